This design comes from an exercise in tuning for small area, a short achievable clock period and few clock cycles per item on the open sky130 flow, not from production work. Where RTL was checked, it was by simulation tests only, not by an equivalence proof against the original. The runs stand in the order in which they began. Some may have run side by side, so a run need not build on the results above it, and the first need not be the original design. Some runs may be left out. An edit can pass the tests and still lose a function that they never use. Only the layout flow was run in runs 21 and 28; the RTL was not checked for function there. No driver is modelled on the clock port, so clocking that relies on it looks cheaper here than on a real chip.

--- flow/design.v ---
`timescale 1ns / 1ps
module mult(
    input clk,
    input rst,
    input start,
    input [7:0] a,
    input [7:0] b,
    output wire ready,
    output wire busy,
    output reg [15:0] y
);
localparam IDLE =      1'b0;
localparam WORK =      1'b1;
reg [2:0] ctr;
wire [2:0] end_step;
wire [7:0] part_sum;
wire [15:0] shifted_part_sum;
reg [15:0] part_res;
reg state;
reg ready_in;
assign part_sum = a & { 8{ b[ctr] }};
assign shifted_part_sum = part_sum << ctr;
assign end_step = (ctr == 3'h7);
assign busy = state;
assign ready = ready_in;
always @(posedge clk)
    if (rst) begin
        ctr <= 0;
        part_res <= 0;
        y <= 0;
        state <= IDLE;
        ready_in <= 1;
    end else begin
        case (state)
            IDLE: 
                if (ready && start) begin
                    state <= WORK;
                    ctr <= 0;
                    part_res <= 0;
                    ready_in <= 0;
                end
            WORK:
                begin
                    if (end_step) begin
                        state <= IDLE;
                        y <= part_res + shifted_part_sum;
                        ready_in <= 1;
                    end
                    part_res <= part_res + shifted_part_sum;
                    ctr <= ctr + 1;
                end
        endcase
    end
endmodule
`timescale 1ns / 1ps
module sqrt(
    input clk,
    input rst,
    input start,
    input [16:0] x_b,
    output wire ready,
    output wire busy,
    output reg [8:0] y_b
);
localparam IDLE = 1'b0;
localparam WORK = 1'b1;
localparam start_m = 1 << 16;
reg state;
reg [16:0] x, b, y;
reg [16:0] m;
reg ready_in;
assign finished = (m == 0);
assign busy = state;
assign ready = ready_in;
always @(posedge clk)
    if (rst) begin
        m <= start_m;
        y <= 0;
        y_b <= 0;
        state <= IDLE;
        ready_in <= 1;
    end else begin
        case (state)
            IDLE:
                if (ready && start) begin
                    state <= WORK;
                    m <= start_m;
                    x <= x_b;
                    y <= 0;
                    ready_in <= 0;
                end
            WORK:
                begin
                    if (finished) begin
                        state <= IDLE;
                        y_b <= y;
                        ready_in <= 1;
                    end 
                    b = y | m;
                    y = y >> 1;
                    if (x >= b) begin
                        x <= x - b;
                        y <= y | m;
                    end
                    m = m >> 2;
                end
        endcase
    end
endmodule
`timescale 1ns / 1ps
module main(
    input clk,
    input rst,
    input start,
    input [7:0] a,
    input [7:0] b,
    output wire ready,
    output wire busy,
    output reg [8:0] y
);
localparam IDLE = 2'b00;
localparam WAIT_MULT = 2'b01;
localparam WAIT_SQRT = 2'b10;
reg [1:0] state;
reg rst_mult;
reg rst_sqrt;
wire [15:0] a_square_wire, b_square_wire;
reg [15:0] a_square, b_square;
wire a_wait, b_wait, sqrt_wait;
wire a_ready, b_ready, sqrt_ready;
reg [16:0] square_sum;
wire [8:0] result_wire;
reg start_multiplying;
reg start_sqrt;
reg ready_in;
assign ready = ready_in;
mult a_square_calc( 
    .clk(clk), .rst(rst_mult), .start(start_multiplying), 
    .a(a), .b(a), .ready(a_ready), .busy(a_wait), .y(a_square_wire)
);
mult b_square_calc( 
    .clk(clk), .rst(rst_mult), .start(start_multiplying), 
    .a(b), .b(b), .ready(b_ready), .busy(b_wait), .y(b_square_wire)
);
sqrt sqrt_calc( 
    .clk(clk), .rst(rst_sqrt), .start(start_sqrt), 
    .x_b(square_sum), .ready(sqrt_ready), .busy(sqrt_wait), .y_b(result_wire)
);
assign busy = (state > 0);
always @(posedge clk)
    if (rst) begin
        state <= IDLE;
        y <= 0;
        start_multiplying <= 0;
        start_sqrt <= 0;
        rst_mult <= 1;
        rst_sqrt <= 1;
        square_sum <= 0;
        ready_in <= 1;
    end else begin
        case (state)
            IDLE:
                if (start && sqrt_ready && b_ready && a_ready) begin
                    rst_mult <= 0;
                    rst_sqrt <= 0;
                    start_multiplying <= 1;
                    state <= WAIT_MULT;
                    ready_in <= 0;
                end
            WAIT_MULT:
                begin
                   if (start_multiplying) begin
                        start_multiplying <= 0;
                   end else if (!a_wait && !b_wait) begin
                        a_square <= a_square_wire;
                        b_square <= b_square_wire;
                        square_sum <= a_square_wire + b_square_wire;
                        start_sqrt <= 1;
                        state <= WAIT_SQRT;
                    end
                end
            WAIT_SQRT:
                begin
                    if (start_sqrt) begin
                        start_sqrt <= 0;
                    end else if (!sqrt_wait) begin
                        y <= result_wire;
                        state <= IDLE;
                        ready_in <= 1;
                    end
                end
        endcase
    end
endmodule
--- flow/run.sh ---
#!/bin/bash
# synth_recipe.tcl (not shown) runs the flow's synth.tcl, then flattens the netlist and writes it again
# the make line also repeats each setting of config.mk as NAME=value (left out here)
make -C /OpenROAD-flow-scripts/flow DESIGN_CONFIG=/design/flow/config.mk WORK_HOME=/design/flow/orfs CLKGATE_MAP_FILE= SYNTH_SCRIPT=/design/flow/synth_recipe.tcl finish
--- flow/config.mk ---
export PLATFORM = sky130hd
export DESIGN_NAME = main
export DESIGN_NICKNAME = main
export VERILOG_FILES = /design/flow/design.v
export SDC_FILE = /design/flow/constraint.sdc
export NUM_CORES = 4
export LEC_CHECK = 0
export CAP_MARGIN = 20
export CORE_MARGIN = 2
export CORE_UTILIZATION = 40
export SLEW_MARGIN = 20
--- flow/constraint.sdc ---
create_clock -name core_clock -period 5.0 [get_ports {clk}]
set_input_delay 1.0000 -clock core_clock [delete_from_list [all_inputs] [get_ports {clk}]]
set_output_delay 1.0000 -clock core_clock [all_outputs]
set_load 0.01 [all_outputs]
==> results of run 1 <==
## cell families after synthesis
| family | Yosys count |
|---|---|
| simple gates | 426 |
| compound gates | 363 |
| flops | 160 |
| buf+inv | 105 |
| fa+ha+maj | 77 |
| mux | 38 |
| xor+xnor | 30 |
## critical path, stage by stage
cell and delay (ps):
clkdlybuf4s50_1 480, mux4_2 540, mux2i_4 260, a211oi_1 80
and2_1 220, ha_1 360, a21o_1 180, a21oi_1 270
nor3b_1 230, a221o_1 230, nor4_1 70, a211o_1 290
## per-layer routing
metal	vias up	routed length, um
met5	-	0
met2	140	11100
li1	4404	-
met3	30	766
met1	3985	11600
met4	0	388
## worst max path at each step
stage | startpoint | end | slack (ps) | cells past startpoint
2_1_floorplan | a[3] | a_square_calc.part_res[14] | 1430 | 11
3_3_place_gp | a[4] | a_square_calc.y[14] | 700 | 12
3_5_place_dp | a[4] | a_square_calc.y[14] | 670 | 12
4_1_cts | a[4] | a_square_calc.y[14] | 1130 | 12
5_1_grt | a[4] | a_square_calc.y[14] | 880 | 12
6_report | a[4] | a_square_calc.y[14] | 1100 | 12
## layout make-up
type                       instances  area [um^2]  area share
clock inverter                    15          166      0.0150
multi-input combinational        934         6180       0.558
tap                              324          405      0.0366
sequential                       160         3380       0.305
inverter                          42          158      0.0142
clock buffer                      17          425      0.0384
timing repair buffer              38          358      0.0323
## metrics by stage
step	cells	area, um^2	util	setup slack (ps)	hold WS [ps]
after floorplan	1199	9950	-	1430	429
after global placement	1498	10500	0.430	700	439
after detailed placement	1498	10500	0.430	665	445
after CTS	1530	11100	0.454	1130	454
after global routing	1530	11100	0.454	881	471
final	1530	11100	0.454	1100	453
## cells in the mapped netlist, drive strengths merged, types with 11 or more instances
library cell,n,area (um^2)
o21bai,11,86.3
xnor2,21,184
nand3,32,160
nor2,150,563
a21o,19,143
buf,13,56.3
and2,13,81.3
clkbuf,50,188
nand2,118,443
inv,41,154
o21ai,45,229
mux2,11,124
dfxtp,143,2860
a31oi,16,100
a22oi,44,330
o21a,14,105
nor3,36,180
ha,73,913
edfxtp,17,510
a21oi,106,531
mux2i,22,233
o211ai,11,87.6
a211oi,29,233
## sequential cells by signal, summed over array words and instances, names as in the netlist, 2 cells and up
signal and count:
b_square_calc.ctr 3, square_sum 17, sqrt_calc.y_b 9, sqrt_calc.y 17
b_square_calc.part_res 16, sqrt_calc.m 9, b_square_calc.y 16, a_square_calc.ctr 3
sqrt_calc.x 17, y 9, a_square_calc.y 16, state 2
a_square_calc.part_res 16
## placed cells by master, fill, tap and decap left out, types with 17 or more instances in the layout
cell type,count
xnor2_1,21
mux2i_1,21
nor3_1,36
clkdlybuf4s50_1,29
a21oi_1,105
inv_1,41
nor2_1,150
a211oi_1,26
edfxtp_1,17
ha_1,73
nand3_1,32
a22oi_1,44
clkbuf_16,17
dfxtp_1,141
o21ai_0,32
nand2_1,118
a21o_1,19
==> report_table.html, run 1 <==
<table>
<tr><th>Metric</th><th>Value</th></tr>
<tr><th colspan="2">GRT</th></tr>
<tr><td>Global Route Usage Sum</td><td>0.187</td></tr>
<tr><td>Routing usage on met1</td><td>0.245</td></tr>
<tr><td>Met3 track demand over resource in global routing</td><td>0.0312</td></tr>
<tr><td>Busiest layer in global routing</td><td>met2</td></tr>
<tr><td>Global-route wire length before repair</td><td>40300 um</td></tr>
<tr><td>Met2 Usage GRT</td><td>0.314</td></tr>
<tr><td>Largest net degree at the start of global routing</td><td>63</td></tr>
<tr><td>Antenna violations before repair</td><td>0</td></tr>
<tr><td>Final global-route overflow total</td><td>0</td></tr>
<tr><td>Number of global-route vias before repair</td><td>between 8000 and 9000</td></tr>
<tr><th colspan="2">Synthesis</th></tr>
<tr><td>Post-synth ARST share</td><td>0</td></tr>
<tr><td>Simple-Gate Fraction of Synth Area</td><td>0.198</td></tr>
<tr><td>Mapped Cells</td><td>1199</td></tr>
<tr><td>Count of flip-flops with a built-in enable after synthesis</td><td>17</td></tr>
<tr><td>Flip-flop and latch count after synthesis</td><td>160</td></tr>
<tr><td>Fraction of synthesized area in multiplexers</td><td>0.0472</td></tr>
<tr><td>Compound-cell area share of the yosys netlist</td><td>0.249</td></tr>
<tr><td>Xor-xnor portion of the synthesized cell area</td><td>0.0264</td></tr>
<tr><td>Syn Std Cell Area</td><td>9950 um^2</td></tr>
<tr><td>Post-Syn Nets</td><td>1295</td></tr>
<tr><td>Primary flip-flop cell chosen by synthesis mapping</td><td>dfxtp_1</td></tr>
<tr><td>Adder-Cell Fraction of Synth Area</td><td>0.0999</td></tr>
<tr><td>Cell variety after synth</td><td>78</td></tr>
<tr><td>Sequential element share of the synthesized area</td><td>0.339</td></tr>
<tr><td>Number of warning messages in the yosys log</td><td>4</td></tr>
<tr><td>Synthesized area divided by synthesized cell count</td><td>8.30 um^2</td></tr>
<tr><td>Dominant combinational cell family by area after synthesis</td><td>compound AO/OA/AOI/OAI gates</td></tr>
<tr><th colspan="2">Worst setup path</th></tr>
<tr><td>Critical Path Fanout Max</td><td>8</td></tr>
<tr><td>Critical path start-end classification</td><td>input pin to register</td></tr>
<tr><td>Beginning of the worst register-to-register path</td><td>b_square_calc.ctr[0]</td></tr>
<tr><td>Critical Path Sink Type</td><td>register</td></tr>
<tr><td>Worst reg-to-reg path cell count</td><td>11</td></tr>
<tr><td>CP required</td><td>5330 ps</td></tr>
<tr><td>Reg2reg end</td><td>b_square_calc.part_res[13]</td></tr>
<tr><td>Worst Setup Start Kind</td><td>input pin</td></tr>
<tr><td>Arrival time at the worst endpoint</td><td>4230 ps</td></tr>
<tr><td>Worst reg2reg setup slack</td><td>between 1000 and 1500 ps</td></tr>
<tr><th colspan="2">Status</th></tr>
<tr><td>Outcome</td><td>complete, no violations</td></tr>
<tr><th colspan="2">Drt</th></tr>
<tr><td>Count of routing violations after the opening detailed-route iteration</td><td>about 540</td></tr>
<tr><td>Per-cell routed wire length</td><td>15.6 um</td></tr>
<tr><td>Remaining design rule violation count</td><td>0</td></tr>
<tr><td>Pre-Repair DR Iteration Count</td><td>5</td></tr>
<tr><td>Final routed wirelength across all metal layers</td><td>23900 um</td></tr>
<tr><td>Routed vias</td><td>8559</td></tr>
<tr><td>Detail Route Antenna Nets</td><td>0</td></tr>
<tr><td>Detail-routed via count per cell</td><td>5.59</td></tr>
<tr><th colspan="2">Timing</th></tr>
<tr><td>Number of slew-limit violations in the final report</td><td>0</td></tr>
<tr><td>Unrepaired setup endpoints after global routing</td><td>no</td></tr>
<tr><td>Max frequency</td><td>~0.26 GHz</td></tr>
<tr><td>Crit path time final</td><td>3900 ps</td></tr>
<tr><td>Aggregate negative setup slack</td><td>0 ps</td></tr>
<tr><td>Final Hold Vio Count</td><td>0</td></tr>
<tr><td>Worst-Margin Slew</td><td>941 ps</td></tr>
<tr><td>Rel. slew slack</td><td>0.370</td></tr>
<tr><td>Share of the cycle needed by the critical path after routing</td><td>0.780</td></tr>
<tr><td>Final-report setup violation count</td><td>0</td></tr>
<tr><td>Final clock skew</td><td>11.0 ps</td></tr>
<tr><th colspan="2">CTS</th></tr>
<tr><td>CTS tree</td><td>built</td></tr>
<tr><td>Clock-pin slew on the worst setup and hold paths</td><td>approximately 70 ps</td></tr>
<tr><td>Depth of the CTS H-tree</td><td>4</td></tr>
<tr><td>TritonCTS Buffers</td><td>17</td></tr>
<tr><td>Maximum count of clock buffers along a single path</td><td>2</td></tr>
<tr><td># Post-CTS Setup Buffers</td><td>0</td></tr>
<tr><td>Hold-fix buffer count after cts</td><td>0</td></tr>
<tr><td>Clock root buffer master</td><td>clkbuf_16</td></tr>
<tr><td>Worst-Skew Late Latency</td><td>430 ps</td></tr>
<tr><td>Number of sinks driven by the clock tree</td><td>160</td></tr>
<tr><td>Gates resized, CTS repair</td><td>0</td></tr>
<tr><th colspan="2">Hold path</th></tr>
<tr><td>Origin of the worst min-delay path</td><td>square_sum[2]</td></tr>
<tr><td>Cell count of the worst hold path</td><td>2</td></tr>
<tr><td>Worst hold-check path type</td><td>register to register</td></tr>
<tr><td>WHS Endpoint</td><td>square_sum[2]</td></tr>
<tr><th colspan="2">Floorplan</th></tr>
<tr><td>Die H</td><td>162 um</td></tr>
<tr><td>Starting utilization of the core area</td><td>0.408</td></tr>
<tr><td>I/O pin cnt</td><td>30</td></tr>
<tr><td>Floorplan core area</td><td>24400 um^2</td></tr>
<tr><td>Floorplan die area</td><td>roughly 26000 um^2</td></tr>
<tr><td>Row count</td><td>57</td></tr>
<tr><td>Die width</td><td>162 um</td></tr>
<tr><th colspan="2">Cells and area</th></tr>
<tr><td>Antenna diode count</td><td>0</td></tr>
<tr><td>Fillcell total</td><td>2432</td></tr>
<tr><td>Final-stage net count</td><td>about 1300</td></tr>
<tr><td>Layout area overhead</td><td>11.3%</td></tr>
<tr><td>Share of post-route cells with drive strength above 1</td><td>0.0680</td></tr>
<tr><th colspan="2">Placed design</th></tr>
<tr><td>Gp weighted congestion</td><td>between 0.8 and 0.9</td></tr>
<tr><td>Detailed-placement wirelength estimate</td><td>17400 um</td></tr>
<tr><td>Port-buffer cells</td><td>29</td></tr>
<tr><th colspan="2">Run</th></tr>
<tr><td>Maximum Capacitance Violations</td><td>0</td></tr>
</table>
Testbench counts, summed over its fixed seeds: cycles 47,104, items 2,048.
Power of run 1 is not shown: the default activity estimate is doubtful for this run.
==> inputs of run 2 (changes only) <==
==> flow/design.v (replaced) <==
`timescale 1ns / 1ps
module main(
    input clk,
    input rst,
    input start,
    input [7:0] a,
    input [7:0] b,
    output wire ready,
    output wire busy,
    output reg [8:0] y
);
reg ready_r;
reg [7:0] ar, br;      
reg [6:0] m;           
reg [9:0] r;           
assign ready = ready_r;
assign busy = ~ready_r;
wire [2:0] a2 = {1'b0, a[7:6]};
wire [2:0] b2 = {1'b0, b[7:6]};
wire [4:0] s2 = a2 * a2 + b2 * b2;
wire [2:0] q2 = (s2 >= 5'd16) ? 3'd4 : (s2 >= 5'd9) ? 3'd3 : (s2 >= 5'd4) ? 3'd2 : (s2 != 5'd0) ? 3'd1 : 3'd0;
wire [4:0] r2 = s2 - q2 * q2;
wire ak = ar[7];
wire bk = br[7];
wire [6:0] ah = ar[6:0] & m & {7{ak}};
wire [6:0] bh = br[6:0] & m & {7{bk}};
wire [10:0] sum3 = r + ah + bh;
wire [12:0] t  = {sum3, ak & bk, ak ^ bk};
wire [8:0] yinc = y + 9'd1;
wire [12:0] c3 = {y, 3'b100} + {yinc, 2'b01};
wire [13:0] t1 = {1'b0, t} - {3'b0, y, 2'b01};
wire [13:0] t2 = {1'b0, t} - {2'b0, y, 3'b100};
wire [13:0] t3 = {1'b0, t} - {1'b0, c3};
always @(posedge clk) begin
    if (ready_r) begin
        ar <= {a[5:0], a[7:6]};
        br <= {b[5:0], b[7:6]};
        m <= 7'b0000011;
        r <= r2;
    end else begin
        ar <= {ar[6:0], ar[7]};
        br <= {br[6:0], br[7]};
        m <= {m[5:0], 1'b1};
        if (!t3[13]) r <= t3[9:0];
        else if (!t2[13]) r <= t2[9:0];
        else if (!t1[13]) r <= t1[9:0];
        else r <= t[9:0];
    end
    if (ready_r) begin
        if (start) y <= q2;
    end else begin
        if (!t3[13]) y <= {yinc[7:0], 1'b1};
        else if (!t2[13]) y <= {yinc[7:0], 1'b0};
        else if (!t1[13]) y <= {y[7:0], 1'b1};
        else y <= {y[7:0], 1'b0};
    end
end
always @(posedge clk)
    if (rst) ready_r <= 1'b1;
    else if (ready_r) ready_r <= ~start;
    else ready_r <= m[6];
endmodule
==> run 2 against run 1 <==
Against the previous run: final cell count shrank 59%; routed wire length shrank 59%; still clean; global-route usage shrank 0.32 points; register-to-register slack lost 980 ps; flip-flop and latch count shrank 119; worst hold slack gained 26 ps.
==> report_table.html, run 2 <==
<table>
<tr><th>Metric</th><th>Value</th></tr>
<tr><th colspan="2">Cells and area</th></tr>
<tr><td>Largest register FFs</td><td>10</td></tr>
<tr><td>Final-stage net count</td><td>578 (-55%)</td></tr>
<tr><td>Layout area overhead</td><td>14.4%</td></tr>
<tr><td>Share of post-route cells with drive strength above 1</td><td>0.0896 (+0.0216)</td></tr>
<tr><td>Register with the most flip-flops</td><td>r</td></tr>
<tr><td>Antenna diode count</td><td>0 (unchanged)</td></tr>
<tr><td>Fillcell total</td><td>967 (-60%)</td></tr>
<tr><td>Most frequent standard cell in the layout excluding fill and tap cells</td><td>ha_1</td></tr>
<tr><td>Largest registers in the final layout</td><td>r: 10 flops, y: 9 flops</td></tr>
<tr><td>Top library cells by usage in the layout, fill and taps aside</td><td>58 x ha_1, 33 x xnor2_1, 32 x inv_1</td></tr>
<tr><th colspan="2">Placed design</th></tr>
<tr><td>Pre-CTS setup slack</td><td>245 ps (-421 ps)</td></tr>
<tr><td>Gp weighted congestion</td><td>0.885 (+1.6%)</td></tr>
<tr><td>Port-buffer cells</td><td>29 (unchanged)</td></tr>
<tr><td>Detailed-placement wirelength estimate</td><td>7870 um (-55%)</td></tr>
<tr><th colspan="2">Synthesis</th></tr>
<tr><td>Syn Std Cell Area</td><td>4080 um^2 (-59%)</td></tr>
<tr><td>Post-synth ARST share</td><td>0 (unchanged)</td></tr>
<tr><td>Number of warning messages in the yosys log</td><td>1 (-3)</td></tr>
<tr><td>Sequential element share of the synthesized area</td><td>0.223 (-0.116)</td></tr>
<tr><td>Cell variety after synth</td><td>62 (-21%)</td></tr>
<tr><td>Area contributors post-synth</td><td>ha_1 18%, dfxtp_1 16%, xnor2_1 7.1%, edfxtp_1 6.6%, fa_1 5.4%</td></tr>
<tr><td>Most common cell in the netlist</td><td>ha_1</td></tr>
<tr><td>Mapped Cells</td><td>458 (-62%)</td></tr>
<tr><td>Flip-flop and latch count after synthesis</td><td>41 (-74%)</td></tr>
<tr><td>Post-Syn Nets</td><td>546 (-58%)</td></tr>
<tr><td>Synthesized area divided by synthesized cell count</td><td>8.92 um^2 (+7.5%)</td></tr>
<tr><td>Count of flip-flops with a built-in enable after synthesis</td><td>9 (-8)</td></tr>
<tr><td>Post-synth top cells</td><td>58 x ha_1, 33 x xnor2_1, 32 x dfxtp_1, 32 x inv_1</td></tr>
<tr><td>Primary flip-flop cell chosen by synthesis mapping</td><td>dfxtp_1</td></tr>
<tr><td>Share of the synthesized area in the top cell type</td><td>0.178 (-0.110)</td></tr>
<tr><td>Cell type with the highest aggregate area in the netlist</td><td>ha_1</td></tr>
<tr><th colspan="2">Floorplan</th></tr>
<tr><td>Die width</td><td>105 um (-35%)</td></tr>
<tr><td>Row count</td><td>36 (-37%)</td></tr>
<tr><td>I/O pin cnt</td><td>30 (unchanged)</td></tr>
<tr><td>Floorplan core area</td><td>9860 um^2 (-60%)</td></tr>
<tr><td>Floorplan die area</td><td>11000 um^2 (-58%)</td></tr>
<tr><td>Die H</td><td>105 um (-35%)</td></tr>
<tr><td>Starting utilization of the core area</td><td>0.414 (+0.00624)</td></tr>
<tr><th colspan="2">Timing</th></tr>
<tr><td>Final clock skew</td><td>12.0 ps (+1.01 ps)</td></tr>
<tr><td>Crit path time final</td><td>4660 ps (+760 ps)</td></tr>
<tr><td>Final-report setup violation count</td><td>0 (unchanged)</td></tr>
<tr><td>Rel. slew slack</td><td>0.595 (+0.225)</td></tr>
<tr><td>Unrepaired setup endpoints after global routing</td><td>no</td></tr>
<tr><td>Number of slew-limit violations in the final report</td><td>0 (unchanged)</td></tr>
<tr><td>Setup slack of the critical path after layout</td><td>339 ps (-760 ps)</td></tr>
<tr><td>Aggregate negative setup slack</td><td>0 ps (unchanged)</td></tr>
<tr><td>Max frequency</td><td>0.215 GHz (-16%)</td></tr>
<tr><td>Final Hold Vio Count</td><td>0 (unchanged)</td></tr>
<tr><td>Share of the cycle needed by the critical path after routing</td><td>0.932 (+0.152)</td></tr>
<tr><td>Worst-Margin Slew</td><td>607 ps (-333 ps)</td></tr>
<tr><th colspan="2">GRT</th></tr>
<tr><td>Global-route wire length before repair</td><td>16300 um (-59%)</td></tr>
<tr><td>Largest net degree at the start of global routing</td><td>50 (-21%)</td></tr>
<tr><td>Number of global-route vias before repair</td><td>3311 (-59%)</td></tr>
<tr><td>Global Route Usage Sum</td><td>0.183 (-0.00324)</td></tr>
<tr><td>Antenna violations before repair</td><td>0 (unchanged)</td></tr>
<tr><td>Final global-route overflow total</td><td>0 (unchanged)</td></tr>
<tr><th colspan="2">CTS</th></tr>
<tr><td>TritonCTS Buffers</td><td>5 (-12)</td></tr>
<tr><td>Depth of the CTS H-tree</td><td>2 (-2)</td></tr>
<tr><td>Number of sinks driven by the clock tree</td><td>41 (-74%)</td></tr>
<tr><td>Worst-Skew Late Latency</td><td>310 ps (-120 ps)</td></tr>
<tr><td>Clock root buffer master</td><td>clkbuf_8</td></tr>
<tr><td>CTS tree</td><td>built</td></tr>
<tr><td>Maximum count of clock buffers along a single path</td><td>2 (unchanged)</td></tr>
<tr><td>Clock-pin slew on the worst setup and hold paths</td><td>80 ps (about the same)</td></tr>
<tr><td>Hold-fix buffer count after cts</td><td>0 (unchanged)</td></tr>
<tr><th colspan="2">Hold path</th></tr>
<tr><td>Worst hold-check path type</td><td>register to register</td></tr>
<tr><td>Cell count of the worst hold path</td><td>1 (-1)</td></tr>
<tr><th colspan="2">Drt</th></tr>
<tr><td>Count of routing violations after the opening detailed-route iteration</td><td>191 (-64%)</td></tr>
<tr><td>Per-cell routed wire length</td><td>15.6 um (+0.24%)</td></tr>
<tr><td>Final routed wirelength across all metal layers</td><td>9760 um (-59%)</td></tr>
<tr><td>Pre-Repair DR Iteration Count</td><td>4 (-1)</td></tr>
<tr><td>Detail Route Antenna Nets</td><td>0 (unchanged)</td></tr>
<tr><td>Detail-routed via count per cell</td><td>5.47 (-2.2%)</td></tr>
<tr><td>Routed vias</td><td>3414 (-60%)</td></tr>
<tr><td>Remaining design rule violation count</td><td>0 (unchanged)</td></tr>
<tr><th colspan="2">Worst setup path</th></tr>
<tr><td>Worst reg2reg setup slack</td><td>340 ps (-980 ps)</td></tr>
<tr><td>Cell type with the highest occurrence count on the critical path</td><td>ha_1</td></tr>
<tr><td>Crit path max-delay cell type</td><td>fa_1</td></tr>
<tr><td>Buffer and inverter count on the worst path</td><td>2 (+1)</td></tr>
<tr><td>Arrival time at the worst endpoint</td><td>4820 ps (+590 ps)</td></tr>
<tr><td>Worst reg-to-reg path cell count</td><td>18 (+7)</td></tr>
<tr><td>Cell depth of the worst setup path</td><td>18 (+6)</td></tr>
<tr><td>Critical path start-end classification</td><td>register to register</td></tr>
<tr><td>Delay contributed by the slowest stage of the critical path</td><td>510 ps (-30 ps)</td></tr>
<tr><td>CP required</td><td>5160 ps (-170 ps)</td></tr>
<tr><td>Critical Path Sink Type</td><td>register</td></tr>
<tr><td>Critical Path Fanout Max</td><td>10 (+2)</td></tr>
<tr><td>Cell Chain, Critical Path</td><td>and2_1 -&gt; fa_1 -&gt; ha_1 -&gt; inv_1 -&gt; fa_1 -&gt; nor2b_4 -&gt; o2111ai_2 -&gt; and4_4 -&gt; a31oi_1 -&gt; nand2_1 -&gt; ha_1 -&gt; inv_1 -&gt; ha_1 -&gt; a2111o_1 -&gt; o22ai_2 -&gt; nand2_1 -&gt; o22ai_1 -&gt; a211oi_1</td></tr>
<tr><td>Kind of cell with the highest combined delay on the critical path</td><td>adder cells</td></tr>
<tr><td>Worst Setup Start Kind</td><td>register</td></tr>
<tr><th colspan="2">Run</th></tr>
<tr><td>Maximum Capacitance Violations</td><td>0 (unchanged)</td></tr>
<tr><th colspan="2">Status</th></tr>
<tr><td>Outcome</td><td>complete, no violations</td></tr>
</table>
-- run 2: cell types whose count changed after synthesis, sizes merged, moves of 31 or more --
cell	delta
a21oi	-79
nor3	-31
nand2	-90
a22oi	-41
dfxtp	-111
nor2	-121
clkbuf	-44
-- run 2: final cells by class --
class	count	area (um^2)	area share
multi-input cells	373	3010	0.644
flip-flops and latches	41	915	0.196
repair buffers	37	350	0.0750
well taps	133	166	0.0356
inverters	32	120	0.0257
clock buffers	5	68.8	0.0147
clock inverters	3	45.0	0.00964
-- run 2: final timing paths --
check,end,startpoint
min,m[5],m[4]
min reg2reg,m[5],m[4]
max reg2reg,r[6],ar[7]
max,r[6],ar[7]
-- run 2: logic make-up after synthesis --
group / count (synthesis) / share of synthesized area
XOR/XNOR: 45 / 0.0965
adder cells (fa/ha/maj): 69 / 0.232
AND/OR/NAND/NOR: 108 / 0.135
AO/OA/AOI/OAI: 132 / 0.221
multiplexers: 19 / 0.0512
buffers and inverters: 44 / 0.0417
flip-flops: 41 / 0.223
-- run 2: metal layers --
metal / global-route usage / up-vias / routed length (um)
met2: 0.297 / 59 / 4510
met5: 0 / - / 0
li1: - / 1728 / -
met3: 0.0206 / 13 / 255
met4: 0.0533 / 0 / 152
met1: 0.256 / 1614 / 4850
-- run 2: stage by stage --
| stage | instance area [um^2] | instances | hold WS (ps) | util |
|---|---|---|---|---|
| 6_report | 4670 | 624 | 479 | 0.474 |
| 5_1_grt | 4670 | 624 | 501 | 0.474 |
| 4_1_cts | 4670 | 624 | 480 | 0.473 |
| 3_5_place_dp | 4550 | 616 | 465 | 0.461 |
| 3_3_place_gp | 4550 | 616 | 458 | 0.461 |
| 2_1_floorplan | 4080 | 458 | 444 | - |
-- run 2: what timing repair did --
| action | 4_1_cts | 5_1_grt |
|---|---|---|
| endpoints found under the setup margin | 0 | 15 |
| setup buffers | 0 | 0 |
| resized for setup | 0 | 4 |
-- run 2: worst reg2reg max path, stage by stage (launching register included) --
cell,delay (ps)
dfxtp_2,380
and2_1,170
fa_1,510
ha_1,190
inv_1,60
fa_1,430
nor2b_4,160
o2111ai_2,130
and4_4,200
a31oi_1,130
nand2_1,110
ha_1,350
inv_1,60
ha_1,220
a2111o_1,420
o22ai_2,400
nand2_1,250
o22ai_1,250
a211oi_1,90
Testbench counts for the RTL of run 2, summed over its fixed seeds: cycles 14,336, items 2,048.
Power of run 2 is not shown: the default activity estimate is doubtful for this run.
==> inputs of run 3 (changes only) <==
--- a/flow/config.mk
+++ b/flow/config.mk
@@ -9,3 +9,4 @@
 export CORE_MARGIN = 2
-export CORE_UTILIZATION = 40
+export CORE_UTILIZATION = 60
+export PLACE_DENSITY = 0.7
 export SLEW_MARGIN = 20
==> run 3 against run 2 <==
Against the previous run: highest routed layer unchanged; final cell count down 8.0%; synthesized cell count unchanged; first-iteration DRC count grew 3.1%; critical path depth shrank 2; global-route usage increased by 9.9 points; clock skew decreased by 1.4 ps; worst setup slack got worse by 23 ps; critical path type unchanged.
==> report_table.html, run 3 <==
<table>
<tr><th>Metric</th><th>Value</th></tr>
<tr><th colspan="2">Status</th></tr>
<tr><td>Outcome</td><td>complete, no violations</td></tr>
<tr><th colspan="2">Drt</th></tr>
<tr><td>Routed vias</td><td>3565 (+4.4%)</td></tr>
<tr><td>Remaining design rule violation count</td><td>0 (unchanged)</td></tr>
<tr><td>Final routed wirelength across all metal layers</td><td>10100 um (+3.4%)</td></tr>
<tr><td>Detail Route Antenna Nets</td><td>0 (unchanged)</td></tr>
<tr><td>Count of routing violations after the opening detailed-route iteration</td><td>197 (+3.1%)</td></tr>
<tr><td>Detail-routed via count per cell</td><td>6.21 (+14%)</td></tr>
<tr><td>Pre-Repair DR Iteration Count</td><td>5 (+1)</td></tr>
<tr><td>Per-cell routed wire length</td><td>17.6 um (+12%)</td></tr>
<tr><th colspan="2">GRT</th></tr>
<tr><td>Largest net degree at the start of global routing</td><td>50 (unchanged)</td></tr>
<tr><td>Global Route Usage Sum</td><td>0.282 (+0.0989)</td></tr>
<tr><td>Global-route wire length before repair</td><td>16600 um (+1.4%)</td></tr>
<tr><td>Final global-route overflow total</td><td>0 (unchanged)</td></tr>
<tr><td>Antenna violations before repair</td><td>0 (unchanged)</td></tr>
<tr><td>Number of global-route vias before repair</td><td>3364 (+1.6%)</td></tr>
<tr><th colspan="2">Worst setup path</th></tr>
<tr><td>Worst reg-to-reg path cell count</td><td>16 (-2)</td></tr>
<tr><td>Critical path start-end classification</td><td>register to register</td></tr>
<tr><td>Delay contributed by the slowest stage of the critical path</td><td>500 ps (about the same)</td></tr>
<tr><td>Cell Chain, Critical Path</td><td>and3_1 -&gt; fa_1 -&gt; ha_1 -&gt; a211oi_1 -&gt; nor2_1 -&gt; or2_2 -&gt; a21oi_1 -&gt; xnor2_1 -&gt; ha_1 -&gt; o21bai_1 -&gt; ha_1 -&gt; a2111o_1 -&gt; o22a_2 -&gt; nor2_4 -&gt; mux2i_1 -&gt; o21ai_0</td></tr>
<tr><td>Crit path max-delay cell type</td><td>dfxtp_1</td></tr>
<tr><td>Critical Path Sink Type</td><td>register</td></tr>
<tr><td>Reg2reg end</td><td>y[2]</td></tr>
<tr><td>Worst Setup Start Kind</td><td>register</td></tr>
<tr><td>Buffer and inverter count on the worst path</td><td>0 (-2)</td></tr>
<tr><td>CP required</td><td>5050 ps (-110 ps)</td></tr>
<tr><td>Arrival time at the worst endpoint</td><td>4730 ps (-90 ps)</td></tr>
<tr><td>Worst reg2reg setup slack</td><td>320 ps (-20 ps)</td></tr>
<tr><td>Critical Path Fanout Max</td><td>10 (unchanged)</td></tr>
<tr><td>Beginning of the worst register-to-register path</td><td>ar[7]</td></tr>
<tr><td>Cell type with the highest occurrence count on the critical path</td><td>ha_1</td></tr>
<tr><td>Kind of cell with the highest combined delay on the critical path</td><td>compound AO/OA/AOI/OAI gates</td></tr>
<tr><th colspan="2">Cells and area</th></tr>
<tr><td>Top library cells by usage in the layout, fill and taps aside</td><td>58 x ha_1, 33 x xnor2_1, 32 x inv_1</td></tr>
<tr><td>Final-stage net count</td><td>581 (+0.52%)</td></tr>
<tr><td>Antenna diode count</td><td>0 (unchanged)</td></tr>
<tr><td>Most frequent standard cell in the layout excluding fill and tap cells</td><td>ha_1</td></tr>
<tr><td>Largest register FFs</td><td>10 (unchanged)</td></tr>
<tr><td>Share of post-route cells with drive strength above 1</td><td>0.0931 (+0.00350)</td></tr>
<tr><td>Layout area overhead</td><td>14.0%</td></tr>
<tr><td>Register with the most flip-flops</td><td>r</td></tr>
<tr><td>Largest registers in the final layout</td><td>r: 10 flops, y: 9 flops</td></tr>
<tr><th colspan="2">Synthesis</th></tr>
<tr><td>Post-Syn Nets</td><td>546 (unchanged)</td></tr>
<tr><td>Most common cell in the netlist</td><td>ha_1</td></tr>
<tr><td>Primary flip-flop cell chosen by synthesis mapping</td><td>dfxtp_1</td></tr>
<tr><td>Cell variety after synth</td><td>62 (unchanged)</td></tr>
<tr><td>Number of warning messages in the yosys log</td><td>1 (unchanged)</td></tr>
<tr><td>Syn Std Cell Area</td><td>4080 um^2 (unchanged)</td></tr>
<tr><td>Post-synth top cells</td><td>58 x ha_1, 33 x xnor2_1, 32 x dfxtp_1, 32 x inv_1</td></tr>
<tr><td>Count of flip-flops with a built-in enable after synthesis</td><td>9 (unchanged)</td></tr>
<tr><td>Post-synth ARST share</td><td>0 (unchanged)</td></tr>
<tr><td>Share of the synthesized area in the top cell type</td><td>0.178 (unchanged)</td></tr>
<tr><td>Cell type with the highest aggregate area in the netlist</td><td>ha_1</td></tr>
<tr><td>Mapped Cells</td><td>458 (unchanged)</td></tr>
<tr><td>Sequential element share of the synthesized area</td><td>0.223 (unchanged)</td></tr>
<tr><td>Flip-flop and latch count after synthesis</td><td>41 (unchanged)</td></tr>
<tr><td>Synthesized area divided by synthesized cell count</td><td>8.92 um^2 (unchanged)</td></tr>
<tr><td>Area contributors post-synth</td><td>ha_1 18%, dfxtp_1 16%, xnor2_1 7.1%, edfxtp_1 6.6%, fa_1 5.4%</td></tr>
<tr><th colspan="2">Floorplan</th></tr>
<tr><td>Die H</td><td>86.5 um (-18%)</td></tr>
<tr><td>Floorplan core area</td><td>6680 um^2 (-32%)</td></tr>
<tr><td>Row count</td><td>30 (-17%)</td></tr>
<tr><td>I/O pin cnt</td><td>30 (unchanged)</td></tr>
<tr><td>Floorplan die area</td><td>7480 um^2 (-32%)</td></tr>
<tr><td>Die width</td><td>86.5 um (-18%)</td></tr>
<tr><td>Starting utilization of the core area</td><td>0.611 (+0.197)</td></tr>
<tr><th colspan="2">CTS</th></tr>
<tr><td>Maximum count of clock buffers along a single path</td><td>2 (unchanged)</td></tr>
<tr><td>Depth of the CTS H-tree</td><td>2 (unchanged)</td></tr>
<tr><td>Worst-Skew Late Latency</td><td>310 ps (about the same)</td></tr>
<tr><td>Clock root buffer master</td><td>clkbuf_8</td></tr>
<tr><td>CTS tree</td><td>built</td></tr>
<tr><td>Clock-pin slew on the worst setup and hold paths</td><td>100 ps (+20 ps)</td></tr>
<tr><td>Hold-fix buffer count after cts</td><td>0 (unchanged)</td></tr>
<tr><td>Number of sinks driven by the clock tree</td><td>41 (unchanged)</td></tr>
<tr><td>TritonCTS Buffers</td><td>5 (unchanged)</td></tr>
<tr><th colspan="2">Placed design</th></tr>
<tr><td>Port-buffer cells</td><td>29 (unchanged)</td></tr>
<tr><td>Gp weighted congestion</td><td>0.937 (+5.8%)</td></tr>
<tr><td>Detailed-placement wirelength estimate</td><td>7920 um (+0.65%)</td></tr>
<tr><th colspan="2">Hold path</th></tr>
<tr><td>Cell count of the worst hold path</td><td>1 (unchanged)</td></tr>
<tr><td>WHS Endpoint</td><td>m[3]</td></tr>
<tr><td>Origin of the worst min-delay path</td><td>m[2]</td></tr>
<tr><td>Worst hold-check path type</td><td>register to register</td></tr>
<tr><th colspan="2">Timing</th></tr>
<tr><td>Share of the cycle needed by the critical path after routing</td><td>0.937 (+0.00459)</td></tr>
<tr><td>Crit path time final</td><td>4680 ps (+22.9 ps)</td></tr>
<tr><td>Hold Worst Slack</td><td>479 ps (+0.800 ps)</td></tr>
<tr><td>Worst-Margin Slew</td><td>652 ps (+44.6 ps)</td></tr>
<tr><td>Number of slew-limit violations in the final report</td><td>0 (unchanged)</td></tr>
<tr><td>Final-report setup violation count</td><td>0 (unchanged)</td></tr>
<tr><td>Max frequency</td><td>0.213 GHz (-0.49%)</td></tr>
<tr><td>Unrepaired setup endpoints after global routing</td><td>no</td></tr>
<tr><td>Rel. slew slack</td><td>0.565 (-0.0297)</td></tr>
<tr><td>Aggregate negative setup slack</td><td>0 ps (unchanged)</td></tr>
<tr><td>Final Hold Vio Count</td><td>0 (unchanged)</td></tr>
<tr><td>Final clock skew</td><td>10.6 ps (-1.44 ps)</td></tr>
<tr><th colspan="2">Run</th></tr>
<tr><td>Maximum Capacitance Violations</td><td>0 (unchanged)</td></tr>
</table>
-- run 3: cell counts after synthesis --
Identical to the previous run, type by type.
-- run 3: worst max path at each step --
stage	startpoint	to	slack, ps	depth (start not counted)
CTS	ar[7]	y[6]	140	16
detailed placement	ar[7]	y[6]	180	16
finish	ar[7]	y[2]	320	16
global placement	ar[7]	y[6]	260	16
floorplan	ar[7]	y[3]	720	19
global route	ar[7]	y[6]	40	18
-- run 3: stage by stage --
step                utilization  cell area (um^2)  worst slack [ps]  std cells
finish                    0.697              4650               316        574
global route              0.697              4650              35.5        574
CTS                       0.696              4650               140        574
detailed placement        0.677              4520               181        566
global placement          0.677              4520               261        566
floorplan                     -              4080               718        458
-- run 3: layer usage --
layer / vias up / share of wire / global-route usage
met4: 0 / 0.019 / 0.0781
li1: 1732 / - / -
met2: 110 / 0.47 / 0.453
met1: 1705 / 0.45 / 0.399
met5: - / 0 / 0
met3: 18 / 0.063 / 0.0381
-- run 3: final cells by class --
| cell class | instances | area (um^2) |
|---|---|---|
| Inverter | 32 | 120 |
| Clock buffer | 7 | 119 |
| Tap cell | 80 | 100 |
| Clock inverter | 1 | 8.76 |
| Multi-Input combinational cell | 373 | 3010 |
| Fill cell | 547 | 2030 |
| Sequential cell | 41 | 913 |
| Timing Repair Buffer | 40 | 385 |
-- run 3: timing repair --
action	CTS	global route
resized for setup	0	3
setup endpoints to repair	0	11
buffers inserted	0	0
endpoints found under the hold margin	0	0
-- run 3: cells by family after synthesis --
logic type,after synthesis,share of synthesized area
AO/OA/AOI/OAI,132,0.221
XOR/XNOR,45,0.0965
adder cells (fa/ha/maj),69,0.232
buffers and inverters,44,0.0417
flip-flops,41,0.223
multiplexers,19,0.0512
AND/OR/NAND/NOR,108,0.135
Power of run 3 is not shown: the default activity estimate is doubtful for this run.
==> inputs of run 4 (changes only) <==
--- a/flow/config.mk
+++ b/flow/config.mk
@@ -7,6 +7,6 @@
 export LEC_CHECK = 0
+export ABC_AREA = 1
 export CAP_MARGIN = 20
 export CORE_MARGIN = 2
-export CORE_UTILIZATION = 60
-export PLACE_DENSITY = 0.7
+export CORE_UTILIZATION = 40
 export SLEW_MARGIN = 20
==> run 4 against run 3 <==
Against the previous run: still clean on timing, DRC and antenna; design area rose by 4.3%; first-iteration DRC count fell by 0.51%; final cell count increased by 30%; synthesized cell count increased by 28%; register-to-register slack better by 130 ps; worst setup slack gained 130 ps; via count rose by 4.0%.
==> report_table.html, run 4 <==
<table>
<tr><th>Metric</th><th>Value</th></tr>
<tr><th colspan="2">Synthesis</th></tr>
<tr><td>Post-Syn Nets</td><td>675 (+24%)</td></tr>
<tr><td>Primary flip-flop cell chosen by synthesis mapping</td><td>dfxtp_1</td></tr>
<tr><td>Sequential element share of the synthesized area</td><td>0.212 (-0.0112)</td></tr>
<tr><td>Cell type with the highest aggregate area in the netlist</td><td>ha_1</td></tr>
<tr><td>Share of the synthesized area in the top cell type</td><td>0.169 (-0.00894)</td></tr>
<tr><td>Post-synth ARST share</td><td>0 (unchanged)</td></tr>
<tr><td>Most common cell in the netlist</td><td>nand2_1</td></tr>
<tr><td>Cell variety after synth</td><td>45 (-27%)</td></tr>
<tr><td>Post-synth top cells</td><td>127 x nand2_1, 95 x inv_1, 58 x ha_1, 39 x a21oi_1, 34 x o21ai_0</td></tr>
<tr><td>Count of flip-flops with a built-in enable after synthesis</td><td>9 (unchanged)</td></tr>
<tr><td>Syn Std Cell Area</td><td>4300 um^2 (+5.3%)</td></tr>
<tr><td>Number of warning messages in the yosys log</td><td>1 (unchanged)</td></tr>
<tr><td>Flip-flop and latch count after synthesis</td><td>41 (unchanged)</td></tr>
<tr><td>Mapped Cells</td><td>587 (+28%)</td></tr>
<tr><td>Synthesized area divided by synthesized cell count</td><td>7.33 um^2 (-18%)</td></tr>
<tr><td>Area contributors post-synth</td><td>ha_1 17%, dfxtp_1 15%, nand2_1 11%, inv_1 8.3%, xor2_1 6.5%</td></tr>
<tr><th colspan="2">Timing</th></tr>
<tr><td>Crit path time final</td><td>4550 ps (-132 ps)</td></tr>
<tr><td>Aggregate negative setup slack</td><td>0 ps (unchanged)</td></tr>
<tr><td>Final Hold Vio Count</td><td>0 (unchanged)</td></tr>
<tr><td>Final-report setup violation count</td><td>0 (unchanged)</td></tr>
<tr><td>Worst-Margin Slew</td><td>673 ps (+21.0 ps)</td></tr>
<tr><td>Max frequency</td><td>0.220 GHz (+2.9%)</td></tr>
<tr><td>Final clock skew</td><td>5.73 ps (-4.84 ps)</td></tr>
<tr><td>Unrepaired setup endpoints after global routing</td><td>no</td></tr>
<tr><td>Share of the cycle needed by the critical path after routing</td><td>0.910 (-0.0264)</td></tr>
<tr><td>Number of slew-limit violations in the final report</td><td>0 (unchanged)</td></tr>
<tr><td>Rel. slew slack</td><td>0.551 (-0.0146)</td></tr>
<tr><th colspan="2">Worst setup path</th></tr>
<tr><td>Critical path start-end classification</td><td>register to register</td></tr>
<tr><td>Critical Path Sink Type</td><td>register</td></tr>
<tr><td>CP endpoint</td><td>y[6]</td></tr>
<tr><td>Beginning of the worst register-to-register path</td><td>br[7]</td></tr>
<tr><td>Timing startpoint of the critical path</td><td>br[7]</td></tr>
<tr><td>Arrival time at the worst endpoint</td><td>4600 ps (-130 ps)</td></tr>
<tr><td>Worst reg-to-reg path cell count</td><td>21 (+5)</td></tr>
<tr><td>Reg2reg end</td><td>y[6]</td></tr>
<tr><td>Critical Path Fanout Max</td><td>15 (+5)</td></tr>
<tr><td>Worst Setup Start Kind</td><td>register</td></tr>
<tr><td>Worst reg2reg setup slack</td><td>450 ps (+130 ps)</td></tr>
<tr><td>CP required</td><td>5050 ps (about the same)</td></tr>
<tr><th colspan="2">Placed design</th></tr>
<tr><td>Port-buffer cells</td><td>29 (unchanged)</td></tr>
<tr><td>Count of placed standard cells including taps</td><td>740 (+31%)</td></tr>
<tr><td>Placed cell areas</td><td>4680 um^2 (+3.6%)</td></tr>
<tr><td>Gp weighted congestion</td><td>0.892 (-4.7%)</td></tr>
<tr><td>Detailed-placement wirelength estimate</td><td>8280 um (+4.5%)</td></tr>
<tr><th colspan="2">GRT</th></tr>
<tr><td>Global Route Usage Sum</td><td>0.186 (-0.0965)</td></tr>
<tr><td>Final global-route overflow total</td><td>0 (unchanged)</td></tr>
<tr><td>Number of global-route vias before repair</td><td>3589 (+6.7%)</td></tr>
<tr><td>Largest net degree at the start of global routing</td><td>29 (-42%)</td></tr>
<tr><td>Antenna violations before repair</td><td>0 (unchanged)</td></tr>
<tr><td>Global-route wire length before repair</td><td>17100 um (+3.2%)</td></tr>
<tr><th colspan="2">Hold path</th></tr>
<tr><td>Worst hold-check path type</td><td>register to register</td></tr>
<tr><th colspan="2">Floorplan</th></tr>
<tr><td>Floorplan die area</td><td>11600 um^2 (+55%)</td></tr>
<tr><td>Starting utilization of the core area</td><td>0.415 (-0.197)</td></tr>
<tr><td>Row count</td><td>37 (+23%)</td></tr>
<tr><td>Floorplan core area</td><td>10400 um^2 (+55%)</td></tr>
<tr><td>I/O pin cnt</td><td>30 (unchanged)</td></tr>
<tr><td>Die H</td><td>108 um (+24%)</td></tr>
<tr><td>Die width</td><td>108 um (+24%)</td></tr>
<tr><th colspan="2">Drt</th></tr>
<tr><td>Final routed wirelength across all metal layers</td><td>10200 um (+0.80%)</td></tr>
<tr><td>Count of routing violations after the opening detailed-route iteration</td><td>196 (-0.51%)</td></tr>
<tr><td>Detail-routed via count per cell</td><td>4.95 (-20%)</td></tr>
<tr><td>Pre-Repair DR Iteration Count</td><td>5 (unchanged)</td></tr>
<tr><td>Routed vias</td><td>3707 (+4.0%)</td></tr>
<tr><td>Detail Route Antenna Nets</td><td>0 (unchanged)</td></tr>
<tr><td>Per-cell routed wire length</td><td>13.6 um (-23%)</td></tr>
<tr><td>Remaining design rule violation count</td><td>0 (unchanged)</td></tr>
<tr><th colspan="2">CTS</th></tr>
<tr><td>Worst-Skew Late Latency</td><td>300 ps (about the same)</td></tr>
<tr><td>Depth of the CTS H-tree</td><td>2 (unchanged)</td></tr>
<tr><td>Number of sinks driven by the clock tree</td><td>41 (unchanged)</td></tr>
<tr><td>Hold-fix buffer count after cts</td><td>0 (unchanged)</td></tr>
<tr><td>Clock-pin slew on the worst setup and hold paths</td><td>90 ps (about the same)</td></tr>
<tr><td>Maximum count of clock buffers along a single path</td><td>2 (unchanged)</td></tr>
<tr><td>CTS tree</td><td>built</td></tr>
<tr><td>Clock root buffer master</td><td>clkbuf_8</td></tr>
<tr><td>TritonCTS Buffers</td><td>5 (unchanged)</td></tr>
<tr><th colspan="2">Cells and area</th></tr>
<tr><td>Largest register FFs</td><td>10 (unchanged)</td></tr>
<tr><td>Most frequent standard cell in the layout excluding fill and tap cells</td><td>nand2_1</td></tr>
<tr><td>Final-stage net count</td><td>700 (+20%)</td></tr>
<tr><td>Antenna diode count</td><td>0 (unchanged)</td></tr>
<tr><td>Largest registers in the final layout</td><td>r: 10 flops, y: 9 flops</td></tr>
<tr><td>Share of post-route cells with drive strength above 1</td><td>0.0783 (-0.0148)</td></tr>
<tr><td>Top library cells by usage in the layout, fill and taps aside</td><td>127 x nand2_1, 94 x inv_1, 58 x ha_1</td></tr>
<tr><td>Non-filler instance count after layout</td><td>749 (+30%)</td></tr>
<tr><td>Core Util, Final</td><td>0.468 (-0.229)</td></tr>
<tr><td>Register with the most flip-flops</td><td>r</td></tr>
<tr><td>Final design instance area without fill</td><td>4850 um^2 (+4.3%)</td></tr>
<tr><td>Layout area overhead</td><td>12.9%</td></tr>
<tr><th colspan="2">Status</th></tr>
<tr><td>Outcome</td><td>complete, no violations</td></tr>
<tr><th colspan="2">Run</th></tr>
<tr><td>Maximum Capacitance Violations</td><td>0 (unchanged)</td></tr>
</table>
==> run 4: cell count changes in the layout (fill, tap and decap cells not counted), moves of 11 or more <==
cell     change
xnor2_1     -21
nand3_1     +20
a21oi_1     +11
nand2_1     +99
mux2_2      -15
inv_1       +62
xor2_1      +20
==> run 4: how the worst min path moves through the flow <==
stage	start	depth (start not counted)	endpoint
after floorplan	ar[1]	2	ar[2]
after global placement	m[3]	2	m[4]
after detailed placement	m[4]	2	m[5]
after CTS	m[4]	2	m[5]
after global routing	ar[1]	2	ar[2]
final	br[1]	2	br[2]
==> run 4: cell families after synthesis <==
kind of cell / Yosys count / share of synthesized area
simple gates: 213 / 0.222
buf+inv: 113 / 0.109
compound gates: 107 / 0.147
fa+ha+maj: 69 / 0.220
xor+xnor: 44 / 0.0896
flops: 41 / 0.212
==> run 4: cell type report <==
class,instances,area [um^2]
fillers,1076,5520
repair buffers,33,320
multi-input cells,433,2940
flip-flops and latches,41,911
inverters,98,375
well taps,136,170
clock inverters,2,38.8
clock buffers,6,93.8
==> run 4: worst max-delay path, cell delays in order, from the launching register on <==
cell and delay (ps):
dfxtp_1 400, inv_1 160, nor3_1 280, fa_1 470, ha_1 370, nand2_1 90, nand2_1 60, nand2_1 50
nand2_1 80, a21oi_2 160, xor2_1 310, inv_1 100, ha_1 300, ha_1 340, a21oi_1 130, o21ai_0 110
nand2_1 90, nand3_2 210, inv_6 180, nand2_4 140, o21ai_0 200, a21oi_1 60
==> run 4: metal layers <==
| layer | part of all wire | up-vias | global-route usage |
|---|---|---|---|
| met2 | 0.48 | 65 | 0.323 |
| met1 | 0.48 | 1690 | 0.249 |
| met4 | 0.0092 | 0 | 0.0339 |
| li1 | - | 1944 | - |
| met3 | 0.029 | 8 | 0.0212 |
| met5 | 0 | - | 0 |
==> run 4: metrics by stage <==
step                setup WS [ps]  hold WS [ps]
finish                        448           465
global route                 62.3           490
CTS                           296           465
detailed placement            322           445
global placement              461           446
floorplan                     972           419
==> run 4: timing repair <==
action,in CTS,in global routing
setup buffers,0,1
gates resized for setup,0,8
setup endpoints to repair,0,10
Power of run 4 is not shown: default switching activity piles up to over one toggle a cycle in this logic, so the estimate is an artifact.
==> inputs of run 5 (changes only) <==
--- a/flow/config.mk
+++ b/flow/config.mk
@@ -7,3 +7,2 @@
 export LEC_CHECK = 0
-export ABC_AREA = 1
 export CAP_MARGIN = 20
@@ -11,2 +10,3 @@
 export CORE_UTILIZATION = 40
+export SETUP_SLACK_MARGIN = 1.2
 export SLEW_MARGIN = 20
==> run 5 against run 4 <==
Against the previous run: still clean; clock-buffer cell count is the same; flip-flop and latch count is the same; synthesized cell count shrank 22%; critical path depth is the same; global-route usage grew 0.55 points; non-clock buffer count grew 36; critical path type unchanged; largest cell class unchanged; highest routed layer unchanged.
==> report_table.html, run 5 <==
<table>
<tr><th>Metric</th><th>Value</th></tr>
<tr><th colspan="2">Worst setup path</th></tr>
<tr><td>CP required</td><td>5150 ps (+100 ps)</td></tr>
<tr><td>Cell Chain, Critical Path</td><td>buf_6 -&gt; buf_6 -&gt; and2_4 -&gt; fa_2 -&gt; ha_4 -&gt; buf_6 -&gt; a211oi_4 -&gt; nor2_4 -&gt; or2_4 -&gt; nor2_4 -&gt; o21ai_4 -&gt; xor2_2 -&gt; ha_2 -&gt; o21bai_4 -&gt; ha_4 -&gt; a2111o_1 -&gt; buf_4 -&gt; o22ai_4 -&gt; nand2_1 -&gt; o22ai_1 -&gt; a211oi_1</td></tr>
<tr><td>Timing startpoint of the critical path</td><td>br[7]</td></tr>
<tr><td>Crit path max-delay cell type</td><td>a2111o_1</td></tr>
<tr><td>Critical path start-end classification</td><td>register to register</td></tr>
<tr><td>Critical Path Sink Type</td><td>register</td></tr>
<tr><td>Cell type with the highest occurrence count on the critical path</td><td>buf_6</td></tr>
<tr><td>Critical Path Fanout Max</td><td>5 (-10)</td></tr>
<tr><td>Beginning of the worst register-to-register path</td><td>br[7]</td></tr>
<tr><td>Delay contributed by the slowest stage of the critical path</td><td>450 ps (-20 ps)</td></tr>
<tr><td>Worst Setup Start Kind</td><td>register</td></tr>
<tr><td>Arrival time at the worst endpoint</td><td>4560 ps (-40 ps)</td></tr>
<tr><th colspan="2">GRT</th></tr>
<tr><td>Global-route wire length before repair</td><td>17000 um (-0.53%)</td></tr>
<tr><td>Final global-route overflow total</td><td>0 (unchanged)</td></tr>
<tr><td>Largest net degree at the start of global routing</td><td>50 (+72%)</td></tr>
<tr><td>Global Route Usage Sum</td><td>0.191 (+0.00552)</td></tr>
<tr><td>Number of global-route vias before repair</td><td>3443 (-4.1%)</td></tr>
<tr><td>Antenna violations before repair</td><td>0 (unchanged)</td></tr>
<tr><th colspan="2">Timing</th></tr>
<tr><td>Worst-Margin Slew</td><td>566 ps (-107 ps)</td></tr>
<tr><td>Final clock skew</td><td>10.0 ps (+4.28 ps)</td></tr>
<tr><td>Hold Worst Slack</td><td>466 ps (+0.929 ps)</td></tr>
<tr><td>Crit path time final</td><td>4410 ps (-143 ps)</td></tr>
<tr><td>Unrepaired setup endpoints after global routing</td><td>yes</td></tr>
<tr><td>Rel. slew slack</td><td>0.619 (+0.0686)</td></tr>
<tr><td>Final Hold Vio Count</td><td>0 (unchanged)</td></tr>
<tr><td>Setup slack of the critical path after layout</td><td>591 ps (+143 ps)</td></tr>
<tr><td>Max frequency</td><td>0.227 GHz (+3.3%)</td></tr>
<tr><td>Final-report setup violation count</td><td>0 (unchanged)</td></tr>
<tr><td>Aggregate negative setup slack</td><td>0 ps (unchanged)</td></tr>
<tr><td>Number of slew-limit violations in the final report</td><td>0 (unchanged)</td></tr>
<tr><td>Share of the cycle needed by the critical path after routing</td><td>0.882 (-0.0287)</td></tr>
<tr><th colspan="2">CTS</th></tr>
<tr><td>CTS tree</td><td>built</td></tr>
<tr><td>Maximum count of clock buffers along a single path</td><td>2 (unchanged)</td></tr>
<tr><td>Number of sinks driven by the clock tree</td><td>41 (unchanged)</td></tr>
<tr><td>Clock-pin slew on the worst setup and hold paths</td><td>100 ps (about the same)</td></tr>
<tr><td>TritonCTS Buffers</td><td>5 (unchanged)</td></tr>
<tr><td>Clock root buffer master</td><td>clkbuf_8</td></tr>
<tr><td>Worst-Skew Late Latency</td><td>300 ps (about the same)</td></tr>
<tr><td>Depth of the CTS H-tree</td><td>2 (unchanged)</td></tr>
<tr><th colspan="2">Synthesis</th></tr>
<tr><td>Flip-flop and latch count after synthesis</td><td>41 (unchanged)</td></tr>
<tr><td>Number of warning messages in the yosys log</td><td>1 (unchanged)</td></tr>
<tr><td>Share of the synthesized area in the top cell type</td><td>0.178 (+0.00894)</td></tr>
<tr><td>Most common cell in the netlist</td><td>ha_1</td></tr>
<tr><td>Fraction of synthesized area in multiplexers</td><td>0.0512 (+0.0512)</td></tr>
<tr><td>Dominant combinational cell family by area after synthesis</td><td>adder cells</td></tr>
<tr><td>Synthesized area divided by synthesized cell count</td><td>8.92 um^2 (+22%)</td></tr>
<tr><td>Syn Std Cell Area</td><td>4080 um^2 (-5.0%)</td></tr>
<tr><td>Simple-Gate Fraction of Synth Area</td><td>0.135 (-0.0872)</td></tr>
<tr><td>Compound-cell area share of the yosys netlist</td><td>0.221 (+0.0737)</td></tr>
<tr><td>Mapped Cells</td><td>458 (-22%)</td></tr>
<tr><td>Area contributors post-synth</td><td>ha_1 18%, dfxtp_1 16%, xnor2_1 7.1%, edfxtp_1 6.6%, fa_1 5.4%</td></tr>
<tr><td>Cell type with the highest aggregate area in the netlist</td><td>ha_1</td></tr>
<tr><td>Post-Syn Nets</td><td>546 (-19%)</td></tr>
<tr><td>Post-synth top cells</td><td>58 x ha_1, 33 x xnor2_1, 32 x dfxtp_1, 32 x inv_1</td></tr>
<tr><td>Adder-Cell Fraction of Synth Area</td><td>0.232 (+0.0117)</td></tr>
<tr><td>Primary flip-flop cell chosen by synthesis mapping</td><td>dfxtp_1</td></tr>
<tr><td>Post-synth ARST share</td><td>0 (unchanged)</td></tr>
<tr><td>Cell variety after synth</td><td>62 (+38%)</td></tr>
<tr><td>Count of flip-flops with a built-in enable after synthesis</td><td>9 (unchanged)</td></tr>
<tr><td>Sequential element share of the synthesized area</td><td>0.223 (+0.0112)</td></tr>
<tr><td>Xor-xnor portion of the synthesized cell area</td><td>0.0965 (+0.00689)</td></tr>
<tr><th colspan="2">Drt</th></tr>
<tr><td>Detail-routed via count per cell</td><td>5.42 (+9.5%)</td></tr>
<tr><td>Remaining design rule violation count</td><td>0 (unchanged)</td></tr>
<tr><td>Detail Route Antenna Nets</td><td>0 (unchanged)</td></tr>
<tr><td>Per-cell routed wire length</td><td>16.3 um (+20%)</td></tr>
<tr><td>Routed vias</td><td>3554 (-4.1%)</td></tr>
<tr><td>Pre-Repair DR Iteration Count</td><td>4 (-1)</td></tr>
<tr><td>Final routed wirelength across all metal layers</td><td>10700 um (+5.1%)</td></tr>
<tr><td>Count of routing violations after the opening detailed-route iteration</td><td>228 (+16%)</td></tr>
<tr><th colspan="2">Placed design</th></tr>
<tr><td>Pre-CTS setup slack</td><td>214 ps (-108 ps)</td></tr>
<tr><td>Detailed-placement wirelength estimate</td><td>7590 um (-8.3%)</td></tr>
<tr><td>Count of placed standard cells including taps</td><td>612 (-17%)</td></tr>
<tr><td>Port-buffer cells</td><td>29 (unchanged)</td></tr>
<tr><td>Gp weighted congestion</td><td>0.880 (-1.4%)</td></tr>
<tr><th colspan="2">Floorplan</th></tr>
<tr><td>Floorplan core area</td><td>9860 um^2 (-4.9%)</td></tr>
<tr><td>Die H</td><td>105 um (-2.5%)</td></tr>
<tr><td>Die width</td><td>105 um (-2.5%)</td></tr>
<tr><td>Row count</td><td>36 (-2.7%)</td></tr>
<tr><td>I/O pin cnt</td><td>30 (unchanged)</td></tr>
<tr><td>Starting utilization of the core area</td><td>0.414 (-0.000693)</td></tr>
<tr><td>Floorplan die area</td><td>11000 um^2 (-4.8%)</td></tr>
<tr><th colspan="2">Hold path</th></tr>
<tr><td>Origin of the worst min-delay path</td><td>m[4]</td></tr>
<tr><td>Worst hold-check path type</td><td>register to register</td></tr>
<tr><th colspan="2">Cells and area</th></tr>
<tr><td>Register with the most flip-flops</td><td>r</td></tr>
<tr><td>Most frequent standard cell in the layout excluding fill and tap cells</td><td>ha_1</td></tr>
<tr><td>Layout area overhead</td><td>31.5%</td></tr>
<tr><td>Share of post-route cells with drive strength above 1</td><td>0.260 (+0.182)</td></tr>
<tr><td>Final-stage net count</td><td>610 (-13%)</td></tr>
<tr><td>Top library cells by usage in the layout, fill and taps aside</td><td>47 x ha_1, 31 x buf_4, 29 x inv_1, 29 x dfxtp_1, 29 x clkdlybuf4s50_1</td></tr>
<tr><td>Largest register FFs</td><td>10 (unchanged)</td></tr>
<tr><td>Antenna diode count</td><td>0 (unchanged)</td></tr>
<tr><td>Non-filler instance count after layout</td><td>656 (-12%)</td></tr>
<tr><td>Largest registers in the final layout</td><td>r: 10 flops, y: 9 flops</td></tr>
<tr><th colspan="2">Status</th></tr>
<tr><td>Outcome</td><td>complete, no violations</td></tr>
<tr><th colspan="2">Run</th></tr>
<tr><td>Maximum Capacitance Violations</td><td>0 (unchanged)</td></tr>
</table>
run 5: cell types whose count changed after synthesis, moves of 7 or more:
| cell | previous run | this run |
|---|---|---|
| nand2_1 | 127 | 28 |
| inv_1 | 95 | 32 |
| xnor2_1 | 12 | 33 |
| nand3_1 | 24 | 4 |
| xor2_1 | 32 | 12 |
| mux2_2 | 0 | 15 |
| a21oi_1 | 39 | 27 |
| and3_1 | 1 | 10 |
| nand2_2 | 9 | 0 |
| nor2b_1 | 0 | 9 |
| nor3_1 | 12 | 5 |
| o21a_1 | 2 | 9 |
run 5: per-layer routing:
layer,up-vias,routed length (um),track usage
li1,1780,-,-
met1,1685,4900,0.252
met2,76,5310,0.330
met3,13,326,0.0218
met4,0,158,0.0524
met5,-,0,0
run 5: what timing repair did:
action                                  CTS  global route
gates cloned                              0             1
pin swaps                                13            33
gates resized for setup                  30            47
endpoints found under the hold margin     0             0
buffers inserted                         19            16
hold buffers                              0             0
endpoints found under the setup margin   19            19
run 5: logic make-up (layout without fill, tap and decap cells):
kind of cell | count (synthesis) | count (layout)
compound gates | 132 | 132
simple gates | 108 | 108
fa+ha+maj | 69 | 69
xor+xnor | 45 | 45
buf+inv | 44 | 109
flops | 41 | 41
mux | 19 | 19
run 5: layout make-up:
type	count	area, um^2
tap	133	166
sequential	41	920
multi-input combinational	373	3440
fill	906	4500
clock buffer	6	82.6
clock inverter	2	13.8
timing repair buffer	69	624
inverter	32	120
run 5: final timing paths:
check | to | slack, ps | cells past startpoint
worst max-delay path | r[6] | 590 | 21
worst min-delay path | m[5] | 470 | 1
worst max register to register | r[6] | 590 | 21
worst min register to register | m[5] | 470 | 1
run 5: worst max-delay path: cells and delay by family, from the launching register on:
family	cells	cell delay (ps)
compound gates	7	1460
buf+inv	4	510
xor+xnor	1	170
flops	1	380
simple gates	5	810
fa+ha+maj	4	920
run 5: through the flow:
step	utilization	instance area, um^2
floorplan	-	4190
global placement	0.469	4620
detailed placement	0.469	4620
CTS	0.509	5020
global route	0.544	5370
finish	0.544	5370
Power of run 5 is not shown: the default activity estimate is doubtful for this run.
==> inputs of run 6 (changes only) <==
--- a/flow/config.mk
+++ b/flow/config.mk
@@ -10,3 +10,3 @@
 export CORE_UTILIZATION = 40
-export SETUP_SLACK_MARGIN = 1.2
+export SETUP_SLACK_MARGIN = 0.5
 export SLEW_MARGIN = 20
==> run 6 against run 5 <==
Against the previous run: still clean on timing, DRC and antenna; sequential share of layout area rose by 1.4 points; clock-buffer cell count fell by 1; synthesized cell count did not move; die area did not move; critical path type unchanged; largest cell class unchanged.
==> report_table.html, run 6 <==
<table>
<tr><th>Metric</th><th>Value</th></tr>
<tr><th colspan="2">Cells and area</th></tr>
<tr><td>Final design instance area without fill</td><td>4950 um^2 (-7.7%)</td></tr>
<tr><td>Final-stage net count</td><td>591 (-3.1%)</td></tr>
<tr><td>Layout area overhead</td><td>21.3%</td></tr>
<tr><td>Non-filler instance count after layout</td><td>637 (-2.9%)</td></tr>
<tr><td>Largest register FFs</td><td>10 (unchanged)</td></tr>
<tr><td>Register with the most flip-flops</td><td>r</td></tr>
<tr><td>Top library cells by usage in the layout, fill and taps aside</td><td>52 x ha_1, 32 x xnor2_1, 29 x dfxtp_1, 29 x clkdlybuf4s50_1, 28 x inv_1</td></tr>
<tr><td>Share of post-route cells with drive strength above 1</td><td>0.171 (-0.0894)</td></tr>
<tr><td>Most frequent standard cell in the layout excluding fill and tap cells</td><td>ha_1</td></tr>
<tr><td>Antenna diode count</td><td>0 (unchanged)</td></tr>
<tr><td>Core Util, Final</td><td>0.502 (-0.0421)</td></tr>
<tr><td>Largest registers in the final layout</td><td>r: 10 flops, y: 9 flops</td></tr>
<tr><th colspan="2">Floorplan</th></tr>
<tr><td>Floorplan core area</td><td>9860 um^2 (unchanged)</td></tr>
<tr><td>I/O pin cnt</td><td>30 (unchanged)</td></tr>
<tr><td>Floorplan die area</td><td>11000 um^2 (unchanged)</td></tr>
<tr><td>Die width</td><td>105 um (unchanged)</td></tr>
<tr><td>Die H</td><td>105 um (unchanged)</td></tr>
<tr><td>Row count</td><td>36 (unchanged)</td></tr>
<tr><td>Starting utilization of the core area</td><td>0.414 (unchanged)</td></tr>
<tr><th colspan="2">Drt</th></tr>
<tr><td>Pre-Repair DR Iteration Count</td><td>4 (unchanged)</td></tr>
<tr><td>Detail-routed via count per cell</td><td>5.51 (+1.7%)</td></tr>
<tr><td>Per-cell routed wire length</td><td>15.9 um (-2.2%)</td></tr>
<tr><td>Detail Route Antenna Nets</td><td>0 (unchanged)</td></tr>
<tr><td>Final routed wirelength across all metal layers</td><td>10200 um (-5.0%)</td></tr>
<tr><td>Routed vias</td><td>3511 (-1.2%)</td></tr>
<tr><td>Remaining design rule violation count</td><td>0 (unchanged)</td></tr>
<tr><td>Count of routing violations after the opening detailed-route iteration</td><td>197 (-14%)</td></tr>
<tr><th colspan="2">Placed design</th></tr>
<tr><td>Placed cell areas</td><td>4550 um^2 (-1.5%)</td></tr>
<tr><td>Detailed-placement wirelength estimate</td><td>7870 um (+3.7%)</td></tr>
<tr><td>Port-buffer cells</td><td>29 (unchanged)</td></tr>
<tr><td>Count of placed standard cells including taps</td><td>616 (+0.65%)</td></tr>
<tr><td>Gp weighted congestion</td><td>0.885 (+0.59%)</td></tr>
<tr><th colspan="2">Timing</th></tr>
<tr><td>Aggregate negative setup slack</td><td>0 ps (unchanged)</td></tr>
<tr><td>Number of slew-limit violations in the final report</td><td>0 (unchanged)</td></tr>
<tr><td>Unrepaired setup endpoints after global routing</td><td>yes</td></tr>
<tr><td>Worst-Margin Slew</td><td>603 ps (+37.3 ps)</td></tr>
<tr><td>Max frequency</td><td>0.227 GHz (+0.25%)</td></tr>
<tr><td>Rel. slew slack</td><td>0.598 (-0.0214)</td></tr>
<tr><td>Crit path time final</td><td>4400 ps (-11.1 ps)</td></tr>
<tr><td>Final clock skew</td><td>7.65 ps (-2.35 ps)</td></tr>
<tr><td>Final-report setup violation count</td><td>0 (unchanged)</td></tr>
<tr><td>Share of the cycle needed by the critical path after routing</td><td>0.880 (-0.00222)</td></tr>
<tr><td>Final Hold Vio Count</td><td>0 (unchanged)</td></tr>
<tr><th colspan="2">Synthesis</th></tr>
<tr><td>Area contributors post-synth</td><td>ha_1 18%, dfxtp_1 16%, xnor2_1 7.1%, edfxtp_1 6.6%, fa_1 5.4%</td></tr>
<tr><td>Cell type with the highest aggregate area in the netlist</td><td>ha_1</td></tr>
<tr><td>Mapped Cells</td><td>458 (unchanged)</td></tr>
<tr><td>Synthesized area divided by synthesized cell count</td><td>8.92 um^2 (unchanged)</td></tr>
<tr><td>Post-synth top cells</td><td>58 x ha_1, 33 x xnor2_1, 32 x dfxtp_1, 32 x inv_1</td></tr>
<tr><td>Primary flip-flop cell chosen by synthesis mapping</td><td>dfxtp_1</td></tr>
<tr><td>Post-synth ARST share</td><td>0 (unchanged)</td></tr>
<tr><td>Cell variety after synth</td><td>62 (unchanged)</td></tr>
<tr><td>Flip-flop and latch count after synthesis</td><td>41 (unchanged)</td></tr>
<tr><td>Syn Std Cell Area</td><td>4080 um^2 (unchanged)</td></tr>
<tr><td>Number of warning messages in the yosys log</td><td>1 (unchanged)</td></tr>
<tr><td>Share of the synthesized area in the top cell type</td><td>0.178 (unchanged)</td></tr>
<tr><td>Sequential element share of the synthesized area</td><td>0.223 (unchanged)</td></tr>
<tr><td>Post-Syn Nets</td><td>546 (unchanged)</td></tr>
<tr><td>Count of flip-flops with a built-in enable after synthesis</td><td>9 (unchanged)</td></tr>
<tr><td>Most common cell in the netlist</td><td>ha_1</td></tr>
<tr><th colspan="2">CTS</th></tr>
<tr><td>Clock root buffer master</td><td>clkbuf_8</td></tr>
<tr><td>Clock-pin slew on the worst setup and hold paths</td><td>90 ps (about the same)</td></tr>
<tr><td>Maximum count of clock buffers along a single path</td><td>2 (unchanged)</td></tr>
<tr><td>TritonCTS Buffers</td><td>5 (unchanged)</td></tr>
<tr><td>Hold-fix buffer count after cts</td><td>0 (unchanged)</td></tr>
<tr><td>Depth of the CTS H-tree</td><td>2 (unchanged)</td></tr>
<tr><td>Worst-Skew Late Latency</td><td>300 ps (about the same)</td></tr>
<tr><td>CTS tree</td><td>built</td></tr>
<tr><td>Number of sinks driven by the clock tree</td><td>41 (unchanged)</td></tr>
<tr><th colspan="2">Worst setup path</th></tr>
<tr><td>CP required</td><td>5220 ps (+70 ps)</td></tr>
<tr><td>Critical path start-end classification</td><td>register to register</td></tr>
<tr><td>Worst Setup Start Kind</td><td>register</td></tr>
<tr><td>Arrival time at the worst endpoint</td><td>4620 ps (+60 ps)</td></tr>
<tr><td>Critical Path Sink Type</td><td>register</td></tr>
<tr><td>Worst reg-to-reg path cell count</td><td>19 (-9.5%)</td></tr>
<tr><td>Critical Path Fanout Max</td><td>7 (+2)</td></tr>
<tr><th colspan="2">Run</th></tr>
<tr><td>Maximum Capacitance Violations</td><td>0 (unchanged)</td></tr>
<tr><th colspan="2">GRT</th></tr>
<tr><td>Global Route Usage Sum</td><td>0.184 (-0.00742)</td></tr>
<tr><td>Largest net degree at the start of global routing</td><td>50 (unchanged)</td></tr>
<tr><td>Global-route wire length before repair</td><td>16400 um (-3.7%)</td></tr>
<tr><td>Antenna violations before repair</td><td>0 (unchanged)</td></tr>
<tr><td>Number of global-route vias before repair</td><td>3319 (-3.6%)</td></tr>
<tr><td>Final global-route overflow total</td><td>0 (unchanged)</td></tr>
<tr><th colspan="2">Status</th></tr>
<tr><td>Outcome</td><td>complete, no violations</td></tr>
<tr><th colspan="2">Hold path</th></tr>
<tr><td>Worst hold-check path type</td><td>register to register</td></tr>
<tr><td>Cell count of the worst hold path</td><td>1 (unchanged)</td></tr>
</table>
## run 6: cell families (layout without fill, tap and decap cells)
logic type / Yosys count / after routing / share of synthesized area
fa+ha+maj: 69 / 69 / 0.232
buf+inv: 44 / 90 / 0.0417
simple gates: 108 / 108 / 0.135
mux: 19 / 19 / 0.0512
xor+xnor: 45 / 45 / 0.0965
compound gates: 132 / 132 / 0.221
flops: 41 / 41 / 0.223
## run 6: area by class of cell
type | instances | area, um^2
Timing Repair Buffer | 50 | 453
Tap cell | 133 | 166
Clock buffer | 5 | 68.8
Sequential cell | 41 | 920
Inverter | 32 | 120
Fill cell | 944 | 4910
Clock inverter | 3 | 45.0
Multi-Input combinational cell | 373 | 3180
## run 6: metal layers
metal	wire, um	vias to the layer above	share of wire	track usage
li1	-	1755	-	-
met3	413	13	0.041	0.0206
met2	4720	91	0.46	0.298
met4	165	0	0.016	0.0533
met1	4860	1652	0.48	0.257
met5	0	-	0	0
## run 6: worst paths after layout
kind | from | slack [ps] | end
max | br[7] | 600 | r[9]
min | m[4] | 480 | m[5]
max reg2reg | br[7] | 600 | r[9]
min reg2reg | m[4] | 480 | m[5]
## run 6: per-stage QoR
step	setup slack, ps	hold slack (ps)
5_1_grt	443	502
3_5_place_dp	245	465
2_1_floorplan	718	444
3_3_place_gp	341	458
4_1_cts	501	480
6_report	602	478
## run 6: critical path, stage by stage (launching register included)
cell       delay (ps)
dfxtp_4           380
and2_4            140
fa_1              500
ha_2              200
inv_2              40
fa_2              390
nor2b_4           150
o2111ai_2         170
and4_4            240
a31oi_4           160
nand2_4            80
ha_4              280
inv_2              40
ha_4              160
a2111o_1          430
o22a_4            270
nor2_4            220
buf_4             160
nand2_1           100
o22ai_1           200
## run 6: what timing repair did
action,CTS,global route
setup buffers,1,12
resized for setup,15,36
pin swaps,3,16
endpoints found under the setup margin,19,19
Power of run 6 is not shown: the default activity estimate is doubtful for this run.
==> inputs of run 7 (changes only) <==
--- a/flow/design.v
+++ b/flow/design.v
@@ -17,7 +17,15 @@
 assign busy = ~ready_r;
-wire [2:0] a2 = {1'b0, a[7:6]};
-wire [2:0] b2 = {1'b0, b[7:6]};
-wire [4:0] s2 = a2 * a2 + b2 * b2;
-wire [2:0] q2 = (s2 >= 5'd16) ? 3'd4 : (s2 >= 5'd9) ? 3'd3 : (s2 >= 5'd4) ? 3'd2 : (s2 != 5'd0) ? 3'd1 : 3'd0;
-wire [4:0] r2 = s2 - q2 * q2;
+wire [5:0] ab3 = {a[7:5], b[7:5]};
+wire [8:0] qr3;
+assign qr3[0] = (ab3 == 6'd9) | (ab3 == 6'd10) | (ab3 == 6'd11) | (ab3 == 6'd12) | (ab3 == 6'd13) | (ab3 == 6'd14) | (ab3 == 6'd15) | (ab3 == 6'd17) | (ab3 == 6'd25) | (ab3 == 6'd29) | (ab3 == 6'd30) | (ab3 == 6'd31) | (ab3 == 6'd33) | (ab3 == 6'd36) | (ab3 == 6'd37) | (ab3 == 6'd38) | (ab3 == 6'd39) | (ab3 == 6'd41) | (ab3 == 6'd43) | (ab3 == 6'd44) | (ab3 == 6'd45) | (ab3 == 6'd49) | (ab3 == 6'd51) | (ab3 == 6'd52) | (ab3 == 6'd57) | (ab3 == 6'd59) | (ab3 == 6'd60) | (ab3 == 6'd63);
+assign qr3[1] = (ab3 == 6'd27) | (ab3 == 6'd36) | (ab3 == 6'd38) | (ab3 == 6'd47) | (ab3 == 6'd52) | (ab3 == 6'd61);
+assign qr3[2] = (ab3 == 6'd18) | (ab3 == 6'd19) | (ab3 == 6'd20) | (ab3 == 6'd21) | (ab3 == 6'd22) | (ab3 == 6'd23) | (ab3 == 6'd26) | (ab3 == 6'd34) | (ab3 == 6'd36) | (ab3 == 6'd37) | (ab3 == 6'd42) | (ab3 == 6'd44) | (ab3 == 6'd46) | (ab3 == 6'd50) | (ab3 == 6'd53) | (ab3 == 6'd55) | (ab3 == 6'd58) | (ab3 == 6'd62);
+assign qr3[3] = (ab3 == 6'd29) | (ab3 == 6'd30) | (ab3 == 6'd31) | (ab3 == 6'd43) | (ab3 == 6'd46) | (ab3 == 6'd47) | (ab3 == 6'd51) | (ab3 == 6'd53) | (ab3 == 6'd54) | (ab3 == 6'd59) | (ab3 == 6'd61);
+assign qr3[4] = (ab3 == 6'd63);
+assign qr3[5] = (ab3 == 6'd1) | (ab3 == 6'd3) | (ab3 == 6'd5) | (ab3 == 6'd7) | (ab3 == 6'd8) | (ab3 == 6'd9) | (ab3 == 6'd11) | (ab3 == 6'd13) | (ab3 == 6'd15) | (ab3 == 6'd19) | (ab3 == 6'd21) | (ab3 == 6'd23) | (ab3 == 6'd24) | (ab3 == 6'd25) | (ab3 == 6'd26) | (ab3 == 6'd28) | (ab3 == 6'd29) | (ab3 == 6'd31) | (ab3 == 6'd35) | (ab3 == 6'd36) | (ab3 == 6'd38) | (ab3 == 6'd40) | (ab3 == 6'd41) | (ab3 == 6'd42) | (ab3 == 6'd43) | (ab3 == 6'd45) | (ab3 == 6'd46) | (ab3 == 6'd52) | (ab3 == 6'd53) | (ab3 == 6'd55) | (ab3 == 6'd56) | (ab3 == 6'd57) | (ab3 == 6'd58) | (ab3 == 6'd59) | (ab3 == 6'd62) | (ab3 == 6'd63);
+assign qr3[6] = (ab3 == 6'd2) | (ab3 == 6'd3) | (ab3 == 6'd6) | (ab3 == 6'd7) | (ab3 == 6'd10) | (ab3 == 6'd11) | (ab3 == 6'd14) | (ab3 == 6'd15) | (ab3 == 6'd16) | (ab3 == 6'd17) | (ab3 == 6'd18) | (ab3 == 6'd19) | (ab3 == 6'd22) | (ab3 == 6'd23) | (ab3 == 6'd24) | (ab3 == 6'd25) | (ab3 == 6'd26) | (ab3 == 6'd30) | (ab3 == 6'd31) | (ab3 == 6'd37) | (ab3 == 6'd38) | (ab3 == 6'd44) | (ab3 == 6'd45) | (ab3 == 6'd46) | (ab3 == 6'd48) | (ab3 == 6'd49) | (ab3 == 6'd50) | (ab3 == 6'd51) | (ab3 == 6'd52) | (ab3 == 6'd53) | (ab3 == 6'd56) | (ab3 == 6'd57) | (ab3 == 6'd58) | (ab3 == 6'd59);
+assign qr3[7] = (ab3 == 6'd4) | (ab3 == 6'd5) | (ab3 == 6'd6) | (ab3 == 6'd7) | (ab3 == 6'd12) | (ab3 == 6'd13) | (ab3 == 6'd14) | (ab3 == 6'd15) | (ab3 == 6'd20) | (ab3 == 6'd21) | (ab3 == 6'd22) | (ab3 == 6'd23) | (ab3 == 6'd27) | (ab3 == 6'd28) | (ab3 == 6'd29) | (ab3 == 6'd30) | (ab3 == 6'd31) | (ab3 == 6'd32) | (ab3 == 6'd33) | (ab3 == 6'd34) | (ab3 == 6'd35) | (ab3 == 6'd36) | (ab3 == 6'd37) | (ab3 == 6'd38) | (ab3 == 6'd40) | (ab3 == 6'd41) | (ab3 == 6'd42) | (ab3 == 6'd43) | (ab3 == 6'd44) | (ab3 == 6'd45) | (ab3 == 6'd46) | (ab3 == 6'd48) | (ab3 == 6'd49) | (ab3 == 6'd50) | (ab3 == 6'd51) | (ab3 == 6'd52) | (ab3 == 6'd53) | (ab3 == 6'd56) | (ab3 == 6'd57) | (ab3 == 6'd58) | (ab3 == 6'd59);
+assign qr3[8] = (ab3 == 6'd39) | (ab3 == 6'd47) | (ab3 == 6'd54) | (ab3 == 6'd55) | (ab3 == 6'd60) | (ab3 == 6'd61) | (ab3 == 6'd62) | (ab3 == 6'd63);
+wire [3:0] q3 = qr3[8:5];
+wire [4:0] r3 = qr3[4:0];
 wire ak = ar[7];
@@ -35,6 +43,6 @@
     if (ready_r) begin
-        ar <= {a[5:0], a[7:6]};
-        br <= {b[5:0], b[7:6]};
-        m <= 7'b0000011;
-        r <= r2;
+        ar <= {a[4:0], a[7:5]};
+        br <= {b[4:0], b[7:5]};
+        m <= 7'b0000111;
+        r <= r3;
     end else begin
@@ -49,3 +57,3 @@
     if (ready_r) begin
-        if (start) y <= q2;
+        if (start) y <= q3;
     end else begin
--- a/flow/config.mk
+++ b/flow/config.mk
@@ -10,3 +10,2 @@
 export CORE_UTILIZATION = 40
-export SETUP_SLACK_MARGIN = 0.5
 export SLEW_MARGIN = 20
==> run 7 against run 6 <==
Against the previous run: non-clock buffer count fell by 8; register-to-register slack worse by 400 ps; worst setup slack worse by 400 ps; routed wire length is 5.0% lower; flip-flop and latch count is 1 lower; design area is 5.9% lower; clock skew is 5.1 ps higher; sequential share of layout area grew 0.63 points; critical endpoint is now y[5].
==> report_table.html, run 7 <==
<table>
<tr><th>Metric</th><th>Value</th></tr>
<tr><th colspan="2">CTS</th></tr>
<tr><td>Worst-Skew Late Latency</td><td>300 ps (about the same)</td></tr>
<tr><td>TritonCTS Buffers</td><td>5 (unchanged)</td></tr>
<tr><td>Clock-pin slew on the worst setup and hold paths</td><td>100 ps (about the same)</td></tr>
<tr><td>CTS tree</td><td>built</td></tr>
<tr><td>Clock root buffer master</td><td>clkbuf_8</td></tr>
<tr><td>Depth of the CTS H-tree</td><td>2 (unchanged)</td></tr>
<tr><td>Number of sinks driven by the clock tree</td><td>40 (-2.4%)</td></tr>
<tr><td>Hold-fix buffer count after cts</td><td>0 (unchanged)</td></tr>
<tr><td>Maximum count of clock buffers along a single path</td><td>2 (unchanged)</td></tr>
<tr><th colspan="2">Floorplan</th></tr>
<tr><td>Starting utilization of the core area</td><td>0.414 (about the same)</td></tr>
<tr><td>Row count</td><td>36 (unchanged)</td></tr>
<tr><td>Die H</td><td>105 um (-0.20%)</td></tr>
<tr><td>I/O pin cnt</td><td>30 (unchanged)</td></tr>
<tr><td>Die width</td><td>105 um (-0.20%)</td></tr>
<tr><td>Floorplan die area</td><td>11000 um^2 (-0.39%)</td></tr>
<tr><td>Floorplan core area</td><td>9820 um^2 (-0.46%)</td></tr>
<tr><th colspan="2">Placed design</th></tr>
<tr><td>Gp weighted congestion</td><td>0.851 (-3.8%)</td></tr>
<tr><td>Detailed-placement wirelength estimate</td><td>7420 um (-5.7%)</td></tr>
<tr><td>Port-buffer cells</td><td>29 (unchanged)</td></tr>
<tr><td>Placed cell areas</td><td>4540 um^2 (-0.28%)</td></tr>
<tr><th colspan="2">Synthesis</th></tr>
<tr><td>Dominant combinational cell family by area after synthesis</td><td>compound AO/OA/AOI/OAI gates</td></tr>
<tr><td>Simple-Gate Fraction of Synth Area</td><td>0.152 (+0.0168)</td></tr>
<tr><td>Cell variety after synth</td><td>72 (+16%)</td></tr>
<tr><td>Area contributors post-synth</td><td>dfxtp_1 15%, ha_1 13%, fa_1 7.9%, xnor2_1 7.3%, edfxtp_1 6.6%</td></tr>
<tr><td>Adder-Cell Fraction of Synth Area</td><td>0.205 (-0.0268)</td></tr>
<tr><td>Fraction of synthesized area in multiplexers</td><td>0.0692 (+0.0180)</td></tr>
<tr><td>Xor-xnor portion of the synthesized cell area</td><td>0.0861 (-0.0104)</td></tr>
<tr><td>Mapped Cells</td><td>461 (+0.66%)</td></tr>
<tr><td>Post-Syn Nets</td><td>537 (-1.6%)</td></tr>
<tr><td>Post-synth ARST share</td><td>0 (unchanged)</td></tr>
<tr><td>Primary flip-flop cell chosen by synthesis mapping</td><td>dfxtp_1</td></tr>
<tr><td>Syn Std Cell Area</td><td>4070 um^2 (-0.40%)</td></tr>
<tr><td>Most common cell in the netlist</td><td>ha_1</td></tr>
<tr><td>Cell type with the highest aggregate area in the netlist</td><td>dfxtp_1</td></tr>
<tr><td>Post-synth top cells</td><td>41 x ha_1, 34 x xnor2_1, 33 x nor2_1, 31 x dfxtp_1</td></tr>
<tr><td>Synthesized area divided by synthesized cell count</td><td>8.82 um^2 (-1.0%)</td></tr>
<tr><td>Count of flip-flops with a built-in enable after synthesis</td><td>9 (unchanged)</td></tr>
<tr><td>Flip-flop and latch count after synthesis</td><td>40 (-2.4%)</td></tr>
<tr><td>Share of the synthesized area in the top cell type</td><td>0.153 (-0.0251)</td></tr>
<tr><td>Number of warning messages in the yosys log</td><td>1 (unchanged)</td></tr>
<tr><td>Compound-cell area share of the yosys netlist</td><td>0.226 (+0.00519)</td></tr>
<tr><td>Sequential element share of the synthesized area</td><td>0.219 (-0.00403)</td></tr>
<tr><th colspan="2">Run</th></tr>
<tr><td>Maximum Capacitance Violations</td><td>0 (unchanged)</td></tr>
<tr><th colspan="2">Drt</th></tr>
<tr><td>Pre-Repair DR Iteration Count</td><td>4 (unchanged)</td></tr>
<tr><td>Per-cell routed wire length</td><td>15.4 um (-3.3%)</td></tr>
<tr><td>Remaining design rule violation count</td><td>0 (unchanged)</td></tr>
<tr><td>Detail-routed via count per cell</td><td>5.48 (-0.59%)</td></tr>
<tr><td>Routed vias</td><td>3430 (-2.3%)</td></tr>
<tr><td>Count of routing violations after the opening detailed-route iteration</td><td>151 (-23%)</td></tr>
<tr><td>Final routed wirelength across all metal layers</td><td>9650 um (-5.0%)</td></tr>
<tr><td>Detail Route Antenna Nets</td><td>0 (unchanged)</td></tr>
<tr><th colspan="2">Cells and area</th></tr>
<tr><td>Most frequent standard cell in the layout excluding fill and tap cells</td><td>ha_1</td></tr>
<tr><td>Register with the most flip-flops</td><td>r</td></tr>
<tr><td>Antenna diode count</td><td>0 (unchanged)</td></tr>
<tr><td>Final-stage net count</td><td>568 (-3.9%)</td></tr>
<tr><td>Share of post-route cells with drive strength above 1</td><td>0.112 (-0.0591)</td></tr>
<tr><td>Layout area overhead</td><td>14.6%</td></tr>
<tr><td>Final design instance area without fill</td><td>4660 um^2 (-5.9%)</td></tr>
<tr><td>Top library cells by usage in the layout, fill and taps aside</td><td>41 x ha_1, 34 x xnor2_1, 33 x nor2_1</td></tr>
<tr><td>Largest register FFs</td><td>10 (unchanged)</td></tr>
<tr><td>Largest registers in the final layout</td><td>r: 10 flops, y: 9 flops</td></tr>
<tr><th colspan="2">Worst setup path</th></tr>
<tr><td>Worst reg2reg setup slack</td><td>200 ps (-400 ps)</td></tr>
<tr><td>CP required</td><td>5040 ps (-180 ps)</td></tr>
<tr><td>Critical Path Fanout Max</td><td>9 (+2)</td></tr>
<tr><td>Reg2reg end</td><td>y[5]</td></tr>
<tr><td>Worst reg-to-reg path cell count</td><td>16 (-3)</td></tr>
<tr><td>Critical path start-end classification</td><td>register to register</td></tr>
<tr><td>Delay contributed by the slowest stage of the critical path</td><td>510 ps (about the same)</td></tr>
<tr><td>Crit path max-delay cell type</td><td>fa_1</td></tr>
<tr><td>Critical Path Sink Type</td><td>register</td></tr>
<tr><td>Buffer and inverter count on the worst path</td><td>1 (-2)</td></tr>
<tr><td>Beginning of the worst register-to-register path</td><td>ar[7]</td></tr>
<tr><td>Kind of cell with the highest combined delay on the critical path</td><td>adder cells</td></tr>
<tr><td>Worst Setup Start Kind</td><td>register</td></tr>
<tr><td>Cell Chain, Critical Path</td><td>and3_1 -&gt; fa_1 -&gt; ha_1 -&gt; nand3_1 -&gt; o211ai_1 -&gt; nor2_1 -&gt; xnor2_1 -&gt; fa_1 -&gt; ha_1 -&gt; a21o_1 -&gt; a41o_1 -&gt; a31o_4 -&gt; nor2_2 -&gt; buf_4 -&gt; or3_1 -&gt; a21oi_1</td></tr>
<tr><td>Arrival time at the worst endpoint</td><td>4840 ps (+220 ps)</td></tr>
<tr><th colspan="2">Hold path</th></tr>
<tr><td>Origin of the worst min-delay path</td><td>m[4]</td></tr>
<tr><td>WHS Endpoint</td><td>m[5]</td></tr>
<tr><td>Worst hold-check path type</td><td>register to register</td></tr>
<tr><td>Cell count of the worst hold path</td><td>1 (unchanged)</td></tr>
<tr><th colspan="2">Timing</th></tr>
<tr><td>Worst-Margin Slew</td><td>713 ps (+110 ps)</td></tr>
<tr><td>Max frequency</td><td>0.208 GHz (-8.4%)</td></tr>
<tr><td>Final clock skew</td><td>12.8 ps (+5.14 ps)</td></tr>
<tr><td>Crit path time final</td><td>4800 ps (+405 ps)</td></tr>
<tr><td>Final Hold Vio Count</td><td>0 (unchanged)</td></tr>
<tr><td>Number of slew-limit violations in the final report</td><td>0 (unchanged)</td></tr>
<tr><td>Rel. slew slack</td><td>0.523 (-0.0748)</td></tr>
<tr><td>Aggregate negative setup slack</td><td>0 ps (unchanged)</td></tr>
<tr><td>Final-report setup violation count</td><td>0 (unchanged)</td></tr>
<tr><td>Unrepaired setup endpoints after global routing</td><td>no</td></tr>
<tr><td>Share of the cycle needed by the critical path after routing</td><td>0.960 (+0.0810)</td></tr>
<tr><th colspan="2">GRT</th></tr>
<tr><td>Antenna violations before repair</td><td>0 (unchanged)</td></tr>
<tr><td>Largest net degree at the start of global routing</td><td>49 (-2.0%)</td></tr>
<tr><td>Final global-route overflow total</td><td>0 (unchanged)</td></tr>
<tr><td>Global Route Usage Sum</td><td>0.179 (-0.00500)</td></tr>
<tr><td>Global-route wire length before repair</td><td>16100 um (-1.7%)</td></tr>
<tr><td>Number of global-route vias before repair</td><td>3312 (-0.21%)</td></tr>
<tr><th colspan="2">Status</th></tr>
<tr><td>Outcome</td><td>complete, no violations</td></tr>
</table>
run 7: cell count changes after synthesis, moves of 6 or more:
cell / previous run / this run
ha_1: 58 / 41
o21ai_0: 28 / 17
inv_1: 32 / 23
clkbuf_1: 6 / 13
nand3_1: 4 / 11
o21ai_1: 2 / 9
nor3_1: 5 / 11
o21a_1: 9 / 3
xor2_1: 12 / 6
run 7: logic make-up after synthesis:
logic type,after synthesis
compound gates,130
simple gates,126
fa+ha+maj,57
buf+inv,42
xor+xnor,40
flops,40
mux,26
run 7: worst max-delay path by stage:
stage               endpoint  slack [ps]  cells after the start  startpoint
finish                  y[5]         200                     16       ar[7]
global route            y[3]          20                     16       ar[7]
CTS                     y[3]         110                     17       ar[7]
detailed placement      y[3]         110                     17       ar[7]
global placement        y[6]         190                     17       ar[7]
floorplan               y[2]         510                     16       ar[7]
run 7: area by class of cell:
cell class,instances,area [um^2]
fill,995,5160
multi-input combinational,379,3010
sequential,40,895
timing repair buffer,42,388
tap,133,166
inverter,24,90.1
clock buffer,5,68.8
clock inverter,3,45.0
run 7: repair_timing:
item / CTS / global route
buffers inserted: 0 / 0
endpoints found under the hold margin: 0 / 0
endpoints found under the setup margin: 0 / 18
resized for setup: 0 / 3
run 7: through the flow:
| step | util | setup slack, ps | std cells | hold WS, ps |
|---|---|---|---|---|
| 2_1_floorplan | - | 506 | 461 | 444 |
| 3_3_place_gp | 0.462 | 192 | 618 | 451 |
| 3_5_place_dp | 0.462 | 114 | 618 | 457 |
| 4_1_cts | 0.474 | 112 | 626 | 455 |
| 5_1_grt | 0.475 | 18.1 | 626 | 486 |
| 6_report | 0.475 | 198 | 626 | 455 |
run 7: routing by layer:
layer	vias up	GRT usage	wire (um)
met5	-	0	0
met1	1635	0.240	4650
met2	44	0.306	4660
met3	9	0.0212	204
met4	0	0.0438	135
li1	1742	-	-
Testbench counts for the RTL of run 7, summed over its fixed seeds: cycles 12,288, items 2,048.
Power of run 7 is not shown: the default activity estimate is doubtful for this run.
==> inputs of run 8 (changes only) <==
--- a/flow/design.v
+++ b/flow/design.v
@@ -15,2 +15,3 @@
 reg [9:0] r;           
+reg [7:0] x;           
 assign ready = ready_r;
@@ -30,7 +31,8 @@
 wire [4:0] r3 = qr3[4:0];
+wire [7:0] ar_n = ready_r ? {a[4:0], a[7:5]} : {ar[6:0], ar[7]};
+wire [7:0] br_n = ready_r ? {b[4:0], b[7:5]} : {br[6:0], br[7]};
+wire [6:0] m_n  = ready_r ? 7'b0000111 : {m[5:0], 1'b1};
 wire ak = ar[7];
 wire bk = br[7];
-wire [6:0] ah = ar[6:0] & m & {7{ak}};
-wire [6:0] bh = br[6:0] & m & {7{bk}};
-wire [10:0] sum3 = r + ah + bh;
+wire [10:0] sum3 = r + x;
 wire [12:0] t  = {sum3, ak & bk, ak ^ bk};
@@ -42,11 +44,9 @@
 always @(posedge clk) begin
+    ar <= ar_n;
+    br <= br_n;
+    m <= m_n;
+    x <= (ar_n[7] ? ar_n[6:0] & m_n : 7'd0) + (br_n[7] ? br_n[6:0] & m_n : 7'd0);
     if (ready_r) begin
-        ar <= {a[4:0], a[7:5]};
-        br <= {b[4:0], b[7:5]};
-        m <= 7'b0000111;
         r <= r3;
     end else begin
-        ar <= {ar[6:0], ar[7]};
-        br <= {br[6:0], br[7]};
-        m <= {m[5:0], 1'b1};
         if (!t3[13]) r <= t3[9:0];
==> run 8 against run 7 <==
Against the previous run: still clean; core utilization down 1.8 points; worst hold slack got worse by 9.0 ps; register-to-register slack improved by 370 ps; clock-buffer cell count grew 1; critical endpoint is now y[3]; largest cell class unchanged.
==> report_table.html, run 8 <==
<table>
<tr><th>Metric</th><th>Value</th></tr>
<tr><th colspan="2">Status</th></tr>
<tr><td>Outcome</td><td>complete, no violations</td></tr>
<tr><th colspan="2">Synthesis</th></tr>
<tr><td>Number of warning messages in the yosys log</td><td>1 (unchanged)</td></tr>
<tr><td>Flip-flop and latch count after synthesis</td><td>48 (+20%)</td></tr>
<tr><td>Cell variety after synth</td><td>70 (-2.8%)</td></tr>
<tr><td>Cell type with the highest aggregate area in the netlist</td><td>dfxtp_1</td></tr>
<tr><td>Post-synth top cells</td><td>53 x ha_1, 44 x nor2_1, 40 x xnor2_1, 39 x dfxtp_1, 37 x a21oi_1</td></tr>
<tr><td>Sequential element share of the synthesized area</td><td>0.238 (+0.0194)</td></tr>
<tr><td>Most common cell in the netlist</td><td>ha_1</td></tr>
<tr><td>Primary flip-flop cell chosen by synthesis mapping</td><td>dfxtp_1</td></tr>
<tr><td>Share of the synthesized area in the top cell type</td><td>0.177 (+0.0246)</td></tr>
<tr><td>Area contributors post-synth</td><td>dfxtp_1 18%, ha_1 15%, xnor2_1 7.9%, edfxtp_1 6.1%, a21oi_1 4.2%</td></tr>
<tr><td>Mapped Cells</td><td>514 (+11%)</td></tr>
<tr><td>Count of flip-flops with a built-in enable after synthesis</td><td>9 (unchanged)</td></tr>
<tr><td>Synthesized area divided by synthesized cell count</td><td>8.58 um^2 (-2.8%)</td></tr>
<tr><td>Post-Syn Nets</td><td>593 (+10%)</td></tr>
<tr><td>Post-synth ARST share</td><td>0 (unchanged)</td></tr>
<tr><td>Syn Std Cell Area</td><td>4410 um^2 (+8.4%)</td></tr>
<tr><th colspan="2">Cells and area</th></tr>
<tr><td>Most frequent standard cell in the layout excluding fill and tap cells</td><td>ha_1</td></tr>
<tr><td>Largest registers in the final layout</td><td>r: 10 flops, y: 9 flops</td></tr>
<tr><td>Register with the most flip-flops</td><td>r</td></tr>
<tr><td>Share of post-route cells with drive strength above 1</td><td>0.0784 (-0.0332)</td></tr>
<tr><td>Antenna diode count</td><td>0 (unchanged)</td></tr>
<tr><td>Largest register FFs</td><td>10 (unchanged)</td></tr>
<tr><td>Layout area overhead</td><td>11.8%</td></tr>
<tr><td>Final-stage net count</td><td>614 (+8.1%)</td></tr>
<tr><td>Area of the multi-input gates</td><td>3150 um^2 (+4.7%)</td></tr>
<tr><td>Sequential cell area</td><td>1050 um^2 (+18%)</td></tr>
<tr><td>Fillcell total</td><td>1037 (+4.2%)</td></tr>
<tr><td>Non-filler instance count after layout</td><td>676 (+8.0%)</td></tr>
<tr><td>Top library cells by usage in the layout, fill and taps aside</td><td>53 x ha_1, 44 x nor2_1, 40 x xnor2_1</td></tr>
<tr><th colspan="2">GRT</th></tr>
<tr><td>Global-route wire length before repair</td><td>16700 um (+4.0%)</td></tr>
<tr><td>Antenna violations before repair</td><td>0 (unchanged)</td></tr>
<tr><td>Global Route Usage Sum</td><td>0.177 (-0.00167)</td></tr>
<tr><td>Largest net degree at the start of global routing</td><td>27 (-45%)</td></tr>
<tr><td>Number of global-route vias before repair</td><td>3432 (+3.6%)</td></tr>
<tr><td>Final global-route overflow total</td><td>0 (unchanged)</td></tr>
<tr><th colspan="2">Timing</th></tr>
<tr><td>Max frequency</td><td>0.225 GHz (+8.3%)</td></tr>
<tr><td>Hold Worst Slack</td><td>446 ps (-9.01 ps)</td></tr>
<tr><td>Worst-Margin Slew</td><td>1000 ps (+287 ps)</td></tr>
<tr><td>Share of the cycle needed by the critical path after routing</td><td>0.887 (-0.0733)</td></tr>
<tr><td>Final-report setup violation count</td><td>0 (unchanged)</td></tr>
<tr><td>Rel. slew slack</td><td>0.331 (-0.193)</td></tr>
<tr><td>Final Hold Vio Count</td><td>0 (unchanged)</td></tr>
<tr><td>Aggregate negative setup slack</td><td>0 ps (unchanged)</td></tr>
<tr><td>Number of slew-limit violations in the final report</td><td>0 (unchanged)</td></tr>
<tr><td>Final clock skew</td><td>8.71 ps (-4.09 ps)</td></tr>
<tr><td>Crit path time final</td><td>4440 ps (-367 ps)</td></tr>
<tr><td>Setup slack of the critical path after layout</td><td>564 ps (+367 ps)</td></tr>
<tr><td>Unrepaired setup endpoints after global routing</td><td>no</td></tr>
<tr><th colspan="2">Hold path</th></tr>
<tr><td>Worst hold-check path type</td><td>register to register</td></tr>
<tr><td>Cell count of the worst hold path</td><td>2 (+1)</td></tr>
<tr><th colspan="2">Worst setup path</th></tr>
<tr><td>Crit path max-delay cell type</td><td>fa_1</td></tr>
<tr><td>Cell depth of the worst setup path</td><td>15 (-1)</td></tr>
<tr><td>Cell Chain, Critical Path</td><td>ha_1 -&gt; fa_1 -&gt; a21oi_1 -&gt; o21ai_0 -&gt; nor2_1 -&gt; fa_1 -&gt; ha_1 -&gt; o21a_1 -&gt; o21ai_0 -&gt; nor3_1 -&gt; o22ai_2 -&gt; nand2_2 -&gt; nand2_1 -&gt; xnor2_1 -&gt; mux2i_1</td></tr>
<tr><td>Buffer and inverter count on the worst path</td><td>0 (-1)</td></tr>
<tr><td>Critical path start-end classification</td><td>register to register</td></tr>
<tr><td>Critical Path Sink Type</td><td>register</td></tr>
<tr><td>Worst reg-to-reg path cell count</td><td>15 (-1)</td></tr>
<tr><td>Worst Setup Start Kind</td><td>register</td></tr>
<tr><td>CP required</td><td>5050 ps (about the same)</td></tr>
<tr><td>Delay contributed by the slowest stage of the critical path</td><td>490 ps (-20 ps)</td></tr>
<tr><td>Kind of cell with the highest combined delay on the critical path</td><td>adder cells</td></tr>
<tr><td>Critical Path Fanout Max</td><td>10 (+1)</td></tr>
<tr><td>Arrival time at the worst endpoint</td><td>4480 ps (-360 ps)</td></tr>
<tr><th colspan="2">Floorplan</th></tr>
<tr><td>Floorplan die area</td><td>11900 um^2 (+8.0%)</td></tr>
<tr><td>Floorplan core area</td><td>10800 um^2 (+9.9%)</td></tr>
<tr><td>I/O pin cnt</td><td>30 (unchanged)</td></tr>
<tr><td>Row count</td><td>38 (+5.6%)</td></tr>
<tr><td>Die width</td><td>109 um (+3.9%)</td></tr>
<tr><td>Die H</td><td>109 um (+3.9%)</td></tr>
<tr><td>Starting utilization of the core area</td><td>0.408 (-0.00583)</td></tr>
<tr><th colspan="2">Drt</th></tr>
<tr><td>Detail-routed via count per cell</td><td>5.38 (-1.8%)</td></tr>
<tr><td>Routed vias</td><td>3638 (+6.1%)</td></tr>
<tr><td>Detail Route Antenna Nets</td><td>0 (unchanged)</td></tr>
<tr><td>Count of routing violations after the opening detailed-route iteration</td><td>150 (-0.66%)</td></tr>
<tr><td>Per-cell routed wire length</td><td>15.1 um (-2.1%)</td></tr>
<tr><td>Final routed wirelength across all metal layers</td><td>10200 um (+5.7%)</td></tr>
<tr><td>Pre-Repair DR Iteration Count</td><td>4 (unchanged)</td></tr>
<tr><td>Remaining design rule violation count</td><td>0 (unchanged)</td></tr>
<tr><th colspan="2">CTS</th></tr>
<tr><td>Maximum count of clock buffers along a single path</td><td>2 (unchanged)</td></tr>
<tr><td>CTS tree</td><td>built</td></tr>
<tr><td>TritonCTS Buffers</td><td>5 (unchanged)</td></tr>
<tr><td>Clock root buffer master</td><td>clkbuf_8</td></tr>
<tr><td>Depth of the CTS H-tree</td><td>2 (unchanged)</td></tr>
<tr><td>Number of sinks driven by the clock tree</td><td>48 (+20%)</td></tr>
<tr><td>Gates resized, CTS repair</td><td>0 (unchanged)</td></tr>
<tr><td># Post-CTS Setup Buffers</td><td>0 (unchanged)</td></tr>
<tr><td>Worst-Skew Late Latency</td><td>310 ps (about the same)</td></tr>
<tr><td>Clock-pin slew on the worst setup and hold paths</td><td>90 ps (about the same)</td></tr>
<tr><td>Hold-fix buffer count after cts</td><td>0 (unchanged)</td></tr>
<tr><th colspan="2">Placed design</th></tr>
<tr><td>Count of placed standard cells including taps</td><td>668 (+8.1%)</td></tr>
<tr><td>Pre-CTS setup slack</td><td>556 ps (+442 ps)</td></tr>
<tr><td>Detailed-placement wirelength estimate</td><td>7970 um (+7.5%)</td></tr>
<tr><td>Port-buffer cells</td><td>29 (unchanged)</td></tr>
<tr><td>Gp weighted congestion</td><td>0.876 (+2.9%)</td></tr>
<tr><th colspan="2">Run</th></tr>
<tr><td>Maximum Capacitance Violations</td><td>0 (unchanged)</td></tr>
</table>
==> run 8: cell count changes in the layout (fill, tap and decap cells not counted), moves of 9 or more <==
cell / change
dfxtp_1: +10
ha_1: +12
a21oi_1: +10
nor2_1: +11
fa_1: -9
buf_4: -9
o21ai_0: +13
nor2b_1: +9
==> run 8: worst paths after layout <==
kind / from / to / slack (ps)
min reg2reg: m[6] / ready_r / 450
min: m[6] / ready_r / 450
max: r[0] / y[3] / 560
max reg2reg: r[0] / y[3] / 560
==> run 8: final cells by class <==
| type | count | area share |
|---|---|---|
| Multi-Input combinational cell | 418 | 0.639 |
| Timing Repair Buffer | 33 | 0.0650 |
| Inverter | 29 | 0.0221 |
| Clock inverter | 2 | 0.00787 |
| Tap cell | 140 | 0.0355 |
| Clock buffer | 6 | 0.0168 |
| Sequential cell | 48 | 0.214 |
==> run 8: worst reg2reg max path: stages, from the launching register on <==
cell and delay, ps:
dfxtp_1 310, ha_1 230, fa_1 410, a21oi_1 190, o21ai_0 260, nor2_1 390, fa_1 490, ha_1 340
o21a_1 130, o21ai_0 230, nor3_1 130, o22ai_2 430, nand2_2 280, nand2_1 150, xnor2_1 120, mux2i_1 90
==> run 8: logic make-up after synthesis <==
family,count (synthesis),share of synthesized area
AND/OR/NAND/NOR,143,0.161
buffers and inverters,48,0.0468
XOR/XNOR,48,0.0954
adder cells (fa/ha/maj),60,0.182
AO/OA/AOI/OAI,143,0.217
flip-flops,48,0.238
multiplexers,24,0.0596
==> run 8: metal layers <==
layer / GRT usage / vias to the layer above / part of all wire
li1: - / 1897 / -
met5: 0 / - / 0
met1: 0.230 / 1684 / 0.48
met2: 0.311 / 47 / 0.49
met4: 0.0449 / 0 / 0.013
met3: 0.0197 / 10 / 0.021
==> run 8: through the flow <==
stage / utilization / cell area [um^2]
3_5_place_dp: 0.445 / 4810
3_3_place_gp: 0.445 / 4810
4_1_cts: 0.457 / 4930
6_report: 0.457 / 4930
5_1_grt: 0.457 / 4930
2_1_floorplan: - / 4410
Testbench counts for the RTL of run 8, summed over its fixed seeds: cycles 12,288, items 2,048.
Power of run 8 is not shown: the default activity estimate is doubtful for this run.
==> inputs of run 9 (changes only) <==
--- a/flow/design.v
+++ b/flow/design.v
@@ -12,6 +12,6 @@
 reg ready_r;
-reg [7:0] ar, br;      
-reg [6:0] m;           
+reg [4:0] kh;          
 reg [9:0] r;           
 reg [7:0] x;           
+reg ak, bk;            
 assign ready = ready_r;
@@ -31,7 +31,11 @@
 wire [4:0] r3 = qr3[4:0];
-wire [7:0] ar_n = ready_r ? {a[4:0], a[7:5]} : {ar[6:0], ar[7]};
-wire [7:0] br_n = ready_r ? {b[4:0], b[7:5]} : {br[6:0], br[7]};
-wire [6:0] m_n  = ready_r ? 7'b0000111 : {m[5:0], 1'b1};
-wire ak = ar[7];
-wire bk = br[7];
+wire [4:0] kh_n = ready_r ? 5'b10000 : {1'b0, kh[4:1]};
+wire ak_n = |(kh_n & a[4:0]);
+wire bk_n = |(kh_n & b[4:0]);
+wire [6:0] a_n = ({7{kh_n[4]}} & {4'd0, a[7:5]}) | ({7{kh_n[3]}} & {3'd0, a[7:4]}) |
+                 ({7{kh_n[2]}} & {2'd0, a[7:3]}) | ({7{kh_n[1]}} & {1'd0, a[7:2]}) |
+                 ({7{kh_n[0]}} & a[7:1]);
+wire [6:0] b_n = ({7{kh_n[4]}} & {4'd0, b[7:5]}) | ({7{kh_n[3]}} & {3'd0, b[7:4]}) |
+                 ({7{kh_n[2]}} & {2'd0, b[7:3]}) | ({7{kh_n[1]}} & {1'd0, b[7:2]}) |
+                 ({7{kh_n[0]}} & b[7:1]);
 wire [10:0] sum3 = r + x;
@@ -44,6 +48,6 @@
 always @(posedge clk) begin
-    ar <= ar_n;
-    br <= br_n;
-    m <= m_n;
-    x <= (ar_n[7] ? ar_n[6:0] & m_n : 7'd0) + (br_n[7] ? br_n[6:0] & m_n : 7'd0);
+    kh <= kh_n;
+    ak <= ak_n;
+    bk <= bk_n;
+    x <= (ak_n ? a_n : 7'd0) + (bk_n ? b_n : 7'd0);
     if (ready_r) begin
@@ -68,3 +72,3 @@
     else if (ready_r) ready_r <= ~start;
-    else ready_r <= m[6];
+    else ready_r <= kh[0];
 endmodule
==> run 9 against run 8 <==
Against the previous run: critical path depth is the same; area after synthesis shrank 2.1%; clock-buffer cell count is the same; core utilization grew 0.86 points; global-route usage grew 2.7 points; sequential share of layout area shrank 5.0 points; register-to-register slack gained 20 ps; worst hold slack is essentially flat; non-clock buffer count grew 7.
==> report_table.html, run 9 <==
<table>
<tr><th>Metric</th><th>Value</th></tr>
<tr><th colspan="2">Floorplan</th></tr>
<tr><td>Row count</td><td>37 (-2.6%)</td></tr>
<tr><td>Floorplan die area</td><td>11600 um^2 (-2.0%)</td></tr>
<tr><td>Starting utilization of the core area</td><td>0.414 (+0.00588)</td></tr>
<tr><td>Floorplan core area</td><td>10400 um^2 (-3.5%)</td></tr>
<tr><td>I/O pin cnt</td><td>30 (unchanged)</td></tr>
<tr><td>Die H</td><td>108 um (-1.0%)</td></tr>
<tr><td>Die width</td><td>108 um (-1.0%)</td></tr>
<tr><th colspan="2">Synthesis</th></tr>
<tr><td>Number of warning messages in the yosys log</td><td>1 (unchanged)</td></tr>
<tr><td>Post-synth top cells</td><td>53 x ha_1, 48 x nand2_1, 47 x a21oi_1, 36 x xnor2_1</td></tr>
<tr><td>Mapped Cells</td><td>555 (+8.0%)</td></tr>
<tr><td>Cell type with the highest aggregate area in the netlist</td><td>ha_1</td></tr>
<tr><td>Most common cell in the netlist</td><td>ha_1</td></tr>
<tr><td>Synthesized area divided by synthesized cell count</td><td>7.78 um^2 (-9.3%)</td></tr>
<tr><td>Flip-flop and latch count after synthesis</td><td>35 (-27%)</td></tr>
<tr><td>Cell variety after synth</td><td>63 (-10%)</td></tr>
<tr><td>Sequential element share of the synthesized area</td><td>0.183 (-0.0552)</td></tr>
<tr><td>Primary flip-flop cell chosen by synthesis mapping</td><td>dfxtp_1</td></tr>
<tr><td>Syn Std Cell Area</td><td>4320 um^2 (-2.1%)</td></tr>
<tr><td>Post-synth ARST share</td><td>0 (unchanged)</td></tr>
<tr><td>Share of the synthesized area in the top cell type</td><td>0.154 (-0.0235)</td></tr>
<tr><td>Area contributors post-synth</td><td>ha_1 15%, dfxtp_1 12%, xnor2_1 7.3%, edfxtp_1 6.3%, a21oi_1 5.5%</td></tr>
<tr><td>Count of flip-flops with a built-in enable after synthesis</td><td>9 (unchanged)</td></tr>
<tr><td>Post-Syn Nets</td><td>634 (+6.9%)</td></tr>
<tr><th colspan="2">GRT</th></tr>
<tr><td>Final global-route overflow total</td><td>0 (unchanged)</td></tr>
<tr><td>Global Route Usage Sum</td><td>0.204 (+0.0265)</td></tr>
<tr><td>Antenna violations before repair</td><td>0 (unchanged)</td></tr>
<tr><td>Global-route wire length before repair</td><td>18900 um (+13%)</td></tr>
<tr><td>Largest net degree at the start of global routing</td><td>30 (+11%)</td></tr>
<tr><td>Number of global-route vias before repair</td><td>3859 (+12%)</td></tr>
<tr><th colspan="2">Timing</th></tr>
<tr><td>Share of the cycle needed by the critical path after routing</td><td>0.884 (-0.00361)</td></tr>
<tr><td>Unrepaired setup endpoints after global routing</td><td>no</td></tr>
<tr><td>Aggregate negative setup slack</td><td>0 ps (unchanged)</td></tr>
<tr><td>Worst-Margin Slew</td><td>990 ps (-9.34 ps)</td></tr>
<tr><td>Rel. slew slack</td><td>0.338 (+0.00780)</td></tr>
<tr><td>Final clock skew</td><td>8.02 ps (-0.686 ps)</td></tr>
<tr><td>Number of slew-limit violations in the final report</td><td>0 (unchanged)</td></tr>
<tr><td>Max frequency</td><td>0.226 GHz (+0.41%)</td></tr>
<tr><td>Crit path time final</td><td>4420 ps (-18.1 ps)</td></tr>
<tr><td>Final-report setup violation count</td><td>0 (unchanged)</td></tr>
<tr><td>Final Hold Vio Count</td><td>0 (unchanged)</td></tr>
<tr><th colspan="2">Drt</th></tr>
<tr><td>Met2 routed wirelength</td><td>5520 um (+11%)</td></tr>
<tr><td>Detail Route Antenna Nets</td><td>0 (unchanged)</td></tr>
<tr><td>Per-cell routed wire length</td><td>16.2 um (+7.2%)</td></tr>
<tr><td>Top layer reached by signal wires</td><td>met4</td></tr>
<tr><td>Remaining design rule violation count</td><td>0 (unchanged)</td></tr>
<tr><td>Final routed wirelength across all metal layers</td><td>11500 um (+12%)</td></tr>
<tr><td>Pre-Repair DR Iteration Count</td><td>5 (+1)</td></tr>
<tr><td>Detail-routed via count per cell</td><td>5.80 (+7.7%)</td></tr>
<tr><td>Routed vias</td><td>4109 (+13%)</td></tr>
<tr><td>Count of routing violations after the opening detailed-route iteration</td><td>211 (+41%)</td></tr>
<tr><td>Total length of routed met3 wires</td><td>430 um (+100%)</td></tr>
<tr><td>Wire length on met1</td><td>5300 um (+8.5%)</td></tr>
<tr><th colspan="2">Cells and area</th></tr>
<tr><td>Largest register FFs</td><td>10 (unchanged)</td></tr>
<tr><td>Final-stage net count</td><td>651 (+6.0%)</td></tr>
<tr><td>Layout area overhead</td><td>12.3%</td></tr>
<tr><td>Top library cells by usage in the layout, fill and taps aside</td><td>53 x ha_1, 48 x nand2_1, 47 x a21oi_1</td></tr>
<tr><td>Register with the most flip-flops</td><td>r</td></tr>
<tr><td>Most frequent standard cell in the layout excluding fill and tap cells</td><td>ha_1</td></tr>
<tr><td>Share of post-route cells with drive strength above 1</td><td>0.0506 (-0.0277)</td></tr>
<tr><td>Largest registers in the final layout</td><td>r: 10 flops, y: 9 flops, x: 8 flops</td></tr>
<tr><td>Antenna diode count</td><td>0 (unchanged)</td></tr>
<tr><th colspan="2">CTS</th></tr>
<tr><td>TritonCTS Buffers</td><td>5 (unchanged)</td></tr>
<tr><td>Depth of the CTS H-tree</td><td>2 (unchanged)</td></tr>
<tr><td>Worst-Skew Late Latency</td><td>300 ps (about the same)</td></tr>
<tr><td>CTS tree</td><td>built</td></tr>
<tr><td>Hold-fix buffer count after cts</td><td>0 (unchanged)</td></tr>
<tr><td>Clock root buffer master</td><td>clkbuf_8</td></tr>
<tr><td>Number of sinks driven by the clock tree</td><td>35 (-27%)</td></tr>
<tr><td>Clock-pin slew on the worst setup and hold paths</td><td>80 ps (about the same)</td></tr>
<tr><td># Post-CTS Setup Buffers</td><td>0 (unchanged)</td></tr>
<tr><td>Gates resized, CTS repair</td><td>0 (unchanged)</td></tr>
<tr><td>Maximum count of clock buffers along a single path</td><td>2 (unchanged)</td></tr>
<tr><th colspan="2">Worst setup path</th></tr>
<tr><td>CP required</td><td>5190 ps (+140 ps)</td></tr>
<tr><td>Critical path start-end classification</td><td>register to register</td></tr>
<tr><td>Beginning of the worst register-to-register path</td><td>r[0]</td></tr>
<tr><td>Timing startpoint of the critical path</td><td>r[0]</td></tr>
<tr><td>Critical Path Fanout Max</td><td>18 (+8)</td></tr>
<tr><td>Critical Path Sink Type</td><td>register</td></tr>
<tr><td>Arrival time at the worst endpoint</td><td>4610 ps (+130 ps)</td></tr>
<tr><td>Worst Setup Start Kind</td><td>register</td></tr>
<tr><th colspan="2">Placed design</th></tr>
<tr><td>Gp weighted congestion</td><td>0.879 (+0.40%)</td></tr>
<tr><td>Port-buffer cells</td><td>29 (unchanged)</td></tr>
<tr><td>Detailed-placement wirelength estimate</td><td>8850 um (+11%)</td></tr>
<tr><th colspan="2">Status</th></tr>
<tr><td>Outcome</td><td>complete, no violations</td></tr>
<tr><th colspan="2">Run</th></tr>
<tr><td>Maximum Capacitance Violations</td><td>0 (unchanged)</td></tr>
<tr><th colspan="2">Hold path</th></tr>
<tr><td>Worst hold-check path type</td><td>register to register</td></tr>
<tr><td>Origin of the worst min-delay path</td><td>kh[0]</td></tr>
</table>
-- run 9: cell types whose count changed in the layout (fill, tap and decap cells not counted), sizes merged, moves of 10 or more --
cell   before  now
mux2       15    1
nand2      32   48
nor2       44   34
a31oi       5   19
dfxtp      39   26
a22oi       0   24
-- run 9: final timing paths --
path	endpoint	slack (ps)	cells past startpoint
worst max-delay path	r[3]	580	15
worst min-delay path	ready_r	450	2
worst min register to register	ready_r	450	2
worst max register to register	r[3]	580	15
-- run 9: area by class of cell --
class                      count  area, um^2
fill                        1054        5570
multi-input combinational    460        3290
sequential                    35         791
timing repair buffer          40         373
tap                          136         170
inverter                      30         113
clock buffer                   6        93.8
clock inverter                 2        13.8
-- run 9: cell families (layout without fill, tap and decap cells) --
family,count (synthesis),after routing,share of synthesized area
muxes,5,5,0.0119
adders and majority gates,60,60,0.186
buffers and inverters,60,78,0.0539
DFF,35,35,0.183
and+or+nand+nor,152,152,0.172
xor gates and xnor gates,44,44,0.0893
AOI/OAI and AO/OA,199,199,0.304
-- run 9: metal layers --
metal,up-vias,GRT usage
li1,2093,-
met1,1902,0.263
met2,100,0.353
met3,14,0.0230
met4,0,0.0650
met5,-,0
-- run 9: worst max-delay path, stage by stage, from the launching register on --
cell     delay [ps]
dfxtp_1         310
ha_1            230
fa_1            410
a21o_1          190
nand4_1         110
a31oi_1         170
xnor2_1         340
ha_1            300
ha_1            290
o21a_1          200
o21ai_0         200
a22oi_1         140
a41o_1          470
or3_4           500
a211o_1         230
a31o_1          210
-- run 9: stage by stage --
step | util | area, um^2 | worst slack, ps | hold WS [ps] | instances
CTS | 0.465 | 4850 | 589 | 459 | 709
finish | 0.465 | 4850 | 582 | 446 | 709
floorplan | - | 4320 | 1090 | 412 | 555
detailed placement | 0.455 | 4740 | 627 | 445 | 701
global route | 0.465 | 4850 | 271 | 471 | 709
global placement | 0.455 | 4740 | 675 | 432 | 701
Testbench counts for the RTL of run 9, summed over its fixed seeds: cycles 12,288, items 2,048.
Power of run 9 is not shown: the default activity estimate is doubtful for this run.
==> inputs of run 10 (changes only) <==
--- a/flow/config.mk
+++ b/flow/config.mk
@@ -10,2 +10,3 @@
 export CORE_UTILIZATION = 40
+export SETUP_SLACK_MARGIN = 0.6
 export SLEW_MARGIN = 20
==> run 10 against run 9 <==
Against the previous run: still clean; fmax increased by 5.3%; final cell count increased by 0.28%; global-route usage about the same; non-clock buffer count increased by 2; first-iteration DRC count increased by 18%; core utilization increased by 0.46 points; area after synthesis unchanged; clock skew increased by 2.6 ps; worst hold slack got worse by 3.2 ps; via count increased by 0.66%; highest routed layer unchanged.
==> report_table.html, run 10 <==
<table>
<tr><th>Metric</th><th>Value</th></tr>
<tr><th colspan="2">Status</th></tr>
<tr><td>Outcome</td><td>complete, no violations</td></tr>
<tr><th colspan="2">Synthesis</th></tr>
<tr><td>Adder-Cell Fraction of Synth Area</td><td>0.186 (unchanged)</td></tr>
<tr><td>Fraction of synthesized area in multiplexers</td><td>0.0119 (unchanged)</td></tr>
<tr><td>Dominant combinational cell family by area after synthesis</td><td>compound AO/OA/AOI/OAI gates</td></tr>
<tr><td>Number of warning messages in the yosys log</td><td>1 (unchanged)</td></tr>
<tr><td>Cell variety after synth</td><td>63 (unchanged)</td></tr>
<tr><td>Most common cell in the netlist</td><td>ha_1</td></tr>
<tr><td>Post-synth top cells</td><td>53 x ha_1, 48 x nand2_1, 47 x a21oi_1, 36 x xnor2_1</td></tr>
<tr><td>Xor-xnor portion of the synthesized cell area</td><td>0.0893 (unchanged)</td></tr>
<tr><td>Sequential element share of the synthesized area</td><td>0.183 (unchanged)</td></tr>
<tr><td>Post-synth ARST share</td><td>0 (unchanged)</td></tr>
<tr><td>Post-Syn Nets</td><td>634 (unchanged)</td></tr>
<tr><td>Cell type with the highest aggregate area in the netlist</td><td>ha_1</td></tr>
<tr><td>Share of the synthesized area in the top cell type</td><td>0.154 (unchanged)</td></tr>
<tr><td>Primary flip-flop cell chosen by synthesis mapping</td><td>dfxtp_1</td></tr>
<tr><td>Mapped Cells</td><td>555 (unchanged)</td></tr>
<tr><td>Syn Std Cell Area</td><td>4320 um^2 (unchanged)</td></tr>
<tr><td>Simple-Gate Fraction of Synth Area</td><td>0.172 (unchanged)</td></tr>
<tr><td>Area contributors post-synth</td><td>ha_1 15%, dfxtp_1 12%, xnor2_1 7.3%, edfxtp_1 6.3%, a21oi_1 5.5%</td></tr>
<tr><td>Count of flip-flops with a built-in enable after synthesis</td><td>9 (unchanged)</td></tr>
<tr><td>Synthesized area divided by synthesized cell count</td><td>7.78 um^2 (unchanged)</td></tr>
<tr><td>Flip-flop and latch count after synthesis</td><td>35 (unchanged)</td></tr>
<tr><td>Compound-cell area share of the yosys netlist</td><td>0.304 (unchanged)</td></tr>
<tr><th colspan="2">Worst setup path</th></tr>
<tr><td>CP required</td><td>5190 ps (about the same)</td></tr>
<tr><td>Critical path start-end classification</td><td>register to register</td></tr>
<tr><td>Delay contributed by the slowest stage of the critical path</td><td>430 ps (-70 ps)</td></tr>
<tr><td>Arrival time at the worst endpoint</td><td>4380 ps (-230 ps)</td></tr>
<tr><td>Beginning of the worst register-to-register path</td><td>r[0]</td></tr>
<tr><td>Timing startpoint of the critical path</td><td>r[0]</td></tr>
<tr><td>Cell type with the highest occurrence count on the critical path</td><td>ha_1</td></tr>
<tr><td>CP endpoint</td><td>r[3]</td></tr>
<tr><td>Worst reg-to-reg path cell count</td><td>15 (unchanged)</td></tr>
<tr><td>Cell Chain, Critical Path</td><td>ha_1 -&gt; fa_1 -&gt; a21o_1 -&gt; nand4_1 -&gt; a31oi_1 -&gt; xnor2_2 -&gt; ha_1 -&gt; ha_1 -&gt; o21a_1 -&gt; o21ai_0 -&gt; a22oi_1 -&gt; a41o_4 -&gt; or3_4 -&gt; a211o_1 -&gt; a31o_1</td></tr>
<tr><td>Worst Setup Start Kind</td><td>register</td></tr>
<tr><td>Crit path max-delay cell type</td><td>or3_4</td></tr>
<tr><td>Critical Path Fanout Max</td><td>18 (unchanged)</td></tr>
<tr><td>Worst reg2reg setup slack</td><td>800 ps (+220 ps)</td></tr>
<tr><td>Reg2reg end</td><td>r[3]</td></tr>
<tr><td>Critical Path Sink Type</td><td>register</td></tr>
<tr><th colspan="2">Floorplan</th></tr>
<tr><td>Die width</td><td>108 um (unchanged)</td></tr>
<tr><td>Floorplan core area</td><td>10400 um^2 (unchanged)</td></tr>
<tr><td>Row count</td><td>37 (unchanged)</td></tr>
<tr><td>I/O pin cnt</td><td>30 (unchanged)</td></tr>
<tr><td>Starting utilization of the core area</td><td>0.414 (unchanged)</td></tr>
<tr><td>Floorplan die area</td><td>11600 um^2 (unchanged)</td></tr>
<tr><td>Die H</td><td>108 um (unchanged)</td></tr>
<tr><th colspan="2">CTS</th></tr>
<tr><td>Worst-Skew Late Latency</td><td>300 ps (about the same)</td></tr>
<tr><td>Clock root buffer master</td><td>clkbuf_8</td></tr>
<tr><td>Depth of the CTS H-tree</td><td>2 (unchanged)</td></tr>
<tr><td>Maximum count of clock buffers along a single path</td><td>2 (unchanged)</td></tr>
<tr><td>TritonCTS Buffers</td><td>5 (unchanged)</td></tr>
<tr><td>Clock-pin slew on the worst setup and hold paths</td><td>90 ps (about the same)</td></tr>
<tr><td>CTS tree</td><td>built</td></tr>
<tr><td>Number of sinks driven by the clock tree</td><td>35 (unchanged)</td></tr>
<tr><th colspan="2">GRT</th></tr>
<tr><td>Global Route Usage Sum</td><td>0.204 (+0.000253)</td></tr>
<tr><td>Antenna violations before repair</td><td>0 (unchanged)</td></tr>
<tr><td>Largest net degree at the start of global routing</td><td>30 (unchanged)</td></tr>
<tr><td>Final global-route overflow total</td><td>0 (unchanged)</td></tr>
<tr><td>Global-route wire length before repair</td><td>18900 um (+0.15%)</td></tr>
<tr><td>Number of global-route vias before repair</td><td>3864 (+0.13%)</td></tr>
<tr><th colspan="2">Cells and area</th></tr>
<tr><td>Top library cells by usage in the layout, fill and taps aside</td><td>53 x ha_1, 48 x nand2_1, 47 x a21oi_1</td></tr>
<tr><td>Antenna diode count</td><td>0 (unchanged)</td></tr>
<tr><td>Final-stage net count</td><td>653 (+0.31%)</td></tr>
<tr><td>Share of post-route cells with drive strength above 1</td><td>0.0591 (+0.00852)</td></tr>
<tr><td>Most frequent standard cell in the layout excluding fill and tap cells</td><td>ha_1</td></tr>
<tr><td>Largest register FFs</td><td>10 (unchanged)</td></tr>
<tr><td>Layout area overhead</td><td>13.4%</td></tr>
<tr><td>Largest registers in the final layout</td><td>r: 10 flops, y: 9 flops, x: 8 flops</td></tr>
<tr><td>Core Util, Final</td><td>0.470 (+0.00456)</td></tr>
<tr><td>Register with the most flip-flops</td><td>r</td></tr>
<tr><th colspan="2">Hold path</th></tr>
<tr><td>Worst hold-check path type</td><td>register to register</td></tr>
<tr><td>Cell count of the worst hold path</td><td>2 (unchanged)</td></tr>
<tr><th colspan="2">Timing</th></tr>
<tr><td>Crit path time final</td><td>4200 ps (-222 ps)</td></tr>
<tr><td>Max frequency</td><td>0.238 GHz (+5.3%)</td></tr>
<tr><td>Rel. slew slack</td><td>0.356 (+0.0175)</td></tr>
<tr><td>Final clock skew</td><td>10.7 ps (+2.63 ps)</td></tr>
<tr><td>Unrepaired setup endpoints after global routing</td><td>no</td></tr>
<tr><td>Setup slack of the critical path after layout</td><td>804 ps (+222 ps)</td></tr>
<tr><td>Number of slew-limit violations in the final report</td><td>0 (unchanged)</td></tr>
<tr><td>Final-report setup violation count</td><td>0 (unchanged)</td></tr>
<tr><td>Share of the cycle needed by the critical path after routing</td><td>0.839 (-0.0444)</td></tr>
<tr><td>Aggregate negative setup slack</td><td>0 ps (unchanged)</td></tr>
<tr><td>Worst-Margin Slew</td><td>964 ps (-26.2 ps)</td></tr>
<tr><td>Final Hold Vio Count</td><td>0 (unchanged)</td></tr>
<tr><th colspan="2">Run</th></tr>
<tr><td>Maximum Capacitance Violations</td><td>0 (unchanged)</td></tr>
<tr><th colspan="2">Drt</th></tr>
<tr><td>Detail Route Antenna Nets</td><td>0 (unchanged)</td></tr>
<tr><td>Detail-routed via count per cell</td><td>5.82 (+0.37%)</td></tr>
<tr><td>Routed vias</td><td>4136 (+0.66%)</td></tr>
<tr><td>Pre-Repair DR Iteration Count</td><td>5 (unchanged)</td></tr>
<tr><td>Per-cell routed wire length</td><td>16.3 um (+0.52%)</td></tr>
<tr><td>Remaining design rule violation count</td><td>0 (unchanged)</td></tr>
<tr><td>Final routed wirelength across all metal layers</td><td>11600 um (+0.80%)</td></tr>
<tr><td>Count of routing violations after the opening detailed-route iteration</td><td>249 (+18%)</td></tr>
<tr><th colspan="2">Placed design</th></tr>
<tr><td>Detailed-placement wirelength estimate</td><td>8850 um (unchanged)</td></tr>
<tr><td>Pre-CTS setup slack</td><td>627 ps (unchanged)</td></tr>
<tr><td>Gp weighted congestion</td><td>0.879 (unchanged)</td></tr>
<tr><td>Port-buffer cells</td><td>29 (unchanged)</td></tr>
</table>
[run 10: cell counts after synthesis]
Identical to the previous run, type by type.
[run 10: layout make-up]
| type | instances | area, um^2 |
|---|---|---|
| clock buffer | 6 | 93.8 |
| clock inverter | 2 | 13.8 |
| fill | 1053 | 5520 |
| inverter | 30 | 113 |
| multi-input combinational | 460 | 3320 |
| sequential | 35 | 791 |
| tap | 136 | 170 |
| timing repair buffer | 42 | 388 |
[run 10: cells by family (layout without fill, tap and decap cells)]
family | count (synthesis) | count (layout)
compound gates | 199 | 199
xor+xnor | 44 | 44
fa+ha+maj | 60 | 60
buf+inv | 60 | 80
flops | 35 | 35
mux | 5 | 5
simple gates | 152 | 152
[run 10: worst max-delay path, delay by kind of cell (launching register included)]
| family | cells | cell delay (ps) |
|---|---|---|
| XOR/XNOR | 1 | 280 |
| AND/OR/NAND/NOR | 2 | 540 |
| AO/OA/AOI/OAI | 8 | 1760 |
| flip-flops | 1 | 310 |
| adder cells (fa/ha/maj) | 4 | 1200 |
[run 10: worst min path at each step]
stage	start	end	slack, ps
floorplan	kh[0]	ready_r	410
global placement	kh[0]	ready_r	430
detailed placement	kh[0]	ready_r	450
CTS	kh[0]	ready_r	460
global route	kh[0]	ready_r	470
finish	kh[0]	ready_r	440
[run 10: layer usage]
| metal | wire, um | up-vias | GRT usage |
|---|---|---|---|
| li1 | - | 2097 | - |
| met1 | 5290 | 1916 | 0.263 |
| met2 | 5590 | 109 | 0.354 |
| met3 | 466 | 14 | 0.0230 |
| met4 | 210 | 0 | 0.0650 |
| met5 | 0 | - | 0 |
[run 10: metrics by stage]
| step | instances | hold slack [ps] | area (um^2) |
|---|---|---|---|
| after global routing | 711 | 471 | 4890 |
| after detailed placement | 701 | 445 | 4740 |
| after floorplan | 555 | 412 | 4320 |
| after global placement | 701 | 432 | 4740 |
| after CTS | 709 | 459 | 4850 |
| final | 711 | 443 | 4890 |
[run 10: what timing repair did]
| action | 4_1_cts | 5_1_grt |
|---|---|---|
| pin swaps | 0 | 1 |
| setup buffers | 0 | 2 |
| hold buffers | 0 | 0 |
| setup endpoints to repair | 1 | 8 |
| gates resized for setup | 1 | 5 |
Power of run 10 is not shown: the default activity estimate is doubtful for this run.
==> inputs of run 11 (changes only) <==
--- a/flow/config.mk
+++ b/flow/config.mk
@@ -10,3 +10,3 @@
 export CORE_UTILIZATION = 40
-export SETUP_SLACK_MARGIN = 0.6
+export SETUP_SLACK_MARGIN = 0.3
 export SLEW_MARGIN = 20
==> run 11 against run 10 <==
Against the previous run: highest routed layer unchanged; largest cell class unchanged; critical endpoint unchanged; final cell count shrank 0.28%; design area shrank 0.82%; global-route usage is essentially flat; worst hold slack is essentially flat; fmax shrank 2.9%.
==> report_table.html, run 11 <==
<table>
<tr><th>Metric</th><th>Value</th></tr>
<tr><th colspan="2">GRT</th></tr>
<tr><td>Number of global-route vias before repair</td><td>3859 (-0.13%)</td></tr>
<tr><td>Global-route wire length before repair</td><td>18900 um (-0.15%)</td></tr>
<tr><td>Largest net degree at the start of global routing</td><td>30 (unchanged)</td></tr>
<tr><td>Final global-route overflow total</td><td>0 (unchanged)</td></tr>
<tr><td>Global Route Usage Sum</td><td>0.204 (-0.000253)</td></tr>
<tr><td>Antenna violations before repair</td><td>0 (unchanged)</td></tr>
<tr><th colspan="2">Placed design</th></tr>
<tr><td>Gp weighted congestion</td><td>0.879 (unchanged)</td></tr>
<tr><td>Port-buffer cells</td><td>29 (unchanged)</td></tr>
<tr><td>Placed cell areas</td><td>4740 um^2 (unchanged)</td></tr>
<tr><td>Detailed-placement wirelength estimate</td><td>8850 um (unchanged)</td></tr>
<tr><th colspan="2">Drt</th></tr>
<tr><td>Final routed wirelength across all metal layers</td><td>11500 um (-0.77%)</td></tr>
<tr><td>Per-cell routed wire length</td><td>16.2 um (-0.49%)</td></tr>
<tr><td>Detail Route Antenna Nets</td><td>0 (unchanged)</td></tr>
<tr><td>Remaining design rule violation count</td><td>0 (unchanged)</td></tr>
<tr><td>Routed vias</td><td>4126 (-0.24%)</td></tr>
<tr><td>Pre-Repair DR Iteration Count</td><td>5 (unchanged)</td></tr>
<tr><td>Detail-routed via count per cell</td><td>5.82 (about the same)</td></tr>
<tr><td>Count of routing violations after the opening detailed-route iteration</td><td>206 (-17%)</td></tr>
<tr><th colspan="2">Synthesis</th></tr>
<tr><td>Post-Syn Nets</td><td>634 (unchanged)</td></tr>
<tr><td>Primary flip-flop cell chosen by synthesis mapping</td><td>dfxtp_1</td></tr>
<tr><td>Synthesized area divided by synthesized cell count</td><td>7.78 um^2 (unchanged)</td></tr>
<tr><td>Mapped Cells</td><td>555 (unchanged)</td></tr>
<tr><td>Count of flip-flops with a built-in enable after synthesis</td><td>9 (unchanged)</td></tr>
<tr><td>Flip-flop and latch count after synthesis</td><td>35 (unchanged)</td></tr>
<tr><td>Post-synth top cells</td><td>53 x ha_1, 48 x nand2_1, 47 x a21oi_1, 36 x xnor2_1</td></tr>
<tr><td>Most common cell in the netlist</td><td>ha_1</td></tr>
<tr><td>Syn Std Cell Area</td><td>4320 um^2 (unchanged)</td></tr>
<tr><td>Post-synth ARST share</td><td>0 (unchanged)</td></tr>
<tr><td>Number of warning messages in the yosys log</td><td>1 (unchanged)</td></tr>
<tr><td>Share of the synthesized area in the top cell type</td><td>0.154 (unchanged)</td></tr>
<tr><td>Cell variety after synth</td><td>63 (unchanged)</td></tr>
<tr><td>Sequential element share of the synthesized area</td><td>0.183 (unchanged)</td></tr>
<tr><td>Cell type with the highest aggregate area in the netlist</td><td>ha_1</td></tr>
<tr><td>Area contributors post-synth</td><td>ha_1 15%, dfxtp_1 12%, xnor2_1 7.3%, edfxtp_1 6.3%, a21oi_1 5.5%</td></tr>
<tr><th colspan="2">Floorplan</th></tr>
<tr><td>Floorplan die area</td><td>11600 um^2 (unchanged)</td></tr>
<tr><td>Die H</td><td>108 um (unchanged)</td></tr>
<tr><td>Starting utilization of the core area</td><td>0.414 (unchanged)</td></tr>
<tr><td>Row count</td><td>37 (unchanged)</td></tr>
<tr><td>Floorplan core area</td><td>10400 um^2 (unchanged)</td></tr>
<tr><td>I/O pin cnt</td><td>30 (unchanged)</td></tr>
<tr><td>Die width</td><td>108 um (unchanged)</td></tr>
<tr><th colspan="2">Worst setup path</th></tr>
<tr><td>Reg2reg end</td><td>r[3]</td></tr>
<tr><td>Worst reg2reg setup slack</td><td>680 ps (-130 ps)</td></tr>
<tr><td>CP endpoint</td><td>r[3]</td></tr>
<tr><td>Critical Path Fanout Max</td><td>18 (unchanged)</td></tr>
<tr><td>Worst reg-to-reg path cell count</td><td>14 (-1)</td></tr>
<tr><td>Critical Path Sink Type</td><td>register</td></tr>
<tr><td>CP required</td><td>5190 ps (about the same)</td></tr>
<tr><td>Critical path start-end classification</td><td>register to register</td></tr>
<tr><td>Timing startpoint of the critical path</td><td>r[0]</td></tr>
<tr><td>Arrival time at the worst endpoint</td><td>4510 ps (+130 ps)</td></tr>
<tr><td>Worst Setup Start Kind</td><td>register</td></tr>
<tr><td>Beginning of the worst register-to-register path</td><td>r[0]</td></tr>
<tr><th colspan="2">CTS</th></tr>
<tr><td>Number of sinks driven by the clock tree</td><td>35 (unchanged)</td></tr>
<tr><td>Maximum count of clock buffers along a single path</td><td>2 (unchanged)</td></tr>
<tr><td>CTS tree</td><td>built</td></tr>
<tr><td>Worst-Skew Late Latency</td><td>300 ps (about the same)</td></tr>
<tr><td>Clock-pin slew on the worst setup and hold paths</td><td>90 ps (about the same)</td></tr>
<tr><td>Depth of the CTS H-tree</td><td>2 (unchanged)</td></tr>
<tr><td>Clock root buffer master</td><td>clkbuf_8</td></tr>
<tr><td>TritonCTS Buffers</td><td>5 (unchanged)</td></tr>
<tr><td># Post-CTS Setup Buffers</td><td>0 (unchanged)</td></tr>
<tr><td>Gates resized, CTS repair</td><td>0 (-1)</td></tr>
<tr><td>Hold-fix buffer count after cts</td><td>0 (unchanged)</td></tr>
<tr><th colspan="2">Timing</th></tr>
<tr><td>Final Hold Vio Count</td><td>0 (unchanged)</td></tr>
<tr><td>Max frequency</td><td>0.231 GHz (-2.9%)</td></tr>
<tr><td>Rel. slew slack</td><td>0.350 (-0.00613)</td></tr>
<tr><td>Aggregate negative setup slack</td><td>0 ps (unchanged)</td></tr>
<tr><td>Share of the cycle needed by the critical path after routing</td><td>0.864 (+0.0252)</td></tr>
<tr><td>Worst-Margin Slew</td><td>973 ps (+9.18 ps)</td></tr>
<tr><td>Final clock skew</td><td>10.7 ps (+0.0202 ps)</td></tr>
<tr><td>Final-report setup violation count</td><td>0 (unchanged)</td></tr>
<tr><td>Number of slew-limit violations in the final report</td><td>0 (unchanged)</td></tr>
<tr><td>Unrepaired setup endpoints after global routing</td><td>no</td></tr>
<tr><td>Crit path time final</td><td>4320 ps (+126 ps)</td></tr>
<tr><th colspan="2">Cells and area</th></tr>
<tr><td>Register with the most flip-flops</td><td>r</td></tr>
<tr><td>Antenna diode count</td><td>0 (unchanged)</td></tr>
<tr><td>Largest registers in the final layout</td><td>r: 10 flops, y: 9 flops, x: 8 flops</td></tr>
<tr><td>Core Util, Final</td><td>0.466 (-0.00384)</td></tr>
<tr><td>Final-stage net count</td><td>651 (-0.31%)</td></tr>
<tr><td>Top library cells by usage in the layout, fill and taps aside</td><td>53 x ha_1, 48 x nand2_1, 47 x a21oi_1</td></tr>
<tr><td>Largest register FFs</td><td>10 (unchanged)</td></tr>
<tr><td>Final design instance area without fill</td><td>4850 um^2 (-0.82%)</td></tr>
<tr><td>Share of post-route cells with drive strength above 1</td><td>0.0524 (-0.00677)</td></tr>
<tr><td>Most frequent standard cell in the layout excluding fill and tap cells</td><td>ha_1</td></tr>
<tr><td>Layout area overhead</td><td>12.5%</td></tr>
<tr><th colspan="2">Hold path</th></tr>
<tr><td>Worst hold-check path type</td><td>register to register</td></tr>
<tr><th colspan="2">Status</th></tr>
<tr><td>Outcome</td><td>complete, no violations</td></tr>
<tr><th colspan="2">Run</th></tr>
<tr><td>Maximum Capacitance Violations</td><td>0 (unchanged)</td></tr>
</table>
## run 11: kinds of logic after synthesis
group | share of synthesized area
AOI/OAI and AO/OA | 0.304
xor gates and xnor gates | 0.0893
DFF | 0.183
adders and majority gates | 0.186
buffers and inverters | 0.0539
and+or+nand+nor | 0.172
muxes | 0.0119
## run 11: worst min-delay path by stage
stage,end,slack [ps],cells after the start,start
3_3_place_gp,ready_r,430,2,kh[0]
5_1_grt,ready_r,470,2,kh[0]
3_5_place_dp,ready_r,450,2,kh[0]
2_1_floorplan,ready_r,410,2,kh[0]
6_report,ready_r,440,2,kh[0]
4_1_cts,ready_r,460,2,kh[0]
## run 11: routing by layer
metal  share of wire  vias up  track usage
li1                -     2094            -
met1            0.45     1890        0.263
met2            0.48      119        0.353
met3           0.045       23       0.0230
met4           0.022        0       0.0650
met5               0        -            0
## run 11: layout make-up
| type | instances | area (um^2) |
|---|---|---|
| repair buffers | 40 | 373 |
| multi-input cells | 460 | 3300 |
| fillers | 1054 | 5560 |
| well taps | 136 | 170 |
| flip-flops and latches | 35 | 791 |
| inverters | 30 | 113 |
| clock inverters | 2 | 13.8 |
| clock buffers | 6 | 93.8 |
## run 11: stage by stage
stage / setup slack (ps) / std cells / hold WS (ps)
finish: 679 / 709 / 443
global route: 424 / 709 / 471
CTS: 589 / 709 / 459
detailed placement: 627 / 701 / 445
global placement: 675 / 701 / 432
floorplan: 1090 / 555 / 412
## run 11: worst max-delay path, stage by stage (launching register included)
cell and delay (ps):
dfxtp_1 310, ha_1 230, fa_1 410, a21o_1 190, a21oi_1 170, xnor2_1 260, fa_1 500, ha_1 360
o21ai_0 190, nand2b_1 70, o41a_1 140, a41o_2 440, or3_4 460, a211o_1 240, a31o_1 220
Power of run 11 is not shown: the default activity estimate is doubtful for this run.
==> inputs of run 12 (changes only) <==
--- a/flow/config.mk
+++ b/flow/config.mk
@@ -10,3 +10,3 @@
 export CORE_UTILIZATION = 40
-export SETUP_SLACK_MARGIN = 0.3
+export SETUP_SLACK_MARGIN = 1.0
 export SLEW_MARGIN = 20
==> run 12 against run 11 <==
Against the previous run: area after synthesis did not move; clock-buffer cell count did not move; global-route usage rose by 0.37 points; critical path depth fell by 2; still clean; clock skew barely moved.
==> report_table.html, run 12 <==
<table>
<tr><th>Metric</th><th>Value</th></tr>
<tr><th colspan="2">Status</th></tr>
<tr><td>Outcome</td><td>complete, no violations</td></tr>
<tr><th colspan="2">Placed design</th></tr>
<tr><td>Detailed-placement wirelength estimate</td><td>8850 um (unchanged)</td></tr>
<tr><td>Gp weighted congestion</td><td>0.879 (unchanged)</td></tr>
<tr><td>Count of placed standard cells including taps</td><td>701 (unchanged)</td></tr>
<tr><td>Port-buffer cells</td><td>29 (unchanged)</td></tr>
<tr><td>Pre-CTS setup slack</td><td>627 ps (unchanged)</td></tr>
<tr><th colspan="2">Timing</th></tr>
<tr><td>Number of slew-limit violations in the final report</td><td>0 (unchanged)</td></tr>
<tr><td>Final clock skew</td><td>10.7 ps (+0.0447 ps)</td></tr>
<tr><td>Worst-Margin Slew</td><td>1020 ps (+51.2 ps)</td></tr>
<tr><td>Rel. slew slack</td><td>0.315 (-0.0342)</td></tr>
<tr><td>Share of the cycle needed by the critical path after routing</td><td>0.779 (-0.0857)</td></tr>
<tr><td>Crit path time final</td><td>3890 ps (-429 ps)</td></tr>
<tr><td>Max frequency</td><td>0.257 GHz (+11%)</td></tr>
<tr><td>Aggregate negative setup slack</td><td>0 ps (unchanged)</td></tr>
<tr><td>Unrepaired setup endpoints after global routing</td><td>no</td></tr>
<tr><td>Final-report setup violation count</td><td>0 (unchanged)</td></tr>
<tr><td>Final Hold Vio Count</td><td>0 (unchanged)</td></tr>
<tr><td>Setup slack of the critical path after layout</td><td>1110 ps (+429 ps)</td></tr>
<tr><th colspan="2">Cells and area</th></tr>
<tr><td>Final-stage net count</td><td>658 (+1.1%)</td></tr>
<tr><td>Fillcell total</td><td>1034 (-1.9%)</td></tr>
<tr><td>Sequential cell area</td><td>791 um^2 (unchanged)</td></tr>
<tr><td>Register with the most flip-flops</td><td>r</td></tr>
<tr><td>Layout area overhead</td><td>17.7%</td></tr>
<tr><td>Core Util, Final</td><td>0.488 (+0.0216)</td></tr>
<tr><td>Most frequent standard cell in the layout excluding fill and tap cells</td><td>ha_1</td></tr>
<tr><td>Largest register FFs</td><td>10 (unchanged)</td></tr>
<tr><td>Antenna diode count</td><td>0 (unchanged)</td></tr>
<tr><td>Largest registers in the final layout</td><td>r: 10 flops, y: 9 flops, x: 8 flops</td></tr>
<tr><td>Area of the multi-input gates</td><td>3470 um^2 (+5.2%)</td></tr>
<tr><td>Non-filler instance count after layout</td><td>716 (+0.99%)</td></tr>
<tr><td>Top library cells by usage in the layout, fill and taps aside</td><td>50 x ha_1, 48 x nand2_1, 43 x a21oi_1</td></tr>
<tr><td>Share of post-route cells with drive strength above 1</td><td>0.107 (+0.0545)</td></tr>
<tr><th colspan="2">Drt</th></tr>
<tr><td>Top layer reached by signal wires</td><td>met4</td></tr>
<tr><td>Total length of routed met3 wires</td><td>424 um (-18%)</td></tr>
<tr><td>Remaining design rule violation count</td><td>0 (unchanged)</td></tr>
<tr><td>Per-cell routed wire length</td><td>16.5 um (+2.3%)</td></tr>
<tr><td>Detail Route Antenna Nets</td><td>0 (unchanged)</td></tr>
<tr><td>Met2 routed wirelength</td><td>5760 um (+4.9%)</td></tr>
<tr><td>Pre-Repair DR Iteration Count</td><td>5 (unchanged)</td></tr>
<tr><td>Wire length on met1</td><td>5360 um (+2.7%)</td></tr>
<tr><td>Count of routing violations after the opening detailed-route iteration</td><td>217 (+5.3%)</td></tr>
<tr><td>Final routed wirelength across all metal layers</td><td>11800 um (+3.3%)</td></tr>
<tr><td>Detail-routed via count per cell</td><td>5.82 (about the same)</td></tr>
<tr><td>Routed vias</td><td>4168 (+1.0%)</td></tr>
<tr><th colspan="2">Floorplan</th></tr>
<tr><td>Floorplan die area</td><td>11600 um^2 (unchanged)</td></tr>
<tr><td>I/O pin cnt</td><td>30 (unchanged)</td></tr>
<tr><td>Die width</td><td>108 um (unchanged)</td></tr>
<tr><td>Floorplan core area</td><td>10400 um^2 (unchanged)</td></tr>
<tr><td>Starting utilization of the core area</td><td>0.414 (unchanged)</td></tr>
<tr><td>Die H</td><td>108 um (unchanged)</td></tr>
<tr><td>Row count</td><td>37 (unchanged)</td></tr>
<tr><th colspan="2">Synthesis</th></tr>
<tr><td>Cell type with the highest aggregate area in the netlist</td><td>ha_1</td></tr>
<tr><td>Post-synth top cells</td><td>53 x ha_1, 48 x nand2_1, 47 x a21oi_1, 36 x xnor2_1</td></tr>
<tr><td>Number of warning messages in the yosys log</td><td>1 (unchanged)</td></tr>
<tr><td>Compound-cell area share of the yosys netlist</td><td>0.304 (unchanged)</td></tr>
<tr><td>Synthesized area divided by synthesized cell count</td><td>7.78 um^2 (unchanged)</td></tr>
<tr><td>Adder-Cell Fraction of Synth Area</td><td>0.186 (unchanged)</td></tr>
<tr><td>Xor-xnor portion of the synthesized cell area</td><td>0.0893 (unchanged)</td></tr>
<tr><td>Post-Syn Nets</td><td>634 (unchanged)</td></tr>
<tr><td>Simple-Gate Fraction of Synth Area</td><td>0.172 (unchanged)</td></tr>
<tr><td>Post-synth ARST share</td><td>0 (unchanged)</td></tr>
<tr><td>Area contributors post-synth</td><td>ha_1 15%, dfxtp_1 12%, xnor2_1 7.3%, edfxtp_1 6.3%, a21oi_1 5.5%</td></tr>
<tr><td>Fraction of synthesized area in multiplexers</td><td>0.0119 (unchanged)</td></tr>
<tr><td>Syn Std Cell Area</td><td>4320 um^2 (unchanged)</td></tr>
<tr><td>Sequential element share of the synthesized area</td><td>0.183 (unchanged)</td></tr>
<tr><td>Mapped Cells</td><td>555 (unchanged)</td></tr>
<tr><td>Flip-flop and latch count after synthesis</td><td>35 (unchanged)</td></tr>
<tr><td>Cell variety after synth</td><td>63 (unchanged)</td></tr>
<tr><td>Share of the synthesized area in the top cell type</td><td>0.154 (unchanged)</td></tr>
<tr><td>Count of flip-flops with a built-in enable after synthesis</td><td>9 (unchanged)</td></tr>
<tr><td>Dominant combinational cell family by area after synthesis</td><td>compound AO/OA/AOI/OAI gates</td></tr>
<tr><td>Primary flip-flop cell chosen by synthesis mapping</td><td>dfxtp_1</td></tr>
<tr><td>Most common cell in the netlist</td><td>ha_1</td></tr>
<tr><th colspan="2">CTS</th></tr>
<tr><td>Depth of the CTS H-tree</td><td>2 (unchanged)</td></tr>
<tr><td>Worst-Skew Late Latency</td><td>300 ps (about the same)</td></tr>
<tr><td>Maximum count of clock buffers along a single path</td><td>2 (unchanged)</td></tr>
<tr><td>TritonCTS Buffers</td><td>5 (unchanged)</td></tr>
<tr><td>Clock-pin slew on the worst setup and hold paths</td><td>90 ps (about the same)</td></tr>
<tr><td>Clock root buffer master</td><td>clkbuf_8</td></tr>
<tr><td>CTS tree</td><td>built</td></tr>
<tr><td>Hold-fix buffer count after cts</td><td>0 (unchanged)</td></tr>
<tr><td>Number of sinks driven by the clock tree</td><td>35 (unchanged)</td></tr>
<tr><th colspan="2">Worst setup path</th></tr>
<tr><td>CP required</td><td>5190 ps (about the same)</td></tr>
<tr><td>Cell type with the highest occurrence count on the critical path</td><td>ha_1</td></tr>
<tr><td>Critical Path Fanout Max</td><td>5 (-13)</td></tr>
<tr><td>Worst reg-to-reg path cell count</td><td>12 (-2)</td></tr>
<tr><td>Kind of cell with the highest combined delay on the critical path</td><td>compound AO/OA/AOI/OAI gates</td></tr>
<tr><td>Worst reg2reg setup slack</td><td>1110 ps (+430 ps)</td></tr>
<tr><td>Beginning of the worst register-to-register path</td><td>r[1]</td></tr>
<tr><td>Worst Setup Start Kind</td><td>register</td></tr>
<tr><td>Critical Path Sink Type</td><td>register</td></tr>
<tr><td>Critical path start-end classification</td><td>register to register</td></tr>
<tr><td>Crit path max-delay cell type</td><td>o41a_1</td></tr>
<tr><td>Arrival time at the worst endpoint</td><td>4080 ps (-430 ps)</td></tr>
<tr><td>Buffer and inverter count on the worst path</td><td>0 (unchanged)</td></tr>
<tr><td>Reg2reg end</td><td>r[3]</td></tr>
<tr><td>Delay contributed by the slowest stage of the critical path</td><td>480 ps (-20 ps)</td></tr>
<tr><td>Cell Chain, Critical Path</td><td>ha_1 -&gt; a211oi_2 -&gt; o21bai_1 -&gt; a21oi_2 -&gt; xnor2_2 -&gt; fa_1 -&gt; ha_1 -&gt; o41a_1 -&gt; a41o_4 -&gt; or3_4 -&gt; a211o_1 -&gt; a31o_1</td></tr>
<tr><th colspan="2">GRT</th></tr>
<tr><td>Largest net degree at the start of global routing</td><td>30 (unchanged)</td></tr>
<tr><td>Number of global-route vias before repair</td><td>3947 (+2.3%)</td></tr>
<tr><td>Global-route wire length before repair</td><td>19200 um (+1.7%)</td></tr>
<tr><td>Antenna violations before repair</td><td>0 (unchanged)</td></tr>
<tr><td>Final global-route overflow total</td><td>0 (unchanged)</td></tr>
<tr><td>Global Route Usage Sum</td><td>0.207 (+0.00373)</td></tr>
<tr><th colspan="2">Hold path</th></tr>
<tr><td>WHS Endpoint</td><td>ready_r</td></tr>
<tr><td>Worst hold-check path type</td><td>register to register</td></tr>
<tr><td>Origin of the worst min-delay path</td><td>kh[0]</td></tr>
<tr><td>Cell count of the worst hold path</td><td>2 (unchanged)</td></tr>
<tr><th colspan="2">Run</th></tr>
<tr><td>Maximum Capacitance Violations</td><td>0 (unchanged)</td></tr>
</table>
==> run 12: repair_timing <==
| item | in CTS | in global routing |
|---|---|---|
| gates resized for setup | 9 | 24 |
| setup buffers | 3 | 4 |
| endpoints found under the setup margin | 14 | 17 |
| pin swaps | 2 | 3 |
==> run 12: area by class of cell <==
| class | instances | share of cell area |
|---|---|---|
| Clock inverter | 2 | 0.00271 |
| Timing Repair Buffer | 47 | 0.0838 |
| Tap cell | 136 | 0.0335 |
| Multi-Input combinational cell | 460 | 0.684 |
| Sequential cell | 35 | 0.156 |
| Inverter | 30 | 0.0222 |
| Clock buffer | 6 | 0.0185 |
==> run 12: worst reg2reg max path: cells and delay by family (launching register included) <==
kind	cells	cell delay [ps]
DFF	1	340
adders and majority gates	3	1050
and+or+nand+nor	1	410
AOI/OAI and AO/OA	7	1810
xor gates and xnor gates	1	170
==> run 12: kinds of logic (layout without fill, tap and decap cells) <==
logic type | Yosys count | in the layout
xor gates and xnor gates | 44 | 44
buffers and inverters | 60 | 85
muxes | 5 | 5
adders and majority gates | 60 | 60
AOI/OAI and AO/OA | 199 | 199
and+or+nand+nor | 152 | 152
DFF | 35 | 35
==> run 12: per-layer routing <==
metal | vias up | global-route usage
met3 | 21 | 0.0230
met1 | 1930 | 0.265
met2 | 108 | 0.358
li1 | 2109 | -
met5 | - | 0
met4 | 0 | 0.0760
==> run 12: worst max path at each step <==
stage,from,end,slack (ps),depth (start not counted)
2_1_floorplan,r[0],r[3],1090,15
3_3_place_gp,r[0],r[3],670,14
3_5_place_dp,r[0],r[3],630,14
4_1_cts,r[0],r[3],1020,14
5_1_grt,r[1],r[3],970,14
6_report,r[1],r[3],1110,12
==> run 12: per-stage QoR <==
| stage | instance area [um^2] | hold slack [ps] |
|---|---|---|
| after floorplan | 4320 | 412 |
| after global placement | 4740 | 432 |
| after detailed placement | 4740 | 445 |
| after CTS | 4910 | 459 |
| after global routing | 5080 | 471 |
| final | 5080 | 444 |
Power of run 12 is not shown: the default activity estimate is doubtful for this run.
==> inputs of run 13 (changes only) <==
--- a/flow/config.mk
+++ b/flow/config.mk
@@ -10,3 +10,3 @@
 export CORE_UTILIZATION = 40
-export SETUP_SLACK_MARGIN = 1.0
+export SETUP_SLACK_MARGIN = 1.5
 export SLEW_MARGIN = 20
==> run 13 against run 12 <==
Against the previous run: highest routed layer unchanged; critical endpoint unchanged; clock skew is 9.5 ps higher; sequential share of layout area is 1.7 points lower; worst setup slack better by 55 ps; area after synthesis unchanged; clock-buffer cell count unchanged; core utilization rose by 6.3 points; synthesized cell count is the same; non-clock buffer count rose by 39.
==> report_table.html, run 13 <==
<table>
<tr><th>Metric</th><th>Value</th></tr>
<tr><th colspan="2">Timing</th></tr>
<tr><td>Worst-Margin Slew</td><td>840 ps (-185 ps)</td></tr>
<tr><td>Share of the cycle needed by the critical path after routing</td><td>0.768 (-0.0110)</td></tr>
<tr><td>Aggregate negative setup slack</td><td>0 ps (unchanged)</td></tr>
<tr><td>Hold Worst Slack</td><td>451 ps (+6.88 ps)</td></tr>
<tr><td>Max frequency</td><td>0.261 GHz (+1.4%)</td></tr>
<tr><td>Crit path time final</td><td>3840 ps (-55.1 ps)</td></tr>
<tr><td>Final-report setup violation count</td><td>0 (unchanged)</td></tr>
<tr><td>Rel. slew slack</td><td>0.439 (+0.123)</td></tr>
<tr><td>Final clock skew</td><td>20.2 ps (+9.48 ps)</td></tr>
<tr><td>Final Hold Vio Count</td><td>0 (unchanged)</td></tr>
<tr><td>Unrepaired setup endpoints after global routing</td><td>yes</td></tr>
<tr><td>Number of slew-limit violations in the final report</td><td>0 (unchanged)</td></tr>
<tr><th colspan="2">Worst setup path</th></tr>
<tr><td>Cell type with the highest occurrence count on the critical path</td><td>ha_1</td></tr>
<tr><td>Worst Setup Start Kind</td><td>register</td></tr>
<tr><td>Cell Chain, Critical Path</td><td>ha_4 -&gt; fa_2 -&gt; a21o_1 -&gt; nand4_1 -&gt; a31oi_4 -&gt; xnor2_2 -&gt; ha_1 -&gt; ha_1 -&gt; o21a_1 -&gt; o21ai_2 -&gt; a22oi_2 -&gt; a41o_4 -&gt; or3_4 -&gt; a211o_1 -&gt; a31o_1</td></tr>
<tr><td>Critical path start-end classification</td><td>register to register</td></tr>
<tr><td>CP required</td><td>5210 ps (+20 ps)</td></tr>
<tr><td>Crit path max-delay cell type</td><td>or3_4</td></tr>
<tr><td>Critical Path Sink Type</td><td>register</td></tr>
<tr><td>Critical Path Fanout Max</td><td>5 (unchanged)</td></tr>
<tr><td>Arrival time at the worst endpoint</td><td>4050 ps (-30 ps)</td></tr>
<tr><td>Delay contributed by the slowest stage of the critical path</td><td>420 ps (-60 ps)</td></tr>
<tr><th colspan="2">Cells and area</th></tr>
<tr><td>Layout area overhead</td><td>33.0%</td></tr>
<tr><td>Largest register FFs</td><td>10 (unchanged)</td></tr>
<tr><td>Top library cells by usage in the layout, fill and taps aside</td><td>48 x buf_4, 46 x nand2_1, 46 x ha_1</td></tr>
<tr><td>Largest registers in the final layout</td><td>r: 10 flops, y: 9 flops, x: 8 flops</td></tr>
<tr><td>Most frequent standard cell in the layout excluding fill and tap cells</td><td>buf_4</td></tr>
<tr><td>Antenna diode count</td><td>0 (unchanged)</td></tr>
<tr><td>Share of post-route cells with drive strength above 1</td><td>0.228 (+0.121)</td></tr>
<tr><td>Register with the most flip-flops</td><td>r</td></tr>
<tr><td>Final-stage net count</td><td>697 (+5.9%)</td></tr>
<tr><th colspan="2">CTS</th></tr>
<tr><td>Number of sinks driven by the clock tree</td><td>35 (unchanged)</td></tr>
<tr><td>CTS tree</td><td>built</td></tr>
<tr><td>TritonCTS Buffers</td><td>5 (unchanged)</td></tr>
<tr><td>Hold-fix buffer count after cts</td><td>0 (unchanged)</td></tr>
<tr><td>Clock-pin slew on the worst setup and hold paths</td><td>100 ps (about the same)</td></tr>
<tr><td>Maximum count of clock buffers along a single path</td><td>2 (unchanged)</td></tr>
<tr><td>Clock root buffer master</td><td>clkbuf_8</td></tr>
<tr><td>Depth of the CTS H-tree</td><td>2 (unchanged)</td></tr>
<tr><td>Worst-Skew Late Latency</td><td>310 ps (about the same)</td></tr>
<tr><th colspan="2">Synthesis</th></tr>
<tr><td>Post-synth ARST share</td><td>0 (unchanged)</td></tr>
<tr><td>Area contributors post-synth</td><td>ha_1 15%, dfxtp_1 12%, xnor2_1 7.3%, edfxtp_1 6.3%, a21oi_1 5.5%</td></tr>
<tr><td>Flip-flop and latch count after synthesis</td><td>35 (unchanged)</td></tr>
<tr><td>Share of the synthesized area in the top cell type</td><td>0.154 (unchanged)</td></tr>
<tr><td>Synthesized area divided by synthesized cell count</td><td>7.78 um^2 (unchanged)</td></tr>
<tr><td>Cell type with the highest aggregate area in the netlist</td><td>ha_1</td></tr>
<tr><td>Primary flip-flop cell chosen by synthesis mapping</td><td>dfxtp_1</td></tr>
<tr><td>Sequential element share of the synthesized area</td><td>0.183 (unchanged)</td></tr>
<tr><td>Most common cell in the netlist</td><td>ha_1</td></tr>
<tr><td>Post-Syn Nets</td><td>634 (unchanged)</td></tr>
<tr><td>Cell variety after synth</td><td>63 (unchanged)</td></tr>
<tr><td>Syn Std Cell Area</td><td>4320 um^2 (unchanged)</td></tr>
<tr><td>Count of flip-flops with a built-in enable after synthesis</td><td>9 (unchanged)</td></tr>
<tr><td>Post-synth top cells</td><td>53 x ha_1, 48 x nand2_1, 47 x a21oi_1, 36 x xnor2_1</td></tr>
<tr><td>Mapped Cells</td><td>555 (unchanged)</td></tr>
<tr><td>Number of warning messages in the yosys log</td><td>1 (unchanged)</td></tr>
<tr><th colspan="2">GRT</th></tr>
<tr><td>Antenna violations before repair</td><td>0 (unchanged)</td></tr>
<tr><td>Global Route Usage Sum</td><td>0.213 (+0.00562)</td></tr>
<tr><td>Global-route wire length before repair</td><td>19900 um (+3.8%)</td></tr>
<tr><td>Number of global-route vias before repair</td><td>4027 (+2.0%)</td></tr>
<tr><td>Final global-route overflow total</td><td>0 (unchanged)</td></tr>
<tr><td>Largest net degree at the start of global routing</td><td>29 (-3.3%)</td></tr>
<tr><th colspan="2">Placed design</th></tr>
<tr><td>Detailed-placement wirelength estimate</td><td>8670 um (-2.0%)</td></tr>
<tr><td>Gp weighted congestion</td><td>0.863 (-1.8%)</td></tr>
<tr><td>Port-buffer cells</td><td>29 (unchanged)</td></tr>
<tr><th colspan="2">Floorplan</th></tr>
<tr><td>Floorplan die area</td><td>11600 um^2 (unchanged)</td></tr>
<tr><td>Row count</td><td>37 (unchanged)</td></tr>
<tr><td>Die width</td><td>108 um (unchanged)</td></tr>
<tr><td>Floorplan core area</td><td>10400 um^2 (unchanged)</td></tr>
<tr><td>Starting utilization of the core area</td><td>0.414 (unchanged)</td></tr>
<tr><td>Die H</td><td>108 um (unchanged)</td></tr>
<tr><td>I/O pin cnt</td><td>30 (unchanged)</td></tr>
<tr><th colspan="2">Hold path</th></tr>
<tr><td>Worst hold-check path type</td><td>register to register</td></tr>
<tr><th colspan="2">Drt</th></tr>
<tr><td>Per-cell routed wire length</td><td>16.9 um (+2.0%)</td></tr>
<tr><td>Detail Route Antenna Nets</td><td>0 (unchanged)</td></tr>
<tr><td>Pre-Repair DR Iteration Count</td><td>4 (-1)</td></tr>
<tr><td>Final routed wirelength across all metal layers</td><td>12700 um (+7.6%)</td></tr>
<tr><td>Routed vias</td><td>4417 (+6.0%)</td></tr>
<tr><td>Count of routing violations after the opening detailed-route iteration</td><td>192 (-12%)</td></tr>
<tr><td>Detail-routed via count per cell</td><td>5.85 (+0.50%)</td></tr>
<tr><td>Remaining design rule violation count</td><td>0 (unchanged)</td></tr>
<tr><th colspan="2">Status</th></tr>
<tr><td>Outcome</td><td>complete, no violations</td></tr>
<tr><th colspan="2">Run</th></tr>
<tr><td>Maximum Capacitance Violations</td><td>0 (unchanged)</td></tr>
</table>
==> run 13: cell counts after synthesis <==
Identical to the previous run, type by type.
==> run 13: worst paths after layout <==
check                           endpoint  slack [ps]  depth (start not counted)  start
worst max register to register      r[3]        1160                         15   r[0]
worst max-delay path                r[3]        1160                         15   r[0]
worst min-delay path             ready_r         450                          2  kh[0]
worst min register to register   ready_r         450                          2  kh[0]
==> run 13: kinds of logic (layout without fill, tap and decap cells) <==
group	after synthesis	in the layout	synth area share
xor gates and xnor gates	44	44	0.0893
muxes	5	5	0.0119
and+or+nand+nor	152	152	0.172
buffers and inverters	60	124	0.0539
AOI/OAI and AO/OA	199	199	0.304
DFF	35	35	0.183
adders and majority gates	60	60	0.186
==> run 13: metrics by stage <==
step | setup slack (ps) | std cells | util | cell area (um^2)
5_1_grt | 1040 | 755 | 0.551 | 5740
2_1_floorplan | 1280 | 555 | - | 4360
6_report | 1160 | 755 | 0.551 | 5740
3_3_place_gp | 658 | 700 | 0.459 | 4780
3_5_place_dp | 618 | 700 | 0.459 | 4780
4_1_cts | 1170 | 730 | 0.510 | 5320
==> run 13: area by class of cell <==
class,count,area [um^2]
Sequential cell,35,796
Clock buffer,6,93.8
Clock inverter,2,13.8
Tap cell,136,170
Fill cell,984,4680
Inverter,30,113
Timing Repair Buffer,86,759
Multi-Input combinational cell,460,3790
==> run 13: critical path, delay by kind of cell (launching register included) <==
kind | cells | cell delay (ps)
xor gates and xnor gates | 1 | 170
AOI/OAI and AO/OA | 8 | 1520
DFF | 1 | 340
and+or+nand+nor | 2 | 580
adders and majority gates | 4 | 1130
==> run 13: layer usage <==
metal | vias up | global-route usage | share of wire
li1 | 2186 | - | -
met1 | 2055 | 0.282 | 0.44
met2 | 145 | 0.362 | 0.48
met3 | 31 | 0.0254 | 0.045
met4 | 0 | 0.0641 | 0.031
met5 | - | 0 | 0
==> run 13: timing repair <==
item / in CTS / in global routing
pin swaps: 37 / 20
endpoints found under the setup margin: 22 / 22
resized for setup: 50 / 48
setup buffers: 21 / 25
cloned: 1 / 0
Power of run 13 is not shown: the default activity estimate is doubtful for this run.
==> inputs of run 14 (changes only) <==
--- a/flow/config.mk
+++ b/flow/config.mk
@@ -10,3 +10,3 @@
 export CORE_UTILIZATION = 40
-export SETUP_SLACK_MARGIN = 1.5
+export SETUP_SLACK_MARGIN = 1.2
 export SLEW_MARGIN = 20
==> run 14 against run 13 <==
Against the previous run: still clean on timing, DRC and antenna; routed wire length down 5.7%; synthesized cell count unchanged; design area down 8.2%; final cell count down 3.8%; flip-flop and latch count unchanged; clock skew down 11 ps; global-route usage down 0.73 points; worst setup slack better by 1.8 ps; via count down 4.5%; register-to-register slack about the same; first-iteration DRC count unchanged; worst hold slack worse by 1.0 ps; largest cell class unchanged.
==> report_table.html, run 14 <==
<table>
<tr><th>Metric</th><th>Value</th></tr>
<tr><th colspan="2">CTS</th></tr>
<tr><td>TritonCTS Buffers</td><td>5 (unchanged)</td></tr>
<tr><td>Number of sinks driven by the clock tree</td><td>35 (unchanged)</td></tr>
<tr><td>Maximum count of clock buffers along a single path</td><td>2 (unchanged)</td></tr>
<tr><td>Clock root buffer master</td><td>clkbuf_8</td></tr>
<tr><td>Depth of the CTS H-tree</td><td>2 (unchanged)</td></tr>
<tr><td>CTS tree</td><td>built</td></tr>
<tr><td>Worst-Skew Late Latency</td><td>300 ps (about the same)</td></tr>
<tr><td>Clock-pin slew on the worst setup and hold paths</td><td>80 ps (-20 ps)</td></tr>
<tr><td>Hold-fix buffer count after cts</td><td>0 (unchanged)</td></tr>
<tr><th colspan="2">Drt</th></tr>
<tr><td>Routed vias</td><td>4217 (-4.5%)</td></tr>
<tr><td>Final routed wirelength across all metal layers</td><td>12000 um (-5.7%)</td></tr>
<tr><td>Count of routing violations after the opening detailed-route iteration</td><td>192 (unchanged)</td></tr>
<tr><td>Detail-routed via count per cell</td><td>5.81 (-0.71%)</td></tr>
<tr><td>Per-cell routed wire length</td><td>16.5 um (-2.0%)</td></tr>
<tr><td>Detail Route Antenna Nets</td><td>0 (unchanged)</td></tr>
<tr><td>Remaining design rule violation count</td><td>0 (unchanged)</td></tr>
<tr><td>Pre-Repair DR Iteration Count</td><td>5 (+1)</td></tr>
<tr><th colspan="2">Synthesis</th></tr>
<tr><td>Area contributors post-synth</td><td>ha_1 15%, dfxtp_1 12%, xnor2_1 7.3%, edfxtp_1 6.3%, a21oi_1 5.5%</td></tr>
<tr><td>Primary flip-flop cell chosen by synthesis mapping</td><td>dfxtp_1</td></tr>
<tr><td>Most common cell in the netlist</td><td>ha_1</td></tr>
<tr><td>Number of warning messages in the yosys log</td><td>1 (unchanged)</td></tr>
<tr><td>Simple-Gate Fraction of Synth Area</td><td>0.172 (unchanged)</td></tr>
<tr><td>Cell type with the highest aggregate area in the netlist</td><td>ha_1</td></tr>
<tr><td>Xor-xnor portion of the synthesized cell area</td><td>0.0893 (unchanged)</td></tr>
<tr><td>Synthesized area divided by synthesized cell count</td><td>7.78 um^2 (unchanged)</td></tr>
<tr><td>Syn Std Cell Area</td><td>4320 um^2 (unchanged)</td></tr>
<tr><td>Fraction of synthesized area in multiplexers</td><td>0.0119 (unchanged)</td></tr>
<tr><td>Post-synth ARST share</td><td>0 (unchanged)</td></tr>
<tr><td>Post-Syn Nets</td><td>634 (unchanged)</td></tr>
<tr><td>Compound-cell area share of the yosys netlist</td><td>0.304 (unchanged)</td></tr>
<tr><td>Mapped Cells</td><td>555 (unchanged)</td></tr>
<tr><td>Cell variety after synth</td><td>63 (unchanged)</td></tr>
<tr><td>Post-synth top cells</td><td>53 x ha_1, 48 x nand2_1, 47 x a21oi_1, 36 x xnor2_1</td></tr>
<tr><td>Adder-Cell Fraction of Synth Area</td><td>0.186 (unchanged)</td></tr>
<tr><td>Share of the synthesized area in the top cell type</td><td>0.154 (unchanged)</td></tr>
<tr><td>Flip-flop and latch count after synthesis</td><td>35 (unchanged)</td></tr>
<tr><td>Dominant combinational cell family by area after synthesis</td><td>compound AO/OA/AOI/OAI gates</td></tr>
<tr><td>Count of flip-flops with a built-in enable after synthesis</td><td>9 (unchanged)</td></tr>
<tr><td>Sequential element share of the synthesized area</td><td>0.183 (unchanged)</td></tr>
<tr><th colspan="2">Worst setup path</th></tr>
<tr><td>Arrival time at the worst endpoint</td><td>4030 ps (-20 ps)</td></tr>
<tr><td>Worst Setup Start Kind</td><td>register</td></tr>
<tr><td>Critical Path Sink Type</td><td>register</td></tr>
<tr><td>Critical path start-end classification</td><td>register to register</td></tr>
<tr><td>Critical Path Fanout Max</td><td>6 (+1)</td></tr>
<tr><td>Worst reg2reg setup slack</td><td>1160 ps (about the same)</td></tr>
<tr><td>Reg2reg end</td><td>r[3]</td></tr>
<tr><td>Worst reg-to-reg path cell count</td><td>15 (unchanged)</td></tr>
<tr><td>Beginning of the worst register-to-register path</td><td>x[0]</td></tr>
<tr><td>CP required</td><td>5190 ps (-20 ps)</td></tr>
<tr><th colspan="2">Timing</th></tr>
<tr><td>Final clock skew</td><td>9.04 ps (-11.2 ps)</td></tr>
<tr><td>Max frequency</td><td>0.261 GHz (about the same)</td></tr>
<tr><td>Final Hold Vio Count</td><td>0 (unchanged)</td></tr>
<tr><td>Unrepaired setup endpoints after global routing</td><td>yes</td></tr>
<tr><td>Final-report setup violation count</td><td>0 (unchanged)</td></tr>
<tr><td>Number of slew-limit violations in the final report</td><td>0 (unchanged)</td></tr>
<tr><td>Rel. slew slack</td><td>0.357 (-0.0820)</td></tr>
<tr><td>Aggregate negative setup slack</td><td>0 ps (unchanged)</td></tr>
<tr><td>Share of the cycle needed by the critical path after routing</td><td>0.767 (about the same)</td></tr>
<tr><td>Worst-Margin Slew</td><td>963 ps (+123 ps)</td></tr>
<tr><td>Crit path time final</td><td>3840 ps (-1.78 ps)</td></tr>
<tr><th colspan="2">Hold path</th></tr>
<tr><td>Origin of the worst min-delay path</td><td>kh[0]</td></tr>
<tr><td>Cell count of the worst hold path</td><td>2 (unchanged)</td></tr>
<tr><td>WHS Endpoint</td><td>ready_r</td></tr>
<tr><td>Worst hold-check path type</td><td>register to register</td></tr>
<tr><th colspan="2">Placed design</th></tr>
<tr><td>Detailed-placement wirelength estimate</td><td>8780 um (+1.2%)</td></tr>
<tr><td>Gp weighted congestion</td><td>0.880 (+1.9%)</td></tr>
<tr><td>Port-buffer cells</td><td>29 (unchanged)</td></tr>
<tr><th colspan="2">Floorplan</th></tr>
<tr><td>Floorplan die area</td><td>11600 um^2 (unchanged)</td></tr>
<tr><td>I/O pin cnt</td><td>30 (unchanged)</td></tr>
<tr><td>Die width</td><td>108 um (unchanged)</td></tr>
<tr><td>Die H</td><td>108 um (unchanged)</td></tr>
<tr><td>Starting utilization of the core area</td><td>0.414 (unchanged)</td></tr>
<tr><td>Row count</td><td>37 (unchanged)</td></tr>
<tr><td>Floorplan core area</td><td>10400 um^2 (unchanged)</td></tr>
<tr><th colspan="2">GRT</th></tr>
<tr><td>Global-route wire length before repair</td><td>19400 um (-2.5%)</td></tr>
<tr><td>Antenna violations before repair</td><td>0 (unchanged)</td></tr>
<tr><td>Final global-route overflow total</td><td>0 (unchanged)</td></tr>
<tr><td>Number of global-route vias before repair</td><td>3912 (-2.9%)</td></tr>
<tr><td>Global Route Usage Sum</td><td>0.206 (-0.00732)</td></tr>
<tr><td>Largest net degree at the start of global routing</td><td>30 (+3.4%)</td></tr>
<tr><th colspan="2">Cells and area</th></tr>
<tr><td>Final-stage net count</td><td>668 (-4.2%)</td></tr>
<tr><td>Largest registers in the final layout</td><td>r: 10 flops, y: 9 flops, x: 8 flops</td></tr>
<tr><td>Top library cells by usage in the layout, fill and taps aside</td><td>50 x ha_1, 47 x nand2_1, 42 x a21oi_1</td></tr>
<tr><td>Area of the multi-input gates</td><td>3580 um^2 (-5.7%)</td></tr>
<tr><td>Layout area overhead</td><td>22.0%</td></tr>
<tr><td>Sequential cell area</td><td>795 um^2 (-0.16%)</td></tr>
<tr><td>Register with the most flip-flops</td><td>r</td></tr>
<tr><td>Largest register FFs</td><td>10 (unchanged)</td></tr>
<tr><td>Antenna diode count</td><td>0 (unchanged)</td></tr>
<tr><td>Share of post-route cells with drive strength above 1</td><td>0.154 (-0.0735)</td></tr>
<tr><td>Most frequent standard cell in the layout excluding fill and tap cells</td><td>ha_1</td></tr>
<tr><td>Fillcell total</td><td>996 (+1.2%)</td></tr>
<tr><th colspan="2">Run</th></tr>
<tr><td>Maximum Capacitance Violations</td><td>0 (unchanged)</td></tr>
<tr><th colspan="2">Status</th></tr>
<tr><td>Outcome</td><td>complete, no violations</td></tr>
</table>
run 14: cell counts after synthesis:
No cell type changed its count.
run 14: cells by family (layout without fill, tap and decap cells):
| group | after synthesis | in the layout |
|---|---|---|
| AOI/OAI and AO/OA | 199 | 199 |
| xor gates and xnor gates | 44 | 44 |
| adders and majority gates | 60 | 60 |
| buffers and inverters | 60 | 95 |
| DFF | 35 | 35 |
| muxes | 5 | 5 |
| and+or+nand+nor | 152 | 152 |
run 14: per-layer routing:
layer  global-route usage  vias up  share of wire
li1                     -     2132              -
met1                0.272     1969           0.45
met2                0.352       99           0.49
met3               0.0278       17          0.042
met4               0.0495        0          0.015
met5                    0        -              0
run 14: how the worst max path moves through the flow:
stage,from,endpoint,cells past startpoint
global placement,r[1],r[3],12
CTS,x[0],r[3],15
detailed placement,r[0],r[3],15
global route,x[0],r[3],15
finish,x[0],r[3],15
floorplan,r[1],r[3],13
run 14: layout make-up:
cell class / count / area share
clock inverter: 2 / 0.00261
inverter: 30 / 0.0214
timing repair buffer: 57 / 0.0957
clock buffer: 6 / 0.0178
tap: 136 / 0.0323
multi-input combinational: 460 / 0.679
sequential: 35 / 0.151
run 14: what timing repair did:
item | CTS | global route
setup endpoints to repair | 19 | 22
setup buffers | 10 | 8
gates resized for setup | 25 | 30
pin swaps | 16 | 19
run 14: metrics by stage:
step                      worst slack [ps]  utilization  hold slack, ps  cell area [um^2]  cells
after floorplan                       1210            -             412              4350    555
after global placement                 745        0.457             424              4760    700
after detailed placement               647        0.457             433              4760    700
after CTS                             1160        0.487             459              5070    718
after global routing                  1000        0.506             479              5270    726
final                                 1160        0.506             450              5270    726
run 14: critical path, stage by stage (launching register included):
cell and delay, ps:
dfxtp_2 340, ha_4 160, fa_2 370, a21o_1 220, nand4_1 170, a31oi_4 120, xnor2_2 190, ha_1 270
ha_1 290, o21a_1 190, o21ai_2 180, a22oi_2 120, a41o_4 300, or3_4 350, a211o_1 230, a31o_1 220
Power of run 14 is not shown: the default activity estimate is doubtful for this run.
==> inputs of run 15 (changes only) <==
--- a/flow/config.mk
+++ b/flow/config.mk
@@ -10,3 +10,3 @@
 export CORE_UTILIZATION = 40
-export SETUP_SLACK_MARGIN = 1.2
+export SETUP_SLACK_MARGIN = 0.8
 export SLEW_MARGIN = 20
==> run 15 against run 14 <==
Against the previous run: flip-flop and latch count did not move; synthesized cell count did not move; still clean on timing, DRC and antenna; critical path depth did not move; first-iteration DRC count rose by 18%; worst hold slack got worse by 8.6 ps; routed wire length fell by 1.4%; clock skew rose by 2.3 ps; critical path type unchanged; final cell count fell by 1.5%; die area did not move; global-route usage fell by 0.16 points; highest routed layer unchanged; design area fell by 5.3%.
==> report_table.html, run 15 <==
<table>
<tr><th>Metric</th><th>Value</th></tr>
<tr><th colspan="2">Worst setup path</th></tr>
<tr><td>Arrival time at the worst endpoint</td><td>4260 ps (+230 ps)</td></tr>
<tr><td>CP required</td><td>5190 ps (about the same)</td></tr>
<tr><td>Reg2reg end</td><td>r[3]</td></tr>
<tr><td>Beginning of the worst register-to-register path</td><td>r[0]</td></tr>
<tr><td>Timing startpoint of the critical path</td><td>r[0]</td></tr>
<tr><td>Critical path start-end classification</td><td>register to register</td></tr>
<tr><td>Worst reg-to-reg path cell count</td><td>15 (unchanged)</td></tr>
<tr><td>Critical Path Sink Type</td><td>register</td></tr>
<tr><td>Worst reg2reg setup slack</td><td>930 ps (-230 ps)</td></tr>
<tr><td>Critical Path Fanout Max</td><td>6 (unchanged)</td></tr>
<tr><td>Worst Setup Start Kind</td><td>register</td></tr>
<tr><th colspan="2">Drt</th></tr>
<tr><td>Pre-Repair DR Iteration Count</td><td>4 (-1)</td></tr>
<tr><td>Routed vias</td><td>4187 (-0.71%)</td></tr>
<tr><td>Per-cell routed wire length</td><td>16.6 um (about the same)</td></tr>
<tr><td>Detail-routed via count per cell</td><td>5.86 (+0.82%)</td></tr>
<tr><td>Detail Route Antenna Nets</td><td>0 (unchanged)</td></tr>
<tr><td>Count of routing violations after the opening detailed-route iteration</td><td>226 (+18%)</td></tr>
<tr><td>Remaining design rule violation count</td><td>0 (unchanged)</td></tr>
<tr><td>Final routed wirelength across all metal layers</td><td>11800 um (-1.4%)</td></tr>
<tr><th colspan="2">Floorplan</th></tr>
<tr><td>Die H</td><td>108 um (unchanged)</td></tr>
<tr><td>Floorplan die area</td><td>11600 um^2 (unchanged)</td></tr>
<tr><td>Die width</td><td>108 um (unchanged)</td></tr>
<tr><td>Row count</td><td>37 (unchanged)</td></tr>
<tr><td>I/O pin cnt</td><td>30 (unchanged)</td></tr>
<tr><td>Starting utilization of the core area</td><td>0.414 (unchanged)</td></tr>
<tr><td>Floorplan core area</td><td>10400 um^2 (unchanged)</td></tr>
<tr><th colspan="2">GRT</th></tr>
<tr><td>Antenna violations before repair</td><td>0 (unchanged)</td></tr>
<tr><td>Final global-route overflow total</td><td>0 (unchanged)</td></tr>
<tr><td>Global Route Usage Sum</td><td>0.204 (-0.00162)</td></tr>
<tr><td>Number of global-route vias before repair</td><td>3887 (-0.64%)</td></tr>
<tr><td>Largest net degree at the start of global routing</td><td>30 (unchanged)</td></tr>
<tr><td>Global-route wire length before repair</td><td>18900 um (-2.5%)</td></tr>
<tr><th colspan="2">Timing</th></tr>
<tr><td>Rel. slew slack</td><td>0.357 (+0.000471)</td></tr>
<tr><td>Unrepaired setup endpoints after global routing</td><td>no</td></tr>
<tr><td>Aggregate negative setup slack</td><td>0 ps (unchanged)</td></tr>
<tr><td>Final-report setup violation count</td><td>0 (unchanged)</td></tr>
<tr><td>Final clock skew</td><td>11.3 ps (+2.30 ps)</td></tr>
<tr><td>Final Hold Vio Count</td><td>0 (unchanged)</td></tr>
<tr><td>Number of slew-limit violations in the final report</td><td>0 (unchanged)</td></tr>
<tr><td>Max frequency</td><td>0.246 GHz (-5.7%)</td></tr>
<tr><td>Worst-Margin Slew</td><td>962 ps (-0.705 ps)</td></tr>
<tr><td>Share of the cycle needed by the critical path after routing</td><td>0.814 (+0.0467)</td></tr>
<tr><td>Crit path time final</td><td>4070 ps (+233 ps)</td></tr>
<tr><th colspan="2">Cells and area</th></tr>
<tr><td>Largest register FFs</td><td>10 (unchanged)</td></tr>
<tr><td>Most frequent standard cell in the layout excluding fill and tap cells</td><td>ha_1</td></tr>
<tr><td>Antenna diode count</td><td>0 (unchanged)</td></tr>
<tr><td>Layout area overhead</td><td>15.5%</td></tr>
<tr><td>Register with the most flip-flops</td><td>r</td></tr>
<tr><td>Largest registers in the final layout</td><td>r: 10 flops, y: 9 flops, x: 8 flops</td></tr>
<tr><td>Share of post-route cells with drive strength above 1</td><td>0.0794 (-0.0748)</td></tr>
<tr><td>Fillcell total</td><td>1044 (+4.8%)</td></tr>
<tr><td>Top library cells by usage in the layout, fill and taps aside</td><td>52 x ha_1, 48 x nand2_1, 46 x a21oi_1</td></tr>
<tr><td>Final-stage net count</td><td>657 (-1.6%)</td></tr>
<tr><th colspan="2">Synthesis</th></tr>
<tr><td>Area contributors post-synth</td><td>ha_1 15%, dfxtp_1 12%, xnor2_1 7.3%, edfxtp_1 6.3%, a21oi_1 5.5%</td></tr>
<tr><td>Post-synth ARST share</td><td>0 (unchanged)</td></tr>
<tr><td>Dominant combinational cell family by area after synthesis</td><td>compound AO/OA/AOI/OAI gates</td></tr>
<tr><td>Primary flip-flop cell chosen by synthesis mapping</td><td>dfxtp_1</td></tr>
<tr><td>Xor-xnor portion of the synthesized cell area</td><td>0.0893 (unchanged)</td></tr>
<tr><td>Compound-cell area share of the yosys netlist</td><td>0.304 (unchanged)</td></tr>
<tr><td>Syn Std Cell Area</td><td>4320 um^2 (unchanged)</td></tr>
<tr><td>Post-Syn Nets</td><td>634 (unchanged)</td></tr>
<tr><td>Mapped Cells</td><td>555 (unchanged)</td></tr>
<tr><td>Cell variety after synth</td><td>63 (unchanged)</td></tr>
<tr><td>Post-synth top cells</td><td>53 x ha_1, 48 x nand2_1, 47 x a21oi_1, 36 x xnor2_1</td></tr>
<tr><td>Fraction of synthesized area in multiplexers</td><td>0.0119 (unchanged)</td></tr>
<tr><td>Adder-Cell Fraction of Synth Area</td><td>0.186 (unchanged)</td></tr>
<tr><td>Synthesized area divided by synthesized cell count</td><td>7.78 um^2 (unchanged)</td></tr>
<tr><td>Share of the synthesized area in the top cell type</td><td>0.154 (unchanged)</td></tr>
<tr><td>Most common cell in the netlist</td><td>ha_1</td></tr>
<tr><td>Number of warning messages in the yosys log</td><td>1 (unchanged)</td></tr>
<tr><td>Count of flip-flops with a built-in enable after synthesis</td><td>9 (unchanged)</td></tr>
<tr><td>Sequential element share of the synthesized area</td><td>0.183 (unchanged)</td></tr>
<tr><td>Cell type with the highest aggregate area in the netlist</td><td>ha_1</td></tr>
<tr><td>Simple-Gate Fraction of Synth Area</td><td>0.172 (unchanged)</td></tr>
<tr><td>Flip-flop and latch count after synthesis</td><td>35 (unchanged)</td></tr>
<tr><th colspan="2">Run</th></tr>
<tr><td>Maximum Capacitance Violations</td><td>0 (unchanged)</td></tr>
<tr><th colspan="2">Status</th></tr>
<tr><td>Outcome</td><td>complete, no violations</td></tr>
<tr><th colspan="2">CTS</th></tr>
<tr><td>Clock-pin slew on the worst setup and hold paths</td><td>90 ps (about the same)</td></tr>
<tr><td>Depth of the CTS H-tree</td><td>2 (unchanged)</td></tr>
<tr><td>Maximum count of clock buffers along a single path</td><td>2 (unchanged)</td></tr>
<tr><td>Clock root buffer master</td><td>clkbuf_8</td></tr>
<tr><td>Worst-Skew Late Latency</td><td>300 ps (about the same)</td></tr>
<tr><td>TritonCTS Buffers</td><td>5 (unchanged)</td></tr>
<tr><td>CTS tree</td><td>built</td></tr>
<tr><td>Number of sinks driven by the clock tree</td><td>35 (unchanged)</td></tr>
<tr><td>Hold-fix buffer count after cts</td><td>0 (unchanged)</td></tr>
<tr><th colspan="2">Placed design</th></tr>
<tr><td>Detailed-placement wirelength estimate</td><td>8850 um (+0.82%)</td></tr>
<tr><td>Gp weighted congestion</td><td>0.879 (about the same)</td></tr>
<tr><td>Port-buffer cells</td><td>29 (unchanged)</td></tr>
<tr><th colspan="2">Hold path</th></tr>
<tr><td>Cell count of the worst hold path</td><td>2 (unchanged)</td></tr>
<tr><td>Worst hold-check path type</td><td>register to register</td></tr>
<tr><td>Origin of the worst min-delay path</td><td>kh[0]</td></tr>
<tr><td>WHS Endpoint</td><td>ready_r</td></tr>
</table>
run 15: cell counts after synthesis:
Identical to the previous run, type by type.
run 15: routing by layer:
metal,global-route usage,vias to the layer above,part of all wire
met5,0,-,0
met4,0.0705,0,0.023
met3,0.0230,18,0.041
met2,0.352,113,0.48
met1,0.262,1945,0.45
li1,-,2111,-
run 15: kinds of logic (layout without fill, tap and decap cells):
logic type,count (synthesis),count (layout)
xor gates and xnor gates,44,44
adders and majority gates,60,60
muxes,5,5
buffers and inverters,60,83
and+or+nand+nor,152,152
DFF,35,35
AOI/OAI and AO/OA,199,200
run 15: what timing repair did:
action / in CTS / in global routing
setup buffers: 0 / 5
hold endpoints to repair: 0 / 0
pin swaps: 0 / 3
setup endpoints to repair: 8 / 13
resized for setup: 4 / 12
cloned: 0 / 1
run 15: critical path, cell delays in order, from the launching register on:
cell and delay, ps:
dfxtp_1 310, ha_1 240, fa_1 420, a21o_1 210
nand4_1 140, a31oi_4 140, xnor2_2 250, ha_1 270
ha_1 290, o21a_1 210, o21ai_2 160, nand2_1 140
a41o_4 330, or3_4 410, a211o_1 230, a31o_1 210
run 15: per-stage QoR:
stage	utilization	hold WS [ps]	area, um^2	worst slack, ps	cells
finish	0.479	441	4990	931	715
global route	0.479	471	4990	771	715
CTS	0.468	459	4870	821	709
detailed placement	0.455	445	4740	627	701
global placement	0.455	432	4740	675	701
floorplan	-	412	4320	1090	555
run 15: layout make-up:
| class | instances | area, um^2 | share of cell area |
|---|---|---|---|
| clock buffers | 6 | 93.8 | 0.0188 |
| multi-input cells | 461 | 3390 | 0.681 |
| well taps | 136 | 170 | 0.0341 |
| repair buffers | 45 | 410 | 0.0823 |
| flip-flops and latches | 35 | 791 | 0.159 |
| inverters | 30 | 113 | 0.0226 |
| clock inverters | 2 | 13.8 | 0.00276 |
run 15: worst max path at each step:
stage	end	slack, ps	depth (start not counted)
2_1_floorplan	r[3]	1090	15
3_3_place_gp	r[3]	670	14
3_5_place_dp	r[3]	630	14
4_1_cts	r[3]	820	14
5_1_grt	r[3]	770	15
6_report	r[3]	930	15
Power of run 15 is not shown: the default activity estimate is doubtful for this run.
==> inputs of run 16 (changes only) <==
==> flow/flow/run.sh (new file) <==
#!/bin/bash
# The standard layout (standard.sh: the standard synthesis, then ORFS to
# the routed layout), with the input and output ports buffered by the smallest
# buffer, sky130_fd_sc_hd__buf_1, instead of the one buffer_ports picks itself.
# make's full output goes to standard.log in the work folder; ORFS's own logs
# stay under orfs/logs.
set -euo pipefail
export BUFFER_PORTS_ARGS="-buffer_cell sky130_fd_sc_hd__buf_1"
bash standard.sh finish > standard.log 2>&1
==> flow/standard.sh (new file) <==
#!/bin/bash
# synth_recipe.tcl (not shown) runs the flow's synth.tcl, then flattens the netlist and writes it again
# the make line also repeats each setting of config.mk as NAME=value (left out here)
make -C /OpenROAD-flow-scripts/flow DESIGN_CONFIG=/design/flow/config.mk WORK_HOME=/design/flow/orfs CLKGATE_MAP_FILE= SYNTH_SCRIPT=/design/flow/synth_recipe.tcl "${@:-finish}"
--- a/flow/config.mk
+++ b/flow/config.mk
@@ -10,3 +10,3 @@
 export CORE_UTILIZATION = 40
-export SETUP_SLACK_MARGIN = 0.8
+export SETUP_SLACK_MARGIN = 1.0
 export SLEW_MARGIN = 20
removed: flow/run.sh
==> run 16 against run 15 <==
Against the previous run: sequential share of layout area increased by 0.35 points; routed wire length shrank 1.8%; still clean; synthesized cell count stayed put; clock-buffer cell count unchanged.
==> report_table.html, run 16 <==
<table>
<tr><th>Metric</th><th>Value</th></tr>
<tr><th colspan="2">Status</th></tr>
<tr><td>Outcome</td><td>complete, no violations</td></tr>
<tr><th colspan="2">CTS</th></tr>
<tr><td>Maximum count of clock buffers along a single path</td><td>2 (unchanged)</td></tr>
<tr><td>Clock-pin slew on the worst setup and hold paths</td><td>90 ps (about the same)</td></tr>
<tr><td>Depth of the CTS H-tree</td><td>2 (unchanged)</td></tr>
<tr><td>CTS tree</td><td>built</td></tr>
<tr><td>Clock root buffer master</td><td>clkbuf_8</td></tr>
<tr><td>Number of sinks driven by the clock tree</td><td>35 (unchanged)</td></tr>
<tr><td>Hold-fix buffer count after cts</td><td>0 (unchanged)</td></tr>
<tr><td>Worst-Skew Late Latency</td><td>300 ps (about the same)</td></tr>
<tr><td>TritonCTS Buffers</td><td>5 (unchanged)</td></tr>
<tr><th colspan="2">Cells and area</th></tr>
<tr><td>Layout area overhead</td><td>13.1%</td></tr>
<tr><td>Most frequent standard cell in the layout excluding fill and tap cells</td><td>ha_1</td></tr>
<tr><td>Final design instance area without fill</td><td>4880 um^2 (-2.1%)</td></tr>
<tr><td>Final-stage net count</td><td>659 (+0.30%)</td></tr>
<tr><td>Non-filler instance count after layout</td><td>717 (+0.28%)</td></tr>
<tr><td>Fillcell total</td><td>1065 (+2.0%)</td></tr>
<tr><td>Register with the most flip-flops</td><td>r</td></tr>
<tr><td>Top library cells by usage in the layout, fill and taps aside</td><td>49 x ha_1, 48 x nand2_1, 43 x a21oi_1</td></tr>
<tr><td>Share of post-route cells with drive strength above 1</td><td>0.103 (+0.0238)</td></tr>
<tr><td>Largest register FFs</td><td>10 (unchanged)</td></tr>
<tr><td>Largest registers in the final layout</td><td>r: 10 flops, y: 9 flops, x: 8 flops</td></tr>
<tr><td>Sequential cell area</td><td>791 um^2 (unchanged)</td></tr>
<tr><td>Area of the multi-input gates</td><td>3450 um^2 (+1.5%)</td></tr>
<tr><td>Antenna diode count</td><td>0 (unchanged)</td></tr>
<tr><th colspan="2">Synthesis</th></tr>
<tr><td>Share of the synthesized area in the top cell type</td><td>0.154 (unchanged)</td></tr>
<tr><td>Most common cell in the netlist</td><td>ha_1</td></tr>
<tr><td>Post-Syn Nets</td><td>634 (unchanged)</td></tr>
<tr><td>Synthesized area divided by synthesized cell count</td><td>7.78 um^2 (unchanged)</td></tr>
<tr><td>Count of flip-flops with a built-in enable after synthesis</td><td>9 (unchanged)</td></tr>
<tr><td>Cell type with the highest aggregate area in the netlist</td><td>ha_1</td></tr>
<tr><td>Post-synth ARST share</td><td>0 (unchanged)</td></tr>
<tr><td>Area contributors post-synth</td><td>ha_1 15%, dfxtp_1 12%, xnor2_1 7.3%, edfxtp_1 6.3%, a21oi_1 5.5%</td></tr>
<tr><td>Cell variety after synth</td><td>63 (unchanged)</td></tr>
<tr><td>Syn Std Cell Area</td><td>4320 um^2 (unchanged)</td></tr>
<tr><td>Number of warning messages in the yosys log</td><td>1 (unchanged)</td></tr>
<tr><td>Post-synth top cells</td><td>53 x ha_1, 48 x nand2_1, 47 x a21oi_1, 36 x xnor2_1</td></tr>
<tr><td>Flip-flop and latch count after synthesis</td><td>35 (unchanged)</td></tr>
<tr><td>Sequential element share of the synthesized area</td><td>0.183 (unchanged)</td></tr>
<tr><td>Mapped Cells</td><td>555 (unchanged)</td></tr>
<tr><td>Primary flip-flop cell chosen by synthesis mapping</td><td>dfxtp_1</td></tr>
<tr><th colspan="2">Worst setup path</th></tr>
<tr><td>CP required</td><td>5240 ps (+50 ps)</td></tr>
<tr><td>Critical Path Fanout Max</td><td>5 (-1)</td></tr>
<tr><td>Critical path start-end classification</td><td>register to register</td></tr>
<tr><td>Arrival time at the worst endpoint</td><td>4090 ps (-170 ps)</td></tr>
<tr><td>Worst Setup Start Kind</td><td>register</td></tr>
<tr><td>Critical Path Sink Type</td><td>register</td></tr>
<tr><th colspan="2">Drt</th></tr>
<tr><td>Wire length on met1</td><td>5250 um (-2.4%)</td></tr>
<tr><td>Detail Route Antenna Nets</td><td>0 (unchanged)</td></tr>
<tr><td>Remaining design rule violation count</td><td>0 (unchanged)</td></tr>
<tr><td>Top layer reached by signal wires</td><td>met4</td></tr>
<tr><td>Final routed wirelength across all metal layers</td><td>11600 um (-1.8%)</td></tr>
<tr><td>Per-cell routed wire length</td><td>16.2 um (-2.0%)</td></tr>
<tr><td>Routed vias</td><td>4195 (+0.19%)</td></tr>
<tr><td>Met2 routed wirelength</td><td>5560 um (-2.6%)</td></tr>
<tr><td>Detail-routed via count per cell</td><td>5.85 (about the same)</td></tr>
<tr><td>Count of routing violations after the opening detailed-route iteration</td><td>218 (-3.5%)</td></tr>
<tr><td>Total length of routed met3 wires</td><td>574 um (+19%)</td></tr>
<tr><td>Pre-Repair DR Iteration Count</td><td>5 (+1)</td></tr>
<tr><th colspan="2">Timing</th></tr>
<tr><td>Share of the cycle needed by the critical path after routing</td><td>0.771 (-0.0427)</td></tr>
<tr><td>Final Hold Vio Count</td><td>0 (unchanged)</td></tr>
<tr><td>Crit path time final</td><td>3860 ps (-213 ps)</td></tr>
<tr><td>Final-report setup violation count</td><td>0 (unchanged)</td></tr>
<tr><td>Rel. slew slack</td><td>0.327 (-0.0306)</td></tr>
<tr><td>Number of slew-limit violations in the final report</td><td>0 (unchanged)</td></tr>
<tr><td>Aggregate negative setup slack</td><td>0 ps (unchanged)</td></tr>
<tr><td>Max frequency</td><td>0.259 GHz (+5.5%)</td></tr>
<tr><td>Final clock skew</td><td>14.8 ps (+3.41 ps)</td></tr>
<tr><td>Worst-Margin Slew</td><td>1010 ps (+45.8 ps)</td></tr>
<tr><td>Unrepaired setup endpoints after global routing</td><td>yes</td></tr>
<tr><th colspan="2">Floorplan</th></tr>
<tr><td>Floorplan die area</td><td>11600 um^2 (unchanged)</td></tr>
<tr><td>Die width</td><td>108 um (unchanged)</td></tr>
<tr><td>Floorplan core area</td><td>10400 um^2 (unchanged)</td></tr>
<tr><td>Die H</td><td>108 um (unchanged)</td></tr>
<tr><td>Row count</td><td>37 (unchanged)</td></tr>
<tr><td>Starting utilization of the core area</td><td>0.414 (unchanged)</td></tr>
<tr><td>I/O pin cnt</td><td>30 (unchanged)</td></tr>
<tr><th colspan="2">Placed design</th></tr>
<tr><td>Gp weighted congestion</td><td>0.872 (-0.88%)</td></tr>
<tr><td>Placed cell areas</td><td>4560 um^2 (-3.7%)</td></tr>
<tr><td>Port-buffer cells</td><td>29 (unchanged)</td></tr>
<tr><td>Detailed-placement wirelength estimate</td><td>8730 um (-1.3%)</td></tr>
<tr><td>Count of placed standard cells including taps</td><td>702 (+0.14%)</td></tr>
<tr><th colspan="2">GRT</th></tr>
<tr><td>Largest net degree at the start of global routing</td><td>31 (+3.3%)</td></tr>
<tr><td>Global-route wire length before repair</td><td>18800 um (-0.47%)</td></tr>
<tr><td>Antenna violations before repair</td><td>0 (unchanged)</td></tr>
<tr><td>Global Route Usage Sum</td><td>0.201 (-0.00344)</td></tr>
<tr><td>Number of global-route vias before repair</td><td>3886 (-0.026%)</td></tr>
<tr><td>Final global-route overflow total</td><td>0 (unchanged)</td></tr>
<tr><th colspan="2">Hold path</th></tr>
<tr><td>Worst hold-check path type</td><td>register to register</td></tr>
<tr><th colspan="2">Run</th></tr>
<tr><td>Maximum Capacitance Violations</td><td>0 (unchanged)</td></tr>
</table>
==> run 16: worst paths after layout <==
check                           slack (ps)  endpoint  cells past startpoint   from
worst max-delay path                  1140      r[7]                     15   r[4]
worst min-delay path                   440   ready_r                      2  kh[0]
worst max register to register        1140      r[7]                     15   r[4]
worst min register to register         440   ready_r                      2  kh[0]
==> run 16: stage by stage <==
stage | hold WS (ps) | util | setup WS, ps
after floorplan | 412 | - | 1090
after global placement | 427 | 0.438 | 837
after detailed placement | 434 | 0.438 | 818
after CTS | 450 | 0.456 | 1000
after global routing | 467 | 0.468 | 950
final | 440 | 0.468 | 1140
==> run 16: layout make-up <==
class,count,area share
clock buffers,6,0.0192
flip-flops and latches,35,0.162
repair buffers,48,0.0515
inverters,30,0.0231
clock inverters,2,0.00282
well taps,136,0.0349
multi-input cells,460,0.706
==> run 16: critical path, stage by stage (launching register included) <==
cell	delay [ps]
dfxtp_1	340
ha_1	400
a21o_1	200
a21oi_1	310
a31oi_4	180
xnor2_2	180
buf_4	150
ha_1	290
and3_1	180
o211a_1	120
a311oi_1	270
buf_4	200
nand2_1	150
mux2i_1	200
a2111oi_1	430
buf_4	190
==> run 16: routing by layer <==
layer,vias to the layer above,track usage
met5,-,0
met4,0,0.0687
met3,20,0.0254
met2,132,0.342
met1,1929,0.260
li1,2114,-
==> run 16: logic make-up after synthesis <==
group,share of synthesized area
simple gates,0.172
compound gates,0.304
mux,0.0119
buf+inv,0.0539
xor+xnor,0.0893
flops,0.183
fa+ha+maj,0.186
==> run 16: repair_timing <==
action / CTS / global route
gates cloned: 0 / 0
gates resized for setup: 12 / 18
pin swaps: 1 / 11
setup buffers: 1 / 6
setup endpoints to repair: 13 / 17
Power of run 16 is not shown: the default activity estimate is doubtful for this run.
==> inputs of run 17 (changes only) <==
--- a/flow/flow/run.sh
+++ b/flow/flow/run.sh
@@ -8,2 +8,3 @@
 export BUFFER_PORTS_ARGS="-buffer_cell sky130_fd_sc_hd__buf_1"
+export RECOVER_POWER=100
 bash standard.sh finish > standard.log 2>&1
==> run 17 against run 16 <==
Against the previous run: still clean on timing, DRC and antenna; non-clock buffer count is the same; global-route usage is the same; via count is essentially flat; register-to-register slack lost 350 ps; synthesized cell count is the same; critical path depth is the same; worst setup slack lost 350 ps; routed wire length shrank 0.55%; clock skew grew 1.3 ps; critical endpoint is now r[4].
==> report_table.html, run 17 <==
<table>
<tr><th>Metric</th><th>Value</th></tr>
<tr><th colspan="2">Status</th></tr>
<tr><td>Outcome</td><td>complete, no violations</td></tr>
<tr><th colspan="2">GRT</th></tr>
<tr><td>Number of global-route vias before repair</td><td>3886 (unchanged)</td></tr>
<tr><td>Antenna violations before repair</td><td>0 (unchanged)</td></tr>
<tr><td>Global Route Usage Sum</td><td>0.201 (unchanged)</td></tr>
<tr><td>Largest net degree at the start of global routing</td><td>31 (unchanged)</td></tr>
<tr><td>Global-route wire length before repair</td><td>18800 um (unchanged)</td></tr>
<tr><td>Final global-route overflow total</td><td>0 (unchanged)</td></tr>
<tr><th colspan="2">Timing</th></tr>
<tr><td>Final-report setup violation count</td><td>0 (unchanged)</td></tr>
<tr><td>Max frequency</td><td>0.238 GHz (-8.4%)</td></tr>
<tr><td>Worst-Margin Slew</td><td>1000 ps (-4.70 ps)</td></tr>
<tr><td>Final Hold Vio Count</td><td>0 (unchanged)</td></tr>
<tr><td>Share of the cycle needed by the critical path after routing</td><td>0.842 (+0.0706)</td></tr>
<tr><td>Rel. slew slack</td><td>0.331 (+0.00452)</td></tr>
<tr><td>Crit path time final</td><td>4210 ps (+353 ps)</td></tr>
<tr><td>Number of slew-limit violations in the final report</td><td>0 (unchanged)</td></tr>
<tr><td>Aggregate negative setup slack</td><td>0 ps (unchanged)</td></tr>
<tr><td>Final clock skew</td><td>16.1 ps (+1.33 ps)</td></tr>
<tr><td>Unrepaired setup endpoints after global routing</td><td>yes</td></tr>
<tr><td>Hold Worst Slack</td><td>439 ps (-1.23 ps)</td></tr>
<tr><th colspan="2">Placed design</th></tr>
<tr><td>Port-buffer cells</td><td>29 (unchanged)</td></tr>
<tr><td>Placed cell areas</td><td>4560 um^2 (unchanged)</td></tr>
<tr><td>Gp weighted congestion</td><td>0.872 (unchanged)</td></tr>
<tr><td>Detailed-placement wirelength estimate</td><td>8730 um (unchanged)</td></tr>
<tr><th colspan="2">CTS</th></tr>
<tr><td>Worst-Skew Late Latency</td><td>300 ps (about the same)</td></tr>
<tr><td>Clock root buffer master</td><td>clkbuf_8</td></tr>
<tr><td>Hold-fix buffer count after cts</td><td>0 (unchanged)</td></tr>
<tr><td>Number of sinks driven by the clock tree</td><td>35 (unchanged)</td></tr>
<tr><td>CTS tree</td><td>built</td></tr>
<tr><td>Depth of the CTS H-tree</td><td>2 (unchanged)</td></tr>
<tr><td>Clock-pin slew on the worst setup and hold paths</td><td>90 ps (about the same)</td></tr>
<tr><td>TritonCTS Buffers</td><td>5 (unchanged)</td></tr>
<tr><td>Maximum count of clock buffers along a single path</td><td>2 (unchanged)</td></tr>
<tr><th colspan="2">Cells and area</th></tr>
<tr><td>Final design instance area without fill</td><td>4820 um^2 (-1.3%)</td></tr>
<tr><td>Layout area overhead</td><td>11.6%</td></tr>
<tr><td>Fillcell total</td><td>1080 (+1.4%)</td></tr>
<tr><td>Antenna diode count</td><td>0 (unchanged)</td></tr>
<tr><td>Largest registers in the final layout</td><td>r: 10 flops, y: 9 flops, x: 8 flops</td></tr>
<tr><td>Top library cells by usage in the layout, fill and taps aside</td><td>50 x ha_1, 48 x nand2_1, 43 x a21oi_1</td></tr>
<tr><td>Most frequent standard cell in the layout excluding fill and tap cells</td><td>ha_1</td></tr>
<tr><td>Share of post-route cells with drive strength above 1</td><td>0.0843 (-0.0189)</td></tr>
<tr><td>Final-stage net count</td><td>659 (unchanged)</td></tr>
<tr><td>Register with the most flip-flops</td><td>r</td></tr>
<tr><td>Largest register FFs</td><td>10 (unchanged)</td></tr>
<tr><th colspan="2">Worst setup path</th></tr>
<tr><td>Cell Chain, Critical Path</td><td>ha_1 -&gt; fa_1 -&gt; a21o_1 -&gt; nand4_1 -&gt; a31oi_1 -&gt; xnor2_2 -&gt; ha_1 -&gt; ha_1 -&gt; o21a_1 -&gt; o21ai_0 -&gt; a22oi_1 -&gt; a41o_1 -&gt; or3_1 -&gt; a211oi_1 -&gt; o22ai_1</td></tr>
<tr><td>Crit path max-delay cell type</td><td>fa_1</td></tr>
<tr><td>Cell type with the highest occurrence count on the critical path</td><td>ha_1</td></tr>
<tr><td>CP endpoint</td><td>r[4]</td></tr>
<tr><td>CP required</td><td>5170 ps (-70 ps)</td></tr>
<tr><td>Critical path start-end classification</td><td>register to register</td></tr>
<tr><td>Timing startpoint of the critical path</td><td>r[0]</td></tr>
<tr><td>Reg2reg end</td><td>r[4]</td></tr>
<tr><td>Critical Path Fanout Max</td><td>8 (+3)</td></tr>
<tr><td>Arrival time at the worst endpoint</td><td>4380 ps (+290 ps)</td></tr>
<tr><td>Worst reg2reg setup slack</td><td>790 ps (-350 ps)</td></tr>
<tr><td>Critical Path Sink Type</td><td>register</td></tr>
<tr><td>Worst Setup Start Kind</td><td>register</td></tr>
<tr><td>Beginning of the worst register-to-register path</td><td>r[0]</td></tr>
<tr><td>Delay contributed by the slowest stage of the critical path</td><td>450 ps (+20 ps)</td></tr>
<tr><td>Worst reg-to-reg path cell count</td><td>15 (unchanged)</td></tr>
<tr><th colspan="2">Synthesis</th></tr>
<tr><td>Count of flip-flops with a built-in enable after synthesis</td><td>9 (unchanged)</td></tr>
<tr><td>Post-synth ARST share</td><td>0 (unchanged)</td></tr>
<tr><td>Flip-flop and latch count after synthesis</td><td>35 (unchanged)</td></tr>
<tr><td>Number of warning messages in the yosys log</td><td>1 (unchanged)</td></tr>
<tr><td>Cell variety after synth</td><td>63 (unchanged)</td></tr>
<tr><td>Share of the synthesized area in the top cell type</td><td>0.154 (unchanged)</td></tr>
<tr><td>Post-Syn Nets</td><td>634 (unchanged)</td></tr>
<tr><td>Post-synth top cells</td><td>53 x ha_1, 48 x nand2_1, 47 x a21oi_1, 36 x xnor2_1</td></tr>
<tr><td>Syn Std Cell Area</td><td>4320 um^2 (unchanged)</td></tr>
<tr><td>Most common cell in the netlist</td><td>ha_1</td></tr>
<tr><td>Synthesized area divided by synthesized cell count</td><td>7.78 um^2 (unchanged)</td></tr>
<tr><td>Mapped Cells</td><td>555 (unchanged)</td></tr>
<tr><td>Cell type with the highest aggregate area in the netlist</td><td>ha_1</td></tr>
<tr><td>Area contributors post-synth</td><td>ha_1 15%, dfxtp_1 12%, xnor2_1 7.3%, edfxtp_1 6.3%, a21oi_1 5.5%</td></tr>
<tr><td>Primary flip-flop cell chosen by synthesis mapping</td><td>dfxtp_1</td></tr>
<tr><td>Sequential element share of the synthesized area</td><td>0.183 (unchanged)</td></tr>
<tr><th colspan="2">Floorplan</th></tr>
<tr><td>Row count</td><td>37 (unchanged)</td></tr>
<tr><td>Starting utilization of the core area</td><td>0.414 (unchanged)</td></tr>
<tr><td>Die width</td><td>108 um (unchanged)</td></tr>
<tr><td>Floorplan die area</td><td>11600 um^2 (unchanged)</td></tr>
<tr><td>I/O pin cnt</td><td>30 (unchanged)</td></tr>
<tr><td>Floorplan core area</td><td>10400 um^2 (unchanged)</td></tr>
<tr><td>Die H</td><td>108 um (unchanged)</td></tr>
<tr><th colspan="2">Drt</th></tr>
<tr><td>Detail-routed via count per cell</td><td>5.85 (about the same)</td></tr>
<tr><td>Routed vias</td><td>4194 (-0.024%)</td></tr>
<tr><td>Detail Route Antenna Nets</td><td>0 (unchanged)</td></tr>
<tr><td>Final routed wirelength across all metal layers</td><td>11600 um (-0.55%)</td></tr>
<tr><td>Per-cell routed wire length</td><td>16.1 um (-0.55%)</td></tr>
<tr><td>Count of routing violations after the opening detailed-route iteration</td><td>284 (+30%)</td></tr>
<tr><td>Pre-Repair DR Iteration Count</td><td>6 (+1)</td></tr>
<tr><td>Remaining design rule violation count</td><td>0 (unchanged)</td></tr>
<tr><th colspan="2">Hold path</th></tr>
<tr><td>Cell count of the worst hold path</td><td>2 (unchanged)</td></tr>
<tr><td>Worst hold-check path type</td><td>register to register</td></tr>
<tr><th colspan="2">Run</th></tr>
<tr><td>Maximum Capacitance Violations</td><td>0 (unchanged)</td></tr>
</table>
[run 17: logic make-up after synthesis]
kind of cell | synth area share
AO/OA/AOI/OAI | 0.304
AND/OR/NAND/NOR | 0.172
buffers and inverters | 0.0539
adder cells (fa/ha/maj) | 0.186
XOR/XNOR | 0.0893
flip-flops | 0.183
multiplexers | 0.0119
[run 17: how the worst min path moves through the flow]
stage,startpoint,end
5_1_grt,kh[0],ready_r
3_3_place_gp,kh[0],ready_r
4_1_cts,kh[0],ready_r
6_report,kh[0],ready_r
3_5_place_dp,kh[0],ready_r
2_1_floorplan,kh[0],ready_r
[run 17: through the flow]
step | utilization | setup WS (ps) | instances
after CTS | 0.456 | 1000 | 711
after global routing | 0.462 | 558 | 717
after detailed placement | 0.438 | 818 | 702
after global placement | 0.438 | 837 | 702
after floorplan | - | 1090 | 555
final | 0.462 | 791 | 717
[run 17: critical path, delay by kind of cell, from the launching register on]
| kind | cells | cell delay, ps |
|---|---|---|
| simple gates | 2 | 540 |
| flops | 1 | 310 |
| fa+ha+maj | 4 | 1290 |
| compound gates | 8 | 1740 |
| xor+xnor | 1 | 210 |
[run 17: layout make-up]
type                            instances  area (um^2)  area share
Timing Repair Buffer                   48          240      0.0499
Clock buffer                            6         93.8      0.0195
Tap cell                              136          170      0.0353
Multi-Input combinational cell        460         3390       0.705
Sequential cell                        35          791       0.164
Inverter                               30          113      0.0234
Clock inverter                          2         13.8     0.00286
[run 17: metal layers]
layer | vias up | routed length [um] | track usage
met5 | - | 0 | 0
met4 | 0 | 235 | 0.0687
met3 | 18 | 594 | 0.0254
met2 | 126 | 5540 | 0.342
met1 | 1939 | 5200 | 0.260
li1 | 2111 | - | -
[run 17: timing repair]
action	CTS	global route
pin swaps	1	11
setup endpoints to repair	13	17
setup buffers	1	6
resized for setup	12	18
Power of run 17 is not shown: the default activity estimate is doubtful for this run.
==> inputs of run 18 (changes only) <==
==> flow/flow/run.sh (replaced) <==
#!/bin/bash
# The standard layout (standard.sh: the standard synthesis, then ORFS to
# the routed layout), with two changes:
#  - the input and output ports are buffered by the smallest buffer,
#    sky130_fd_sc_hd__buf_1, instead of the one buffer_ports picks itself;
#  - after CTS, flow/recover.tcl downsizes cells off the critical paths.
# make's full output goes to standard.log in the work folder; ORFS's own logs
# stay under orfs/logs.
set -euo pipefail
export BUFFER_PORTS_ARGS="-buffer_cell sky130_fd_sc_hd__buf_1"
export POST_CTS_TCL="$PWD/flow/recover.tcl"
bash standard.sh finish > standard.log 2>&1
==> flow/flow/recover.tcl (new file) <==
# After CTS and its timing repair: downsize the cells whose paths have slack to
# spare, keeping the setup slack margin that the repair aimed for.
repair_timing -recover_power 100 -setup_margin $::env(SETUP_SLACK_MARGIN) -verbose
detailed_placement
check_placement -verbose
==> run 18 against run 17 <==
Against the previous run: clock-buffer cell count unchanged; design area increased by 1.3%; global-route usage about the same; fmax increased by 8.9%; worst hold slack improved by 1.9 ps; worst setup slack improved by 340 ps; via count about the same; still clean on timing, DRC and antenna; routed wire length increased by 0.11%; flip-flop and latch count unchanged.
==> report_table.html, run 18 <==
<table>
<tr><th>Metric</th><th>Value</th></tr>
<tr><th colspan="2">Status</th></tr>
<tr><td>Outcome</td><td>complete, no violations</td></tr>
<tr><th colspan="2">Worst setup path</th></tr>
<tr><td>Worst Setup Start Kind</td><td>register</td></tr>
<tr><td>CP required</td><td>5190 ps (+20 ps)</td></tr>
<tr><td>Critical Path Sink Type</td><td>register</td></tr>
<tr><td>Critical path start-end classification</td><td>register to register</td></tr>
<tr><td>Arrival time at the worst endpoint</td><td>4060 ps (-320 ps)</td></tr>
<tr><td>Critical Path Fanout Max</td><td>8 (unchanged)</td></tr>
<tr><th colspan="2">Placed design</th></tr>
<tr><td>Detailed-placement wirelength estimate</td><td>8730 um (unchanged)</td></tr>
<tr><td>Port-buffer cells</td><td>29 (unchanged)</td></tr>
<tr><td>Pre-CTS setup slack</td><td>818 ps (unchanged)</td></tr>
<tr><td>Gp weighted congestion</td><td>0.872 (unchanged)</td></tr>
<tr><th colspan="2">Synthesis</th></tr>
<tr><td>Syn Std Cell Area</td><td>4320 um^2 (unchanged)</td></tr>
<tr><td>Dominant combinational cell family by area after synthesis</td><td>compound AO/OA/AOI/OAI gates</td></tr>
<tr><td>Simple-Gate Fraction of Synth Area</td><td>0.172 (unchanged)</td></tr>
<tr><td>Synthesized area divided by synthesized cell count</td><td>7.78 um^2 (unchanged)</td></tr>
<tr><td>Cell variety after synth</td><td>63 (unchanged)</td></tr>
<tr><td>Post-Syn Nets</td><td>634 (unchanged)</td></tr>
<tr><td>Most common cell in the netlist</td><td>ha_1</td></tr>
<tr><td>Fraction of synthesized area in multiplexers</td><td>0.0119 (unchanged)</td></tr>
<tr><td>Area contributors post-synth</td><td>ha_1 15%, dfxtp_1 12%, xnor2_1 7.3%, edfxtp_1 6.3%, a21oi_1 5.5%</td></tr>
<tr><td>Post-synth ARST share</td><td>0 (unchanged)</td></tr>
<tr><td>Adder-Cell Fraction of Synth Area</td><td>0.186 (unchanged)</td></tr>
<tr><td>Compound-cell area share of the yosys netlist</td><td>0.304 (unchanged)</td></tr>
<tr><td>Number of warning messages in the yosys log</td><td>1 (unchanged)</td></tr>
<tr><td>Post-synth top cells</td><td>53 x ha_1, 48 x nand2_1, 47 x a21oi_1, 36 x xnor2_1</td></tr>
<tr><td>Count of flip-flops with a built-in enable after synthesis</td><td>9 (unchanged)</td></tr>
<tr><td>Xor-xnor portion of the synthesized cell area</td><td>0.0893 (unchanged)</td></tr>
<tr><td>Flip-flop and latch count after synthesis</td><td>35 (unchanged)</td></tr>
<tr><td>Cell type with the highest aggregate area in the netlist</td><td>ha_1</td></tr>
<tr><td>Primary flip-flop cell chosen by synthesis mapping</td><td>dfxtp_1</td></tr>
<tr><td>Mapped Cells</td><td>555 (unchanged)</td></tr>
<tr><td>Sequential element share of the synthesized area</td><td>0.183 (unchanged)</td></tr>
<tr><td>Share of the synthesized area in the top cell type</td><td>0.154 (unchanged)</td></tr>
<tr><th colspan="2">GRT</th></tr>
<tr><td>Global Route Usage Sum</td><td>0.200 (about the same)</td></tr>
<tr><td>Antenna violations before repair</td><td>0 (unchanged)</td></tr>
<tr><td>Number of global-route vias before repair</td><td>3885 (-0.026%)</td></tr>
<tr><td>Global-route wire length before repair</td><td>18800 um (about the same)</td></tr>
<tr><td>Largest net degree at the start of global routing</td><td>31 (unchanged)</td></tr>
<tr><td>Final global-route overflow total</td><td>0 (unchanged)</td></tr>
<tr><th colspan="2">Timing</th></tr>
<tr><td>Max frequency</td><td>0.259 GHz (+8.9%)</td></tr>
<tr><td>Worst-Margin Slew</td><td>1020 ps (+15.8 ps)</td></tr>
<tr><td>Setup slack of the critical path after layout</td><td>1130 ps (+343 ps)</td></tr>
<tr><td>Final clock skew</td><td>16.4 ps (+0.358 ps)</td></tr>
<tr><td>Unrepaired setup endpoints after global routing</td><td>yes</td></tr>
<tr><td>Final-report setup violation count</td><td>0 (unchanged)</td></tr>
<tr><td>Rel. slew slack</td><td>0.319 (-0.0119)</td></tr>
<tr><td>Aggregate negative setup slack</td><td>0 ps (unchanged)</td></tr>
<tr><td>Share of the cycle needed by the critical path after routing</td><td>0.773 (-0.0687)</td></tr>
<tr><td>Final Hold Vio Count</td><td>0 (unchanged)</td></tr>
<tr><td>Hold Worst Slack</td><td>441 ps (+1.91 ps)</td></tr>
<tr><td>Crit path time final</td><td>3870 ps (-343 ps)</td></tr>
<tr><td>Number of slew-limit violations in the final report</td><td>0 (unchanged)</td></tr>
<tr><th colspan="2">Drt</th></tr>
<tr><td>Count of routing violations after the opening detailed-route iteration</td><td>267 (-6.0%)</td></tr>
<tr><td>Per-cell routed wire length</td><td>16.1 um (about the same)</td></tr>
<tr><td>Final routed wirelength across all metal layers</td><td>11600 um (+0.11%)</td></tr>
<tr><td>Detail Route Antenna Nets</td><td>0 (unchanged)</td></tr>
<tr><td>Pre-Repair DR Iteration Count</td><td>5 (-1)</td></tr>
<tr><td>Remaining design rule violation count</td><td>0 (unchanged)</td></tr>
<tr><td>Routed vias</td><td>4191 (-0.072%)</td></tr>
<tr><td>Detail-routed via count per cell</td><td>5.84 (-0.21%)</td></tr>
<tr><th colspan="2">Cells and area</th></tr>
<tr><td>Register with the most flip-flops</td><td>r</td></tr>
<tr><td>Largest registers in the final layout</td><td>r: 10 flops, y: 9 flops, x: 8 flops</td></tr>
<tr><td>Largest register FFs</td><td>10 (unchanged)</td></tr>
<tr><td>Layout area overhead</td><td>13.0%</td></tr>
<tr><td>Top library cells by usage in the layout, fill and taps aside</td><td>49 x ha_1, 48 x nand2_1, 43 x a21oi_1</td></tr>
<tr><td>Most frequent standard cell in the layout excluding fill and tap cells</td><td>ha_1</td></tr>
<tr><td>Antenna diode count</td><td>0 (unchanged)</td></tr>
<tr><td>Final-stage net count</td><td>660 (+0.15%)</td></tr>
<tr><td>Sequential cell area</td><td>791 um^2 (unchanged)</td></tr>
<tr><td>Fillcell total</td><td>1071 (-0.83%)</td></tr>
<tr><td>Share of post-route cells with drive strength above 1</td><td>0.101 (+0.0170)</td></tr>
<tr><td>Area of the multi-input gates</td><td>3450 um^2 (+1.6%)</td></tr>
<tr><th colspan="2">CTS</th></tr>
<tr><td>Clock-pin slew on the worst setup and hold paths</td><td>90 ps (about the same)</td></tr>
<tr><td>CTS tree</td><td>built</td></tr>
<tr><td>Number of sinks driven by the clock tree</td><td>35 (unchanged)</td></tr>
<tr><td>Worst-Skew Late Latency</td><td>300 ps (about the same)</td></tr>
<tr><th colspan="2">Hold path</th></tr>
<tr><td>Worst hold-check path type</td><td>register to register</td></tr>
<tr><th colspan="2">Run</th></tr>
<tr><td>Maximum Capacitance Violations</td><td>0 (unchanged)</td></tr>
<tr><th colspan="2">Floorplan</th></tr>
<tr><td>Row count</td><td>37 (unchanged)</td></tr>
<tr><td>I/O pin cnt</td><td>30 (unchanged)</td></tr>
<tr><td>Die H</td><td>108 um (unchanged)</td></tr>
<tr><td>Floorplan core area</td><td>10400 um^2 (unchanged)</td></tr>
<tr><td>Starting utilization of the core area</td><td>0.414 (unchanged)</td></tr>
<tr><td>Floorplan die area</td><td>11600 um^2 (unchanged)</td></tr>
<tr><td>Die width</td><td>108 um (unchanged)</td></tr>
</table>
==> run 18: changes by cell type in the layout (fill, tap and decap cells not counted), sizes merged <==
| cell | before | now |
|---|---|---|
| buf | 43 | 45 |
| clkbuf | 11 | 10 |
==> run 18: final timing paths <==
path	startpoint	endpoint	slack [ps]	cells past startpoint
worst max-delay path	r[4]	r[3]	1130	14
worst min-delay path	kh[0]	ready_r	440	2
worst max register to register	r[4]	r[3]	1130	14
worst min register to register	kh[0]	ready_r	440	2
==> run 18: per-stage QoR <==
step           area, um^2  utilization  cells
2_1_floorplan        4320            -    555
3_3_place_gp         4560        0.438    702
3_5_place_dp         4560        0.438    702
5_1_grt              4880        0.468    718
6_report             4880        0.468    718
==> run 18: layout make-up <==
cell class              instances  area share
flip-flops and latches         35       0.162
multi-input cells             460       0.707
clock buffers                   6      0.0192
repair buffers                 49      0.0508
inverters                      30      0.0231
well taps                     136      0.0349
clock inverters                 2     0.00282
==> run 18: cell families after synthesis <==
logic type | count (synthesis)
buf+inv | 60
fa+ha+maj | 60
simple gates | 152
flops | 35
xor+xnor | 44
compound gates | 199
mux | 5
==> run 18: worst max-delay path, cell delays in order, from the launching register on <==
cell and delay, ps:
dfxtp_1 340, ha_1 400, a21o_1 200, a21oi_1 310, a31oi_4 180, xnor2_2 180, ha_1 300, ha_1 290
o21a_1 200, o21ai_2 120, a22oi_1 130, a41o_4 300, or3_4 350, a211o_1 240, a31o_1 220
==> run 18: layer usage <==
metal | part of all wire | track usage | vias up
met2 | 0.48 | 0.342 | 122
li1 | - | - | 2117
met5 | 0 | 0 | -
met4 | 0.023 | 0.0687 | 0
met3 | 0.045 | 0.0254 | 24
met1 | 0.45 | 0.260 | 1928
Power of run 18 is not shown: the default activity estimate is doubtful for this run.
==> inputs of run 19 (changes only) <==
==> flow/flow/run.sh (replaced) <==
#!/bin/bash
# The standard layout (standard.sh: the standard synthesis, then ORFS to
# the routed layout), with the input and output ports buffered by the smallest
# buffer, sky130_fd_sc_hd__buf_1, instead of the one buffer_ports picks itself.
# make's full output goes to standard.log in the work folder; ORFS's own logs
# stay under orfs/logs.
set -euo pipefail
export BUFFER_PORTS_ARGS="-buffer_cell sky130_fd_sc_hd__buf_1"
bash standard.sh finish > standard.log 2>&1
--- a/flow/config.mk
+++ b/flow/config.mk
@@ -9,3 +9,4 @@
 export CORE_MARGIN = 2
-export CORE_UTILIZATION = 40
+export CORE_UTILIZATION = 50
+export PLACE_DENSITY = 0.75
 export SETUP_SLACK_MARGIN = 1.0
removed: flow/flow/recover.tcl
==> run 19 against run 18 <==
Against the previous run: die area fell by 19%; core utilization rose by 12 points; critical path depth fell by 2; worst setup slack got worse by 110 ps; still clean on timing, DRC and antenna.
==> report_table.html, run 19 <==
<table>
<tr><th>Metric</th><th>Value</th></tr>
<tr><th colspan="2">Floorplan</th></tr>
<tr><td>Die width</td><td>96.9 um (-10%)</td></tr>
<tr><td>Floorplan die area</td><td>9390 um^2 (-19%)</td></tr>
<tr><td>Die H</td><td>96.9 um (-10%)</td></tr>
<tr><td>Floorplan core area</td><td>8300 um^2 (-20%)</td></tr>
<tr><td>I/O pin cnt</td><td>30 (unchanged)</td></tr>
<tr><td>Starting utilization of the core area</td><td>0.520 (+0.106)</td></tr>
<tr><td>Row count</td><td>33 (-11%)</td></tr>
<tr><th colspan="2">Worst setup path</th></tr>
<tr><td>Worst reg-to-reg path cell count</td><td>12 (-2)</td></tr>
<tr><td>Cell Chain, Critical Path</td><td>ha_1 -&gt; a211oi_2 -&gt; o21bai_1 -&gt; a21oi_2 -&gt; xnor2_2 -&gt; fa_1 -&gt; ha_1 -&gt; o41a_1 -&gt; a41o_4 -&gt; or3_4 -&gt; a211o_1 -&gt; a31o_1</td></tr>
<tr><td>Crit path max-delay cell type</td><td>o41a_1</td></tr>
<tr><td>Beginning of the worst register-to-register path</td><td>r[1]</td></tr>
<tr><td>CP required</td><td>5200 ps (about the same)</td></tr>
<tr><td>Cell type with the highest occurrence count on the critical path</td><td>ha_1</td></tr>
<tr><td>Delay contributed by the slowest stage of the critical path</td><td>490 ps (+90 ps)</td></tr>
<tr><td>Kind of cell with the highest combined delay on the critical path</td><td>compound AO/OA/AOI/OAI gates</td></tr>
<tr><td>Arrival time at the worst endpoint</td><td>4180 ps (+120 ps)</td></tr>
<tr><td>Reg2reg end</td><td>r[3]</td></tr>
<tr><td>Buffer and inverter count on the worst path</td><td>0 (unchanged)</td></tr>
<tr><td>Critical Path Sink Type</td><td>register</td></tr>
<tr><td>Critical Path Fanout Max</td><td>8 (unchanged)</td></tr>
<tr><td>Worst Setup Start Kind</td><td>register</td></tr>
<tr><td>Worst reg2reg setup slack</td><td>1020 ps (-110 ps)</td></tr>
<tr><td>Critical path start-end classification</td><td>register to register</td></tr>
<tr><th colspan="2">Synthesis</th></tr>
<tr><td>Simple-Gate Fraction of Synth Area</td><td>0.172 (unchanged)</td></tr>
<tr><td>Mapped Cells</td><td>555 (unchanged)</td></tr>
<tr><td>Most common cell in the netlist</td><td>ha_1</td></tr>
<tr><td>Share of the synthesized area in the top cell type</td><td>0.154 (unchanged)</td></tr>
<tr><td>Xor-xnor portion of the synthesized cell area</td><td>0.0893 (unchanged)</td></tr>
<tr><td>Sequential element share of the synthesized area</td><td>0.183 (unchanged)</td></tr>
<tr><td>Post-synth ARST share</td><td>0 (unchanged)</td></tr>
<tr><td>Compound-cell area share of the yosys netlist</td><td>0.304 (unchanged)</td></tr>
<tr><td>Cell type with the highest aggregate area in the netlist</td><td>ha_1</td></tr>
<tr><td>Primary flip-flop cell chosen by synthesis mapping</td><td>dfxtp_1</td></tr>
<tr><td>Adder-Cell Fraction of Synth Area</td><td>0.186 (unchanged)</td></tr>
<tr><td>Cell variety after synth</td><td>63 (unchanged)</td></tr>
<tr><td>Area contributors post-synth</td><td>ha_1 15%, dfxtp_1 12%, xnor2_1 7.3%, edfxtp_1 6.3%, a21oi_1 5.5%</td></tr>
<tr><td>Flip-flop and latch count after synthesis</td><td>35 (unchanged)</td></tr>
<tr><td>Dominant combinational cell family by area after synthesis</td><td>compound AO/OA/AOI/OAI gates</td></tr>
<tr><td>Fraction of synthesized area in multiplexers</td><td>0.0119 (unchanged)</td></tr>
<tr><td>Count of flip-flops with a built-in enable after synthesis</td><td>9 (unchanged)</td></tr>
<tr><td>Post-synth top cells</td><td>53 x ha_1, 48 x nand2_1, 47 x a21oi_1, 36 x xnor2_1</td></tr>
<tr><td>Synthesized area divided by synthesized cell count</td><td>7.78 um^2 (unchanged)</td></tr>
<tr><td>Post-Syn Nets</td><td>634 (unchanged)</td></tr>
<tr><td>Number of warning messages in the yosys log</td><td>1 (unchanged)</td></tr>
<tr><td>Syn Std Cell Area</td><td>4320 um^2 (unchanged)</td></tr>
<tr><th colspan="2">Timing</th></tr>
<tr><td>Rel. slew slack</td><td>0.327 (+0.00725)</td></tr>
<tr><td>Setup slack of the critical path after layout</td><td>1020 ps (-112 ps)</td></tr>
<tr><td>Crit path time final</td><td>3980 ps (+112 ps)</td></tr>
<tr><td>Number of slew-limit violations in the final report</td><td>0 (unchanged)</td></tr>
<tr><td>Unrepaired setup endpoints after global routing</td><td>yes</td></tr>
<tr><td>Aggregate negative setup slack</td><td>0 ps (unchanged)</td></tr>
<tr><td>Final clock skew</td><td>18.2 ps (+1.76 ps)</td></tr>
<tr><td>Max frequency</td><td>0.251 GHz (-2.8%)</td></tr>
<tr><td>Share of the cycle needed by the critical path after routing</td><td>0.795 (+0.0223)</td></tr>
<tr><td>Worst-Margin Slew</td><td>1010 ps (-10.8 ps)</td></tr>
<tr><td>Final-report setup violation count</td><td>0 (unchanged)</td></tr>
<tr><td>Final Hold Vio Count</td><td>0 (unchanged)</td></tr>
<tr><th colspan="2">Drt</th></tr>
<tr><td>Remaining design rule violation count</td><td>0 (unchanged)</td></tr>
<tr><td>Pre-Repair DR Iteration Count</td><td>5 (unchanged)</td></tr>
<tr><td>Routed vias</td><td>4305 (+2.7%)</td></tr>
<tr><td>Detail Route Antenna Nets</td><td>0 (unchanged)</td></tr>
<tr><td>Count of routing violations after the opening detailed-route iteration</td><td>250 (-6.4%)</td></tr>
<tr><td>Final routed wirelength across all metal layers</td><td>11800 um (+2.2%)</td></tr>
<tr><td>Detail-routed via count per cell</td><td>6.27 (+7.4%)</td></tr>
<tr><td>Per-cell routed wire length</td><td>17.2 um (+6.8%)</td></tr>
<tr><th colspan="2">Hold path</th></tr>
<tr><td>Worst hold-check path type</td><td>register to register</td></tr>
<tr><td>WHS Endpoint</td><td>ready_r</td></tr>
<tr><td>Origin of the worst min-delay path</td><td>kh[0]</td></tr>
<tr><td>Cell count of the worst hold path</td><td>2 (unchanged)</td></tr>
<tr><th colspan="2">CTS</th></tr>
<tr><td>Worst-Skew Late Latency</td><td>300 ps (about the same)</td></tr>
<tr><td>Depth of the CTS H-tree</td><td>2</td></tr>
<tr><td>Clock root buffer master</td><td>clkbuf_8</td></tr>
<tr><td>TritonCTS Buffers</td><td>5</td></tr>
<tr><td>Hold-fix buffer count after cts</td><td>0</td></tr>
<tr><td>Clock-pin slew on the worst setup and hold paths</td><td>90 ps (about the same)</td></tr>
<tr><td>Number of sinks driven by the clock tree</td><td>35 (unchanged)</td></tr>
<tr><td>Maximum count of clock buffers along a single path</td><td>2</td></tr>
<tr><td>CTS tree</td><td>built</td></tr>
<tr><th colspan="2">Placed design</th></tr>
<tr><td>Gp weighted congestion</td><td>0.998 (+14%)</td></tr>
<tr><td>Detailed-placement wirelength estimate</td><td>8460 um (-3.1%)</td></tr>
<tr><td>Port-buffer cells</td><td>29 (unchanged)</td></tr>
<tr><td>Pre-CTS setup slack</td><td>698 ps (-120 ps)</td></tr>
<tr><td>Placed cell areas</td><td>4520 um^2 (-1.0%)</td></tr>
<tr><td>Count of placed standard cells including taps</td><td>670 (-4.6%)</td></tr>
<tr><th colspan="2">GRT</th></tr>
<tr><td>Number of global-route vias before repair</td><td>4001 (+3.0%)</td></tr>
<tr><td>Antenna violations before repair</td><td>0 (unchanged)</td></tr>
<tr><td>Global-route wire length before repair</td><td>19100 um (+1.8%)</td></tr>
<tr><td>Final global-route overflow total</td><td>0 (unchanged)</td></tr>
<tr><td>Global Route Usage Sum</td><td>0.242 (+0.0419)</td></tr>
<tr><td>Largest net degree at the start of global routing</td><td>31 (unchanged)</td></tr>
<tr><th colspan="2">Cells and area</th></tr>
<tr><td>Antenna diode count</td><td>0 (unchanged)</td></tr>
<tr><td>Layout area overhead</td><td>12.8%</td></tr>
<tr><td>Top library cells by usage in the layout, fill and taps aside</td><td>49 x ha_1, 47 x nand2_1, 42 x a21oi_1</td></tr>
<tr><td>Largest registers in the final layout</td><td>r: 10 flops, y: 9 flops, x: 8 flops</td></tr>
<tr><td>Largest register FFs</td><td>10 (unchanged)</td></tr>
<tr><td>Share of post-route cells with drive strength above 1</td><td>0.112 (+0.0103)</td></tr>
<tr><td>Register with the most flip-flops</td><td>r</td></tr>
<tr><td>Final-stage net count</td><td>660 (unchanged)</td></tr>
<tr><td>Most frequent standard cell in the layout excluding fill and tap cells</td><td>ha_1</td></tr>
<tr><td>Non-filler instance count after layout</td><td>687 (-4.3%)</td></tr>
<tr><td>Final design instance area without fill</td><td>4870 um^2 (-0.26%)</td></tr>
<tr><th colspan="2">Run</th></tr>
<tr><td>Maximum Capacitance Violations</td><td>0 (unchanged)</td></tr>
<tr><th colspan="2">Status</th></tr>
<tr><td>Outcome</td><td>complete, no violations</td></tr>
</table>
==> run 19: worst max-delay path by stage <==
stage	startpoint	endpoint	slack (ps)	cells after the start
5_1_grt	r[1]	r[3]	860	13
6_report	r[1]	r[3]	1020	12
3_3_place_gp	r[0]	y[1]	820	15
3_5_place_dp	r[0]	y[1]	700	15
4_1_cts	r[1]	r[3]	1010	12
2_1_floorplan	r[0]	r[3]	1090	15
==> run 19: timing repair <==
action                                  CTS  global route
buffers inserted                          1             8
pin swaps                                 1             9
endpoints found under the setup margin   15            16
gates resized for setup                  18            19
==> run 19: layer usage <==
metal,vias up,track usage,share of wire,wire length (um)
li1,2110,-,-,-
met5,-,0,0,0
met2,157,0.420,0.50,5930
met4,0,0.0715,0.019,222
met1,2014,0.316,0.43,5120
met3,24,0.0289,0.048,567
==> run 19: per-stage QoR <==
| stage | hold WS, ps | utilization |
|---|---|---|
| after floorplan | 412 | - |
| after global placement | 431 | 0.544 |
| after detailed placement | 436 | 0.544 |
| after CTS | 460 | 0.567 |
| after global routing | 478 | 0.586 |
| final | 456 | 0.586 |
==> run 19: kinds of logic (layout without fill, tap and decap cells) <==
kind of cell               Yosys count  in the layout
adders and majority gates           60             60
xor gates and xnor gates            44             44
muxes                                5              5
AOI/OAI and AO/OA                  199            199
buffers and inverters               60             87
and+or+nand+nor                    152            152
DFF                                 35             35
==> run 19: worst reg2reg max path: cells and delay by family, from the launching register on <==
kind                     cells  cell delay, ps
AO/OA/AOI/OAI                7            1860
adder cells (fa/ha/maj)      3            1070
AND/OR/NAND/NOR              1             420
flip-flops                   1             340
XOR/XNOR                     1             190
==> run 19: final cells by class <==
type | instances | area, um^2
Clock inverter | 3 | 15.0
Tap cell | 105 | 131
Fill cell | 763 | 3430
Sequential cell | 35 | 791
Inverter | 30 | 113
Clock buffer | 5 | 68.8
Multi-Input combinational cell | 460 | 3490
Timing Repair Buffer | 49 | 259
Power of run 19 is not shown: the default activity estimate is doubtful for this run.
==> inputs of run 20 (changes only) <==
--- a/flow/config.mk
+++ b/flow/config.mk
@@ -9,5 +9,6 @@
 export CORE_MARGIN = 2
-export CORE_UTILIZATION = 50
-export PLACE_DENSITY = 0.75
+export CORE_UTILIZATION = 40
+export GPL_ROUTABILITY_DRIVEN = 0
 export SETUP_SLACK_MARGIN = 1.0
 export SLEW_MARGIN = 20
+export TNS_END_PERCENT = 100
==> run 20 against run 19 <==
Against the previous run: largest cell class unchanged; via count fell by 2.6%; still clean; area after synthesis is the same; synthesized cell count unchanged.
==> report_table.html, run 20 <==
<table>
<tr><th>Metric</th><th>Value</th></tr>
<tr><th colspan="2">Synthesis</th></tr>
<tr><td>Mapped Cells</td><td>555 (unchanged)</td></tr>
<tr><td>Sequential element share of the synthesized area</td><td>0.183 (unchanged)</td></tr>
<tr><td>Primary flip-flop cell chosen by synthesis mapping</td><td>dfxtp_1</td></tr>
<tr><td>Number of warning messages in the yosys log</td><td>1 (unchanged)</td></tr>
<tr><td>Compound-cell area share of the yosys netlist</td><td>0.304 (unchanged)</td></tr>
<tr><td>Syn Std Cell Area</td><td>4320 um^2 (unchanged)</td></tr>
<tr><td>Post-synth top cells</td><td>53 x ha_1, 48 x nand2_1, 47 x a21oi_1, 36 x xnor2_1</td></tr>
<tr><td>Simple-Gate Fraction of Synth Area</td><td>0.172 (unchanged)</td></tr>
<tr><td>Post-Syn Nets</td><td>634 (unchanged)</td></tr>
<tr><td>Area contributors post-synth</td><td>ha_1 15%, dfxtp_1 12%, xnor2_1 7.3%, edfxtp_1 6.3%, a21oi_1 5.5%</td></tr>
<tr><td>Post-synth ARST share</td><td>0 (unchanged)</td></tr>
<tr><td>Adder-Cell Fraction of Synth Area</td><td>0.186 (unchanged)</td></tr>
<tr><td>Cell type with the highest aggregate area in the netlist</td><td>ha_1</td></tr>
<tr><td>Fraction of synthesized area in multiplexers</td><td>0.0119 (unchanged)</td></tr>
<tr><td>Synthesized area divided by synthesized cell count</td><td>7.78 um^2 (unchanged)</td></tr>
<tr><td>Xor-xnor portion of the synthesized cell area</td><td>0.0893 (unchanged)</td></tr>
<tr><td>Cell variety after synth</td><td>63 (unchanged)</td></tr>
<tr><td>Share of the synthesized area in the top cell type</td><td>0.154 (unchanged)</td></tr>
<tr><td>Count of flip-flops with a built-in enable after synthesis</td><td>9 (unchanged)</td></tr>
<tr><td>Dominant combinational cell family by area after synthesis</td><td>compound AO/OA/AOI/OAI gates</td></tr>
<tr><td>Most common cell in the netlist</td><td>ha_1</td></tr>
<tr><td>Flip-flop and latch count after synthesis</td><td>35 (unchanged)</td></tr>
<tr><th colspan="2">Worst setup path</th></tr>
<tr><td>Worst Setup Start Kind</td><td>register</td></tr>
<tr><td>Delay contributed by the slowest stage of the critical path</td><td>430 ps (-60 ps)</td></tr>
<tr><td>CP required</td><td>5240 ps (+40 ps)</td></tr>
<tr><td>Worst reg2reg setup slack</td><td>1140 ps (+120 ps)</td></tr>
<tr><td>Worst reg-to-reg path cell count</td><td>15 (+3)</td></tr>
<tr><td>Crit path max-delay cell type</td><td>a2111oi_1</td></tr>
<tr><td>Critical Path Fanout Max</td><td>5 (-3)</td></tr>
<tr><td>Beginning of the worst register-to-register path</td><td>r[4]</td></tr>
<tr><td>Critical Path Sink Type</td><td>register</td></tr>
<tr><td>Cell Chain, Critical Path</td><td>ha_1 -&gt; a21o_1 -&gt; a21oi_1 -&gt; a31oi_4 -&gt; xnor2_2 -&gt; buf_4 -&gt; ha_1 -&gt; and3_1 -&gt; o211a_1 -&gt; a311oi_1 -&gt; buf_4 -&gt; nand2_1 -&gt; mux2i_1 -&gt; a2111oi_1 -&gt; buf_4</td></tr>
<tr><td>Critical path start-end classification</td><td>register to register</td></tr>
<tr><td>Reg2reg end</td><td>r[7]</td></tr>
<tr><td>Arrival time at the worst endpoint</td><td>4090 ps (-90 ps)</td></tr>
<tr><td>Cell type with the highest occurrence count on the critical path</td><td>buf_4</td></tr>
<tr><th colspan="2">CTS</th></tr>
<tr><td>Clock-pin slew on the worst setup and hold paths</td><td>90 ps (about the same)</td></tr>
<tr><td>Number of sinks driven by the clock tree</td><td>35 (unchanged)</td></tr>
<tr><td>Hold-fix buffer count after cts</td><td>0 (unchanged)</td></tr>
<tr><td>CTS tree</td><td>built</td></tr>
<tr><td>Worst-Skew Late Latency</td><td>300 ps (about the same)</td></tr>
<tr><td>Maximum count of clock buffers along a single path</td><td>2 (unchanged)</td></tr>
<tr><td>TritonCTS Buffers</td><td>5 (unchanged)</td></tr>
<tr><td>Clock root buffer master</td><td>clkbuf_8</td></tr>
<tr><td>Depth of the CTS H-tree</td><td>2 (unchanged)</td></tr>
<tr><th colspan="2">Cells and area</th></tr>
<tr><td>Share of post-route cells with drive strength above 1</td><td>0.103 (-0.00841)</td></tr>
<tr><td>Register with the most flip-flops</td><td>r</td></tr>
<tr><td>Largest register FFs</td><td>10 (unchanged)</td></tr>
<tr><td>Top library cells by usage in the layout, fill and taps aside</td><td>49 x ha_1, 48 x nand2_1, 43 x a21oi_1</td></tr>
<tr><td>Final-stage net count</td><td>659 (-0.15%)</td></tr>
<tr><td>Final design instance area without fill</td><td>4880 um^2 (+0.28%)</td></tr>
<tr><td>Non-filler instance count after layout</td><td>717 (+4.4%)</td></tr>
<tr><td>Fillcell total</td><td>1065 (+40%)</td></tr>
<tr><td>Antenna diode count</td><td>0 (unchanged)</td></tr>
<tr><td>Most frequent standard cell in the layout excluding fill and tap cells</td><td>ha_1</td></tr>
<tr><td>Layout area overhead</td><td>13.1%</td></tr>
<tr><td>Largest registers in the final layout</td><td>r: 10 flops, y: 9 flops, x: 8 flops</td></tr>
<tr><td>Core Util, Final</td><td>0.468 (-0.118)</td></tr>
<tr><th colspan="2">GRT</th></tr>
<tr><td>Number of global-route vias before repair</td><td>3886 (-2.9%)</td></tr>
<tr><td>Global Route Usage Sum</td><td>0.201 (-0.0417)</td></tr>
<tr><td>Largest net degree at the start of global routing</td><td>31 (unchanged)</td></tr>
<tr><td>Antenna violations before repair</td><td>0 (unchanged)</td></tr>
<tr><td>Global-route wire length before repair</td><td>18800 um (-1.7%)</td></tr>
<tr><td>Final global-route overflow total</td><td>0 (unchanged)</td></tr>
<tr><th colspan="2">Floorplan</th></tr>
<tr><td>I/O pin cnt</td><td>30 (unchanged)</td></tr>
<tr><td>Starting utilization of the core area</td><td>0.414 (-0.106)</td></tr>
<tr><td>Row count</td><td>37 (+12%)</td></tr>
<tr><td>Floorplan core area</td><td>10400 um^2 (+26%)</td></tr>
<tr><td>Floorplan die area</td><td>11600 um^2 (+24%)</td></tr>
<tr><td>Die H</td><td>108 um (+11%)</td></tr>
<tr><td>Die width</td><td>108 um (+11%)</td></tr>
<tr><th colspan="2">Timing</th></tr>
<tr><td>Aggregate negative setup slack</td><td>0 ps (unchanged)</td></tr>
<tr><td>Final-report setup violation count</td><td>0 (unchanged)</td></tr>
<tr><td>Unrepaired setup endpoints after global routing</td><td>yes</td></tr>
<tr><td>Final Hold Vio Count</td><td>0 (unchanged)</td></tr>
<tr><td>Final clock skew</td><td>14.8 ps (-3.44 ps)</td></tr>
<tr><td>Worst-Margin Slew</td><td>1010 ps (-0.210 ps)</td></tr>
<tr><td>Rel. slew slack</td><td>0.327 (about the same)</td></tr>
<tr><td>Share of the cycle needed by the critical path after routing</td><td>0.771 (-0.0242)</td></tr>
<tr><td>Number of slew-limit violations in the final report</td><td>0 (unchanged)</td></tr>
<tr><td>Max frequency</td><td>0.259 GHz (+3.1%)</td></tr>
<tr><td>Crit path time final</td><td>3860 ps (-121 ps)</td></tr>
<tr><th colspan="2">Drt</th></tr>
<tr><td>Detail-routed via count per cell</td><td>5.85 (-6.6%)</td></tr>
<tr><td>Remaining design rule violation count</td><td>0 (unchanged)</td></tr>
<tr><td>Count of routing violations after the opening detailed-route iteration</td><td>218 (-13%)</td></tr>
<tr><td>Per-cell routed wire length</td><td>16.2 um (-5.8%)</td></tr>
<tr><td>Pre-Repair DR Iteration Count</td><td>5 (unchanged)</td></tr>
<tr><td>Detail Route Antenna Nets</td><td>0 (unchanged)</td></tr>
<tr><td>Final routed wirelength across all metal layers</td><td>11600 um (-1.7%)</td></tr>
<tr><td>Routed vias</td><td>4195 (-2.6%)</td></tr>
<tr><th colspan="2">Hold path</th></tr>
<tr><td>Cell count of the worst hold path</td><td>2 (unchanged)</td></tr>
<tr><td>WHS Endpoint</td><td>ready_r</td></tr>
<tr><td>Worst hold-check path type</td><td>register to register</td></tr>
<tr><td>Origin of the worst min-delay path</td><td>kh[0]</td></tr>
<tr><th colspan="2">Status</th></tr>
<tr><td>Outcome</td><td>complete, no violations</td></tr>
<tr><th colspan="2">Placed design</th></tr>
<tr><td>Placed cell areas</td><td>4560 um^2 (+1.0%)</td></tr>
<tr><td>Count of placed standard cells including taps</td><td>702 (+4.8%)</td></tr>
<tr><td>Detailed-placement wirelength estimate</td><td>8730 um (+3.2%)</td></tr>
<tr><td>Port-buffer cells</td><td>29 (unchanged)</td></tr>
<tr><th colspan="2">Run</th></tr>
<tr><td>Maximum Capacitance Violations</td><td>0 (unchanged)</td></tr>
</table>
run 20: cells by family (layout without fill, tap and decap cells):
| logic type | count (synthesis) | after routing |
|---|---|---|
| compound gates | 199 | 199 |
| xor+xnor | 44 | 44 |
| fa+ha+maj | 60 | 60 |
| buf+inv | 60 | 86 |
| flops | 35 | 35 |
| mux | 5 | 5 |
| simple gates | 152 | 152 |
run 20: critical path: cells and delay by family, from the launching register on:
family	cells	cell delay, ps
adders and majority gates	2	690
and+or+nand+nor	2	330
muxes	1	200
AOI/OAI and AO/OA	6	1510
xor gates and xnor gates	1	180
buffers and inverters	3	540
DFF	1	340
run 20: worst max-delay path by stage:
| stage | from | end | slack (ps) | depth (start not counted) |
|---|---|---|---|---|
| after global placement | r[0] | r[3] | 840 | 14 |
| final | r[4] | r[7] | 1140 | 15 |
| after CTS | r[0] | r[3] | 1000 | 14 |
| after detailed placement | r[0] | r[3] | 820 | 15 |
| after global routing | r[0] | r[7] | 950 | 15 |
| after floorplan | r[0] | r[3] | 1090 | 15 |
run 20: area by class of cell:
| cell class | count | area, um^2 | share of cell area |
|---|---|---|---|
| Multi-Input combinational cell | 460 | 3450 | 0.706 |
| Sequential cell | 35 | 791 | 0.162 |
| Timing Repair Buffer | 48 | 251 | 0.0515 |
| Tap cell | 136 | 170 | 0.0349 |
| Inverter | 30 | 113 | 0.0231 |
| Clock buffer | 6 | 93.8 | 0.0192 |
| Clock inverter | 2 | 13.8 | 0.00282 |
run 20: metrics by stage:
| stage | worst slack (ps) | hold WS (ps) |
|---|---|---|
| 4_1_cts | 1000 | 450 |
| 3_5_place_dp | 818 | 434 |
| 2_1_floorplan | 1090 | 412 |
| 3_3_place_gp | 837 | 427 |
| 5_1_grt | 950 | 467 |
| 6_report | 1140 | 440 |
run 20: what timing repair did:
| item | CTS | global route |
|---|---|---|
| resized for setup | 12 | 18 |
| buffers inserted | 1 | 6 |
| pin swaps | 1 | 11 |
| cloned | 0 | 0 |
| setup endpoints to repair | 13 | 17 |
| endpoints found under the hold margin | 0 | 0 |
run 20: metal layers:
metal  vias to the layer above  global-route usage  part of all wire
met5                         -                   0                 0
met3                        20              0.0254             0.049
li1                       2114                   -                 -
met4                         0              0.0687             0.021
met1                      1929               0.260              0.45
met2                       132               0.342              0.48
Power of run 20 is not shown: the default activity estimate is doubtful for this run.
==> inputs of run 21 (changes only) <==
--- a/flow/design.v
+++ b/flow/design.v
@@ -43,3 +43,3 @@
 wire [8:0] yinc = y + 9'd1;
-wire [12:0] c3 = {y, 3'b100} + {yinc, 2'b01};
+wire [12:0] c3 = {1'b0, y, 2'b11} + {y, 3'b110};    
 wire [13:0] t1 = {1'b0, t} - {3'b0, y, 2'b01};
--- a/flow/config.mk
+++ b/flow/config.mk
@@ -10,5 +10,3 @@
 export CORE_UTILIZATION = 40
-export GPL_ROUTABILITY_DRIVEN = 0
 export SETUP_SLACK_MARGIN = 1.0
 export SLEW_MARGIN = 20
-export TNS_END_PERCENT = 100
==> run 21 against run 20 <==
Against the previous run: critical endpoint is now y[7]; synthesized cell count unchanged; fmax decreased by 3.0%; via count increased by 2.9%; register-to-register slack got worse by 120 ps; sequential share of layout area decreased by 1.2 points; non-clock buffer count increased by 15.
==> report_table.html, run 21 <==
<table>
<tr><th>Metric</th><th>Value</th></tr>
<tr><th colspan="2">Status</th></tr>
<tr><td>Outcome</td><td>complete, no violations</td></tr>
<tr><th colspan="2">Worst setup path</th></tr>
<tr><td>CP required</td><td>5050 ps (-190 ps)</td></tr>
<tr><td>Critical Path Sink Type</td><td>register</td></tr>
<tr><td>Critical path start-end classification</td><td>register to register</td></tr>
<tr><td>Critical Path Fanout Max</td><td>6 (+1)</td></tr>
<tr><td>Worst reg2reg setup slack</td><td>1020 ps (-120 ps)</td></tr>
<tr><td>Worst Setup Start Kind</td><td>register</td></tr>
<tr><td>Arrival time at the worst endpoint</td><td>4020 ps (-70 ps)</td></tr>
<tr><th colspan="2">Synthesis</th></tr>
<tr><td>Post-synth ARST share</td><td>0 (unchanged)</td></tr>
<tr><td>Number of warning messages in the yosys log</td><td>1 (unchanged)</td></tr>
<tr><td>Post-Syn Nets</td><td>640 (+0.95%)</td></tr>
<tr><td>Area contributors post-synth</td><td>ha_1 16%, dfxtp_1 12%, edfxtp_1 6.1%, fa_1 5.0%, a21oi_1 4.5%</td></tr>
<tr><td>Sequential element share of the synthesized area</td><td>0.178 (-0.00496)</td></tr>
<tr><td>Post-synth top cells</td><td>55 x ha_1, 52 x inv_1, 43 x nand2_1, 40 x a21oi_1, 35 x nor2_1</td></tr>
<tr><td>Mapped Cells</td><td>555 (unchanged)</td></tr>
<tr><td>Cell variety after synth</td><td>72 (+14%)</td></tr>
<tr><td>Flip-flop and latch count after synthesis</td><td>35 (unchanged)</td></tr>
<tr><td>Synthesized area divided by synthesized cell count</td><td>7.99 um^2 (+2.8%)</td></tr>
<tr><td>Syn Std Cell Area</td><td>4440 um^2 (+2.8%)</td></tr>
<tr><td>Primary flip-flop cell chosen by synthesis mapping</td><td>dfxtp_1</td></tr>
<tr><td>Share of the synthesized area in the top cell type</td><td>0.155 (+0.00148)</td></tr>
<tr><td>Cell type with the highest aggregate area in the netlist</td><td>ha_1</td></tr>
<tr><td>Most common cell in the netlist</td><td>ha_1</td></tr>
<tr><td>Count of flip-flops with a built-in enable after synthesis</td><td>9 (unchanged)</td></tr>
<tr><th colspan="2">Drt</th></tr>
<tr><td>Per-cell routed wire length</td><td>17.4 um (+7.6%)</td></tr>
<tr><td>Routed vias</td><td>4316 (+2.9%)</td></tr>
<tr><td>Pre-Repair DR Iteration Count</td><td>7 (+2)</td></tr>
<tr><td>Detail Route Antenna Nets</td><td>0 (unchanged)</td></tr>
<tr><td>Count of routing violations after the opening detailed-route iteration</td><td>274 (+26%)</td></tr>
<tr><td>Final routed wirelength across all metal layers</td><td>12900 um (+11%)</td></tr>
<tr><td>Remaining design rule violation count</td><td>0 (unchanged)</td></tr>
<tr><td>Detail-routed via count per cell</td><td>5.82 (-0.45%)</td></tr>
<tr><th colspan="2">Floorplan</th></tr>
<tr><td>Floorplan die area</td><td>11900 um^2 (+2.7%)</td></tr>
<tr><td>Floorplan core area</td><td>10800 um^2 (+4.1%)</td></tr>
<tr><td>I/O pin cnt</td><td>30 (unchanged)</td></tr>
<tr><td>Die width</td><td>109 um (+1.3%)</td></tr>
<tr><td>Die H</td><td>109 um (+1.3%)</td></tr>
<tr><td>Starting utilization of the core area</td><td>0.409 (-0.00513)</td></tr>
<tr><td>Row count</td><td>38 (+2.7%)</td></tr>
<tr><th colspan="2">CTS</th></tr>
<tr><td>Maximum count of clock buffers along a single path</td><td>2 (unchanged)</td></tr>
<tr><td>Depth of the CTS H-tree</td><td>2 (unchanged)</td></tr>
<tr><td>Clock-pin slew on the worst setup and hold paths</td><td>80 ps (about the same)</td></tr>
<tr><td>Number of sinks driven by the clock tree</td><td>35 (unchanged)</td></tr>
<tr><td>TritonCTS Buffers</td><td>5 (unchanged)</td></tr>
<tr><td>CTS tree</td><td>built</td></tr>
<tr><td>Worst-Skew Late Latency</td><td>310 ps (about the same)</td></tr>
<tr><td>Clock root buffer master</td><td>clkbuf_8</td></tr>
<tr><th colspan="2">Timing</th></tr>
<tr><td>Final clock skew</td><td>15.3 ps (+0.509 ps)</td></tr>
<tr><td>Final Hold Vio Count</td><td>0 (unchanged)</td></tr>
<tr><td>Rel. slew slack</td><td>0.344 (+0.0176)</td></tr>
<tr><td>Crit path time final</td><td>3980 ps (+119 ps)</td></tr>
<tr><td>Worst-Margin Slew</td><td>981 ps (-26.4 ps)</td></tr>
<tr><td>Aggregate negative setup slack</td><td>0 ps (unchanged)</td></tr>
<tr><td>Unrepaired setup endpoints after global routing</td><td>yes</td></tr>
<tr><td>Max frequency</td><td>0.252 GHz (-3.0%)</td></tr>
<tr><td>Final-report setup violation count</td><td>0 (unchanged)</td></tr>
<tr><td>Number of slew-limit violations in the final report</td><td>0 (unchanged)</td></tr>
<tr><td>Share of the cycle needed by the critical path after routing</td><td>0.795 (+0.0239)</td></tr>
<tr><th colspan="2">Cells and area</th></tr>
<tr><td>Register with the most flip-flops</td><td>r</td></tr>
<tr><td>Top library cells by usage in the layout, fill and taps aside</td><td>50 x inv_1, 49 x ha_1, 42 x nand2_1</td></tr>
<tr><td>Fillcell total</td><td>1090 (+2.3%)</td></tr>
<tr><td>Largest register FFs</td><td>10 (unchanged)</td></tr>
<tr><td>Antenna diode count</td><td>0 (unchanged)</td></tr>
<tr><td>Largest registers in the final layout</td><td>r: 10 flops, y: 9 flops, x: 8 flops</td></tr>
<tr><td>Area of the multi-input gates</td><td>3650 um^2 (+6.0%)</td></tr>
<tr><td>Sequential cell area</td><td>793 um^2 (+0.32%)</td></tr>
<tr><td>Share of post-route cells with drive strength above 1</td><td>0.170 (+0.0664)</td></tr>
<tr><td>Most frequent standard cell in the layout excluding fill and tap cells</td><td>inv_1</td></tr>
<tr><td>Layout area overhead</td><td>19.6%</td></tr>
<tr><td>Final-stage net count</td><td>685 (+3.9%)</td></tr>
<tr><th colspan="2">GRT</th></tr>
<tr><td>Global-route wire length before repair</td><td>20100 um (+7.0%)</td></tr>
<tr><td>Number of global-route vias before repair</td><td>4007 (+3.1%)</td></tr>
<tr><td>Antenna violations before repair</td><td>0 (unchanged)</td></tr>
<tr><td>Final global-route overflow total</td><td>0 (unchanged)</td></tr>
<tr><td>Largest net degree at the start of global routing</td><td>33 (+6.5%)</td></tr>
<tr><td>Global Route Usage Sum</td><td>0.214 (+0.0138)</td></tr>
<tr><th colspan="2">Placed design</th></tr>
<tr><td>Detailed-placement wirelength estimate</td><td>9380 um (+7.4%)</td></tr>
<tr><td>Gp weighted congestion</td><td>0.950</td></tr>
<tr><td>Port-buffer cells</td><td>29 (unchanged)</td></tr>
<tr><th colspan="2">Run</th></tr>
<tr><td>Maximum Capacitance Violations</td><td>0 (unchanged)</td></tr>
<tr><th colspan="2">Hold path</th></tr>
<tr><td>Worst hold-check path type</td><td>register to register</td></tr>
</table>
run 21: worst paths after layout:
| check | startpoint | endpoint | depth (start not counted) |
|---|---|---|---|
| worst max-delay path | x[0] | y[7] | 17 |
| worst min-delay path | kh[0] | ready_r | 2 |
| worst max register to register | x[0] | y[7] | 17 |
| worst min register to register | kh[0] | ready_r | 2 |
run 21: worst max-delay path, stage by stage, from the launching register on:
cell      delay, ps
dfxtp_2         340
ha_4            170
fa_2            350
a21o_1          210
nand4_1         140
nand3_2         110
nor2b_4         140
xor2_2          210
inv_1            90
fa_2            520
inv_1            60
ha_4            170
a211oi_4        230
a21boi_4        110
a41o_4          300
o311ai_1        340
xnor2_1         160
nor2_1           50
run 21: through the flow:
step                      cell area (um^2)  worst slack, ps  cells   util  hold slack [ps]
after floorplan                       4440             1060    555      -              412
final                                 5300             1020    741  0.489              446
after CTS                             4970              946    727  0.459              452
after detailed placement              4690              328    708  0.433              433
after global routing                  5300              859    741  0.489              470
after global placement                4690              501    708  0.433              426
run 21: per-layer routing:
metal | global-route usage | wire (um) | vias to the layer above | part of all wire
met5 | 0 | 0 | - | 0
met4 | 0.0660 | 286 | 0 | 0.022
met3 | 0.0332 | 685 | 24 | 0.053
met2 | 0.363 | 6180 | 158 | 0.48
met1 | 0.281 | 5770 | 2012 | 0.45
li1 | - | - | 2122 | -
run 21: area by class of cell:
type	count	area share
clock buffer	6	0.0137
clock inverter	2	0.00212
inverter	54	0.0387
multi-input combinational	441	0.689
sequential	35	0.150
tap	140	0.0330
timing repair buffer	63	0.0738
run 21: kinds of logic (layout without fill, tap and decap cells):
| family | Yosys count | in the layout | share of synthesized area |
|---|---|---|---|
| simple gates | 136 | 136 | 0.149 |
| fa+ha+maj | 66 | 66 | 0.205 |
| compound gates | 201 | 201 | 0.320 |
| buf+inv | 79 | 125 | 0.0674 |
| xor+xnor | 34 | 34 | 0.0714 |
| mux | 4 | 4 | 0.00903 |
| flops | 35 | 35 | 0.178 |
run 21: what timing repair did:
action | CTS | global route
hold buffers | 0 | 0
setup endpoints to repair | 19 | 19
pin swaps | 8 | 28
endpoints found under the hold margin | 0 | 0
resized for setup | 23 | 51
setup buffers | 11 | 14
Power of run 21 is not shown: the default activity estimate is doubtful for this run.
==> inputs of run 22 (changes only) <==
--- a/flow/design.v
+++ b/flow/design.v
@@ -13,3 +13,3 @@
 reg [4:0] kh;          
-reg [9:0] r;           
+reg [8:0] r;           
 reg [7:0] x;           
@@ -40,9 +40,10 @@
                  ({7{kh_n[0]}} & b[7:1]);
-wire [10:0] sum3 = r + x;
-wire [12:0] t  = {sum3, ak & bk, ak ^ bk};
-wire [8:0] yinc = y + 9'd1;
-wire [12:0] c3 = {1'b0, y, 2'b11} + {y, 3'b110};    
-wire [13:0] t1 = {1'b0, t} - {3'b0, y, 2'b01};
-wire [13:0] t2 = {1'b0, t} - {2'b0, y, 3'b100};
-wire [13:0] t3 = {1'b0, t} - {1'b0, c3};
+wire [7:0] q = y[7:0];
+wire [9:0] sum3 = r + x;
+wire [11:0] t  = {sum3, ak & bk, ak ^ bk};
+wire [7:0] qinc = q + 8'd1;
+wire [11:0] c3 = {1'b0, q, 3'b100} + {2'b0, qinc, 2'b01};
+wire [12:0] t1 = {1'b0, t} - {3'b0, q, 2'b01};
+wire [12:0] t2 = {1'b0, t} - {2'b0, q, 3'b100};
+wire [12:0] t3 = {1'b0, t} - {1'b0, c3};
 always @(posedge clk) begin
@@ -53,16 +54,16 @@
     if (ready_r) begin
-        r <= r3;
+        r <= {4'd0, r3};
     end else begin
-        if (!t3[13]) r <= t3[9:0];
-        else if (!t2[13]) r <= t2[9:0];
-        else if (!t1[13]) r <= t1[9:0];
-        else r <= t[9:0];
+        if (!t3[12]) r <= t3[8:0];
+        else if (!t2[12]) r <= t2[8:0];
+        else if (!t1[12]) r <= t1[8:0];
+        else r <= t[8:0];
     end
     if (ready_r) begin
-        if (start) y <= q3;
+        if (start) y <= {5'd0, q3};
     end else begin
-        if (!t3[13]) y <= {yinc[7:0], 1'b1};
-        else if (!t2[13]) y <= {yinc[7:0], 1'b0};
-        else if (!t1[13]) y <= {y[7:0], 1'b1};
-        else y <= {y[7:0], 1'b0};
+        if (!t3[12]) y <= {qinc, 1'b1};
+        else if (!t2[12]) y <= {qinc, 1'b0};
+        else if (!t1[12]) y <= {q, 1'b1};
+        else y <= {q, 1'b0};
     end
==> run 22 against run 21 <==
Against the previous run: final cell count shrank 5.9%; via count down 4.0%; sequential share of layout area rose by 1.4 points; global-route usage decreased by 1.2 points; routed wire length fell by 13%; clock skew is 6.9 ps lower; non-clock buffer count is 19 lower; first-iteration DRC count decreased by 14%.
==> report_table.html, run 22 <==
<table>
<tr><th>Metric</th><th>Value</th></tr>
<tr><th colspan="2">Status</th></tr>
<tr><td>Outcome</td><td>complete, no violations</td></tr>
<tr><th colspan="2">Run</th></tr>
<tr><td>Maximum Capacitance Violations</td><td>0 (unchanged)</td></tr>
<tr><th colspan="2">Synthesis</th></tr>
<tr><td>Most common cell in the netlist</td><td>nand2_1</td></tr>
<tr><td>Post-synth top cells</td><td>52 x nand2_1, 50 x ha_1, 41 x a21oi_1, 33 x nor2_1, 33 x xnor2_1</td></tr>
<tr><td>Area contributors post-synth</td><td>ha_1 15%, dfxtp_1 12%, xnor2_1 6.8%, edfxtp_1 6.4%, a21oi_1 4.8%</td></tr>
<tr><td>Number of warning messages in the yosys log</td><td>1 (unchanged)</td></tr>
<tr><td>Flip-flop and latch count after synthesis</td><td>34 (-2.9%)</td></tr>
<tr><td>Mapped Cells</td><td>545 (-1.8%)</td></tr>
<tr><td>Post-Syn Nets</td><td>619 (-3.3%)</td></tr>
<tr><td>Synthesized area divided by synthesized cell count</td><td>7.78 um^2 (-2.6%)</td></tr>
<tr><td>Primary flip-flop cell chosen by synthesis mapping</td><td>dfxtp_1</td></tr>
<tr><td>Post-synth ARST share</td><td>0 (unchanged)</td></tr>
<tr><td>Cell type with the highest aggregate area in the netlist</td><td>ha_1</td></tr>
<tr><td>Count of flip-flops with a built-in enable after synthesis</td><td>9 (unchanged)</td></tr>
<tr><td>Sequential element share of the synthesized area</td><td>0.182 (+0.00349)</td></tr>
<tr><td>Share of the synthesized area in the top cell type</td><td>0.148 (-0.00761)</td></tr>
<tr><td>Syn Std Cell Area</td><td>4240 um^2 (-4.4%)</td></tr>
<tr><td>Cell variety after synth</td><td>69 (-4.2%)</td></tr>
<tr><th colspan="2">Floorplan</th></tr>
<tr><td>Starting utilization of the core area</td><td>0.411 (+0.00157)</td></tr>
<tr><td>Floorplan core area</td><td>10300 um^2 (-4.8%)</td></tr>
<tr><td>Die width</td><td>107 um (-2.1%)</td></tr>
<tr><td>I/O pin cnt</td><td>30 (unchanged)</td></tr>
<tr><td>Die H</td><td>107 um (-2.1%)</td></tr>
<tr><td>Row count</td><td>37 (-2.6%)</td></tr>
<tr><td>Floorplan die area</td><td>11400 um^2 (-4.2%)</td></tr>
<tr><th colspan="2">Cells and area</th></tr>
<tr><td>Antenna diode count</td><td>0 (unchanged)</td></tr>
<tr><td>Top library cells by usage in the layout, fill and taps aside</td><td>51 x nand2_1, 48 x ha_1, 38 x a21oi_1</td></tr>
<tr><td>Final-stage net count</td><td>634 (-7.4%)</td></tr>
<tr><td>Most frequent standard cell in the layout excluding fill and tap cells</td><td>nand2_1</td></tr>
<tr><td>Share of post-route cells with drive strength above 1</td><td>0.0802 (-0.0895)</td></tr>
<tr><td>Layout area overhead</td><td>11.1%</td></tr>
<tr><td>Largest registers in the final layout</td><td>r: 9 flops, y: 9 flops, x: 8 flops</td></tr>
<tr><th colspan="2">Drt</th></tr>
<tr><td>Pre-Repair DR Iteration Count</td><td>5 (-2)</td></tr>
<tr><td>Detail-routed via count per cell</td><td>5.94 (+2.0%)</td></tr>
<tr><td>Count of routing violations after the opening detailed-route iteration</td><td>235 (-14%)</td></tr>
<tr><td>Routed vias</td><td>4142 (-4.0%)</td></tr>
<tr><td>Per-cell routed wire length</td><td>16.2 um (-7.3%)</td></tr>
<tr><td>Detail Route Antenna Nets</td><td>0 (unchanged)</td></tr>
<tr><td>Final routed wirelength across all metal layers</td><td>11300 um (-13%)</td></tr>
<tr><td>Remaining design rule violation count</td><td>0 (unchanged)</td></tr>
<tr><th colspan="2">Timing</th></tr>
<tr><td>Unrepaired setup endpoints after global routing</td><td>no</td></tr>
<tr><td>Final Hold Vio Count</td><td>0 (unchanged)</td></tr>
<tr><td>Final clock skew</td><td>8.36 ps (-6.90 ps)</td></tr>
<tr><td>Share of the cycle needed by the critical path after routing</td><td>0.762 (-0.0333)</td></tr>
<tr><td>Aggregate negative setup slack</td><td>0 ps (unchanged)</td></tr>
<tr><td>Rel. slew slack</td><td>0.333 (-0.0116)</td></tr>
<tr><td>Worst-Margin Slew</td><td>999 ps (+17.4 ps)</td></tr>
<tr><td>Crit path time final</td><td>3810 ps (-166 ps)</td></tr>
<tr><td>Final-report setup violation count</td><td>0 (unchanged)</td></tr>
<tr><td>Number of slew-limit violations in the final report</td><td>0 (unchanged)</td></tr>
<tr><td>Max frequency</td><td>0.263 GHz (+4.4%)</td></tr>
<tr><th colspan="2">CTS</th></tr>
<tr><td>Number of sinks driven by the clock tree</td><td>34 (-2.9%)</td></tr>
<tr><td>Clock root buffer master</td><td>clkbuf_8</td></tr>
<tr><td>Hold-fix buffer count after cts</td><td>0 (unchanged)</td></tr>
<tr><td>Depth of the CTS H-tree</td><td>2 (unchanged)</td></tr>
<tr><td>Clock-pin slew on the worst setup and hold paths</td><td>80 ps (about the same)</td></tr>
<tr><td>TritonCTS Buffers</td><td>5 (unchanged)</td></tr>
<tr><td>Maximum count of clock buffers along a single path</td><td>2 (unchanged)</td></tr>
<tr><td>CTS tree</td><td>built</td></tr>
<tr><td>Worst-Skew Late Latency</td><td>300 ps (about the same)</td></tr>
<tr><th colspan="2">Placed design</th></tr>
<tr><td>Gp weighted congestion</td><td>0.873 (-8.1%)</td></tr>
<tr><td>Detailed-placement wirelength estimate</td><td>8490 um (-9.4%)</td></tr>
<tr><td>Port-buffer cells</td><td>29 (unchanged)</td></tr>
<tr><th colspan="2">Worst setup path</th></tr>
<tr><td>Timing startpoint of the critical path</td><td>r[2]</td></tr>
<tr><td>Arrival time at the worst endpoint</td><td>3850 ps (-170 ps)</td></tr>
<tr><td>Critical Path Fanout Max</td><td>4 (-2)</td></tr>
<tr><td>Reg2reg end</td><td>y[1]</td></tr>
<tr><td>Worst reg2reg setup slack</td><td>1190 ps (+170 ps)</td></tr>
<tr><td>CP endpoint</td><td>y[1]</td></tr>
<tr><td>CP required</td><td>5040 ps (about the same)</td></tr>
<tr><td>Beginning of the worst register-to-register path</td><td>r[2]</td></tr>
<tr><td>Worst Setup Start Kind</td><td>register</td></tr>
<tr><td>Critical path start-end classification</td><td>register to register</td></tr>
<tr><td>Worst reg-to-reg path cell count</td><td>15 (-2)</td></tr>
<tr><td>Critical Path Sink Type</td><td>register</td></tr>
<tr><th colspan="2">GRT</th></tr>
<tr><td>Final global-route overflow total</td><td>0 (unchanged)</td></tr>
<tr><td>Global-route wire length before repair</td><td>18700 um (-7.3%)</td></tr>
<tr><td>Number of global-route vias before repair</td><td>3922 (-2.1%)</td></tr>
<tr><td>Largest net degree at the start of global routing</td><td>36 (+9.1%)</td></tr>
<tr><td>Antenna violations before repair</td><td>0 (unchanged)</td></tr>
<tr><td>Global Route Usage Sum</td><td>0.202 (-0.0119)</td></tr>
<tr><th colspan="2">Hold path</th></tr>
<tr><td>Worst hold-check path type</td><td>register to register</td></tr>
</table>
## run 22: cell types whose count changed in the layout (fill, tap and decap cells not counted), sizes merged, moves of 5 or more
cell | previous run | this run
o22ai | 1 | 6
inv | 55 | 27
ha | 55 | 50
fa | 11 | 5
buf | 63 | 44
nand2 | 43 | 52
nor3 | 13 | 7
xnor2 | 21 | 33
## run 22: layout make-up
cell class,count,area [um^2]
inverters,27,101
flip-flops and latches,34,771
multi-input cells,448,3310
clock buffers,6,93.8
clock inverters,2,38.8
well taps,136,170
repair buffers,44,229
fillers,1040,5610
## run 22: how the worst min path moves through the flow
stage	start	to	slack [ps]	depth (start not counted)
after floorplan	ready_r	kh[4]	390	0
after global placement	kh[0]	ready_r	420	2
after detailed placement	kh[0]	ready_r	420	2
after CTS	kh[0]	ready_r	440	2
after global routing	kh[0]	ready_r	470	2
final	kh[0]	ready_r	440	2
## run 22: what timing repair did
item / in CTS / in global routing
endpoints found under the setup margin: 18 / 16
pin swaps: 1 / 5
gates resized for setup: 2 / 15
buffers inserted: 3 / 3
## run 22: logic make-up after synthesis
kind of cell / Yosys count / synth area share
compound gates: 200 / 0.323
simple gates: 142 / 0.159
buf+inv: 63 / 0.0567
fa+ha+maj: 55 / 0.171
xor+xnor: 42 / 0.0868
flops: 34 / 0.182
mux: 9 / 0.0218
## run 22: per-layer routing
layer | GRT usage | routed length (um) | part of all wire | vias to the layer above
met5 | 0 | 0 | 0 | -
met4 | 0.0631 | 250 | 0.022 | 0
met3 | 0.0347 | 604 | 0.054 | 23
met2 | 0.345 | 5360 | 0.48 | 133
met1 | 0.261 | 5060 | 0.45 | 1929
li1 | - | - | - | 2057
## run 22: per-stage QoR
| stage | std cells | hold WS (ps) | util | setup WS (ps) | area (um^2) |
|---|---|---|---|---|---|
| after floorplan | 545 | 392 | - | 1320 | 4240 |
| after global routing | 697 | 468 | 0.456 | 955 | 4710 |
| final | 697 | 441 | 0.456 | 1190 | 4710 |
| after detailed placement | 683 | 423 | 0.431 | 655 | 4450 |
| after global placement | 683 | 424 | 0.431 | 759 | 4450 |
| after CTS | 694 | 445 | 0.448 | 1070 | 4620 |
## run 22: worst max-delay path, cell delays in order (launching register included)
cell and delay (ps):
dfxtp_1 340, ha_1 350, o21ai_0 90, nor2_1 240
o21a_1 150, nor2_1 50, xnor2_1 420, ha_1 330
ha_1 350, a21oi_1 180, o211ai_1 170, a221oi_4 330
buf_6 160, nand2_1 110, xnor2_1 200, o21ai_0 90
Testbench counts for the RTL of run 22, summed over its fixed seeds: cycles 12,288, items 2,048.
Power of run 22 is not shown: the default activity estimate is doubtful for this run.
==> inputs of run 23 (changes only) <==
--- a/flow/config.mk
+++ b/flow/config.mk
@@ -10,3 +10,3 @@
 export CORE_UTILIZATION = 40
-export SETUP_SLACK_MARGIN = 1.0
+export SETUP_SLACK_MARGIN = 0.7
 export SLEW_MARGIN = 20
==> run 23 against run 22 <==
Against the previous run: non-clock buffer count down 3; via count down 1.3%; worst setup slack worse by 150 ps; flip-flop and latch count unchanged; final cell count down 0.43%; fmax down 3.8%; synthesized cell count unchanged; critical path type unchanged; highest routed layer unchanged; global-route usage about the same.
==> report_table.html, run 23 <==
<table>
<tr><th>Metric</th><th>Value</th></tr>
<tr><th colspan="2">Timing</th></tr>
<tr><td>Crit path time final</td><td>3960 ps (+150 ps)</td></tr>
<tr><td>Number of slew-limit violations in the final report</td><td>0 (unchanged)</td></tr>
<tr><td>Final clock skew</td><td>8.56 ps (+0.195 ps)</td></tr>
<tr><td>Aggregate negative setup slack</td><td>0 ps (unchanged)</td></tr>
<tr><td>Rel. slew slack</td><td>0.328 (-0.00451)</td></tr>
<tr><td>Share of the cycle needed by the critical path after routing</td><td>0.792 (+0.0300)</td></tr>
<tr><td>Final Hold Vio Count</td><td>0 (unchanged)</td></tr>
<tr><td>Final-report setup violation count</td><td>0 (unchanged)</td></tr>
<tr><td>Unrepaired setup endpoints after global routing</td><td>no</td></tr>
<tr><td>Max frequency</td><td>0.253 GHz (-3.8%)</td></tr>
<tr><td>Worst-Margin Slew</td><td>1010 ps (+6.75 ps)</td></tr>
<tr><td>Hold Worst Slack</td><td>441 ps (+0.0290 ps)</td></tr>
<tr><th colspan="2">Placed design</th></tr>
<tr><td>Detailed-placement wirelength estimate</td><td>8490 um (unchanged)</td></tr>
<tr><td>Gp weighted congestion</td><td>0.873 (unchanged)</td></tr>
<tr><td>Port-buffer cells</td><td>29 (unchanged)</td></tr>
<tr><th colspan="2">CTS</th></tr>
<tr><td>Number of sinks driven by the clock tree</td><td>34 (unchanged)</td></tr>
<tr><td>Clock root buffer master</td><td>clkbuf_8</td></tr>
<tr><td>Hold-fix buffer count after cts</td><td>0 (unchanged)</td></tr>
<tr><td>Depth of the CTS H-tree</td><td>2 (unchanged)</td></tr>
<tr><td>CTS tree</td><td>built</td></tr>
<tr><td>Worst-Skew Late Latency</td><td>300 ps (about the same)</td></tr>
<tr><td>Maximum count of clock buffers along a single path</td><td>2 (unchanged)</td></tr>
<tr><td>Clock-pin slew on the worst setup and hold paths</td><td>90 ps (about the same)</td></tr>
<tr><td>TritonCTS Buffers</td><td>5 (unchanged)</td></tr>
<tr><th colspan="2">GRT</th></tr>
<tr><td>Final global-route overflow total</td><td>0 (unchanged)</td></tr>
<tr><td>Global-route wire length before repair</td><td>18700 um (-0.11%)</td></tr>
<tr><td>Antenna violations before repair</td><td>0 (unchanged)</td></tr>
<tr><td>Number of global-route vias before repair</td><td>3910 (-0.31%)</td></tr>
<tr><td>Global Route Usage Sum</td><td>0.202 (about the same)</td></tr>
<tr><td>Largest net degree at the start of global routing</td><td>36 (unchanged)</td></tr>
<tr><th colspan="2">Hold path</th></tr>
<tr><td>Origin of the worst min-delay path</td><td>kh[0]</td></tr>
<tr><td>WHS Endpoint</td><td>ready_r</td></tr>
<tr><td>Worst hold-check path type</td><td>register to register</td></tr>
<tr><td>Cell count of the worst hold path</td><td>2 (unchanged)</td></tr>
<tr><th colspan="2">Synthesis</th></tr>
<tr><td>Syn Std Cell Area</td><td>4240 um^2 (unchanged)</td></tr>
<tr><td>Fraction of synthesized area in multiplexers</td><td>0.0218 (unchanged)</td></tr>
<tr><td>Compound-cell area share of the yosys netlist</td><td>0.323 (unchanged)</td></tr>
<tr><td>Post-Syn Nets</td><td>619 (unchanged)</td></tr>
<tr><td>Area contributors post-synth</td><td>ha_1 15%, dfxtp_1 12%, xnor2_1 6.8%, edfxtp_1 6.4%, a21oi_1 4.8%</td></tr>
<tr><td>Cell variety after synth</td><td>69 (unchanged)</td></tr>
<tr><td>Count of flip-flops with a built-in enable after synthesis</td><td>9 (unchanged)</td></tr>
<tr><td>Most common cell in the netlist</td><td>nand2_1</td></tr>
<tr><td>Simple-Gate Fraction of Synth Area</td><td>0.159 (unchanged)</td></tr>
<tr><td>Xor-xnor portion of the synthesized cell area</td><td>0.0868 (unchanged)</td></tr>
<tr><td>Post-synth ARST share</td><td>0 (unchanged)</td></tr>
<tr><td>Share of the synthesized area in the top cell type</td><td>0.148 (unchanged)</td></tr>
<tr><td>Cell type with the highest aggregate area in the netlist</td><td>ha_1</td></tr>
<tr><td>Mapped Cells</td><td>545 (unchanged)</td></tr>
<tr><td>Post-synth top cells</td><td>52 x nand2_1, 50 x ha_1, 41 x a21oi_1, 33 x nor2_1, 33 x xnor2_1</td></tr>
<tr><td>Adder-Cell Fraction of Synth Area</td><td>0.171 (unchanged)</td></tr>
<tr><td>Sequential element share of the synthesized area</td><td>0.182 (unchanged)</td></tr>
<tr><td>Dominant combinational cell family by area after synthesis</td><td>compound AO/OA/AOI/OAI gates</td></tr>
<tr><td>Synthesized area divided by synthesized cell count</td><td>7.78 um^2 (unchanged)</td></tr>
<tr><td>Primary flip-flop cell chosen by synthesis mapping</td><td>dfxtp_1</td></tr>
<tr><td>Flip-flop and latch count after synthesis</td><td>34 (unchanged)</td></tr>
<tr><td>Number of warning messages in the yosys log</td><td>1 (unchanged)</td></tr>
<tr><th colspan="2">Drt</th></tr>
<tr><td>Detail Route Antenna Nets</td><td>0 (unchanged)</td></tr>
<tr><td>Per-cell routed wire length</td><td>16.0 um (-0.84%)</td></tr>
<tr><td>Remaining design rule violation count</td><td>0 (unchanged)</td></tr>
<tr><td>Final routed wirelength across all metal layers</td><td>11100 um (-1.3%)</td></tr>
<tr><td>Count of routing violations after the opening detailed-route iteration</td><td>233 (-0.85%)</td></tr>
<tr><td>Detail-routed via count per cell</td><td>5.89 (-0.90%)</td></tr>
<tr><td>Routed vias</td><td>4087 (-1.3%)</td></tr>
<tr><td>Pre-Repair DR Iteration Count</td><td>4 (-1)</td></tr>
<tr><th colspan="2">Floorplan</th></tr>
<tr><td>Row count</td><td>37 (unchanged)</td></tr>
<tr><td>I/O pin cnt</td><td>30 (unchanged)</td></tr>
<tr><td>Die width</td><td>107 um (unchanged)</td></tr>
<tr><td>Floorplan die area</td><td>11400 um^2 (unchanged)</td></tr>
<tr><td>Starting utilization of the core area</td><td>0.411 (unchanged)</td></tr>
<tr><td>Die H</td><td>107 um (unchanged)</td></tr>
<tr><td>Floorplan core area</td><td>10300 um^2 (unchanged)</td></tr>
<tr><th colspan="2">Worst setup path</th></tr>
<tr><td>Worst Setup Start Kind</td><td>register</td></tr>
<tr><td>Critical Path Sink Type</td><td>register</td></tr>
<tr><td>Arrival time at the worst endpoint</td><td>4000 ps (+150 ps)</td></tr>
<tr><td>CP required</td><td>5040 ps (about the same)</td></tr>
<tr><td>Critical path start-end classification</td><td>register to register</td></tr>
<tr><td>Worst reg-to-reg path cell count</td><td>16 (+1)</td></tr>
<tr><td>Beginning of the worst register-to-register path</td><td>r[0]</td></tr>
<tr><td>Worst reg2reg setup slack</td><td>1040 ps (-150 ps)</td></tr>
<tr><td>Reg2reg end</td><td>y[5]</td></tr>
<tr><td>Critical Path Fanout Max</td><td>5 (+1)</td></tr>
<tr><th colspan="2">Cells and area</th></tr>
<tr><td>Fillcell total</td><td>1047 (+0.67%)</td></tr>
<tr><td>Largest registers in the final layout</td><td>r: 9 flops, y: 9 flops, x: 8 flops</td></tr>
<tr><td>Core Util, Final</td><td>0.448 (-0.00873)</td></tr>
<tr><td>Layout area overhead</td><td>9.00%</td></tr>
<tr><td>Final-stage net count</td><td>631 (-0.47%)</td></tr>
<tr><td>Antenna diode count</td><td>0 (unchanged)</td></tr>
<tr><td>Top library cells by usage in the layout, fill and taps aside</td><td>52 x nand2_1, 50 x ha_1, 41 x a21oi_1</td></tr>
<tr><td>Share of post-route cells with drive strength above 1</td><td>0.0556 (-0.0247)</td></tr>
<tr><td>Most frequent standard cell in the layout excluding fill and tap cells</td><td>nand2_1</td></tr>
<tr><th colspan="2">Status</th></tr>
<tr><td>Outcome</td><td>complete, no violations</td></tr>
<tr><th colspan="2">Run</th></tr>
<tr><td>Maximum Capacitance Violations</td><td>0 (unchanged)</td></tr>
</table>
==> run 23: cell counts after synthesis <==
Identical to the previous run, type by type.
==> run 23: worst max path at each step <==
stage | startpoint | endpoint | slack [ps] | cells past startpoint
after floorplan | r[0] | y[5] | 1320 | 15
after global routing | r[0] | r[7] | 750 | 15
final | r[0] | y[5] | 1040 | 16
after CTS | r[0] | y[0] | 770 | 14
after detailed placement | r[0] | y[0] | 660 | 14
after global placement | r[0] | y[0] | 760 | 14
==> run 23: final cells by class <==
cell class,instances,area [um^2],area share
Clock buffer,6,93.8,0.0203
Clock inverter,2,38.8,0.00839
Inverter,27,101,0.0219
Multi-Input combinational cell,448,3250,0.703
Sequential cell,34,771,0.167
Tap cell,136,170,0.0368
Timing Repair Buffer,41,199,0.0430
==> run 23: critical path, stage by stage (launching register included) <==
cell and delay, ps:
dfxtp_1 310, ha_1 220, fa_1 420, a21o_1 200, nand4_1 110, nand2_1 160, xor2_2 280, fa_1 470
ha_1 320, o21ai_0 90, a21oi_1 270, a221oi_4 100, buf_4 180, buf_4 130, a211oi_1 240, xnor2_1 150
nor2_1 50
==> run 23: kinds of logic (layout without fill, tap and decap cells) <==
family | Yosys count | count (layout)
compound gates | 200 | 200
flops | 34 | 34
buf+inv | 63 | 76
xor+xnor | 42 | 42
fa+ha+maj | 55 | 55
mux | 9 | 9
simple gates | 142 | 142
==> run 23: repair_timing <==
| item | CTS | global route |
|---|---|---|
| setup endpoints to repair | 5 | 14 |
| pin swaps | 0 | 1 |
| setup buffers | 0 | 3 |
| gates resized for setup | 1 | 1 |
==> run 23: per-stage QoR <==
| step | std cells | instance area [um^2] | setup slack (ps) |
|---|---|---|---|
| 2_1_floorplan | 545 | 4240 | 1320 |
| 3_3_place_gp | 683 | 4450 | 759 |
| 3_5_place_dp | 683 | 4450 | 655 |
| 4_1_cts | 691 | 4590 | 772 |
| 5_1_grt | 694 | 4620 | 755 |
| 6_report | 694 | 4620 | 1040 |
==> run 23: routing by layer <==
| metal | vias up | wire (um) | track usage |
|---|---|---|---|
| met4 | 0 | 249 | 0.0649 |
| met1 | 1896 | 5040 | 0.261 |
| met2 | 119 | 5260 | 0.343 |
| li1 | 2049 | - | - |
| met3 | 23 | 585 | 0.0347 |
| met5 | - | 0 | 0 |
Power of run 23 is not shown: the default activity estimate is doubtful for this run.
==> inputs of run 24 (changes only) <==
--- a/flow/config.mk
+++ b/flow/config.mk
@@ -10,3 +10,3 @@
 export CORE_UTILIZATION = 40
-export SETUP_SLACK_MARGIN = 0.7
+export SETUP_SLACK_MARGIN = 1.6
 export SLEW_MARGIN = 20
==> run 24 against run 23 <==
Against the previous run: final cell count up 3.3%; die area unchanged; routed wire length up 6.8%; area after synthesis stayed put; non-clock buffer count is 23 higher; clock skew shrank 4.3 ps; synthesized cell count unchanged.
==> report_table.html, run 24 <==
<table>
<tr><th>Metric</th><th>Value</th></tr>
<tr><th colspan="2">Status</th></tr>
<tr><td>Outcome</td><td>complete, no violations</td></tr>
<tr><th colspan="2">Synthesis</th></tr>
<tr><td>Number of warning messages in the yosys log</td><td>1 (unchanged)</td></tr>
<tr><td>Post-synth top cells</td><td>52 x nand2_1, 50 x ha_1, 41 x a21oi_1, 33 x nor2_1, 33 x xnor2_1</td></tr>
<tr><td>Post-synth ARST share</td><td>0 (unchanged)</td></tr>
<tr><td>Most common cell in the netlist</td><td>nand2_1</td></tr>
<tr><td>Mapped Cells</td><td>545 (unchanged)</td></tr>
<tr><td>Sequential element share of the synthesized area</td><td>0.182 (unchanged)</td></tr>
<tr><td>Flip-flop and latch count after synthesis</td><td>34 (unchanged)</td></tr>
<tr><td>Synthesized area divided by synthesized cell count</td><td>7.78 um^2 (unchanged)</td></tr>
<tr><td>Cell type with the highest aggregate area in the netlist</td><td>ha_1</td></tr>
<tr><td>Post-Syn Nets</td><td>619 (unchanged)</td></tr>
<tr><td>Cell variety after synth</td><td>69 (unchanged)</td></tr>
<tr><td>Area contributors post-synth</td><td>ha_1 15%, dfxtp_1 12%, xnor2_1 6.8%, edfxtp_1 6.4%, a21oi_1 4.8%</td></tr>
<tr><td>Count of flip-flops with a built-in enable after synthesis</td><td>9 (unchanged)</td></tr>
<tr><td>Primary flip-flop cell chosen by synthesis mapping</td><td>dfxtp_1</td></tr>
<tr><td>Syn Std Cell Area</td><td>4240 um^2 (unchanged)</td></tr>
<tr><td>Share of the synthesized area in the top cell type</td><td>0.148 (unchanged)</td></tr>
<tr><th colspan="2">CTS</th></tr>
<tr><td>Hold-fix buffer count after cts</td><td>0 (unchanged)</td></tr>
<tr><td>Clock-pin slew on the worst setup and hold paths</td><td>80 ps (about the same)</td></tr>
<tr><td>Clock root buffer master</td><td>clkbuf_8</td></tr>
<tr><td>Depth of the CTS H-tree</td><td>2 (unchanged)</td></tr>
<tr><td>TritonCTS Buffers</td><td>5 (unchanged)</td></tr>
<tr><td>Maximum count of clock buffers along a single path</td><td>2 (unchanged)</td></tr>
<tr><td>Number of sinks driven by the clock tree</td><td>34 (unchanged)</td></tr>
<tr><td>CTS tree</td><td>built</td></tr>
<tr><td>Worst-Skew Late Latency</td><td>290 ps (about the same)</td></tr>
<tr><th colspan="2">Worst setup path</th></tr>
<tr><td>CP endpoint</td><td>r[4]</td></tr>
<tr><td>Critical path start-end classification</td><td>register to register</td></tr>
<tr><td>Worst reg-to-reg path cell count</td><td>17 (+1)</td></tr>
<tr><td>Beginning of the worst register-to-register path</td><td>x[0]</td></tr>
<tr><td>CP required</td><td>5230 ps (+190 ps)</td></tr>
<tr><td>Timing startpoint of the critical path</td><td>x[0]</td></tr>
<tr><td>Worst Setup Start Kind</td><td>register</td></tr>
<tr><td>Critical Path Sink Type</td><td>register</td></tr>
<tr><td>Worst reg2reg setup slack</td><td>1370 ps (+330 ps)</td></tr>
<tr><td>Reg2reg end</td><td>r[4]</td></tr>
<tr><td>Critical Path Fanout Max</td><td>5 (unchanged)</td></tr>
<tr><td>Arrival time at the worst endpoint</td><td>3860 ps (-140 ps)</td></tr>
<tr><th colspan="2">GRT</th></tr>
<tr><td>Number of global-route vias before repair</td><td>3948 (+0.97%)</td></tr>
<tr><td>Largest net degree at the start of global routing</td><td>36 (unchanged)</td></tr>
<tr><td>Global Route Usage Sum</td><td>0.208 (+0.00605)</td></tr>
<tr><td>Global-route wire length before repair</td><td>19400 um (+3.9%)</td></tr>
<tr><td>Final global-route overflow total</td><td>0 (unchanged)</td></tr>
<tr><td>Antenna violations before repair</td><td>0 (unchanged)</td></tr>
<tr><th colspan="2">Drt</th></tr>
<tr><td>Remaining design rule violation count</td><td>0 (unchanged)</td></tr>
<tr><td>Detail Route Antenna Nets</td><td>0 (unchanged)</td></tr>
<tr><td>Detail-routed via count per cell</td><td>5.87 (-0.25%)</td></tr>
<tr><td>Pre-Repair DR Iteration Count</td><td>5 (+1)</td></tr>
<tr><td>Final routed wirelength across all metal layers</td><td>11900 um (+6.8%)</td></tr>
<tr><td>Routed vias</td><td>4212 (+3.1%)</td></tr>
<tr><td>Count of routing violations after the opening detailed-route iteration</td><td>231 (-0.86%)</td></tr>
<tr><td>Per-cell routed wire length</td><td>16.6 um (+3.4%)</td></tr>
<tr><th colspan="2">Cells and area</th></tr>
<tr><td>Largest registers in the final layout</td><td>r: 9 flops, y: 9 flops, x: 8 flops</td></tr>
<tr><td>Fillcell total</td><td>984 (-6.0%)</td></tr>
<tr><td>Share of post-route cells with drive strength above 1</td><td>0.182 (+0.127)</td></tr>
<tr><td>Antenna diode count</td><td>0 (unchanged)</td></tr>
<tr><td>Final-stage net count</td><td>654 (+3.6%)</td></tr>
<tr><td>Layout area overhead</td><td>22.5%</td></tr>
<tr><td>Top library cells by usage in the layout, fill and taps aside</td><td>48 x nand2_1, 43 x ha_1, 37 x a21oi_1</td></tr>
<tr><td>Most frequent standard cell in the layout excluding fill and tap cells</td><td>nand2_1</td></tr>
<tr><td>Core Util, Final</td><td>0.503 (+0.0553)</td></tr>
<tr><th colspan="2">Timing</th></tr>
<tr><td>Rel. slew slack</td><td>0.429 (+0.101)</td></tr>
<tr><td>Hold Worst Slack</td><td>444 ps (+2.80 ps)</td></tr>
<tr><td>Worst-Margin Slew</td><td>855 ps (-151 ps)</td></tr>
<tr><td>Share of the cycle needed by the critical path after routing</td><td>0.726 (-0.0656)</td></tr>
<tr><td>Crit path time final</td><td>3630 ps (-328 ps)</td></tr>
<tr><td>Final clock skew</td><td>4.28 ps (-4.27 ps)</td></tr>
<tr><td>Final Hold Vio Count</td><td>0 (unchanged)</td></tr>
<tr><td>Number of slew-limit violations in the final report</td><td>0 (unchanged)</td></tr>
<tr><td>Max frequency</td><td>0.275 GHz (+9.0%)</td></tr>
<tr><td>Unrepaired setup endpoints after global routing</td><td>yes</td></tr>
<tr><td>Final-report setup violation count</td><td>0 (unchanged)</td></tr>
<tr><td>Aggregate negative setup slack</td><td>0 ps (unchanged)</td></tr>
<tr><th colspan="2">Floorplan</th></tr>
<tr><td>Starting utilization of the core area</td><td>0.411 (unchanged)</td></tr>
<tr><td>Floorplan core area</td><td>10300 um^2 (unchanged)</td></tr>
<tr><td>Die H</td><td>107 um (unchanged)</td></tr>
<tr><td>Row count</td><td>37 (unchanged)</td></tr>
<tr><td>I/O pin cnt</td><td>30 (unchanged)</td></tr>
<tr><td>Die width</td><td>107 um (unchanged)</td></tr>
<tr><td>Floorplan die area</td><td>11400 um^2 (unchanged)</td></tr>
<tr><th colspan="2">Run</th></tr>
<tr><td>Maximum Capacitance Violations</td><td>0 (unchanged)</td></tr>
<tr><th colspan="2">Placed design</th></tr>
<tr><td>Port-buffer cells</td><td>29 (unchanged)</td></tr>
<tr><td>Detailed-placement wirelength estimate</td><td>8480 um (-0.18%)</td></tr>
<tr><td>Gp weighted congestion</td><td>0.868 (-0.68%)</td></tr>
<tr><th colspan="2">Hold path</th></tr>
<tr><td>Worst hold-check path type</td><td>register to register</td></tr>
</table>
## run 24: metrics by stage
step	instances	area [um^2]	setup WS (ps)
final	717	5190	1370
after global routing	717	5190	1210
after CTS	709	4950	1420
after detailed placement	683	4480	859
after floorplan	545	4280	1560
after global placement	683	4480	945
## run 24: critical path, stage by stage (launching register included)
cell and delay (ps):
dfxtp_2 330, ha_4 160, fa_2 390, a21o_1 230, nand4_1 150, nand2_4 110, xor2_4 180, fa_1 540
ha_4 210, o21ai_2 120, a21oi_2 90, a221oi_4 290, buf_6 160, buf_12 100, buf_16 100, nand4_1 80
mux2i_1 190, a311o_1 130
## run 24: layout make-up
cell class                 count  area, um^2  share of cell area
timing repair buffer          64         450              0.0867
multi-input combinational    448        3600               0.694
sequential                    34         773               0.149
clock inverter                 2        11.3             0.00217
clock buffer                   6        82.6              0.0159
inverter                      27         101              0.0195
tap                          136         170              0.0328
## run 24: cell families after synthesis
| family | share of synthesized area |
|---|---|
| mux | 0.0218 |
| compound gates | 0.323 |
| simple gates | 0.159 |
| flops | 0.182 |
| buf+inv | 0.0567 |
| xor+xnor | 0.0868 |
| fa+ha+maj | 0.171 |
## run 24: worst min path at each step
stage	startpoint	cells past startpoint	slack, ps	to
4_1_cts	kh[0]	2	450	ready_r
5_1_grt	kh[0]	2	460	ready_r
6_report	kh[0]	2	440	ready_r
2_1_floorplan	ready_r	0	390	kh[4]
3_5_place_dp	kh[0]	2	430	ready_r
3_3_place_gp	kh[0]	2	420	ready_r
## run 24: what timing repair did
action | CTS | global route
pin swaps | 22 | 20
hold endpoints to repair | 0 | 0
gates cloned | 1 | 0
resized for setup | 48 | 32
setup endpoints to repair | 20 | 22
setup buffers | 17 | 8
## run 24: layer usage
layer  vias to the layer above  wire (um)  global-route usage
met5                         -          0                   0
met1                      1944       5430               0.275
met3                        26        587              0.0274
met2                       148       5540               0.352
li1                       2094          -                   -
met4                         0        329              0.0677
Power of run 24 is not shown: the default activity estimate is doubtful for this run.
==> inputs of run 25 (changes only) <==
--- a/flow/config.mk
+++ b/flow/config.mk
@@ -10,3 +10,5 @@
 export CORE_UTILIZATION = 40
-export SETUP_SLACK_MARGIN = 1.6
+export CTS_CLUSTER_DIAMETER = 100
+export CTS_CLUSTER_SIZE = 30
+export SETUP_SLACK_MARGIN = 1.3
 export SLEW_MARGIN = 20
==> run 25 against run 24 <==
Against the previous run: global-route usage decreased by 0.34 points; flip-flop and latch count unchanged; core utilization decreased by 2.7 points; worst setup slack improved by 8.8 ps; register-to-register slack about the same; still clean; critical endpoint is now r[5]; first-iteration DRC count decreased by 7.8%.
==> report_table.html, run 25 <==
<table>
<tr><th>Metric</th><th>Value</th></tr>
<tr><th colspan="2">Status</th></tr>
<tr><td>Outcome</td><td>complete, no violations</td></tr>
<tr><th colspan="2">Worst setup path</th></tr>
<tr><td>CP required</td><td>5180 ps (-50 ps)</td></tr>
<tr><td>Crit path max-delay cell type</td><td>fa_2</td></tr>
<tr><td>Critical Path Sink Type</td><td>register</td></tr>
<tr><td>Delay contributed by the slowest stage of the critical path</td><td>370 ps (-170 ps)</td></tr>
<tr><td>Buffer and inverter count on the worst path</td><td>2 (-1)</td></tr>
<tr><td>Arrival time at the worst endpoint</td><td>3800 ps (-60 ps)</td></tr>
<tr><td>Critical path start-end classification</td><td>register to register</td></tr>
<tr><td>Kind of cell with the highest combined delay on the critical path</td><td>compound AO/OA/AOI/OAI gates</td></tr>
<tr><td>Critical Path Fanout Max</td><td>7 (+2)</td></tr>
<tr><td>Worst Setup Start Kind</td><td>register</td></tr>
<tr><td>Cell Chain, Critical Path</td><td>ha_4 -&gt; fa_2 -&gt; a21o_1 -&gt; a21oi_2 -&gt; xnor2_2 -&gt; ha_1 -&gt; ha_4 -&gt; a21o_1 -&gt; a21oi_2 -&gt; o211ai_1 -&gt; a221oi_4 -&gt; buf_6 -&gt; buf_6 -&gt; nor2_1 -&gt; a311oi_1</td></tr>
<tr><th colspan="2">Synthesis</th></tr>
<tr><td>Area contributors post-synth</td><td>ha_1 15%, dfxtp_1 12%, xnor2_1 6.8%, edfxtp_1 6.4%, a21oi_1 4.8%</td></tr>
<tr><td>Synthesized area divided by synthesized cell count</td><td>7.78 um^2 (unchanged)</td></tr>
<tr><td>Number of warning messages in the yosys log</td><td>1 (unchanged)</td></tr>
<tr><td>Sequential element share of the synthesized area</td><td>0.182 (unchanged)</td></tr>
<tr><td>Adder-Cell Fraction of Synth Area</td><td>0.171 (unchanged)</td></tr>
<tr><td>Simple-Gate Fraction of Synth Area</td><td>0.159 (unchanged)</td></tr>
<tr><td>Dominant combinational cell family by area after synthesis</td><td>compound AO/OA/AOI/OAI gates</td></tr>
<tr><td>Primary flip-flop cell chosen by synthesis mapping</td><td>dfxtp_1</td></tr>
<tr><td>Post-Syn Nets</td><td>619 (unchanged)</td></tr>
<tr><td>Flip-flop and latch count after synthesis</td><td>34 (unchanged)</td></tr>
<tr><td>Mapped Cells</td><td>545 (unchanged)</td></tr>
<tr><td>Cell variety after synth</td><td>69 (unchanged)</td></tr>
<tr><td>Cell type with the highest aggregate area in the netlist</td><td>ha_1</td></tr>
<tr><td>Count of flip-flops with a built-in enable after synthesis</td><td>9 (unchanged)</td></tr>
<tr><td>Syn Std Cell Area</td><td>4240 um^2 (unchanged)</td></tr>
<tr><td>Post-synth top cells</td><td>52 x nand2_1, 50 x ha_1, 41 x a21oi_1, 33 x nor2_1, 33 x xnor2_1</td></tr>
<tr><td>Xor-xnor portion of the synthesized cell area</td><td>0.0868 (unchanged)</td></tr>
<tr><td>Post-synth ARST share</td><td>0 (unchanged)</td></tr>
<tr><td>Compound-cell area share of the yosys netlist</td><td>0.323 (unchanged)</td></tr>
<tr><td>Most common cell in the netlist</td><td>nand2_1</td></tr>
<tr><td>Share of the synthesized area in the top cell type</td><td>0.148 (unchanged)</td></tr>
<tr><td>Fraction of synthesized area in multiplexers</td><td>0.0218 (unchanged)</td></tr>
<tr><th colspan="2">Cells and area</th></tr>
<tr><td>Non-filler instance count after layout</td><td>702 (-2.1%)</td></tr>
<tr><td>Most frequent standard cell in the layout excluding fill and tap cells</td><td>nand2_1</td></tr>
<tr><td>Top library cells by usage in the layout, fill and taps aside</td><td>50 x nand2_1, 43 x ha_1, 36 x a21oi_1</td></tr>
<tr><td>Largest registers in the final layout</td><td>r: 9 flops, y: 9 flops, x: 8 flops</td></tr>
<tr><td>Antenna diode count</td><td>0 (unchanged)</td></tr>
<tr><td>Share of post-route cells with drive strength above 1</td><td>0.133 (-0.0499)</td></tr>
<tr><td>Final design instance area without fill</td><td>4910 um^2 (-5.4%)</td></tr>
<tr><td>Layout area overhead</td><td>15.9%</td></tr>
<tr><td>Final-stage net count</td><td>639 (-2.3%)</td></tr>
<tr><th colspan="2">GRT</th></tr>
<tr><td>Busiest layer in global routing</td><td>met2</td></tr>
<tr><td>Met2 Usage GRT</td><td>0.352 (-0.000455)</td></tr>
<tr><td>Global-route wire length before repair</td><td>18900 um (-2.6%)</td></tr>
<tr><td>Met3 track demand over resource in global routing</td><td>0.0347 (+0.00729)</td></tr>
<tr><td>Routing usage on met1</td><td>0.263 (-0.0116)</td></tr>
<tr><td>Number of global-route vias before repair</td><td>3937 (-0.28%)</td></tr>
<tr><td>Global Route Usage Sum</td><td>0.205 (-0.00344)</td></tr>
<tr><td>Largest net degree at the start of global routing</td><td>36 (unchanged)</td></tr>
<tr><td>Final global-route overflow total</td><td>0 (unchanged)</td></tr>
<tr><td>Antenna violations before repair</td><td>0 (unchanged)</td></tr>
<tr><th colspan="2">CTS</th></tr>
<tr><td>Worst-Skew Late Latency</td><td>300 ps (about the same)</td></tr>
<tr><td>Clock root buffer master</td><td>clkbuf_8</td></tr>
<tr><td>Depth of the CTS H-tree</td><td>2 (unchanged)</td></tr>
<tr><td>CTS tree</td><td>built</td></tr>
<tr><td>Hold-fix buffer count after cts</td><td>0 (unchanged)</td></tr>
<tr><td>TritonCTS Buffers</td><td>5 (unchanged)</td></tr>
<tr><td>Maximum count of clock buffers along a single path</td><td>2 (unchanged)</td></tr>
<tr><td>Clock-pin slew on the worst setup and hold paths</td><td>80 ps (about the same)</td></tr>
<tr><td>Number of sinks driven by the clock tree</td><td>34 (unchanged)</td></tr>
<tr><th colspan="2">Timing</th></tr>
<tr><td>Crit path time final</td><td>3620 ps (-8.83 ps)</td></tr>
<tr><td>Final clock skew</td><td>6.82 ps (+2.54 ps)</td></tr>
<tr><td>Aggregate negative setup slack</td><td>0 ps (unchanged)</td></tr>
<tr><td>Final Hold Vio Count</td><td>0 (unchanged)</td></tr>
<tr><td>Final-report setup violation count</td><td>0 (unchanged)</td></tr>
<tr><td>Share of the cycle needed by the critical path after routing</td><td>0.724 (-0.00177)</td></tr>
<tr><td>Unrepaired setup endpoints after global routing</td><td>yes</td></tr>
<tr><td>Rel. slew slack</td><td>0.461 (+0.0324)</td></tr>
<tr><td>Number of slew-limit violations in the final report</td><td>0 (unchanged)</td></tr>
<tr><td>Worst-Margin Slew</td><td>807 ps (-48.5 ps)</td></tr>
<tr><td>Max frequency</td><td>0.276 GHz (+0.24%)</td></tr>
<tr><th colspan="2">Drt</th></tr>
<tr><td>Detail Route Antenna Nets</td><td>0 (unchanged)</td></tr>
<tr><td>Remaining design rule violation count</td><td>0 (unchanged)</td></tr>
<tr><td>Pre-Repair DR Iteration Count</td><td>4 (-1)</td></tr>
<tr><td>Detail-routed via count per cell</td><td>5.94 (+1.1%)</td></tr>
<tr><td>Routed vias</td><td>4171 (-0.97%)</td></tr>
<tr><td>Per-cell routed wire length</td><td>16.5 um (-0.48%)</td></tr>
<tr><td>Count of routing violations after the opening detailed-route iteration</td><td>213 (-7.8%)</td></tr>
<tr><td>Final routed wirelength across all metal layers</td><td>11600 um (-2.6%)</td></tr>
<tr><th colspan="2">Floorplan</th></tr>
<tr><td>Starting utilization of the core area</td><td>0.411 (unchanged)</td></tr>
<tr><td>Row count</td><td>37 (unchanged)</td></tr>
<tr><td>Floorplan die area</td><td>11400 um^2 (unchanged)</td></tr>
<tr><td>Die H</td><td>107 um (unchanged)</td></tr>
<tr><td>Floorplan core area</td><td>10300 um^2 (unchanged)</td></tr>
<tr><td>Die width</td><td>107 um (unchanged)</td></tr>
<tr><td>I/O pin cnt</td><td>30 (unchanged)</td></tr>
<tr><th colspan="2">Placed design</th></tr>
<tr><td>Port-buffer cells</td><td>29 (unchanged)</td></tr>
<tr><td>Detailed-placement wirelength estimate</td><td>8490 um (+0.18%)</td></tr>
<tr><td>Placed cell areas</td><td>4450 um^2 (-0.61%)</td></tr>
<tr><td>Count of placed standard cells including taps</td><td>683 (unchanged)</td></tr>
<tr><td>Gp weighted congestion</td><td>0.873 (+0.68%)</td></tr>
<tr><th colspan="2">Hold path</th></tr>
<tr><td>Worst hold-check path type</td><td>register to register</td></tr>
<tr><th colspan="2">Run</th></tr>
<tr><td>Maximum Capacitance Violations</td><td>0 (unchanged)</td></tr>
</table>
[run 25: changes by cell type in the layout (fill, tap and decap cells not counted), sizes merged]
cell    change
inv         -1
buf        -15
bufinv      +1
[run 25: timing repair]
item | 4_1_cts | 5_1_grt
resized for setup | 20 | 34
buffers inserted | 4 | 6
gates cloned | 0 | 1
setup endpoints to repair | 18 | 19
pin swaps | 7 | 27
[run 25: final timing paths]
| path | startpoint | depth (start not counted) | to | slack, ps |
|---|---|---|---|---|
| setup / recovery | x[0] | 15 | r[5] | 1380 |
| hold / removal | kh[0] | 2 | ready_r | 440 |
| setup reg to reg | x[0] | 15 | r[5] | 1380 |
| hold reg to reg | kh[0] | 2 | ready_r | 440 |
[run 25: metrics by stage]
step	hold slack, ps	utilization	worst slack (ps)
4_1_cts	445	0.458	1310
6_report	440	0.476	1380
3_3_place_gp	424	0.431	759
3_5_place_dp	423	0.431	655
2_1_floorplan	392	-	1320
5_1_grt	468	0.476	1190
[run 25: layout make-up]
cell class	count	area, um^2
inverter	27	101
clock inverter	2	38.8
sequential	34	773
multi-input combinational	448	3450
fill	1023	5410
tap	136	170
timing repair buffer	49	282
clock buffer	6	93.8
[run 25: logic make-up (layout without fill, tap and decap cells)]
logic type               Yosys count  after routing
AO/OA/AOI/OAI                    200            200
adder cells (fa/ha/maj)           55             55
multiplexers                       9              9
buffers and inverters             63             84
AND/OR/NAND/NOR                  142            142
flip-flops                        34             34
XOR/XNOR                          42             42
[run 25: tightest hold or removal path, cell delays in order (launching register included)]
cell and delay [ps]:
dfxtp_1 310, a21oi_1 50, nand2_1 50
[run 25: layer usage]
layer | vias up | share of wire
met3 | 27 | 0.050
met4 | 0 | 0.026
li1 | 2066 | -
met5 | - | 0
met1 | 1942 | 0.45
met2 | 136 | 0.48
Power of run 25 is not shown: the default activity estimate is doubtful for this run.
==> inputs of run 26 (changes only) <==
--- a/flow/config.mk
+++ b/flow/config.mk
@@ -10,4 +10,2 @@
 export CORE_UTILIZATION = 40
-export CTS_CLUSTER_DIAMETER = 100
-export CTS_CLUSTER_SIZE = 30
 export SETUP_SLACK_MARGIN = 1.3
==> run 26 against run 25 <==
Against the previous run: worst hold slack stayed put; global-route usage stayed put; critical path type unchanged; still clean on timing, DRC and antenna; sequential share of layout area is the same; via count unchanged; final cell count did not move; synthesized cell count unchanged.
==> report_table.html, run 26 <==
<table>
<tr><th>Metric</th><th>Value</th></tr>
<tr><th colspan="2">Worst setup path</th></tr>
<tr><td>Critical Path Fanout Max</td><td>7 (unchanged)</td></tr>
<tr><td>Critical Path Sink Type</td><td>register</td></tr>
<tr><td>Worst reg-to-reg path cell count</td><td>15 (unchanged)</td></tr>
<tr><td>Arrival time at the worst endpoint</td><td>3800 ps (about the same)</td></tr>
<tr><td>Reg2reg end</td><td>r[5]</td></tr>
<tr><td>Critical path start-end classification</td><td>register to register</td></tr>
<tr><td>Worst Setup Start Kind</td><td>register</td></tr>
<tr><td>Worst reg2reg setup slack</td><td>1380 ps (about the same)</td></tr>
<tr><td>Beginning of the worst register-to-register path</td><td>x[0]</td></tr>
<tr><td>CP required</td><td>5180 ps (about the same)</td></tr>
<tr><th colspan="2">Drt</th></tr>
<tr><td>Per-cell routed wire length</td><td>16.5 um (unchanged)</td></tr>
<tr><td>Pre-Repair DR Iteration Count</td><td>4 (unchanged)</td></tr>
<tr><td>Routed vias</td><td>4171 (unchanged)</td></tr>
<tr><td>Final routed wirelength across all metal layers</td><td>11600 um (unchanged)</td></tr>
<tr><td>Remaining design rule violation count</td><td>0 (unchanged)</td></tr>
<tr><td>Detail-routed via count per cell</td><td>5.94 (unchanged)</td></tr>
<tr><td>Detail Route Antenna Nets</td><td>0 (unchanged)</td></tr>
<tr><td>Count of routing violations after the opening detailed-route iteration</td><td>213 (unchanged)</td></tr>
<tr><th colspan="2">Cells and area</th></tr>
<tr><td>Non-filler instance count after layout</td><td>702 (unchanged)</td></tr>
<tr><td>Final-stage net count</td><td>639 (unchanged)</td></tr>
<tr><td>Antenna diode count</td><td>0 (unchanged)</td></tr>
<tr><td>Final design instance area without fill</td><td>4910 um^2 (unchanged)</td></tr>
<tr><td>Largest registers in the final layout</td><td>r: 9 flops, y: 9 flops, x: 8 flops</td></tr>
<tr><td>Layout area overhead</td><td>15.9% (unchanged)</td></tr>
<tr><td>Most frequent standard cell in the layout excluding fill and tap cells</td><td>nand2_1</td></tr>
<tr><td>Top library cells by usage in the layout, fill and taps aside</td><td>50 x nand2_1, 43 x ha_1, 36 x a21oi_1</td></tr>
<tr><td>Share of post-route cells with drive strength above 1</td><td>0.133 (unchanged)</td></tr>
<tr><th colspan="2">Synthesis</th></tr>
<tr><td>Area contributors post-synth</td><td>ha_1 15%, dfxtp_1 12%, xnor2_1 6.8%, edfxtp_1 6.4%, a21oi_1 4.8%</td></tr>
<tr><td>Primary flip-flop cell chosen by synthesis mapping</td><td>dfxtp_1</td></tr>
<tr><td>Synthesized area divided by synthesized cell count</td><td>7.78 um^2 (unchanged)</td></tr>
<tr><td>Post-synth top cells</td><td>52 x nand2_1, 50 x ha_1, 41 x a21oi_1, 33 x nor2_1, 33 x xnor2_1</td></tr>
<tr><td>Share of the synthesized area in the top cell type</td><td>0.148 (unchanged)</td></tr>
<tr><td>Cell variety after synth</td><td>69 (unchanged)</td></tr>
<tr><td>Cell type with the highest aggregate area in the netlist</td><td>ha_1</td></tr>
<tr><td>Syn Std Cell Area</td><td>4240 um^2 (unchanged)</td></tr>
<tr><td>Post-Syn Nets</td><td>619 (unchanged)</td></tr>
<tr><td>Mapped Cells</td><td>545 (unchanged)</td></tr>
<tr><td>Flip-flop and latch count after synthesis</td><td>34 (unchanged)</td></tr>
<tr><td>Count of flip-flops with a built-in enable after synthesis</td><td>9 (unchanged)</td></tr>
<tr><td>Most common cell in the netlist</td><td>nand2_1</td></tr>
<tr><td>Number of warning messages in the yosys log</td><td>1 (unchanged)</td></tr>
<tr><td>Post-synth ARST share</td><td>0 (unchanged)</td></tr>
<tr><td>Sequential element share of the synthesized area</td><td>0.182 (unchanged)</td></tr>
<tr><th colspan="2">Placed design</th></tr>
<tr><td>Gp weighted congestion</td><td>0.873 (unchanged)</td></tr>
<tr><td>Port-buffer cells</td><td>29 (unchanged)</td></tr>
<tr><td>Placed cell areas</td><td>4450 um^2 (unchanged)</td></tr>
<tr><td>Count of placed standard cells including taps</td><td>683 (unchanged)</td></tr>
<tr><td>Detailed-placement wirelength estimate</td><td>8490 um (unchanged)</td></tr>
<tr><th colspan="2">Timing</th></tr>
<tr><td>Share of the cycle needed by the critical path after routing</td><td>0.724 (unchanged)</td></tr>
<tr><td>Worst-Margin Slew</td><td>807 ps (unchanged)</td></tr>
<tr><td>Max frequency</td><td>0.276 GHz (unchanged)</td></tr>
<tr><td>Aggregate negative setup slack</td><td>0 ps (unchanged)</td></tr>
<tr><td>Rel. slew slack</td><td>0.461 (unchanged)</td></tr>
<tr><td>Unrepaired setup endpoints after global routing</td><td>yes</td></tr>
<tr><td>Final-report setup violation count</td><td>0 (unchanged)</td></tr>
<tr><td>Final Hold Vio Count</td><td>0 (unchanged)</td></tr>
<tr><td>Crit path time final</td><td>3620 ps (unchanged)</td></tr>
<tr><td>Number of slew-limit violations in the final report</td><td>0 (unchanged)</td></tr>
<tr><td>Hold Worst Slack</td><td>440 ps (unchanged)</td></tr>
<tr><td>Final clock skew</td><td>6.82 ps (unchanged)</td></tr>
<tr><th colspan="2">CTS</th></tr>
<tr><td>Depth of the CTS H-tree</td><td>2 (unchanged)</td></tr>
<tr><td>Number of sinks driven by the clock tree</td><td>34 (unchanged)</td></tr>
<tr><td>TritonCTS Buffers</td><td>5 (unchanged)</td></tr>
<tr><td>Worst-Skew Late Latency</td><td>300 ps (about the same)</td></tr>
<tr><td>Clock-pin slew on the worst setup and hold paths</td><td>80 ps (about the same)</td></tr>
<tr><td>Clock root buffer master</td><td>clkbuf_8</td></tr>
<tr><td>Maximum count of clock buffers along a single path</td><td>2 (unchanged)</td></tr>
<tr><td>Hold-fix buffer count after cts</td><td>0 (unchanged)</td></tr>
<tr><td>CTS tree</td><td>built</td></tr>
<tr><th colspan="2">Floorplan</th></tr>
<tr><td>Die H</td><td>107 um (unchanged)</td></tr>
<tr><td>Floorplan core area</td><td>10300 um^2 (unchanged)</td></tr>
<tr><td>I/O pin cnt</td><td>30 (unchanged)</td></tr>
<tr><td>Row count</td><td>37 (unchanged)</td></tr>
<tr><td>Starting utilization of the core area</td><td>0.411 (unchanged)</td></tr>
<tr><td>Floorplan die area</td><td>11400 um^2 (unchanged)</td></tr>
<tr><td>Die width</td><td>107 um (unchanged)</td></tr>
<tr><th colspan="2">GRT</th></tr>
<tr><td>Antenna violations before repair</td><td>0 (unchanged)</td></tr>
<tr><td>Final global-route overflow total</td><td>0 (unchanged)</td></tr>
<tr><td>Global-route wire length before repair</td><td>18900 um (unchanged)</td></tr>
<tr><td>Number of global-route vias before repair</td><td>3937 (unchanged)</td></tr>
<tr><td>Global Route Usage Sum</td><td>0.205 (unchanged)</td></tr>
<tr><td>Largest net degree at the start of global routing</td><td>36 (unchanged)</td></tr>
<tr><th colspan="2">Run</th></tr>
<tr><td>Maximum Capacitance Violations</td><td>0 (unchanged)</td></tr>
<tr><th colspan="2">Status</th></tr>
<tr><td>Outcome</td><td>complete, no violations</td></tr>
<tr><th colspan="2">Hold path</th></tr>
<tr><td>Worst hold-check path type</td><td>register to register</td></tr>
<tr><td>Origin of the worst min-delay path</td><td>kh[0]</td></tr>
<tr><td>Cell count of the worst hold path</td><td>2 (unchanged)</td></tr>
<tr><td>WHS Endpoint</td><td>ready_r</td></tr>
</table>
[run 26: cell counts after synthesis]
No cell type changed its count.
[run 26: cell families (layout without fill, tap and decap cells)]
family,after synthesis,after routing,synth area share
xor gates and xnor gates,42,42,0.0868
AOI/OAI and AO/OA,200,200,0.323
buffers and inverters,63,84,0.0567
and+or+nand+nor,142,142,0.159
adders and majority gates,55,55,0.171
DFF,34,34,0.182
muxes,9,9,0.0218
[run 26: how the worst max path moves through the flow]
stage | slack [ps] | start | to
CTS | 1310 | r[0] | y[6]
detailed placement | 660 | r[0] | y[0]
floorplan | 1320 | r[0] | y[5]
global placement | 760 | r[0] | y[0]
finish | 1380 | x[0] | r[5]
global route | 1190 | x[0] | y[5]
[run 26: critical path: stages (launching register included)]
cell and delay, ps:
dfxtp_2 340, ha_4 160, fa_2 370, a21o_1 230, a21oi_2 170, xnor2_2 180
ha_1 320, ha_4 240, a21o_1 190, a21oi_2 150, o211ai_1 160, a221oi_4 320
buf_6 160, buf_6 120, nor2_1 60, a311oi_1 340
[run 26: repair_timing]
item / CTS / global route
gates cloned: 0 / 1
setup endpoints to repair: 18 / 19
pin swaps: 7 / 27
buffers inserted: 4 / 6
gates resized for setup: 20 / 34
[run 26: through the flow]
step                setup slack (ps)  utilization
detailed placement               655        0.431
global placement                 759        0.431
floorplan                       1320            -
global route                    1190        0.476
finish                          1380        0.476
CTS                             1310        0.458
[run 26: area by class of cell]
type	count	area (um^2)
clock buffers	6	93.8
multi-input cells	448	3450
fillers	1023	5410
inverters	27	101
well taps	136	170
repair buffers	49	282
clock inverters	2	38.8
flip-flops and latches	34	773
[run 26: routing by layer]
metal  vias up  wire length [um]  global-route usage
li1       2066                 -                   -
met1      1942              5170               0.263
met2       136              5530               0.352
met3        27               583              0.0347
met4         0               300              0.0612
met5         -                 0                   0
Power of run 26 is not shown: the default activity estimate is doubtful for this run.
==> inputs of run 27 (changes only) <==
--- a/flow/config.mk
+++ b/flow/config.mk
@@ -7,2 +7,3 @@
 export LEC_CHECK = 0
+export ABC_AREA = 1
 export CAP_MARGIN = 20
==> run 27 against run 26 <==
Against the previous run: sequential share of layout area down 0.51 points; worst setup slack better by 110 ps; flip-flop and latch count unchanged; fmax up 3.0%; still clean; area after synthesis grew 6.3%; highest routed layer unchanged; via count up 13%; design area grew 3.0%; register-to-register slack better by 110 ps; core utilization fell by 1.3 points; worst hold slack improved by 3.0 ps; critical path type unchanged; clock skew is 2.0 ps lower.
==> report_table.html, run 27 <==
<table>
<tr><th>Metric</th><th>Value</th></tr>
<tr><th colspan="2">Placed design</th></tr>
<tr><td>Gp weighted congestion</td><td>0.950 (+8.7%)</td></tr>
<tr><td>Detailed-placement wirelength estimate</td><td>10600 um (+25%)</td></tr>
<tr><td>Port-buffer cells</td><td>29 (unchanged)</td></tr>
<tr><th colspan="2">Worst setup path</th></tr>
<tr><td>CP required</td><td>5020 ps (-160 ps)</td></tr>
<tr><td>Worst reg2reg setup slack</td><td>1480 ps (+110 ps)</td></tr>
<tr><td>Worst reg-to-reg path cell count</td><td>17 (+2)</td></tr>
<tr><td>Worst Setup Start Kind</td><td>register</td></tr>
<tr><td>Critical path start-end classification</td><td>register to register</td></tr>
<tr><td>Arrival time at the worst endpoint</td><td>3540 ps (-260 ps)</td></tr>
<tr><td>Beginning of the worst register-to-register path</td><td>r[0]</td></tr>
<tr><td>Reg2reg end</td><td>y[3]</td></tr>
<tr><td>Critical Path Sink Type</td><td>register</td></tr>
<tr><td>Critical Path Fanout Max</td><td>17 (+10)</td></tr>
<tr><th colspan="2">Cells and area</th></tr>
<tr><td>Fillcell total</td><td>1149 (+12%)</td></tr>
<tr><td>Antenna diode count</td><td>0 (unchanged)</td></tr>
<tr><td>Most frequent standard cell in the layout excluding fill and tap cells</td><td>nand2_1</td></tr>
<tr><td>Share of post-route cells with drive strength above 1</td><td>0.121 (-0.0114)</td></tr>
<tr><td>Largest registers in the final layout</td><td>r: 9 flops, y: 9 flops, x: 8 flops</td></tr>
<tr><td>Sequential cell area</td><td>771 um^2 (-0.32%)</td></tr>
<tr><td>Layout area overhead</td><td>12.3%</td></tr>
<tr><td>Area of the multi-input gates</td><td>3420 um^2 (-1.0%)</td></tr>
<tr><td>Final-stage net count</td><td>775 (+21%)</td></tr>
<tr><td>Top library cells by usage in the layout, fill and taps aside</td><td>145 x nand2_1, 71 x inv_1, 58 x a21oi_1</td></tr>
<tr><th colspan="2">CTS</th></tr>
<tr><td>Maximum count of clock buffers along a single path</td><td>2 (unchanged)</td></tr>
<tr><td>TritonCTS Buffers</td><td>5 (unchanged)</td></tr>
<tr><td>Depth of the CTS H-tree</td><td>2 (unchanged)</td></tr>
<tr><td>CTS tree</td><td>built</td></tr>
<tr><td>Number of sinks driven by the clock tree</td><td>34 (unchanged)</td></tr>
<tr><td>Worst-Skew Late Latency</td><td>290 ps (about the same)</td></tr>
<tr><td>Clock root buffer master</td><td>clkbuf_16</td></tr>
<tr><td>Hold-fix buffer count after cts</td><td>0 (unchanged)</td></tr>
<tr><td>Clock-pin slew on the worst setup and hold paths</td><td>60 ps (-20 ps)</td></tr>
<tr><th colspan="2">Synthesis</th></tr>
<tr><td>Share of the synthesized area in the top cell type</td><td>0.139 (-0.00872)</td></tr>
<tr><td>Compound-cell area share of the yosys netlist</td><td>0.179 (-0.145)</td></tr>
<tr><td>Simple-Gate Fraction of Synth Area</td><td>0.325 (+0.166)</td></tr>
<tr><td>Primary flip-flop cell chosen by synthesis mapping</td><td>dfxtp_1</td></tr>
<tr><td>Flip-flop and latch count after synthesis</td><td>34 (unchanged)</td></tr>
<tr><td>Most common cell in the netlist</td><td>nand2_1</td></tr>
<tr><td>Post-Syn Nets</td><td>747 (+21%)</td></tr>
<tr><td>Area contributors post-synth</td><td>ha_1 14%, nand2_1 12%, dfxtp_1 11%, a21oi_1 6.8%, edfxtp_1 6.0%</td></tr>
<tr><td>Mapped Cells</td><td>673 (+23%)</td></tr>
<tr><td>Post-synth ARST share</td><td>0 (unchanged)</td></tr>
<tr><td>Post-synth top cells</td><td>146 x nand2_1, 72 x inv_1, 61 x a21oi_1, 50 x ha_1, 43 x nand3_1</td></tr>
<tr><td>Count of flip-flops with a built-in enable after synthesis</td><td>9 (unchanged)</td></tr>
<tr><td>Synthesized area divided by synthesized cell count</td><td>6.70 um^2 (-14%)</td></tr>
<tr><td>Cell type with the highest aggregate area in the netlist</td><td>ha_1</td></tr>
<tr><td>Xor-xnor portion of the synthesized cell area</td><td>0.0700 (-0.0168)</td></tr>
<tr><td>Fraction of synthesized area in multiplexers</td><td>0 (-0.0218)</td></tr>
<tr><td>Syn Std Cell Area</td><td>4510 um^2 (+6.3%)</td></tr>
<tr><td>Cell variety after synth</td><td>55 (-20%)</td></tr>
<tr><td>Sequential element share of the synthesized area</td><td>0.171 (-0.0107)</td></tr>
<tr><td>Adder-Cell Fraction of Synth Area</td><td>0.161 (-0.0101)</td></tr>
<tr><td>Number of warning messages in the yosys log</td><td>1 (unchanged)</td></tr>
<tr><td>Dominant combinational cell family by area after synthesis</td><td>simple AND/OR/NAND/NOR gates</td></tr>
<tr><th colspan="2">Timing</th></tr>
<tr><td>Share of the cycle needed by the critical path after routing</td><td>0.703 (-0.0213)</td></tr>
<tr><td>Final-report setup violation count</td><td>0 (unchanged)</td></tr>
<tr><td>Final Hold Vio Count</td><td>0 (unchanged)</td></tr>
<tr><td>Aggregate negative setup slack</td><td>0 ps (unchanged)</td></tr>
<tr><td>Crit path time final</td><td>3520 ps (-107 ps)</td></tr>
<tr><td>Max frequency</td><td>0.284 GHz (+3.0%)</td></tr>
<tr><td>Unrepaired setup endpoints after global routing</td><td>no</td></tr>
<tr><td>Final clock skew</td><td>4.79 ps (-2.03 ps)</td></tr>
<tr><td>Number of slew-limit violations in the final report</td><td>0 (unchanged)</td></tr>
<tr><td>Rel. slew slack</td><td>0.541 (+0.0802)</td></tr>
<tr><td>Worst-Margin Slew</td><td>688 ps (-119 ps)</td></tr>
<tr><th colspan="2">GRT</th></tr>
<tr><td>Final global-route overflow total</td><td>0 (unchanged)</td></tr>
<tr><td>Global Route Usage Sum</td><td>0.231 (+0.0265)</td></tr>
<tr><td>Number of global-route vias before repair</td><td>4393 (+12%)</td></tr>
<tr><td>Largest net degree at the start of global routing</td><td>26 (-28%)</td></tr>
<tr><td>Global-route wire length before repair</td><td>21700 um (+15%)</td></tr>
<tr><td>Antenna violations before repair</td><td>0 (unchanged)</td></tr>
<tr><th colspan="2">Drt</th></tr>
<tr><td>Routed vias</td><td>4722 (+13%)</td></tr>
<tr><td>Per-cell routed wire length</td><td>16.3 um (-1.1%)</td></tr>
<tr><td>Final routed wirelength across all metal layers</td><td>13700 um (+19%)</td></tr>
<tr><td>Count of routing violations after the opening detailed-route iteration</td><td>313 (+47%)</td></tr>
<tr><td>Pre-Repair DR Iteration Count</td><td>7 (+3)</td></tr>
<tr><td>Remaining design rule violation count</td><td>0 (unchanged)</td></tr>
<tr><td>Detail Route Antenna Nets</td><td>0 (unchanged)</td></tr>
<tr><td>Detail-routed via count per cell</td><td>5.61 (-5.6%)</td></tr>
<tr><th colspan="2">Hold path</th></tr>
<tr><td>Worst hold-check path type</td><td>register to register</td></tr>
<tr><td>Cell count of the worst hold path</td><td>2 (unchanged)</td></tr>
<tr><td>WHS Endpoint</td><td>ready_r</td></tr>
<tr><td>Origin of the worst min-delay path</td><td>kh[0]</td></tr>
<tr><th colspan="2">Floorplan</th></tr>
<tr><td>Die width</td><td>110 um (+3.0%)</td></tr>
<tr><td>Die H</td><td>110 um (+3.0%)</td></tr>
<tr><td>Starting utilization of the core area</td><td>0.412 (+0.00139)</td></tr>
<tr><td>Row count</td><td>38 (+2.7%)</td></tr>
<tr><td>Floorplan die area</td><td>12100 um^2 (+6.0%)</td></tr>
<tr><td>Floorplan core area</td><td>10900 um^2 (+5.9%)</td></tr>
<tr><td>I/O pin cnt</td><td>30 (unchanged)</td></tr>
<tr><th colspan="2">Run</th></tr>
<tr><td>Maximum Capacitance Violations</td><td>0 (unchanged)</td></tr>
<tr><th colspan="2">Status</th></tr>
<tr><td>Outcome</td><td>complete, no violations</td></tr>
</table>
## run 27: repair_timing
| action | 4_1_cts | 5_1_grt |
|---|---|---|
| setup endpoints to repair | 16 | 17 |
| gates resized for setup | 4 | 22 |
| pin swaps | 1 | 1 |
| buffers inserted | 1 | 8 |
## run 27: kinds of logic (layout without fill, tap and decap cells)
family	Yosys count	in the layout
xor gates and xnor gates	36	36
DFF	34	34
adders and majority gates	55	55
buffers and inverters	107	136
AOI/OAI and AO/OA	135	135
and+or+nand+nor	306	306
## run 27: critical path: stages, from the launching register on
cell	delay [ps]
dfxtp_1	300
ha_1	270
fa_2	400
nand4_1	110
nand3_1	90
xnor2_1	130
inv_1	170
fa_1	450
ha_1	350
nand2_1	90
nor2_1	130
nand3_1	110
nand3_2	140
clkinv_4	100
nand2_8	160
nand2_1	100
o21ai_2	70
o21ai_1	70
## run 27: how the worst max path moves through the flow
| stage | from | endpoint | slack (ps) | depth (start not counted) |
|---|---|---|---|---|
| floorplan | r[2] | y[8] | 1500 | 20 |
| global placement | r[2] | y[3] | 1070 | 19 |
| detailed placement | y[0] | y[3] | 950 | 15 |
| CTS | r[2] | y[3] | 1340 | 19 |
| global route | y[1] | r[3] | 1250 | 16 |
| finish | r[0] | y[3] | 1480 | 17 |
## run 27: cell type report
type | instances | share of cell area
timing repair buffer | 39 | 0.0388
clock inverter | 2 | 0.00198
sequential | 34 | 0.152
inverter | 89 | 0.0670
multi-input combinational | 532 | 0.676
tap | 140 | 0.0346
clock buffer | 6 | 0.0297
## run 27: per-stage QoR
| stage | setup slack (ps) | area (um^2) | hold slack [ps] | instances | util |
|---|---|---|---|---|---|
| 6_report | 1480 | 5060 | 443 | 842 | 0.463 |
| 5_1_grt | 1250 | 5060 | 481 | 842 | 0.463 |
| 4_1_cts | 1340 | 4890 | 450 | 834 | 0.447 |
| 3_5_place_dp | 946 | 4710 | 425 | 825 | 0.430 |
| 3_3_place_gp | 1070 | 4710 | 425 | 825 | 0.430 |
| 2_1_floorplan | 1500 | 4510 | 390 | 673 | - |
## run 27: per-layer routing
layer	up-vias	global-route usage	part of all wire	routed length, um
li1	2355	-	-	-
met1	2116	0.288	0.43	5940
met2	202	0.390	0.47	6480
met3	49	0.0329	0.055	749
met4	0	0.116	0.042	573
met5	-	0	0	0
Power of run 27 is not shown: the default activity estimate is doubtful for this run.
==> inputs of run 28 (changes only) <==
==> flow/design.v (replaced) <==
`timescale 1ns / 1ps
module main(
    input clk,
    input rst,
    input start,
    input [7:0] a,
    input [7:0] b,
    output wire ready,
    output wire busy,
    output reg [8:0] y
);
reg ready_r;
reg [4:0] kh;          
reg [8:0] r;           
reg [7:0] x;           
reg ak, bk;            
assign ready = ready_r;
assign busy = ~ready_r;
wire [8:0] qr3;
assign qr3[0] = (~a[7] & ~a[6] & a[5] & b[6]) | (a[6] & ~b[7] & ~b[6] & b[5]) | (~a[7] & a[5] & b[7] & b[6]) | (a[7] & ~a[6] & ~a[5] & b[7]) | (a[7] & a[6] & ~b[7] & b[5]) | (a[7] & b[7] & ~b[6] & ~b[5]) | (~a[6] & a[5] & ~b[6] & b[5]) | (~a[6] & a[5] & b[7] & ~b[6]) | (~a[6] & a[5] & ~b[7] & b[5]) | (~a[7] & a[5] & ~b[6] & b[5]) | (a[7] & ~b[7] & ~b[6] & b[5]) | (a[6] & a[5] & b[7] & b[6] & b[5]);
assign qr3[1] = (a[7] & ~a[6] & ~a[5] & b[7] & ~b[5]) | (~a[7] & a[6] & a[5] & ~b[7] & b[6] & b[5]) | (a[7] & ~a[5] & b[7] & ~b[6] & ~b[5]) | (a[7] & a[6] & a[5] & b[7] & ~b[6] & b[5]) | (a[7] & ~a[6] & a[5] & b[7] & b[6] & b[5]);
assign qr3[2] = (a[7] & ~b[7] & b[6] & ~b[5]) | (~a[7] & a[6] & ~a[5] & b[6]) | (~a[7] & a[6] & ~a[5] & b[7]) | (a[6] & ~a[5] & b[7] & b[5]) | (a[6] & ~b[7] & b[6] & ~b[5]) | (a[7] & a[5] & b[6] & ~b[5]) | (a[7] & ~a[6] & b[7] & ~b[6] & ~b[5]) | (a[7] & ~a[5] & b[7] & ~b[6] & b[5]);
assign qr3[3] = (a[7] & ~a[6] & a[5] & b[7] & b[6]) | (a[7] & a[6] & ~b[7] & b[6] & b[5]) | (a[7] & a[6] & b[7] & ~b[6] & b[5]) | (a[7] & a[6] & ~a[5] & b[7] & b[6] & ~b[5]) | (~a[7] & a[6] & a[5] & b[7] & b[6]) | (a[7] & ~a[6] & a[5] & b[6] & b[5]) | (a[6] & a[5] & b[7] & ~b[6] & b[5]);
assign qr3[4] = (a[7] & a[6] & a[5] & b[7] & b[6] & b[5]);
assign qr3[5] = (~a[7] & ~a[6] & b[5]) | (a[5] & ~b[7] & ~b[6]) | (~a[7] & ~a[5] & b[6] & b[5]) | (a[6] & a[5] & ~b[7] & ~b[5]) | (~a[6] & ~b[7] & b[6] & b[5]) | (~a[6] & a[5] & ~b[6] & b[5]) | (~a[7] & a[6] & a[5] & ~b[6]) | (a[6] & ~a[5] & b[7] & b[5]) | (a[7] & a[6] & a[5] & b[6]) | (a[7] & a[5] & b[6] & ~b[5]) | (a[7] & ~a[5] & b[7] & ~b[6] & ~b[5]) | (~a[7] & b[7] & b[5]) | (a[7] & ~a[6] & ~a[5] & b[7] & ~b[5]);
assign qr3[6] = (~a[7] & ~a[6] & b[6]) | (a[6] & ~b[7] & ~b[6]) | (~a[6] & b[7] & b[6] & ~b[5]) | (a[7] & a[6] & ~a[5] & ~b[6]) | (a[7] & a[6] & ~b[7]) | (~a[7] & b[7] & b[6]) | (a[6] & ~b[7] & ~b[5]) | (a[7] & ~a[6] & a[5] & b[7] & ~b[6]) | (a[6] & ~a[5] & ~b[7]) | (a[7] & ~a[5] & b[7] & ~b[6] & b[5]);
assign qr3[7] = (~a[7] & b[7]) | (a[7] & ~b[7]) | (~a[5] & b[7] & ~b[6]) | (~a[6] & b[7] & ~b[5]) | (~a[6] & b[7] & ~b[6]) | (~a[7] & a[6] & a[5] & b[6] & b[5]);
assign qr3[8] = (a[7] & b[7] & b[6] & b[5]) | (a[7] & a[6] & a[5] & b[7]) | (a[7] & a[6] & b[7] & b[6]);
wire [3:0] q3 = qr3[8:5];
wire [4:0] r3 = qr3[4:0];
wire [4:0] kh_n = ready_r ? 5'b10000 : {1'b0, kh[4:1]};
wire ak_n = |(kh_n & a[4:0]);
wire bk_n = |(kh_n & b[4:0]);
wire [6:0] a_n = ({7{kh_n[4]}} & {4'd0, a[7:5]}) | ({7{kh_n[3]}} & {3'd0, a[7:4]}) |
                 ({7{kh_n[2]}} & {2'd0, a[7:3]}) | ({7{kh_n[1]}} & {1'd0, a[7:2]}) |
                 ({7{kh_n[0]}} & a[7:1]);
wire [6:0] b_n = ({7{kh_n[4]}} & {4'd0, b[7:5]}) | ({7{kh_n[3]}} & {3'd0, b[7:4]}) |
                 ({7{kh_n[2]}} & {2'd0, b[7:3]}) | ({7{kh_n[1]}} & {1'd0, b[7:2]}) |
                 ({7{kh_n[0]}} & b[7:1]);
wire [7:0] q = y[7:0];
wire [9:0] sum3 = r + x;
wire [11:0] t  = {sum3, ak & bk, ak ^ bk};
wire [7:0] qinc = q + 8'd1;
wire [11:0] c3 = {1'b0, q, 3'b100} + {2'b0, qinc, 2'b01};
wire [12:0] t1 = {1'b0, t} - {3'b0, q, 2'b01};
wire [12:0] t2 = {1'b0, t} - {2'b0, q, 3'b100};
wire [12:0] t3 = {1'b0, t} - {1'b0, c3};
always @(posedge clk) begin
    kh <= kh_n;
    ak <= ak_n;
    bk <= bk_n;
    x <= (ak_n ? a_n : 7'd0) + (bk_n ? b_n : 7'd0);
    if (ready_r) begin
        r <= {4'd0, r3};
    end else begin
        if (!t3[12]) r <= t3[8:0];
        else if (!t2[12]) r <= t2[8:0];
        else if (!t1[12]) r <= t1[8:0];
        else r <= t[8:0];
    end
    if (ready_r) begin
        if (start) y <= {5'd0, q3};
    end else begin
        if (!t3[12]) y <= {qinc, 1'b1};
        else if (!t2[12]) y <= {qinc, 1'b0};
        else if (!t1[12]) y <= {q, 1'b1};
        else y <= {q, 1'b0};
    end
end
always @(posedge clk)
    if (rst) ready_r <= 1'b1;
    else if (ready_r) ready_r <= ~start;
    else ready_r <= kh[0];
endmodule
--- a/flow/config.mk
+++ b/flow/config.mk
@@ -7,3 +7,2 @@
 export LEC_CHECK = 0
-export ABC_AREA = 1
 export CAP_MARGIN = 20
==> run 28 against run 27 <==
Against the previous run: design area decreased by 3.2%; global-route usage decreased by 4.0 points; highest routed layer unchanged; still clean; fmax decreased by 5.7%; register-to-register slack got worse by 210 ps; clock-buffer cell count unchanged; critical endpoint is now y[7].
==> report_table.html, run 28 <==
<table>
<tr><th>Metric</th><th>Value</th></tr>
<tr><th colspan="2">Timing</th></tr>
<tr><td>Unrepaired setup endpoints after global routing</td><td>yes</td></tr>
<tr><td>Crit path time final</td><td>3730 ps (+211 ps)</td></tr>
<tr><td>Aggregate negative setup slack</td><td>0 ps (unchanged)</td></tr>
<tr><td>Max frequency</td><td>0.268 GHz (-5.7%)</td></tr>
<tr><td>Final Hold Vio Count</td><td>0 (unchanged)</td></tr>
<tr><td>Final-report setup violation count</td><td>0 (unchanged)</td></tr>
<tr><td>Share of the cycle needed by the critical path after routing</td><td>0.745 (+0.0422)</td></tr>
<tr><td>Rel. slew slack</td><td>0.323 (-0.218)</td></tr>
<tr><td>Worst-Margin Slew</td><td>1010 ps (+326 ps)</td></tr>
<tr><td>Number of slew-limit violations in the final report</td><td>0 (unchanged)</td></tr>
<tr><td>Final clock skew</td><td>11.3 ps (+6.54 ps)</td></tr>
<tr><th colspan="2">Worst setup path</th></tr>
<tr><td>Worst Setup Start Kind</td><td>register</td></tr>
<tr><td>Critical path start-end classification</td><td>register to register</td></tr>
<tr><td>Crit path max-delay cell type</td><td>fa_1</td></tr>
<tr><td>Critical Path Fanout Max</td><td>7 (-10)</td></tr>
<tr><td>Reg2reg end</td><td>y[7]</td></tr>
<tr><td>CP required</td><td>5170 ps (+150 ps)</td></tr>
<tr><td>Worst reg2reg setup slack</td><td>1270 ps (-210 ps)</td></tr>
<tr><td>Cell Chain, Critical Path</td><td>ha_4 -&gt; inv_2 -&gt; fa_2 -&gt; buf_4 -&gt; xnor2_4 -&gt; inv_2 -&gt; fa_1 -&gt; inv_1 -&gt; ha_4 -&gt; a21o_1 -&gt; a31o_1 -&gt; a211oi_2 -&gt; or2_4 -&gt; a31oi_4 -&gt; nor2_4 -&gt; or3_4 -&gt; a21oi_2</td></tr>
<tr><td>Delay contributed by the slowest stage of the critical path</td><td>470 ps (+20 ps)</td></tr>
<tr><td>Beginning of the worst register-to-register path</td><td>x[0]</td></tr>
<tr><td>Arrival time at the worst endpoint</td><td>3890 ps (+350 ps)</td></tr>
<tr><td>Worst reg-to-reg path cell count</td><td>17 (unchanged)</td></tr>
<tr><td>Critical Path Sink Type</td><td>register</td></tr>
<tr><th colspan="2">GRT</th></tr>
<tr><td>Largest net degree at the start of global routing</td><td>31 (+19%)</td></tr>
<tr><td>Final global-route overflow total</td><td>0 (unchanged)</td></tr>
<tr><td>Global Route Usage Sum</td><td>0.191 (-0.0400)</td></tr>
<tr><td>Antenna violations before repair</td><td>0 (unchanged)</td></tr>
<tr><td>Global-route wire length before repair</td><td>17200 um (-21%)</td></tr>
<tr><td>Number of global-route vias before repair</td><td>3521 (-20%)</td></tr>
<tr><th colspan="2">Drt</th></tr>
<tr><td>Count of routing violations after the opening detailed-route iteration</td><td>171 (-45%)</td></tr>
<tr><td>Remaining design rule violation count</td><td>0 (unchanged)</td></tr>
<tr><td>Per-cell routed wire length</td><td>16.3 um (-0.38%)</td></tr>
<tr><td>Final routed wirelength across all metal layers</td><td>11200 um (-18%)</td></tr>
<tr><td>Routed vias</td><td>3877 (-18%)</td></tr>
<tr><td>Detail Route Antenna Nets</td><td>0 (unchanged)</td></tr>
<tr><td>Detail-routed via count per cell</td><td>5.62 (+0.19%)</td></tr>
<tr><td>Pre-Repair DR Iteration Count</td><td>5 (-2)</td></tr>
<tr><th colspan="2">Synthesis</th></tr>
<tr><td>Post-synth ARST share</td><td>0 (unchanged)</td></tr>
<tr><td>Cell variety after synth</td><td>58 (+5.5%)</td></tr>
<tr><td>Mapped Cells</td><td>521 (-23%)</td></tr>
<tr><td>Count of flip-flops with a built-in enable after synthesis</td><td>9 (unchanged)</td></tr>
<tr><td>Primary flip-flop cell chosen by synthesis mapping</td><td>dfxtp_1</td></tr>
<tr><td>Post-synth top cells</td><td>50 x ha_1, 46 x a21oi_1, 44 x nand2_1, 37 x inv_1, 37 x nor2_1</td></tr>
<tr><td>Sequential element share of the synthesized area</td><td>0.190 (+0.0188)</td></tr>
<tr><td>Most common cell in the netlist</td><td>ha_1</td></tr>
<tr><td>Synthesized area divided by synthesized cell count</td><td>7.79 um^2 (+16%)</td></tr>
<tr><td>Flip-flop and latch count after synthesis</td><td>34 (unchanged)</td></tr>
<tr><td>Cell type with the highest aggregate area in the netlist</td><td>ha_1</td></tr>
<tr><td>Syn Std Cell Area</td><td>4060 um^2 (-9.9%)</td></tr>
<tr><td>Post-Syn Nets</td><td>597 (-20%)</td></tr>
<tr><td>Share of the synthesized area in the top cell type</td><td>0.154 (+0.0153)</td></tr>
<tr><td>Number of warning messages in the yosys log</td><td>1 (unchanged)</td></tr>
<tr><td>Area contributors post-synth</td><td>ha_1 15%, dfxtp_1 12%, xnor2_1 6.9%, edfxtp_1 6.7%, a21oi_1 5.7%</td></tr>
<tr><th colspan="2">Status</th></tr>
<tr><td>Outcome</td><td>complete, no violations</td></tr>
<tr><th colspan="2">Cells and area</th></tr>
<tr><td>Most frequent standard cell in the layout excluding fill and tap cells</td><td>nand2_1</td></tr>
<tr><td>Largest registers in the final layout</td><td>r: 9 flops, y: 9 flops, x: 8 flops</td></tr>
<tr><td>Final-stage net count</td><td>632 (-18%)</td></tr>
<tr><td>Top library cells by usage in the layout, fill and taps aside</td><td>43 x nand2_1, 42 x ha_1, 41 x a21oi_1</td></tr>
<tr><td>Share of post-route cells with drive strength above 1</td><td>0.180 (+0.0585)</td></tr>
<tr><td>Core Util, Final</td><td>0.499 (+0.0360)</td></tr>
<tr><td>Layout area overhead</td><td>20.6%</td></tr>
<tr><td>Antenna diode count</td><td>0 (unchanged)</td></tr>
<tr><th colspan="2">Placed design</th></tr>
<tr><td>Port-buffer cells</td><td>29 (unchanged)</td></tr>
<tr><td>Gp weighted congestion</td><td>0.888 (-6.5%)</td></tr>
<tr><td>Detailed-placement wirelength estimate</td><td>7890 um (-26%)</td></tr>
<tr><th colspan="2">CTS</th></tr>
<tr><td>TritonCTS Buffers</td><td>5 (unchanged)</td></tr>
<tr><td>Number of sinks driven by the clock tree</td><td>34 (unchanged)</td></tr>
<tr><td>Hold-fix buffer count after cts</td><td>0 (unchanged)</td></tr>
<tr><td>Clock root buffer master</td><td>clkbuf_8</td></tr>
<tr><td>Worst-Skew Late Latency</td><td>300 ps (about the same)</td></tr>
<tr><td>Depth of the CTS H-tree</td><td>2 (unchanged)</td></tr>
<tr><td>Clock-pin slew on the worst setup and hold paths</td><td>90 ps (+30 ps)</td></tr>
<tr><td>CTS tree</td><td>built</td></tr>
<tr><td>Maximum count of clock buffers along a single path</td><td>2 (unchanged)</td></tr>
<tr><th colspan="2">Hold path</th></tr>
<tr><td>Worst hold-check path type</td><td>register to register</td></tr>
<tr><td>WHS Endpoint</td><td>ready_r</td></tr>
<tr><td>Origin of the worst min-delay path</td><td>kh[0]</td></tr>
<tr><td>Cell count of the worst hold path</td><td>2 (unchanged)</td></tr>
<tr><th colspan="2">Floorplan</th></tr>
<tr><td>Floorplan die area</td><td>11000 um^2 (-9.6%)</td></tr>
<tr><td>Row count</td><td>36 (-5.3%)</td></tr>
<tr><td>Starting utilization of the core area</td><td>0.413 (+0.00135)</td></tr>
<tr><td>I/O pin cnt</td><td>30 (unchanged)</td></tr>
<tr><td>Die H</td><td>105 um (-4.9%)</td></tr>
<tr><td>Die width</td><td>105 um (-4.9%)</td></tr>
<tr><td>Floorplan core area</td><td>9820 um^2 (-10%)</td></tr>
<tr><th colspan="2">Run</th></tr>
<tr><td>Maximum Capacitance Violations</td><td>0 (unchanged)</td></tr>
</table>
run 28: worst max-delay path: cells and delay by family (launching register included):
| kind | cells | cell delay [ps] |
|---|---|---|
| and+or+nand+nor | 3 | 760 |
| AOI/OAI and AO/OA | 5 | 770 |
| buffers and inverters | 4 | 310 |
| adders and majority gates | 4 | 1230 |
| xor gates and xnor gates | 1 | 160 |
| DFF | 1 | 350 |
run 28: how the worst max path moves through the flow:
stage,from,slack [ps],to,cells past startpoint
2_1_floorplan,r[1],1300,y[8],17
3_3_place_gp,r[0],950,y[7],16
3_5_place_dp,r[2],810,y[7],15
4_1_cts,x[1],1220,y[2],15
5_1_grt,x[0],1130,y[7],19
6_report,x[0],1270,y[7],17
run 28: layout make-up:
class,count,area [um^2]
multi-input cells,419,3350
flip-flops and latches,34,777
repair buffers,58,334
well taps,133,166
clock buffers,6,93.8
fillers,1002,4920
clock inverters,2,38.8
inverters,38,143
run 28: cell families (layout without fill, tap and decap cells):
group	count (synthesis)	after routing	synth area share
fa+ha+maj	57	57	0.189
flops	34	34	0.190
simple gates	133	133	0.153
compound gates	178	178	0.291
xor+xnor	43	43	0.0928
buf+inv	68	104	0.0650
mux	8	8	0.0197
run 28: timing repair:
action / CTS / global route
setup endpoints to repair: 18 / 20
endpoints found under the hold margin: 0 / 0
resized for setup: 27 / 41
buffers inserted: 8 / 14
cloned: 0 / 0
pin swaps: 24 / 29
run 28: layer usage:
metal,wire [um],global-route usage,vias to the layer above,share of wire
li1,-,-,1951,-
met1,5050,0.248,1803,0.45
met2,5600,0.335,109,0.50
met3,421,0.0274,14,0.038
met4,150,0.0438,0,0.013
met5,0,0,-,0
run 28: per-stage QoR:
stage	area, um^2	setup WS [ps]	hold slack [ps]	std cells
floorplan	4080	1300	412	521
global placement	4280	952	467	660
detailed placement	4280	814	459	660
CTS	4630	1220	478	676
global route	4900	1130	485	690
finish	4900	1270	471	690
Power of run 28 is not shown: the default activity estimate is doubtful for this run.

## re-timing with driven ports
No port has a modelled driver above. Below, the same layouts with a new extraction and two added sets of constraints. Step 1 assumes that a clkbuf_16 drives the clock port and a buf_2 every other input. Step 2 moves the port delays by t, midway between the first and last clock arrival at a register: inputs arrive t later, outputs are due t later. That takes back most of the time a late clock gives input paths. Three values: ideal, step 1, step 2; two values: the first two.
run | t (ns) | setup WS [ns] | hold WS [ns] | pins driven straight from the clock port
run 1 | 0.476 | 1.098 / 1.125 / 0.649 | 0.453 / 0.453 / 0.453 | 1
run 2 | 0.335 | 0.339 / 0.339 / 0.339 | 0.479 / 0.479 / 0.479 | 1
run 3 | 0.337 | 0.316 / 0.316 / 0.316 | 0.479 / 0.479 / 0.479 | 1
run 4 | 0.326 | 0.448 / 0.448 / 0.448 | 0.465 / 0.465 / 0.465 | 1
run 5 | 0.332 | 0.591 / 0.591 / 0.481 | 0.466 / 0.466 / 0.466 | 1
run 6 | 0.333 | 0.602 / 0.602 / 0.382 | 0.478 / 0.478 / 0.478 | 1
run 7 | 0.333 | 0.198 / 0.198 / 0.198 | 0.455 / 0.455 / 0.455 | 1
run 8 | 0.342 | 0.564 / 0.564 / 0.564 | 0.446 / 0.446 / 0.446 | 1
run 9 | 0.331 | 0.582 / 0.582 / 0.582 | 0.446 / 0.446 / 0.446 | 1
run 10 | 0.329 | 0.804 / 0.804 / 0.804 | 0.443 / 0.443 / 0.443 | 1
run 11 | 0.333 | 0.679 / 0.679 / 0.679 | 0.443 / 0.443 / 0.443 | 1
run 12 | 0.327 | 1.107 / 1.107 / 1.107 | 0.444 / 0.444 / 0.444 | 1
run 13 | 0.331 | 1.162 / 1.162 / 1.162 | 0.451 / 0.451 / 0.451 | 1
run 14 | 0.325 | 1.164 / 1.164 / 1.164 | 0.450 / 0.450 / 0.450 | 1
run 15 | 0.330 | 0.931 / 0.931 / 0.931 | 0.441 / 0.441 / 0.441 | 1
run 16 | 0.325 | 1.144 / 1.144 / 1.144 | 0.440 / 0.440 / 0.440 | 1
run 17 | 0.326 | 0.791 / 0.791 / 0.791 | 0.439 / 0.439 / 0.439 | 1
run 18 | 0.325 | 1.135 / 1.135 / 1.135 | 0.441 / 0.441 / 0.441 | 1
run 19 | 0.325 | 1.023 / 1.023 / 1.023 | 0.456 / 0.456 / 0.456 | 1
run 20 | 0.325 | 1.144 / 1.144 / 1.144 | 0.440 / 0.440 / 0.440 | 1
run 21 | 0.332 | 1.025 / 1.025 / 1.025 | 0.446 / 0.446 / 0.446 | 1
run 22 | 0.325 | 1.191 / 1.191 / 1.191 | 0.441 / 0.441 / 0.441 | 1
run 23 | 0.325 | 1.041 / 1.041 / 1.041 | 0.441 / 0.441 / 0.441 | 1
run 24 | 0.315 | 1.369 / 1.369 / 1.369 | 0.444 / 0.444 / 0.444 | 1
run 25 | 0.324 | 1.378 / 1.378 / 1.378 | 0.440 / 0.440 / 0.440 | 1
run 26 | 0.324 | 1.378 / 1.378 / 1.378 | 0.440 / 0.440 / 0.440 | 1
run 27 | 0.322 | 1.484 / 1.484 / 1.357 | 0.443 / 0.443 / 0.443 | 1
run 28 | 0.334 | 1.273 / 1.273 / 1.273 | 0.471 / 0.471 / 0.471 | 1
After both steps setup and hold are still met in every run listed. The setup slack of run 1, which loses most, moves by +0.027 ns with the drivers and by -0.449 ns with both steps.
